What follows belongs to an exercise in optimizing a design on an open flow for small area and a short achievable clock period; a production flow would make more cautious choices.
At most, simulation tests tie the RTL to the original design; equivalence was not proved.
Order is by start time. A run may have started before the one above it ended, and the first run may already hold edits.
Not every run is shown, and edits may drop behaviour that the tests do not exercise.
Only the layout flow was run in runs 2 and 4 to 8; the RTL was not checked for function there.
Power and IR drop assume default switching activity.

### design/flow/run.sh
#!/bin/bash
# synth_recipe.tcl (not shown) runs the flow's synth.tcl, then flattens the netlist and writes it again
# the make line also repeats each setting of config.mk as NAME=value (left out here)
make -C /OpenROAD-flow-scripts/flow DESIGN_CONFIG=/design/flow/config.mk WORK_HOME=/design/flow/orfs CLKGATE_MAP_FILE= SYNTH_SCRIPT=/design/flow/synth_recipe.tcl finish
### design/flow/config.mk
export PLATFORM = sky130hd
export DESIGN_NAME = ex2_1
export DESIGN_NICKNAME = ex2_1
export VERILOG_FILES = /design/flow/design.v
export SDC_FILE = /design/flow/constraint.sdc
export NUM_CORES = 4
export LEC_CHECK = 0
export CAP_MARGIN = 20
export CORE_MARGIN = 2
export CORE_UTILIZATION = 40
export SLEW_MARGIN = 20
### design/flow/constraint.sdc
create_clock -name core_clock -period 10.0 [get_ports {clk}]
set_input_delay 2.0000 -clock core_clock [delete_from_list [all_inputs] [get_ports {clk}]]
set_output_delay 2.0000 -clock core_clock [all_outputs]
set_load 0.01 [all_outputs]
### design/flow/design.v
module ex2_1 (
	      input 		 clk, rst, validi,
	      input [31:0] 	 data_in,
	      output logic 	 valido, 
	      output logic [31:0] data_out
	      );
   enum 			 {S0, S1, S2} state, next;
   logic [31:0]  		 a1, a2, a3;
   logic [31:0]			 counter;
   always_ff @(posedge clk or posedge rst) begin
      if (rst) begin
	 data_out <= 32'b0;
	 valido <= 1'b0;
	 state = S0;
	 counter = 0;
	 a1 = 0;
	 a2 = 0;
	 a3 = 0;
      end
      else begin
	 case (state)
	   S0: begin
	      if (validi) 
		  	begin
		  		a1 = data_in;
		  		a2 += data_in;
		  		a3 *= data_in;
		  		data_out <= a2;
		 		if(counter > 2 && (counter % 3 == 0)) 
					begin
	 	 				valido <= 1'b1;
		 			end
		 		next = S1;
		 		counter += 1;
		  	end
		  else 
		  	begin
		 		next = S0;
		 		counter = 0;
				valido <= 1'b0;
	      	end
	   end
	   S1: begin
	      if (validi) 
		  	begin
		 		a1 *= data_in;
		 		a2 = data_in;
		 		a3 += data_in;
		 		data_out <= a3;
		 		if(counter > 2 && (counter % 3 == 1)) 
					begin
	 	 				valido <= 1'b1;
		 			end
		 		next = S2;
		 		counter += 1;
			end	      
		  else 
		  	begin
				next = S0;
				counter = 0;
				valido <= 1'b0;
		  	end
	   end
	   S2: begin
	      if (validi) 
		  	begin
		 		a1 += data_in;
		 		a2 *= data_in;
		 		a3 = data_in;
		 		data_out <= a1;
		 		if(counter % 3 == 2) 
					begin
		 				valido <= 1'b1;
		  			end
	      		next = S0;
		  		counter += 1;
			end
		  else 
		  	begin
				next = S0;
		 		counter = 0;
				valido <= 1'b0;
			end
	   end
	 endcase
	 state = next;
      end
   end
endmodule
==> key figures, run 1 <==
Floorplan
  • Die ar.: 159000 um2
  • Die width: 399 um
  • I/O pin count: 68
  • Die Y-Extent: 399 um
  • Initial core utilization: 40.4%
  • Core Footprint: 154000 um2
  • Standard-cell rows: 144

Yosys
  • Sequential-to-total area share from yosys stat: 9.29%
  • Largest area contributor in the synthesized netlist: sky130_fd_sc_hd__fa_1
  • Number of different library cells in the post-synthesis netlist: 99
  • Commonest register cell after synthesis: sky130_fd_sc_hd__dfrtp_1
  • Area share of the leading cell type in the synthesized netlist: 39.4%
  • Cells after synthesis: 7328
  • Largest cells by area after synthesis: sky130_fd_sc_hd__fa_1, sky130_fd_sc_hd__inv_1, sky130_fd_sc_hd__ha_1
  • Post-synthesis cell area: 62300 um2
  • EDFF count, synth: 32
  • Synthesized area divided by synthesized cell count: 8.51 um2
  • Proportion of register bits with asynchronous set or reset after synthesis: 85.8%
  • Register bit total from synthesis: 225
  • Count of synthesis-stage warnings from yosys: 1

Final layout
  • Utilization of the core after routing: 44.3%
  • Area added between synthesis and finish: 9.65%
  • Final cell area excluding filler cells: 68400 um2
  • Top library cells by usage in the layout, fill and taps aside: sky130_fd_sc_hd__inv_1, sky130_fd_sc_hd__nand2_1, sky130_fd_sc_hd__fa_1
  • Leading cell type in the layout, fill and taps excluded: sky130_fd_sc_hd__inv_1
  • Final-layout fill cell count: 15200
  • Final nets: 9090
  • Fraction of final layout cells sized beyond drive strength 1: 7.46%

Timing
  • # setup viols final: 0
  • Worst-Margin Slew: 1070 ps
  • Final worst path period share: 96.9%
  • Max-Slew Margin vs Limit: 28.8%
  • RSZ-0062 raised after global routing: true
  • Worst clock skew: 19.9 ps
  • Number of max-slew violations in the final report: 0
  • Final-report hold violation count: 0
  • Fin Hold WS: 469 ps
  • Highest Clock Rate: 103 MHz
  • Post-layout minimum cycle time: 9690 ps

Min path
  • HP Class: reg -> reg
  • Cell depth of the worst min-delay path: 1
  • Hold worst-path end: state[10]$_DFF_PP0_
  • Startpoint of the lowest-slack hold path: next[10]$_DFFE_PN_

CTS
  • CTS tree: built
  • Root Buffer: sky130_fd_sc_hd__clkbuf_16
  • Clock latency reported for the late side of the worst-skew pair: 620 ps
  • H-tree depth reported by CTS: 1
  • Total clock buffers created by CTS: 30
  • Deepest clock path buffer count: 3
  • Clock-pin slew on the worst setup and hold paths: 70 ps
  • CTS Sinks: 225
  • CTS Hold Bufs: 0

Worst setup path
  • Library cell appearing most often on the critical path: sky130_fd_sc_hd__a21boi_2
  • Worst path arrival time: 10180 ps
  • Critical Path Slowest Stage Cell: sky130_fd_sc_hd__fa_2
  • Worst reg-to-reg setup slack: 720 ps
  • Worst reg2reg path depth: 32
  • Crit-path max cell delay: 560 ps
  • R2R Path Start: counter[29]$_DFFE_PP0P_
  • Peak fanout along the critical path: 5
  • Critical Path Sink Type: flip-flop
  • Reg2Reg Capture Point: valido$_DFFE_PP0P_
  • Worst EP required: 10490 ps
  • Startpoint type of the worst setup path: input port
  • Crit Path Class: in -> reg

Drt
  • Number of violations reported at the end of detailed-routing iteration 0: 4211
  • Router iterations before antenna repair: 6
  • Per-cell via count in the routed design: 5.34
  • Total Wirelength: 209000 um
  • Antenna Nets Post-Route: 0
  • Avg WL per Cell: 22.1 um
  • Total DRC errors in the routed layout: 0
  • Via count: 50400

GRT
  • Pin count of the biggest net entering global routing: 107
  • Aggregate global-route resource usage: 26.7%
  • Overflow left after global routing: 0
  • Number of antenna violations at the first check in global routing: 19
  • Via count of the first global-routing pass: 53100
  • Wire length of the first global-routing pass: 323000 um

Placed design
  • Final RePlAce weighted congestion: 0.973
  • Estimated wirelength of the detail-placed design: 165000 um
  • Placed Instance Area: 66700 um2
  • PortBufs: 67

Job
  • Max_cap viols: 0

Status
  • Result of the run: no timing/DRC/antenna violations
==> kinds of logic after synthesis <==
kind of cell | Yosys count | synth area share, %
compound gates | 781 | 8.19
xor+xnor | 341 | 4.79
fa+ha+maj | 1694 | 48.8
buf+inv | 1990 | 12.1
flops | 225 | 9.29
mux | 23 | 0.395
simple gates | 2274 | 16.5
==> final cells by class <==
class	instances	area (um2)	area share, %
clock inverter	18	284	0.415
multi-input combinational	5113	49300	72.1
sequential	225	5790	8.47
inverter	1557	5850	8.56
clock buffer	38	841	1.23
antenna	7	17.5	0.0256
tap	2044	2560	3.74
timing repair buffer	434	3710	5.43
==> timing repair <==
| item | CTS | global route |
|---|---|---|
| pin swaps | 7 | 60 |
| setup endpoints to repair | 9 | 20 |
| resized for setup | 22 | 96 |
| buffers inserted | 2 | 15 |
| hold endpoints to repair | 0 | 0 |
==> how the worst max path moves through the flow <==
stage | cells after the start | slack, ps | endpoint | start
finish | 39 | 310 | a2[31]$_DFFE_PP0P_ | data_in[4]
floorplan | 39 | 5 | a2[31]$_DFFE_PP0P_ | data_in[2]
CTS | 39 | 10 | a2[30]$_DFFE_PP0P_ | data_in[4]
global placement | 39 | -860 | a2[31]$_DFFE_PP0P_ | data_in[4]
detailed placement | 40 | -920 | a3[29]$_DFFE_PP0P_ | data_in[4]
global route | 38 | -70 | a2[31]$_DFFE_PP0P_ | data_in[4]
==> cell usage after synthesis, drive strengths merged, types with 12 or more instances <==
cell and number:
nor3 49, a221oi 21, inv 1557, and3 16, a21o 28, nand3 51, a21oi 207, edfxtp 32
clkbuf 390, nand4 18, o21bai 36, or3 12, dfrtp 193, o21ai 167, buf 43, and2 426
a31oi 87, nor2b 13, xor2 53, nor4 20, xnor2 288, fa 1227, mux2i 16, a22oi 45
nor2 261, o31a 22, a22o 14, a21boi 35, ha 467, o211ai 14, nand2b 18, nand2 1333
==> flip-flops by register name, summed over array words and instances (netlist names) <==
signal and flops:
a2 32, counter 32, valido 1, a1 32, state 32, a3 32, data_out 32, next 32
==> metal layers <==
layer / up-vias / track usage (%) / wire [um]
met5: - / 0 / 118
met4: 18 / 9.19 / 8240
met3: 446 / 6.27 / 20000
met2: 2147 / 42.9 / 95800
met1: 25600 / 35.4 / 84700
li1: 22200 / - / -
==> per-stage QoR <==
step	std cells	setup WS, ps	TNS (ps)
global placement	9356	-864	-9250
CTS	9414	12.6	0
finish	9436	312	0
global route	9431	-71.0	-166
floorplan	7328	4.88	0
detailed placement	9356	-919	-11220
==> critical path: cells and delay by family <==
kind / cells / cell delay [ps]
AOI/OAI and AO/OA: 22 / 3430
adders and majority gates: 10 / 3900
buffers and inverters: 6 / 490
and+or+nand+nor: 1 / 350
Power of run 1 is left out: the tool's default activity adds up to more than one toggle a clock period on the data nets, which glitch-free logic cannot reach.
==> run 2, diff against run 1 <==
==> design/flow/design.v (replaced) <==
module ex2_1 (
  input               clk, rst, validi,
  input        [31:0] data_in,
  output logic        valido,
  output logic [31:0] data_out
);
  logic        h1, h2;
  always_ff @(posedge clk or posedge rst) begin
    if (rst) begin
      h1     <= 1'b0;
      h2     <= 1'b0;
      valido <= 1'b0;
    end else begin
      h1     <= validi;
      h2     <= h1;
      valido <= validi & h1 & h2;
    end
  end
  logic [31:0] xa;
  logic [31:0] xa3;
  logic [10:0] one, two, thr, fou, neg;
  wire  [34:0] be = {2'b00, xa, 1'b0};
  logic [31:0] sum_r, car_r;
  always_ff @(posedge clk) begin
    xa <= data_in;
    xa3 <= data_in + {data_in[30:0], 1'b0};
    for (int i = 0; i < 11; i++) begin
      case (be[3*i+3 -: 4])
        4'b0000, 4'b1111: begin one[i] <= 0; two[i] <= 0; thr[i] <= 0; fou[i] <= 0; neg[i] <= 0; end
        4'b0001, 4'b0010: begin one[i] <= 1; two[i] <= 0; thr[i] <= 0; fou[i] <= 0; neg[i] <= 0; end
        4'b0011, 4'b0100: begin one[i] <= 0; two[i] <= 1; thr[i] <= 0; fou[i] <= 0; neg[i] <= 0; end
        4'b0101, 4'b0110: begin one[i] <= 0; two[i] <= 0; thr[i] <= 1; fou[i] <= 0; neg[i] <= 0; end
        4'b0111:          begin one[i] <= 0; two[i] <= 0; thr[i] <= 0; fou[i] <= 1; neg[i] <= 0; end
        4'b1000:          begin one[i] <= 0; two[i] <= 0; thr[i] <= 0; fou[i] <= 1; neg[i] <= 1; end
        4'b1001, 4'b1010: begin one[i] <= 0; two[i] <= 0; thr[i] <= 1; fou[i] <= 0; neg[i] <= 1; end
        4'b1011, 4'b1100: begin one[i] <= 0; two[i] <= 1; thr[i] <= 0; fou[i] <= 0; neg[i] <= 1; end
        default:          begin one[i] <= 1; two[i] <= 0; thr[i] <= 0; fou[i] <= 0; neg[i] <= 1; end
      endcase
    end
  end
  wire pp1;
  assign pp1 = ((one[0] & xa[0]) | (thr[0] & xa3[0])) ^ neg[0];
  wire pp2;
  assign pp2 = ((one[0] & xa[1]) | (thr[0] & xa3[1]) | (two[0] & xa[0])) ^ neg[0];
  wire pp3;
  assign pp3 = ((one[0] & xa[2]) | (thr[0] & xa3[2]) | (two[0] & xa[1]) | (fou[0] & xa[0])) ^ neg[0];
  wire pp4;
  assign pp4 = ((one[0] & xa[3]) | (thr[0] & xa3[3]) | (two[0] & xa[2]) | (fou[0] & xa[1])) ^ neg[0];
  wire pp5;
  assign pp5 = ((one[0] & xa[4]) | (thr[0] & xa3[4]) | (two[0] & xa[3]) | (fou[0] & xa[2])) ^ neg[0];
  wire pp6;
  assign pp6 = ((one[0] & xa[5]) | (thr[0] & xa3[5]) | (two[0] & xa[4]) | (fou[0] & xa[3])) ^ neg[0];
  wire pp7;
  assign pp7 = ((one[0] & xa[6]) | (thr[0] & xa3[6]) | (two[0] & xa[5]) | (fou[0] & xa[4])) ^ neg[0];
  wire pp8;
  assign pp8 = ((one[0] & xa[7]) | (thr[0] & xa3[7]) | (two[0] & xa[6]) | (fou[0] & xa[5])) ^ neg[0];
  wire pp9;
  assign pp9 = ((one[0] & xa[8]) | (thr[0] & xa3[8]) | (two[0] & xa[7]) | (fou[0] & xa[6])) ^ neg[0];
  wire pp10;
  assign pp10 = ((one[0] & xa[9]) | (thr[0] & xa3[9]) | (two[0] & xa[8]) | (fou[0] & xa[7])) ^ neg[0];
  wire pp11;
  assign pp11 = ((one[0] & xa[10]) | (thr[0] & xa3[10]) | (two[0] & xa[9]) | (fou[0] & xa[8])) ^ neg[0];
  wire pp12;
  assign pp12 = ((one[0] & xa[11]) | (thr[0] & xa3[11]) | (two[0] & xa[10]) | (fou[0] & xa[9])) ^ neg[0];
  wire pp13;
  assign pp13 = ((one[0] & xa[12]) | (thr[0] & xa3[12]) | (two[0] & xa[11]) | (fou[0] & xa[10])) ^ neg[0];
  wire pp14;
  assign pp14 = ((one[0] & xa[13]) | (thr[0] & xa3[13]) | (two[0] & xa[12]) | (fou[0] & xa[11])) ^ neg[0];
  wire pp15;
  assign pp15 = ((one[0] & xa[14]) | (thr[0] & xa3[14]) | (two[0] & xa[13]) | (fou[0] & xa[12])) ^ neg[0];
  wire pp16;
  assign pp16 = ((one[0] & xa[15]) | (thr[0] & xa3[15]) | (two[0] & xa[14]) | (fou[0] & xa[13])) ^ neg[0];
  wire pp17;
  assign pp17 = ((one[0] & xa[16]) | (thr[0] & xa3[16]) | (two[0] & xa[15]) | (fou[0] & xa[14])) ^ neg[0];
  wire pp18;
  assign pp18 = ((one[0] & xa[17]) | (thr[0] & xa3[17]) | (two[0] & xa[16]) | (fou[0] & xa[15])) ^ neg[0];
  wire pp19;
  assign pp19 = ((one[0] & xa[18]) | (thr[0] & xa3[18]) | (two[0] & xa[17]) | (fou[0] & xa[16])) ^ neg[0];
  wire pp20;
  assign pp20 = ((one[0] & xa[19]) | (thr[0] & xa3[19]) | (two[0] & xa[18]) | (fou[0] & xa[17])) ^ neg[0];
  wire pp21;
  assign pp21 = ((one[0] & xa[20]) | (thr[0] & xa3[20]) | (two[0] & xa[19]) | (fou[0] & xa[18])) ^ neg[0];
  wire pp22;
  assign pp22 = ((one[0] & xa[21]) | (thr[0] & xa3[21]) | (two[0] & xa[20]) | (fou[0] & xa[19])) ^ neg[0];
  wire pp23;
  assign pp23 = ((one[0] & xa[22]) | (thr[0] & xa3[22]) | (two[0] & xa[21]) | (fou[0] & xa[20])) ^ neg[0];
  wire pp24;
  assign pp24 = ((one[0] & xa[23]) | (thr[0] & xa3[23]) | (two[0] & xa[22]) | (fou[0] & xa[21])) ^ neg[0];
  wire pp25;
  assign pp25 = ((one[0] & xa[24]) | (thr[0] & xa3[24]) | (two[0] & xa[23]) | (fou[0] & xa[22])) ^ neg[0];
  wire pp26;
  assign pp26 = ((one[0] & xa[25]) | (thr[0] & xa3[25]) | (two[0] & xa[24]) | (fou[0] & xa[23])) ^ neg[0];
  wire pp27;
  assign pp27 = ((one[0] & xa[26]) | (thr[0] & xa3[26]) | (two[0] & xa[25]) | (fou[0] & xa[24])) ^ neg[0];
  wire pp28;
  assign pp28 = ((one[0] & xa[27]) | (thr[0] & xa3[27]) | (two[0] & xa[26]) | (fou[0] & xa[25])) ^ neg[0];
  wire pp29;
  assign pp29 = ((one[0] & xa[28]) | (thr[0] & xa3[28]) | (two[0] & xa[27]) | (fou[0] & xa[26])) ^ neg[0];
  wire pp30;
  assign pp30 = ((one[0] & xa[29]) | (thr[0] & xa3[29]) | (two[0] & xa[28]) | (fou[0] & xa[27])) ^ neg[0];
  wire pp31;
  assign pp31 = ((one[0] & xa[30]) | (thr[0] & xa3[30]) | (two[0] & xa[29]) | (fou[0] & xa[28])) ^ neg[0];
  wire pp32;
  assign pp32 = ((one[0] & xa[31]) | (thr[0] & xa3[31]) | (two[0] & xa[30]) | (fou[0] & xa[29])) ^ neg[0];
  wire pp33;
  assign pp33 = ((one[1] & xa[0]) | (thr[1] & xa3[0])) ^ neg[1];
  wire pp34;
  assign pp34 = ((one[1] & xa[1]) | (thr[1] & xa3[1]) | (two[1] & xa[0])) ^ neg[1];
  wire pp35;
  assign pp35 = ((one[1] & xa[2]) | (thr[1] & xa3[2]) | (two[1] & xa[1]) | (fou[1] & xa[0])) ^ neg[1];
  wire pp36;
  assign pp36 = ((one[1] & xa[3]) | (thr[1] & xa3[3]) | (two[1] & xa[2]) | (fou[1] & xa[1])) ^ neg[1];
  wire pp37;
  assign pp37 = ((one[1] & xa[4]) | (thr[1] & xa3[4]) | (two[1] & xa[3]) | (fou[1] & xa[2])) ^ neg[1];
  wire pp38;
  assign pp38 = ((one[1] & xa[5]) | (thr[1] & xa3[5]) | (two[1] & xa[4]) | (fou[1] & xa[3])) ^ neg[1];
  wire pp39;
  assign pp39 = ((one[1] & xa[6]) | (thr[1] & xa3[6]) | (two[1] & xa[5]) | (fou[1] & xa[4])) ^ neg[1];
  wire pp40;
  assign pp40 = ((one[1] & xa[7]) | (thr[1] & xa3[7]) | (two[1] & xa[6]) | (fou[1] & xa[5])) ^ neg[1];
  wire pp41;
  assign pp41 = ((one[1] & xa[8]) | (thr[1] & xa3[8]) | (two[1] & xa[7]) | (fou[1] & xa[6])) ^ neg[1];
  wire pp42;
  assign pp42 = ((one[1] & xa[9]) | (thr[1] & xa3[9]) | (two[1] & xa[8]) | (fou[1] & xa[7])) ^ neg[1];
  wire pp43;
  assign pp43 = ((one[1] & xa[10]) | (thr[1] & xa3[10]) | (two[1] & xa[9]) | (fou[1] & xa[8])) ^ neg[1];
  wire pp44;
  assign pp44 = ((one[1] & xa[11]) | (thr[1] & xa3[11]) | (two[1] & xa[10]) | (fou[1] & xa[9])) ^ neg[1];
  wire pp45;
  assign pp45 = ((one[1] & xa[12]) | (thr[1] & xa3[12]) | (two[1] & xa[11]) | (fou[1] & xa[10])) ^ neg[1];
  wire pp46;
  assign pp46 = ((one[1] & xa[13]) | (thr[1] & xa3[13]) | (two[1] & xa[12]) | (fou[1] & xa[11])) ^ neg[1];
  wire pp47;
  assign pp47 = ((one[1] & xa[14]) | (thr[1] & xa3[14]) | (two[1] & xa[13]) | (fou[1] & xa[12])) ^ neg[1];
  wire pp48;
  assign pp48 = ((one[1] & xa[15]) | (thr[1] & xa3[15]) | (two[1] & xa[14]) | (fou[1] & xa[13])) ^ neg[1];
  wire pp49;
  assign pp49 = ((one[1] & xa[16]) | (thr[1] & xa3[16]) | (two[1] & xa[15]) | (fou[1] & xa[14])) ^ neg[1];
  wire pp50;
  assign pp50 = ((one[1] & xa[17]) | (thr[1] & xa3[17]) | (two[1] & xa[16]) | (fou[1] & xa[15])) ^ neg[1];
  wire pp51;
  assign pp51 = ((one[1] & xa[18]) | (thr[1] & xa3[18]) | (two[1] & xa[17]) | (fou[1] & xa[16])) ^ neg[1];
  wire pp52;
  assign pp52 = ((one[1] & xa[19]) | (thr[1] & xa3[19]) | (two[1] & xa[18]) | (fou[1] & xa[17])) ^ neg[1];
  wire pp53;
  assign pp53 = ((one[1] & xa[20]) | (thr[1] & xa3[20]) | (two[1] & xa[19]) | (fou[1] & xa[18])) ^ neg[1];
  wire pp54;
  assign pp54 = ((one[1] & xa[21]) | (thr[1] & xa3[21]) | (two[1] & xa[20]) | (fou[1] & xa[19])) ^ neg[1];
  wire pp55;
  assign pp55 = ((one[1] & xa[22]) | (thr[1] & xa3[22]) | (two[1] & xa[21]) | (fou[1] & xa[20])) ^ neg[1];
  wire pp56;
  assign pp56 = ((one[1] & xa[23]) | (thr[1] & xa3[23]) | (two[1] & xa[22]) | (fou[1] & xa[21])) ^ neg[1];
  wire pp57;
  assign pp57 = ((one[1] & xa[24]) | (thr[1] & xa3[24]) | (two[1] & xa[23]) | (fou[1] & xa[22])) ^ neg[1];
  wire pp58;
  assign pp58 = ((one[1] & xa[25]) | (thr[1] & xa3[25]) | (two[1] & xa[24]) | (fou[1] & xa[23])) ^ neg[1];
  wire pp59;
  assign pp59 = ((one[1] & xa[26]) | (thr[1] & xa3[26]) | (two[1] & xa[25]) | (fou[1] & xa[24])) ^ neg[1];
  wire pp60;
  assign pp60 = ((one[1] & xa[27]) | (thr[1] & xa3[27]) | (two[1] & xa[26]) | (fou[1] & xa[25])) ^ neg[1];
  wire pp61;
  assign pp61 = ((one[1] & xa[28]) | (thr[1] & xa3[28]) | (two[1] & xa[27]) | (fou[1] & xa[26])) ^ neg[1];
  wire pp62;
  assign pp62 = ((one[2] & xa[0]) | (thr[2] & xa3[0])) ^ neg[2];
  wire pp63;
  assign pp63 = ((one[2] & xa[1]) | (thr[2] & xa3[1]) | (two[2] & xa[0])) ^ neg[2];
  wire pp64;
  assign pp64 = ((one[2] & xa[2]) | (thr[2] & xa3[2]) | (two[2] & xa[1]) | (fou[2] & xa[0])) ^ neg[2];
  wire pp65;
  assign pp65 = ((one[2] & xa[3]) | (thr[2] & xa3[3]) | (two[2] & xa[2]) | (fou[2] & xa[1])) ^ neg[2];
  wire pp66;
  assign pp66 = ((one[2] & xa[4]) | (thr[2] & xa3[4]) | (two[2] & xa[3]) | (fou[2] & xa[2])) ^ neg[2];
  wire pp67;
  assign pp67 = ((one[2] & xa[5]) | (thr[2] & xa3[5]) | (two[2] & xa[4]) | (fou[2] & xa[3])) ^ neg[2];
  wire pp68;
  assign pp68 = ((one[2] & xa[6]) | (thr[2] & xa3[6]) | (two[2] & xa[5]) | (fou[2] & xa[4])) ^ neg[2];
  wire pp69;
  assign pp69 = ((one[2] & xa[7]) | (thr[2] & xa3[7]) | (two[2] & xa[6]) | (fou[2] & xa[5])) ^ neg[2];
  wire pp70;
  assign pp70 = ((one[2] & xa[8]) | (thr[2] & xa3[8]) | (two[2] & xa[7]) | (fou[2] & xa[6])) ^ neg[2];
  wire pp71;
  assign pp71 = ((one[2] & xa[9]) | (thr[2] & xa3[9]) | (two[2] & xa[8]) | (fou[2] & xa[7])) ^ neg[2];
  wire pp72;
  assign pp72 = ((one[2] & xa[10]) | (thr[2] & xa3[10]) | (two[2] & xa[9]) | (fou[2] & xa[8])) ^ neg[2];
  wire pp73;
  assign pp73 = ((one[2] & xa[11]) | (thr[2] & xa3[11]) | (two[2] & xa[10]) | (fou[2] & xa[9])) ^ neg[2];
  wire pp74;
  assign pp74 = ((one[2] & xa[12]) | (thr[2] & xa3[12]) | (two[2] & xa[11]) | (fou[2] & xa[10])) ^ neg[2];
  wire pp75;
  assign pp75 = ((one[2] & xa[13]) | (thr[2] & xa3[13]) | (two[2] & xa[12]) | (fou[2] & xa[11])) ^ neg[2];
  wire pp76;
  assign pp76 = ((one[2] & xa[14]) | (thr[2] & xa3[14]) | (two[2] & xa[13]) | (fou[2] & xa[12])) ^ neg[2];
  wire pp77;
  assign pp77 = ((one[2] & xa[15]) | (thr[2] & xa3[15]) | (two[2] & xa[14]) | (fou[2] & xa[13])) ^ neg[2];
  wire pp78;
  assign pp78 = ((one[2] & xa[16]) | (thr[2] & xa3[16]) | (two[2] & xa[15]) | (fou[2] & xa[14])) ^ neg[2];
  wire pp79;
  assign pp79 = ((one[2] & xa[17]) | (thr[2] & xa3[17]) | (two[2] & xa[16]) | (fou[2] & xa[15])) ^ neg[2];
  wire pp80;
  assign pp80 = ((one[2] & xa[18]) | (thr[2] & xa3[18]) | (two[2] & xa[17]) | (fou[2] & xa[16])) ^ neg[2];
  wire pp81;
  assign pp81 = ((one[2] & xa[19]) | (thr[2] & xa3[19]) | (two[2] & xa[18]) | (fou[2] & xa[17])) ^ neg[2];
  wire pp82;
  assign pp82 = ((one[2] & xa[20]) | (thr[2] & xa3[20]) | (two[2] & xa[19]) | (fou[2] & xa[18])) ^ neg[2];
  wire pp83;
  assign pp83 = ((one[2] & xa[21]) | (thr[2] & xa3[21]) | (two[2] & xa[20]) | (fou[2] & xa[19])) ^ neg[2];
  wire pp84;
  assign pp84 = ((one[2] & xa[22]) | (thr[2] & xa3[22]) | (two[2] & xa[21]) | (fou[2] & xa[20])) ^ neg[2];
  wire pp85;
  assign pp85 = ((one[2] & xa[23]) | (thr[2] & xa3[23]) | (two[2] & xa[22]) | (fou[2] & xa[21])) ^ neg[2];
  wire pp86;
  assign pp86 = ((one[2] & xa[24]) | (thr[2] & xa3[24]) | (two[2] & xa[23]) | (fou[2] & xa[22])) ^ neg[2];
  wire pp87;
  assign pp87 = ((one[2] & xa[25]) | (thr[2] & xa3[25]) | (two[2] & xa[24]) | (fou[2] & xa[23])) ^ neg[2];
  wire pp88;
  assign pp88 = ((one[3] & xa[0]) | (thr[3] & xa3[0])) ^ neg[3];
  wire pp89;
  assign pp89 = ((one[3] & xa[1]) | (thr[3] & xa3[1]) | (two[3] & xa[0])) ^ neg[3];
  wire pp90;
  assign pp90 = ((one[3] & xa[2]) | (thr[3] & xa3[2]) | (two[3] & xa[1]) | (fou[3] & xa[0])) ^ neg[3];
  wire pp91;
  assign pp91 = ((one[3] & xa[3]) | (thr[3] & xa3[3]) | (two[3] & xa[2]) | (fou[3] & xa[1])) ^ neg[3];
  wire pp92;
  assign pp92 = ((one[3] & xa[4]) | (thr[3] & xa3[4]) | (two[3] & xa[3]) | (fou[3] & xa[2])) ^ neg[3];
  wire pp93;
  assign pp93 = ((one[3] & xa[5]) | (thr[3] & xa3[5]) | (two[3] & xa[4]) | (fou[3] & xa[3])) ^ neg[3];
  wire pp94;
  assign pp94 = ((one[3] & xa[6]) | (thr[3] & xa3[6]) | (two[3] & xa[5]) | (fou[3] & xa[4])) ^ neg[3];
  wire pp95;
  assign pp95 = ((one[3] & xa[7]) | (thr[3] & xa3[7]) | (two[3] & xa[6]) | (fou[3] & xa[5])) ^ neg[3];
  wire pp96;
  assign pp96 = ((one[3] & xa[8]) | (thr[3] & xa3[8]) | (two[3] & xa[7]) | (fou[3] & xa[6])) ^ neg[3];
  wire pp97;
  assign pp97 = ((one[3] & xa[9]) | (thr[3] & xa3[9]) | (two[3] & xa[8]) | (fou[3] & xa[7])) ^ neg[3];
  wire pp98;
  assign pp98 = ((one[3] & xa[10]) | (thr[3] & xa3[10]) | (two[3] & xa[9]) | (fou[3] & xa[8])) ^ neg[3];
  wire pp99;
  assign pp99 = ((one[3] & xa[11]) | (thr[3] & xa3[11]) | (two[3] & xa[10]) | (fou[3] & xa[9])) ^ neg[3];
  wire pp100;
  assign pp100 = ((one[3] & xa[12]) | (thr[3] & xa3[12]) | (two[3] & xa[11]) | (fou[3] & xa[10])) ^ neg[3];
  wire pp101;
  assign pp101 = ((one[3] & xa[13]) | (thr[3] & xa3[13]) | (two[3] & xa[12]) | (fou[3] & xa[11])) ^ neg[3];
  wire pp102;
  assign pp102 = ((one[3] & xa[14]) | (thr[3] & xa3[14]) | (two[3] & xa[13]) | (fou[3] & xa[12])) ^ neg[3];
  wire pp103;
  assign pp103 = ((one[3] & xa[15]) | (thr[3] & xa3[15]) | (two[3] & xa[14]) | (fou[3] & xa[13])) ^ neg[3];
  wire pp104;
  assign pp104 = ((one[3] & xa[16]) | (thr[3] & xa3[16]) | (two[3] & xa[15]) | (fou[3] & xa[14])) ^ neg[3];
  wire pp105;
  assign pp105 = ((one[3] & xa[17]) | (thr[3] & xa3[17]) | (two[3] & xa[16]) | (fou[3] & xa[15])) ^ neg[3];
  wire pp106;
  assign pp106 = ((one[3] & xa[18]) | (thr[3] & xa3[18]) | (two[3] & xa[17]) | (fou[3] & xa[16])) ^ neg[3];
  wire pp107;
  assign pp107 = ((one[3] & xa[19]) | (thr[3] & xa3[19]) | (two[3] & xa[18]) | (fou[3] & xa[17])) ^ neg[3];
  wire pp108;
  assign pp108 = ((one[3] & xa[20]) | (thr[3] & xa3[20]) | (two[3] & xa[19]) | (fou[3] & xa[18])) ^ neg[3];
  wire pp109;
  assign pp109 = ((one[3] & xa[21]) | (thr[3] & xa3[21]) | (two[3] & xa[20]) | (fou[3] & xa[19])) ^ neg[3];
  wire pp110;
  assign pp110 = ((one[3] & xa[22]) | (thr[3] & xa3[22]) | (two[3] & xa[21]) | (fou[3] & xa[20])) ^ neg[3];
  wire pp111;
  assign pp111 = ((one[4] & xa[0]) | (thr[4] & xa3[0])) ^ neg[4];
  wire pp112;
  assign pp112 = ((one[4] & xa[1]) | (thr[4] & xa3[1]) | (two[4] & xa[0])) ^ neg[4];
  wire pp113;
  assign pp113 = ((one[4] & xa[2]) | (thr[4] & xa3[2]) | (two[4] & xa[1]) | (fou[4] & xa[0])) ^ neg[4];
  wire pp114;
  assign pp114 = ((one[4] & xa[3]) | (thr[4] & xa3[3]) | (two[4] & xa[2]) | (fou[4] & xa[1])) ^ neg[4];
  wire pp115;
  assign pp115 = ((one[4] & xa[4]) | (thr[4] & xa3[4]) | (two[4] & xa[3]) | (fou[4] & xa[2])) ^ neg[4];
  wire pp116;
  assign pp116 = ((one[4] & xa[5]) | (thr[4] & xa3[5]) | (two[4] & xa[4]) | (fou[4] & xa[3])) ^ neg[4];
  wire pp117;
  assign pp117 = ((one[4] & xa[6]) | (thr[4] & xa3[6]) | (two[4] & xa[5]) | (fou[4] & xa[4])) ^ neg[4];
  wire pp118;
  assign pp118 = ((one[4] & xa[7]) | (thr[4] & xa3[7]) | (two[4] & xa[6]) | (fou[4] & xa[5])) ^ neg[4];
  wire pp119;
  assign pp119 = ((one[4] & xa[8]) | (thr[4] & xa3[8]) | (two[4] & xa[7]) | (fou[4] & xa[6])) ^ neg[4];
  wire pp120;
  assign pp120 = ((one[4] & xa[9]) | (thr[4] & xa3[9]) | (two[4] & xa[8]) | (fou[4] & xa[7])) ^ neg[4];
  wire pp121;
  assign pp121 = ((one[4] & xa[10]) | (thr[4] & xa3[10]) | (two[4] & xa[9]) | (fou[4] & xa[8])) ^ neg[4];
  wire pp122;
  assign pp122 = ((one[4] & xa[11]) | (thr[4] & xa3[11]) | (two[4] & xa[10]) | (fou[4] & xa[9])) ^ neg[4];
  wire pp123;
  assign pp123 = ((one[4] & xa[12]) | (thr[4] & xa3[12]) | (two[4] & xa[11]) | (fou[4] & xa[10])) ^ neg[4];
  wire pp124;
  assign pp124 = ((one[4] & xa[13]) | (thr[4] & xa3[13]) | (two[4] & xa[12]) | (fou[4] & xa[11])) ^ neg[4];
  wire pp125;
  assign pp125 = ((one[4] & xa[14]) | (thr[4] & xa3[14]) | (two[4] & xa[13]) | (fou[4] & xa[12])) ^ neg[4];
  wire pp126;
  assign pp126 = ((one[4] & xa[15]) | (thr[4] & xa3[15]) | (two[4] & xa[14]) | (fou[4] & xa[13])) ^ neg[4];
  wire pp127;
  assign pp127 = ((one[4] & xa[16]) | (thr[4] & xa3[16]) | (two[4] & xa[15]) | (fou[4] & xa[14])) ^ neg[4];
  wire pp128;
  assign pp128 = ((one[4] & xa[17]) | (thr[4] & xa3[17]) | (two[4] & xa[16]) | (fou[4] & xa[15])) ^ neg[4];
  wire pp129;
  assign pp129 = ((one[4] & xa[18]) | (thr[4] & xa3[18]) | (two[4] & xa[17]) | (fou[4] & xa[16])) ^ neg[4];
  wire pp130;
  assign pp130 = ((one[4] & xa[19]) | (thr[4] & xa3[19]) | (two[4] & xa[18]) | (fou[4] & xa[17])) ^ neg[4];
  wire pp131;
  assign pp131 = ((one[5] & xa[0]) | (thr[5] & xa3[0])) ^ neg[5];
  wire pp132;
  assign pp132 = ((one[5] & xa[1]) | (thr[5] & xa3[1]) | (two[5] & xa[0])) ^ neg[5];
  wire pp133;
  assign pp133 = ((one[5] & xa[2]) | (thr[5] & xa3[2]) | (two[5] & xa[1]) | (fou[5] & xa[0])) ^ neg[5];
  wire pp134;
  assign pp134 = ((one[5] & xa[3]) | (thr[5] & xa3[3]) | (two[5] & xa[2]) | (fou[5] & xa[1])) ^ neg[5];
  wire pp135;
  assign pp135 = ((one[5] & xa[4]) | (thr[5] & xa3[4]) | (two[5] & xa[3]) | (fou[5] & xa[2])) ^ neg[5];
  wire pp136;
  assign pp136 = ((one[5] & xa[5]) | (thr[5] & xa3[5]) | (two[5] & xa[4]) | (fou[5] & xa[3])) ^ neg[5];
  wire pp137;
  assign pp137 = ((one[5] & xa[6]) | (thr[5] & xa3[6]) | (two[5] & xa[5]) | (fou[5] & xa[4])) ^ neg[5];
  wire pp138;
  assign pp138 = ((one[5] & xa[7]) | (thr[5] & xa3[7]) | (two[5] & xa[6]) | (fou[5] & xa[5])) ^ neg[5];
  wire pp139;
  assign pp139 = ((one[5] & xa[8]) | (thr[5] & xa3[8]) | (two[5] & xa[7]) | (fou[5] & xa[6])) ^ neg[5];
  wire pp140;
  assign pp140 = ((one[5] & xa[9]) | (thr[5] & xa3[9]) | (two[5] & xa[8]) | (fou[5] & xa[7])) ^ neg[5];
  wire pp141;
  assign pp141 = ((one[5] & xa[10]) | (thr[5] & xa3[10]) | (two[5] & xa[9]) | (fou[5] & xa[8])) ^ neg[5];
  wire pp142;
  assign pp142 = ((one[5] & xa[11]) | (thr[5] & xa3[11]) | (two[5] & xa[10]) | (fou[5] & xa[9])) ^ neg[5];
  wire pp143;
  assign pp143 = ((one[5] & xa[12]) | (thr[5] & xa3[12]) | (two[5] & xa[11]) | (fou[5] & xa[10])) ^ neg[5];
  wire pp144;
  assign pp144 = ((one[5] & xa[13]) | (thr[5] & xa3[13]) | (two[5] & xa[12]) | (fou[5] & xa[11])) ^ neg[5];
  wire pp145;
  assign pp145 = ((one[5] & xa[14]) | (thr[5] & xa3[14]) | (two[5] & xa[13]) | (fou[5] & xa[12])) ^ neg[5];
  wire pp146;
  assign pp146 = ((one[5] & xa[15]) | (thr[5] & xa3[15]) | (two[5] & xa[14]) | (fou[5] & xa[13])) ^ neg[5];
  wire pp147;
  assign pp147 = ((one[5] & xa[16]) | (thr[5] & xa3[16]) | (two[5] & xa[15]) | (fou[5] & xa[14])) ^ neg[5];
  wire pp148;
  assign pp148 = ((one[6] & xa[0]) | (thr[6] & xa3[0])) ^ neg[6];
  wire pp149;
  assign pp149 = ((one[6] & xa[1]) | (thr[6] & xa3[1]) | (two[6] & xa[0])) ^ neg[6];
  wire pp150;
  assign pp150 = ((one[6] & xa[2]) | (thr[6] & xa3[2]) | (two[6] & xa[1]) | (fou[6] & xa[0])) ^ neg[6];
  wire pp151;
  assign pp151 = ((one[6] & xa[3]) | (thr[6] & xa3[3]) | (two[6] & xa[2]) | (fou[6] & xa[1])) ^ neg[6];
  wire pp152;
  assign pp152 = ((one[6] & xa[4]) | (thr[6] & xa3[4]) | (two[6] & xa[3]) | (fou[6] & xa[2])) ^ neg[6];
  wire pp153;
  assign pp153 = ((one[6] & xa[5]) | (thr[6] & xa3[5]) | (two[6] & xa[4]) | (fou[6] & xa[3])) ^ neg[6];
  wire pp154;
  assign pp154 = ((one[6] & xa[6]) | (thr[6] & xa3[6]) | (two[6] & xa[5]) | (fou[6] & xa[4])) ^ neg[6];
  wire pp155;
  assign pp155 = ((one[6] & xa[7]) | (thr[6] & xa3[7]) | (two[6] & xa[6]) | (fou[6] & xa[5])) ^ neg[6];
  wire pp156;
  assign pp156 = ((one[6] & xa[8]) | (thr[6] & xa3[8]) | (two[6] & xa[7]) | (fou[6] & xa[6])) ^ neg[6];
  wire pp157;
  assign pp157 = ((one[6] & xa[9]) | (thr[6] & xa3[9]) | (two[6] & xa[8]) | (fou[6] & xa[7])) ^ neg[6];
  wire pp158;
  assign pp158 = ((one[6] & xa[10]) | (thr[6] & xa3[10]) | (two[6] & xa[9]) | (fou[6] & xa[8])) ^ neg[6];
  wire pp159;
  assign pp159 = ((one[6] & xa[11]) | (thr[6] & xa3[11]) | (two[6] & xa[10]) | (fou[6] & xa[9])) ^ neg[6];
  wire pp160;
  assign pp160 = ((one[6] & xa[12]) | (thr[6] & xa3[12]) | (two[6] & xa[11]) | (fou[6] & xa[10])) ^ neg[6];
  wire pp161;
  assign pp161 = ((one[6] & xa[13]) | (thr[6] & xa3[13]) | (two[6] & xa[12]) | (fou[6] & xa[11])) ^ neg[6];
  wire pp162;
  assign pp162 = ((one[7] & xa[0]) | (thr[7] & xa3[0])) ^ neg[7];
  wire pp163;
  assign pp163 = ((one[7] & xa[1]) | (thr[7] & xa3[1]) | (two[7] & xa[0])) ^ neg[7];
  wire pp164;
  assign pp164 = ((one[7] & xa[2]) | (thr[7] & xa3[2]) | (two[7] & xa[1]) | (fou[7] & xa[0])) ^ neg[7];
  wire pp165;
  assign pp165 = ((one[7] & xa[3]) | (thr[7] & xa3[3]) | (two[7] & xa[2]) | (fou[7] & xa[1])) ^ neg[7];
  wire pp166;
  assign pp166 = ((one[7] & xa[4]) | (thr[7] & xa3[4]) | (two[7] & xa[3]) | (fou[7] & xa[2])) ^ neg[7];
  wire pp167;
  assign pp167 = ((one[7] & xa[5]) | (thr[7] & xa3[5]) | (two[7] & xa[4]) | (fou[7] & xa[3])) ^ neg[7];
  wire pp168;
  assign pp168 = ((one[7] & xa[6]) | (thr[7] & xa3[6]) | (two[7] & xa[5]) | (fou[7] & xa[4])) ^ neg[7];
  wire pp169;
  assign pp169 = ((one[7] & xa[7]) | (thr[7] & xa3[7]) | (two[7] & xa[6]) | (fou[7] & xa[5])) ^ neg[7];
  wire pp170;
  assign pp170 = ((one[7] & xa[8]) | (thr[7] & xa3[8]) | (two[7] & xa[7]) | (fou[7] & xa[6])) ^ neg[7];
  wire pp171;
  assign pp171 = ((one[7] & xa[9]) | (thr[7] & xa3[9]) | (two[7] & xa[8]) | (fou[7] & xa[7])) ^ neg[7];
  wire pp172;
  assign pp172 = ((one[7] & xa[10]) | (thr[7] & xa3[10]) | (two[7] & xa[9]) | (fou[7] & xa[8])) ^ neg[7];
  wire pp173;
  assign pp173 = ((one[8] & xa[0]) | (thr[8] & xa3[0])) ^ neg[8];
  wire pp174;
  assign pp174 = ((one[8] & xa[1]) | (thr[8] & xa3[1]) | (two[8] & xa[0])) ^ neg[8];
  wire pp175;
  assign pp175 = ((one[8] & xa[2]) | (thr[8] & xa3[2]) | (two[8] & xa[1]) | (fou[8] & xa[0])) ^ neg[8];
  wire pp176;
  assign pp176 = ((one[8] & xa[3]) | (thr[8] & xa3[3]) | (two[8] & xa[2]) | (fou[8] & xa[1])) ^ neg[8];
  wire pp177;
  assign pp177 = ((one[8] & xa[4]) | (thr[8] & xa3[4]) | (two[8] & xa[3]) | (fou[8] & xa[2])) ^ neg[8];
  wire pp178;
  assign pp178 = ((one[8] & xa[5]) | (thr[8] & xa3[5]) | (two[8] & xa[4]) | (fou[8] & xa[3])) ^ neg[8];
  wire pp179;
  assign pp179 = ((one[8] & xa[6]) | (thr[8] & xa3[6]) | (two[8] & xa[5]) | (fou[8] & xa[4])) ^ neg[8];
  wire pp180;
  assign pp180 = ((one[8] & xa[7]) | (thr[8] & xa3[7]) | (two[8] & xa[6]) | (fou[8] & xa[5])) ^ neg[8];
  wire pp181;
  assign pp181 = ((one[9] & xa[0]) | (thr[9] & xa3[0])) ^ neg[9];
  wire pp182;
  assign pp182 = ((one[9] & xa[1]) | (thr[9] & xa3[1]) | (two[9] & xa[0])) ^ neg[9];
  wire pp183;
  assign pp183 = ((one[9] & xa[2]) | (thr[9] & xa3[2]) | (two[9] & xa[1]) | (fou[9] & xa[0])) ^ neg[9];
  wire pp184;
  assign pp184 = ((one[9] & xa[3]) | (thr[9] & xa3[3]) | (two[9] & xa[2]) | (fou[9] & xa[1])) ^ neg[9];
  wire pp185;
  assign pp185 = ((one[9] & xa[4]) | (thr[9] & xa3[4]) | (two[9] & xa[3]) | (fou[9] & xa[2])) ^ neg[9];
  wire pp186;
  assign pp186 = ((one[10] & xa[0]) | (thr[10] & xa3[0])) ^ neg[10];
  wire pp187;
  assign pp187 = ((one[10] & xa[1]) | (thr[10] & xa3[1]) | (two[10] & xa[0])) ^ neg[10];
  wire s188;
  wire c189;
  assign s188 = neg[0] ^ pp1;
  assign c189 = neg[0] & pp1;
  wire s190;
  wire c191;
  assign s190 = pp2 ^ c189;
  assign c191 = pp2 & c189;
  wire s192;
  wire c193;
  assign s192 = pp3 ^ c191;
  assign c193 = pp3 & c191;
  wire s194;
  wire c195;
  assign s194 = neg[1] ^ pp4 ^ pp33;
  assign c195 = (neg[1] & pp4) | (neg[1] & pp33) | (pp4 & pp33);
  wire s196;
  wire c197;
  assign s196 = s194 ^ c193;
  assign c197 = s194 & c193;
  wire s198;
  wire c199;
  assign s198 = pp5 ^ pp34 ^ c195;
  assign c199 = (pp5 & pp34) | (pp5 & c195) | (pp34 & c195);
  wire s200;
  wire c201;
  assign s200 = s198 ^ c197;
  assign c201 = s198 & c197;
  wire s202;
  wire c203;
  assign s202 = pp6 ^ pp35 ^ c199;
  assign c203 = (pp6 & pp35) | (pp6 & c199) | (pp35 & c199);
  wire s204;
  wire c205;
  assign s204 = data_in[5] ^ c201;
  assign c205 = data_in[5] & c201;
  wire s206;
  wire c207;
  assign s206 = neg[2] ^ pp7 ^ pp36;
  assign c207 = (neg[2] & pp7) | (neg[2] & pp36) | (pp7 & pp36);
  wire s208;
  wire c209;
  assign s208 = pp62 ^ s206 ^ data_in[6];
  assign c209 = (pp62 & s206) | (pp62 & data_in[6]) | (s206 & data_in[6]);
  wire s210;
  wire c211;
  assign s210 = c203 ^ c205;
  assign c211 = c203 & c205;
  wire s212;
  wire c213;
  assign s212 = pp8 ^ pp37 ^ pp63;
  assign c213 = (pp8 & pp37) | (pp8 & pp63) | (pp37 & pp63);
  wire s214;
  wire c215;
  assign s214 = c207 ^ s212 ^ data_in[7];
  assign c215 = (c207 & s212) | (c207 & data_in[7]) | (s212 & data_in[7]);
  wire s216;
  wire c217;
  assign s216 = c209 ^ s214;
  assign c217 = c209 & s214;
  wire s218;
  wire c219;
  assign s218 = pp9 ^ pp38 ^ pp64;
  assign c219 = (pp9 & pp38) | (pp9 & pp64) | (pp38 & pp64);
  wire s220;
  wire c221;
  assign s220 = c213 ^ s218 ^ data_in[8];
  assign c221 = (c213 & s218) | (c213 & data_in[8]) | (s218 & data_in[8]);
  wire s222;
  wire c223;
  assign s222 = c215 ^ s220;
  assign c223 = c215 & s220;
  wire s224;
  wire c225;
  assign s224 = neg[3] ^ pp10 ^ pp39;
  assign c225 = (neg[3] & pp10) | (neg[3] & pp39) | (pp10 & pp39);
  wire s226;
  wire c227;
  assign s226 = pp65 ^ pp88 ^ c219;
  assign c227 = (pp65 & pp88) | (pp65 & c219) | (pp88 & c219);
  wire s228;
  wire c229;
  assign s228 = s224 ^ s226 ^ data_in[9];
  assign c229 = (s224 & s226) | (s224 & data_in[9]) | (s226 & data_in[9]);
  wire s230;
  wire c231;
  assign s230 = c221 ^ s228;
  assign c231 = c221 & s228;
  wire s232;
  wire c233;
  assign s232 = pp11 ^ pp40 ^ pp66;
  assign c233 = (pp11 & pp40) | (pp11 & pp66) | (pp40 & pp66);
  wire s234;
  wire c235;
  assign s234 = pp89 ^ c225 ^ s232;
  assign c235 = (pp89 & c225) | (pp89 & s232) | (c225 & s232);
  wire s236;
  wire c237;
  assign s236 = c227 ^ s234 ^ data_in[10];
  assign c237 = (c227 & s234) | (c227 & data_in[10]) | (s234 & data_in[10]);
  wire s238;
  wire c239;
  assign s238 = c229 ^ s236;
  assign c239 = c229 & s236;
  wire s240;
  wire c241;
  assign s240 = pp12 ^ pp41 ^ pp67;
  assign c241 = (pp12 & pp41) | (pp12 & pp67) | (pp41 & pp67);
  wire s242;
  wire c243;
  assign s242 = pp90 ^ c233 ^ s240;
  assign c243 = (pp90 & c233) | (pp90 & s240) | (c233 & s240);
  wire s244;
  wire c245;
  assign s244 = c235 ^ s242 ^ data_in[11];
  assign c245 = (c235 & s242) | (c235 & data_in[11]) | (s242 & data_in[11]);
  wire s246;
  wire c247;
  assign s246 = c237 ^ s244;
  assign c247 = c237 & s244;
  wire s248;
  wire c249;
  assign s248 = neg[4] ^ pp13 ^ pp42;
  assign c249 = (neg[4] & pp13) | (neg[4] & pp42) | (pp13 & pp42);
  wire s250;
  wire c251;
  assign s250 = pp68 ^ pp91 ^ pp111;
  assign c251 = (pp68 & pp91) | (pp68 & pp111) | (pp91 & pp111);
  wire s252;
  wire c253;
  assign s252 = c241 ^ s248 ^ s250;
  assign c253 = (c241 & s248) | (c241 & s250) | (s248 & s250);
  wire s254;
  wire c255;
  assign s254 = c243 ^ s252 ^ data_in[12];
  assign c255 = (c243 & s252) | (c243 & data_in[12]) | (s252 & data_in[12]);
  wire s256;
  wire c257;
  assign s256 = c245 ^ s254;
  assign c257 = c245 & s254;
  wire s258;
  wire c259;
  assign s258 = pp14 ^ pp43 ^ pp69;
  assign c259 = (pp14 & pp43) | (pp14 & pp69) | (pp43 & pp69);
  wire s260;
  wire c261;
  assign s260 = pp92 ^ pp112 ^ c249;
  assign c261 = (pp92 & pp112) | (pp92 & c249) | (pp112 & c249);
  wire s262;
  wire c263;
  assign s262 = c251 ^ s258 ^ c253;
  assign c263 = (c251 & s258) | (c251 & c253) | (s258 & c253);
  wire s264;
  wire c265;
  assign s264 = s260 ^ data_in[13] ^ s262;
  assign c265 = (s260 & data_in[13]) | (s260 & s262) | (data_in[13] & s262);
  wire s266;
  wire c267;
  assign s266 = c255 ^ c257;
  assign c267 = c255 & c257;
  wire s268;
  wire c269;
  assign s268 = pp15 ^ pp44 ^ pp70;
  assign c269 = (pp15 & pp44) | (pp15 & pp70) | (pp44 & pp70);
  wire s270;
  wire c271;
  assign s270 = pp93 ^ pp113 ^ c259;
  assign c271 = (pp93 & pp113) | (pp93 & c259) | (pp113 & c259);
  wire s272;
  wire c273;
  assign s272 = s268 ^ c261 ^ s270;
  assign c273 = (s268 & c261) | (s268 & s270) | (c261 & s270);
  wire s274;
  wire c275;
  assign s274 = data_in[14] ^ c263 ^ s272;
  assign c275 = (data_in[14] & c263) | (data_in[14] & s272) | (c263 & s272);
  wire s276;
  wire c277;
  assign s276 = c265 ^ s274;
  assign c277 = c265 & s274;
  wire s278;
  wire c279;
  assign s278 = neg[5] ^ pp16 ^ pp45;
  assign c279 = (neg[5] & pp16) | (neg[5] & pp45) | (pp16 & pp45);
  wire s280;
  wire c281;
  assign s280 = pp71 ^ pp94 ^ pp114;
  assign c281 = (pp71 & pp94) | (pp71 & pp114) | (pp94 & pp114);
  wire s282;
  wire c283;
  assign s282 = pp131 ^ c269 ^ s278;
  assign c283 = (pp131 & c269) | (pp131 & s278) | (c269 & s278);
  wire s284;
  wire c285;
  assign s284 = s280 ^ c271 ^ s282;
  assign c285 = (s280 & c271) | (s280 & s282) | (c271 & s282);
  wire s286;
  wire c287;
  assign s286 = data_in[15] ^ c273 ^ s284;
  assign c287 = (data_in[15] & c273) | (data_in[15] & s284) | (c273 & s284);
  wire s288;
  wire c289;
  assign s288 = c275 ^ s286;
  assign c289 = c275 & s286;
  wire s290;
  wire c291;
  assign s290 = pp17 ^ pp46 ^ pp72;
  assign c291 = (pp17 & pp46) | (pp17 & pp72) | (pp46 & pp72);
  wire s292;
  wire c293;
  assign s292 = pp95 ^ pp115 ^ pp132;
  assign c293 = (pp95 & pp115) | (pp95 & pp132) | (pp115 & pp132);
  wire s294;
  wire c295;
  assign s294 = c279 ^ c281 ^ s290;
  assign c295 = (c279 & c281) | (c279 & s290) | (c281 & s290);
  wire s296;
  wire c297;
  assign s296 = s292 ^ c283 ^ s294;
  assign c297 = (s292 & c283) | (s292 & s294) | (c283 & s294);
  wire s298;
  wire c299;
  assign s298 = data_in[16] ^ c285 ^ s296;
  assign c299 = (data_in[16] & c285) | (data_in[16] & s296) | (c285 & s296);
  wire s300;
  wire c301;
  assign s300 = c287 ^ s298;
  assign c301 = c287 & s298;
  wire s302;
  wire c303;
  assign s302 = pp18 ^ pp47 ^ pp73;
  assign c303 = (pp18 & pp47) | (pp18 & pp73) | (pp47 & pp73);
  wire s304;
  wire c305;
  assign s304 = pp96 ^ pp116 ^ pp133;
  assign c305 = (pp96 & pp116) | (pp96 & pp133) | (pp116 & pp133);
  wire s306;
  wire c307;
  assign s306 = c291 ^ c293 ^ s302;
  assign c307 = (c291 & c293) | (c291 & s302) | (c293 & s302);
  wire s308;
  wire c309;
  assign s308 = s304 ^ c295 ^ s306;
  assign c309 = (s304 & c295) | (s304 & s306) | (c295 & s306);
  wire s310;
  wire c311;
  assign s310 = data_in[17] ^ c297 ^ s308;
  assign c311 = (data_in[17] & c297) | (data_in[17] & s308) | (c297 & s308);
  wire s312;
  wire c313;
  assign s312 = c299 ^ s310;
  assign c313 = c299 & s310;
  wire s314;
  wire c315;
  assign s314 = neg[6] ^ pp19 ^ pp48;
  assign c315 = (neg[6] & pp19) | (neg[6] & pp48) | (pp19 & pp48);
  wire s316;
  wire c317;
  assign s316 = pp74 ^ pp97 ^ pp117;
  assign c317 = (pp74 & pp97) | (pp74 & pp117) | (pp97 & pp117);
  wire s318;
  wire c319;
  assign s318 = pp134 ^ pp148 ^ c303;
  assign c319 = (pp134 & pp148) | (pp134 & c303) | (pp148 & c303);
  wire s320;
  wire c321;
  assign s320 = c305 ^ s314 ^ s316;
  assign c321 = (c305 & s314) | (c305 & s316) | (s314 & s316);
  wire s322;
  wire c323;
  assign s322 = c307 ^ s318 ^ s320;
  assign c323 = (c307 & s318) | (c307 & s320) | (s318 & s320);
  wire s324;
  wire c325;
  assign s324 = data_in[18] ^ c309 ^ s322;
  assign c325 = (data_in[18] & c309) | (data_in[18] & s322) | (c309 & s322);
  wire s326;
  wire c327;
  assign s326 = c311 ^ s324;
  assign c327 = c311 & s324;
  wire s328;
  wire c329;
  assign s328 = pp20 ^ pp49 ^ pp75;
  assign c329 = (pp20 & pp49) | (pp20 & pp75) | (pp49 & pp75);
  wire s330;
  wire c331;
  assign s330 = pp98 ^ pp118 ^ pp135;
  assign c331 = (pp98 & pp118) | (pp98 & pp135) | (pp118 & pp135);
  wire s332;
  wire c333;
  assign s332 = pp149 ^ c315 ^ c317;
  assign c333 = (pp149 & c315) | (pp149 & c317) | (c315 & c317);
  wire s334;
  wire c335;
  assign s334 = s328 ^ s330 ^ c319;
  assign c335 = (s328 & s330) | (s328 & c319) | (s330 & c319);
  wire s336;
  wire c337;
  assign s336 = c321 ^ s332 ^ data_in[19];
  assign c337 = (c321 & s332) | (c321 & data_in[19]) | (s332 & data_in[19]);
  wire s338;
  wire c339;
  assign s338 = s334 ^ c323 ^ s336;
  assign c339 = (s334 & c323) | (s334 & s336) | (c323 & s336);
  wire s340;
  wire c341;
  assign s340 = c325 ^ s338;
  assign c341 = c325 & s338;
  wire s342;
  wire c343;
  assign s342 = pp21 ^ pp50 ^ pp76;
  assign c343 = (pp21 & pp50) | (pp21 & pp76) | (pp50 & pp76);
  wire s344;
  wire c345;
  assign s344 = pp99 ^ pp119 ^ pp136;
  assign c345 = (pp99 & pp119) | (pp99 & pp136) | (pp119 & pp136);
  wire s346;
  wire c347;
  assign s346 = pp150 ^ c329 ^ c331;
  assign c347 = (pp150 & c329) | (pp150 & c331) | (c329 & c331);
  wire s348;
  wire c349;
  assign s348 = s342 ^ s344 ^ c333;
  assign c349 = (s342 & s344) | (s342 & c333) | (s344 & c333);
  wire s350;
  wire c351;
  assign s350 = s346 ^ data_in[20] ^ c335;
  assign c351 = (s346 & data_in[20]) | (s346 & c335) | (data_in[20] & c335);
  wire s352;
  wire c353;
  assign s352 = s348 ^ c337 ^ s350;
  assign c353 = (s348 & c337) | (s348 & s350) | (c337 & s350);
  wire s354;
  wire c355;
  assign s354 = c339 ^ s352;
  assign c355 = c339 & s352;
  wire s356;
  wire c357;
  assign s356 = neg[7] ^ pp22 ^ pp51;
  assign c357 = (neg[7] & pp22) | (neg[7] & pp51) | (pp22 & pp51);
  wire s358;
  wire c359;
  assign s358 = pp77 ^ pp100 ^ pp120;
  assign c359 = (pp77 & pp100) | (pp77 & pp120) | (pp100 & pp120);
  wire s360;
  wire c361;
  assign s360 = pp137 ^ pp151 ^ pp162;
  assign c361 = (pp137 & pp151) | (pp137 & pp162) | (pp151 & pp162);
  wire s362;
  wire c363;
  assign s362 = c343 ^ c345 ^ s356;
  assign c363 = (c343 & c345) | (c343 & s356) | (c345 & s356);
  wire s364;
  wire c365;
  assign s364 = s358 ^ s360 ^ c347;
  assign c365 = (s358 & s360) | (s358 & c347) | (s360 & c347);
  wire s366;
  wire c367;
  assign s366 = s362 ^ data_in[21] ^ c349;
  assign c367 = (s362 & data_in[21]) | (s362 & c349) | (data_in[21] & c349);
  wire s368;
  wire c369;
  assign s368 = s364 ^ c351 ^ s366;
  assign c369 = (s364 & c351) | (s364 & s366) | (c351 & s366);
  wire s370;
  wire c371;
  assign s370 = c353 ^ s368;
  assign c371 = c353 & s368;
  wire s372;
  wire c373;
  assign s372 = pp23 ^ pp52 ^ pp78;
  assign c373 = (pp23 & pp52) | (pp23 & pp78) | (pp52 & pp78);
  wire s374;
  wire c375;
  assign s374 = pp101 ^ pp121 ^ pp138;
  assign c375 = (pp101 & pp121) | (pp101 & pp138) | (pp121 & pp138);
  wire s376;
  wire c377;
  assign s376 = pp152 ^ pp163 ^ c357;
  assign c377 = (pp152 & pp163) | (pp152 & c357) | (pp163 & c357);
  wire s378;
  wire c379;
  assign s378 = c359 ^ c361 ^ s372;
  assign c379 = (c359 & c361) | (c359 & s372) | (c361 & s372);
  wire s380;
  wire c381;
  assign s380 = s374 ^ c363 ^ s376;
  assign c381 = (s374 & c363) | (s374 & s376) | (c363 & s376);
  wire s382;
  wire c383;
  assign s382 = s378 ^ data_in[22] ^ c365;
  assign c383 = (s378 & data_in[22]) | (s378 & c365) | (data_in[22] & c365);
  wire s384;
  wire c385;
  assign s384 = s380 ^ c367 ^ s382;
  assign c385 = (s380 & c367) | (s380 & s382) | (c367 & s382);
  wire s386;
  wire c387;
  assign s386 = c369 ^ s384;
  assign c387 = c369 & s384;
  wire s388;
  wire c389;
  assign s388 = pp24 ^ pp53 ^ pp79;
  assign c389 = (pp24 & pp53) | (pp24 & pp79) | (pp53 & pp79);
  wire s390;
  wire c391;
  assign s390 = pp102 ^ pp122 ^ pp139;
  assign c391 = (pp102 & pp122) | (pp102 & pp139) | (pp122 & pp139);
  wire s392;
  wire c393;
  assign s392 = pp153 ^ pp164 ^ c373;
  assign c393 = (pp153 & pp164) | (pp153 & c373) | (pp164 & c373);
  wire s394;
  wire c395;
  assign s394 = c375 ^ s388 ^ s390;
  assign c395 = (c375 & s388) | (c375 & s390) | (s388 & s390);
  wire s396;
  wire c397;
  assign s396 = c377 ^ c379 ^ s392;
  assign c397 = (c377 & c379) | (c377 & s392) | (c379 & s392);
  wire s398;
  wire c399;
  assign s398 = s394 ^ data_in[23] ^ c381;
  assign c399 = (s394 & data_in[23]) | (s394 & c381) | (data_in[23] & c381);
  wire s400;
  wire c401;
  assign s400 = s396 ^ c383 ^ s398;
  assign c401 = (s396 & c383) | (s396 & s398) | (c383 & s398);
  wire s402;
  wire c403;
  assign s402 = c385 ^ s400;
  assign c403 = c385 & s400;
  wire s404;
  wire c405;
  assign s404 = neg[8] ^ pp25 ^ pp54;
  assign c405 = (neg[8] & pp25) | (neg[8] & pp54) | (pp25 & pp54);
  wire s406;
  wire c407;
  assign s406 = pp80 ^ pp103 ^ pp123;
  assign c407 = (pp80 & pp103) | (pp80 & pp123) | (pp103 & pp123);
  wire s408;
  wire c409;
  assign s408 = pp140 ^ pp154 ^ pp165;
  assign c409 = (pp140 & pp154) | (pp140 & pp165) | (pp154 & pp165);
  wire s410;
  wire c411;
  assign s410 = pp173 ^ c389 ^ c391;
  assign c411 = (pp173 & c389) | (pp173 & c391) | (c389 & c391);
  wire s412;
  wire c413;
  assign s412 = s404 ^ s406 ^ s408;
  assign c413 = (s404 & s406) | (s404 & s408) | (s406 & s408);
  wire s414;
  wire c415;
  assign s414 = c393 ^ c395 ^ s410;
  assign c415 = (c393 & c395) | (c393 & s410) | (c395 & s410);
  wire s416;
  wire c417;
  assign s416 = s412 ^ data_in[24] ^ c397;
  assign c417 = (s412 & data_in[24]) | (s412 & c397) | (data_in[24] & c397);
  wire s418;
  wire c419;
  assign s418 = s414 ^ c399 ^ s416;
  assign c419 = (s414 & c399) | (s414 & s416) | (c399 & s416);
  wire s420;
  wire c421;
  assign s420 = c401 ^ s418;
  assign c421 = c401 & s418;
  wire s422;
  wire c423;
  assign s422 = pp26 ^ pp55 ^ pp81;
  assign c423 = (pp26 & pp55) | (pp26 & pp81) | (pp55 & pp81);
  wire s424;
  wire c425;
  assign s424 = pp104 ^ pp124 ^ pp141;
  assign c425 = (pp104 & pp124) | (pp104 & pp141) | (pp124 & pp141);
  wire s426;
  wire c427;
  assign s426 = pp155 ^ pp166 ^ pp174;
  assign c427 = (pp155 & pp166) | (pp155 & pp174) | (pp166 & pp174);
  wire s428;
  wire c429;
  assign s428 = c405 ^ c407 ^ c409;
  assign c429 = (c405 & c407) | (c405 & c409) | (c407 & c409);
  wire s430;
  wire c431;
  assign s430 = s422 ^ s424 ^ s426;
  assign c431 = (s422 & s424) | (s422 & s426) | (s424 & s426);
  wire s432;
  wire c433;
  assign s432 = c411 ^ c413 ^ s428;
  assign c433 = (c411 & c413) | (c411 & s428) | (c413 & s428);
  wire s434;
  wire c435;
  assign s434 = s430 ^ data_in[25] ^ c415;
  assign c435 = (s430 & data_in[25]) | (s430 & c415) | (data_in[25] & c415);
  wire s436;
  wire c437;
  assign s436 = s432 ^ c417 ^ s434;
  assign c437 = (s432 & c417) | (s432 & s434) | (c417 & s434);
  wire s438;
  wire c439;
  assign s438 = c419 ^ s436;
  assign c439 = c419 & s436;
  wire s440;
  wire c441;
  assign s440 = pp27 ^ pp56 ^ pp82;
  assign c441 = (pp27 & pp56) | (pp27 & pp82) | (pp56 & pp82);
  wire s442;
  wire c443;
  assign s442 = pp105 ^ pp125 ^ pp142;
  assign c443 = (pp105 & pp125) | (pp105 & pp142) | (pp125 & pp142);
  wire s444;
  wire c445;
  assign s444 = pp156 ^ pp167 ^ pp175;
  assign c445 = (pp156 & pp167) | (pp156 & pp175) | (pp167 & pp175);
  wire s446;
  wire c447;
  assign s446 = c423 ^ c425 ^ c427;
  assign c447 = (c423 & c425) | (c423 & c427) | (c425 & c427);
  wire s448;
  wire c449;
  assign s448 = s440 ^ s442 ^ s444;
  assign c449 = (s440 & s442) | (s440 & s444) | (s442 & s444);
  wire s450;
  wire c451;
  assign s450 = c429 ^ c431 ^ s446;
  assign c451 = (c429 & c431) | (c429 & s446) | (c431 & s446);
  wire s452;
  wire c453;
  assign s452 = s448 ^ data_in[26] ^ c433;
  assign c453 = (s448 & data_in[26]) | (s448 & c433) | (data_in[26] & c433);
  wire s454;
  wire c455;
  assign s454 = s450 ^ c435 ^ s452;
  assign c455 = (s450 & c435) | (s450 & s452) | (c435 & s452);
  wire s456;
  wire c457;
  assign s456 = c437 ^ s454;
  assign c457 = c437 & s454;
  wire s458;
  wire c459;
  assign s458 = neg[9] ^ pp28 ^ pp57;
  assign c459 = (neg[9] & pp28) | (neg[9] & pp57) | (pp28 & pp57);
  wire s460;
  wire c461;
  assign s460 = pp83 ^ pp106 ^ pp126;
  assign c461 = (pp83 & pp106) | (pp83 & pp126) | (pp106 & pp126);
  wire s462;
  wire c463;
  assign s462 = pp143 ^ pp157 ^ pp168;
  assign c463 = (pp143 & pp157) | (pp143 & pp168) | (pp157 & pp168);
  wire s464;
  wire c465;
  assign s464 = pp176 ^ pp181 ^ c441;
  assign c465 = (pp176 & pp181) | (pp176 & c441) | (pp181 & c441);
  wire s466;
  wire c467;
  assign s466 = c443 ^ c445 ^ s458;
  assign c467 = (c443 & c445) | (c443 & s458) | (c445 & s458);
  wire s468;
  wire c469;
  assign s468 = s460 ^ s462 ^ c447;
  assign c469 = (s460 & s462) | (s460 & c447) | (s462 & c447);
  wire s470;
  wire c471;
  assign s470 = c449 ^ s464 ^ s466;
  assign c471 = (c449 & s464) | (c449 & s466) | (s464 & s466);
  wire s472;
  wire c473;
  assign s472 = data_in[27] ^ s468 ^ c451;
  assign c473 = (data_in[27] & s468) | (data_in[27] & c451) | (s468 & c451);
  wire s474;
  wire c475;
  assign s474 = s470 ^ c453 ^ s472;
  assign c475 = (s470 & c453) | (s470 & s472) | (c453 & s472);
  wire s476;
  wire c477;
  assign s476 = c455 ^ s474;
  assign c477 = c455 & s474;
  wire s478;
  wire c479;
  assign s478 = pp29 ^ pp58 ^ pp84;
  assign c479 = (pp29 & pp58) | (pp29 & pp84) | (pp58 & pp84);
  wire s480;
  wire c481;
  assign s480 = pp107 ^ pp127 ^ pp144;
  assign c481 = (pp107 & pp127) | (pp107 & pp144) | (pp127 & pp144);
  wire s482;
  wire c483;
  assign s482 = pp158 ^ pp169 ^ pp177;
  assign c483 = (pp158 & pp169) | (pp158 & pp177) | (pp169 & pp177);
  wire s484;
  wire c485;
  assign s484 = pp182 ^ c459 ^ c461;
  assign c485 = (pp182 & c459) | (pp182 & c461) | (c459 & c461);
  wire s486;
  wire c487;
  assign s486 = c463 ^ s478 ^ s480;
  assign c487 = (c463 & s478) | (c463 & s480) | (s478 & s480);
  wire s488;
  wire c489;
  assign s488 = s482 ^ c465 ^ c467;
  assign c489 = (s482 & c465) | (s482 & c467) | (c465 & c467);
  wire s490;
  wire c491;
  assign s490 = s484 ^ s486 ^ data_in[28];
  assign c491 = (s484 & s486) | (s484 & data_in[28]) | (s486 & data_in[28]);
  wire s492;
  wire c493;
  assign s492 = c469 ^ c471 ^ s488;
  assign c493 = (c469 & c471) | (c469 & s488) | (c471 & s488);
  wire s494;
  wire c495;
  assign s494 = s490 ^ c473 ^ s492;
  assign c495 = (s490 & c473) | (s490 & s492) | (c473 & s492);
  wire s496;
  wire c497;
  assign s496 = c475 ^ s494;
  assign c497 = c475 & s494;
  wire s498;
  wire c499;
  assign s498 = pp30 ^ pp59 ^ pp85;
  assign c499 = (pp30 & pp59) | (pp30 & pp85) | (pp59 & pp85);
  wire s500;
  wire c501;
  assign s500 = pp108 ^ pp128 ^ pp145;
  assign c501 = (pp108 & pp128) | (pp108 & pp145) | (pp128 & pp145);
  wire s502;
  wire c503;
  assign s502 = pp159 ^ pp170 ^ pp178;
  assign c503 = (pp159 & pp170) | (pp159 & pp178) | (pp170 & pp178);
  wire s504;
  wire c505;
  assign s504 = pp183 ^ c479 ^ c481;
  assign c505 = (pp183 & c479) | (pp183 & c481) | (c479 & c481);
  wire s506;
  wire c507;
  assign s506 = c483 ^ s498 ^ s500;
  assign c507 = (c483 & s498) | (c483 & s500) | (s498 & s500);
  wire s508;
  wire c509;
  assign s508 = s502 ^ c485 ^ c487;
  assign c509 = (s502 & c485) | (s502 & c487) | (c485 & c487);
  wire s510;
  wire c511;
  assign s510 = s504 ^ s506 ^ data_in[29];
  assign c511 = (s504 & s506) | (s504 & data_in[29]) | (s506 & data_in[29]);
  wire s512;
  wire c513;
  assign s512 = c489 ^ s508 ^ c491;
  assign c513 = (c489 & s508) | (c489 & c491) | (s508 & c491);
  wire s514;
  wire c515;
  assign s514 = s510 ^ c493 ^ s512;
  assign c515 = (s510 & c493) | (s510 & s512) | (c493 & s512);
  wire s516;
  wire c517;
  assign s516 = c495 ^ s514;
  assign c517 = c495 & s514;
  wire s518;
  wire c519;
  assign s518 = neg[10] ^ pp31 ^ pp60;
  assign c519 = (neg[10] & pp31) | (neg[10] & pp60) | (pp31 & pp60);
  wire s520;
  wire c521;
  assign s520 = pp86 ^ pp109 ^ pp129;
  assign c521 = (pp86 & pp109) | (pp86 & pp129) | (pp109 & pp129);
  wire s522;
  wire c523;
  assign s522 = pp146 ^ pp160 ^ pp171;
  assign c523 = (pp146 & pp160) | (pp146 & pp171) | (pp160 & pp171);
  wire s524;
  wire c525;
  assign s524 = pp179 ^ pp184 ^ pp186;
  assign c525 = (pp179 & pp184) | (pp179 & pp186) | (pp184 & pp186);
  wire s526;
  wire c527;
  assign s526 = c499 ^ c501 ^ c503;
  assign c527 = (c499 & c501) | (c499 & c503) | (c501 & c503);
  wire s528;
  wire c529;
  assign s528 = s518 ^ s520 ^ s522;
  assign c529 = (s518 & s520) | (s518 & s522) | (s520 & s522);
  wire s530;
  wire c531;
  assign s530 = s524 ^ c505 ^ c507;
  assign c531 = (s524 & c505) | (s524 & c507) | (c505 & c507);
  wire s532;
  wire c533;
  assign s532 = s526 ^ s528 ^ data_in[30];
  assign c533 = (s526 & s528) | (s526 & data_in[30]) | (s528 & data_in[30]);
  wire s534;
  wire c535;
  assign s534 = c509 ^ s530 ^ c511;
  assign c535 = (c509 & s530) | (c509 & c511) | (s530 & c511);
  wire s536;
  wire c537;
  assign s536 = s532 ^ c513 ^ s534;
  assign c537 = (s532 & c513) | (s532 & s534) | (c513 & s534);
  wire s538;
  wire c539;
  assign s538 = c515 ^ s536;
  assign c539 = c515 & s536;
  wire x540;
  assign x540 = pp32 ^ pp61;
  wire x541;
  assign x541 = pp87 ^ pp110;
  wire x542;
  assign x542 = pp130 ^ pp147;
  wire x543;
  assign x543 = pp161 ^ pp172;
  wire x544;
  assign x544 = pp180 ^ pp185;
  wire x545;
  assign x545 = pp187 ^ x540;
  wire x546;
  assign x546 = x541 ^ x542;
  wire x547;
  assign x547 = x543 ^ x544;
  wire x548;
  assign x548 = x545 ^ x546;
  wire x549;
  assign x549 = x547 ^ c519;
  wire x550;
  assign x550 = c521 ^ c523;
  wire x551;
  assign x551 = c525 ^ x548;
  wire x552;
  assign x552 = x549 ^ x550;
  wire x553;
  assign x553 = x551 ^ c527;
  wire x554;
  assign x554 = x552 ^ c529;
  wire x555;
  assign x555 = x553 ^ data_in[31];
  wire x556;
  assign x556 = x554 ^ x555;
  wire x557;
  assign x557 = c531 ^ c533;
  wire x558;
  assign x558 = x556 ^ x557;
  wire x559;
  assign x559 = c535 ^ x558;
  wire x560;
  assign x560 = x559 ^ c537;
  always_ff @(posedge clk) begin
    sum_r <= {c539, c517, c497, c477, c457, c439, c421, c403, c387, c371, c355, c341, c327, c313, c301, c289, c277, c267, s264, c247, c239, c231, c223, c217, c211, s208, s202, data_in[4], data_in[3], data_in[2], data_in[1], data_in[0]};
    car_r <= {x560, s538, s516, s496, s476, s456, s438, s420, s402, s386, s370, s354, s340, s326, s312, s300, s288, s276, s266, s256, s246, s238, s230, s222, s216, s210, s204, s200, s196, s192, s190, s188};
  end
  assign data_out = sum_r + car_r;
endmodule
==> run 2 against run 1 <==
  * Still clean on timing, DRC and antenna
  * Via count down 73%
  * Cell area down 73%
  * Utilization down 0.11 points
  * Hold slack worse by 83 ps
  * Sequential share of layout area up 11 points
  * Maximum frequency up 42%
  * Worst setup slack better by 2900 ps
  * Register-to-register slack better by 4300 ps
  * Synthesized cell count down 76%
  * Critical path depth down 24
  * Largest cell class unchanged
  * Highest routed layer is now met4
==> key figures, run 2 <==
CTS
  • Total clock buffers created by CTS: 17 (-43%)
  • Count of instances resized after the clock tree is built: 0 (-100%)
  • Setup repair bufs after CTS: 0 (-2)
  • Root Buffer: sky130_fd_sc_hd__clkbuf_16
  • CTS Hold Bufs: 0 (unchanged)
  • CTS Sinks: 178 (-21%)
  • Clock latency reported for the late side of the worst-skew pair: 470 ps (-150 ps)
  • H-tree depth reported by CTS: 4 (+3)
  • CTS tree: built
  • Clock-pin slew on the worst setup and hold paths: 70 ps (about the same)
  • Deepest clock path buffer count: 2 (-1)

Yosys
  • Most frequent cell after synthesis: sky130_fd_sc_hd__inv_1
  • Proportion of register bits with asynchronous set or reset after synthesis: 1.69% (-84 points)
  • Post-synthesis cell area: 16800 um2 (-73%)
  • Leading post-synthesis cells by instance count: sky130_fd_sc_hd__inv_1, sky130_fd_sc_hd__dfxtp_1, sky130_fd_sc_hd__a221oi_1
  • Largest area contributor in the synthesized netlist: sky130_fd_sc_hd__dfxtp_1
  • Synthesized area divided by synthesized cell count: 9.51 um2 (+12%)
  • Register bit total from synthesis: 178 (-21%)
  • EDFF count, synth: 0 (-100%)
  • Count of synthesis-stage warnings from yosys: 1 (unchanged)
  • Number of different library cells in the post-synthesis netlist: 61 (-38%)
  • Area share of the leading cell type in the synthesized netlist: 20.9% (-19 points)
  • Commonest register cell after synthesis: sky130_fd_sc_hd__dfxtp_1
  • Largest cells by area after synthesis: sky130_fd_sc_hd__dfxtp_1, sky130_fd_sc_hd__fa_1, sky130_fd_sc_hd__a221oi_1
  • Sequential-to-total area share from yosys stat: 21.3% (+12 points)
  • Cells after synthesis: 1764 (-76%)

Job
  • Max_cap viols: 0 (unchanged)

Placed design
  • Estimated wirelength of the detail-placed design: 38500 um (-77%)
  • Final RePlAce weighted congestion: 0.908 (-6.7%)
  • PortBufs: 67 (unchanged)
  • Placed Instance Area: 17800 um2 (-73%)
  • Placed instance count: 2242 (-76%)

Timing
  • Worst-Margin Slew: 974 ps (-94.5 ps)
  • Final-report hold violation count: 0 (unchanged)
  • Setup TNS after final layout: 0 ps (unchanged)
  • Number of max-slew violations in the final report: 0 (unchanged)
  • Post-layout minimum cycle time: 6840 ps (-2850 ps)
  • Worst clock skew: 13.6 ps (-6.29 ps)
  • Fin Hold WS: 385 ps (-83.2 ps)
  • # setup viols final: 0 (unchanged)
  • Highest Clock Rate: 146 MHz (+42%)
  • Final worst path period share: 68.4% (-29 points)
  • Max-Slew Margin vs Limit: 35.0% (+6.2 points)
  • RSZ-0062 raised after global routing: false

Worst setup path
  • Worst reg-to-reg setup slack: 5040 ps (+4320 ps)
  • R2R Path Start: xa[17]$_DFF_P_
  • Startpoint type of the worst setup path: flip-flop
  • Reg2Reg Capture Point: car_r[31]$_DFF_P_
  • Critical Path Sink Type: output port
  • Worst reg2reg path depth: 12 (-63%)
  • Worst EP required: 8000 ps (-2490 ps)
  • Peak fanout along the critical path: 37 (+32)
  • Crit Path Class: reg -> out
  • Worst path arrival time: 4840 ps (-5340 ps)

Final layout
  • Leading cell type in the layout, fill and taps excluded: sky130_fd_sc_hd__inv_1
  • Number of antenna repair diodes: 0 (-7)
  • Biggest regs: car_r: 32 flops, xa3: 32 flops, xa: 31 flops
  • Fraction of final layout cells sized beyond drive strength 1: 5.24% (-2.2 points)
  • Final nets: 2015 (-78%)
  • Top library cells by usage in the layout, fill and taps aside: sky130_fd_sc_hd__inv_1, sky130_fd_sc_hd__dfxtp_1, sky130_fd_sc_hd__a221oi_1
  • Final cell area excluding filler cells: 18400 um2 (-73%)
  • Number of non-filler instances in the completed layout: 2274 (-76%)
  • Utilization of the core after routing: 44.2% (-0.11 points)
  • Area added between synthesis and finish: 9.71% (about the same)

GRT
  • Pin count of the biggest net entering global routing: 38 (-64%)
  • Met2 track demand over resource: 39.7% (-3.2 points)
  • Global-route met3 utilization: 4.45% (-1.8 points)
  • GR Util met1: 31.9% (-3.5 points)
  • Via count of the first global-routing pass: 13600 (-74%)
  • Most heavily used metal layer in global routing: met2
  • Wire length of the first global-routing pass: 81600 um (-75%)
  • Aggregate global-route resource usage: 24.4% (-2.3 points)
  • Number of antenna violations at the first check in global routing: 0 (-19)
  • Overflow left after global routing: 0 (unchanged)

Power
  • Max IR drop VDD: 284 uV
  • Standby leakage power: 7.83 nW
  • Cell area power density: 351 nW/um2

Floorplan
  • Die Y-Extent: 209 um (-48%)
  • Die width: 209 um (-48%)
  • I/O pin count: 68 (unchanged)
  • Die ar.: 43600 um2 (-73%)
  • Standard-cell rows: 75 (-48%)
  • Core Footprint: 41700 um2 (-73%)
  • Initial core utilization: 40.3% (-0.12 points)

Drt
  • Total Wirelength: 52700 um (-75%)
  • Router iterations before antenna repair: 8 (+2)
  • Avg WL per Cell: 23.2 um (+4.6%)
  • Antenna Nets Post-Route: 0 (unchanged)
  • Via count: 13700 (-73%)
  • Per-cell via count in the routed design: 6.04 (+13%)
  • Total DRC errors in the routed layout: 0 (unchanged)
  • Number of violations reported at the end of detailed-routing iteration 0: 1360 (-68%)

Min path
  • HP Class: reg -> reg
  • Startpoint of the lowest-slack hold path: h1$_DFF_PP0_
  • Hold worst-path end: h2$_DFF_PP0_
  • Cell depth of the worst min-delay path: 0 (-1)

Status
  • Result of the run: no timing/DRC/antenna violations
run 2: cell count changes after synthesis, moves of 147 or more:
cell,change
sky130_fd_sc_hd__inv_1,-1361
sky130_fd_sc_hd__a21oi_1,-149
sky130_fd_sc_hd__clkbuf_1,-255
sky130_fd_sc_hd__and2_1,-412
sky130_fd_sc_hd__a22o_1,+151
sky130_fd_sc_hd__dfrtp_1,-190
sky130_fd_sc_hd__nor2_1,-219
sky130_fd_sc_hd__ha_1,-354
sky130_fd_sc_hd__dfxtp_1,+175
sky130_fd_sc_hd__xnor2_1,-147
sky130_fd_sc_hd__nand2_1,-1300
sky130_fd_sc_hd__fa_1,-1082
run 2: worst max-delay path: stages (launching register included):
cell                              delay, ps
sky130_fd_sc_hd__dfxtp_1                310
sky130_fd_sc_hd__buf_4                  360
sky130_fd_sc_hd__ha_1                   260
sky130_fd_sc_hd__inv_1                   60
sky130_fd_sc_hd__fa_1                   400
sky130_fd_sc_hd__nor2b_1                180
sky130_fd_sc_hd__o31ai_1                170
sky130_fd_sc_hd__a2111oi_1              420
sky130_fd_sc_hd__buf_4                  220
sky130_fd_sc_hd__o21ai_1                 90
sky130_fd_sc_hd__a21oi_1                410
sky130_fd_sc_hd__o2111ai_1              330
sky130_fd_sc_hd__a211oi_1               350
sky130_fd_sc_hd__nor3_1                 100
sky130_fd_sc_hd__xnor2_1                140
sky130_fd_sc_hd__clkdlybuf4s50_1        550
run 2: metal layers:
| metal | vias up | routed length (um) | share of wire, % |
|---|---|---|---|
| met3 | 136 | 3500 | 6.6 |
| li1 | 6178 | - | - |
| met4 | 0 | 2300 | 4.4 |
| met1 | 6790 | 22200 | 42 |
| met5 | - | 0 | 0 |
| met2 | 621 | 24600 | 47 |
run 2: cell type report:
cell class | instances | area (um2)
multi-input combinational | 1222 | 11800
sequential | 178 | 3580
clock buffer | 22 | 464
clock inverter | 10 | 149
inverter | 196 | 736
timing repair buffer | 107 | 971
fill | 4000 | 23300
tap | 539 | 674
run 2: cell families after synthesis:
family / count (synthesis) / share of synthesized area, %
muxes: 11 / 0.731
DFF: 178 / 21.3
and+or+nand+nor: 168 / 5.08
xor gates and xnor gates: 269 / 14.0
buffers and inverters: 364 / 8.15
AOI/OAI and AO/OA: 516 / 24.9
adders and majority gates: 258 / 25.7
run 2: worst max-delay path by stage:
stage,from,end,slack [ps],cells past startpoint
3_5_place_dp,xa3[0]$_DFF_P_,data_out[30],3660,15
5_1_grt,xa3[0]$_DFF_P_,data_out[30],2900,15
4_1_cts,xa3[0]$_DFF_P_,data_out[30],3120,15
3_3_place_gp,xa3[0]$_DFF_P_,data_out[30],3740,15
2_1_floorplan,xa[1]$_DFF_P_,data_out[30],4890,13
6_report,xa3[0]$_DFF_P_,data_out[30],3160,15
run 2: per-stage QoR:
step                setup slack [ps]  power (W)
floorplan                       4890    0.00426
global placement                3740    0.00574
detailed placement              3660    0.00581
CTS                             3120    0.00657
global route                    2900    0.00721
finish                          3160    0.00647
run 2: power breakdown:
group          internal [W]  switching [W]
Clock              0.000409       0.000308
Sequential         0.000976       0.000186
Combinational       0.00212        0.00247
## Run 3: large edit since run 2, in outline
design/flow/design.v: 1166 -> 1666 lines; modules unchanged: 0
  ex2_1: edited, 1166 -> 1666 lines, shown in part
==> module ex2_1, changes in run 3, first 35 of 2602 lines <==
@@ -17,1150 +17,1650 @@
     end
   end
   logic [31:0] xa;
-  logic [31:0] xa3;
-  logic [10:0] one, two, thr, fou, neg;
-  wire  [34:0] be = {2'b00, xa, 1'b0};
+  logic [15:0] one, two, neg;
+  wire  [32:0] be = {xa, 1'b0};
   logic [31:0] sum_r, car_r;
   always_ff @(posedge clk) begin
     xa <= data_in;
-    xa3 <= data_in + {data_in[30:0], 1'b0};
-    for (int i = 0; i < 11; i++) begin
-      case (be[3*i+3 -: 4])
-        4'b0000, 4'b1111: begin one[i] <= 0; two[i] <= 0; thr[i] <= 0; fou[i] <= 0; neg[i] <= 0; end
-        4'b0001, 4'b0010: begin one[i] <= 1; two[i] <= 0; thr[i] <= 0; fou[i] <= 0; neg[i] <= 0; end
-        4'b0011, 4'b0100: begin one[i] <= 0; two[i] <= 1; thr[i] <= 0; fou[i] <= 0; neg[i] <= 0; end
-        4'b0101, 4'b0110: begin one[i] <= 0; two[i] <= 0; thr[i] <= 1; fou[i] <= 0; neg[i] <= 0; end
-        4'b0111:          begin one[i] <= 0; two[i] <= 0; thr[i] <= 0; fou[i] <= 1; neg[i] <= 0; end
-        4'b1000:          begin one[i] <= 0; two[i] <= 0; thr[i] <= 0; fou[i] <= 1; neg[i] <= 1; end
-        4'b1001, 4'b1010: begin one[i] <= 0; two[i] <= 0; thr[i] <= 1; fou[i] <= 0; neg[i] <= 1; end
-        4'b1011, 4'b1100: begin one[i] <= 0; two[i] <= 1; thr[i] <= 0; fou[i] <= 0; neg[i] <= 1; end
-        default:          begin one[i] <= 1; two[i] <= 0; thr[i] <= 0; fou[i] <= 0; neg[i] <= 1; end
-      endcase
+    for (int i = 0; i < 16; i++) begin
+      one[i] <= be[2*i+1] ^ be[2*i];
+      two[i] <= (be[2*i+2] & ~be[2*i+1] & ~be[2*i]) | (~be[2*i+2] & be[2*i+1] & be[2*i]);
+      neg[i] <= be[2*i+2] & ~(be[2*i+1] & be[2*i]);
     end
   end
   wire pp1;
-  assign pp1 = ((one[0] & xa[0]) | (thr[0] & xa3[0])) ^ neg[0];
+  assign pp1 = (one[0] & xa[0]) ^ neg[0];
   wire pp2;
==> run 3 against run 2 <==
  * First-iteration DRC count is 3.2% higher
  * Non-clock buffer count is 3 higher
  * Still clean
  * Maximum frequency is 5.8% higher
  * Area after synthesis fell by 4.4%
  * Die area fell by 4.3%
  * Critical path depth fell by 2
  * Sequential cell count shrank 35
  * Synthesized cell count is 4.4% lower
  * Utilization up 0.52 points
  * Highest routed layer unchanged
==> key figures, run 3 <==
Worst setup path
  • Critical path cell sequence: buf_4, ha_1, inv_1, fa_1, nor2b_1, o31a_1, o21ba_2, o21ai_2, a21boi_0, o22ai_1, or4_1, nand4_1, clkdlybuf4s50_1
  • Worst reg2reg path depth: 14 (+2)
  • Worst path arrival time: 4460 ps (-380 ps)
  • Number of buffer and inverter stages on the critical path: 3 (-1)
  • Startpoint type of the worst setup path: flip-flop
  • Top cell family by delay on the critical path: compound AO/OA/AOI/OAI gates
  • Number of gates on the worst path with buffers counted: 13 (-2)
  • Reg2Reg Capture Point: car_r[31]$_DFF_P_
  • Peak fanout along the critical path: 35 (-5.4%)
  • Worst EP required: 8000 ps (about the same)
  • Crit-path max cell delay: 560 ps (about the same)
  • Worst setup endpoint: data_out[26]
  • Worst reg-to-reg setup slack: 4680 ps (-360 ps)
  • Critical Path Slowest Stage Cell: sky130_fd_sc_hd__or4_1
  • Setup crit start: xa[0]$_DFF_P_
  • Critical Path Sink Type: output port
  • R2R Path Start: neg[9]$_DFF_P_
  • Crit Path Class: reg -> out

Floorplan
  • Die width: 204 um (-2.2%)
  • Die ar.: 41700 um2 (-4.3%)
  • Standard-cell rows: 73 (-2.7%)
  • I/O pin count: 68 (unchanged)
  • Initial core utilization: 40.5% (+0.20 points)
  • Die Y-Extent: 204 um (-2.2%)
  • Core Footprint: 39600 um2 (-4.9%)

CTS
  • Root Buffer: sky130_fd_sc_hd__clkbuf_16
  • Setup repair bufs after CTS: 0 (unchanged)
  • CTS Hold Bufs: 0 (unchanged)
  • Total clock buffers created by CTS: 17 (unchanged)
  • CTS tree: built
  • Clock-pin slew on the worst setup and hold paths: 70 ps (about the same)
  • Clock latency reported for the late side of the worst-skew pair: 450 ps (-20 ps)
  • Deepest clock path buffer count: 2 (unchanged)
  • H-tree depth reported by CTS: 4 (unchanged)
  • CTS Sinks: 143 (-20%)
  • Count of instances resized after the clock tree is built: 0 (unchanged)

Drt
  • Router iterations before antenna repair: 8 (unchanged)
  • Total DRC errors in the routed layout: 0 (unchanged)
  • Antenna Nets Post-Route: 0 (unchanged)
  • Per-cell via count in the routed design: 5.51 (-8.8%)
  • Total Wirelength: 44800 um (-15%)
  • Uppermost layer routed: met4
  • Via count: 12100 (-12%)
  • Avg WL per Cell: 20.4 um (-12%)
  • Amount of wire on met3 after detailed routing: 3210 um (-8.3%)
  • Number of violations reported at the end of detailed-routing iteration 0: 1403 (+3.2%)
  • Detailed-routing wirelength on met1: 18800 um (-15%)
  • Met2 routed wirelength: 21300 um (-14%)

Min path
  • HP Class: reg -> reg

Yosys
  • Register bit total from synthesis: 143 (-20%)
  • Post-synthesis cell area: 16000 um2 (-4.4%)
  • Sequential-to-total area share from yosys stat: 17.9% (-3.4 points)
  • Count of synthesis-stage warnings from yosys: 1 (unchanged)
  • EDFF count, synth: 0 (unchanged)
  • Most frequent cell after synthesis: sky130_fd_sc_hd__a22oi_1
  • Proportion of register bits with asynchronous set or reset after synthesis: 2.10% (+0.41 points)
  • Number of different library cells in the post-synthesis netlist: 59 (-3.3%)
  • Synthesized area divided by synthesized cell count: 9.51 um2 (about the same)
  • Largest area contributor in the synthesized netlist: sky130_fd_sc_hd__fa_1
  • Commonest register cell after synthesis: sky130_fd_sc_hd__dfxtp_1
  • Area share of the leading cell type in the synthesized netlist: 28.1% (+7.2 points)
  • Leading post-synthesis cells by instance count: sky130_fd_sc_hd__a22oi_1, sky130_fd_sc_hd__inv_1, sky130_fd_sc_hd__fa_1
  • Largest cells by area after synthesis: sky130_fd_sc_hd__fa_1, sky130_fd_sc_hd__dfxtp_1, sky130_fd_sc_hd__a22oi_1
  • Cells after synthesis: 1686 (-4.4%)

Timing
  • Final-report hold violation count: 0 (unchanged)
  • Number of max-slew violations in the final report: 0 (unchanged)
  • RSZ-0062 raised after global routing: false
  • Highest Clock Rate: 155 MHz (+5.8%)
  • Fin Hold WS: 374 ps (-11.0 ps)
  • # setup viols final: 0 (unchanged)
  • Setup TNS after final layout: 0 ps (unchanged)
  • Worst clock skew: 10.9 ps (-2.70 ps)
  • Max-Slew Margin vs Limit: 27.3% (-7.7 points)
  • Worst-Margin Slew: 1090 ps (+115 ps)
  • Final worst path period share: 64.6% (-3.7 points)
  • Post-layout minimum cycle time: 6460 ps (-373 ps)

GRT
  • Overflow left after global routing: 0 (unchanged)
  • Aggregate global-route resource usage: 22.4% (-2.0 points)
  • Wire length of the first global-routing pass: 71900 um (-12%)
  • Via count of the first global-routing pass: 12700 (-6.9%)
  • Number of antenna violations at the first check in global routing: 0 (unchanged)
  • Pin count of the biggest net entering global routing: 38 (unchanged)

Placed design
  • PortBufs: 67 (unchanged)
  • Final RePlAce weighted congestion: 0.891 (-1.8%)
  • Estimated wirelength of the detail-placed design: 32500 um (-15%)

Final layout
  • Leading cell type in the layout, fill and taps excluded: sky130_fd_sc_hd__a22oi_1
  • Area added between synthesis and finish: 10.4%
  • Number of antenna repair diodes: 0 (unchanged)
  • Biggest regs: car_r: 32 flops, xa: 32 flops, sum_r: 28 flops
  • Fraction of final layout cells sized beyond drive strength 1: 5.42% (+0.18 points)
  • Top library cells by usage in the layout, fill and taps aside: sky130_fd_sc_hd__a22oi_1, sky130_fd_sc_hd__inv_1, sky130_fd_sc_hd__fa_1
  • Final nets: 2002 (-0.65%)

Status
  • Result of the run: no timing/DRC/antenna violations

Job
  • Max_cap viols: 0 (unchanged)
[run 3: worst min-delay path by stage]
| stage | from | end | slack (ps) | cells past startpoint |
|---|---|---|---|---|
| 2_1_floorplan | h1$_DFF_PP0_ | h2$_DFF_PP0_ | 350 | 0 |
| 5_1_grt | h1$_DFF_PP0_ | h2$_DFF_PP0_ | 400 | 0 |
| 6_report | h1$_DFF_PP0_ | h2$_DFF_PP0_ | 370 | 0 |
| 3_3_place_gp | h1$_DFF_PP0_ | h2$_DFF_PP0_ | 360 | 0 |
| 4_1_cts | h1$_DFF_PP0_ | h2$_DFF_PP0_ | 380 | 0 |
| 3_5_place_dp | h1$_DFF_PP0_ | h2$_DFF_PP0_ | 360 | 0 |
[run 3: worst register-to-register path: cells and delay by family (launching register included)]
family	cells	cell delay (ps)
buf+inv	1	80
xor+xnor	7	1270
flops	1	1040
fa+ha+maj	6	2800
[run 3: per-stage QoR]
stage | setup WS [ps] | cell area, um2 | util [%] | cells
2_1_floorplan | 4670 | 16000 | - | 1686
3_3_place_gp | 4080 | 17100 | 43.2 | 2172
3_5_place_dp | 4000 | 17100 | 43.2 | 2172
4_1_cts | 3500 | 17700 | 44.7 | 2203
5_1_grt | 3300 | 17700 | 44.7 | 2203
6_report | 3540 | 17700 | 44.7 | 2203
[run 3: kinds of logic after synthesis]
group                    count (synthesis)  share of synthesized area [%]
flip-flops                             143                           17.9
multiplexers                             2                          0.133
adder cells (fa/ha/maj)                301                           34.0
AO/OA/AOI/OAI                          360                           16.2
buffers and inverters                  384                           9.05
XOR/XNOR                               323                           17.6
AND/OR/NAND/NOR                        173                           5.01
[run 3: area by class of cell]
| class | instances | area (um2) |
|---|---|---|
| clock buffer | 18 | 439 |
| clock inverter | 13 | 151 |
| fill | 3816 | 21900 |
| inverter | 235 | 882 |
| multi-input combinational | 1159 | 11700 |
| sequential | 143 | 2880 |
| tap | 525 | 657 |
| timing repair buffer | 110 | 993 |
[run 3: routing by layer]
metal | global-route usage (%) | vias to the layer above
li1 | - | 5426
met1 | 29.6 | 6059
met2 | 37.0 | 548
met3 | 3.73 | 98
met4 | 8.00 | 0
met5 | 0 | -
Power of run 3 is not shown: the default activity estimate is doubtful for this run.
==> run 4, diff against run 3 <==
==> design/flow/design.v: back to that of run 2 <==
--- a/design/flow/config.mk
+++ b/design/flow/config.mk
@@ -8,4 +8,5 @@
 export CAP_MARGIN = 20
 export CORE_MARGIN = 2
 export CORE_UTILIZATION = 40
+export SETUP_SLACK_MARGIN = 5
 export SLEW_MARGIN = 20
==> run 4 against run 3 <==
  * Still clean on timing, DRC and antenna
  * Routed wire length is 21% higher
  * Critical path depth is 3 higher
  * Area after synthesis is 4.6% higher
==> key figures, run 4 <==
Placed design
  • Worst slack, placed: 3630 ps (-369 ps)
  • Estimated wirelength of the detail-placed design: 38400 um (+18%)
  • Final RePlAce weighted congestion: 0.926 (+3.9%)
  • PortBufs: 67 (unchanged)

Final layout
  • Sequential standard cell area: 3610 um2 (+25%)
  • Leading cell type in the layout, fill and taps excluded: sky130_fd_sc_hd__inv_1
  • Multi-input gate area: 12200 um2 (+4.4%)
  • Top library cells by usage in the layout, fill and taps aside: sky130_fd_sc_hd__inv_1, sky130_fd_sc_hd__a22o_1, sky130_fd_sc_hd__a221oi_1
  • Area added between synthesis and finish: 14.8%
  • Fraction of final layout cells sized beyond drive strength 1: 11.7% (+6.3 points)
  • Biggest regs: car_r: 32 flops, xa3: 32 flops, xa: 31 flops
  • Final-layout fill cell count: 3911 (+2.5%)
  • Final nets: 2054 (+2.6%)
  • Number of antenna repair diodes: 0 (unchanged)

Drt
  • Total DRC errors in the routed layout: 0 (unchanged)
  • Avg WL per Cell: 23.4 um (+15%)
  • Router iterations before antenna repair: 6 (-2)
  • Number of violations reported at the end of detailed-routing iteration 0: 1219 (-13%)
  • Via count: 14000 (+15%)
  • Antenna Nets Post-Route: 0 (unchanged)
  • Total Wirelength: 54200 um (+21%)
  • Per-cell via count in the routed design: 6.03 (+9.6%)

Yosys
  • Count of synthesis-stage warnings from yosys: 1 (unchanged)
  • Register bit total from synthesis: 178 (+24%)
  • Synthesized area divided by synthesized cell count: 9.51 um2 (about the same)
  • Post-synthesis cell area: 16800 um2 (+4.6%)
  • Number of different library cells in the post-synthesis netlist: 61 (+3.4%)
  • Proportion of register bits with asynchronous set or reset after synthesis: 1.69% (-0.41 points)
  • Sequential-to-total area share from yosys stat: 21.3% (+3.4 points)
  • Area share of the leading cell type in the synthesized netlist: 20.9% (-7.2 points)
  • Cells after synthesis: 1764 (+4.6%)
  • Most frequent cell after synthesis: sky130_fd_sc_hd__inv_1
  • Leading post-synthesis cells by instance count: sky130_fd_sc_hd__inv_1, sky130_fd_sc_hd__dfxtp_1, sky130_fd_sc_hd__a221oi_1
  • Commonest register cell after synthesis: sky130_fd_sc_hd__dfxtp_1
  • EDFF count, synth: 0 (unchanged)
  • Largest area contributor in the synthesized netlist: sky130_fd_sc_hd__dfxtp_1
  • Largest cells by area after synthesis: sky130_fd_sc_hd__dfxtp_1, sky130_fd_sc_hd__fa_1, sky130_fd_sc_hd__a221oi_1

Floorplan
  • Die width: 209 um (+2.2%)
  • Core Footprint: 41700 um2 (+5.1%)
  • Standard-cell rows: 75 (+2.7%)
  • Die ar.: 43600 um2 (+4.5%)
  • Initial core utilization: 40.3% (-0.20 points)
  • Die Y-Extent: 209 um (+2.2%)
  • I/O pin count: 68 (unchanged)

Worst setup path
  • Critical Path Slowest Stage Cell: sky130_fd_sc_hd__fa_2
  • Worst EP required: 8000 ps (about the same)
  • Top cell family by delay on the critical path: compound AO/OA/AOI/OAI gates
  • R2R Path Start: two[3]$_DFF_P_
  • Number of buffer and inverter stages on the critical path: 5 (+2)
  • Peak fanout along the critical path: 3 (-91%)
  • Critical Path Sink Type: output port
  • Critical path cell sequence: buf_12, ha_4, inv_2, fa_2, nor2b_4, o31ai_4, a2111oi_2, buf_4, o21ai_4, a21oi_2, buf_6, o2111ai_4, a211oi_2, nor3_2, xnor2_1, buf_2
  • Startpoint type of the worst setup path: flip-flop
  • Crit-path max cell delay: 370 ps (-190 ps)
  • Setup crit start: xa3[0]$_DFF_P_
  • Worst path arrival time: 3410 ps (-1050 ps)
  • Crit Path Class: reg -> out

GRT
  • Via count of the first global-routing pass: 13800 (+9.4%)
  • Number of antenna violations at the first check in global routing: 0 (unchanged)
  • Aggregate global-route resource usage: 25.0% (+2.6 points)
  • Wire length of the first global-routing pass: 83600 um (+16%)
  • Overflow left after global routing: 0 (unchanged)
  • Pin count of the biggest net entering global routing: 33 (-13%)

CTS
  • Total clock buffers created by CTS: 17 (unchanged)
  • Deepest clock path buffer count: 2 (unchanged)
  • H-tree depth reported by CTS: 4 (unchanged)
  • Root Buffer: sky130_fd_sc_hd__clkbuf_16
  • Clock latency reported for the late side of the worst-skew pair: 460 ps (about the same)
  • Clock-pin slew on the worst setup and hold paths: 80 ps (about the same)
  • CTS Sinks: 178 (+24%)
  • CTS tree: built
  • CTS Hold Bufs: 0 (unchanged)

Timing
  • RSZ-0062 raised after global routing: true
  • Highest Clock Rate: 185 MHz (+19%)
  • Setup TNS after final layout: 0 ps (unchanged)
  • Number of max-slew violations in the final report: 0 (unchanged)
  • Max-Slew Margin vs Limit: 34.5% (+7.2 points)
  • Final-report hold violation count: 0 (unchanged)
  • Worst-Margin Slew: 981 ps (-107 ps)
  • Worst clock skew: 10.9 ps (+0.0167 ps)
  • # setup viols final: 0 (unchanged)
  • Final worst setup slack: 4590 ps (+1050 ps)
  • Post-layout minimum cycle time: 5410 ps (-1050 ps)
  • Final worst path period share: 54.1% (-10 points)

Power
  • Cell area power density: 346 nW/um2
  • Max IR drop VDD: 265 uV
  • Standby leakage power: 8.22 nW

Min path
  • HP Class: reg -> reg
  • Startpoint of the lowest-slack hold path: h1$_DFF_PP0_

Status
  • Result of the run: no timing/DRC/antenna violations

Job
  • Max_cap viols: 0 (unchanged)
run 4: per-layer routing:
metal	vias to the layer above	GRT usage, %	part of all wire [%]
li1	6254	-	-
met1	6923	32.8	41
met2	644	41.1	47
met3	136	3.80	7.2
met4	0	10.9	4.3
met5	-	0	0
run 4: stage by stage:
step                      utilization [%]  hold slack [ps]  instance area [um2]  cells  total power, W
after global routing                 46.2              401                19300   2313         0.00742
after detailed placement             42.7              366                17800   2242         0.00581
after floorplan                         -              346                16800   1764         0.00426
after CTS                            45.7              383                19100   2306         0.00663
after global placement               42.7              357                17800   2242         0.00576
final                                46.2              380                19300   2313         0.00667
run 4: cells by family (layout without fill, tap and decap cells):
family	after synthesis	in the layout	share of synthesized area [%]
AOI/OAI and AO/OA	516	516	24.9
DFF	178	178	21.3
and+or+nand+nor	168	168	5.08
xor gates and xnor gates	269	269	14.0
muxes	11	11	0.731
buffers and inverters	364	374	8.15
adders and majority gates	258	258	25.7
run 4: cell type report:
type	count	area share, %
timing repair buffer	146	7.23
sequential	178	18.7
clock inverter	14	0.981
inverter	196	3.82
multi-input combinational	1222	63.5
clock buffer	18	2.23
tap	539	3.50
run 4: final timing paths:
| check | end | slack [ps] | depth (start not counted) |
|---|---|---|---|
| max in group asynchronous | h2$_DFF_PP0_ | 8180 | 2 |
| min | h2$_DFF_PP0_ | 380 | 0 |
| min reg2reg | h2$_DFF_PP0_ | 380 | 0 |
| min in group asynchronous | h1$_DFF_PP0_ | 1700 | 2 |
| max | data_out[30] | 4590 | 16 |
| max reg2reg | car_r[31]$_DFF_P_ | 5110 | 14 |
run 4: timing repair:
item | CTS | global route
gates cloned | 5 | 0
endpoints found under the setup margin | 30 | 23
resized for setup | 132 | 38
pin swaps | 31 | 27
buffers inserted | 27 | 7
run 4: report_power, final:
part | internal [W] | switching [W]
registers | 0.000976 | 0.000194
clock network | 0.000382 | 0.000335
logic | 0.00217 | 0.00261
total | 0.00352 | 0.00314
==> run 5, diff against run 4 <==
==> design/flow/flow/run.sh (new file) <==
#!/bin/bash
# Standard layout, with repair_timing asked for a larger setup margin.
cp standard.sh standard_copy.sh.txt
export SETUP_SLACK_MARGIN=6.5
bash standard.sh > standard.log 2>&1
==> design/flow/standard.sh (new file) <==
#!/bin/bash
# synth_recipe.tcl (not shown) runs the flow's synth.tcl, then flattens the netlist and writes it again
# the make line also repeats each setting of config.mk as NAME=value (left out here)
make -C /OpenROAD-flow-scripts/flow DESIGN_CONFIG=/design/flow/config.mk WORK_HOME=/design/flow/orfs CLKGATE_MAP_FILE= SYNTH_SCRIPT=/design/flow/synth_recipe.tcl "${@:-finish}"
--- a/design/flow/config.mk
+++ b/design/flow/config.mk
@@ -8,5 +8,4 @@
 export CAP_MARGIN = 20
 export CORE_MARGIN = 2
 export CORE_UTILIZATION = 40
-export SETUP_SLACK_MARGIN = 5
 export SLEW_MARGIN = 20
removed: design/flow/run.sh
==> run 5 against run 4 <==
  * Global-route usage increased by 1.3 points
  * Clock power fell by 2%
  * Still clean on timing, DRC and antenna
  * Final cell count increased by 2.6%
==> key figures, run 5 <==
Status
  • Result of the run: no timing/DRC/antenna violations

Placed design
  • Estimated wirelength of the detail-placed design: 38900 um (+1.4%)
  • Placed instance count: 2239 (-0.13%)
  • Final RePlAce weighted congestion: 0.895 (-3.3%)
  • PortBufs: 67 (unchanged)
  • Worst slack, placed: 3550 ps (-83.7 ps)

Timing
  • RSZ-0062 raised after global routing: true
  • # setup viols final: 0 (unchanged)
  • Final-report hold violation count: 0 (unchanged)
  • Max-Slew Margin vs Limit: 44.4% (+9.9 points)
  • Worst clock skew: 17.2 ps (+6.29 ps)
  • Setup TNS after final layout: 0 ps (unchanged)
  • Worst-Margin Slew: 833 ps (-148 ps)
  • Final worst setup slack: 4610 ps (+23.7 ps)
  • Number of max-slew violations in the final report: 0 (unchanged)
  • Highest Clock Rate: 186 MHz (+0.44%)
  • Final worst path period share: 53.9% (-0.24 points)
  • Post-layout minimum cycle time: 5390 ps (-23.7 ps)

Worst setup path
  • Worst path arrival time: 3390 ps (-20 ps)
  • Library cell appearing most often on the critical path: sky130_fd_sc_hd__buf_6
  • Critical Path Slowest Stage Cell: sky130_fd_sc_hd__dfxtp_4
  • Worst EP required: 8000 ps (about the same)
  • Peak fanout along the critical path: 3 (unchanged)
  • Startpoint type of the worst setup path: flip-flop
  • Crit-path max cell delay: 360 ps (about the same)
  • Crit Path Class: reg -> out
  • Critical path cell sequence: buf_12, ha_4, inv_2, fa_2, nor2b_4, o31ai_4, a2111oi_4, buf_6, o21ai_4, a21oi_2, buf_6, o2111ai_4, a211oi_2, nor3_2, xnor2_1, buf_2
  • Critical Path Sink Type: output port

CTS
  • Clock latency reported for the late side of the worst-skew pair: 480 ps (+20 ps)
  • Clock-pin slew on the worst setup and hold paths: 70 ps (about the same)
  • Deepest clock path buffer count: 2 (unchanged)
  • Root Buffer: sky130_fd_sc_hd__clkbuf_16
  • H-tree depth reported by CTS: 4 (unchanged)
  • Total clock buffers created by CTS: 17 (unchanged)
  • CTS tree: built
  • CTS Sinks: 178 (unchanged)

Power
  • Cell area power density: 353 nW/um2 (+1.8%)
  • Switching fraction of total power: 46.5% (-0.69 points)
  • Psw: 0.00352 W (+12%)
  • Max IR drop VDD: 344 uV (+30%)
  • Power Internal: 0.00405 W (+15%)
  • Total power consumption of the routed design: 0.00757 W (+14%)
  • Sequential group share of total power: 15.8% (-1.8 points)
  • Clock share of power: 9.3% (-1.5 points)
  • Portion of total power attributed to combinational logic: 74.8% (+3.1 points)
  • Standby leakage power: 8.82 nW (+7.4%)

Floorplan
  • Die Y-Extent: 209 um (unchanged)
  • Die ar.: 43600 um2 (unchanged)
  • Initial core utilization: 40.3% (unchanged)
  • I/O pin count: 68 (unchanged)
  • Die width: 209 um (unchanged)
  • Standard-cell rows: 75 (unchanged)
  • Core Footprint: 41700 um2 (unchanged)

Final layout
  • Biggest regs: car_r: 32 flops, xa3: 32 flops, xa: 31 flops
  • Number of non-filler instances in the completed layout: 2373 (+2.6%)
  • Top library cells by usage in the layout, fill and taps aside: sky130_fd_sc_hd__a22o_1, sky130_fd_sc_hd__inv_1, sky130_fd_sc_hd__dfxtp_1
  • Fraction of final layout cells sized beyond drive strength 1: 31.5% (+20 points)
  • Leading cell type in the layout, fill and taps excluded: sky130_fd_sc_hd__a22o_1
  • Number of antenna repair diodes: 0 (unchanged)
  • Final nets: 2114 (+2.9%)
  • Area added between synthesis and finish: 28.0%
  • Utilization of the core after routing: 51.5% (+5.3 points)

Yosys
  • EDFF count, synth: 0 (unchanged)
  • Cells after synthesis: 1764 (unchanged)
  • Count of synthesis-stage warnings from yosys: 1 (unchanged)
  • Post-synthesis cell area: 16800 um2 (unchanged)
  • Number of different library cells in the post-synthesis netlist: 61 (unchanged)
  • Synthesized area divided by synthesized cell count: 9.51 um2 (unchanged)
  • Largest area contributor in the synthesized netlist: sky130_fd_sc_hd__dfxtp_1
  • Leading post-synthesis cells by instance count: sky130_fd_sc_hd__inv_1, sky130_fd_sc_hd__dfxtp_1, sky130_fd_sc_hd__a221oi_1
  • Sequential-to-total area share from yosys stat: 21.3% (unchanged)
  • Proportion of register bits with asynchronous set or reset after synthesis: 1.69% (unchanged)
  • Area share of the leading cell type in the synthesized netlist: 20.9% (unchanged)
  • Commonest register cell after synthesis: sky130_fd_sc_hd__dfxtp_1
  • Most frequent cell after synthesis: sky130_fd_sc_hd__inv_1
  • Largest cells by area after synthesis: sky130_fd_sc_hd__dfxtp_1, sky130_fd_sc_hd__fa_1, sky130_fd_sc_hd__a221oi_1
  • Register bit total from synthesis: 178 (unchanged)

GRT
  • Wire length of the first global-routing pass: 87900 um (+5.1%)
  • Overflow left after global routing: 0 (unchanged)
  • Via count of the first global-routing pass: 14500 (+4.9%)
  • Number of antenna violations at the first check in global routing: 0 (unchanged)
  • Pin count of the biggest net entering global routing: 33 (unchanged)
  • Aggregate global-route resource usage: 26.4% (+1.3 points)

Drt
  • Via count: 14500 (+3.6%)
  • Per-cell via count in the routed design: 6.09 (+0.98%)
  • Antenna Nets Post-Route: 0 (unchanged)
  • Avg WL per Cell: 24.1 um (+2.8%)
  • Total Wirelength: 57100 um (+5.4%)
  • Router iterations before antenna repair: 5 (-1)
  • Number of violations reported at the end of detailed-routing iteration 0: 1157 (-5.1%)
  • Total DRC errors in the routed layout: 0 (unchanged)

Min path
  • HP Class: reg -> reg

Job
  • Max_cap viols: 0 (unchanged)
run 5: per-stage QoR:
| stage | hold slack [ps] | instance area (um2) |
|---|---|---|
| after floorplan | 346 | 17800 |
| after global placement | 358 | 18500 |
| after detailed placement | 366 | 18500 |
| after CTS | 383 | 20800 |
| after global routing | 408 | 21500 |
| final | 382 | 21500 |
run 5: path summary, 6_finish.rpt:
kind,startpoint,endpoint,slack (ps),cells past startpoint
worst min register to register,h1$_DFF_PP0_,h2$_DFF_PP0_,380,0
min in group asynchronous,rst,h2$_DFF_PP0_,1670,2
worst max register to register,xa[16]$_DFF_P_,car_r[31]$_DFF_P_,5520,16
worst min-delay path,h1$_DFF_PP0_,h2$_DFF_PP0_,380,0
max in group asynchronous,rst,h1$_DFF_PP0_,8200,2
worst max-delay path,xa3[0]$_DFF_P_,data_out[30],4610,16
run 5: worst max-delay path, delay by kind of cell (launching register included):
kind / cells / cell delay, ps
compound gates: 6 / 1070
buf+inv: 5 / 620
flops: 1 / 360
simple gates: 2 / 230
xor+xnor: 1 / 120
fa+ha+maj: 2 / 490
run 5: power groups by stage:
stage	registers (W)	clock network (W)	logic [W]
after global routing	0.00121	0.000744	0.00645
after CTS	0.00118	0.000716	0.00533
after floorplan	0.00107	0	0.00345
final	0.00120	0.000706	0.00566
after global placement	0.00119	0	0.00482
after detailed placement	0.00120	0	0.00490
run 5: layer usage:
metal	global-route usage (%)	vias up	share of wire, %
li1	-	6387	-
met1	33.1	7279	41
met2	43.0	641	47
met3	5.17	153	7.0
met4	13.7	0	5.5
met5	0	-	0
run 5: area by class of cell:
class	instances	area, um2
clock buffer	24	462
fill	3728	20200
clock inverter	8	130
inverter	196	738
timing repair buffer	206	2130
multi-input combinational	1222	13700
tap	539	674
sequential	178	3670
run 5: logic make-up after synthesis:
group | count (synthesis) | synth area share (%)
flops | 178 | 21.3
buf+inv | 364 | 8.15
fa+ha+maj | 258 | 25.7
mux | 11 | 0.731
simple gates | 168 | 5.08
compound gates | 516 | 24.9
xor+xnor | 269 | 14.0
run 5: timing repair:
item,4_1_cts,5_1_grt
setup endpoints to repair,100,87
hold buffers,0,0
gates resized for setup,422,125
buffers inserted,62,34
pin swaps,126,124
cloned,6,0
--- run 6: outline of the changes from run 5 ---
design/flow/design.v: 1166 -> 2165 lines; modules unchanged: 0
  ex2_1: edited, 1166 -> 40 lines
  ex2_1_add: new, 7 lines
  ex2_1_tree: new, 2118 lines, shown in part
==> module ex2_1 as of run 6 <==
module ex2_1 (
  input               clk, rst, validi,
  input        [31:0] data_in,
  output logic        valido,
  output logic [31:0] data_out
);
  logic        h1, h2;
  always_ff @(posedge clk or posedge rst) begin
    if (rst) begin
      h1     <= 1'b0;
      h2     <= 1'b0;
      valido <= 1'b0;
    end else begin
      h1     <= validi;
      h2     <= h1;
      valido <= validi & h1 & h2;
    end
  end
  logic [31:0] xa;
  logic [15:0] one, two, neg;
  wire  [32:0] be = {xa, 1'b0};
  always_ff @(posedge clk) begin
    xa <= data_in;
    for (int i = 0; i < 16; i++) begin
      one[i] <= be[2*i+1] ^ be[2*i];
      two[i] <= (be[2*i+2] & ~be[2*i+1] & ~be[2*i]) | (~be[2*i+2] & be[2*i+1] & be[2*i]);
      neg[i] <= be[2*i+2] & ~(be[2*i+1] & be[2*i]);
    end
  end
  logic [31:0] hi0_r, hi1_r;
  wire  [31:0] hi0_d, hi1_d;
  ex2_1_tree u_tree (.xa(xa), .one(one), .two(two), .neg(neg), .data_in(data_in), .hi0(hi0_d), .hi1(hi1_d));
  always_ff @(posedge clk) begin
    hi0_r <= hi0_d;
    hi1_r <= hi1_d;
  end
  wire [32:0] hi_sum;
  ex2_1_add #(32) u_hi (.a(hi0_r), .b(hi1_r), .ci(1'b0), .s(hi_sum));
  assign data_out = hi_sum[31:0];
endmodule
==> module ex2_1_add as of run 6 <==
module ex2_1_add #(parameter N = 32) (
  input  [N-1:0] a, b,
  input          ci,
  output [N:0]   s
);
  assign s = {1'b0, a} + {1'b0, b} + {{N{1'b0}}, ci};
endmodule
==> module ex2_1_tree as of run 6, first 49 of 2118 lines <==
module ex2_1_tree (
  input [31:0] xa, input [15:0] one, two, neg,
  input [31:0] data_in,
  output [31:0] hi0, hi1
);
  wire pp1;
  assign pp1 = (one[0] & xa[0]) ^ neg[0];
  wire pp2;
  assign pp2 = ((one[0] & xa[1]) | (two[0] & xa[0])) ^ neg[0];
  wire pp3;
  assign pp3 = ((one[0] & xa[2]) | (two[0] & xa[1])) ^ neg[0];
  wire pp4;
  assign pp4 = ((one[0] & xa[3]) | (two[0] & xa[2])) ^ neg[0];
  wire pp5;
  assign pp5 = ((one[0] & xa[4]) | (two[0] & xa[3])) ^ neg[0];
  wire pp6;
  assign pp6 = ((one[0] & xa[5]) | (two[0] & xa[4])) ^ neg[0];
  wire pp7;
  assign pp7 = ((one[0] & xa[6]) | (two[0] & xa[5])) ^ neg[0];
  wire pp8;
  assign pp8 = ((one[0] & xa[7]) | (two[0] & xa[6])) ^ neg[0];
  wire pp9;
  assign pp9 = ((one[0] & xa[8]) | (two[0] & xa[7])) ^ neg[0];
  wire pp10;
  assign pp10 = ((one[0] & xa[9]) | (two[0] & xa[8])) ^ neg[0];
  wire pp11;
  assign pp11 = ((one[0] & xa[10]) | (two[0] & xa[9])) ^ neg[0];
  wire pp12;
  assign pp12 = ((one[0] & xa[11]) | (two[0] & xa[10])) ^ neg[0];
  wire pp13;
  assign pp13 = ((one[0] & xa[12]) | (two[0] & xa[11])) ^ neg[0];
  wire pp14;
  assign pp14 = ((one[0] & xa[13]) | (two[0] & xa[12])) ^ neg[0];
  wire pp15;
  assign pp15 = ((one[0] & xa[14]) | (two[0] & xa[13])) ^ neg[0];
  wire pp16;
  assign pp16 = ((one[0] & xa[15]) | (two[0] & xa[14])) ^ neg[0];
  wire pp17;
  assign pp17 = ((one[0] & xa[16]) | (two[0] & xa[15])) ^ neg[0];
  wire pp18;
  assign pp18 = ((one[0] & xa[17]) | (two[0] & xa[16])) ^ neg[0];
  wire pp19;
  assign pp19 = ((one[0] & xa[18]) | (two[0] & xa[17])) ^ neg[0];
  wire pp20;
  assign pp20 = ((one[0] & xa[19]) | (two[0] & xa[18])) ^ neg[0];
  wire pp21;
  assign pp21 = ((one[0] & xa[20]) | (two[0] & xa[19])) ^ neg[0];
  wire pp22;
  assign pp22 = ((one[0] & xa[21]) | (two[0] & xa[20])) ^ neg[0];
removed: design/flow/flow/run.sh
removed: design/flow/standard.sh
==> design/flow/run.sh (new file) <==
#!/bin/bash
# synth_recipe.tcl (not shown) runs the flow's synth.tcl, then flattens the netlist and writes it again
# the make line also repeats each setting of config.mk as NAME=value (left out here)
make -C /OpenROAD-flow-scripts/flow DESIGN_CONFIG=/design/flow/config.mk WORK_HOME=/design/flow/orfs CLKGATE_MAP_FILE= SYNTH_SCRIPT=/design/flow/synth_recipe.tcl finish
--- a/design/flow/config.mk
+++ b/design/flow/config.mk
@@ -8,4 +8,6 @@
 export CAP_MARGIN = 20
 export CORE_MARGIN = 2
 export CORE_UTILIZATION = 40
+export SETUP_SLACK_MARGIN = 5
 export SLEW_MARGIN = 20
+export SYNTH_HIERARCHICAL = 1
==> run 6 against run 5 <==
  * Still clean
  * Worst setup slack improved by 170 ps
  * Clock skew shrank 3.6 ps
  * Non-clock buffer count decreased by 86
  * Count of clock-buffer cells in the layout is 6 lower
  * Cell area is 3.7% lower
  * Critical path depth shrank 4
  * Final cell count increased by 19%
  * Die area is 14% higher
  * Register-to-register slack worse by 260 ps
  * Via count increased by 7.7%
  * Sequential cell count decreased by 31
  * Largest cell class unchanged
==> key figures, run 6 <==
Floorplan
  • Die width: 223 um (+6.6%)
  • Standard-cell rows: 80 (+6.7%)
  • I/O pin count: 68 (unchanged)
  • Die ar.: 49500 um2 (+14%)
  • Die Y-Extent: 223 um (+6.6%)
  • Core Footprint: 47400 um2 (+14%)
  • Initial core utilization: 40.3% (about the same)

Yosys
  • Count of synthesis-stage warnings from yosys: 7 (+6)
  • Synthesized area divided by synthesized cell count: 8.53 um2 (-10%)
  • Post-synthesis cell area: 19100 um2 (+14%)
  • Cells after synthesis: 2242 (+27%)

Drt
  • Per-cell via count in the routed design: 5.51 (-9.5%)
  • Via count: 15600 (+7.7%)
  • Total DRC errors in the routed layout: 0 (unchanged)
  • Avg WL per Cell: 19.3 um (-20%)
  • Router iterations before antenna repair: 6 (+1)
  • Number of violations reported at the end of detailed-routing iteration 0: 1131 (-2.2%)
  • Total Wirelength: 54600 um (-4.4%)
  • Antenna Nets Post-Route: 0 (unchanged)

Placed design
  • Worst slack, placed: 4370 ps (+820 ps)
  • Final RePlAce weighted congestion: 0.866 (-3.2%)
  • Estimated wirelength of the detail-placed design: 38600 um (-0.77%)
  • PortBufs: 67 (unchanged)

Final layout
  • Multi-input gate area: 15100 um2 (+10%)
  • Area added between synthesis and finish: 8.22%
  • Top library cells by usage in the layout, fill and taps aside: sky130_fd_sc_hd__xnor2_1, sky130_fd_sc_hd__a22oi_1, sky130_fd_sc_hd__xor2_1
  • Number of antenna repair diodes: 0 (unchanged)
  • Final-layout fill cell count: 4695 (+26%)
  • Sequential standard cell area: 3010 um2 (-18%)
  • Biggest regs: hi0_r: 32 flops, hi1_r: 32 flops, xa: 32 flops
  • Utilization of the core after routing: 43.6% (-7.9 points)
  • Leading cell type in the layout, fill and taps excluded: sky130_fd_sc_hd__xnor2_1
  • Fraction of final layout cells sized beyond drive strength 1: 10.0% (-21 points)
  • Final nets: 2311 (+9.3%)

Timing
  • RSZ-0062 raised after global routing: true
  • Final worst setup slack: 4780 ps (+170 ps)
  • # setup viols final: 0 (unchanged)
  • Highest Clock Rate: 192 MHz (+3.2%)
  • Post-layout minimum cycle time: 5220 ps (-170 ps)
  • Setup TNS after final layout: 0 ps (unchanged)
  • Max-Slew Margin vs Limit: 38.7% (-5.7 points)
  • Worst clock skew: 13.6 ps (-3.58 ps)
  • Fin Hold WS: 371 ps (-11.8 ps)
  • Final-report hold violation count: 0 (unchanged)
  • Worst-Margin Slew: 913 ps (+79.2 ps)
  • Number of max-slew violations in the final report: 0 (unchanged)
  • Final worst path period share: 52.2% (-1.7 points)

CTS
  • Total clock buffers created by CTS: 17 (unchanged)
  • H-tree depth reported by CTS: 4 (unchanged)
  • CTS tree: built
  • CTS Sinks: 147 (-17%)
  • Clock-pin slew on the worst setup and hold paths: 60 ps (about the same)
  • Deepest clock path buffer count: 2 (unchanged)
  • Root Buffer: sky130_fd_sc_hd__clkbuf_16
  • Clock latency reported for the late side of the worst-skew pair: 460 ps (-20 ps)
  • CTS Hold Bufs: 0 (unchanged)

Worst setup path
  • Crit Path Class: reg -> out
  • Peak fanout along the critical path: 3 (unchanged)
  • Worst EP required: 8000 ps (about the same)
  • Startpoint type of the worst setup path: flip-flop
  • Worst path arrival time: 3220 ps (-170 ps)
  • Worst reg2reg path depth: 17 (+1)
  • Critical Path Sink Type: output port

GRT
  • Overflow left after global routing: 0 (unchanged)
  • Pin count of the biggest net entering global routing: 37 (+12%)
  • Wire length of the first global-routing pass: 85200 um (-3.1%)
  • Via count of the first global-routing pass: 15500 (+6.9%)
  • Aggregate global-route resource usage: 21.9% (-4.5 points)
  • Number of antenna violations at the first check in global routing: 2 (+2)

Status
  • Result of the run: no timing/DRC/antenna violations

Job
  • Max_cap viols: 0 (unchanged)

Min path
  • HP Class: reg -> reg
  • Cell depth of the worst min-delay path: 0 (unchanged)
## run 6: worst paths after layout
path	to	start	slack [ps]
max reg2reg	hi1_r[20]$_DFF_P_	one[3]$_DFF_P_	5260
min	h2$_DFF_PP0_	h1$_DFF_PP0_	370
min in group asynchronous	h2$_DFF_PP0_	rst	1710
min reg2reg	h2$_DFF_PP0_	h1$_DFF_PP0_	370
max	data_out[18]	hi1_r[0]$_DFF_P_	4780
max in group asynchronous	h1$_DFF_PP0_	rst	8160
## run 6: cell type report
cell class                 instances  share of cell area [%]
inverter                          50                   0.907
sequential                       147                    14.6
multi-input combinational       1861                    72.8
timing repair buffer             120                    5.07
clock buffer                      18                    2.07
tap                              615                    3.72
clock inverter                    14                   0.859
## run 6: timing repair
action / 4_1_cts / 5_1_grt
setup buffers: 14 / 2
endpoints found under the setup margin: 28 / 28
resized for setup: 98 / 58
gates cloned: 0 / 0
pin swaps: 21 / 19
## run 6: per-layer routing
metal	track usage, %	share of wire (%)
met1	27.7	44
met2	37.4	48
met3	3.86	5.9
met4	7.56	2.3
met5	0	0
## run 6: per-stage QoR
step	cell area, um2	instances
after global routing	20700	2825
after floorplan	19200	2263
after detailed placement	19700	2777
after CTS	20500	2823
after global placement	19700	2777
final	20700	2825
## run 6: worst max-delay path, stage by stage, from the launching register on
cell                        delay [ps]
sky130_fd_sc_hd__dfxtp_2           340
sky130_fd_sc_hd__fa_2              240
sky130_fd_sc_hd__fa_2              240
sky130_fd_sc_hd__a21oi_4            70
sky130_fd_sc_hd__o32ai_4           450
sky130_fd_sc_hd__o211ai_4          130
sky130_fd_sc_hd__buf_6             150
sky130_fd_sc_hd__a2111oi_4         410
sky130_fd_sc_hd__o21bai_2          100
sky130_fd_sc_hd__buf_4             150
sky130_fd_sc_hd__o21bai_1          160
sky130_fd_sc_hd__xor2_1            160
sky130_fd_sc_hd__buf_2             150
Power of run 6 is left out: the tool's default activity adds up to more than one toggle a clock period on the data nets, which glitch-free logic cannot reach.
==> run 7, diff against run 6 <==
==> design/flow/design.v (replaced) <==
module ex2_1 (
  input               clk, rst, validi,
  input        [31:0] data_in,
  output logic        valido,
  output logic [31:0] data_out
);
  logic        h1, h2;
  always_ff @(posedge clk or posedge rst) begin
    if (rst) begin
      h1     <= 1'b0;
      h2     <= 1'b0;
      valido <= 1'b0;
    end else begin
      h1     <= validi;
      h2     <= h1;
      valido <= validi & h1 & h2;
    end
  end
  logic [31:0] xa;
  logic [31:0] xa3;
  wire  [32:0] x3_d;
  ex2_1_add #(32) u_x3 (.a(data_in), .b({data_in[30:0], 1'b0}), .ci(1'b0), .s(x3_d));
  logic [10:0] one, two, thr, fou, neg;
  wire  [34:0] be = {2'b00, xa, 1'b0};
  always_ff @(posedge clk) begin
    xa <= data_in;
    xa3 <= x3_d[31:0];
    for (int i = 0; i < 11; i++) begin
      case (be[3*i+3 -: 4])
        4'b0000, 4'b1111: begin one[i] <= 0; two[i] <= 0; thr[i] <= 0; fou[i] <= 0; neg[i] <= 0; end
        4'b0001, 4'b0010: begin one[i] <= 1; two[i] <= 0; thr[i] <= 0; fou[i] <= 0; neg[i] <= 0; end
        4'b0011, 4'b0100: begin one[i] <= 0; two[i] <= 1; thr[i] <= 0; fou[i] <= 0; neg[i] <= 0; end
        4'b0101, 4'b0110: begin one[i] <= 0; two[i] <= 0; thr[i] <= 1; fou[i] <= 0; neg[i] <= 0; end
        4'b0111:          begin one[i] <= 0; two[i] <= 0; thr[i] <= 0; fou[i] <= 1; neg[i] <= 0; end
        4'b1000:          begin one[i] <= 0; two[i] <= 0; thr[i] <= 0; fou[i] <= 1; neg[i] <= 1; end
        4'b1001, 4'b1010: begin one[i] <= 0; two[i] <= 0; thr[i] <= 1; fou[i] <= 0; neg[i] <= 1; end
        4'b1011, 4'b1100: begin one[i] <= 0; two[i] <= 1; thr[i] <= 0; fou[i] <= 0; neg[i] <= 1; end
        default:          begin one[i] <= 1; two[i] <= 0; thr[i] <= 0; fou[i] <= 0; neg[i] <= 1; end
      endcase
    end
  end
  logic [31:0] hi0_r, hi1_r;
  wire  [31:0] hi0_d, hi1_d;
  ex2_1_tree u_tree (.xa(xa), .xa3(xa3), .one(one), .two(two), .thr(thr), .fou(fou), .neg(neg), .data_in(data_in), .hi0(hi0_d), .hi1(hi1_d));
  always_ff @(posedge clk) begin
    hi0_r <= hi0_d;
    hi1_r <= hi1_d;
  end
  wire [32:0] hi_sum;
  ex2_1_add #(32) u_hi (.a(hi0_r), .b(hi1_r), .ci(1'b0), .s(hi_sum));
  assign data_out = hi_sum[31:0];
endmodule
module ex2_1_add #(parameter N = 32) (
  input  [N-1:0] a, b,
  input          ci,
  output [N:0]   s
);
  assign s = {1'b0, a} + {1'b0, b} + {{N{1'b0}}, ci};
endmodule
module ex2_1_tree (
  input [31:0] xa, xa3, input [10:0] one, two, thr, fou, neg,
  input [31:0] data_in,
  output [31:0] hi0, hi1
);
  wire pp1;
  assign pp1 = ((one[0] & xa[0]) | (thr[0] & xa3[0])) ^ neg[0];
  wire pp2;
  assign pp2 = ((one[0] & xa[1]) | (thr[0] & xa3[1]) | (two[0] & xa[0])) ^ neg[0];
  wire pp3;
  assign pp3 = ((one[0] & xa[2]) | (thr[0] & xa3[2]) | (two[0] & xa[1]) | (fou[0] & xa[0])) ^ neg[0];
  wire pp4;
  assign pp4 = ((one[0] & xa[3]) | (thr[0] & xa3[3]) | (two[0] & xa[2]) | (fou[0] & xa[1])) ^ neg[0];
  wire pp5;
  assign pp5 = ((one[0] & xa[4]) | (thr[0] & xa3[4]) | (two[0] & xa[3]) | (fou[0] & xa[2])) ^ neg[0];
  wire pp6;
  assign pp6 = ((one[0] & xa[5]) | (thr[0] & xa3[5]) | (two[0] & xa[4]) | (fou[0] & xa[3])) ^ neg[0];
  wire pp7;
  assign pp7 = ((one[0] & xa[6]) | (thr[0] & xa3[6]) | (two[0] & xa[5]) | (fou[0] & xa[4])) ^ neg[0];
  wire pp8;
  assign pp8 = ((one[0] & xa[7]) | (thr[0] & xa3[7]) | (two[0] & xa[6]) | (fou[0] & xa[5])) ^ neg[0];
  wire pp9;
  assign pp9 = ((one[0] & xa[8]) | (thr[0] & xa3[8]) | (two[0] & xa[7]) | (fou[0] & xa[6])) ^ neg[0];
  wire pp10;
  assign pp10 = ((one[0] & xa[9]) | (thr[0] & xa3[9]) | (two[0] & xa[8]) | (fou[0] & xa[7])) ^ neg[0];
  wire pp11;
  assign pp11 = ((one[0] & xa[10]) | (thr[0] & xa3[10]) | (two[0] & xa[9]) | (fou[0] & xa[8])) ^ neg[0];
  wire pp12;
  assign pp12 = ((one[0] & xa[11]) | (thr[0] & xa3[11]) | (two[0] & xa[10]) | (fou[0] & xa[9])) ^ neg[0];
  wire pp13;
  assign pp13 = ((one[0] & xa[12]) | (thr[0] & xa3[12]) | (two[0] & xa[11]) | (fou[0] & xa[10])) ^ neg[0];
  wire pp14;
  assign pp14 = ((one[0] & xa[13]) | (thr[0] & xa3[13]) | (two[0] & xa[12]) | (fou[0] & xa[11])) ^ neg[0];
  wire pp15;
  assign pp15 = ((one[0] & xa[14]) | (thr[0] & xa3[14]) | (two[0] & xa[13]) | (fou[0] & xa[12])) ^ neg[0];
  wire pp16;
  assign pp16 = ((one[0] & xa[15]) | (thr[0] & xa3[15]) | (two[0] & xa[14]) | (fou[0] & xa[13])) ^ neg[0];
  wire pp17;
  assign pp17 = ((one[0] & xa[16]) | (thr[0] & xa3[16]) | (two[0] & xa[15]) | (fou[0] & xa[14])) ^ neg[0];
  wire pp18;
  assign pp18 = ((one[0] & xa[17]) | (thr[0] & xa3[17]) | (two[0] & xa[16]) | (fou[0] & xa[15])) ^ neg[0];
  wire pp19;
  assign pp19 = ((one[0] & xa[18]) | (thr[0] & xa3[18]) | (two[0] & xa[17]) | (fou[0] & xa[16])) ^ neg[0];
  wire pp20;
  assign pp20 = ((one[0] & xa[19]) | (thr[0] & xa3[19]) | (two[0] & xa[18]) | (fou[0] & xa[17])) ^ neg[0];
  wire pp21;
  assign pp21 = ((one[0] & xa[20]) | (thr[0] & xa3[20]) | (two[0] & xa[19]) | (fou[0] & xa[18])) ^ neg[0];
  wire pp22;
  assign pp22 = ((one[0] & xa[21]) | (thr[0] & xa3[21]) | (two[0] & xa[20]) | (fou[0] & xa[19])) ^ neg[0];
  wire pp23;
  assign pp23 = ((one[0] & xa[22]) | (thr[0] & xa3[22]) | (two[0] & xa[21]) | (fou[0] & xa[20])) ^ neg[0];
  wire pp24;
  assign pp24 = ((one[0] & xa[23]) | (thr[0] & xa3[23]) | (two[0] & xa[22]) | (fou[0] & xa[21])) ^ neg[0];
  wire pp25;
  assign pp25 = ((one[0] & xa[24]) | (thr[0] & xa3[24]) | (two[0] & xa[23]) | (fou[0] & xa[22])) ^ neg[0];
  wire pp26;
  assign pp26 = ((one[0] & xa[25]) | (thr[0] & xa3[25]) | (two[0] & xa[24]) | (fou[0] & xa[23])) ^ neg[0];
  wire pp27;
  assign pp27 = ((one[0] & xa[26]) | (thr[0] & xa3[26]) | (two[0] & xa[25]) | (fou[0] & xa[24])) ^ neg[0];
  wire pp28;
  assign pp28 = ((one[0] & xa[27]) | (thr[0] & xa3[27]) | (two[0] & xa[26]) | (fou[0] & xa[25])) ^ neg[0];
  wire pp29;
  assign pp29 = ((one[0] & xa[28]) | (thr[0] & xa3[28]) | (two[0] & xa[27]) | (fou[0] & xa[26])) ^ neg[0];
  wire pp30;
  assign pp30 = ((one[0] & xa[29]) | (thr[0] & xa3[29]) | (two[0] & xa[28]) | (fou[0] & xa[27])) ^ neg[0];
  wire pp31;
  assign pp31 = ((one[0] & xa[30]) | (thr[0] & xa3[30]) | (two[0] & xa[29]) | (fou[0] & xa[28])) ^ neg[0];
  wire pp32;
  assign pp32 = ((one[0] & xa[31]) | (thr[0] & xa3[31]) | (two[0] & xa[30]) | (fou[0] & xa[29])) ^ neg[0];
  wire pp33;
  assign pp33 = ((one[1] & xa[0]) | (thr[1] & xa3[0])) ^ neg[1];
  wire pp34;
  assign pp34 = ((one[1] & xa[1]) | (thr[1] & xa3[1]) | (two[1] & xa[0])) ^ neg[1];
  wire pp35;
  assign pp35 = ((one[1] & xa[2]) | (thr[1] & xa3[2]) | (two[1] & xa[1]) | (fou[1] & xa[0])) ^ neg[1];
  wire pp36;
  assign pp36 = ((one[1] & xa[3]) | (thr[1] & xa3[3]) | (two[1] & xa[2]) | (fou[1] & xa[1])) ^ neg[1];
  wire pp37;
  assign pp37 = ((one[1] & xa[4]) | (thr[1] & xa3[4]) | (two[1] & xa[3]) | (fou[1] & xa[2])) ^ neg[1];
  wire pp38;
  assign pp38 = ((one[1] & xa[5]) | (thr[1] & xa3[5]) | (two[1] & xa[4]) | (fou[1] & xa[3])) ^ neg[1];
  wire pp39;
  assign pp39 = ((one[1] & xa[6]) | (thr[1] & xa3[6]) | (two[1] & xa[5]) | (fou[1] & xa[4])) ^ neg[1];
  wire pp40;
  assign pp40 = ((one[1] & xa[7]) | (thr[1] & xa3[7]) | (two[1] & xa[6]) | (fou[1] & xa[5])) ^ neg[1];
  wire pp41;
  assign pp41 = ((one[1] & xa[8]) | (thr[1] & xa3[8]) | (two[1] & xa[7]) | (fou[1] & xa[6])) ^ neg[1];
  wire pp42;
  assign pp42 = ((one[1] & xa[9]) | (thr[1] & xa3[9]) | (two[1] & xa[8]) | (fou[1] & xa[7])) ^ neg[1];
  wire pp43;
  assign pp43 = ((one[1] & xa[10]) | (thr[1] & xa3[10]) | (two[1] & xa[9]) | (fou[1] & xa[8])) ^ neg[1];
  wire pp44;
  assign pp44 = ((one[1] & xa[11]) | (thr[1] & xa3[11]) | (two[1] & xa[10]) | (fou[1] & xa[9])) ^ neg[1];
  wire pp45;
  assign pp45 = ((one[1] & xa[12]) | (thr[1] & xa3[12]) | (two[1] & xa[11]) | (fou[1] & xa[10])) ^ neg[1];
  wire pp46;
  assign pp46 = ((one[1] & xa[13]) | (thr[1] & xa3[13]) | (two[1] & xa[12]) | (fou[1] & xa[11])) ^ neg[1];
  wire pp47;
  assign pp47 = ((one[1] & xa[14]) | (thr[1] & xa3[14]) | (two[1] & xa[13]) | (fou[1] & xa[12])) ^ neg[1];
  wire pp48;
  assign pp48 = ((one[1] & xa[15]) | (thr[1] & xa3[15]) | (two[1] & xa[14]) | (fou[1] & xa[13])) ^ neg[1];
  wire pp49;
  assign pp49 = ((one[1] & xa[16]) | (thr[1] & xa3[16]) | (two[1] & xa[15]) | (fou[1] & xa[14])) ^ neg[1];
  wire pp50;
  assign pp50 = ((one[1] & xa[17]) | (thr[1] & xa3[17]) | (two[1] & xa[16]) | (fou[1] & xa[15])) ^ neg[1];
  wire pp51;
  assign pp51 = ((one[1] & xa[18]) | (thr[1] & xa3[18]) | (two[1] & xa[17]) | (fou[1] & xa[16])) ^ neg[1];
  wire pp52;
  assign pp52 = ((one[1] & xa[19]) | (thr[1] & xa3[19]) | (two[1] & xa[18]) | (fou[1] & xa[17])) ^ neg[1];
  wire pp53;
  assign pp53 = ((one[1] & xa[20]) | (thr[1] & xa3[20]) | (two[1] & xa[19]) | (fou[1] & xa[18])) ^ neg[1];
  wire pp54;
  assign pp54 = ((one[1] & xa[21]) | (thr[1] & xa3[21]) | (two[1] & xa[20]) | (fou[1] & xa[19])) ^ neg[1];
  wire pp55;
  assign pp55 = ((one[1] & xa[22]) | (thr[1] & xa3[22]) | (two[1] & xa[21]) | (fou[1] & xa[20])) ^ neg[1];
  wire pp56;
  assign pp56 = ((one[1] & xa[23]) | (thr[1] & xa3[23]) | (two[1] & xa[22]) | (fou[1] & xa[21])) ^ neg[1];
  wire pp57;
  assign pp57 = ((one[1] & xa[24]) | (thr[1] & xa3[24]) | (two[1] & xa[23]) | (fou[1] & xa[22])) ^ neg[1];
  wire pp58;
  assign pp58 = ((one[1] & xa[25]) | (thr[1] & xa3[25]) | (two[1] & xa[24]) | (fou[1] & xa[23])) ^ neg[1];
  wire pp59;
  assign pp59 = ((one[1] & xa[26]) | (thr[1] & xa3[26]) | (two[1] & xa[25]) | (fou[1] & xa[24])) ^ neg[1];
  wire pp60;
  assign pp60 = ((one[1] & xa[27]) | (thr[1] & xa3[27]) | (two[1] & xa[26]) | (fou[1] & xa[25])) ^ neg[1];
  wire pp61;
  assign pp61 = ((one[1] & xa[28]) | (thr[1] & xa3[28]) | (two[1] & xa[27]) | (fou[1] & xa[26])) ^ neg[1];
  wire pp62;
  assign pp62 = ((one[2] & xa[0]) | (thr[2] & xa3[0])) ^ neg[2];
  wire pp63;
  assign pp63 = ((one[2] & xa[1]) | (thr[2] & xa3[1]) | (two[2] & xa[0])) ^ neg[2];
  wire pp64;
  assign pp64 = ((one[2] & xa[2]) | (thr[2] & xa3[2]) | (two[2] & xa[1]) | (fou[2] & xa[0])) ^ neg[2];
  wire pp65;
  assign pp65 = ((one[2] & xa[3]) | (thr[2] & xa3[3]) | (two[2] & xa[2]) | (fou[2] & xa[1])) ^ neg[2];
  wire pp66;
  assign pp66 = ((one[2] & xa[4]) | (thr[2] & xa3[4]) | (two[2] & xa[3]) | (fou[2] & xa[2])) ^ neg[2];
  wire pp67;
  assign pp67 = ((one[2] & xa[5]) | (thr[2] & xa3[5]) | (two[2] & xa[4]) | (fou[2] & xa[3])) ^ neg[2];
  wire pp68;
  assign pp68 = ((one[2] & xa[6]) | (thr[2] & xa3[6]) | (two[2] & xa[5]) | (fou[2] & xa[4])) ^ neg[2];
  wire pp69;
  assign pp69 = ((one[2] & xa[7]) | (thr[2] & xa3[7]) | (two[2] & xa[6]) | (fou[2] & xa[5])) ^ neg[2];
  wire pp70;
  assign pp70 = ((one[2] & xa[8]) | (thr[2] & xa3[8]) | (two[2] & xa[7]) | (fou[2] & xa[6])) ^ neg[2];
  wire pp71;
  assign pp71 = ((one[2] & xa[9]) | (thr[2] & xa3[9]) | (two[2] & xa[8]) | (fou[2] & xa[7])) ^ neg[2];
  wire pp72;
  assign pp72 = ((one[2] & xa[10]) | (thr[2] & xa3[10]) | (two[2] & xa[9]) | (fou[2] & xa[8])) ^ neg[2];
  wire pp73;
  assign pp73 = ((one[2] & xa[11]) | (thr[2] & xa3[11]) | (two[2] & xa[10]) | (fou[2] & xa[9])) ^ neg[2];
  wire pp74;
  assign pp74 = ((one[2] & xa[12]) | (thr[2] & xa3[12]) | (two[2] & xa[11]) | (fou[2] & xa[10])) ^ neg[2];
  wire pp75;
  assign pp75 = ((one[2] & xa[13]) | (thr[2] & xa3[13]) | (two[2] & xa[12]) | (fou[2] & xa[11])) ^ neg[2];
  wire pp76;
  assign pp76 = ((one[2] & xa[14]) | (thr[2] & xa3[14]) | (two[2] & xa[13]) | (fou[2] & xa[12])) ^ neg[2];
  wire pp77;
  assign pp77 = ((one[2] & xa[15]) | (thr[2] & xa3[15]) | (two[2] & xa[14]) | (fou[2] & xa[13])) ^ neg[2];
  wire pp78;
  assign pp78 = ((one[2] & xa[16]) | (thr[2] & xa3[16]) | (two[2] & xa[15]) | (fou[2] & xa[14])) ^ neg[2];
  wire pp79;
  assign pp79 = ((one[2] & xa[17]) | (thr[2] & xa3[17]) | (two[2] & xa[16]) | (fou[2] & xa[15])) ^ neg[2];
  wire pp80;
  assign pp80 = ((one[2] & xa[18]) | (thr[2] & xa3[18]) | (two[2] & xa[17]) | (fou[2] & xa[16])) ^ neg[2];
  wire pp81;
  assign pp81 = ((one[2] & xa[19]) | (thr[2] & xa3[19]) | (two[2] & xa[18]) | (fou[2] & xa[17])) ^ neg[2];
  wire pp82;
  assign pp82 = ((one[2] & xa[20]) | (thr[2] & xa3[20]) | (two[2] & xa[19]) | (fou[2] & xa[18])) ^ neg[2];
  wire pp83;
  assign pp83 = ((one[2] & xa[21]) | (thr[2] & xa3[21]) | (two[2] & xa[20]) | (fou[2] & xa[19])) ^ neg[2];
  wire pp84;
  assign pp84 = ((one[2] & xa[22]) | (thr[2] & xa3[22]) | (two[2] & xa[21]) | (fou[2] & xa[20])) ^ neg[2];
  wire pp85;
  assign pp85 = ((one[2] & xa[23]) | (thr[2] & xa3[23]) | (two[2] & xa[22]) | (fou[2] & xa[21])) ^ neg[2];
  wire pp86;
  assign pp86 = ((one[2] & xa[24]) | (thr[2] & xa3[24]) | (two[2] & xa[23]) | (fou[2] & xa[22])) ^ neg[2];
  wire pp87;
  assign pp87 = ((one[2] & xa[25]) | (thr[2] & xa3[25]) | (two[2] & xa[24]) | (fou[2] & xa[23])) ^ neg[2];
  wire pp88;
  assign pp88 = ((one[3] & xa[0]) | (thr[3] & xa3[0])) ^ neg[3];
  wire pp89;
  assign pp89 = ((one[3] & xa[1]) | (thr[3] & xa3[1]) | (two[3] & xa[0])) ^ neg[3];
  wire pp90;
  assign pp90 = ((one[3] & xa[2]) | (thr[3] & xa3[2]) | (two[3] & xa[1]) | (fou[3] & xa[0])) ^ neg[3];
  wire pp91;
  assign pp91 = ((one[3] & xa[3]) | (thr[3] & xa3[3]) | (two[3] & xa[2]) | (fou[3] & xa[1])) ^ neg[3];
  wire pp92;
  assign pp92 = ((one[3] & xa[4]) | (thr[3] & xa3[4]) | (two[3] & xa[3]) | (fou[3] & xa[2])) ^ neg[3];
  wire pp93;
  assign pp93 = ((one[3] & xa[5]) | (thr[3] & xa3[5]) | (two[3] & xa[4]) | (fou[3] & xa[3])) ^ neg[3];
  wire pp94;
  assign pp94 = ((one[3] & xa[6]) | (thr[3] & xa3[6]) | (two[3] & xa[5]) | (fou[3] & xa[4])) ^ neg[3];
  wire pp95;
  assign pp95 = ((one[3] & xa[7]) | (thr[3] & xa3[7]) | (two[3] & xa[6]) | (fou[3] & xa[5])) ^ neg[3];
  wire pp96;
  assign pp96 = ((one[3] & xa[8]) | (thr[3] & xa3[8]) | (two[3] & xa[7]) | (fou[3] & xa[6])) ^ neg[3];
  wire pp97;
  assign pp97 = ((one[3] & xa[9]) | (thr[3] & xa3[9]) | (two[3] & xa[8]) | (fou[3] & xa[7])) ^ neg[3];
  wire pp98;
  assign pp98 = ((one[3] & xa[10]) | (thr[3] & xa3[10]) | (two[3] & xa[9]) | (fou[3] & xa[8])) ^ neg[3];
  wire pp99;
  assign pp99 = ((one[3] & xa[11]) | (thr[3] & xa3[11]) | (two[3] & xa[10]) | (fou[3] & xa[9])) ^ neg[3];
  wire pp100;
  assign pp100 = ((one[3] & xa[12]) | (thr[3] & xa3[12]) | (two[3] & xa[11]) | (fou[3] & xa[10])) ^ neg[3];
  wire pp101;
  assign pp101 = ((one[3] & xa[13]) | (thr[3] & xa3[13]) | (two[3] & xa[12]) | (fou[3] & xa[11])) ^ neg[3];
  wire pp102;
  assign pp102 = ((one[3] & xa[14]) | (thr[3] & xa3[14]) | (two[3] & xa[13]) | (fou[3] & xa[12])) ^ neg[3];
  wire pp103;
  assign pp103 = ((one[3] & xa[15]) | (thr[3] & xa3[15]) | (two[3] & xa[14]) | (fou[3] & xa[13])) ^ neg[3];
  wire pp104;
  assign pp104 = ((one[3] & xa[16]) | (thr[3] & xa3[16]) | (two[3] & xa[15]) | (fou[3] & xa[14])) ^ neg[3];
  wire pp105;
  assign pp105 = ((one[3] & xa[17]) | (thr[3] & xa3[17]) | (two[3] & xa[16]) | (fou[3] & xa[15])) ^ neg[3];
  wire pp106;
  assign pp106 = ((one[3] & xa[18]) | (thr[3] & xa3[18]) | (two[3] & xa[17]) | (fou[3] & xa[16])) ^ neg[3];
  wire pp107;
  assign pp107 = ((one[3] & xa[19]) | (thr[3] & xa3[19]) | (two[3] & xa[18]) | (fou[3] & xa[17])) ^ neg[3];
  wire pp108;
  assign pp108 = ((one[3] & xa[20]) | (thr[3] & xa3[20]) | (two[3] & xa[19]) | (fou[3] & xa[18])) ^ neg[3];
  wire pp109;
  assign pp109 = ((one[3] & xa[21]) | (thr[3] & xa3[21]) | (two[3] & xa[20]) | (fou[3] & xa[19])) ^ neg[3];
  wire pp110;
  assign pp110 = ((one[3] & xa[22]) | (thr[3] & xa3[22]) | (two[3] & xa[21]) | (fou[3] & xa[20])) ^ neg[3];
  wire pp111;
  assign pp111 = ((one[4] & xa[0]) | (thr[4] & xa3[0])) ^ neg[4];
  wire pp112;
  assign pp112 = ((one[4] & xa[1]) | (thr[4] & xa3[1]) | (two[4] & xa[0])) ^ neg[4];
  wire pp113;
  assign pp113 = ((one[4] & xa[2]) | (thr[4] & xa3[2]) | (two[4] & xa[1]) | (fou[4] & xa[0])) ^ neg[4];
  wire pp114;
  assign pp114 = ((one[4] & xa[3]) | (thr[4] & xa3[3]) | (two[4] & xa[2]) | (fou[4] & xa[1])) ^ neg[4];
  wire pp115;
  assign pp115 = ((one[4] & xa[4]) | (thr[4] & xa3[4]) | (two[4] & xa[3]) | (fou[4] & xa[2])) ^ neg[4];
  wire pp116;
  assign pp116 = ((one[4] & xa[5]) | (thr[4] & xa3[5]) | (two[4] & xa[4]) | (fou[4] & xa[3])) ^ neg[4];
  wire pp117;
  assign pp117 = ((one[4] & xa[6]) | (thr[4] & xa3[6]) | (two[4] & xa[5]) | (fou[4] & xa[4])) ^ neg[4];
  wire pp118;
  assign pp118 = ((one[4] & xa[7]) | (thr[4] & xa3[7]) | (two[4] & xa[6]) | (fou[4] & xa[5])) ^ neg[4];
  wire pp119;
  assign pp119 = ((one[4] & xa[8]) | (thr[4] & xa3[8]) | (two[4] & xa[7]) | (fou[4] & xa[6])) ^ neg[4];
  wire pp120;
  assign pp120 = ((one[4] & xa[9]) | (thr[4] & xa3[9]) | (two[4] & xa[8]) | (fou[4] & xa[7])) ^ neg[4];
  wire pp121;
  assign pp121 = ((one[4] & xa[10]) | (thr[4] & xa3[10]) | (two[4] & xa[9]) | (fou[4] & xa[8])) ^ neg[4];
  wire pp122;
  assign pp122 = ((one[4] & xa[11]) | (thr[4] & xa3[11]) | (two[4] & xa[10]) | (fou[4] & xa[9])) ^ neg[4];
  wire pp123;
  assign pp123 = ((one[4] & xa[12]) | (thr[4] & xa3[12]) | (two[4] & xa[11]) | (fou[4] & xa[10])) ^ neg[4];
  wire pp124;
  assign pp124 = ((one[4] & xa[13]) | (thr[4] & xa3[13]) | (two[4] & xa[12]) | (fou[4] & xa[11])) ^ neg[4];
  wire pp125;
  assign pp125 = ((one[4] & xa[14]) | (thr[4] & xa3[14]) | (two[4] & xa[13]) | (fou[4] & xa[12])) ^ neg[4];
  wire pp126;
  assign pp126 = ((one[4] & xa[15]) | (thr[4] & xa3[15]) | (two[4] & xa[14]) | (fou[4] & xa[13])) ^ neg[4];
  wire pp127;
  assign pp127 = ((one[4] & xa[16]) | (thr[4] & xa3[16]) | (two[4] & xa[15]) | (fou[4] & xa[14])) ^ neg[4];
  wire pp128;
  assign pp128 = ((one[4] & xa[17]) | (thr[4] & xa3[17]) | (two[4] & xa[16]) | (fou[4] & xa[15])) ^ neg[4];
  wire pp129;
  assign pp129 = ((one[4] & xa[18]) | (thr[4] & xa3[18]) | (two[4] & xa[17]) | (fou[4] & xa[16])) ^ neg[4];
  wire pp130;
  assign pp130 = ((one[4] & xa[19]) | (thr[4] & xa3[19]) | (two[4] & xa[18]) | (fou[4] & xa[17])) ^ neg[4];
  wire pp131;
  assign pp131 = ((one[5] & xa[0]) | (thr[5] & xa3[0])) ^ neg[5];
  wire pp132;
  assign pp132 = ((one[5] & xa[1]) | (thr[5] & xa3[1]) | (two[5] & xa[0])) ^ neg[5];
  wire pp133;
  assign pp133 = ((one[5] & xa[2]) | (thr[5] & xa3[2]) | (two[5] & xa[1]) | (fou[5] & xa[0])) ^ neg[5];
  wire pp134;
  assign pp134 = ((one[5] & xa[3]) | (thr[5] & xa3[3]) | (two[5] & xa[2]) | (fou[5] & xa[1])) ^ neg[5];
  wire pp135;
  assign pp135 = ((one[5] & xa[4]) | (thr[5] & xa3[4]) | (two[5] & xa[3]) | (fou[5] & xa[2])) ^ neg[5];
  wire pp136;
  assign pp136 = ((one[5] & xa[5]) | (thr[5] & xa3[5]) | (two[5] & xa[4]) | (fou[5] & xa[3])) ^ neg[5];
  wire pp137;
  assign pp137 = ((one[5] & xa[6]) | (thr[5] & xa3[6]) | (two[5] & xa[5]) | (fou[5] & xa[4])) ^ neg[5];
  wire pp138;
  assign pp138 = ((one[5] & xa[7]) | (thr[5] & xa3[7]) | (two[5] & xa[6]) | (fou[5] & xa[5])) ^ neg[5];
  wire pp139;
  assign pp139 = ((one[5] & xa[8]) | (thr[5] & xa3[8]) | (two[5] & xa[7]) | (fou[5] & xa[6])) ^ neg[5];
  wire pp140;
  assign pp140 = ((one[5] & xa[9]) | (thr[5] & xa3[9]) | (two[5] & xa[8]) | (fou[5] & xa[7])) ^ neg[5];
  wire pp141;
  assign pp141 = ((one[5] & xa[10]) | (thr[5] & xa3[10]) | (two[5] & xa[9]) | (fou[5] & xa[8])) ^ neg[5];
  wire pp142;
  assign pp142 = ((one[5] & xa[11]) | (thr[5] & xa3[11]) | (two[5] & xa[10]) | (fou[5] & xa[9])) ^ neg[5];
  wire pp143;
  assign pp143 = ((one[5] & xa[12]) | (thr[5] & xa3[12]) | (two[5] & xa[11]) | (fou[5] & xa[10])) ^ neg[5];
  wire pp144;
  assign pp144 = ((one[5] & xa[13]) | (thr[5] & xa3[13]) | (two[5] & xa[12]) | (fou[5] & xa[11])) ^ neg[5];
  wire pp145;
  assign pp145 = ((one[5] & xa[14]) | (thr[5] & xa3[14]) | (two[5] & xa[13]) | (fou[5] & xa[12])) ^ neg[5];
  wire pp146;
  assign pp146 = ((one[5] & xa[15]) | (thr[5] & xa3[15]) | (two[5] & xa[14]) | (fou[5] & xa[13])) ^ neg[5];
  wire pp147;
  assign pp147 = ((one[5] & xa[16]) | (thr[5] & xa3[16]) | (two[5] & xa[15]) | (fou[5] & xa[14])) ^ neg[5];
  wire pp148;
  assign pp148 = ((one[6] & xa[0]) | (thr[6] & xa3[0])) ^ neg[6];
  wire pp149;
  assign pp149 = ((one[6] & xa[1]) | (thr[6] & xa3[1]) | (two[6] & xa[0])) ^ neg[6];
  wire pp150;
  assign pp150 = ((one[6] & xa[2]) | (thr[6] & xa3[2]) | (two[6] & xa[1]) | (fou[6] & xa[0])) ^ neg[6];
  wire pp151;
  assign pp151 = ((one[6] & xa[3]) | (thr[6] & xa3[3]) | (two[6] & xa[2]) | (fou[6] & xa[1])) ^ neg[6];
  wire pp152;
  assign pp152 = ((one[6] & xa[4]) | (thr[6] & xa3[4]) | (two[6] & xa[3]) | (fou[6] & xa[2])) ^ neg[6];
  wire pp153;
  assign pp153 = ((one[6] & xa[5]) | (thr[6] & xa3[5]) | (two[6] & xa[4]) | (fou[6] & xa[3])) ^ neg[6];
  wire pp154;
  assign pp154 = ((one[6] & xa[6]) | (thr[6] & xa3[6]) | (two[6] & xa[5]) | (fou[6] & xa[4])) ^ neg[6];
  wire pp155;
  assign pp155 = ((one[6] & xa[7]) | (thr[6] & xa3[7]) | (two[6] & xa[6]) | (fou[6] & xa[5])) ^ neg[6];
  wire pp156;
  assign pp156 = ((one[6] & xa[8]) | (thr[6] & xa3[8]) | (two[6] & xa[7]) | (fou[6] & xa[6])) ^ neg[6];
  wire pp157;
  assign pp157 = ((one[6] & xa[9]) | (thr[6] & xa3[9]) | (two[6] & xa[8]) | (fou[6] & xa[7])) ^ neg[6];
  wire pp158;
  assign pp158 = ((one[6] & xa[10]) | (thr[6] & xa3[10]) | (two[6] & xa[9]) | (fou[6] & xa[8])) ^ neg[6];
  wire pp159;
  assign pp159 = ((one[6] & xa[11]) | (thr[6] & xa3[11]) | (two[6] & xa[10]) | (fou[6] & xa[9])) ^ neg[6];
  wire pp160;
  assign pp160 = ((one[6] & xa[12]) | (thr[6] & xa3[12]) | (two[6] & xa[11]) | (fou[6] & xa[10])) ^ neg[6];
  wire pp161;
  assign pp161 = ((one[6] & xa[13]) | (thr[6] & xa3[13]) | (two[6] & xa[12]) | (fou[6] & xa[11])) ^ neg[6];
  wire pp162;
  assign pp162 = ((one[7] & xa[0]) | (thr[7] & xa3[0])) ^ neg[7];
  wire pp163;
  assign pp163 = ((one[7] & xa[1]) | (thr[7] & xa3[1]) | (two[7] & xa[0])) ^ neg[7];
  wire pp164;
  assign pp164 = ((one[7] & xa[2]) | (thr[7] & xa3[2]) | (two[7] & xa[1]) | (fou[7] & xa[0])) ^ neg[7];
  wire pp165;
  assign pp165 = ((one[7] & xa[3]) | (thr[7] & xa3[3]) | (two[7] & xa[2]) | (fou[7] & xa[1])) ^ neg[7];
  wire pp166;
  assign pp166 = ((one[7] & xa[4]) | (thr[7] & xa3[4]) | (two[7] & xa[3]) | (fou[7] & xa[2])) ^ neg[7];
  wire pp167;
  assign pp167 = ((one[7] & xa[5]) | (thr[7] & xa3[5]) | (two[7] & xa[4]) | (fou[7] & xa[3])) ^ neg[7];
  wire pp168;
  assign pp168 = ((one[7] & xa[6]) | (thr[7] & xa3[6]) | (two[7] & xa[5]) | (fou[7] & xa[4])) ^ neg[7];
  wire pp169;
  assign pp169 = ((one[7] & xa[7]) | (thr[7] & xa3[7]) | (two[7] & xa[6]) | (fou[7] & xa[5])) ^ neg[7];
  wire pp170;
  assign pp170 = ((one[7] & xa[8]) | (thr[7] & xa3[8]) | (two[7] & xa[7]) | (fou[7] & xa[6])) ^ neg[7];
  wire pp171;
  assign pp171 = ((one[7] & xa[9]) | (thr[7] & xa3[9]) | (two[7] & xa[8]) | (fou[7] & xa[7])) ^ neg[7];
  wire pp172;
  assign pp172 = ((one[7] & xa[10]) | (thr[7] & xa3[10]) | (two[7] & xa[9]) | (fou[7] & xa[8])) ^ neg[7];
  wire pp173;
  assign pp173 = ((one[8] & xa[0]) | (thr[8] & xa3[0])) ^ neg[8];
  wire pp174;
  assign pp174 = ((one[8] & xa[1]) | (thr[8] & xa3[1]) | (two[8] & xa[0])) ^ neg[8];
  wire pp175;
  assign pp175 = ((one[8] & xa[2]) | (thr[8] & xa3[2]) | (two[8] & xa[1]) | (fou[8] & xa[0])) ^ neg[8];
  wire pp176;
  assign pp176 = ((one[8] & xa[3]) | (thr[8] & xa3[3]) | (two[8] & xa[2]) | (fou[8] & xa[1])) ^ neg[8];
  wire pp177;
  assign pp177 = ((one[8] & xa[4]) | (thr[8] & xa3[4]) | (two[8] & xa[3]) | (fou[8] & xa[2])) ^ neg[8];
  wire pp178;
  assign pp178 = ((one[8] & xa[5]) | (thr[8] & xa3[5]) | (two[8] & xa[4]) | (fou[8] & xa[3])) ^ neg[8];
  wire pp179;
  assign pp179 = ((one[8] & xa[6]) | (thr[8] & xa3[6]) | (two[8] & xa[5]) | (fou[8] & xa[4])) ^ neg[8];
  wire pp180;
  assign pp180 = ((one[8] & xa[7]) | (thr[8] & xa3[7]) | (two[8] & xa[6]) | (fou[8] & xa[5])) ^ neg[8];
  wire pp181;
  assign pp181 = ((one[9] & xa[0]) | (thr[9] & xa3[0])) ^ neg[9];
  wire pp182;
  assign pp182 = ((one[9] & xa[1]) | (thr[9] & xa3[1]) | (two[9] & xa[0])) ^ neg[9];
  wire pp183;
  assign pp183 = ((one[9] & xa[2]) | (thr[9] & xa3[2]) | (two[9] & xa[1]) | (fou[9] & xa[0])) ^ neg[9];
  wire pp184;
  assign pp184 = ((one[9] & xa[3]) | (thr[9] & xa3[3]) | (two[9] & xa[2]) | (fou[9] & xa[1])) ^ neg[9];
  wire pp185;
  assign pp185 = ((one[9] & xa[4]) | (thr[9] & xa3[4]) | (two[9] & xa[3]) | (fou[9] & xa[2])) ^ neg[9];
  wire pp186;
  assign pp186 = ((one[10] & xa[0]) | (thr[10] & xa3[0])) ^ neg[10];
  wire pp187;
  assign pp187 = ((one[10] & xa[1]) | (thr[10] & xa3[1]) | (two[10] & xa[0])) ^ neg[10];
  wire s188;
  wire c189;
  assign s188 = neg[0] ^ pp1;
  assign c189 = neg[0] & pp1;
  wire s190;
  wire c191;
  assign s190 = pp2 ^ c189;
  assign c191 = pp2 & c189;
  wire s192;
  wire c193;
  assign s192 = pp3 ^ c191 ^ data_in[2];
  assign c193 = (pp3 & c191) | (pp3 & data_in[2]) | (c191 & data_in[2]);
  wire u194;
  wire v195;
  wire t196;
  wire s197;
  wire cy198;
  wire co199;
  assign u194 = neg[1] ^ pp4;
  assign v195 = pp33 ^ data_in[3];
  assign t196 = u194 ^ v195;
  assign co199 = u194 ? pp33 : neg[1];
  assign s197 = t196 ^ c193;
  assign cy198 = t196 ? c193 : data_in[3];
  wire u200;
  wire v201;
  wire t202;
  wire s203;
  wire cy204;
  wire co205;
  assign u200 = pp5 ^ pp34;
  assign v201 = co199 ^ data_in[4];
  assign t202 = u200 ^ v201;
  assign co205 = u200 ? co199 : pp5;
  assign s203 = t202 ^ cy198;
  assign cy204 = t202 ? cy198 : data_in[4];
  wire u206;
  wire v207;
  wire t208;
  wire s209;
  wire cy210;
  wire co211;
  assign u206 = pp6 ^ pp35;
  assign v207 = data_in[5] ^ co205;
  assign t208 = u206 ^ v207;
  assign co211 = u206 ? data_in[5] : pp6;
  assign s209 = t208 ^ cy204;
  assign cy210 = t208 ? cy204 : co205;
  wire u212;
  wire v213;
  wire t214;
  wire s215;
  wire cy216;
  wire co217;
  assign u212 = neg[2] ^ pp7;
  assign v213 = pp36 ^ pp62;
  assign t214 = u212 ^ v213;
  assign co217 = u212 ? pp36 : neg[2];
  assign s215 = t214 ^ data_in[6];
  assign cy216 = t214 ? data_in[6] : pp62;
  wire s218;
  wire c219;
  assign s218 = s215 ^ co211;
  assign c219 = s215 & co211;
  wire u220;
  wire v221;
  wire t222;
  wire s223;
  wire cy224;
  wire co225;
  assign u220 = pp8 ^ pp37;
  assign v221 = pp63 ^ co217;
  assign t222 = u220 ^ v221;
  assign co225 = u220 ? pp63 : pp8;
  assign s223 = t222 ^ data_in[7];
  assign cy224 = t222 ? data_in[7] : co217;
  wire s226;
  wire c227;
  assign s226 = cy216 ^ c219 ^ s223;
  assign c227 = (cy216 & c219) | (cy216 & s223) | (c219 & s223);
  wire u228;
  wire v229;
  wire t230;
  wire s231;
  wire cy232;
  wire co233;
  assign u228 = pp9 ^ pp38;
  assign v229 = pp64 ^ co225;
  assign t230 = u228 ^ v229;
  assign co233 = u228 ? pp64 : pp9;
  assign s231 = t230 ^ data_in[8];
  assign cy232 = t230 ? data_in[8] : co225;
  wire s234;
  wire c235;
  assign s234 = s231 ^ cy224;
  assign c235 = s231 & cy224;
  wire u236;
  wire v237;
  wire t238;
  wire s239;
  wire cy240;
  wire co241;
  assign u236 = neg[3] ^ pp10;
  assign v237 = pp39 ^ pp65;
  assign t238 = u236 ^ v237;
  assign co241 = u236 ? pp39 : neg[3];
  assign s239 = t238 ^ pp88;
  assign cy240 = t238 ? pp88 : pp65;
  wire u242;
  wire v243;
  wire t244;
  wire s245;
  wire cy246;
  wire co247;
  assign u242 = co233 ^ data_in[9];
  assign v243 = s239 ^ cy232;
  assign t244 = u242 ^ v243;
  assign co247 = u242 ? s239 : co233;
  assign s245 = t244 ^ c235;
  assign cy246 = t244 ? c235 : cy232;
  wire u248;
  wire v249;
  wire t250;
  wire s251;
  wire cy252;
  wire co253;
  assign u248 = pp11 ^ pp40;
  assign v249 = pp66 ^ pp89;
  assign t250 = u248 ^ v249;
  assign co253 = u248 ? pp66 : pp11;
  assign s251 = t250 ^ co241;
  assign cy252 = t250 ? co241 : pp89;
  wire u254;
  wire v255;
  wire t256;
  wire s257;
  wire cy258;
  wire co259;
  assign u254 = data_in[10] ^ cy240;
  assign v255 = s251 ^ co247;
  assign t256 = u254 ^ v255;
  assign co259 = u254 ? s251 : data_in[10];
  assign s257 = t256 ^ cy246;
  assign cy258 = t256 ? cy246 : co247;
  wire u260;
  wire v261;
  wire t262;
  wire s263;
  wire cy264;
  wire co265;
  assign u260 = pp12 ^ pp41;
  assign v261 = pp67 ^ pp90;
  assign t262 = u260 ^ v261;
  assign co265 = u260 ? pp67 : pp12;
  assign s263 = t262 ^ co253;
  assign cy264 = t262 ? co253 : pp90;
  wire u266;
  wire v267;
  wire t268;
  wire s269;
  wire cy270;
  wire co271;
  assign u266 = data_in[11] ^ s263;
  assign v267 = cy252 ^ co259;
  assign t268 = u266 ^ v267;
  assign co271 = u266 ? cy252 : data_in[11];
  assign s269 = t268 ^ cy258;
  assign cy270 = t268 ? cy258 : co259;
  wire u272;
  wire v273;
  wire t274;
  wire s275;
  wire cy276;
  wire co277;
  assign u272 = neg[4] ^ pp13;
  assign v273 = pp42 ^ pp68;
  assign t274 = u272 ^ v273;
  assign co277 = u272 ? pp42 : neg[4];
  assign s275 = t274 ^ pp91;
  assign cy276 = t274 ? pp91 : pp68;
  wire u278;
  wire v279;
  wire t280;
  wire s281;
  wire cy282;
  wire co283;
  assign u278 = pp111 ^ co265;
  assign v279 = data_in[12] ^ s275;
  assign t280 = u278 ^ v279;
  assign co283 = u278 ? data_in[12] : pp111;
  assign s281 = t280 ^ cy264;
  assign cy282 = t280 ? cy264 : s275;
  wire s284;
  wire c285;
  assign s284 = co271 ^ s281;
  assign c285 = co271 & s281;
  wire u286;
  wire v287;
  wire t288;
  wire s289;
  wire cy290;
  wire co291;
  assign u286 = pp14 ^ pp43;
  assign v287 = pp69 ^ pp92;
  assign t288 = u286 ^ v287;
  assign co291 = u286 ? pp69 : pp14;
  assign s289 = t288 ^ pp112;
  assign cy290 = t288 ? pp112 : pp92;
  wire u292;
  wire v293;
  wire t294;
  wire s295;
  wire cy296;
  wire co297;
  assign u292 = co277 ^ data_in[13];
  assign v293 = s289 ^ cy276;
  assign t294 = u292 ^ v293;
  assign co297 = u292 ? s289 : co277;
  assign s295 = t294 ^ co283;
  assign cy296 = t294 ? co283 : cy276;
  wire s298;
  wire c299;
  assign s298 = cy282 ^ s295 ^ c285;
  assign c299 = (cy282 & s295) | (cy282 & c285) | (s295 & c285);
  wire u300;
  wire v301;
  wire t302;
  wire s303;
  wire cy304;
  wire co305;
  assign u300 = pp15 ^ pp44;
  assign v301 = pp70 ^ pp93;
  assign t302 = u300 ^ v301;
  assign co305 = u300 ? pp70 : pp15;
  assign s303 = t302 ^ pp113;
  assign cy304 = t302 ? pp113 : pp93;
  wire u306;
  wire v307;
  wire t308;
  wire s309;
  wire cy310;
  wire co311;
  assign u306 = co291 ^ data_in[14];
  assign v307 = s303 ^ cy290;
  assign t308 = u306 ^ v307;
  assign co311 = u306 ? s303 : co291;
  assign s309 = t308 ^ co297;
  assign cy310 = t308 ? co297 : cy290;
  wire s312;
  wire c313;
  assign s312 = s309 ^ cy296;
  assign c313 = s309 & cy296;
  wire u314;
  wire v315;
  wire t316;
  wire s317;
  wire cy318;
  wire co319;
  assign u314 = neg[5] ^ pp16;
  assign v315 = pp45 ^ pp71;
  assign t316 = u314 ^ v315;
  assign co319 = u314 ? pp45 : neg[5];
  assign s317 = t316 ^ pp94;
  assign cy318 = t316 ? pp94 : pp71;
  wire u320;
  wire v321;
  wire t322;
  wire s323;
  wire cy324;
  wire co325;
  assign u320 = pp114 ^ pp131;
  assign v321 = co305 ^ data_in[15];
  assign t322 = u320 ^ v321;
  assign co325 = u320 ? co305 : pp114;
  assign s323 = t322 ^ s317;
  assign cy324 = t322 ? s317 : data_in[15];
  wire u326;
  wire v327;
  wire t328;
  wire s329;
  wire cy330;
  wire co331;
  assign u326 = cy304 ^ co311;
  assign v327 = s323 ^ cy310;
  assign t328 = u326 ^ v327;
  assign co331 = u326 ? s323 : cy304;
  assign s329 = t328 ^ c313;
  assign cy330 = t328 ? c313 : cy310;
  wire u332;
  wire v333;
  wire t334;
  wire s335;
  wire cy336;
  wire co337;
  assign u332 = pp17 ^ pp46;
  assign v333 = pp72 ^ pp95;
  assign t334 = u332 ^ v333;
  assign co337 = u332 ? pp72 : pp17;
  assign s335 = t334 ^ pp115;
  assign cy336 = t334 ? pp115 : pp95;
  wire u338;
  wire v339;
  wire t340;
  wire s341;
  wire cy342;
  wire co343;
  assign u338 = pp132 ^ co319;
  assign v339 = data_in[16] ^ s335;
  assign t340 = u338 ^ v339;
  assign co343 = u338 ? data_in[16] : pp132;
  assign s341 = t340 ^ cy318;
  assign cy342 = t340 ? cy318 : s335;
  wire u344;
  wire v345;
  wire t346;
  wire s347;
  wire cy348;
  wire co349;
  assign u344 = co325 ^ s341;
  assign v345 = cy324 ^ co331;
  assign t346 = u344 ^ v345;
  assign co349 = u344 ? cy324 : co325;
  assign s347 = t346 ^ cy330;
  assign cy348 = t346 ? cy330 : co331;
  wire u350;
  wire v351;
  wire t352;
  wire s353;
  wire cy354;
  wire co355;
  assign u350 = pp18 ^ pp47;
  assign v351 = pp73 ^ pp96;
  assign t352 = u350 ^ v351;
  assign co355 = u350 ? pp73 : pp18;
  assign s353 = t352 ^ pp116;
  assign cy354 = t352 ? pp116 : pp96;
  wire u356;
  wire v357;
  wire t358;
  wire s359;
  wire cy360;
  wire co361;
  assign u356 = pp133 ^ co337;
  assign v357 = data_in[17] ^ s353;
  assign t358 = u356 ^ v357;
  assign co361 = u356 ? data_in[17] : pp133;
  assign s359 = t358 ^ cy336;
  assign cy360 = t358 ? cy336 : s353;
  wire u362;
  wire v363;
  wire t364;
  wire s365;
  wire cy366;
  wire co367;
  assign u362 = co343 ^ s359;
  assign v363 = cy342 ^ co349;
  assign t364 = u362 ^ v363;
  assign co367 = u362 ? cy342 : co343;
  assign s365 = t364 ^ cy348;
  assign cy366 = t364 ? cy348 : co349;
  wire u368;
  wire v369;
  wire t370;
  wire s371;
  wire cy372;
  wire co373;
  assign u368 = neg[6] ^ pp19;
  assign v369 = pp48 ^ pp74;
  assign t370 = u368 ^ v369;
  assign co373 = u368 ? pp48 : neg[6];
  assign s371 = t370 ^ pp97;
  assign cy372 = t370 ? pp97 : pp74;
  wire u374;
  wire v375;
  wire t376;
  wire s377;
  wire cy378;
  wire co379;
  assign u374 = pp117 ^ pp134;
  assign v375 = pp148 ^ co355;
  assign t376 = u374 ^ v375;
  assign co379 = u374 ? pp148 : pp117;
  assign s377 = t376 ^ data_in[18];
  assign cy378 = t376 ? data_in[18] : co355;
  wire u380;
  wire v381;
  wire t382;
  wire s383;
  wire cy384;
  wire co385;
  assign u380 = s371 ^ cy354;
  assign v381 = co361 ^ s377;
  assign t382 = u380 ^ v381;
  assign co385 = u380 ? co361 : s371;
  assign s383 = t382 ^ cy360;
  assign cy384 = t382 ? cy360 : s377;
  wire s386;
  wire c387;
  assign s386 = co367 ^ s383;
  assign c387 = co367 & s383;
  wire u388;
  wire v389;
  wire t390;
  wire s391;
  wire cy392;
  wire co393;
  assign u388 = pp20 ^ pp49;
  assign v389 = pp75 ^ pp98;
  assign t390 = u388 ^ v389;
  assign co393 = u388 ? pp75 : pp20;
  assign s391 = t390 ^ pp118;
  assign cy392 = t390 ? pp118 : pp98;
  wire u394;
  wire v395;
  wire t396;
  wire s397;
  wire cy398;
  wire co399;
  assign u394 = pp135 ^ pp149;
  assign v395 = co373 ^ co379;
  assign t396 = u394 ^ v395;
  assign co399 = u394 ? co373 : pp135;
  assign s397 = t396 ^ data_in[19];
  assign cy398 = t396 ? data_in[19] : co379;
  wire u400;
  wire v401;
  wire t402;
  wire s403;
  wire cy404;
  wire co405;
  assign u400 = s391 ^ cy372;
  assign v401 = s397 ^ cy378;
  assign t402 = u400 ^ v401;
  assign co405 = u400 ? s397 : s391;
  assign s403 = t402 ^ co385;
  assign cy404 = t402 ? co385 : cy378;
  wire s406;
  wire c407;
  assign s406 = cy384 ^ s403 ^ c387;
  assign c407 = (cy384 & s403) | (cy384 & c387) | (s403 & c387);
  wire u408;
  wire v409;
  wire t410;
  wire s411;
  wire cy412;
  wire co413;
  assign u408 = pp21 ^ pp50;
  assign v409 = pp76 ^ pp99;
  assign t410 = u408 ^ v409;
  assign co413 = u408 ? pp76 : pp21;
  assign s411 = t410 ^ pp119;
  assign cy412 = t410 ? pp119 : pp99;
  wire u414;
  wire v415;
  wire t416;
  wire s417;
  wire cy418;
  wire co419;
  assign u414 = pp136 ^ pp150;
  assign v415 = co393 ^ data_in[20];
  assign t416 = u414 ^ v415;
  assign co419 = u414 ? co393 : pp136;
  assign s417 = t416 ^ s411;
  assign cy418 = t416 ? s411 : data_in[20];
  wire u420;
  wire v421;
  wire t422;
  wire s423;
  wire cy424;
  wire co425;
  assign u420 = cy392 ^ co399;
  assign v421 = cy398 ^ s417;
  assign t422 = u420 ^ v421;
  assign co425 = u420 ? cy398 : cy392;
  assign s423 = t422 ^ co405;
  assign cy424 = t422 ? co405 : s417;
  wire s426;
  wire c427;
  assign s426 = cy404 ^ s423;
  assign c427 = cy404 & s423;
  wire u428;
  wire v429;
  wire t430;
  wire s431;
  wire cy432;
  wire co433;
  assign u428 = neg[7] ^ pp22;
  assign v429 = pp51 ^ pp77;
  assign t430 = u428 ^ v429;
  assign co433 = u428 ? pp51 : neg[7];
  assign s431 = t430 ^ pp100;
  assign cy432 = t430 ? pp100 : pp77;
  wire u434;
  wire v435;
  wire t436;
  wire s437;
  wire cy438;
  wire co439;
  assign u434 = pp120 ^ pp137;
  assign v435 = pp151 ^ pp162;
  assign t436 = u434 ^ v435;
  assign co439 = u434 ? pp151 : pp120;
  assign s437 = t436 ^ co413;
  assign cy438 = t436 ? co413 : pp162;
  wire u440;
  wire v441;
  wire t442;
  wire s443;
  wire cy444;
  wire co445;
  assign u440 = data_in[21] ^ s431;
  assign v441 = cy412 ^ s437;
  assign t442 = u440 ^ v441;
  assign co445 = u440 ? cy412 : data_in[21];
  assign s443 = t442 ^ co419;
  assign cy444 = t442 ? co419 : s437;
  wire u446;
  wire v447;
  wire t448;
  wire s449;
  wire cy450;
  wire co451;
  assign u446 = cy418 ^ s443;
  assign v447 = co425 ^ cy424;
  assign t448 = u446 ^ v447;
  assign co451 = u446 ? co425 : cy418;
  assign s449 = t448 ^ c427;
  assign cy450 = t448 ? c427 : cy424;
  wire u452;
  wire v453;
  wire t454;
  wire s455;
  wire cy456;
  wire co457;
  assign u452 = pp23 ^ pp52;
  assign v453 = pp78 ^ pp101;
  assign t454 = u452 ^ v453;
  assign co457 = u452 ? pp78 : pp23;
  assign s455 = t454 ^ pp121;
  assign cy456 = t454 ? pp121 : pp101;
  wire u458;
  wire v459;
  wire t460;
  wire s461;
  wire cy462;
  wire co463;
  assign u458 = pp138 ^ pp152;
  assign v459 = pp163 ^ co433;
  assign t460 = u458 ^ v459;
  assign co463 = u458 ? pp163 : pp138;
  assign s461 = t460 ^ co439;
  assign cy462 = t460 ? co439 : co433;
  wire u464;
  wire v465;
  wire t466;
  wire s467;
  wire cy468;
  wire co469;
  assign u464 = data_in[22] ^ s455;
  assign v465 = cy432 ^ cy438;
  assign t466 = u464 ^ v465;
  assign co469 = u464 ? cy432 : data_in[22];
  assign s467 = t466 ^ co445;
  assign cy468 = t466 ? co445 : cy438;
  wire u470;
  wire v471;
  wire t472;
  wire s473;
  wire cy474;
  wire co475;
  assign u470 = s461 ^ cy444;
  assign v471 = s467 ^ co451;
  assign t472 = u470 ^ v471;
  assign co475 = u470 ? s467 : s461;
  assign s473 = t472 ^ cy450;
  assign cy474 = t472 ? cy450 : co451;
  wire u476;
  wire v477;
  wire t478;
  wire s479;
  wire cy480;
  wire co481;
  assign u476 = pp24 ^ pp53;
  assign v477 = pp79 ^ pp102;
  assign t478 = u476 ^ v477;
  assign co481 = u476 ? pp79 : pp24;
  assign s479 = t478 ^ pp122;
  assign cy480 = t478 ? pp122 : pp102;
  wire u482;
  wire v483;
  wire t484;
  wire s485;
  wire cy486;
  wire co487;
  assign u482 = pp139 ^ pp153;
  assign v483 = pp164 ^ co457;
  assign t484 = u482 ^ v483;
  assign co487 = u482 ? pp164 : pp139;
  assign s485 = t484 ^ co463;
  assign cy486 = t484 ? co463 : co457;
  wire u488;
  wire v489;
  wire t490;
  wire s491;
  wire cy492;
  wire co493;
  assign u488 = data_in[23] ^ s479;
  assign v489 = cy456 ^ co469;
  assign t490 = u488 ^ v489;
  assign co493 = u488 ? cy456 : data_in[23];
  assign s491 = t490 ^ s485;
  assign cy492 = t490 ? s485 : co469;
  wire u494;
  wire v495;
  wire t496;
  wire s497;
  wire cy498;
  wire co499;
  assign u494 = cy462 ^ cy468;
  assign v495 = s491 ^ co475;
  assign t496 = u494 ^ v495;
  assign co499 = u494 ? s491 : cy462;
  assign s497 = t496 ^ cy474;
  assign cy498 = t496 ? cy474 : co475;
  wire u500;
  wire v501;
  wire t502;
  wire s503;
  wire cy504;
  wire co505;
  assign u500 = neg[8] ^ pp25;
  assign v501 = pp54 ^ pp80;
  assign t502 = u500 ^ v501;
  assign co505 = u500 ? pp54 : neg[8];
  assign s503 = t502 ^ pp103;
  assign cy504 = t502 ? pp103 : pp80;
  wire u506;
  wire v507;
  wire t508;
  wire s509;
  wire cy510;
  wire co511;
  assign u506 = pp123 ^ pp140;
  assign v507 = pp154 ^ pp165;
  assign t508 = u506 ^ v507;
  assign co511 = u506 ? pp154 : pp123;
  assign s509 = t508 ^ pp173;
  assign cy510 = t508 ? pp173 : pp165;
  wire u512;
  wire v513;
  wire t514;
  wire s515;
  wire cy516;
  wire co517;
  assign u512 = co481 ^ co487;
  assign v513 = data_in[24] ^ s503;
  assign t514 = u512 ^ v513;
  assign co517 = u512 ? data_in[24] : co481;
  assign s515 = t514 ^ s509;
  assign cy516 = t514 ? s509 : s503;
  wire u518;
  wire v519;
  wire t520;
  wire s521;
  wire cy522;
  wire co523;
  assign u518 = cy480 ^ co493;
  assign v519 = cy486 ^ s515;
  assign t520 = u518 ^ v519;
  assign co523 = u518 ? cy486 : cy480;
  assign s521 = t520 ^ cy492;
  assign cy522 = t520 ? cy492 : s515;
  wire s524;
  wire c525;
  assign s524 = co499 ^ s521;
  assign c525 = co499 & s521;
  wire u526;
  wire v527;
  wire t528;
  wire s529;
  wire cy530;
  wire co531;
  assign u526 = pp26 ^ pp55;
  assign v527 = pp81 ^ pp104;
  assign t528 = u526 ^ v527;
  assign co531 = u526 ? pp81 : pp26;
  assign s529 = t528 ^ pp124;
  assign cy530 = t528 ? pp124 : pp104;
  wire u532;
  wire v533;
  wire t534;
  wire s535;
  wire cy536;
  wire co537;
  assign u532 = pp141 ^ pp155;
  assign v533 = pp166 ^ pp174;
  assign t534 = u532 ^ v533;
  assign co537 = u532 ? pp166 : pp141;
  assign s535 = t534 ^ co505;
  assign cy536 = t534 ? co505 : pp174;
  wire u538;
  wire v539;
  wire t540;
  wire s541;
  wire cy542;
  wire co543;
  assign u538 = co511 ^ data_in[25];
  assign v539 = s529 ^ cy504;
  assign t540 = u538 ^ v539;
  assign co543 = u538 ? s529 : co511;
  assign s541 = t540 ^ cy510;
  assign cy542 = t540 ? cy510 : cy504;
  wire u544;
  wire v545;
  wire t546;
  wire s547;
  wire cy548;
  wire co549;
  assign u544 = s535 ^ co517;
  assign v545 = cy516 ^ s541;
  assign t546 = u544 ^ v545;
  assign co549 = u544 ? cy516 : s535;
  assign s547 = t546 ^ co523;
  assign cy548 = t546 ? co523 : s541;
  wire s550;
  wire c551;
  assign s550 = s547 ^ cy522 ^ c525;
  assign c551 = (s547 & cy522) | (s547 & c525) | (cy522 & c525);
  wire u552;
  wire v553;
  wire t554;
  wire s555;
  wire cy556;
  wire co557;
  assign u552 = pp27 ^ pp56;
  assign v553 = pp82 ^ pp105;
  assign t554 = u552 ^ v553;
  assign co557 = u552 ? pp82 : pp27;
  assign s555 = t554 ^ pp125;
  assign cy556 = t554 ? pp125 : pp105;
  wire u558;
  wire v559;
  wire t560;
  wire s561;
  wire cy562;
  wire co563;
  assign u558 = pp142 ^ pp156;
  assign v559 = pp167 ^ pp175;
  assign t560 = u558 ^ v559;
  assign co563 = u558 ? pp167 : pp142;
  assign s561 = t560 ^ co531;
  assign cy562 = t560 ? co531 : pp175;
  wire u564;
  wire v565;
  wire t566;
  wire s567;
  wire cy568;
  wire co569;
  assign u564 = co537 ^ data_in[26];
  assign v565 = s555 ^ cy530;
  assign t566 = u564 ^ v565;
  assign co569 = u564 ? s555 : co537;
  assign s567 = t566 ^ s561;
  assign cy568 = t566 ? s561 : cy530;
  wire u570;
  wire v571;
  wire t572;
  wire s573;
  wire cy574;
  wire co575;
  assign u570 = cy536 ^ co543;
  assign v571 = s567 ^ cy542;
  assign t572 = u570 ^ v571;
  assign co575 = u570 ? s567 : cy536;
  assign s573 = t572 ^ co549;
  assign cy574 = t572 ? co549 : cy542;
  wire s576;
  wire c577;
  assign s576 = cy548 ^ s573;
  assign c577 = cy548 & s573;
  wire u578;
  wire v579;
  wire t580;
  wire s581;
  wire cy582;
  wire co583;
  assign u578 = neg[9] ^ pp28;
  assign v579 = pp57 ^ pp83;
  assign t580 = u578 ^ v579;
  assign co583 = u578 ? pp57 : neg[9];
  assign s581 = t580 ^ pp106;
  assign cy582 = t580 ? pp106 : pp83;
  wire u584;
  wire v585;
  wire t586;
  wire s587;
  wire cy588;
  wire co589;
  assign u584 = pp126 ^ pp143;
  assign v585 = pp157 ^ pp168;
  assign t586 = u584 ^ v585;
  assign co589 = u584 ? pp157 : pp126;
  assign s587 = t586 ^ pp176;
  assign cy588 = t586 ? pp176 : pp168;
  wire u590;
  wire v591;
  wire t592;
  wire s593;
  wire cy594;
  wire co595;
  assign u590 = pp181 ^ co557;
  assign v591 = co563 ^ data_in[27];
  assign t592 = u590 ^ v591;
  assign co595 = u590 ? co563 : pp181;
  assign s593 = t592 ^ s581;
  assign cy594 = t592 ? s581 : data_in[27];
  wire u596;
  wire v597;
  wire t598;
  wire s599;
  wire cy600;
  wire co601;
  assign u596 = s587 ^ cy556;
  assign v597 = cy562 ^ co569;
  assign t598 = u596 ^ v597;
  assign co601 = u596 ? cy562 : s587;
  assign s599 = t598 ^ s593;
  assign cy600 = t598 ? s593 : co569;
  wire u602;
  wire v603;
  wire t604;
  wire s605;
  wire cy606;
  wire co607;
  assign u602 = cy568 ^ co575;
  assign v603 = s599 ^ cy574;
  assign t604 = u602 ^ v603;
  assign co607 = u602 ? s599 : cy568;
  assign s605 = t604 ^ c577;
  assign cy606 = t604 ? c577 : cy574;
  wire u608;
  wire v609;
  wire t610;
  wire s611;
  wire cy612;
  wire co613;
  assign u608 = pp29 ^ pp58;
  assign v609 = pp84 ^ pp107;
  assign t610 = u608 ^ v609;
  assign co613 = u608 ? pp84 : pp29;
  assign s611 = t610 ^ pp127;
  assign cy612 = t610 ? pp127 : pp107;
  wire u614;
  wire v615;
  wire t616;
  wire s617;
  wire cy618;
  wire co619;
  assign u614 = pp144 ^ pp158;
  assign v615 = pp169 ^ pp177;
  assign t616 = u614 ^ v615;
  assign co619 = u614 ? pp169 : pp144;
  assign s617 = t616 ^ pp182;
  assign cy618 = t616 ? pp182 : pp177;
  wire u620;
  wire v621;
  wire t622;
  wire s623;
  wire cy624;
  wire co625;
  assign u620 = co583 ^ co589;
  assign v621 = data_in[28] ^ s611;
  assign t622 = u620 ^ v621;
  assign co625 = u620 ? data_in[28] : co583;
  assign s623 = t622 ^ s617;
  assign cy624 = t622 ? s617 : s611;
  wire u626;
  wire v627;
  wire t628;
  wire s629;
  wire cy630;
  wire co631;
  assign u626 = cy582 ^ cy588;
  assign v627 = co595 ^ co601;
  assign t628 = u626 ^ v627;
  assign co631 = u626 ? co595 : cy582;
  assign s629 = t628 ^ s623;
  assign cy630 = t628 ? s623 : co601;
  wire u632;
  wire v633;
  wire t634;
  wire s635;
  wire cy636;
  wire co637;
  assign u632 = cy594 ^ cy600;
  assign v633 = s629 ^ co607;
  assign t634 = u632 ^ v633;
  assign co637 = u632 ? s629 : cy594;
  assign s635 = t634 ^ cy606;
  assign cy636 = t634 ? cy606 : co607;
  wire u638;
  wire v639;
  wire t640;
  wire s641;
  wire cy642;
  wire co643;
  assign u638 = pp30 ^ pp59;
  assign v639 = pp85 ^ pp108;
  assign t640 = u638 ^ v639;
  assign co643 = u638 ? pp85 : pp30;
  assign s641 = t640 ^ pp128;
  assign cy642 = t640 ? pp128 : pp108;
  wire u644;
  wire v645;
  wire t646;
  wire s647;
  wire cy648;
  wire co649;
  assign u644 = pp145 ^ pp159;
  assign v645 = pp170 ^ pp178;
  assign t646 = u644 ^ v645;
  assign co649 = u644 ? pp170 : pp145;
  assign s647 = t646 ^ pp183;
  assign cy648 = t646 ? pp183 : pp178;
  wire u650;
  wire v651;
  wire t652;
  wire s653;
  wire cy654;
  wire co655;
  assign u650 = co613 ^ co619;
  assign v651 = data_in[29] ^ s641;
  assign t652 = u650 ^ v651;
  assign co655 = u650 ? data_in[29] : co613;
  assign s653 = t652 ^ s647;
  assign cy654 = t652 ? s647 : s641;
  wire u656;
  wire v657;
  wire t658;
  wire s659;
  wire cy660;
  wire co661;
  assign u656 = cy612 ^ cy618;
  assign v657 = co625 ^ co631;
  assign t658 = u656 ^ v657;
  assign co661 = u656 ? co625 : cy612;
  assign s659 = t658 ^ s653;
  assign cy660 = t658 ? s653 : co631;
  wire u662;
  wire v663;
  wire t664;
  wire s665;
  wire cy666;
  wire co667;
  assign u662 = cy624 ^ cy630;
  assign v663 = s659 ^ co637;
  assign t664 = u662 ^ v663;
  assign co667 = u662 ? s659 : cy624;
  assign s665 = t664 ^ cy636;
  assign cy666 = t664 ? cy636 : co637;
  wire u668;
  wire v669;
  wire t670;
  wire s671;
  wire cy672;
  wire co673;
  assign u668 = neg[10] ^ pp31;
  assign v669 = pp60 ^ pp86;
  assign t670 = u668 ^ v669;
  assign co673 = u668 ? pp60 : neg[10];
  assign s671 = t670 ^ pp109;
  assign cy672 = t670 ? pp109 : pp86;
  wire u674;
  wire v675;
  wire t676;
  wire s677;
  wire cy678;
  wire co679;
  assign u674 = pp129 ^ pp146;
  assign v675 = pp160 ^ pp171;
  assign t676 = u674 ^ v675;
  assign co679 = u674 ? pp160 : pp129;
  assign s677 = t676 ^ pp179;
  assign cy678 = t676 ? pp179 : pp171;
  wire u680;
  wire v681;
  wire t682;
  wire s683;
  wire cy684;
  wire co685;
  assign u680 = pp184 ^ pp186;
  assign v681 = co643 ^ co649;
  assign t682 = u680 ^ v681;
  assign co685 = u680 ? co643 : pp184;
  assign s683 = t682 ^ data_in[30];
  assign cy684 = t682 ? data_in[30] : co649;
  wire u686;
  wire v687;
  wire t688;
  wire s689;
  wire cy690;
  wire co691;
  assign u686 = s671 ^ s677;
  assign v687 = cy642 ^ cy648;
  assign t688 = u686 ^ v687;
  assign co691 = u686 ? cy642 : s671;
  assign s689 = t688 ^ co655;
  assign cy690 = t688 ? co655 : cy648;
  wire u692;
  wire v693;
  wire t694;
  wire s695;
  wire cy696;
  wire co697;
  assign u692 = s683 ^ co661;
  assign v693 = cy654 ^ s689;
  assign t694 = u692 ^ v693;
  assign co697 = u692 ? cy654 : s683;
  assign s695 = t694 ^ cy660;
  assign cy696 = t694 ? cy660 : s689;
  wire s698;
  wire c699;
  assign s698 = s695 ^ co667;
  assign c699 = s695 & co667;
  wire x700;
  assign x700 = pp32 ^ pp61;
  wire x701;
  assign x701 = pp87 ^ pp110;
  wire x702;
  assign x702 = pp130 ^ pp147;
  wire x703;
  assign x703 = pp161 ^ pp172;
  wire x704;
  assign x704 = pp180 ^ pp185;
  wire x705;
  assign x705 = pp187 ^ x700;
  wire x706;
  assign x706 = x701 ^ x702;
  wire x707;
  assign x707 = x703 ^ x704;
  wire x708;
  assign x708 = x705 ^ x706;
  wire x709;
  assign x709 = x707 ^ co673;
  wire x710;
  assign x710 = co679 ^ data_in[31];
  wire x711;
  assign x711 = x708 ^ cy672;
  wire x712;
  assign x712 = cy678 ^ x709;
  wire x713;
  assign x713 = co685 ^ x710;
  wire x714;
  assign x714 = x711 ^ x712;
  wire x715;
  assign x715 = x713 ^ co691;
  wire x716;
  assign x716 = x714 ^ cy684;
  wire x717;
  assign x717 = x715 ^ cy690;
  wire x718;
  assign x718 = x716 ^ x717;
  wire x719;
  assign x719 = co697 ^ x718;
  wire x720;
  assign x720 = x719 ^ cy696;
  assign hi0 = {x720, s698, s665, s635, s605, s576, s550, s524, s497, s473, s449, s426, s406, s386, s365, s347, s329, s312, s298, s284, s269, s257, s245, s234, s226, s218, s209, s203, s197, s192, s190, s188};
  assign hi1 = {c699, cy666, 1'b0, 1'b0, 1'b0, c551, 1'b0, cy498, 1'b0, 1'b0, 1'b0, c407, 1'b0, cy366, 1'b0, 1'b0, 1'b0, c299, 1'b0, cy270, 1'b0, 1'b0, 1'b0, c227, 1'b0, cy210, 1'b0, 1'b0, 1'b0, 1'b0, data_in[1], data_in[0]};
endmodule
==> run 7 against run 6 <==
  * Hold slack improved by 11 ps
  * Sequential cell count is 37 higher
  * Area after synthesis up 2.2%
  * Still clean
  * Die area grew 2.2%
  * Count of clock-buffer cells in the layout up 1
  * Critical path depth grew 1
==> key figures, run 7 <==
Floorplan
  • Die width: 225 um (+1.1%)
  • Initial core utilization: 40.7% (+0.46 points)
  • Die ar.: 50600 um2 (+2.2%)
  • I/O pin count: 68 (unchanged)
  • Die Y-Extent: 225 um (+1.1%)
  • Core Footprint: 47900 um2 (+1.1%)
  • Standard-cell rows: 80 (unchanged)

Min path
  • Hold worst-path end: h2$_DFF_PP0_
  • HP Class: reg -> reg
  • Cell depth of the worst min-delay path: 0 (unchanged)
  • Startpoint of the lowest-slack hold path: h1$_DFF_PP0_

Timing
  • Final-report hold violation count: 0 (unchanged)
  • Highest Clock Rate: 186 MHz (-3.1%)
  • Final worst path period share: 53.9% (+1.7 points)
  • RSZ-0062 raised after global routing: true
  • # setup viols final: 0 (unchanged)
  • Worst clock skew: 19.3 ps (+5.73 ps)
  • Max-Slew Margin vs Limit: 32.6% (-6.1 points)
  • Setup TNS after final layout: 0 ps (unchanged)
  • Post-layout minimum cycle time: 5390 ps (+169 ps)
  • Worst-Margin Slew: 1010 ps (+97.1 ps)
  • Number of max-slew violations in the final report: 0 (unchanged)

Worst setup path
  • Worst reg-to-reg setup slack: 5330 ps (+70 ps)
  • Startpoint type of the worst setup path: flip-flop
  • Worst reg2reg path depth: 15 (-2)
  • Number of buffer and inverter stages on the critical path: 5 (+2)
  • Crit Path Class: reg -> out
  • Critical Path Slowest Stage Cell: sky130_fd_sc_hd__fa_2
  • Library cell appearing most often on the critical path: sky130_fd_sc_hd__buf_6
  • Reg2Reg Capture Point: hi1_r[24]$_DFF_P_
  • Crit-path max cell delay: 390 ps (-60 ps)
  • Top cell family by delay on the critical path: compound AO/OA/AOI/OAI gates
  • Peak fanout along the critical path: 3 (unchanged)
  • Worst path arrival time: 3390 ps (+170 ps)
  • Worst EP required: 8000 ps (about the same)
  • Critical path cell sequence: fa_2, fa_2, a211oi_4, o211ai_1, buf_4, buf_6, a211oi_4, or2_4, buf_6, buf_6, o221a_1, o211ai_1, buf_2
  • Critical Path Sink Type: output port
  • R2R Path Start: xa[17]$_DFF_P_

Drt
  • Total DRC errors in the routed layout: 0 (unchanged)
  • Router iterations before antenna repair: 6 (unchanged)
  • Per-cell via count in the routed design: 6.06 (+9.8%)
  • Avg WL per Cell: 21.1 um (+9.3%)
  • Number of violations reported at the end of detailed-routing iteration 0: 1758 (+55%)
  • Antenna Nets Post-Route: 0 (unchanged)
  • Total Wirelength: 59000 um (+8.1%)
  • Via count: 16900 (+8.7%)

Placed design
  • PortBufs: 67 (unchanged)
  • Final RePlAce weighted congestion: 0.931 (+7.6%)
  • Placed Instance Area: 20200 um2 (+2.5%)
  • Estimated wirelength of the detail-placed design: 43700 um (+13%)

CTS
  • CTS Hold Bufs: 0 (unchanged)
  • Clock-pin slew on the worst setup and hold paths: 80 ps (+20 ps)
  • Deepest clock path buffer count: 2 (unchanged)
  • Root Buffer: sky130_fd_sc_hd__clkbuf_16
  • CTS tree: built
  • Total clock buffers created by CTS: 17 (unchanged)
  • CTS Sinks: 184 (+25%)
  • Clock latency reported for the late side of the worst-skew pair: 470 ps (about the same)
  • H-tree depth reported by CTS: 4 (unchanged)

Final layout
  • Top library cells by usage in the layout, fill and taps aside: sky130_fd_sc_hd__xnor2_1, sky130_fd_sc_hd__dfxtp_1, sky130_fd_sc_hd__a22o_1
  • Final nets: 2310 (-0.043%)
  • Number of antenna repair diodes: 0 (unchanged)
  • Sequential standard cell area: 3700 um2 (+23%)
  • Final-layout fill cell count: 4635 (-1.3%)
  • Fraction of final layout cells sized beyond drive strength 1: 6.88% (-3.2 points)
  • Leading cell type in the layout, fill and taps excluded: sky130_fd_sc_hd__xnor2_1
  • Multi-input gate area: 14600 um2 (-3.2%)
  • Area added between synthesis and finish: 7.20%
  • Final cell area excluding filler cells: 20900 um2 (+1.2%)

GRT
  • Wire length of the first global-routing pass: 92400 um (+8.4%)
  • Number of antenna violations at the first check in global routing: 1 (-1)
  • Pin count of the biggest net entering global routing: 37 (unchanged)
  • Via count of the first global-routing pass: 16100 (+3.8%)
  • Overflow left after global routing: 0 (unchanged)
  • Aggregate global-route resource usage: 23.3% (+1.4 points)

Yosys
  • Synthesized area divided by synthesized cell count: 8.72 um2 (+2.3%)
  • Post-synthesis cell area: 19500 um2 (+2.2%)
  • Count of synthesis-stage warnings from yosys: 7 (unchanged)
  • Cells after synthesis: 2240 (-0.089%)

Job
  • Max_cap viols: 0 (unchanged)

Status
  • Result of the run: no timing/DRC/antenna violations
[run 7: worst max path at each step]
stage | start | end | slack (ps) | depth (start not counted)
2_1_floorplan | data_in[24] | hi1_r[30]$_DFF_P_ | 5330 | 13
3_3_place_gp | hi0_r[0]$_DFF_P_ | data_out[30] | 3800 | 9
3_5_place_dp | hi0_r[0]$_DFF_P_ | data_out[30] | 3790 | 9
4_1_cts | hi1_r[0]$_DFF_P_ | data_out[30] | 4520 | 10
5_1_grt | hi1_r[0]$_DFF_P_ | data_out[30] | 4480 | 10
6_report | hi1_r[0]$_DFF_P_ | data_out[24] | 4610 | 13
[run 7: worst register-to-register path: stages (launching register included)]
cell	delay, ps
sky130_fd_sc_hd__dfxtp_1	860
sky130_fd_sc_hd__a22o_1	280
sky130_fd_sc_hd__a221oi_2	70
sky130_fd_sc_hd__xnor2_1	440
sky130_fd_sc_hd__xnor2_1	170
sky130_fd_sc_hd__xnor2_1	180
sky130_fd_sc_hd__maj3_1	380
sky130_fd_sc_hd__ha_1	340
sky130_fd_sc_hd__a21oi_1	270
sky130_fd_sc_hd__xnor2_1	140
sky130_fd_sc_hd__xnor2_1	140
sky130_fd_sc_hd__ha_1	230
sky130_fd_sc_hd__maj3_1	390
sky130_fd_sc_hd__maj3_1	350
sky130_fd_sc_hd__ha_1	200
sky130_fd_sc_hd__o21bai_1	140
[run 7: area by class of cell]
type	count	share of cell area, %
multi-input combinational	1778	69.6
sequential	184	17.7
timing repair buffer	119	4.97
tap	615	3.67
clock buffer	19	2.07
inverter	67	1.20
clock inverter	13	0.771
[run 7: through the flow]
step	worst slack [ps]	utilization [%]	hold slack, ps	cells
after detailed placement	3790	42.1	368	2749
after CTS	4520	43.6	383	2792
final	4610	43.7	382	2795
after floorplan	5330	-	346	2262
after global routing	4480	43.7	401	2795
after global placement	3800	42.1	357	2749
[run 7: routing by layer]
metal	track usage [%]	part of all wire, %
met5	0	0
met4	9.74	3.9
met3	4.02	8.8
met2	36.2	43
met1	31.8	44
[run 7: what timing repair did]
item                                    CTS  global route
resized for setup                        61             6
endpoints found under the setup margin   24            22
pin swaps                                18            13
setup buffers                            11             3
Power of run 7 is not shown: the default activity estimate is doubtful for this run.
==> run 8, diff against run 7 <==
--- a/design/flow/design.v
+++ b/design/flow/design.v
@@ -55,7 +55,8 @@
   input          ci,
   output [N:0]   s
 );
-  assign s = {1'b0, a} + {1'b0, b} + {{N{1'b0}}, ci};
+  wire [N+1:0] t = {1'b0, a, ci} + {1'b0, b, ci};
+  assign s = t[N+1:1];
 endmodule
 module ex2_1_tree (
   input [31:0] xa, xa3, input [10:0] one, two, thr, fou, neg,
==> design/flow/flow/run.sh (new file) <==
#!/bin/bash
# The standard layout (standard.sh), with repair_timing asked for a larger setup margin.
export SETUP_SLACK_MARGIN=6
bash standard.sh > standard.log 2>&1
==> design/flow/standard.sh (new file) <==
#!/bin/bash
# synth_recipe.tcl (not shown) runs the flow's synth.tcl, then flattens the netlist and writes it again
# the make line also repeats each setting of config.mk as NAME=value (left out here)
make -C /OpenROAD-flow-scripts/flow DESIGN_CONFIG=/design/flow/config.mk WORK_HOME=/design/flow/orfs CLKGATE_MAP_FILE= SYNTH_SCRIPT=/design/flow/synth_recipe.tcl "${@:-finish}"
--- a/design/flow/config.mk
+++ b/design/flow/config.mk
@@ -8,6 +8,5 @@
 export CAP_MARGIN = 20
 export CORE_MARGIN = 2
 export CORE_UTILIZATION = 40
-export SETUP_SLACK_MARGIN = 5
 export SLEW_MARGIN = 20
 export SYNTH_HIERARCHICAL = 1
removed: design/flow/run.sh
==> run 8 against run 7 <==
  * Area after synthesis rose by 1.2%
  * Cell area rose by 15%
  * Critical endpoint is now data_out[29]
  * Clock skew fell by 5.3 ps
  * Hold slack barely moved
  * Still clean on timing, DRC and antenna
  * Register-to-register slack improved by 570 ps
  * Maximum frequency rose by 13%
  * Worst setup slack improved by 610 ps
  * Via count rose by 5.5%
==> key figures, run 8 <==
Status
  • Result of the run: no timing/DRC/antenna violations

Timing
  • Max-Slew Margin vs Limit: 45.5% (+13 points)
  • Final worst path period share: 47.8% (-6.1 points)
  • Worst-Margin Slew: 816 ps (-194 ps)
  • Worst clock skew: 14.1 ps (-5.29 ps)
  • Fin Hold WS: 381 ps (-0.0240 ps)
  • # setup viols final: 0 (unchanged)
  • Final worst setup slack: 5220 ps (+611 ps)
  • RSZ-0062 raised after global routing: true
  • Number of max-slew violations in the final report: 0 (unchanged)
  • Setup TNS after final layout: 0 ps (unchanged)
  • Highest Clock Rate: 209 MHz (+13%)
  • Post-layout minimum cycle time: 4780 ps (-611 ps)
  • Final-report hold violation count: 0 (unchanged)

CTS
  • Total clock buffers created by CTS: 17 (unchanged)
  • Clock-pin slew on the worst setup and hold paths: 70 ps (about the same)
  • CTS tree: built
  • Root Buffer: sky130_fd_sc_hd__clkbuf_16
  • H-tree depth reported by CTS: 4 (unchanged)
  • Clock latency reported for the late side of the worst-skew pair: 480 ps (about the same)
  • CTS Sinks: 184 (unchanged)
  • Deepest clock path buffer count: 2 (unchanged)

Yosys
  • Post-synthesis cell area: 19800 um2 (+1.2%)
  • Cells after synthesis: 2278 (+1.7%)
  • Count of synthesis-stage warnings from yosys: 7 (unchanged)
  • Synthesized area divided by synthesized cell count: 8.68 um2 (-0.51%)

GRT
  • Met2 track demand over resource: 40.2% (+4.0 points)
  • Aggregate global-route resource usage: 25.2% (+1.9 points)
  • GR Util met1: 32.2% (+0.40 points)
  • Via count of the first global-routing pass: 17300 (+7.3%)
  • Number of antenna violations at the first check in global routing: 1 (unchanged)
  • Global-route met3 utilization: 5.81% (+1.8 points)
  • Wire length of the first global-routing pass: 100000 um (+8.3%)
  • Pin count of the biggest net entering global routing: 37 (unchanged)
  • Most heavily used metal layer in global routing: met2
  • Overflow left after global routing: 0 (unchanged)

Worst setup path
  • Critical Path Sink Type: output port
  • Peak fanout along the critical path: 7 (+4)
  • Critical path cell sequence: ha_4, a21oi_1, nand2_1, a31oi_4, buf_6, buf_6, a2bb2oi_4, mux2i_1, nand2_1, buf_2
  • Worst reg2reg path depth: 17 (+2)
  • Top cell family by delay on the critical path: compound AO/OA/AOI/OAI gates
  • Worst setup endpoint: data_out[29]
  • Number of gates on the worst path with buffers counted: 10 (-3)
  • Number of buffer and inverter stages on the critical path: 3 (-2)
  • Setup crit start: hi1_r[6]$_DFF_P_
  • R2R Path Start: thr[0]$_DFF_P_
  • Worst reg-to-reg setup slack: 5900 ps (+570 ps)
  • Crit-path max cell delay: 380 ps (about the same)
  • Startpoint type of the worst setup path: flip-flop
  • Crit Path Class: reg -> out
  • Worst EP required: 8000 ps (about the same)
  • Worst path arrival time: 2780 ps (-610 ps)
  • Critical Path Slowest Stage Cell: sky130_fd_sc_hd__a21oi_1
  • Reg2Reg Capture Point: hi1_r[30]$_DFF_P_

Placed design
  • Estimated wirelength of the detail-placed design: 45600 um (+4.5%)
  • PortBufs: 67 (unchanged)
  • Final RePlAce weighted congestion: 0.943 (+1.2%)
  • Worst slack, placed: 4810 ps (+1030 ps)

Final layout
  • Top library cells by usage in the layout, fill and taps aside: sky130_fd_sc_hd__xnor2_1, sky130_fd_sc_hd__a22o_1, sky130_fd_sc_hd__a221oi_1
  • Number of antenna repair diodes: 0 (unchanged)
  • Leading cell type in the layout, fill and taps excluded: sky130_fd_sc_hd__xnor2_1
  • Fraction of final layout cells sized beyond drive strength 1: 26.9% (+20 points)
  • Final nets: 2442 (+5.7%)
  • Utilization of the core after routing: 49.3% (+5.7 points)
  • Area added between synthesis and finish: 22.0%

Job
  • Max_cap viols: 0 (unchanged)

Floorplan
  • Initial core utilization: 40.5% (-0.28 points)
  • Standard-cell rows: 81 (+1.3%)
  • I/O pin count: 68 (unchanged)
  • Die Y-Extent: 226 um (+0.58%)
  • Die width: 226 um (+0.58%)
  • Die ar.: 51200 um2 (+1.2%)
  • Core Footprint: 48800 um2 (+1.9%)

Drt
  • Total DRC errors in the routed layout: 0 (unchanged)
  • Router iterations before antenna repair: 9 (+3)
  • Per-cell via count in the routed design: 6.00 (-0.93%)
  • Total Wirelength: 67100 um (+14%)
  • Number of violations reported at the end of detailed-routing iteration 0: 1675 (-4.7%)
  • Via count: 17800 (+5.5%)
  • Avg WL per Cell: 22.6 um (+6.8%)
  • Antenna Nets Post-Route: 0 (unchanged)

Min path
  • HP Class: reg -> reg
  • Cell depth of the worst min-delay path: 0 (unchanged)
run 8: metal layers:
metal / part of all wire [%] / routed length, um / vias up
met5: 0.16 / 107 / -
met4: 4.8 / 3260 / 2
met3: 8.2 / 5480 / 207
met2: 46 / 30700 / 799
met1: 41 / 27600 / 8596
li1: - / - / 8243
run 8: repair_timing:
item,4_1_cts,5_1_grt
pin swaps,89,109
hold buffers,0,0
hold endpoints to repair,0,0
setup buffers,55,54
cloned,0,6
setup endpoints to repair,63,47
resized for setup,429,236
run 8: area by class of cell:
cell class                      count  area, um2
Sequential cell                   184       3820
Inverter                           63        239
Multi-Input combinational cell   1813      16700
Clock inverter                     13        131
Timing Repair Buffer              220       1980
Fill cell                        4565      24700
Tap cell                          664        831
Clock buffer                       18        450
run 8: worst register-to-register path, cell delays in order (launching register included):
cell	delay (ps)
sky130_fd_sc_hd__dfxtp_4	350
sky130_fd_sc_hd__buf_12	150
sky130_fd_sc_hd__a22o_1	240
sky130_fd_sc_hd__a221oi_2	260
sky130_fd_sc_hd__xnor2_2	150
sky130_fd_sc_hd__maj3_2	400
sky130_fd_sc_hd__xor3_1	430
sky130_fd_sc_hd__maj3_2	380
sky130_fd_sc_hd__a21oi_4	210
sky130_fd_sc_hd__nand2b_4	100
sky130_fd_sc_hd__inv_4	60
sky130_fd_sc_hd__nor2_4	40
sky130_fd_sc_hd__xor2_2	150
sky130_fd_sc_hd__ha_4	190
sky130_fd_sc_hd__maj3_2	330
sky130_fd_sc_hd__o21ai_2	160
sky130_fd_sc_hd__a22oi_2	80
sky130_fd_sc_hd__maj3_2	290
run 8: per-stage QoR:
step,instances,area (um2)
after floorplan,2305,20000
after global placement,2829,20600
after detailed placement,2829,20600
after CTS,2915,22600
after global routing,2975,24100
final,2975,24100
run 8: worst min-delay path by stage:
stage,endpoint,start
2_1_floorplan,h2$_DFF_PP0_,h1$_DFF_PP0_
3_3_place_gp,h2$_DFF_PP0_,h1$_DFF_PP0_
3_5_place_dp,h2$_DFF_PP0_,h1$_DFF_PP0_
4_1_cts,h2$_DFF_PP0_,h1$_DFF_PP0_
5_1_grt,h2$_DFF_PP0_,h1$_DFF_PP0_
6_report,h2$_DFF_PP0_,h1$_DFF_PP0_
Power of run 8 is not shown: the default activity estimate is doubtful for this run.
==> run 9, diff against run 8 <==
==> design/flow/design.v: back to that of run 3 <==
--- a/design/flow/config.mk
+++ b/design/flow/config.mk
@@ -9,4 +9,3 @@
 export CORE_MARGIN = 2
 export CORE_UTILIZATION = 40
 export SLEW_MARGIN = 20
-export SYNTH_HIERARCHICAL = 1
==> run 9 against run 8 <==
  * Worst setup slack got worse by 290 ps
  * Utilization increased by 2.5 points
  * Synthesized cell count decreased by 26%
  * Final cell count decreased by 23%
  * Routed wire length decreased by 22%
  * Clock skew increased by 1.5 ps
  * Count of clock-buffer cells in the layout unchanged
  * Still clean on timing, DRC and antenna
==> key figures, run 9 <==
Drt
  • Amount of wire on met3 after detailed routing: 3700 um (-32%)
  • Router iterations before antenna repair: 7 (-2)
  • Detailed-routing wirelength on met1: 21200 um (-23%)
  • Avg WL per Cell: 22.8 um (+0.85%)
  • Total Wirelength: 52300 um (-22%)
  • Met2 routed wirelength: 25200 um (-18%)
  • Total DRC errors in the routed layout: 0 (unchanged)
  • Antenna Nets Post-Route: 0 (unchanged)
  • Uppermost layer routed: met4
  • Number of violations reported at the end of detailed-routing iteration 0: 1199 (-28%)
  • Per-cell via count in the routed design: 5.61 (-6.5%)
  • Via count: 12900 (-28%)

Yosys
  • Leading post-synthesis cells by instance count: sky130_fd_sc_hd__a22oi_1, sky130_fd_sc_hd__inv_1, sky130_fd_sc_hd__fa_1
  • Commonest register cell after synthesis: sky130_fd_sc_hd__dfxtp_1
  • Synthesized area divided by synthesized cell count: 9.51 um2 (+9.6%)
  • Largest area contributor in the synthesized netlist: sky130_fd_sc_hd__fa_1
  • Proportion of register bits with asynchronous set or reset after synthesis: 2.10%
  • EDFF count, synth: 0
  • Count of synthesis-stage warnings from yosys: 1 (-6)
  • Area share of the leading cell type in the synthesized netlist: 28.1%
  • Post-synthesis cell area: 16000 um2 (-19%)
  • Sequential-to-total area share from yosys stat: 17.9%
  • Most frequent cell after synthesis: sky130_fd_sc_hd__a22oi_1
  • Largest cells by area after synthesis: sky130_fd_sc_hd__fa_1, sky130_fd_sc_hd__dfxtp_1, sky130_fd_sc_hd__a22oi_1
  • Cells after synthesis: 1686 (-26%)
  • Number of different library cells in the post-synthesis netlist: 59
  • Register bit total from synthesis: 143

Placed design
  • Final RePlAce weighted congestion: 0.883 (-6.4%)
  • Worst slack, placed: 4390 ps (-420 ps)
  • Estimated wirelength of the detail-placed design: 32600 um (-29%)
  • PortBufs: 67 (unchanged)

CTS
  • CTS tree: built
  • CTS Hold Bufs: 0 (unchanged)
  • Root Buffer: sky130_fd_sc_hd__clkbuf_16
  • H-tree depth reported by CTS: 4 (unchanged)
  • Clock latency reported for the late side of the worst-skew pair: 460 ps (-20 ps)
  • Total clock buffers created by CTS: 17 (unchanged)
  • Deepest clock path buffer count: 2 (unchanged)
  • CTS Sinks: 143 (-22%)
  • Clock-pin slew on the worst setup and hold paths: 70 ps (about the same)

Worst setup path
  • Critical Path Sink Type: output port
  • Peak fanout along the critical path: 4 (-3)
  • Startpoint type of the worst setup path: flip-flop
  • Worst path arrival time: 3070 ps (+290 ps)
  • Critical Path Slowest Stage Cell: sky130_fd_sc_hd__or4_1
  • Worst EP required: 8000 ps (about the same)
  • Crit Path Class: reg -> out
  • Crit-path max cell delay: 420 ps (+40 ps)
  • Critical path cell sequence: buf_12, ha_4, inv_2, fa_2, nor2b_2, o31a_1, o21ba_4, o21ai_4, a21boi_4, o22ai_4, or4_1, o2111ai_2, buf_2

Floorplan
  • Die Y-Extent: 204 um (-9.7%)
  • Core Footprint: 39600 um2 (-19%)
  • I/O pin count: 68 (unchanged)
  • Initial core utilization: 40.5% (about the same)
  • Standard-cell rows: 73 (-9.9%)
  • Die width: 204 um (-9.7%)
  • Die ar.: 41700 um2 (-19%)

Final layout
  • Leading cell type in the layout, fill and taps excluded: sky130_fd_sc_hd__inv_1
  • Fraction of final layout cells sized beyond drive strength 1: 29.0% (+2.1 points)
  • Number of antenna repair diodes: 0 (unchanged)
  • Biggest regs: car_r: 32 flops, xa: 32 flops, sum_r: 28 flops
  • Utilization of the core after routing: 51.9% (+2.5 points)
  • Sequential standard cell area: 3030 um2 (-21%)
  • Multi-input gate area: 12900 um2 (-23%)
  • Final nets: 2095 (-14%)
  • Top library cells by usage in the layout, fill and taps aside: sky130_fd_sc_hd__inv_1, sky130_fd_sc_hd__a22oi_1, sky130_fd_sc_hd__xor2_1
  • Final-layout fill cell count: 3484 (-24%)
  • Area added between synthesis and finish: 28.3%

Status
  • Result of the run: no timing/DRC/antenna violations

Timing
  • Final worst setup slack: 4930 ps (-294 ps)
  • Final-report hold violation count: 0 (unchanged)
  • Post-layout minimum cycle time: 5070 ps (+294 ps)
  • Worst-Margin Slew: 555 ps (-261 ps)
  • Final worst path period share: 50.7% (+2.9 points)
  • Highest Clock Rate: 197 MHz (-5.8%)
  • Number of max-slew violations in the final report: 0 (unchanged)
  • # setup viols final: 0 (unchanged)
  • Worst clock skew: 15.6 ps (+1.52 ps)
  • RSZ-0062 raised after global routing: true
  • Setup TNS after final layout: 0 ps (unchanged)
  • Max-Slew Margin vs Limit: 63.0% (+17 points)

GRT
  • Aggregate global-route resource usage: 25.9% (+0.62 points)
  • Via count of the first global-routing pass: 13500 (-22%)
  • Overflow left after global routing: 0 (unchanged)
  • Wire length of the first global-routing pass: 80900 um (-19%)
  • Pin count of the biggest net entering global routing: 33 (-11%)
  • Number of antenna violations at the first check in global routing: 0 (-1)

Min path
  • HP Class: reg -> reg

Job
  • Max_cap viols: 0 (unchanged)
run 9: through the flow:
step	cell area [um2]	std cells	hold slack, ps
after floorplan	16700	1686	346
after global placement	17300	2169	357
after detailed placement	17300	2169	357
after CTS	20100	2286	383
after global routing	20600	2297	393
final	20600	2297	381
run 9: repair_timing:
| action | 4_1_cts | 5_1_grt |
|---|---|---|
| resized for setup | 474 | 87 |
| gates cloned | 18 | 0 |
| pin swaps | 144 | 62 |
| setup endpoints to repair | 67 | 58 |
| setup buffers | 67 | 11 |
run 9: final timing paths:
| check | from | to | slack [ps] | cells after the start |
|---|---|---|---|---|
| min in group asynchronous | rst | valido$_DFF_PP0_ | 1710 | 2 |
| setup reg to reg | xa[2]$_DFF_P_ | car_r[31]$_DFF_P_ | 5440 | 18 |
| setup / recovery | xa[0]$_DFF_P_ | data_out[22] | 4930 | 13 |
| hold / removal | h1$_DFF_PP0_ | h2$_DFF_PP0_ | 380 | 0 |
| hold reg to reg | h1$_DFF_PP0_ | h2$_DFF_PP0_ | 380 | 0 |
| max in group asynchronous | rst | h2$_DFF_PP0_ | 8170 | 2 |
run 9: layer usage:
metal	up-vias	GRT usage, %
met5	-	0
met4	0	10.7
met3	133	4.86
met2	604	43.1
met1	6519	32.9
li1	5625	-
run 9: area by class of cell:
type | instances | area share (%)
inverters | 235 | 4.30
multi-input cells | 1159 | 62.6
flip-flops and latches | 143 | 14.7
clock buffers | 18 | 2.13
clock inverters | 14 | 0.590
repair buffers | 203 | 12.4
well taps | 525 | 3.19
run 9: critical path, delay by kind of cell (launching register included):
kind	cells	cell delay, ps
AOI/OAI and AO/OA	6	920
and+or+nand+nor	2	580
adders and majority gates	2	460
DFF	1	360
buffers and inverters	3	280
run 9: cells by family (layout without fill, tap and decap cells):
| kind of cell | Yosys count | after routing | share of synthesized area [%] |
|---|---|---|---|
| simple gates | 173 | 173 | 5.01 |
| compound gates | 360 | 360 | 16.2 |
| xor+xnor | 323 | 323 | 17.6 |
| fa+ha+maj | 301 | 301 | 34.0 |
| flops | 143 | 143 | 17.9 |
| mux | 2 | 2 | 0.133 |
| buf+inv | 384 | 470 | 9.05 |
Power of run 9 is not shown: the default activity estimate is doubtful for this run.
==> run 10, diff against run 9 <==
==> design/flow/run.sh (new file) <==
#!/bin/bash
# synth_recipe.tcl (not shown) runs the flow's synth.tcl, then flattens the netlist and writes it again
# the make line also repeats each setting of config.mk as NAME=value (left out here)
make -C /OpenROAD-flow-scripts/flow DESIGN_CONFIG=/design/flow/config.mk WORK_HOME=/design/flow/orfs CLKGATE_MAP_FILE= SYNTH_SCRIPT=/design/flow/synth_recipe.tcl finish
--- a/design/flow/config.mk
+++ b/design/flow/config.mk
@@ -8,4 +8,5 @@
 export CAP_MARGIN = 20
 export CORE_MARGIN = 2
 export CORE_UTILIZATION = 40
+export SETUP_SLACK_MARGIN = 5
 export SLEW_MARGIN = 20
removed: design/flow/flow/run.sh
removed: design/flow/standard.sh
==> run 10 against run 9 <==
  * Sequential cell count stayed put
  * Clock skew hardly changed
  * Global-route usage is 1.8 points lower
  * Sequential share of layout area is 0.80 points higher
  * Critical endpoint is now data_out[26]
  * Non-clock buffer count is 42 lower
  * Worst setup slack worse by 48 ps
  * Final cell count is 1.8% lower
  * Cell area is 6.4% lower
  * Largest cell class unchanged
  * First-iteration DRC count is 17% higher
  * Still clean
==> key figures, run 10 <==
Timing
  • Worst-Margin Slew: 596 ps (+41.2 ps)
  • Post-layout minimum cycle time: 5120 ps (+48.1 ps)
  • Final worst path period share: 51.2% (+0.48 points)
  • Final-report hold violation count: 0 (unchanged)
  • Highest Clock Rate: 195 MHz (-0.94%)
  • # setup viols final: 0 (unchanged)
  • Worst clock skew: 16.1 ps (+0.498 ps)
  • Max-Slew Margin vs Limit: 60.3% (-2.7 points)
  • Setup TNS after final layout: 0 ps (unchanged)
  • Number of max-slew violations in the final report: 0 (unchanged)
  • RSZ-0062 raised after global routing: true
  • Fin Hold WS: 370 ps (-11.5 ps)

CTS
  • Clock-pin slew on the worst setup and hold paths: 70 ps (about the same)
  • Clock latency reported for the late side of the worst-skew pair: 460 ps (about the same)
  • H-tree depth reported by CTS: 4 (unchanged)
  • Total clock buffers created by CTS: 17 (unchanged)
  • CTS Sinks: 143 (unchanged)
  • Root Buffer: sky130_fd_sc_hd__clkbuf_16
  • Deepest clock path buffer count: 2 (unchanged)
  • CTS Hold Bufs: 0 (unchanged)
  • CTS tree: built

Placed design
  • PortBufs: 67 (unchanged)
  • Final RePlAce weighted congestion: 0.919 (+4.1%)
  • Estimated wirelength of the detail-placed design: 32700 um (+0.17%)

Drt
  • Number of violations reported at the end of detailed-routing iteration 0: 1404 (+17%)
  • Amount of wire on met3 after detailed routing: 4030 um (+8.7%)
  • Total DRC errors in the routed layout: 0 (unchanged)
  • Per-cell via count in the routed design: 5.61 (about the same)
  • Detailed-routing wirelength on met1: 20200 um (-4.9%)
  • Via count: 12700 (-1.8%)
  • Total Wirelength: 49900 um (-4.5%)
  • Avg WL per Cell: 22.1 um (-2.7%)
  • Uppermost layer routed: met4
  • Router iterations before antenna repair: 7 (unchanged)
  • Met2 routed wirelength: 24300 um (-3.7%)
  • Antenna Nets Post-Route: 0 (unchanged)

Yosys
  • Most frequent cell after synthesis: sky130_fd_sc_hd__a22oi_1
  • EDFF count, synth: 0 (unchanged)
  • Commonest register cell after synthesis: sky130_fd_sc_hd__dfxtp_1
  • Post-synthesis cell area: 16000 um2 (unchanged)
  • Proportion of register bits with asynchronous set or reset after synthesis: 2.10% (unchanged)
  • Count of synthesis-stage warnings from yosys: 1 (unchanged)
  • Cells after synthesis: 1686 (unchanged)
  • Largest cells by area after synthesis: sky130_fd_sc_hd__fa_1, sky130_fd_sc_hd__dfxtp_1, sky130_fd_sc_hd__a22oi_1
  • Sequential-to-total area share from yosys stat: 17.9% (unchanged)
  • Synthesized area divided by synthesized cell count: 9.51 um2 (unchanged)
  • Leading post-synthesis cells by instance count: sky130_fd_sc_hd__a22oi_1, sky130_fd_sc_hd__inv_1, sky130_fd_sc_hd__fa_1
  • Number of different library cells in the post-synthesis netlist: 59 (unchanged)
  • Register bit total from synthesis: 143 (unchanged)
  • Area share of the leading cell type in the synthesized netlist: 28.1% (unchanged)
  • Largest area contributor in the synthesized netlist: sky130_fd_sc_hd__fa_1

Floorplan
  • Die width: 204 um (unchanged)
  • Standard-cell rows: 73 (unchanged)
  • Initial core utilization: 40.5% (unchanged)
  • Core Footprint: 39600 um2 (unchanged)
  • Die ar.: 41700 um2 (unchanged)
  • Die Y-Extent: 204 um (unchanged)
  • I/O pin count: 68 (unchanged)

Final layout
  • Utilization of the core after routing: 48.6% (-3.3 points)
  • Leading cell type in the layout, fill and taps excluded: sky130_fd_sc_hd__a22oi_1
  • Final nets: 2053 (-2.0%)
  • Area added between synthesis and finish: 20.0%
  • Fraction of final layout cells sized beyond drive strength 1: 15.5% (-14 points)
  • Biggest regs: car_r: 32 flops, xa: 32 flops, sum_r: 28 flops
  • Number of antenna repair diodes: 0 (unchanged)
  • Top library cells by usage in the layout, fill and taps aside: sky130_fd_sc_hd__a22oi_1, sky130_fd_sc_hd__inv_1, sky130_fd_sc_hd__fa_1
  • Multi-input gate area: 12200 um2 (-5.4%)
  • Sequential standard cell area: 2990 um2 (-1.4%)
  • Final-layout fill cell count: 3665 (+5.2%)

Worst setup path
  • Peak fanout along the critical path: 4 (unchanged)
  • Worst reg-to-reg setup slack: 5160 ps (-280 ps)
  • Crit-path max cell delay: 480 ps (+60 ps)
  • Critical Path Sink Type: output port
  • Worst setup endpoint: data_out[26]
  • Number of buffer and inverter stages on the critical path: 3 (unchanged)
  • Setup crit start: xa[0]$_DFF_P_
  • Worst path arrival time: 3120 ps (+50 ps)
  • Critical Path Slowest Stage Cell: sky130_fd_sc_hd__or4_4
  • Crit Path Class: reg -> out
  • Reg2Reg Capture Point: car_r[31]$_DFF_P_
  • R2R Path Start: two[2]$_DFF_P_
  • Critical path cell sequence: buf_12, ha_4, inv_2, fa_2, nor2b_4, o31a_1, o21ba_4, o21ai_4, a21boi_4, o22ai_4, or4_4, nand4_1, buf_2
  • Startpoint type of the worst setup path: flip-flop
  • Worst reg2reg path depth: 14 (-4)
  • Worst EP required: 8000 ps (about the same)
  • Number of gates on the worst path with buffers counted: 13 (unchanged)
  • Top cell family by delay on the critical path: compound AO/OA/AOI/OAI gates

GRT
  • Number of antenna violations at the first check in global routing: 0 (unchanged)
  • Aggregate global-route resource usage: 24.1% (-1.8 points)
  • Via count of the first global-routing pass: 13300 (-2.0%)
  • Overflow left after global routing: 0 (unchanged)
  • Pin count of the biggest net entering global routing: 34 (+3.0%)
  • Wire length of the first global-routing pass: 76400 um (-5.6%)

Status
  • Result of the run: no timing/DRC/antenna violations

Job
  • Max_cap viols: 0 (unchanged)

Min path
  • HP Class: reg -> reg
  • Startpoint of the lowest-slack hold path: h1$_DFF_PP0_
## run 10: cell counts after synthesis
No cell type changed its count.
## run 10: per-stage QoR
step           instances  area [um2]  setup WS [ps]
2_1_floorplan       1686       16000           5000
3_3_place_gp        2172       17100           4110
3_5_place_dp        2172       17100           4020
4_1_cts             2235       18600           4790
5_1_grt             2255       19200           4770
6_report            2255       19200           4880
## run 10: worst min path at each step
stage / cells after the start / end
after global placement: 0 / h2$_DFF_PP0_
after floorplan: 0 / h2$_DFF_PP0_
after detailed placement: 0 / h2$_DFF_PP0_
after global routing: 0 / h2$_DFF_PP0_
final: 0 / h2$_DFF_PP0_
after CTS: 0 / h2$_DFF_PP0_
## run 10: logic make-up after synthesis
kind of cell    share of synthesized area [%]
buf+inv                                  9.05
mux                                     0.133
simple gates                             5.01
compound gates                           16.2
xor+xnor                                 17.6
flops                                    17.9
fa+ha+maj                                34.0
## run 10: timing repair
item,CTS,global route
pin swaps,27,42
cloned,7,7
buffers inserted,24,13
endpoints found under the setup margin,27,20
resized for setup,179,125
## run 10: cell type report
cell class / instances / share of cell area, %
clock buffers: 18 / 2.28
clock inverters: 14 / 0.637
inverters: 235 / 4.58
multi-input cells: 1159 / 63.3
flip-flops and latches: 143 / 15.5
well taps: 525 / 3.41
repair buffers: 161 / 10.3
## run 10: per-layer routing
metal / global-route usage (%) / vias to the layer above
met1: 31.4 / 6337
met4: 9.50 / 0
met3: 3.99 / 119
li1: - / 5543
met2: 39.8 / 652
met5: 0 / -
Power of run 10 is not shown: the default activity estimate is doubtful for this run.
==> run 11, diff against run 10 <==
==> design/flow/design.v (replaced) <==
module ex2_1 (
  input               clk, rst, validi,
  input        [31:0] data_in,
  output logic        valido,
  output logic [31:0] data_out
);
  logic        h1, h2;
  always_ff @(posedge clk or posedge rst) begin
    if (rst) begin
      h1     <= 1'b0;
      h2     <= 1'b0;
      valido <= 1'b0;
    end else begin
      h1     <= validi;
      h2     <= h1;
      valido <= validi & h1 & h2;
    end
  end
  logic [31:0] xa;
  logic [15:0] one, two, neg;
  wire  [32:0] be = {xa, 1'b0};
  always_ff @(posedge clk) begin
    xa <= data_in;
    for (int i = 0; i < 16; i++) begin
      one[i] <= be[2*i+1] ^ be[2*i];
      two[i] <= (be[2*i+2] & ~be[2*i+1] & ~be[2*i]) | (~be[2*i+2] & be[2*i+1] & be[2*i]);
      neg[i] <= be[2*i+2] & ~(be[2*i+1] & be[2*i]);
    end
  end
  logic [46:0] q_r;
  wire  [46:0] q_d;
  ex2_1_tree u_tree (.xa(xa), .one(one), .two(two), .neg(neg), .data_in(data_in), .q(q_d));
  always_ff @(posedge clk) q_r <= q_d;
  wire [31:0] hi0 = {q_r[31], q_r[30], q_r[29], q_r[28], q_r[27], q_r[26], q_r[25], q_r[24], q_r[23], q_r[22], q_r[21], q_r[20], q_r[19], q_r[18], q_r[17], q_r[16], q_r[15], q_r[14], q_r[13], q_r[12], q_r[11], q_r[10], q_r[9], q_r[8], q_r[7], q_r[6], q_r[5], q_r[4], q_r[3], q_r[2], q_r[1], q_r[0]};
  wire [31:0] hi1 = {q_r[45], 1'b0, q_r[44], 1'b0, q_r[43], 1'b0, q_r[42], 1'b0, q_r[41], 1'b0, q_r[40], 1'b0, q_r[39], 1'b0, q_r[38], 1'b0, q_r[37], 1'b0, q_r[36], 1'b0, q_r[35], 1'b0, q_r[34], 1'b0, q_r[33], 1'b0, q_r[32], 1'b0, 1'b0, xa[2], xa[1], xa[0]};
  wire [32:0] hi_sum;
  ex2_1_add #(32) u_hi (.a(hi0), .b(hi1), .ci(1'b0), .s(hi_sum));
  assign data_out = {hi_sum[31] ^ q_r[46], hi_sum[30:0]};
endmodule
module ex2_1_add #(parameter N = 32) (
  input  [N-1:0] a, b,
  input          ci,
  output [N:0]   s
);
  wire [N+1:0] t = {1'b0, a, ci} + {1'b0, b, ci};
  assign s = t[N+1:1];
endmodule
module ex2_1_tree (
  input [31:0] xa, input [15:0] one, two, neg,
  input [31:0] data_in,
  output [46:0] q
);
  wire pp1;
  assign pp1 = (one[0] & xa[0]) ^ neg[0];
  wire pp2;
  assign pp2 = ((one[0] & xa[1]) | (two[0] & xa[0])) ^ neg[0];
  wire pp3;
  assign pp3 = ((one[0] & xa[2]) | (two[0] & xa[1])) ^ neg[0];
  wire pp4;
  assign pp4 = ((one[0] & xa[3]) | (two[0] & xa[2])) ^ neg[0];
  wire pp5;
  assign pp5 = ((one[0] & xa[4]) | (two[0] & xa[3])) ^ neg[0];
  wire pp6;
  assign pp6 = ((one[0] & xa[5]) | (two[0] & xa[4])) ^ neg[0];
  wire pp7;
  assign pp7 = ((one[0] & xa[6]) | (two[0] & xa[5])) ^ neg[0];
  wire pp8;
  assign pp8 = ((one[0] & xa[7]) | (two[0] & xa[6])) ^ neg[0];
  wire pp9;
  assign pp9 = ((one[0] & xa[8]) | (two[0] & xa[7])) ^ neg[0];
  wire pp10;
  assign pp10 = ((one[0] & xa[9]) | (two[0] & xa[8])) ^ neg[0];
  wire pp11;
  assign pp11 = ((one[0] & xa[10]) | (two[0] & xa[9])) ^ neg[0];
  wire pp12;
  assign pp12 = ((one[0] & xa[11]) | (two[0] & xa[10])) ^ neg[0];
  wire pp13;
  assign pp13 = ((one[0] & xa[12]) | (two[0] & xa[11])) ^ neg[0];
  wire pp14;
  assign pp14 = ((one[0] & xa[13]) | (two[0] & xa[12])) ^ neg[0];
  wire pp15;
  assign pp15 = ((one[0] & xa[14]) | (two[0] & xa[13])) ^ neg[0];
  wire pp16;
  assign pp16 = ((one[0] & xa[15]) | (two[0] & xa[14])) ^ neg[0];
  wire pp17;
  assign pp17 = ((one[0] & xa[16]) | (two[0] & xa[15])) ^ neg[0];
  wire pp18;
  assign pp18 = ((one[0] & xa[17]) | (two[0] & xa[16])) ^ neg[0];
  wire pp19;
  assign pp19 = ((one[0] & xa[18]) | (two[0] & xa[17])) ^ neg[0];
  wire pp20;
  assign pp20 = ((one[0] & xa[19]) | (two[0] & xa[18])) ^ neg[0];
  wire pp21;
  assign pp21 = ((one[0] & xa[20]) | (two[0] & xa[19])) ^ neg[0];
  wire pp22;
  assign pp22 = ((one[0] & xa[21]) | (two[0] & xa[20])) ^ neg[0];
  wire pp23;
  assign pp23 = ((one[0] & xa[22]) | (two[0] & xa[21])) ^ neg[0];
  wire pp24;
  assign pp24 = ((one[0] & xa[23]) | (two[0] & xa[22])) ^ neg[0];
  wire pp25;
  assign pp25 = ((one[0] & xa[24]) | (two[0] & xa[23])) ^ neg[0];
  wire pp26;
  assign pp26 = ((one[0] & xa[25]) | (two[0] & xa[24])) ^ neg[0];
  wire pp27;
  assign pp27 = ((one[0] & xa[26]) | (two[0] & xa[25])) ^ neg[0];
  wire pp28;
  assign pp28 = ((one[0] & xa[27]) | (two[0] & xa[26])) ^ neg[0];
  wire pp29;
  assign pp29 = ((one[0] & xa[28]) | (two[0] & xa[27])) ^ neg[0];
  wire pp30;
  assign pp30 = ((one[0] & xa[29]) | (two[0] & xa[28])) ^ neg[0];
  wire pp31;
  assign pp31 = ((one[0] & xa[30]) | (two[0] & xa[29])) ^ neg[0];
  wire pp32;
  assign pp32 = ((one[0] & xa[31]) | (two[0] & xa[30])) ^ neg[0];
  wire pp33;
  assign pp33 = (one[1] & xa[0]) ^ neg[1];
  wire pp34;
  assign pp34 = ((one[1] & xa[1]) | (two[1] & xa[0])) ^ neg[1];
  wire pp35;
  assign pp35 = ((one[1] & xa[2]) | (two[1] & xa[1])) ^ neg[1];
  wire pp36;
  assign pp36 = ((one[1] & xa[3]) | (two[1] & xa[2])) ^ neg[1];
  wire pp37;
  assign pp37 = ((one[1] & xa[4]) | (two[1] & xa[3])) ^ neg[1];
  wire pp38;
  assign pp38 = ((one[1] & xa[5]) | (two[1] & xa[4])) ^ neg[1];
  wire pp39;
  assign pp39 = ((one[1] & xa[6]) | (two[1] & xa[5])) ^ neg[1];
  wire pp40;
  assign pp40 = ((one[1] & xa[7]) | (two[1] & xa[6])) ^ neg[1];
  wire pp41;
  assign pp41 = ((one[1] & xa[8]) | (two[1] & xa[7])) ^ neg[1];
  wire pp42;
  assign pp42 = ((one[1] & xa[9]) | (two[1] & xa[8])) ^ neg[1];
  wire pp43;
  assign pp43 = ((one[1] & xa[10]) | (two[1] & xa[9])) ^ neg[1];
  wire pp44;
  assign pp44 = ((one[1] & xa[11]) | (two[1] & xa[10])) ^ neg[1];
  wire pp45;
  assign pp45 = ((one[1] & xa[12]) | (two[1] & xa[11])) ^ neg[1];
  wire pp46;
  assign pp46 = ((one[1] & xa[13]) | (two[1] & xa[12])) ^ neg[1];
  wire pp47;
  assign pp47 = ((one[1] & xa[14]) | (two[1] & xa[13])) ^ neg[1];
  wire pp48;
  assign pp48 = ((one[1] & xa[15]) | (two[1] & xa[14])) ^ neg[1];
  wire pp49;
  assign pp49 = ((one[1] & xa[16]) | (two[1] & xa[15])) ^ neg[1];
  wire pp50;
  assign pp50 = ((one[1] & xa[17]) | (two[1] & xa[16])) ^ neg[1];
  wire pp51;
  assign pp51 = ((one[1] & xa[18]) | (two[1] & xa[17])) ^ neg[1];
  wire pp52;
  assign pp52 = ((one[1] & xa[19]) | (two[1] & xa[18])) ^ neg[1];
  wire pp53;
  assign pp53 = ((one[1] & xa[20]) | (two[1] & xa[19])) ^ neg[1];
  wire pp54;
  assign pp54 = ((one[1] & xa[21]) | (two[1] & xa[20])) ^ neg[1];
  wire pp55;
  assign pp55 = ((one[1] & xa[22]) | (two[1] & xa[21])) ^ neg[1];
  wire pp56;
  assign pp56 = ((one[1] & xa[23]) | (two[1] & xa[22])) ^ neg[1];
  wire pp57;
  assign pp57 = ((one[1] & xa[24]) | (two[1] & xa[23])) ^ neg[1];
  wire pp58;
  assign pp58 = ((one[1] & xa[25]) | (two[1] & xa[24])) ^ neg[1];
  wire pp59;
  assign pp59 = ((one[1] & xa[26]) | (two[1] & xa[25])) ^ neg[1];
  wire pp60;
  assign pp60 = ((one[1] & xa[27]) | (two[1] & xa[26])) ^ neg[1];
  wire pp61;
  assign pp61 = ((one[1] & xa[28]) | (two[1] & xa[27])) ^ neg[1];
  wire pp62;
  assign pp62 = ((one[1] & xa[29]) | (two[1] & xa[28])) ^ neg[1];
  wire pp63;
  assign pp63 = (one[2] & xa[0]) ^ neg[2];
  wire pp64;
  assign pp64 = ((one[2] & xa[1]) | (two[2] & xa[0])) ^ neg[2];
  wire pp65;
  assign pp65 = ((one[2] & xa[2]) | (two[2] & xa[1])) ^ neg[2];
  wire pp66;
  assign pp66 = ((one[2] & xa[3]) | (two[2] & xa[2])) ^ neg[2];
  wire pp67;
  assign pp67 = ((one[2] & xa[4]) | (two[2] & xa[3])) ^ neg[2];
  wire pp68;
  assign pp68 = ((one[2] & xa[5]) | (two[2] & xa[4])) ^ neg[2];
  wire pp69;
  assign pp69 = ((one[2] & xa[6]) | (two[2] & xa[5])) ^ neg[2];
  wire pp70;
  assign pp70 = ((one[2] & xa[7]) | (two[2] & xa[6])) ^ neg[2];
  wire pp71;
  assign pp71 = ((one[2] & xa[8]) | (two[2] & xa[7])) ^ neg[2];
  wire pp72;
  assign pp72 = ((one[2] & xa[9]) | (two[2] & xa[8])) ^ neg[2];
  wire pp73;
  assign pp73 = ((one[2] & xa[10]) | (two[2] & xa[9])) ^ neg[2];
  wire pp74;
  assign pp74 = ((one[2] & xa[11]) | (two[2] & xa[10])) ^ neg[2];
  wire pp75;
  assign pp75 = ((one[2] & xa[12]) | (two[2] & xa[11])) ^ neg[2];
  wire pp76;
  assign pp76 = ((one[2] & xa[13]) | (two[2] & xa[12])) ^ neg[2];
  wire pp77;
  assign pp77 = ((one[2] & xa[14]) | (two[2] & xa[13])) ^ neg[2];
  wire pp78;
  assign pp78 = ((one[2] & xa[15]) | (two[2] & xa[14])) ^ neg[2];
  wire pp79;
  assign pp79 = ((one[2] & xa[16]) | (two[2] & xa[15])) ^ neg[2];
  wire pp80;
  assign pp80 = ((one[2] & xa[17]) | (two[2] & xa[16])) ^ neg[2];
  wire pp81;
  assign pp81 = ((one[2] & xa[18]) | (two[2] & xa[17])) ^ neg[2];
  wire pp82;
  assign pp82 = ((one[2] & xa[19]) | (two[2] & xa[18])) ^ neg[2];
  wire pp83;
  assign pp83 = ((one[2] & xa[20]) | (two[2] & xa[19])) ^ neg[2];
  wire pp84;
  assign pp84 = ((one[2] & xa[21]) | (two[2] & xa[20])) ^ neg[2];
  wire pp85;
  assign pp85 = ((one[2] & xa[22]) | (two[2] & xa[21])) ^ neg[2];
  wire pp86;
  assign pp86 = ((one[2] & xa[23]) | (two[2] & xa[22])) ^ neg[2];
  wire pp87;
  assign pp87 = ((one[2] & xa[24]) | (two[2] & xa[23])) ^ neg[2];
  wire pp88;
  assign pp88 = ((one[2] & xa[25]) | (two[2] & xa[24])) ^ neg[2];
  wire pp89;
  assign pp89 = ((one[2] & xa[26]) | (two[2] & xa[25])) ^ neg[2];
  wire pp90;
  assign pp90 = ((one[2] & xa[27]) | (two[2] & xa[26])) ^ neg[2];
  wire pp91;
  assign pp91 = (one[3] & xa[0]) ^ neg[3];
  wire pp92;
  assign pp92 = ((one[3] & xa[1]) | (two[3] & xa[0])) ^ neg[3];
  wire pp93;
  assign pp93 = ((one[3] & xa[2]) | (two[3] & xa[1])) ^ neg[3];
  wire pp94;
  assign pp94 = ((one[3] & xa[3]) | (two[3] & xa[2])) ^ neg[3];
  wire pp95;
  assign pp95 = ((one[3] & xa[4]) | (two[3] & xa[3])) ^ neg[3];
  wire pp96;
  assign pp96 = ((one[3] & xa[5]) | (two[3] & xa[4])) ^ neg[3];
  wire pp97;
  assign pp97 = ((one[3] & xa[6]) | (two[3] & xa[5])) ^ neg[3];
  wire pp98;
  assign pp98 = ((one[3] & xa[7]) | (two[3] & xa[6])) ^ neg[3];
  wire pp99;
  assign pp99 = ((one[3] & xa[8]) | (two[3] & xa[7])) ^ neg[3];
  wire pp100;
  assign pp100 = ((one[3] & xa[9]) | (two[3] & xa[8])) ^ neg[3];
  wire pp101;
  assign pp101 = ((one[3] & xa[10]) | (two[3] & xa[9])) ^ neg[3];
  wire pp102;
  assign pp102 = ((one[3] & xa[11]) | (two[3] & xa[10])) ^ neg[3];
  wire pp103;
  assign pp103 = ((one[3] & xa[12]) | (two[3] & xa[11])) ^ neg[3];
  wire pp104;
  assign pp104 = ((one[3] & xa[13]) | (two[3] & xa[12])) ^ neg[3];
  wire pp105;
  assign pp105 = ((one[3] & xa[14]) | (two[3] & xa[13])) ^ neg[3];
  wire pp106;
  assign pp106 = ((one[3] & xa[15]) | (two[3] & xa[14])) ^ neg[3];
  wire pp107;
  assign pp107 = ((one[3] & xa[16]) | (two[3] & xa[15])) ^ neg[3];
  wire pp108;
  assign pp108 = ((one[3] & xa[17]) | (two[3] & xa[16])) ^ neg[3];
  wire pp109;
  assign pp109 = ((one[3] & xa[18]) | (two[3] & xa[17])) ^ neg[3];
  wire pp110;
  assign pp110 = ((one[3] & xa[19]) | (two[3] & xa[18])) ^ neg[3];
  wire pp111;
  assign pp111 = ((one[3] & xa[20]) | (two[3] & xa[19])) ^ neg[3];
  wire pp112;
  assign pp112 = ((one[3] & xa[21]) | (two[3] & xa[20])) ^ neg[3];
  wire pp113;
  assign pp113 = ((one[3] & xa[22]) | (two[3] & xa[21])) ^ neg[3];
  wire pp114;
  assign pp114 = ((one[3] & xa[23]) | (two[3] & xa[22])) ^ neg[3];
  wire pp115;
  assign pp115 = ((one[3] & xa[24]) | (two[3] & xa[23])) ^ neg[3];
  wire pp116;
  assign pp116 = ((one[3] & xa[25]) | (two[3] & xa[24])) ^ neg[3];
  wire pp117;
  assign pp117 = (one[4] & xa[0]) ^ neg[4];
  wire pp118;
  assign pp118 = ((one[4] & xa[1]) | (two[4] & xa[0])) ^ neg[4];
  wire pp119;
  assign pp119 = ((one[4] & xa[2]) | (two[4] & xa[1])) ^ neg[4];
  wire pp120;
  assign pp120 = ((one[4] & xa[3]) | (two[4] & xa[2])) ^ neg[4];
  wire pp121;
  assign pp121 = ((one[4] & xa[4]) | (two[4] & xa[3])) ^ neg[4];
  wire pp122;
  assign pp122 = ((one[4] & xa[5]) | (two[4] & xa[4])) ^ neg[4];
  wire pp123;
  assign pp123 = ((one[4] & xa[6]) | (two[4] & xa[5])) ^ neg[4];
  wire pp124;
  assign pp124 = ((one[4] & xa[7]) | (two[4] & xa[6])) ^ neg[4];
  wire pp125;
  assign pp125 = ((one[4] & xa[8]) | (two[4] & xa[7])) ^ neg[4];
  wire pp126;
  assign pp126 = ((one[4] & xa[9]) | (two[4] & xa[8])) ^ neg[4];
  wire pp127;
  assign pp127 = ((one[4] & xa[10]) | (two[4] & xa[9])) ^ neg[4];
  wire pp128;
  assign pp128 = ((one[4] & xa[11]) | (two[4] & xa[10])) ^ neg[4];
  wire pp129;
  assign pp129 = ((one[4] & xa[12]) | (two[4] & xa[11])) ^ neg[4];
  wire pp130;
  assign pp130 = ((one[4] & xa[13]) | (two[4] & xa[12])) ^ neg[4];
  wire pp131;
  assign pp131 = ((one[4] & xa[14]) | (two[4] & xa[13])) ^ neg[4];
  wire pp132;
  assign pp132 = ((one[4] & xa[15]) | (two[4] & xa[14])) ^ neg[4];
  wire pp133;
  assign pp133 = ((one[4] & xa[16]) | (two[4] & xa[15])) ^ neg[4];
  wire pp134;
  assign pp134 = ((one[4] & xa[17]) | (two[4] & xa[16])) ^ neg[4];
  wire pp135;
  assign pp135 = ((one[4] & xa[18]) | (two[4] & xa[17])) ^ neg[4];
  wire pp136;
  assign pp136 = ((one[4] & xa[19]) | (two[4] & xa[18])) ^ neg[4];
  wire pp137;
  assign pp137 = ((one[4] & xa[20]) | (two[4] & xa[19])) ^ neg[4];
  wire pp138;
  assign pp138 = ((one[4] & xa[21]) | (two[4] & xa[20])) ^ neg[4];
  wire pp139;
  assign pp139 = ((one[4] & xa[22]) | (two[4] & xa[21])) ^ neg[4];
  wire pp140;
  assign pp140 = ((one[4] & xa[23]) | (two[4] & xa[22])) ^ neg[4];
  wire pp141;
  assign pp141 = (one[5] & xa[0]) ^ neg[5];
  wire pp142;
  assign pp142 = ((one[5] & xa[1]) | (two[5] & xa[0])) ^ neg[5];
  wire pp143;
  assign pp143 = ((one[5] & xa[2]) | (two[5] & xa[1])) ^ neg[5];
  wire pp144;
  assign pp144 = ((one[5] & xa[3]) | (two[5] & xa[2])) ^ neg[5];
  wire pp145;
  assign pp145 = ((one[5] & xa[4]) | (two[5] & xa[3])) ^ neg[5];
  wire pp146;
  assign pp146 = ((one[5] & xa[5]) | (two[5] & xa[4])) ^ neg[5];
  wire pp147;
  assign pp147 = ((one[5] & xa[6]) | (two[5] & xa[5])) ^ neg[5];
  wire pp148;
  assign pp148 = ((one[5] & xa[7]) | (two[5] & xa[6])) ^ neg[5];
  wire pp149;
  assign pp149 = ((one[5] & xa[8]) | (two[5] & xa[7])) ^ neg[5];
  wire pp150;
  assign pp150 = ((one[5] & xa[9]) | (two[5] & xa[8])) ^ neg[5];
  wire pp151;
  assign pp151 = ((one[5] & xa[10]) | (two[5] & xa[9])) ^ neg[5];
  wire pp152;
  assign pp152 = ((one[5] & xa[11]) | (two[5] & xa[10])) ^ neg[5];
  wire pp153;
  assign pp153 = ((one[5] & xa[12]) | (two[5] & xa[11])) ^ neg[5];
  wire pp154;
  assign pp154 = ((one[5] & xa[13]) | (two[5] & xa[12])) ^ neg[5];
  wire pp155;
  assign pp155 = ((one[5] & xa[14]) | (two[5] & xa[13])) ^ neg[5];
  wire pp156;
  assign pp156 = ((one[5] & xa[15]) | (two[5] & xa[14])) ^ neg[5];
  wire pp157;
  assign pp157 = ((one[5] & xa[16]) | (two[5] & xa[15])) ^ neg[5];
  wire pp158;
  assign pp158 = ((one[5] & xa[17]) | (two[5] & xa[16])) ^ neg[5];
  wire pp159;
  assign pp159 = ((one[5] & xa[18]) | (two[5] & xa[17])) ^ neg[5];
  wire pp160;
  assign pp160 = ((one[5] & xa[19]) | (two[5] & xa[18])) ^ neg[5];
  wire pp161;
  assign pp161 = ((one[5] & xa[20]) | (two[5] & xa[19])) ^ neg[5];
  wire pp162;
  assign pp162 = ((one[5] & xa[21]) | (two[5] & xa[20])) ^ neg[5];
  wire pp163;
  assign pp163 = (one[6] & xa[0]) ^ neg[6];
  wire pp164;
  assign pp164 = ((one[6] & xa[1]) | (two[6] & xa[0])) ^ neg[6];
  wire pp165;
  assign pp165 = ((one[6] & xa[2]) | (two[6] & xa[1])) ^ neg[6];
  wire pp166;
  assign pp166 = ((one[6] & xa[3]) | (two[6] & xa[2])) ^ neg[6];
  wire pp167;
  assign pp167 = ((one[6] & xa[4]) | (two[6] & xa[3])) ^ neg[6];
  wire pp168;
  assign pp168 = ((one[6] & xa[5]) | (two[6] & xa[4])) ^ neg[6];
  wire pp169;
  assign pp169 = ((one[6] & xa[6]) | (two[6] & xa[5])) ^ neg[6];
  wire pp170;
  assign pp170 = ((one[6] & xa[7]) | (two[6] & xa[6])) ^ neg[6];
  wire pp171;
  assign pp171 = ((one[6] & xa[8]) | (two[6] & xa[7])) ^ neg[6];
  wire pp172;
  assign pp172 = ((one[6] & xa[9]) | (two[6] & xa[8])) ^ neg[6];
  wire pp173;
  assign pp173 = ((one[6] & xa[10]) | (two[6] & xa[9])) ^ neg[6];
  wire pp174;
  assign pp174 = ((one[6] & xa[11]) | (two[6] & xa[10])) ^ neg[6];
  wire pp175;
  assign pp175 = ((one[6] & xa[12]) | (two[6] & xa[11])) ^ neg[6];
  wire pp176;
  assign pp176 = ((one[6] & xa[13]) | (two[6] & xa[12])) ^ neg[6];
  wire pp177;
  assign pp177 = ((one[6] & xa[14]) | (two[6] & xa[13])) ^ neg[6];
  wire pp178;
  assign pp178 = ((one[6] & xa[15]) | (two[6] & xa[14])) ^ neg[6];
  wire pp179;
  assign pp179 = ((one[6] & xa[16]) | (two[6] & xa[15])) ^ neg[6];
  wire pp180;
  assign pp180 = ((one[6] & xa[17]) | (two[6] & xa[16])) ^ neg[6];
  wire pp181;
  assign pp181 = ((one[6] & xa[18]) | (two[6] & xa[17])) ^ neg[6];
  wire pp182;
  assign pp182 = ((one[6] & xa[19]) | (two[6] & xa[18])) ^ neg[6];
  wire pp183;
  assign pp183 = (one[7] & xa[0]) ^ neg[7];
  wire pp184;
  assign pp184 = ((one[7] & xa[1]) | (two[7] & xa[0])) ^ neg[7];
  wire pp185;
  assign pp185 = ((one[7] & xa[2]) | (two[7] & xa[1])) ^ neg[7];
  wire pp186;
  assign pp186 = ((one[7] & xa[3]) | (two[7] & xa[2])) ^ neg[7];
  wire pp187;
  assign pp187 = ((one[7] & xa[4]) | (two[7] & xa[3])) ^ neg[7];
  wire pp188;
  assign pp188 = ((one[7] & xa[5]) | (two[7] & xa[4])) ^ neg[7];
  wire pp189;
  assign pp189 = ((one[7] & xa[6]) | (two[7] & xa[5])) ^ neg[7];
  wire pp190;
  assign pp190 = ((one[7] & xa[7]) | (two[7] & xa[6])) ^ neg[7];
  wire pp191;
  assign pp191 = ((one[7] & xa[8]) | (two[7] & xa[7])) ^ neg[7];
  wire pp192;
  assign pp192 = ((one[7] & xa[9]) | (two[7] & xa[8])) ^ neg[7];
  wire pp193;
  assign pp193 = ((one[7] & xa[10]) | (two[7] & xa[9])) ^ neg[7];
  wire pp194;
  assign pp194 = ((one[7] & xa[11]) | (two[7] & xa[10])) ^ neg[7];
  wire pp195;
  assign pp195 = ((one[7] & xa[12]) | (two[7] & xa[11])) ^ neg[7];
  wire pp196;
  assign pp196 = ((one[7] & xa[13]) | (two[7] & xa[12])) ^ neg[7];
  wire pp197;
  assign pp197 = ((one[7] & xa[14]) | (two[7] & xa[13])) ^ neg[7];
  wire pp198;
  assign pp198 = ((one[7] & xa[15]) | (two[7] & xa[14])) ^ neg[7];
  wire pp199;
  assign pp199 = ((one[7] & xa[16]) | (two[7] & xa[15])) ^ neg[7];
  wire pp200;
  assign pp200 = ((one[7] & xa[17]) | (two[7] & xa[16])) ^ neg[7];
  wire pp201;
  assign pp201 = (one[8] & xa[0]) ^ neg[8];
  wire pp202;
  assign pp202 = ((one[8] & xa[1]) | (two[8] & xa[0])) ^ neg[8];
  wire pp203;
  assign pp203 = ((one[8] & xa[2]) | (two[8] & xa[1])) ^ neg[8];
  wire pp204;
  assign pp204 = ((one[8] & xa[3]) | (two[8] & xa[2])) ^ neg[8];
  wire pp205;
  assign pp205 = ((one[8] & xa[4]) | (two[8] & xa[3])) ^ neg[8];
  wire pp206;
  assign pp206 = ((one[8] & xa[5]) | (two[8] & xa[4])) ^ neg[8];
  wire pp207;
  assign pp207 = ((one[8] & xa[6]) | (two[8] & xa[5])) ^ neg[8];
  wire pp208;
  assign pp208 = ((one[8] & xa[7]) | (two[8] & xa[6])) ^ neg[8];
  wire pp209;
  assign pp209 = ((one[8] & xa[8]) | (two[8] & xa[7])) ^ neg[8];
  wire pp210;
  assign pp210 = ((one[8] & xa[9]) | (two[8] & xa[8])) ^ neg[8];
  wire pp211;
  assign pp211 = ((one[8] & xa[10]) | (two[8] & xa[9])) ^ neg[8];
  wire pp212;
  assign pp212 = ((one[8] & xa[11]) | (two[8] & xa[10])) ^ neg[8];
  wire pp213;
  assign pp213 = ((one[8] & xa[12]) | (two[8] & xa[11])) ^ neg[8];
  wire pp214;
  assign pp214 = ((one[8] & xa[13]) | (two[8] & xa[12])) ^ neg[8];
  wire pp215;
  assign pp215 = ((one[8] & xa[14]) | (two[8] & xa[13])) ^ neg[8];
  wire pp216;
  assign pp216 = ((one[8] & xa[15]) | (two[8] & xa[14])) ^ neg[8];
  wire pp217;
  assign pp217 = (one[9] & xa[0]) ^ neg[9];
  wire pp218;
  assign pp218 = ((one[9] & xa[1]) | (two[9] & xa[0])) ^ neg[9];
  wire pp219;
  assign pp219 = ((one[9] & xa[2]) | (two[9] & xa[1])) ^ neg[9];
  wire pp220;
  assign pp220 = ((one[9] & xa[3]) | (two[9] & xa[2])) ^ neg[9];
  wire pp221;
  assign pp221 = ((one[9] & xa[4]) | (two[9] & xa[3])) ^ neg[9];
  wire pp222;
  assign pp222 = ((one[9] & xa[5]) | (two[9] & xa[4])) ^ neg[9];
  wire pp223;
  assign pp223 = ((one[9] & xa[6]) | (two[9] & xa[5])) ^ neg[9];
  wire pp224;
  assign pp224 = ((one[9] & xa[7]) | (two[9] & xa[6])) ^ neg[9];
  wire pp225;
  assign pp225 = ((one[9] & xa[8]) | (two[9] & xa[7])) ^ neg[9];
  wire pp226;
  assign pp226 = ((one[9] & xa[9]) | (two[9] & xa[8])) ^ neg[9];
  wire pp227;
  assign pp227 = ((one[9] & xa[10]) | (two[9] & xa[9])) ^ neg[9];
  wire pp228;
  assign pp228 = ((one[9] & xa[11]) | (two[9] & xa[10])) ^ neg[9];
  wire pp229;
  assign pp229 = ((one[9] & xa[12]) | (two[9] & xa[11])) ^ neg[9];
  wire pp230;
  assign pp230 = ((one[9] & xa[13]) | (two[9] & xa[12])) ^ neg[9];
  wire pp231;
  assign pp231 = (one[10] & xa[0]) ^ neg[10];
  wire pp232;
  assign pp232 = ((one[10] & xa[1]) | (two[10] & xa[0])) ^ neg[10];
  wire pp233;
  assign pp233 = ((one[10] & xa[2]) | (two[10] & xa[1])) ^ neg[10];
  wire pp234;
  assign pp234 = ((one[10] & xa[3]) | (two[10] & xa[2])) ^ neg[10];
  wire pp235;
  assign pp235 = ((one[10] & xa[4]) | (two[10] & xa[3])) ^ neg[10];
  wire pp236;
  assign pp236 = ((one[10] & xa[5]) | (two[10] & xa[4])) ^ neg[10];
  wire pp237;
  assign pp237 = ((one[10] & xa[6]) | (two[10] & xa[5])) ^ neg[10];
  wire pp238;
  assign pp238 = ((one[10] & xa[7]) | (two[10] & xa[6])) ^ neg[10];
  wire pp239;
  assign pp239 = ((one[10] & xa[8]) | (two[10] & xa[7])) ^ neg[10];
  wire pp240;
  assign pp240 = ((one[10] & xa[9]) | (two[10] & xa[8])) ^ neg[10];
  wire pp241;
  assign pp241 = ((one[10] & xa[10]) | (two[10] & xa[9])) ^ neg[10];
  wire pp242;
  assign pp242 = ((one[10] & xa[11]) | (two[10] & xa[10])) ^ neg[10];
  wire pp243;
  assign pp243 = (one[11] & xa[0]) ^ neg[11];
  wire pp244;
  assign pp244 = ((one[11] & xa[1]) | (two[11] & xa[0])) ^ neg[11];
  wire pp245;
  assign pp245 = ((one[11] & xa[2]) | (two[11] & xa[1])) ^ neg[11];
  wire pp246;
  assign pp246 = ((one[11] & xa[3]) | (two[11] & xa[2])) ^ neg[11];
  wire pp247;
  assign pp247 = ((one[11] & xa[4]) | (two[11] & xa[3])) ^ neg[11];
  wire pp248;
  assign pp248 = ((one[11] & xa[5]) | (two[11] & xa[4])) ^ neg[11];
  wire pp249;
  assign pp249 = ((one[11] & xa[6]) | (two[11] & xa[5])) ^ neg[11];
  wire pp250;
  assign pp250 = ((one[11] & xa[7]) | (two[11] & xa[6])) ^ neg[11];
  wire pp251;
  assign pp251 = ((one[11] & xa[8]) | (two[11] & xa[7])) ^ neg[11];
  wire pp252;
  assign pp252 = ((one[11] & xa[9]) | (two[11] & xa[8])) ^ neg[11];
  wire pp253;
  assign pp253 = (one[12] & xa[0]) ^ neg[12];
  wire pp254;
  assign pp254 = ((one[12] & xa[1]) | (two[12] & xa[0])) ^ neg[12];
  wire pp255;
  assign pp255 = ((one[12] & xa[2]) | (two[12] & xa[1])) ^ neg[12];
  wire pp256;
  assign pp256 = ((one[12] & xa[3]) | (two[12] & xa[2])) ^ neg[12];
  wire pp257;
  assign pp257 = ((one[12] & xa[4]) | (two[12] & xa[3])) ^ neg[12];
  wire pp258;
  assign pp258 = ((one[12] & xa[5]) | (two[12] & xa[4])) ^ neg[12];
  wire pp259;
  assign pp259 = ((one[12] & xa[6]) | (two[12] & xa[5])) ^ neg[12];
  wire pp260;
  assign pp260 = ((one[12] & xa[7]) | (two[12] & xa[6])) ^ neg[12];
  wire pp261;
  assign pp261 = (one[13] & xa[0]) ^ neg[13];
  wire pp262;
  assign pp262 = ((one[13] & xa[1]) | (two[13] & xa[0])) ^ neg[13];
  wire pp263;
  assign pp263 = ((one[13] & xa[2]) | (two[13] & xa[1])) ^ neg[13];
  wire pp264;
  assign pp264 = ((one[13] & xa[3]) | (two[13] & xa[2])) ^ neg[13];
  wire pp265;
  assign pp265 = ((one[13] & xa[4]) | (two[13] & xa[3])) ^ neg[13];
  wire pp266;
  assign pp266 = ((one[13] & xa[5]) | (two[13] & xa[4])) ^ neg[13];
  wire pp267;
  assign pp267 = (one[14] & xa[0]) ^ neg[14];
  wire pp268;
  assign pp268 = ((one[14] & xa[1]) | (two[14] & xa[0])) ^ neg[14];
  wire pp269;
  assign pp269 = ((one[14] & xa[2]) | (two[14] & xa[1])) ^ neg[14];
  wire pp270;
  assign pp270 = ((one[14] & xa[3]) | (two[14] & xa[2])) ^ neg[14];
  wire pp271;
  assign pp271 = (one[15] & xa[0]) ^ neg[15];
  wire pp272;
  assign pp272 = ((one[15] & xa[1]) | (two[15] & xa[0])) ^ neg[15];
  wire s273;
  wire c274;
  assign s273 = neg[0] ^ pp1;
  assign c274 = neg[0] & pp1;
  wire s275;
  wire c276;
  assign s275 = pp2 ^ c274;
  assign c276 = pp2 & c274;
  wire s277;
  wire c278;
  assign {c278, s277} = {1'b0, neg[1]} + {1'b0, pp3} + {1'b0, pp33};
  wire s279;
  wire c280;
  assign s279 = c276 ^ s277;
  assign c280 = c276 & s277;
  wire s281;
  wire c282;
  assign {c282, s281} = {1'b0, pp4} + {1'b0, pp34} + {1'b0, c278};
  wire s283;
  wire c284;
  assign {c284, s283} = {1'b0, c280} + {1'b0, data_in[3]} + {1'b0, s281};
  wire s285;
  wire c286;
  assign {c286, s285} = {1'b0, neg[2]} + {1'b0, pp5} + {1'b0, pp35};
  wire s287;
  wire c288;
  assign {c288, s287} = {1'b0, pp63} + {1'b0, s285} + {1'b0, data_in[4]};
  wire s289;
  wire c290;
  assign {c290, s289} = {1'b0, c282} + {1'b0, s287} + {1'b0, c284};
  wire s291;
  wire c292;
  assign {c292, s291} = {1'b0, pp6} + {1'b0, pp36} + {1'b0, pp64};
  wire s293;
  wire c294;
  assign {c294, s293} = {1'b0, c286} + {1'b0, s291} + {1'b0, data_in[5]};
  wire s295;
  wire c296;
  assign s295 = c288 ^ s293;
  assign c296 = c288 & s293;
  wire s297;
  wire c298;
  assign {c298, s297} = {1'b0, neg[3]} + {1'b0, pp7} + {1'b0, pp37};
  wire s299;
  wire c300;
  assign {c300, s299} = {1'b0, pp65} + {1'b0, pp91} + {1'b0, c292};
  wire s301;
  wire c302;
  assign {c302, s301} = {1'b0, s297} + {1'b0, data_in[6]} + {1'b0, s299};
  wire s303;
  wire c304;
  assign {c304, s303} = {1'b0, c294} + {1'b0, s301} + {1'b0, c296};
  wire s305;
  wire c306;
  assign {c306, s305} = {1'b0, pp8} + {1'b0, pp38} + {1'b0, pp66};
  wire s307;
  wire c308;
  assign {c308, s307} = {1'b0, pp92} + {1'b0, c298} + {1'b0, s305};
  wire s309;
  wire c310;
  assign {c310, s309} = {1'b0, data_in[7]} + {1'b0, c300} + {1'b0, s307};
  wire s311;
  wire c312;
  assign s311 = c302 ^ s309;
  assign c312 = c302 & s309;
  wire s313;
  wire c314;
  assign {c314, s313} = {1'b0, neg[4]} + {1'b0, pp9} + {1'b0, pp39};
  wire s315;
  wire c316;
  assign {c316, s315} = {1'b0, pp67} + {1'b0, pp93} + {1'b0, pp117};
  wire s317;
  wire c318;
  assign {c318, s317} = {1'b0, c306} + {1'b0, s313} + {1'b0, s315};
  wire s319;
  wire c320;
  assign {c320, s319} = {1'b0, data_in[8]} + {1'b0, c308} + {1'b0, s317};
  wire s321;
  wire c322;
  assign {c322, s321} = {1'b0, c310} + {1'b0, s319} + {1'b0, c312};
  wire s323;
  wire c324;
  assign {c324, s323} = {1'b0, pp10} + {1'b0, pp40} + {1'b0, pp68};
  wire s325;
  wire c326;
  assign {c326, s325} = {1'b0, pp94} + {1'b0, pp118} + {1'b0, c314};
  wire s327;
  wire c328;
  assign {c328, s327} = {1'b0, c316} + {1'b0, s323} + {1'b0, data_in[9]};
  wire s329;
  wire c330;
  assign {c330, s329} = {1'b0, c318} + {1'b0, s325} + {1'b0, s327};
  wire s331;
  wire c332;
  assign s331 = c320 ^ s329;
  assign c332 = c320 & s329;
  wire s333;
  wire c334;
  assign {c334, s333} = {1'b0, neg[5]} + {1'b0, pp11} + {1'b0, pp41};
  wire s335;
  wire c336;
  assign {c336, s335} = {1'b0, pp69} + {1'b0, pp95} + {1'b0, pp119};
  wire s337;
  wire c338;
  assign {c338, s337} = {1'b0, pp141} + {1'b0, c324} + {1'b0, s333};
  wire s339;
  wire c340;
  assign {c340, s339} = {1'b0, s335} + {1'b0, data_in[10]} + {1'b0, c326};
  wire s341;
  wire c342;
  assign {c342, s341} = {1'b0, s337} + {1'b0, c328} + {1'b0, s339};
  wire s343;
  wire c344;
  assign {c344, s343} = {1'b0, c330} + {1'b0, s341} + {1'b0, c332};
  wire s345;
  wire c346;
  assign {c346, s345} = {1'b0, pp12} + {1'b0, pp42} + {1'b0, pp70};
  wire s347;
  wire c348;
  assign {c348, s347} = {1'b0, pp96} + {1'b0, pp120} + {1'b0, pp142};
  wire s349;
  wire c350;
  assign {c350, s349} = {1'b0, c334} + {1'b0, c336} + {1'b0, s345};
  wire s351;
  wire c352;
  assign {c352, s351} = {1'b0, s347} + {1'b0, data_in[11]} + {1'b0, c338};
  wire s353;
  wire c354;
  assign {c354, s353} = {1'b0, s349} + {1'b0, c340} + {1'b0, s351};
  wire s355;
  wire c356;
  assign s355 = c342 ^ s353;
  assign c356 = c342 & s353;
  wire s357;
  wire c358;
  assign {c358, s357} = {1'b0, neg[6]} + {1'b0, pp13} + {1'b0, pp43};
  wire s359;
  wire c360;
  assign {c360, s359} = {1'b0, pp71} + {1'b0, pp97} + {1'b0, pp121};
  wire s361;
  wire c362;
  assign {c362, s361} = {1'b0, pp143} + {1'b0, pp163} + {1'b0, c346};
  wire s363;
  wire c364;
  assign {c364, s363} = {1'b0, c348} + {1'b0, s357} + {1'b0, s359};
  wire s365;
  wire c366;
  assign {c366, s365} = {1'b0, data_in[12]} + {1'b0, c350} + {1'b0, s361};
  wire s367;
  wire c368;
  assign {c368, s367} = {1'b0, s363} + {1'b0, c352} + {1'b0, s365};
  wire s369;
  wire c370;
  assign {c370, s369} = {1'b0, c354} + {1'b0, s367} + {1'b0, c356};
  wire s371;
  wire c372;
  assign {c372, s371} = {1'b0, pp14} + {1'b0, pp44} + {1'b0, pp72};
  wire s373;
  wire c374;
  assign {c374, s373} = {1'b0, pp98} + {1'b0, pp122} + {1'b0, pp144};
  wire s375;
  wire c376;
  assign {c376, s375} = {1'b0, pp164} + {1'b0, c358} + {1'b0, c360};
  wire s377;
  wire c378;
  assign {c378, s377} = {1'b0, s371} + {1'b0, s373} + {1'b0, data_in[13]};
  wire s379;
  wire c380;
  assign {c380, s379} = {1'b0, c362} + {1'b0, c364} + {1'b0, s375};
  wire s381;
  wire c382;
  assign {c382, s381} = {1'b0, s377} + {1'b0, c366} + {1'b0, s379};
  wire s383;
  wire c384;
  assign s383 = c368 ^ s381;
  assign c384 = c368 & s381;
  wire s385;
  wire c386;
  assign {c386, s385} = {1'b0, neg[7]} + {1'b0, pp15} + {1'b0, pp45};
  wire s387;
  wire c388;
  assign {c388, s387} = {1'b0, pp73} + {1'b0, pp99} + {1'b0, pp123};
  wire s389;
  wire c390;
  assign {c390, s389} = {1'b0, pp145} + {1'b0, pp165} + {1'b0, pp183};
  wire s391;
  wire c392;
  assign {c392, s391} = {1'b0, c372} + {1'b0, c374} + {1'b0, s385};
  wire s393;
  wire c394;
  assign {c394, s393} = {1'b0, s387} + {1'b0, s389} + {1'b0, data_in[14]};
  wire s395;
  wire c396;
  assign {c396, s395} = {1'b0, c376} + {1'b0, s391} + {1'b0, c378};
  wire s397;
  wire c398;
  assign {c398, s397} = {1'b0, s393} + {1'b0, c380} + {1'b0, s395};
  wire s399;
  wire c400;
  assign {c400, s399} = {1'b0, c382} + {1'b0, c384} + {1'b0, s397};
  wire s401;
  wire c402;
  assign {c402, s401} = {1'b0, pp16} + {1'b0, pp46} + {1'b0, pp74};
  wire s403;
  wire c404;
  assign {c404, s403} = {1'b0, pp100} + {1'b0, pp124} + {1'b0, pp146};
  wire s405;
  wire c406;
  assign {c406, s405} = {1'b0, pp166} + {1'b0, pp184} + {1'b0, c386};
  wire s407;
  wire c408;
  assign {c408, s407} = {1'b0, c388} + {1'b0, c390} + {1'b0, s401};
  wire s409;
  wire c410;
  assign {c410, s409} = {1'b0, s403} + {1'b0, data_in[15]} + {1'b0, c392};
  wire s411;
  wire c412;
  assign {c412, s411} = {1'b0, s405} + {1'b0, s407} + {1'b0, c394};
  wire s413;
  wire c414;
  assign {c414, s413} = {1'b0, s409} + {1'b0, c396} + {1'b0, s411};
  wire s415;
  wire c416;
  assign s415 = c398 ^ s413;
  assign c416 = c398 & s413;
  wire s417;
  wire c418;
  assign {c418, s417} = {1'b0, neg[8]} + {1'b0, pp17} + {1'b0, pp47};
  wire s419;
  wire c420;
  assign {c420, s419} = {1'b0, pp75} + {1'b0, pp101} + {1'b0, pp125};
  wire s421;
  wire c422;
  assign {c422, s421} = {1'b0, pp147} + {1'b0, pp167} + {1'b0, pp185};
  wire s423;
  wire c424;
  assign {c424, s423} = {1'b0, pp201} + {1'b0, c402} + {1'b0, c404};
  wire s425;
  wire c426;
  assign {c426, s425} = {1'b0, s417} + {1'b0, s419} + {1'b0, s421};
  wire s427;
  wire c428;
  assign {c428, s427} = {1'b0, data_in[16]} + {1'b0, c406} + {1'b0, c408};
  wire s429;
  wire c430;
  assign {c430, s429} = {1'b0, s423} + {1'b0, s425} + {1'b0, c410};
  wire s431;
  wire c432;
  assign {c432, s431} = {1'b0, s427} + {1'b0, c412} + {1'b0, s429};
  wire s433;
  wire c434;
  assign {c434, s433} = {1'b0, c414} + {1'b0, s431} + {1'b0, c416};
  wire s435;
  wire c436;
  assign {c436, s435} = {1'b0, pp18} + {1'b0, pp48} + {1'b0, pp76};
  wire s437;
  wire c438;
  assign {c438, s437} = {1'b0, pp102} + {1'b0, pp126} + {1'b0, pp148};
  wire s439;
  wire c440;
  assign {c440, s439} = {1'b0, pp168} + {1'b0, pp186} + {1'b0, pp202};
  wire s441;
  wire c442;
  assign {c442, s441} = {1'b0, c418} + {1'b0, c420} + {1'b0, c422};
  wire s443;
  wire c444;
  assign {c444, s443} = {1'b0, s435} + {1'b0, s437} + {1'b0, s439};
  wire s445;
  wire c446;
  assign {c446, s445} = {1'b0, data_in[17]} + {1'b0, c424} + {1'b0, c426};
  wire s447;
  wire c448;
  assign {c448, s447} = {1'b0, s441} + {1'b0, s443} + {1'b0, c428};
  wire s449;
  wire c450;
  assign {c450, s449} = {1'b0, s445} + {1'b0, c430} + {1'b0, s447};
  wire s451;
  wire c452;
  assign s451 = c432 ^ s449;
  assign c452 = c432 & s449;
  wire s453;
  wire c454;
  assign {c454, s453} = {1'b0, neg[9]} + {1'b0, pp19} + {1'b0, pp49};
  wire s455;
  wire c456;
  assign {c456, s455} = {1'b0, pp77} + {1'b0, pp103} + {1'b0, pp127};
  wire s457;
  wire c458;
  assign {c458, s457} = {1'b0, pp149} + {1'b0, pp169} + {1'b0, pp187};
  wire s459;
  wire c460;
  assign {c460, s459} = {1'b0, pp203} + {1'b0, pp217} + {1'b0, c436};
  wire s461;
  wire c462;
  assign {c462, s461} = {1'b0, c438} + {1'b0, c440} + {1'b0, s453};
  wire s463;
  wire c464;
  assign {c464, s463} = {1'b0, s455} + {1'b0, s457} + {1'b0, data_in[18]};
  wire s465;
  wire c466;
  assign {c466, s465} = {1'b0, c442} + {1'b0, c444} + {1'b0, s459};
  wire s467;
  wire c468;
  assign {c468, s467} = {1'b0, s461} + {1'b0, s463} + {1'b0, c446};
  wire s469;
  wire c470;
  assign {c470, s469} = {1'b0, s465} + {1'b0, c448} + {1'b0, s467};
  wire s471;
  wire c472;
  assign {c472, s471} = {1'b0, c450} + {1'b0, s469} + {1'b0, c452};
  wire s473;
  wire c474;
  assign {c474, s473} = {1'b0, pp20} + {1'b0, pp50} + {1'b0, pp78};
  wire s475;
  wire c476;
  assign {c476, s475} = {1'b0, pp104} + {1'b0, pp128} + {1'b0, pp150};
  wire s477;
  wire c478;
  assign {c478, s477} = {1'b0, pp170} + {1'b0, pp188} + {1'b0, pp204};
  wire s479;
  wire c480;
  assign {c480, s479} = {1'b0, pp218} + {1'b0, c454} + {1'b0, c456};
  wire s481;
  wire c482;
  assign {c482, s481} = {1'b0, c458} + {1'b0, s473} + {1'b0, s475};
  wire s483;
  wire c484;
  assign {c484, s483} = {1'b0, s477} + {1'b0, data_in[19]} + {1'b0, c460};
  wire s485;
  wire c486;
  assign {c486, s485} = {1'b0, c462} + {1'b0, s479} + {1'b0, s481};
  wire s487;
  wire c488;
  assign {c488, s487} = {1'b0, c464} + {1'b0, c466} + {1'b0, s483};
  wire s489;
  wire c490;
  assign {c490, s489} = {1'b0, s485} + {1'b0, c468} + {1'b0, s487};
  wire s491;
  wire c492;
  assign s491 = c470 ^ s489;
  assign c492 = c470 & s489;
  wire s493;
  wire c494;
  assign {c494, s493} = {1'b0, neg[10]} + {1'b0, pp21} + {1'b0, pp51};
  wire s495;
  wire c496;
  assign {c496, s495} = {1'b0, pp79} + {1'b0, pp105} + {1'b0, pp129};
  wire s497;
  wire c498;
  assign {c498, s497} = {1'b0, pp151} + {1'b0, pp171} + {1'b0, pp189};
  wire s499;
  wire c500;
  assign {c500, s499} = {1'b0, pp205} + {1'b0, pp219} + {1'b0, pp231};
  wire s501;
  wire c502;
  assign {c502, s501} = {1'b0, c474} + {1'b0, c476} + {1'b0, c478};
  wire s503;
  wire c504;
  assign {c504, s503} = {1'b0, s493} + {1'b0, s495} + {1'b0, s497};
  wire s505;
  wire c506;
  assign {c506, s505} = {1'b0, s499} + {1'b0, data_in[20]} + {1'b0, c480};
  wire s507;
  wire c508;
  assign {c508, s507} = {1'b0, c482} + {1'b0, s501} + {1'b0, s503};
  wire s509;
  wire c510;
  assign {c510, s509} = {1'b0, c484} + {1'b0, s505} + {1'b0, c486};
  wire s511;
  wire c512;
  assign {c512, s511} = {1'b0, s507} + {1'b0, c488} + {1'b0, s509};
  wire s513;
  wire c514;
  assign {c514, s513} = {1'b0, c490} + {1'b0, s511} + {1'b0, c492};
  wire s515;
  wire c516;
  assign {c516, s515} = {1'b0, pp22} + {1'b0, pp52} + {1'b0, pp80};
  wire s517;
  wire c518;
  assign {c518, s517} = {1'b0, pp106} + {1'b0, pp130} + {1'b0, pp152};
  wire s519;
  wire c520;
  assign {c520, s519} = {1'b0, pp172} + {1'b0, pp190} + {1'b0, pp206};
  wire s521;
  wire c522;
  assign {c522, s521} = {1'b0, pp220} + {1'b0, pp232} + {1'b0, c494};
  wire s523;
  wire c524;
  assign {c524, s523} = {1'b0, c496} + {1'b0, c498} + {1'b0, c500};
  wire s525;
  wire c526;
  assign {c526, s525} = {1'b0, s515} + {1'b0, s517} + {1'b0, s519};
  wire s527;
  wire c528;
  assign {c528, s527} = {1'b0, data_in[21]} + {1'b0, c502} + {1'b0, c504};
  wire s529;
  wire c530;
  assign {c530, s529} = {1'b0, s521} + {1'b0, s523} + {1'b0, s525};
  wire s531;
  wire c532;
  assign {c532, s531} = {1'b0, c506} + {1'b0, c508} + {1'b0, s527};
  wire s533;
  wire c534;
  assign {c534, s533} = {1'b0, s529} + {1'b0, c510} + {1'b0, s531};
  wire s535;
  wire c536;
  assign s535 = c512 ^ s533;
  assign c536 = c512 & s533;
  wire s537;
  wire c538;
  assign {c538, s537} = {1'b0, neg[11]} + {1'b0, pp23} + {1'b0, pp53};
  wire s539;
  wire c540;
  assign {c540, s539} = {1'b0, pp81} + {1'b0, pp107} + {1'b0, pp131};
  wire s541;
  wire c542;
  assign {c542, s541} = {1'b0, pp153} + {1'b0, pp173} + {1'b0, pp191};
  wire s543;
  wire c544;
  assign {c544, s543} = {1'b0, pp207} + {1'b0, pp221} + {1'b0, pp233};
  wire s545;
  wire c546;
  assign {c546, s545} = {1'b0, pp243} + {1'b0, c516} + {1'b0, c518};
  wire s547;
  wire c548;
  assign {c548, s547} = {1'b0, c520} + {1'b0, s537} + {1'b0, s539};
  wire s549;
  wire c550;
  assign {c550, s549} = {1'b0, s541} + {1'b0, s543} + {1'b0, data_in[22]};
  wire s551;
  wire c552;
  assign {c552, s551} = {1'b0, c522} + {1'b0, c524} + {1'b0, c526};
  wire s553;
  wire c554;
  assign {c554, s553} = {1'b0, s545} + {1'b0, s547} + {1'b0, s549};
  wire s555;
  wire c556;
  assign {c556, s555} = {1'b0, c528} + {1'b0, c530} + {1'b0, s551};
  wire s557;
  wire c558;
  assign {c558, s557} = {1'b0, s553} + {1'b0, c532} + {1'b0, s555};
  wire s559;
  wire c560;
  assign {c560, s559} = {1'b0, c534} + {1'b0, s557} + {1'b0, c536};
  wire s561;
  wire c562;
  assign {c562, s561} = {1'b0, pp24} + {1'b0, pp54} + {1'b0, pp82};
  wire s563;
  wire c564;
  assign {c564, s563} = {1'b0, pp108} + {1'b0, pp132} + {1'b0, pp154};
  wire s565;
  wire c566;
  assign {c566, s565} = {1'b0, pp174} + {1'b0, pp192} + {1'b0, pp208};
  wire s567;
  wire c568;
  assign {c568, s567} = {1'b0, pp222} + {1'b0, pp234} + {1'b0, pp244};
  wire s569;
  wire c570;
  assign {c570, s569} = {1'b0, c538} + {1'b0, c540} + {1'b0, c542};
  wire s571;
  wire c572;
  assign {c572, s571} = {1'b0, c544} + {1'b0, s561} + {1'b0, s563};
  wire s573;
  wire c574;
  assign {c574, s573} = {1'b0, s565} + {1'b0, s567} + {1'b0, data_in[23]};
  wire s575;
  wire c576;
  assign {c576, s575} = {1'b0, c546} + {1'b0, c548} + {1'b0, s569};
  wire s577;
  wire c578;
  assign {c578, s577} = {1'b0, s571} + {1'b0, c550} + {1'b0, s573};
  wire s579;
  wire c580;
  assign {c580, s579} = {1'b0, c552} + {1'b0, s575} + {1'b0, c554};
  wire s581;
  wire c582;
  assign {c582, s581} = {1'b0, s577} + {1'b0, c556} + {1'b0, s579};
  wire s583;
  wire c584;
  assign s583 = c558 ^ s581;
  assign c584 = c558 & s581;
  wire s585;
  wire c586;
  assign {c586, s585} = {1'b0, neg[12]} + {1'b0, pp25} + {1'b0, pp55};
  wire s587;
  wire c588;
  assign {c588, s587} = {1'b0, pp83} + {1'b0, pp109} + {1'b0, pp133};
  wire s589;
  wire c590;
  assign {c590, s589} = {1'b0, pp155} + {1'b0, pp175} + {1'b0, pp193};
  wire s591;
  wire c592;
  assign {c592, s591} = {1'b0, pp209} + {1'b0, pp223} + {1'b0, pp235};
  wire s593;
  wire c594;
  assign {c594, s593} = {1'b0, pp245} + {1'b0, pp253} + {1'b0, c562};
  wire s595;
  wire c596;
  assign {c596, s595} = {1'b0, c564} + {1'b0, c566} + {1'b0, c568};
  wire s597;
  wire c598;
  assign {c598, s597} = {1'b0, s585} + {1'b0, s587} + {1'b0, s589};
  wire s599;
  wire c600;
  assign {c600, s599} = {1'b0, s591} + {1'b0, data_in[24]} + {1'b0, c570};
  wire s601;
  wire c602;
  assign {c602, s601} = {1'b0, c572} + {1'b0, s593} + {1'b0, s595};
  wire s603;
  wire c604;
  assign {c604, s603} = {1'b0, s597} + {1'b0, c574} + {1'b0, c576};
  wire s605;
  wire c606;
  assign {c606, s605} = {1'b0, s599} + {1'b0, s601} + {1'b0, c578};
  wire s607;
  wire c608;
  assign {c608, s607} = {1'b0, s603} + {1'b0, c580} + {1'b0, s605};
  wire s609;
  wire c610;
  assign {c610, s609} = {1'b0, c582} + {1'b0, s607} + {1'b0, c584};
  wire s611;
  wire c612;
  assign {c612, s611} = {1'b0, pp26} + {1'b0, pp56} + {1'b0, pp84};
  wire s613;
  wire c614;
  assign {c614, s613} = {1'b0, pp110} + {1'b0, pp134} + {1'b0, pp156};
  wire s615;
  wire c616;
  assign {c616, s615} = {1'b0, pp176} + {1'b0, pp194} + {1'b0, pp210};
  wire s617;
  wire c618;
  assign {c618, s617} = {1'b0, pp224} + {1'b0, pp236} + {1'b0, pp246};
  wire s619;
  wire c620;
  assign {c620, s619} = {1'b0, pp254} + {1'b0, c586} + {1'b0, c588};
  wire s621;
  wire c622;
  assign {c622, s621} = {1'b0, c590} + {1'b0, c592} + {1'b0, s611};
  wire s623;
  wire c624;
  assign {c624, s623} = {1'b0, s613} + {1'b0, s615} + {1'b0, s617};
  wire s625;
  wire c626;
  assign {c626, s625} = {1'b0, data_in[25]} + {1'b0, c594} + {1'b0, c596};
  wire s627;
  wire c628;
  assign {c628, s627} = {1'b0, c598} + {1'b0, s619} + {1'b0, s621};
  wire s629;
  wire c630;
  assign {c630, s629} = {1'b0, s623} + {1'b0, c600} + {1'b0, c602};
  wire s631;
  wire c632;
  assign {c632, s631} = {1'b0, s625} + {1'b0, s627} + {1'b0, c604};
  wire s633;
  wire c634;
  assign {c634, s633} = {1'b0, s629} + {1'b0, c606} + {1'b0, s631};
  wire s635;
  wire c636;
  assign s635 = c608 ^ s633;
  assign c636 = c608 & s633;
  wire s637;
  wire c638;
  assign {c638, s637} = {1'b0, neg[13]} + {1'b0, pp27} + {1'b0, pp57};
  wire s639;
  wire c640;
  assign {c640, s639} = {1'b0, pp85} + {1'b0, pp111} + {1'b0, pp135};
  wire s641;
  wire c642;
  assign {c642, s641} = {1'b0, pp157} + {1'b0, pp177} + {1'b0, pp195};
  wire s643;
  wire c644;
  assign {c644, s643} = {1'b0, pp211} + {1'b0, pp225} + {1'b0, pp237};
  wire s645;
  wire c646;
  assign {c646, s645} = {1'b0, pp247} + {1'b0, pp255} + {1'b0, pp261};
  wire s647;
  wire c648;
  assign {c648, s647} = {1'b0, c612} + {1'b0, c614} + {1'b0, c616};
  wire s649;
  wire c650;
  assign {c650, s649} = {1'b0, c618} + {1'b0, s637} + {1'b0, s639};
  wire s651;
  wire c652;
  assign {c652, s651} = {1'b0, s641} + {1'b0, s643} + {1'b0, s645};
  wire s653;
  wire c654;
  assign {c654, s653} = {1'b0, data_in[26]} + {1'b0, c620} + {1'b0, c622};
  wire s655;
  wire c656;
  assign {c656, s655} = {1'b0, c624} + {1'b0, s647} + {1'b0, s649};
  wire s657;
  wire c658;
  assign {c658, s657} = {1'b0, s651} + {1'b0, c626} + {1'b0, c628};
  wire s659;
  wire c660;
  assign {c660, s659} = {1'b0, s653} + {1'b0, s655} + {1'b0, c630};
  wire s661;
  wire c662;
  assign {c662, s661} = {1'b0, s657} + {1'b0, c632} + {1'b0, s659};
  wire s663;
  wire c664;
  assign {c664, s663} = {1'b0, c634} + {1'b0, s661} + {1'b0, c636};
  wire s665;
  wire c666;
  assign {c666, s665} = {1'b0, pp28} + {1'b0, pp58} + {1'b0, pp86};
  wire s667;
  wire c668;
  assign {c668, s667} = {1'b0, pp112} + {1'b0, pp136} + {1'b0, pp158};
  wire s669;
  wire c670;
  assign {c670, s669} = {1'b0, pp178} + {1'b0, pp196} + {1'b0, pp212};
  wire s671;
  wire c672;
  assign {c672, s671} = {1'b0, pp226} + {1'b0, pp238} + {1'b0, pp248};
  wire s673;
  wire c674;
  assign {c674, s673} = {1'b0, pp256} + {1'b0, pp262} + {1'b0, c638};
  wire s675;
  wire c676;
  assign {c676, s675} = {1'b0, c640} + {1'b0, c642} + {1'b0, c644};
  wire s677;
  wire c678;
  assign {c678, s677} = {1'b0, c646} + {1'b0, s665} + {1'b0, s667};
  wire s679;
  wire c680;
  assign {c680, s679} = {1'b0, s669} + {1'b0, s671} + {1'b0, data_in[27]};
  wire s681;
  wire c682;
  assign {c682, s681} = {1'b0, c648} + {1'b0, c650} + {1'b0, c652};
  wire s683;
  wire c684;
  assign {c684, s683} = {1'b0, s673} + {1'b0, s675} + {1'b0, s677};
  wire s685;
  wire c686;
  assign {c686, s685} = {1'b0, s679} + {1'b0, c654} + {1'b0, c656};
  wire s687;
  wire c688;
  assign {c688, s687} = {1'b0, s681} + {1'b0, s683} + {1'b0, c658};
  wire s689;
  wire c690;
  assign {c690, s689} = {1'b0, s685} + {1'b0, c660} + {1'b0, s687};
  wire s691;
  wire c692;
  assign s691 = c662 ^ s689;
  assign c692 = c662 & s689;
  wire s693;
  wire c694;
  assign {c694, s693} = {1'b0, neg[14]} + {1'b0, pp29} + {1'b0, pp59};
  wire s695;
  wire c696;
  assign {c696, s695} = {1'b0, pp87} + {1'b0, pp113} + {1'b0, pp137};
  wire s697;
  wire c698;
  assign {c698, s697} = {1'b0, pp159} + {1'b0, pp179} + {1'b0, pp197};
  wire s699;
  wire c700;
  assign {c700, s699} = {1'b0, pp213} + {1'b0, pp227} + {1'b0, pp239};
  wire s701;
  wire c702;
  assign {c702, s701} = {1'b0, pp249} + {1'b0, pp257} + {1'b0, pp263};
  wire s703;
  wire c704;
  assign {c704, s703} = {1'b0, pp267} + {1'b0, c666} + {1'b0, c668};
  wire s705;
  wire c706;
  assign {c706, s705} = {1'b0, c670} + {1'b0, c672} + {1'b0, s693};
  wire s707;
  wire c708;
  assign {c708, s707} = {1'b0, s695} + {1'b0, s697} + {1'b0, s699};
  wire s709;
  wire c710;
  assign {c710, s709} = {1'b0, s701} + {1'b0, data_in[28]} + {1'b0, c674};
  wire s711;
  wire c712;
  assign {c712, s711} = {1'b0, c676} + {1'b0, c678} + {1'b0, s703};
  wire s713;
  wire c714;
  assign {c714, s713} = {1'b0, s705} + {1'b0, s707} + {1'b0, c680};
  wire s715;
  wire c716;
  assign {c716, s715} = {1'b0, c682} + {1'b0, s709} + {1'b0, c684};
  wire s717;
  wire c718;
  assign {c718, s717} = {1'b0, s711} + {1'b0, s713} + {1'b0, c686};
  wire s719;
  wire c720;
  assign {c720, s719} = {1'b0, s715} + {1'b0, c688} + {1'b0, s717};
  wire s721;
  wire c722;
  assign {c722, s721} = {1'b0, c690} + {1'b0, s719} + {1'b0, c692};
  wire s723;
  wire c724;
  assign {c724, s723} = {1'b0, pp30} + {1'b0, pp60} + {1'b0, pp88};
  wire s725;
  wire c726;
  assign {c726, s725} = {1'b0, pp114} + {1'b0, pp138} + {1'b0, pp160};
  wire s727;
  wire c728;
  assign {c728, s727} = {1'b0, pp180} + {1'b0, pp198} + {1'b0, pp214};
  wire s729;
  wire c730;
  assign {c730, s729} = {1'b0, pp228} + {1'b0, pp240} + {1'b0, pp250};
  wire s731;
  wire c732;
  assign {c732, s731} = {1'b0, pp258} + {1'b0, pp264} + {1'b0, pp268};
  wire s733;
  wire c734;
  assign {c734, s733} = {1'b0, c694} + {1'b0, c696} + {1'b0, c698};
  wire s735;
  wire c736;
  assign {c736, s735} = {1'b0, c700} + {1'b0, c702} + {1'b0, s723};
  wire s737;
  wire c738;
  assign {c738, s737} = {1'b0, s725} + {1'b0, s727} + {1'b0, s729};
  wire s739;
  wire c740;
  assign {c740, s739} = {1'b0, s731} + {1'b0, data_in[29]} + {1'b0, c704};
  wire s741;
  wire c742;
  assign {c742, s741} = {1'b0, c706} + {1'b0, c708} + {1'b0, s733};
  wire s743;
  wire c744;
  assign {c744, s743} = {1'b0, s735} + {1'b0, s737} + {1'b0, c710};
  wire s745;
  wire c746;
  assign {c746, s745} = {1'b0, c712} + {1'b0, s739} + {1'b0, s741};
  wire s747;
  wire c748;
  assign {c748, s747} = {1'b0, c714} + {1'b0, s743} + {1'b0, c716};
  wire s749;
  wire c750;
  assign {c750, s749} = {1'b0, s745} + {1'b0, c718} + {1'b0, s747};
  wire s751;
  wire c752;
  assign s751 = c720 ^ s749;
  assign c752 = c720 & s749;
  wire s753;
  wire c754;
  assign {c754, s753} = {1'b0, neg[15]} + {1'b0, pp31} + {1'b0, pp61};
  wire s755;
  wire c756;
  assign {c756, s755} = {1'b0, pp89} + {1'b0, pp115} + {1'b0, pp139};
  wire s757;
  wire c758;
  assign {c758, s757} = {1'b0, pp161} + {1'b0, pp181} + {1'b0, pp199};
  wire s759;
  wire c760;
  assign {c760, s759} = {1'b0, pp215} + {1'b0, pp229} + {1'b0, pp241};
  wire s761;
  wire c762;
  assign {c762, s761} = {1'b0, pp251} + {1'b0, pp259} + {1'b0, pp265};
  wire s763;
  wire c764;
  assign {c764, s763} = {1'b0, pp269} + {1'b0, pp271} + {1'b0, c724};
  wire s765;
  wire c766;
  assign {c766, s765} = {1'b0, c726} + {1'b0, c728} + {1'b0, c730};
  wire s767;
  wire c768;
  assign {c768, s767} = {1'b0, c732} + {1'b0, s753} + {1'b0, s755};
  wire s769;
  wire c770;
  assign {c770, s769} = {1'b0, s757} + {1'b0, s759} + {1'b0, s761};
  wire s771;
  wire c772;
  assign {c772, s771} = {1'b0, data_in[30]} + {1'b0, c734} + {1'b0, c736};
  wire s773;
  wire c774;
  assign {c774, s773} = {1'b0, c738} + {1'b0, s763} + {1'b0, s765};
  wire s775;
  wire c776;
  assign {c776, s775} = {1'b0, s767} + {1'b0, s769} + {1'b0, c740};
  wire s777;
  wire c778;
  assign {c778, s777} = {1'b0, c742} + {1'b0, s771} + {1'b0, s773};
  wire s779;
  wire c780;
  assign {c780, s779} = {1'b0, c744} + {1'b0, s775} + {1'b0, c746};
  wire s781;
  wire c782;
  assign {c782, s781} = {1'b0, s777} + {1'b0, c748} + {1'b0, s779};
  wire s783;
  wire c784;
  assign {c784, s783} = {1'b0, c750} + {1'b0, s781} + {1'b0, c752};
  wire x785;
  assign x785 = pp32 ^ pp62;
  wire x786;
  assign x786 = pp90 ^ pp116;
  wire x787;
  assign x787 = pp140 ^ pp162;
  wire x788;
  assign x788 = pp182 ^ pp200;
  wire x789;
  assign x789 = pp216 ^ pp230;
  wire x790;
  assign x790 = pp242 ^ pp252;
  wire x791;
  assign x791 = pp260 ^ pp266;
  wire x792;
  assign x792 = pp270 ^ pp272;
  wire x793;
  assign x793 = x785 ^ x786;
  wire x794;
  assign x794 = x787 ^ x788;
  wire x795;
  assign x795 = x789 ^ x790;
  wire x796;
  assign x796 = x791 ^ x792;
  wire x797;
  assign x797 = x793 ^ x794;
  wire x798;
  assign x798 = x795 ^ x796;
  wire x799;
  assign x799 = c754 ^ c756;
  wire x800;
  assign x800 = c758 ^ c760;
  wire x801;
  assign x801 = c762 ^ x797;
  wire x802;
  assign x802 = x798 ^ x799;
  wire x803;
  assign x803 = x800 ^ x801;
  wire x804;
  assign x804 = x802 ^ data_in[31];
  wire x805;
  assign x805 = c764 ^ c766;
  wire x806;
  assign x806 = c768 ^ c770;
  wire x807;
  assign x807 = x803 ^ x804;
  wire x808;
  assign x808 = x805 ^ x806;
  wire x809;
  assign x809 = x807 ^ x808;
  wire x810;
  assign x810 = c772 ^ c774;
  wire x811;
  assign x811 = x809 ^ x810;
  wire x812;
  assign x812 = c776 ^ x811;
  wire x813;
  assign x813 = c778 ^ x812;
  wire x814;
  assign x814 = x813 ^ c780;
  assign q = {c784, c782, c722, c664, c610, c560, c514, c472, c434, c400, c370, c344, c322, c304, c290, x814, s783, s751, s721, s691, s663, s635, s609, s583, s559, s535, s513, s491, s471, s451, s433, s415, s399, s383, s369, s355, s343, s331, s321, s311, s303, s295, s289, s283, s279, s275, s273};
endmodule
==> run 11 against run 10 <==
  * Hold slack improved by 6.1 ps
  * Routed wire length decreased by 9.5%
  * First-iteration DRC count decreased by 19%
  * Global-route usage about the same
  * Sequential share of layout area decreased by 0.13 points
==> key figures, run 11 <==
Yosys
  • Register bit total from synthesis: 130 (-9.1%)
  • Cells after synthesis: 1530 (-9.3%)
  • Post-synthesis cell area: 15200 um2 (-5.2%)
  • Leading post-synthesis cells by instance count: sky130_fd_sc_hd__a22oi_1, sky130_fd_sc_hd__fa_1, sky130_fd_sc_hd__xor2_1
  • Count of synthesis-stage warnings from yosys: 1 (unchanged)
  • Largest area contributor in the synthesized netlist: sky130_fd_sc_hd__fa_1
  • Proportion of register bits with asynchronous set or reset after synthesis: 2.31% (+0.21 points)
  • Largest cells by area after synthesis: sky130_fd_sc_hd__fa_1, sky130_fd_sc_hd__dfxtp_1, sky130_fd_sc_hd__xor2_1
  • EDFF count, synth: 0 (unchanged)
  • Area share of the leading cell type in the synthesized netlist: 31.6% (+3.5 points)
  • Commonest register cell after synthesis: sky130_fd_sc_hd__dfxtp_1
  • Sequential-to-total area share from yosys stat: 17.2% (-0.72 points)
  • Synthesized area divided by synthesized cell count: 9.93 um2 (+4.4%)
  • Most frequent cell after synthesis: sky130_fd_sc_hd__a22oi_1
  • Number of different library cells in the post-synthesis netlist: 56 (-5.1%)

Drt
  • Router iterations before antenna repair: 6 (-1)
  • Total DRC errors in the routed layout: 0 (unchanged)
  • Avg WL per Cell: 22.0 um (-0.60%)
  • Via count: 11400 (-9.8%)
  • Number of violations reported at the end of detailed-routing iteration 0: 1139 (-19%)
  • Total Wirelength: 45200 um (-9.5%)
  • Per-cell via count in the routed design: 5.56 (-0.91%)
  • Antenna Nets Post-Route: 0 (unchanged)

Worst setup path
  • Critical path cell sequence: buf_12, ha_4, inv_2, fa_2, and2b_2, o2111ai_4, a2111o_2, a41oi_4, buf_6, buf_6, a21o_1, xor2_1, buf_2
  • Number of buffer and inverter stages on the critical path: 5 (+2)
  • Peak fanout along the critical path: 3 (-1)
  • Library cell appearing most often on the critical path: sky130_fd_sc_hd__buf_6
  • Crit Path Class: reg -> out
  • Top cell family by delay on the critical path: compound AO/OA/AOI/OAI gates
  • Critical Path Sink Type: output port
  • Worst EP required: 8000 ps (about the same)
  • Startpoint type of the worst setup path: flip-flop
  • Worst path arrival time: 3240 ps (+120 ps)
  • Crit-path max cell delay: 570 ps (+90 ps)
  • Critical Path Slowest Stage Cell: sky130_fd_sc_hd__a2111o_2

Timing
  • Post-layout minimum cycle time: 5240 ps (+117 ps)
  • Final worst setup slack: 4760 ps (-117 ps)
  • Final-report hold violation count: 0 (unchanged)
  • Worst clock skew: 10.2 ps (-5.89 ps)
  • Worst-Margin Slew: 828 ps (+232 ps)
  • Number of max-slew violations in the final report: 0 (unchanged)
  • Final worst path period share: 52.4% (+1.2 points)
  • Highest Clock Rate: 191 MHz (-2.2%)
  • # setup viols final: 0 (unchanged)
  • Setup TNS after final layout: 0 ps (unchanged)
  • Max-Slew Margin vs Limit: 44.7% (-16 points)
  • RSZ-0062 raised after global routing: true

CTS
  • Total clock buffers created by CTS: 17 (unchanged)
  • Deepest clock path buffer count: 2 (unchanged)
  • H-tree depth reported by CTS: 4 (unchanged)
  • Clock-pin slew on the worst setup and hold paths: 60 ps (about the same)
  • CTS Sinks: 130 (-9.1%)
  • Root Buffer: sky130_fd_sc_hd__clkbuf_16
  • Clock latency reported for the late side of the worst-skew pair: 460 ps (about the same)
  • CTS tree: built

Floorplan
  • Initial core utilization: 40.4% (about the same)
  • Die width: 199 um (-2.6%)
  • Standard-cell rows: 71 (-2.7%)
  • I/O pin count: 68 (unchanged)
  • Die ar.: 39600 um2 (-5.1%)
  • Die Y-Extent: 199 um (-2.6%)
  • Core Footprint: 37600 um2 (-5.2%)

Final layout
  • Fraction of final layout cells sized beyond drive strength 1: 11.5% (-4.0 points)
  • Number of non-filler instances in the completed layout: 2053 (-9.0%)
  • Number of antenna repair diodes: 0 (unchanged)
  • Final nets: 1851 (-9.8%)
  • Utilization of the core after routing: 46.2% (-2.4 points)
  • Top library cells by usage in the layout, fill and taps aside: sky130_fd_sc_hd__a22oi_1, sky130_fd_sc_hd__xor2_1, sky130_fd_sc_hd__fa_1
  • Top register by number of flip-flops: q_r
  • Largest register FFs: 47
  • Biggest regs: q_r: 47 flops, xa: 32 flops
  • Leading cell type in the layout, fill and taps excluded: sky130_fd_sc_hd__a22oi_1
  • Area added between synthesis and finish: 14.2%

GRT
  • Pin count of the biggest net entering global routing: 36 (+5.9%)
  • Wire length of the first global-routing pass: 70900 um (-7.2%)
  • Overflow left after global routing: 0 (unchanged)
  • Via count of the first global-routing pass: 12000 (-9.4%)
  • Aggregate global-route resource usage: 24.1% (about the same)
  • Number of antenna violations at the first check in global routing: 0 (unchanged)

Placed design
  • Estimated wirelength of the detail-placed design: 31700 um (-2.8%)
  • Placed instance count: 2002 (-7.8%)
  • Worst slack, placed: 4310 ps (+288 ps)
  • Final RePlAce weighted congestion: 0.862 (-6.2%)
  • PortBufs: 67 (unchanged)

Status
  • Result of the run: no timing/DRC/antenna violations

Job
  • Max_cap viols: 0 (unchanged)

Min path
  • HP Class: reg -> reg
run 11: cell types whose count changed after synthesis, moves of 8 or more:
cell and delta:
sky130_fd_sc_hd__nor2_1 -22, sky130_fd_sc_hd__clkbuf_1 -12, sky130_fd_sc_hd__xnor2_1 -56, sky130_fd_sc_hd__dfxtp_1 -13, sky130_fd_sc_hd__inv_1 -52, sky130_fd_sc_hd__xor2_1 +65
sky130_fd_sc_hd__ha_1 -30, sky130_fd_sc_hd__fa_1 +15, sky130_fd_sc_hd__nand2_1 -17, sky130_fd_sc_hd__nand2b_1 +8, sky130_fd_sc_hd__a21oi_1 -12
run 11: cells by family after synthesis:
group | synth area share (%)
flip-flops | 17.2
multiplexers | 0.0659
buffers and inverters | 8.23
adder cells (fa/ha/maj) | 35.4
AO/OA/AOI/OAI | 15.8
XOR/XNOR | 19.1
AND/OR/NAND/NOR | 4.17
run 11: per-layer routing:
layer	up-vias	routed length [um]	track usage (%)
li1	4985	-	-
met5	-	0	0
met2	508	21600	38.8
met3	92	3130	3.92
met4	0	1530	10.4
met1	5828	18900	32.0
run 11: final cells by class:
| cell class | instances | area, um2 |
|---|---|---|
| Clock buffer | 19 | 443 |
| Clock inverter | 12 | 180 |
| Fill cell | 3522 | 20200 |
| Inverter | 181 | 679 |
| Multi-Input combinational cell | 1073 | 11500 |
| Sequential cell | 130 | 2680 |
| Tap cell | 511 | 639 |
| Timing Repair Buffer | 127 | 1210 |
run 11: per-stage QoR:
step                      hold WS, ps  cell area [um2]
after floorplan                   346            15200
after global placement            358            16200
after detailed placement          363            16200
after CTS                         383            17200
after global routing              403            17400
final                             376            17400
run 11: what timing repair did:
| action | CTS | global route |
|---|---|---|
| hold buffers | 0 | 0 |
| pin swaps | 12 | 10 |
| resized for setup | 97 | 60 |
| gates cloned | 2 | 1 |
| setup endpoints to repair | 33 | 30 |
| buffers inserted | 12 | 5 |
run 11: path summary, 6_finish.rpt:
| path | to | slack (ps) | from | depth (start not counted) |
|---|---|---|---|---|
| setup / recovery | data_out[28] | 4760 | xa[0]$_DFF_P_ | 13 |
| hold / removal | h2$_DFF_PP0_ | 380 | h1$_DFF_PP0_ | 0 |
| setup reg to reg | q_r[28]$_DFF_P_ | 5180 | xa[3]$_DFF_P_ | 12 |
| hold reg to reg | h2$_DFF_PP0_ | 380 | h1$_DFF_PP0_ | 0 |
| max in group asynchronous | h1$_DFF_PP0_ | 8170 | rst | 2 |
| min in group asynchronous | h2$_DFF_PP0_ | 1710 | rst | 2 |
Power of run 11 is not shown: the default activity estimate is doubtful for this run.
==> run 12, diff against run 11 <==
--- a/design/flow/config.mk
+++ b/design/flow/config.mk
@@ -10,3 +10,4 @@
 export CORE_UTILIZATION = 40
 export SETUP_SLACK_MARGIN = 5
 export SLEW_MARGIN = 20
+export SYNTH_HIERARCHICAL = 1
==> run 12 against run 11 <==
  * Hold slack lost 5.8 ps
  * Utilization is 0.18 points lower
  * Non-clock buffer count rose by 12
  * Area after synthesis increased by 4.7%
  * Die area increased by 4.6%
  * Cell area rose by 4.6%
  * Final cell count increased by 5.3%
  * Critical path depth is 1 lower
  * Sequential share of layout area down 0.66 points
  * Global-route usage fell by 0.93 points
  * Still clean on timing, DRC and antenna
  * First-iteration DRC count down 23%
  * Sequential cell count did not move
==> key figures, run 12 <==
GRT
  • Aggregate global-route resource usage: 23.1% (-0.93 points)
  • Overflow left after global routing: 0 (unchanged)
  • Via count of the first global-routing pass: 12800 (+6.7%)
  • Number of antenna violations at the first check in global routing: 0 (unchanged)
  • Wire length of the first global-routing pass: 73100 um (+3.1%)
  • Pin count of the biggest net entering global routing: 36 (unchanged)

Timing
  • Max-Slew Margin vs Limit: 47.9% (+3.2 points)
  • # setup viols final: 0 (unchanged)
  • Post-layout minimum cycle time: 5090 ps (-143 ps)
  • Final worst path period share: 50.9% (-1.4 points)
  • Number of max-slew violations in the final report: 0 (unchanged)
  • Worst clock skew: 11.3 ps (+1.08 ps)
  • Fin Hold WS: 370 ps (-5.83 ps)
  • Final-report hold violation count: 0 (unchanged)
  • Setup TNS after final layout: 0 ps (unchanged)
  • Final worst setup slack: 4910 ps (+143 ps)
  • Worst-Margin Slew: 781 ps (-47.3 ps)
  • RSZ-0062 raised after global routing: true
  • Highest Clock Rate: 196 MHz (+2.8%)

Placed design
  • Estimated wirelength of the detail-placed design: 32600 um (+2.8%)
  • Worst slack, placed: 4240 ps (-67.4 ps)
  • PortBufs: 67 (unchanged)
  • Final RePlAce weighted congestion: 0.897 (+4.1%)

Yosys
  • Cells after synthesis: 1603 (+4.8%)
  • Post-synthesis cell area: 15900 um2 (+4.7%)
  • Synthesized area divided by synthesized cell count: 9.93 um2 (about the same)
  • Count of synthesis-stage warnings from yosys: 7 (+6)

CTS
  • Clock-pin slew on the worst setup and hold paths: 60 ps (about the same)
  • H-tree depth reported by CTS: 4 (unchanged)
  • CTS tree: built
  • CTS Hold Bufs: 0 (unchanged)
  • Deepest clock path buffer count: 2 (unchanged)
  • Root Buffer: sky130_fd_sc_hd__clkbuf_16
  • Clock latency reported for the late side of the worst-skew pair: 460 ps (about the same)
  • Total clock buffers created by CTS: 17 (unchanged)
  • CTS Sinks: 130 (unchanged)

Floorplan
  • Standard-cell rows: 73 (+2.8%)
  • I/O pin count: 68 (unchanged)
  • Die Y-Extent: 203 um (+2.3%)
  • Die ar.: 41400 um2 (+4.6%)
  • Core Footprint: 39500 um2 (+5.0%)
  • Die width: 203 um (+2.3%)
  • Initial core utilization: 40.3% (-0.11 points)

Drt
  • Per-cell via count in the routed design: 5.49 (-1.3%)
  • Met2 routed wirelength: 22500 um (+4.2%)
  • Router iterations before antenna repair: 7 (+1)
  • Via count: 11900 (+4.0%)
  • Total Wirelength: 46500 um (+2.8%)
  • Avg WL per Cell: 21.5 um (-2.4%)
  • Amount of wire on met3 after detailed routing: 2940 um (-6.1%)
  • Detailed-routing wirelength on met1: 19600 um (+3.4%)
  • Total DRC errors in the routed layout: 0 (unchanged)
  • Number of violations reported at the end of detailed-routing iteration 0: 875 (-23%)
  • Uppermost layer routed: met4
  • Antenna Nets Post-Route: 0 (unchanged)

Worst setup path
  • Worst path arrival time: 3090 ps (-150 ps)
  • Critical Path Sink Type: output port
  • Worst EP required: 8000 ps (about the same)
  • Peak fanout along the critical path: 4 (+1)
  • Startpoint type of the worst setup path: flip-flop
  • Crit Path Class: reg -> out

Job
  • Max_cap viols: 0 (unchanged)

Final layout
  • Area added between synthesis and finish: 14.1%
  • Utilization of the core after routing: 46.0% (-0.18 points)
  • Leading cell type in the layout, fill and taps excluded: sky130_fd_sc_hd__a22oi_1
  • Biggest regs: q_r: 47 flops, xa: 32 flops
  • Fraction of final layout cells sized beyond drive strength 1: 11.2% (-0.30 points)
  • Final nets: 1961 (+5.9%)
  • Top register by number of flip-flops: q_r
  • Top library cells by usage in the layout, fill and taps aside: sky130_fd_sc_hd__a22oi_1, sky130_fd_sc_hd__fa_1, sky130_fd_sc_hd__xor2_1
  • Largest register FFs: 47 (unchanged)
  • Number of antenna repair diodes: 0 (unchanged)

Status
  • Result of the run: no timing/DRC/antenna violations

Min path
  • HP Class: reg -> reg
==> run 12: changes by cell type in the layout (fill, tap and decap cells not counted), moves of 7 or more <==
cell / previous run / this run
sky130_fd_sc_hd__a21o_1: 1 / 14
sky130_fd_sc_hd__nand2_1: 50 / 41
sky130_fd_sc_hd__nand3b_1: 6 / 13
sky130_fd_sc_hd__buf_4: 40 / 54
sky130_fd_sc_hd__ha_1: 44 / 56
sky130_fd_sc_hd__conb_1: 0 / 18
sky130_fd_sc_hd__dfxtp_2: 31 / 22
sky130_fd_sc_hd__nand2b_1: 10 / 18
sky130_fd_sc_hd__inv_1: 180 / 192
sky130_fd_sc_hd__a21oi_1: 9 / 21
==> run 12: timing repair <==
action / in CTS / in global routing
pin swaps: 22 / 23
gates resized for setup: 89 / 56
buffers inserted: 16 / 12
gates cloned: 3 / 0
endpoints found under the setup margin: 30 / 23
endpoints found under the hold margin: 0 / 0
==> run 12: cell type report <==
class	instances	area [um2]
Clock buffer	19	454
Multi-Input combinational cell	1144	12200
Clock inverter	13	138
Tap cell	525	657
Fill cell	3744	21300
Sequential cell	130	2680
Inverter	192	721
Timing Repair Buffer	139	1330
==> run 12: per-layer routing <==
| layer | track usage [%] | vias to the layer above |
|---|---|---|
| met4 | 8.92 | 0 |
| met1 | 29.7 | 6025 |
| li1 | - | 5268 |
| met2 | 38.6 | 484 |
| met5 | 0 | - |
| met3 | 4.43 | 91 |
==> run 12: stage by stage <==
step / area (um2) / instances
final: 18200 / 2162
after global routing: 18200 / 2162
after CTS: 17900 / 2150
after detailed placement: 16900 / 2099
after global placement: 16900 / 2099
after floorplan: 16000 / 1620
==> run 12: worst max-delay path, cell delays in order (launching register included) <==
cell and delay [ps]:
sky130_fd_sc_hd__dfxtp_4 350, sky130_fd_sc_hd__buf_12 120, sky130_fd_sc_hd__fa_2 340, sky130_fd_sc_hd__a21o_1 200, sky130_fd_sc_hd__nand4_1 100, sky130_fd_sc_hd__nand2_1 90
sky130_fd_sc_hd__o21ai_1 140, sky130_fd_sc_hd__buf_4 200, sky130_fd_sc_hd__o21ai_4 100, sky130_fd_sc_hd__nor2_1 200, sky130_fd_sc_hd__a21oi_1 110, sky130_fd_sc_hd__xor2_1 140
sky130_fd_sc_hd__clkdlybuf4s50_1 550
==> run 12: worst paths after layout <==
| path | slack, ps | end | from | cells past startpoint |
|---|---|---|---|---|
| setup / recovery | 4910 | data_out[23] | xa[0]$_DFF_P_ | 12 |
| hold / removal | 370 | h2$_DFF_PP0_ | h1$_DFF_PP0_ | 0 |
| setup reg to reg | 5190 | q_r[26]$_DFF_P_ | neg[1]$_DFF_P_ | 13 |
| hold reg to reg | 370 | h2$_DFF_PP0_ | h1$_DFF_PP0_ | 0 |
| max in group asynchronous | 8160 | h1$_DFF_PP0_ | rst | 2 |
| min in group asynchronous | 1710 | valido$_DFF_PP0_ | rst | 2 |
Power of run 12 is not shown: the default activity estimate is doubtful for this run.
==> run 13, diff against run 12 <==
--- a/design/flow/config.mk
+++ b/design/flow/config.mk
@@ -7,7 +7,6 @@
 export LEC_CHECK = 0
 export CAP_MARGIN = 20
 export CORE_MARGIN = 2
-export CORE_UTILIZATION = 40
+export CORE_UTILIZATION = 60
 export SETUP_SLACK_MARGIN = 5
 export SLEW_MARGIN = 20
-export SYNTH_HIERARCHICAL = 1
==> run 13 against run 12 <==
  * First-iteration DRC count grew 61%
  * Utilization grew 22 points
  * Cell area shrank 5.6%
  * Sequential cell count is the same
  * Routed wire length shrank 6.1%
  * Count of clock-buffer cells in the layout shrank 2
  * Critical path depth grew 1
  * Synthesized cell count shrank 4.6%
  * Critical endpoint is now data_out[30]
  * Still clean on timing, DRC and antenna
  * Largest cell class unchanged
==> key figures, run 13 <==
Yosys
  • Number of different library cells in the post-synthesis netlist: 56
  • Fraction of synthesized area in multiplexers: 0.0659%
  • Area share of fa/ha/maj cells after synthesis: 35.4%
  • Largest area contributor in the synthesized netlist: sky130_fd_sc_hd__fa_1
  • Post-synthesis cell area: 15200 um2 (-4.5%)
  • Register bit total from synthesis: 130
  • Leading post-synthesis cells by instance count: sky130_fd_sc_hd__a22oi_1, sky130_fd_sc_hd__fa_1, sky130_fd_sc_hd__xor2_1
  • Commonest register cell after synthesis: sky130_fd_sc_hd__dfxtp_1
  • EDFF count, synth: 0
  • Count of synthesis-stage warnings from yosys: 1 (-6)
  • Sequential-to-total area share from yosys stat: 17.2%
  • Area fraction in compound gates after synthesis: 15.8%
  • Synthesized area divided by synthesized cell count: 9.93 um2 (about the same)
  • XOR/XNOR Fraction of Synth Area: 19.1%
  • Cells after synthesis: 1530 (-4.6%)
  • Most frequent cell after synthesis: sky130_fd_sc_hd__a22oi_1
  • Area share of the leading cell type in the synthesized netlist: 31.6%
  • Largest family of logic cells by synthesized area: adder cells
  • Proportion of register bits with asynchronous set or reset after synthesis: 2.31%
  • Largest cells by area after synthesis: sky130_fd_sc_hd__fa_1, sky130_fd_sc_hd__dfxtp_1, sky130_fd_sc_hd__xor2_1
  • Simple-gate share of the synthesized area: 4.17%

Timing
  • Final-report hold violation count: 0 (unchanged)
  • Post-layout minimum cycle time: 5260 ps (+163 ps)
  • Highest Clock Rate: 190 MHz (-3.1%)
  • Worst-Margin Slew: 812 ps (+31.4 ps)
  • Final worst setup slack: 4740 ps (-163 ps)
  • Final worst path period share: 52.6% (+1.6 points)
  • Worst clock skew: 17.3 ps (+6.04 ps)
  • Setup TNS after final layout: 0 ps (unchanged)
  • Max-Slew Margin vs Limit: 45.8% (-2.1 points)
  • RSZ-0062 raised after global routing: true
  • Number of max-slew violations in the final report: 0 (unchanged)
  • # setup viols final: 0 (unchanged)

CTS
  • Clock-pin slew on the worst setup and hold paths: 70 ps (about the same)
  • Total clock buffers created by CTS: 17 (unchanged)
  • Clock latency reported for the late side of the worst-skew pair: 440 ps (-20 ps)
  • CTS Sinks: 130 (unchanged)
  • Deepest clock path buffer count: 2 (unchanged)
  • Root Buffer: sky130_fd_sc_hd__clkbuf_16
  • CTS tree: built
  • H-tree depth reported by CTS: 4 (unchanged)

GRT
  • Via count of the first global-routing pass: 12000 (-6.9%)
  • Number of antenna violations at the first check in global routing: 1 (+1)
  • Pin count of the biggest net entering global routing: 36 (unchanged)
  • Overflow left after global routing: 0 (unchanged)
  • Wire length of the first global-routing pass: 69000 um (-5.5%)
  • Aggregate global-route resource usage: 34.6% (+11 points)

Placed design
  • Worst slack, placed: 4420 ps (+180 ps)
  • Estimated wirelength of the detail-placed design: 30100 um (-7.6%)
  • Final RePlAce weighted congestion: 0.890 (-0.84%)
  • PortBufs: 67 (unchanged)

Min path
  • HP Class: reg -> reg

Floorplan
  • Die Y-Extent: 163 um (-20%)
  • Die ar.: 26600 um2 (-36%)
  • Standard-cell rows: 58 (-21%)
  • I/O pin count: 68 (unchanged)
  • Core Footprint: 25000 um2 (-37%)
  • Initial core utilization: 60.7% (+20 points)
  • Die width: 163 um (-20%)

Drt
  • Router iterations before antenna repair: 6 (-1)
  • Number of violations reported at the end of detailed-routing iteration 0: 1411 (+61%)
  • Total Wirelength: 43600 um (-6.1%)
  • Avg WL per Cell: 23.2 um (+8.0%)
  • Per-cell via count in the routed design: 6.09 (+11%)
  • Antenna Nets Post-Route: 0 (unchanged)
  • Total DRC errors in the routed layout: 0 (unchanged)
  • Via count: 11400 (-3.5%)

Final layout
  • Area added between synthesis and finish: 12.8%
  • Top library cells by usage in the layout, fill and taps aside: sky130_fd_sc_hd__a22oi_1, sky130_fd_sc_hd__xor2_1, sky130_fd_sc_hd__fa_1
  • Final-layout fill cell count: 1960 (-48%)
  • Leading cell type in the layout, fill and taps excluded: sky130_fd_sc_hd__a22oi_1
  • Final nets: 1857 (-5.3%)
  • Top register by number of flip-flops: q_r
  • Biggest regs: q_r: 47 flops, xa: 32 flops
  • Fraction of final layout cells sized beyond drive strength 1: 10.9% (-0.27 points)
  • Number of antenna repair diodes: 0 (unchanged)
  • Largest register FFs: 47 (unchanged)

Worst setup path
  • Critical Path Sink Type: output port
  • Crit Path Class: reg -> out
  • Worst EP required: 8000 ps (about the same)
  • Critical path cell sequence: buf_12, ha_4, inv_2, fa_2, and2b_2, o2111ai_4, a2111o_1, a41oi_2, buf_4, buf_6, a31oi_1, xnor2_1, buf_2
  • Worst path arrival time: 3260 ps (+170 ps)
  • Startpoint type of the worst setup path: flip-flop
  • Critical Path Slowest Stage Cell: sky130_fd_sc_hd__a2111o_1
  • Worst reg-to-reg setup slack: 5190 ps (about the same)
  • Peak fanout along the critical path: 3 (-1)
  • Crit-path max cell delay: 530 ps (-20 ps)

Status
  • Result of the run: no timing/DRC/antenna violations

Job
  • Max_cap viols: 0 (unchanged)
## run 13: area by class of cell
type | count | area (um2) | share of cell area [%]
Clock buffer | 17 | 425 | 2.48
Tap cell | 330 | 413 | 2.41
Clock inverter | 15 | 185 | 1.08
Timing Repair Buffer | 133 | 1290 | 7.53
Multi-Input combinational cell | 1073 | 11500 | 67.0
Inverter | 181 | 679 | 3.96
Sequential cell | 130 | 2660 | 15.5
## run 13: what timing repair did
action                     CTS  global route
pin swaps                   14             6
setup endpoints to repair   27            25
gates cloned                 2             1
gates resized for setup     80            48
hold buffers                 0             0
buffers inserted            11             8
## run 13: logic make-up (layout without fill, tap and decap cells)
kind of cell | count (synthesis) | in the layout
buf+inv | 327 | 346
flops | 130 | 130
compound gates | 326 | 326
fa+ha+maj | 286 | 286
mux | 1 | 1
simple gates | 128 | 128
xor+xnor | 332 | 332
## run 13: path summary, 6_finish.rpt
kind	start	endpoint	cells after the start
min in group asynchronous	rst	h1$_DFF_PP0_	2
min reg2reg	h1$_DFF_PP0_	h2$_DFF_PP0_	0
max	xa[0]$_DFF_P_	data_out[30]	13
max reg2reg	xa[9]$_DFF_P_	q_r[30]$_DFF_P_	12
min	h1$_DFF_PP0_	h2$_DFF_PP0_	0
max in group asynchronous	rst	valido$_DFF_PP0_	2
## run 13: routing by layer
layer / GRT usage, % / routed length, um / vias up
met5: 0 / 0 / -
met4: 10.5 / 1300 / 0
met3: 6.02 / 3970 / 98
met2: 56.7 / 20800 / 634
met1: 47.2 / 17600 / 5717
li1: - / - / 5000
## run 13: per-stage QoR
step	utilization (%)	hold WS, ps	instances	cell area, um2
2_1_floorplan	-	346	1530	15200
3_3_place_gp	64.1	359	1825	16000
3_5_place_dp	64.1	362	1825	16000
4_1_cts	67.6	389	1870	16900
5_1_grt	68.5	395	1879	17100
6_report	68.5	388	1879	17100
## run 13: critical path: cells and delay by family (launching register included)
kind                       cells  cell delay, ps
buffers and inverters          5             540
xor gates and xnor gates       1             170
and+or+nand+nor                1             250
adders and majority gates      2             460
AOI/OAI and AO/OA              4            1030
DFF                            1             360
Power of run 13 is not shown: the default activity estimate is doubtful for this run.
==> run 14, diff against run 13 <==
--- a/design/flow/config.mk
+++ b/design/flow/config.mk
@@ -7,6 +7,7 @@
 export LEC_CHECK = 0
 export CAP_MARGIN = 20
 export CORE_MARGIN = 2
-export CORE_UTILIZATION = 60
+export CORE_UTILIZATION = 40
 export SETUP_SLACK_MARGIN = 5
 export SLEW_MARGIN = 20
+export TNS_END_PERCENT = 5
==> run 14 against run 13 <==
  * Still clean
  * Final cell count rose by 8.8%
  * Non-clock buffer count fell by 14
  * Utilization fell by 23 points
==> key figures, run 14 <==
Worst setup path
  • Worst EP required: 8000 ps (about the same)
  • Peak fanout along the critical path: 3 (unchanged)
  • Crit Path Class: reg -> out
  • Critical Path Sink Type: output port
  • Library cell appearing most often on the critical path: sky130_fd_sc_hd__buf_6
  • Startpoint type of the worst setup path: flip-flop
  • Critical Path Slowest Stage Cell: sky130_fd_sc_hd__a2111o_2
  • Crit-path max cell delay: 570 ps (+40 ps)
  • Worst path arrival time: 3250 ps (about the same)
  • Critical path cell sequence: buf_12, ha_4, inv_2, fa_2, and2b_2, o2111ai_4, a2111o_2, a41oi_4, buf_6, buf_6, a21o_1, xor2_1, buf_2

Final layout
  • Top library cells by usage in the layout, fill and taps aside: sky130_fd_sc_hd__a22oi_1, sky130_fd_sc_hd__fa_1, sky130_fd_sc_hd__xor2_1
  • Fraction of final layout cells sized beyond drive strength 1: 7.82% (-3.1 points)
  • Area added between synthesis and finish: 13.1%
  • Multi-input gate area: 11500 um2 (-0.25%)
  • Top register by number of flip-flops: q_r
  • Final cell area excluding filler cells: 17200 um2 (+0.22%)
  • Leading cell type in the layout, fill and taps excluded: sky130_fd_sc_hd__a22oi_1
  • Sequential standard cell area: 2630 um2 (-1.2%)
  • Largest register FFs: 47 (unchanged)
  • Final-layout fill cell count: 3543 (+81%)
  • Final nets: 1843 (-0.75%)
  • Number of antenna repair diodes: 0 (unchanged)
  • Biggest regs: q_r: 47 flops, xa: 32 flops

Yosys
  • Sequential-to-total area share from yosys stat: 17.2% (unchanged)
  • XOR/XNOR Fraction of Synth Area: 19.1% (unchanged)
  • Cells after synthesis: 1530 (unchanged)
  • Simple-gate share of the synthesized area: 4.17% (unchanged)
  • Area share of the leading cell type in the synthesized netlist: 31.6% (unchanged)
  • Most frequent cell after synthesis: sky130_fd_sc_hd__a22oi_1
  • Synthesized area divided by synthesized cell count: 9.93 um2 (unchanged)
  • Largest cells by area after synthesis: sky130_fd_sc_hd__fa_1, sky130_fd_sc_hd__dfxtp_1, sky130_fd_sc_hd__xor2_1
  • Commonest register cell after synthesis: sky130_fd_sc_hd__dfxtp_1
  • Post-synthesis cell area: 15200 um2 (unchanged)
  • Register bit total from synthesis: 130 (unchanged)
  • Leading post-synthesis cells by instance count: sky130_fd_sc_hd__a22oi_1, sky130_fd_sc_hd__fa_1, sky130_fd_sc_hd__xor2_1
  • Fraction of synthesized area in multiplexers: 0.0659% (unchanged)
  • Largest area contributor in the synthesized netlist: sky130_fd_sc_hd__fa_1
  • Area share of fa/ha/maj cells after synthesis: 35.4% (unchanged)
  • Proportion of register bits with asynchronous set or reset after synthesis: 2.31% (unchanged)
  • Largest family of logic cells by synthesized area: adder cells
  • Count of synthesis-stage warnings from yosys: 1 (unchanged)
  • Number of different library cells in the post-synthesis netlist: 56 (unchanged)
  • EDFF count, synth: 0 (unchanged)
  • Area fraction in compound gates after synthesis: 15.8% (unchanged)

Timing
  • Number of max-slew violations in the final report: 0 (unchanged)
  • # setup viols final: 0 (unchanged)
  • RSZ-0062 raised after global routing: true
  • Final worst path period share: 52.5% (about the same)
  • Post-layout minimum cycle time: 5250 ps (-5.03 ps)
  • Worst-Margin Slew: 1100 ps (+292 ps)
  • Max-Slew Margin vs Limit: 26.2% (-20 points)
  • Highest Clock Rate: 190 MHz (about the same)
  • Worst clock skew: 13.3 ps (-3.98 ps)
  • Setup TNS after final layout: 0 ps (unchanged)
  • Final-report hold violation count: 0 (unchanged)

Job
  • Max_cap viols: 0 (unchanged)

Drt
  • Per-cell via count in the routed design: 5.56 (-8.8%)
  • Router iterations before antenna repair: 6 (unchanged)
  • Via count: 11400 (-0.70%)
  • Number of violations reported at the end of detailed-routing iteration 0: 1160 (-18%)
  • Avg WL per Cell: 21.8 um (-5.9%)
  • Antenna Nets Post-Route: 0 (unchanged)
  • Total Wirelength: 44600 um (+2.4%)
  • Total DRC errors in the routed layout: 0 (unchanged)

GRT
  • Number of antenna violations at the first check in global routing: 0 (-1)
  • GR Util met1: 31.5% (-16 points)
  • Overflow left after global routing: 0 (unchanged)
  • Global-route met3 utilization: 4.24% (-1.8 points)
  • Wire length of the first global-routing pass: 70600 um (+2.2%)
  • Aggregate global-route resource usage: 23.9% (-11 points)
  • Via count of the first global-routing pass: 12000 (+0.49%)
  • Met2 track demand over resource: 38.9% (-18 points)
  • Most heavily used metal layer in global routing: met2
  • Pin count of the biggest net entering global routing: 36 (unchanged)

Placed design
  • PortBufs: 67 (unchanged)
  • Final RePlAce weighted congestion: 0.862 (-3.1%)
  • Estimated wirelength of the detail-placed design: 31700 um (+5.3%)
  • Placed Instance Area: 16200 um2 (+1.2%)

CTS
  • Total clock buffers created by CTS: 17 (unchanged)
  • Clock-pin slew on the worst setup and hold paths: 60 ps (about the same)
  • CTS tree: built
  • Root Buffer: sky130_fd_sc_hd__clkbuf_16
  • CTS Sinks: 130 (unchanged)
  • Deepest clock path buffer count: 2 (unchanged)
  • Clock latency reported for the late side of the worst-skew pair: 460 ps (+20 ps)
  • H-tree depth reported by CTS: 4 (unchanged)
  • CTS Hold Bufs: 0 (unchanged)

Floorplan
  • Standard-cell rows: 71 (+22%)
  • Die Y-Extent: 199 um (+22%)
  • Core Footprint: 37600 um2 (+50%)
  • Die ar.: 39600 um2 (+49%)
  • Initial core utilization: 40.4% (-20 points)
  • I/O pin count: 68 (unchanged)
  • Die width: 199 um (+22%)

Min path
  • HP Class: reg -> reg

Status
  • Result of the run: no timing/DRC/antenna violations
run 14: final timing paths:
kind	startpoint	to	slack (ps)	cells past startpoint
setup / recovery	xa[0]$_DFF_P_	data_out[28]	4750	13
hold / removal	h1$_DFF_PP0_	h2$_DFF_PP0_	380	0
setup reg to reg	two[0]$_DFF_P_	q_r[28]$_DFF_P_	4900	12
hold reg to reg	h1$_DFF_PP0_	h2$_DFF_PP0_	380	0
max in group asynchronous	rst	h1$_DFF_PP0_	8160	2
min in group asynchronous	rst	h2$_DFF_PP0_	1710	2
run 14: cell families after synthesis:
group | Yosys count
AOI/OAI and AO/OA | 326
xor gates and xnor gates | 332
adders and majority gates | 286
buffers and inverters | 327
DFF | 130
muxes | 1
and+or+nand+nor | 128
run 14: what timing repair did:
| action | CTS | global route |
|---|---|---|
| endpoints found under the setup margin | 33 | 34 |
| pin swaps | 9 | 1 |
| cloned | 2 | 0 |
| gates resized for setup | 50 | 6 |
| buffers inserted | 10 | 0 |
run 14: per-stage QoR:
step / cells / util (%) / hold slack (ps) / worst slack (ps)
2_1_floorplan: 1530 / - / 346 / 5020
3_3_place_gp: 2002 / 43.2 / 358 / 4360
3_5_place_dp: 2002 / 43.2 / 363 / 4310
4_1_cts: 2045 / 45.7 / 383 / 4730
5_1_grt: 2045 / 45.7 / 403 / 4610
6_report: 2045 / 45.7 / 376 / 4750
run 14: area by class of cell:
class / instances / area share, %
inverter: 181 / 3.95
tap: 511 / 3.72
clock buffer: 19 / 2.58
timing repair buffer: 119 / 6.69
clock inverter: 12 / 1.05
sequential: 130 / 15.3
multi-input combinational: 1073 / 66.7
run 14: metal layers:
| metal | wire, um | vias up |
|---|---|---|
| met2 | 21400 | 504 |
| met4 | 1400 | 0 |
| met5 | 0 | - |
| li1 | - | 4965 |
| met1 | 18700 | 5814 |
| met3 | 3070 | 86 |
run 14: critical path: cells and delay by family (launching register included):
kind / cells / cell delay [ps]
AOI/OAI and AO/OA: 4 / 1060
DFF: 1 / 350
xor gates and xnor gates: 1 / 130
and+or+nand+nor: 1 / 260
adders and majority gates: 2 / 470
buffers and inverters: 5 / 510
Power of run 14 is not shown: the default activity estimate is doubtful for this run.
==> run 15, diff against run 14 <==
==> design/flow/flow/run.sh (new file) <==
#!/bin/bash
# The standard layout (standard.sh), with repair_timing asked for a larger setup margin.
export SETUP_SLACK_MARGIN=5.5
bash standard.sh > standard.log 2>&1
==> design/flow/standard.sh (new file) <==
#!/bin/bash
# synth_recipe.tcl (not shown) runs the flow's synth.tcl, then flattens the netlist and writes it again
# the make line also repeats each setting of config.mk as NAME=value (left out here)
make -C /OpenROAD-flow-scripts/flow DESIGN_CONFIG=/design/flow/config.mk WORK_HOME=/design/flow/orfs CLKGATE_MAP_FILE= SYNTH_SCRIPT=/design/flow/synth_recipe.tcl "${@:-finish}"
--- a/design/flow/config.mk
+++ b/design/flow/config.mk
@@ -8,6 +8,5 @@
 export CAP_MARGIN = 20
 export CORE_MARGIN = 2
 export CORE_UTILIZATION = 40
-export SETUP_SLACK_MARGIN = 5
 export SLEW_MARGIN = 20
 export TNS_END_PERCENT = 5
removed: design/flow/run.sh
==> run 15 against run 14 <==
  * Area after synthesis did not move
  * Worst setup slack better by 91 ps
  * Sequential cell count did not move
  * Final cell count grew 0.39%
  * Die area is the same
  * Via count increased by 0.84%
  * Register-to-register slack better by 20 ps
  * Utilization increased by 0.21 points
  * First-iteration DRC count rose by 8.6%
  * Clock skew decreased by 3.3 ps
  * Critical endpoint unchanged
  * Largest cell class unchanged
==> key figures, run 15 <==
Final layout
  • Final nets: 1850 (+0.38%)
  • Largest register FFs: 47 (unchanged)
  • Biggest regs: q_r: 47 flops, xa: 32 flops
  • Final-layout fill cell count: 3570 (+0.76%)
  • Number of antenna repair diodes: 0 (unchanged)
  • Top library cells by usage in the layout, fill and taps aside: sky130_fd_sc_hd__a22oi_1, sky130_fd_sc_hd__xor2_1, sky130_fd_sc_hd__fa_1
  • Area added between synthesis and finish: 13.6%
  • Leading cell type in the layout, fill and taps excluded: sky130_fd_sc_hd__a22oi_1
  • Fraction of final layout cells sized beyond drive strength 1: 9.21% (+1.4 points)
  • Top register by number of flip-flops: q_r
  • Final cell area excluding filler cells: 17300 um2 (+0.47%)

CTS
  • Total clock buffers created by CTS: 17 (unchanged)
  • H-tree depth reported by CTS: 4 (unchanged)
  • Deepest clock path buffer count: 2 (unchanged)
  • CTS tree: built
  • CTS Hold Bufs: 0 (unchanged)
  • Root Buffer: sky130_fd_sc_hd__clkbuf_16
  • Clock-pin slew on the worst setup and hold paths: 60 ps (about the same)
  • Clock latency reported for the late side of the worst-skew pair: 450 ps (about the same)
  • CTS Sinks: 130 (unchanged)

Yosys
  • Sequential-to-total area share from yosys stat: 17.2% (unchanged)
  • Post-synthesis cell area: 15200 um2 (unchanged)
  • Synthesized area divided by synthesized cell count: 9.93 um2 (unchanged)
  • EDFF count, synth: 0 (unchanged)
  • Area share of the leading cell type in the synthesized netlist: 31.6% (unchanged)
  • Count of synthesis-stage warnings from yosys: 1 (unchanged)
  • Cells after synthesis: 1530 (unchanged)
  • Most frequent cell after synthesis: sky130_fd_sc_hd__a22oi_1
  • Register bit total from synthesis: 130 (unchanged)
  • Commonest register cell after synthesis: sky130_fd_sc_hd__dfxtp_1
  • Largest cells by area after synthesis: sky130_fd_sc_hd__fa_1, sky130_fd_sc_hd__dfxtp_1, sky130_fd_sc_hd__xor2_1
  • Proportion of register bits with asynchronous set or reset after synthesis: 2.31% (unchanged)
  • Leading post-synthesis cells by instance count: sky130_fd_sc_hd__a22oi_1, sky130_fd_sc_hd__fa_1, sky130_fd_sc_hd__xor2_1
  • Largest area contributor in the synthesized netlist: sky130_fd_sc_hd__fa_1
  • Number of different library cells in the post-synthesis netlist: 56 (unchanged)

Timing
  • Number of max-slew violations in the final report: 0 (unchanged)
  • Post-layout minimum cycle time: 5160 ps (-90.9 ps)
  • Worst clock skew: 10.0 ps (-3.31 ps)
  • Highest Clock Rate: 194 MHz (+1.8%)
  • Final worst setup slack: 4840 ps (+90.9 ps)
  • Max-Slew Margin vs Limit: 25.6% (-0.63 points)
  • RSZ-0062 raised after global routing: true
  • Final worst path period share: 51.6% (-0.91 points)
  • Setup TNS after final layout: 0 ps (unchanged)
  • Worst-Margin Slew: 1110 ps (+9.47 ps)
  • # setup viols final: 0 (unchanged)
  • Final-report hold violation count: 0 (unchanged)

Worst setup path
  • Peak fanout along the critical path: 3 (unchanged)
  • Critical path cell sequence: buf_12, ha_4, inv_2, fa_2, and2b_2, o2111ai_2, a2111o_2, a41oi_4, buf_6, a21o_1, xor2_2, buf_2
  • Critical Path Sink Type: output port
  • Startpoint type of the worst setup path: flip-flop
  • Crit Path Class: reg -> out
  • Worst path arrival time: 3160 ps (-90 ps)
  • Critical Path Slowest Stage Cell: sky130_fd_sc_hd__a2111o_2
  • Worst EP required: 8000 ps (about the same)
  • Crit-path max cell delay: 590 ps (+20 ps)

Placed design
  • Placed Instance Area: 16300 um2 (+0.39%)
  • Estimated wirelength of the detail-placed design: 31500 um (-0.81%)
  • Final RePlAce weighted congestion: 0.859 (-0.39%)
  • PortBufs: 67 (unchanged)
  • Worst slack, placed: 4410 ps (+99.0 ps)

Floorplan
  • I/O pin count: 68 (unchanged)
  • Die Y-Extent: 199 um (unchanged)
  • Core Footprint: 37600 um2 (unchanged)
  • Standard-cell rows: 71 (unchanged)
  • Die width: 199 um (unchanged)
  • Initial core utilization: 40.4% (unchanged)
  • Die ar.: 39600 um2 (unchanged)

Job
  • Max_cap viols: 0 (unchanged)

GRT
  • Number of antenna violations at the first check in global routing: 0 (unchanged)
  • Via count of the first global-routing pass: 12300 (+2.1%)
  • Pin count of the biggest net entering global routing: 36 (unchanged)
  • Wire length of the first global-routing pass: 71300 um (+1.1%)
  • Overflow left after global routing: 0 (unchanged)
  • Aggregate global-route resource usage: 24.2% (+0.24 points)

Status
  • Result of the run: no timing/DRC/antenna violations

Drt
  • Number of violations reported at the end of detailed-routing iteration 0: 1260 (+8.6%)
  • Total DRC errors in the routed layout: 0 (unchanged)
  • Avg WL per Cell: 22.4 um (+2.5%)
  • Router iterations before antenna repair: 6 (unchanged)
  • Total Wirelength: 45900 um (+2.9%)
  • Per-cell via count in the routed design: 5.58 (+0.45%)
  • Antenna Nets Post-Route: 0 (unchanged)
  • Via count: 11500 (+0.84%)

Min path
  • HP Class: reg -> reg
run 15: cell count changes in the layout (fill, tap and decap cells not counted), moves of 3 or more:
cell,change
sky130_fd_sc_hd__fa_1,-8
sky130_fd_sc_hd__fa_2,+8
sky130_fd_sc_hd__buf_4,+7
sky130_fd_sc_hd__clkdlybuf4s50_1,-5
sky130_fd_sc_hd__dlymetal6s2s_1,+5
sky130_fd_sc_hd__inv_6,+4
sky130_fd_sc_hd__buf_2,+3
sky130_fd_sc_hd__dfxtp_2,-3
run 15: cell type report:
class | count | area [um2] | share of cell area [%]
repair buffers | 126 | 1210 | 7.00
multi-input cells | 1073 | 11500 | 66.5
flip-flops and latches | 130 | 2630 | 15.3
clock buffers | 18 | 429 | 2.49
well taps | 511 | 639 | 3.70
inverters | 181 | 679 | 3.94
clock inverters | 14 | 199 | 1.15
run 15: cells by family after synthesis:
family,Yosys count,synth area share [%]
simple gates,128,4.17
flops,130,17.2
fa+ha+maj,286,35.4
mux,1,0.0659
compound gates,326,15.8
xor+xnor,332,19.1
buf+inv,327,8.23
run 15: worst max-delay path, delay by kind of cell (launching register included):
family	cells	cell delay (ps)
fa+ha+maj	2	460
buf+inv	4	420
flops	1	360
compound gates	4	1080
simple gates	1	240
xor+xnor	1	140
run 15: metrics by stage:
step / instances / utilization, % / hold slack [ps]
6_report: 2053 / 45.9 / 376
5_1_grt: 2053 / 45.9 / 394
3_5_place_dp: 2006 / 43.4 / 368
3_3_place_gp: 2006 / 43.4 / 358
2_1_floorplan: 1530 / - / 346
4_1_cts: 2051 / 45.7 / 381
run 15: worst paths after layout:
check                           slack, ps  cells past startpoint           start                to
worst max-delay path                 4840                     12   xa[0]$_DFF_P_      data_out[28]
worst min-delay path                  380                      0    h1$_DFF_PP0_      h2$_DFF_PP0_
worst max register to register       4920                     11  xa[18]$_DFF_P_   q_r[26]$_DFF_P_
worst min register to register        380                      0    h1$_DFF_PP0_      h2$_DFF_PP0_
max in group asynchronous            8160                      2             rst      h1$_DFF_PP0_
min in group asynchronous            1710                      2             rst  valido$_DFF_PP0_
run 15: per-layer routing:
metal / routed length (um) / global-route usage (%)
met5: 0 / 0
met4: 1440 / 9.76
met3: 3480 / 4.46
met2: 22300 / 39.9
met1: 18700 / 31.3
run 15: repair_timing:
| item | CTS | global route |
|---|---|---|
| gates resized for setup | 42 | 25 |
| endpoints found under the hold margin | 0 | 0 |
| endpoints found under the setup margin | 50 | 56 |
| buffers inserted | 11 | 1 |
| cloned | 2 | 1 |
| pin swaps | 10 | 10 |
Power of run 15 is not shown: the default activity estimate is doubtful for this run.
==> run 16, diff against run 15 <==
==> design/flow/run.sh (new file) <==
#!/bin/bash
# synth_recipe.tcl (not shown) runs the flow's synth.tcl, then flattens the netlist and writes it again
# the make line also repeats each setting of config.mk as NAME=value (left out here)
make -C /OpenROAD-flow-scripts/flow DESIGN_CONFIG=/design/flow/config.mk WORK_HOME=/design/flow/orfs CLKGATE_MAP_FILE= SYNTH_SCRIPT=/design/flow/synth_recipe.tcl finish
--- a/design/flow/config.mk
+++ b/design/flow/config.mk
@@ -8,5 +8,6 @@
 export CAP_MARGIN = 20
 export CORE_MARGIN = 2
 export CORE_UTILIZATION = 40
+export SETUP_SLACK_MARGIN = 4.5
 export SLEW_MARGIN = 20
 export TNS_END_PERCENT = 5
removed: design/flow/flow/run.sh
removed: design/flow/standard.sh
==> run 16 against run 15 <==
  * Via count decreased by 2.0%
  * Sequential share of layout area increased by 0.21 points
  * Hold slack better by 3.0 ps
  * Critical path depth did not move
  * Clock skew grew 3.6 ps
  * Area after synthesis did not move
  * Register-to-register slack got worse by 270 ps
  * Sequential cell count stayed put
  * Global-route usage fell by 0.16 points
  * Count of clock-buffer cells in the layout fell by 1
  * Critical endpoint is now data_out[30]
  * Highest routed layer unchanged
  * Routed wire length down 2.9%
==> key figures, run 16 <==
Worst setup path
  • Critical Path Sink Type: output port
  • Number of buffer and inverter stages on the critical path: 4 (unchanged)
  • Worst path arrival time: 3710 ps (+550 ps)
  • Critical Path Slowest Stage Cell: sky130_fd_sc_hd__a2111o_2
  • Top cell family by delay on the critical path: compound AO/OA/AOI/OAI gates
  • Worst EP required: 8000 ps (about the same)
  • Critical path cell sequence: buf_12, ha_1, inv_1, fa_1, and2b_1, o2111ai_2, a2111o_2, a41oi_4, buf_4, a31oi_1, xnor2_1, dlygate4sd2_1
  • Crit-path max cell delay: 640 ps (+50 ps)
  • Crit Path Class: reg -> out
  • Setup crit start: xa[0]$_DFF_P_
  • Peak fanout along the critical path: 18 (+15)
  • Startpoint type of the worst setup path: flip-flop
  • R2R Path Start: two[0]$_DFF_P_

Final layout
  • Largest register FFs: 47 (unchanged)
  • Biggest regs: q_r: 47 flops, xa: 32 flops
  • Multi-input gate area: 11400 um2 (-0.82%)
  • Fraction of final layout cells sized beyond drive strength 1: 6.16% (-3.0 points)
  • Top register by number of flip-flops: q_r
  • Number of antenna repair diodes: 0 (unchanged)
  • Utilization of the core after routing: 45.1% (-0.87 points)
  • Final-layout fill cell count: 3575 (+0.14%)
  • Top library cells by usage in the layout, fill and taps aside: sky130_fd_sc_hd__a22oi_1, sky130_fd_sc_hd__fa_1, sky130_fd_sc_hd__xor2_1
  • Leading cell type in the layout, fill and taps excluded: sky130_fd_sc_hd__a22oi_1
  • Sequential standard cell area: 2620 um2 (-0.52%)
  • Area added between synthesis and finish: 11.4%
  • Final nets: 1835 (-0.81%)

Floorplan
  • Standard-cell rows: 71 (unchanged)
  • I/O pin count: 68 (unchanged)
  • Die Y-Extent: 199 um (unchanged)
  • Core Footprint: 37600 um2 (unchanged)
  • Initial core utilization: 40.4% (unchanged)
  • Die ar.: 39600 um2 (unchanged)
  • Die width: 199 um (unchanged)

Yosys
  • EDFF count, synth: 0 (unchanged)
  • Largest cells by area after synthesis: sky130_fd_sc_hd__fa_1, sky130_fd_sc_hd__dfxtp_1, sky130_fd_sc_hd__xor2_1
  • Number of different library cells in the post-synthesis netlist: 56 (unchanged)
  • Cells after synthesis: 1530 (unchanged)
  • Proportion of register bits with asynchronous set or reset after synthesis: 2.31% (unchanged)
  • Sequential-to-total area share from yosys stat: 17.2% (unchanged)
  • Most frequent cell after synthesis: sky130_fd_sc_hd__a22oi_1
  • Area share of the leading cell type in the synthesized netlist: 31.6% (unchanged)
  • Post-synthesis cell area: 15200 um2 (unchanged)
  • Register bit total from synthesis: 130 (unchanged)
  • Count of synthesis-stage warnings from yosys: 1 (unchanged)
  • Synthesized area divided by synthesized cell count: 9.93 um2 (unchanged)
  • Leading post-synthesis cells by instance count: sky130_fd_sc_hd__a22oi_1, sky130_fd_sc_hd__fa_1, sky130_fd_sc_hd__xor2_1
  • Commonest register cell after synthesis: sky130_fd_sc_hd__dfxtp_1
  • Largest area contributor in the synthesized netlist: sky130_fd_sc_hd__fa_1

Drt
  • Amount of wire on met3 after detailed routing: 3000 um (-14%)
  • Antenna Nets Post-Route: 0 (unchanged)
  • Detailed-routing wirelength on met1: 18600 um (-0.67%)
  • Uppermost layer routed: met4
  • Total DRC errors in the routed layout: 0 (unchanged)
  • Total Wirelength: 44600 um (-2.9%)
  • Number of violations reported at the end of detailed-routing iteration 0: 1134 (-10%)
  • Met2 routed wirelength: 21800 um (-2.1%)
  • Router iterations before antenna repair: 9 (+3)
  • Via count: 11200 (-2.0%)
  • Avg WL per Cell: 21.9 um (-2.0%)
  • Per-cell via count in the routed design: 5.52 (-1.2%)

Timing
  • # setup viols final: 0 (unchanged)
  • Final worst path period share: 57.1% (+5.5 points)
  • Post-layout minimum cycle time: 5710 ps (+547 ps)
  • Final-report hold violation count: 0 (unchanged)
  • Worst clock skew: 13.6 ps (+3.56 ps)
  • Setup TNS after final layout: 0 ps (unchanged)
  • RSZ-0062 raised after global routing: true
  • Number of max-slew violations in the final report: 0 (unchanged)
  • Highest Clock Rate: 175 MHz (-9.6%)
  • Worst-Margin Slew: 1030 ps (-87.4 ps)
  • Max-Slew Margin vs Limit: 31.4% (+5.8 points)

CTS
  • H-tree depth reported by CTS: 4 (unchanged)
  • Clock latency reported for the late side of the worst-skew pair: 450 ps (about the same)
  • CTS tree: built
  • Root Buffer: sky130_fd_sc_hd__clkbuf_16
  • Total clock buffers created by CTS: 17 (unchanged)
  • CTS Sinks: 130 (unchanged)
  • Clock-pin slew on the worst setup and hold paths: 60 ps (about the same)
  • Deepest clock path buffer count: 2 (unchanged)

GRT
  • Number of antenna violations at the first check in global routing: 0 (unchanged)
  • Pin count of the biggest net entering global routing: 38 (+5.6%)
  • Wire length of the first global-routing pass: 70900 um (-0.65%)
  • Overflow left after global routing: 0 (unchanged)
  • Via count of the first global-routing pass: 11900 (-2.7%)
  • Aggregate global-route resource usage: 24.0% (-0.16 points)

Placed design
  • Final RePlAce weighted congestion: 0.857 (-0.17%)
  • Estimated wirelength of the detail-placed design: 31900 um (+1.2%)
  • PortBufs: 67 (unchanged)

Status
  • Result of the run: no timing/DRC/antenna violations

Min path
  • Startpoint of the lowest-slack hold path: h1$_DFF_PP0_
  • HP Class: reg -> reg

Job
  • Max_cap viols: 0 (unchanged)
[run 16: cell counts after synthesis]
No cell type changed its count.
[run 16: area by class of cell]
| class | count | share of cell area (%) |
|---|---|---|
| Timing Repair Buffer | 111 | 6.22 |
| Inverter | 181 | 4.01 |
| Tap cell | 511 | 3.78 |
| Multi-Input combinational cell | 1073 | 67.2 |
| Clock inverter | 13 | 0.813 |
| Clock buffer | 17 | 2.51 |
| Sequential cell | 130 | 15.5 |
[run 16: cell families after synthesis]
kind of cell,Yosys count,synth area share (%)
compound gates,326,15.8
mux,1,0.0659
flops,130,17.2
xor+xnor,332,19.1
buf+inv,327,8.23
fa+ha+maj,286,35.4
simple gates,128,4.17
[run 16: metrics by stage]
step,hold WS [ps],instances,worst slack (ps),instance area [um2]
2_1_floorplan,346,1530,5000,15200
4_1_cts,384,2036,4250,16900
6_report,379,2036,4290,16900
3_3_place_gp,358,2002,4360,16200
5_1_grt,394,2036,4170,16900
3_5_place_dp,367,2002,4250,16200
[run 16: routing by layer]
layer	GRT usage, %	vias to the layer above
li1	-	4945
met1	31.9	5744
met2	39.2	470
met3	4.43	74
met4	8.68	0
met5	0	-
[run 16: path summary, 6_finish.rpt]
kind	to	slack, ps	cells after the start
worst max-delay path	data_out[30]	4290	12
worst min-delay path	h2$_DFF_PP0_	380	0
worst max register to register	q_r[28]$_DFF_P_	4650	12
worst min register to register	h2$_DFF_PP0_	380	0
max in group asynchronous	h2$_DFF_PP0_	8160	2
min in group asynchronous	valido$_DFF_PP0_	1720	2
[run 16: what timing repair did]
action	in CTS	in global routing
hold buffers	0	0
setup endpoints to repair	21	17
gates resized for setup	16	8
pin swaps	3	2
buffers inserted	3	0
cloned	1	0
Power of run 16 is not shown: the default activity estimate is doubtful for this run.
==> run 17, diff against run 16 <==
==> design/flow/flow/run.sh (new file) <==
#!/bin/bash
# The standard layout (standard.sh), with two changes:
#  - after the standard synthesis, fapol.py removes inverters between full-adder
#    cells by choosing the polarity each full adder computes in (a full adder is
#    self-dual); registers and everything else are left as synthesis made them;
#  - repair_timing is asked for a larger setup margin.
set -e
NET=$PWD/orfs/results/sky130hd/ex2_1/base/1_2_yosys.v
bash standard.sh $NET > synth.log 2>&1
cp $NET 1_2_yosys.orig.v
python3 flow/fapol.py 1_2_yosys.orig.v $NET > fapol.log 2>&1
export SETUP_SLACK_MARGIN=5.5
bash standard.sh > standard.log 2>&1
==> design/flow/flow/fapol.py (new file) <==
#!/usr/bin/env python3
"""Remove inverters around full-adder cells in a mapped netlist.

A full adder is self-dual: FA(~a, ~b, ~c) = (~cout, ~sum). Synthesis leaves
inverters between full adders; this picks, for each full adder, whether it
computes on true or complemented signals so that as few inverters as
possible are needed, and rewrites the netlist accordingly.

usage: fapol.py in.v out.v
"""
import re
import sys
from collections import defaultdict

FA = 'sky130_fd_sc_hd__fa_1'
INV = ('sky130_fd_sc_hd__inv_1',)
OUTPINS = {'X', 'Y', 'Q', 'Q_N', 'SUM', 'COUT', 'HI', 'LO'}

src = open(sys.argv[1]).read()
cell_re = re.compile(r'^(\s*)(sky130_fd_sc_hd__\w+)\s+(\S+)\s*\((.*?)\);\n', re.M | re.S)
pin_re = re.compile(r'\.(\w+)\(((?:[^()]|\([^()]*\))*)\)')

cells = []   # [type, name, [(pin, net)], span]
for m in cell_re.finditer(src):
    pins = [(p, n.strip()) for p, n in pin_re.findall(m.group(4))]
    cells.append([m.group(2), m.group(3), pins, m.span()])

rest = cell_re.sub('', src)
rest = '\n'.join(l for l in rest.split('\n')
                 if not re.match(r'\s*(wire|input|output|inout|reg)\b', l))
outside = set()
for tok in re.findall(r'\\\S+ |[A-Za-z_][\w$]*(?:\[\d+\])?', rest):
    outside.add(tok.strip())

ports = set(re.findall(r'^\s*(?:input|output|inout)\s+(?:\[[^]]*\]\s*)?(\S+?)\s*;', src, re.M))


def is_port(n):
    return re.sub(r'\[\d+\]$', '', n) in ports


driver = {}
for ci, (typ, name, pins, _) in enumerate(cells):
    for p, n in pins:
        if p in OUTPINS:
            driver[n] = (ci, p)

# inverters that can be dissolved: output used only by cell pins
inv_of = {}   # out net -> in net
dissolve = set()
for ci, (typ, name, pins, _) in enumerate(cells):
    if typ in INV:
        d = dict(pins)
        if d['Y'] not in outside and not is_port(d['Y']) and d['Y']:
            inv_of[d['Y']] = d['A']
            dissolve.add(ci)


def resolve(n):
    par = 0
    seen = 0
    while n in inv_of and seen < 100:
        n = inv_of[n]
        par ^= 1
        seen += 1
    return n, par

fas = [ci for ci, c in enumerate(cells) if c[0] == FA]
fa_index = {ci: k for k, ci in enumerate(fas)}
flag = [0] * len(fas)
fixed = set()
for ci in fas:
    for p, n in cells[ci][2]:
        if p in OUTPINS and (n in outside or is_port(n)):
            fixed.add(fa_index[ci])

# consumers of each root: list of (fa k or None, parity)
cons = defaultdict(list)
for ci, (typ, name, pins, _) in enumerate(cells):
    if ci in dissolve:
        continue
    for p, n in pins:
        if p in OUTPINS:
            continue
        if not n or n.startswith("1'"):
            continue
        r, par = resolve(n)
        cons[r].append((fa_index.get(ci), par))
# nets used outside cells (ports, assigns) consume with parity 0 on their resolved root
for n in outside:
    r, par = resolve(n)
    cons[r].append((None, par))

root_drv = {}
for r in cons:
    d = driver.get(r)
    if d and d[0] in fa_index:
        root_drv[r] = fa_index[d[0]]

fa_roots = defaultdict(set)
for r, lst in cons.items():
    if r in root_drv:
        fa_roots[root_drv[r]].add(r)
    for k, _ in lst:
        if k is not None:
            fa_roots[k].add(r)


def root_cost(r):
    pd = flag[root_drv[r]] if r in root_drv else 0
    need = set()
    for k, par in cons[r]:
        pk = flag[k] if k is not None else 0
        need.add(par ^ pk ^ pd)
    return 1 if 1 in need else 0


def total():
    return sum(root_cost(r) for r in cons)

before = total()
import random
rng = random.Random(1)


def descend(order):
    improved = True
    it = 0
    while improved and it < 50:
        improved = False
        it += 1
        for k in order:
            rs = fa_roots[k]
            c0 = sum(root_cost(r) for r in rs)
            flag[k] ^= 1
            c1 = sum(root_cost(r) for r in rs)
            if c1 < c0 or (c1 == c0 and rng.random() < 0.3):
                improved = improved or c1 < c0
            else:
                flag[k] ^= 1

free = [k for k in range(len(fas)) if k not in fixed]
best = (before, list(flag))
for trial in range(60):
    if trial:
        flag[:] = best[1]
        for k in rng.sample(free, max(1, len(free) // 10)):
            flag[k] ^= 1
    order = list(free)
    rng.shuffle(order)
    descend(order)
    c = total()
    if c < best[0]:
        best = (c, list(flag))
flag[:] = best[1]
after = total()
sys.stderr.write(f'fapol: {len(fas)} full adders, {len(dissolve)} inverters dissolved, '
                 f'inverters needed {before} -> {after}, {sum(flag)} flipped\n')

# rewrite
newinv = {}
newwires = []
invcells = []


def inv_net(r):
    if r not in newinv:
        w = f'_fapol_{len(newinv)}_'
        newinv[r] = w
        newwires.append(w)
        invcells.append(f'  {INV[0]} _fapol_inv_{len(invcells)}_ (\n    .A({r if not r.startswith(chr(92)) else r + " "}),\n    .Y({w})\n  );\n')
    return newinv[r]


def fmt(n):
    return n + ' ' if n.startswith('\\') else n

out = []
pos = 0
for ci, (typ, name, pins, span) in enumerate(cells):
    out.append(src[pos:span[0]])
    pos = span[1]
    if ci in dissolve:
        continue
    k = fa_index.get(ci)
    pk = flag[k] if k is not None else 0
    newpins = []
    for p, n in pins:
        if p in OUTPINS or not n or n.startswith("1'"):
            newpins.append((p, n))
            continue
        r, par = resolve(n)
        pd = flag[root_drv[r]] if r in root_drv else 0
        if par ^ pk ^ pd:
            newpins.append((p, inv_net(r)))
        else:
            newpins.append((p, r))
    body = ',\n'.join(f'    .{p}({fmt(n)})' for p, n in newpins)
    out.append(f'  {typ} {name} (\n{body}\n  );\n')
out.append(src[pos:])
res = ''.join(out)
# nets used outside cells whose inverter was dissolved: drive them from the rewritten root
extra = []
for n in sorted(outside):
    if n in inv_of:
        r, par = resolve(n)
        pd = flag[root_drv[r]] if r in root_drv else 0
        extra.append(f'  assign {fmt(n)} = {fmt(inv_net(r)) if par ^ pd else fmt(r)};\n')
decl = ''.join(f'  wire {w};\n' for w in newwires)
i = res.rindex('endmodule')
res = res[:i] + ''.join(invcells) + ''.join(extra) + res[i:]
h = res.index(');', res.index('module ')) + 3
res = res[:h] + decl + res[h:]
open(sys.argv[2], 'w').write(res)
==> design/flow/standard.sh (new file) <==
#!/bin/bash
# synth_recipe.tcl (not shown) runs the flow's synth.tcl, then flattens the netlist and writes it again
# the make line also repeats each setting of config.mk as NAME=value (left out here)
make -C /OpenROAD-flow-scripts/flow DESIGN_CONFIG=/design/flow/config.mk WORK_HOME=/design/flow/orfs CLKGATE_MAP_FILE= SYNTH_SCRIPT=/design/flow/synth_recipe.tcl "${@:-finish}"
--- a/design/flow/config.mk
+++ b/design/flow/config.mk
@@ -8,6 +8,5 @@
 export CAP_MARGIN = 20
 export CORE_MARGIN = 2
 export CORE_UTILIZATION = 40
-export SETUP_SLACK_MARGIN = 4.5
 export SLEW_MARGIN = 20
 export TNS_END_PERCENT = 5
removed: design/flow/run.sh
==> run 17 against run 16 <==
  * Global-route usage hardly changed
  * Utilization is 1.2 points higher
  * Hold slack worse by 2.6 ps
  * Cell area is 0.29% higher
  * Final cell count is 4.9% lower
  * Maximum frequency is 9.7% higher
  * Area after synthesis is 1.8% lower
  * Synthesized cell count is 4.8% lower
  * Count of clock-buffer cells in the layout is 3 higher
  * Sequential share of layout area hardly changed
  * Clock skew is 1.9 ps lower
  * Register-to-register slack better by 290 ps
  * Critical endpoint unchanged
==> key figures, run 17 <==
Status
  • Result of the run: no timing/DRC/antenna violations

Worst setup path
  • Critical path cell sequence: buf_12, ha_4, inv_2, fa_2, and2b_2, o2111ai_4, a2111o_2, a41oi_4, buf_6, a31oi_4, xnor2_2, buf_2
  • Top cell family by delay on the critical path: compound AO/OA/AOI/OAI gates
  • Setup crit start: xa[0]$_DFF_P_
  • Worst EP required: 8000 ps (about the same)
  • Crit Path Class: reg -> out
  • Critical Path Sink Type: output port
  • Worst reg-to-reg setup slack: 4940 ps (+290 ps)
  • Number of buffer and inverter stages on the critical path: 4 (unchanged)
  • R2R Path Start: xa[21]$_DFF_P_
  • Peak fanout along the critical path: 4 (-14)
  • Crit-path max cell delay: 580 ps (-60 ps)
  • Startpoint type of the worst setup path: flip-flop
  • Worst path arrival time: 3200 ps (-510 ps)
  • Reg2Reg Capture Point: q_r[30]$_DFF_P_
  • Critical Path Slowest Stage Cell: sky130_fd_sc_hd__a2111o_2
  • Worst reg2reg path depth: 11 (-1)

CTS
  • Root Buffer: sky130_fd_sc_hd__clkbuf_16
  • CTS Sinks: 130 (unchanged)
  • CTS tree: built
  • Clock latency reported for the late side of the worst-skew pair: 450 ps (about the same)
  • CTS Hold Bufs: 0 (unchanged)
  • Deepest clock path buffer count: 2 (unchanged)
  • Clock-pin slew on the worst setup and hold paths: 60 ps (about the same)
  • Total clock buffers created by CTS: 17 (unchanged)
  • H-tree depth reported by CTS: 4 (unchanged)

Min path
  • Hold worst-path end: h2$_DFF_PP0_
  • Startpoint of the lowest-slack hold path: h1$_DFF_PP0_
  • HP Class: reg -> reg
  • Cell depth of the worst min-delay path: 0 (unchanged)

Timing
  • Number of max-slew violations in the final report: 0 (unchanged)
  • Final-report hold violation count: 0 (unchanged)
  • Max-Slew Margin vs Limit: 30.8% (-0.69 points)
  • Worst-Margin Slew: 1040 ps (+10.4 ps)
  • Worst clock skew: 11.6 ps (-1.92 ps)
  • Fin Hold WS: 376 ps (-2.62 ps)
  • RSZ-0062 raised after global routing: true
  • Setup TNS after final layout: 0 ps (unchanged)
  • Post-layout minimum cycle time: 5200 ps (-504 ps)
  • Final worst path period share: 52.0% (-5.0 points)
  • # setup viols final: 0 (unchanged)
  • Highest Clock Rate: 192 MHz (+9.7%)

Final layout
  • Leading cell type in the layout, fill and taps excluded: sky130_fd_sc_hd__a22oi_1
  • Number of non-filler instances in the completed layout: 1937 (-4.9%)
  • Number of antenna repair diodes: 0 (unchanged)
  • Area added between synthesis and finish: 13.8%
  • Top library cells by usage in the layout, fill and taps aside: sky130_fd_sc_hd__a22oi_1, sky130_fd_sc_hd__xor2_1, sky130_fd_sc_hd__fa_1
  • Fraction of final layout cells sized beyond drive strength 1: 10.4% (+4.3 points)
  • Biggest regs: q_r: 47 flops, xa: 32 flops
  • Top register by number of flip-flops: q_r
  • Final nets: 1777 (-3.2%)
  • Utilization of the core after routing: 46.3% (+1.2 points)
  • Largest register FFs: 47 (unchanged)

Floorplan
  • Initial core utilization: 40.7% (+0.21 points)
  • Die Y-Extent: 197 um (-0.90%)
  • Die width: 197 um (-0.90%)
  • Core Footprint: 36700 um2 (-2.3%)
  • Die ar.: 38900 um2 (-1.8%)
  • I/O pin count: 68 (unchanged)
  • Standard-cell rows: 70 (-1.4%)

Yosys
  • Cells after synthesis: 1456 (-4.8%)
  • Post-synthesis cell area: 14900 um2 (-1.8%)
  • Count of synthesis-stage warnings from yosys: 1 (unchanged)
  • Synthesized area divided by synthesized cell count: 10.2 um2 (+3.2%)

GRT
  • Wire length of the first global-routing pass: 70500 um (-0.52%)
  • Via count of the first global-routing pass: 11800 (-0.79%)
  • Overflow left after global routing: 0 (unchanged)
  • Aggregate global-route resource usage: 24.0% (about the same)
  • Pin count of the biggest net entering global routing: 36 (-5.3%)
  • Number of antenna violations at the first check in global routing: 0 (unchanged)

Drt
  • Avg WL per Cell: 23.2 um (+5.7%)
  • Total DRC errors in the routed layout: 0 (unchanged)
  • Antenna Nets Post-Route: 0 (unchanged)
  • Met2 routed wirelength: 21500 um (-1.4%)
  • Router iterations before antenna repair: 6 (-3)
  • Number of violations reported at the end of detailed-routing iteration 0: 1242 (+9.5%)
  • Per-cell via count in the routed design: 5.73 (+3.8%)
  • Via count: 11100 (-1.3%)
  • Detailed-routing wirelength on met1: 18800 um (+0.86%)
  • Amount of wire on met3 after detailed routing: 3110 um (+3.7%)
  • Total Wirelength: 44900 um (+0.56%)
  • Uppermost layer routed: met4

Placed design
  • Final RePlAce weighted congestion: 0.872 (+1.7%)
  • Placed instance count: 1887 (-5.7%)
  • Estimated wirelength of the detail-placed design: 31300 um (-1.7%)
  • PortBufs: 67 (unchanged)

Job
  • Max_cap viols: 0 (unchanged)
==> run 17: repair_timing <==
item / 4_1_cts / 5_1_grt
cloned: 2 / 1
pin swaps: 9 / 13
setup buffers: 10 / 5
setup endpoints to repair: 52 / 54
hold endpoints to repair: 0 / 0
resized for setup: 45 / 35
==> run 17: worst max path at each step <==
stage                            endpoint  cells after the start
after floorplan           q_r[30]$_DFF_P_                      8
after detailed placement     data_out[31]                      9
final                        data_out[30]                     12
after CTS                    data_out[30]                     12
after global placement       data_out[31]                      9
after global routing         data_out[30]                     12
==> run 17: layer usage <==
layer	global-route usage, %	vias to the layer above
li1	-	4836
met1	32.1	5629
met2	39.2	515
met3	3.79	112
met4	9.33	0
met5	0	-
==> run 17: per-stage QoR <==
stage / area, um2 / setup WS (ps)
after floorplan: 15100 / 5470
after global placement: 16000 / 4380
after detailed placement: 16000 / 4310
after CTS: 16800 / 4650
after global routing: 17000 / 4700
final: 17000 / 4800
==> run 17: area by class of cell <==
class                   instances  area [um2]
clock inverters                12         108
repair buffers                127        1220
clock buffers                  20         447
multi-input cells            1073       11600
well taps                     468         586
fillers                      3384       19700
flip-flops and latches        130        2630
inverters                     107         409
Power of run 17 is not shown: the default activity estimate is doubtful for this run.
==> run 18, diff against run 17 <==
==> design/flow/flow/run.sh (replaced) <==
#!/bin/bash
# The standard layout (standard.sh), with two changes:
#  - after the standard synthesis, fapol.py removes inverters between full-adder
#    cells by choosing the polarity each full adder computes in (a full adder is
#    self-dual); registers and everything else are left as synthesis made them;
#  - port buffers start as the smallest buffer (repair sizes them up as needed);
#  - repair_timing is asked for a larger setup margin.
set -e
NET=$PWD/orfs/results/sky130hd/ex2_1/base/1_2_yosys.v
bash standard.sh $NET > synth.log 2>&1
cp $NET 1_2_yosys.orig.v
python3 flow/fapol.py 1_2_yosys.orig.v $NET > fapol.log 2>&1
export SETUP_SLACK_MARGIN=5.5
export BUFFER_PORTS_ARGS="-buffer_cell sky130_fd_sc_hd__buf_2"
bash standard.sh > standard.log 2>&1
==> run 18 against run 17 <==
  * Routed wire length is 0.25% higher
  * Worst setup slack gained 120 ps
  * Critical path depth decreased by 1
  * Cell area is 2.5% lower
  * Synthesized cell count unchanged
  * Still clean on timing, DRC and antenna
  * Critical endpoint is now data_out[28]
  * Sequential cell count did not move
  * Die area unchanged
  * Sequential share of layout area rose by 0.42 points
  * Area after synthesis is the same
  * Maximum frequency up 2.3%
  * Largest cell class unchanged
  * Via count fell by 0.77%
  * Final cell count is 0.57% lower
==> key figures, run 18 <==
Floorplan
  • Die Y-Extent: 197 um (unchanged)
  • Die width: 197 um (unchanged)
  • Core Footprint: 36700 um2 (unchanged)
  • I/O pin count: 68 (unchanged)
  • Die ar.: 38900 um2 (unchanged)
  • Initial core utilization: 40.7% (unchanged)
  • Standard-cell rows: 70 (unchanged)

Timing
  • Setup TNS after final layout: 0 ps (unchanged)
  • Final-report hold violation count: 0 (unchanged)
  • # setup viols final: 0 (unchanged)
  • Worst clock skew: 9.15 ps (-2.50 ps)
  • Number of max-slew violations in the final report: 0 (unchanged)
  • Worst-Margin Slew: 972 ps (-64.8 ps)
  • Final worst path period share: 50.9% (-1.2 points)
  • Post-layout minimum cycle time: 5090 ps (-116 ps)
  • Highest Clock Rate: 197 MHz (+2.3%)
  • Max-Slew Margin vs Limit: 35.1% (+4.3 points)
  • RSZ-0062 raised after global routing: true

Drt
  • Antenna Nets Post-Route: 0 (unchanged)
  • Router iterations before antenna repair: 6 (unchanged)
  • Total DRC errors in the routed layout: 0 (unchanged)
  • Avg WL per Cell: 23.3 um (+0.82%)
  • Number of violations reported at the end of detailed-routing iteration 0: 1205 (-3.0%)
  • Total Wirelength: 45000 um (+0.25%)
  • Per-cell via count in the routed design: 5.71 (-0.20%)
  • Via count: 11000 (-0.77%)

GRT
  • Wire length of the first global-routing pass: 70500 um (about the same)
  • Via count of the first global-routing pass: 11800 (-0.69%)
  • Number of antenna violations at the first check in global routing: 0 (unchanged)
  • Aggregate global-route resource usage: 24.2% (+0.23 points)
  • Pin count of the biggest net entering global routing: 36 (unchanged)
  • Overflow left after global routing: 0 (unchanged)

CTS
  • Root Buffer: sky130_fd_sc_hd__clkbuf_16
  • CTS tree: built
  • CTS Sinks: 130 (unchanged)
  • Clock-pin slew on the worst setup and hold paths: 60 ps (about the same)
  • Clock latency reported for the late side of the worst-skew pair: 450 ps (about the same)
  • CTS Hold Bufs: 0 (unchanged)
  • Total clock buffers created by CTS: 17 (unchanged)
  • H-tree depth reported by CTS: 4 (unchanged)
  • Deepest clock path buffer count: 2 (unchanged)

Worst setup path
  • Critical Path Sink Type: output port
  • Worst path arrival time: 3090 ps (-110 ps)
  • Critical path cell sequence: buf_12, ha_4, inv_2, fa_2, and2b_2, o2111ai_4, a2111o_2, a41oi_4, a21o_1, xor2_2, buf_2
  • Critical Path Slowest Stage Cell: sky130_fd_sc_hd__a2111o_2
  • Crit-path max cell delay: 590 ps (about the same)
  • Crit Path Class: reg -> out
  • Worst EP required: 8000 ps (about the same)
  • Startpoint type of the worst setup path: flip-flop
  • Peak fanout along the critical path: 4 (unchanged)

Final layout
  • Fraction of final layout cells sized beyond drive strength 1: 13.9% (+3.4 points)
  • Top library cells by usage in the layout, fill and taps aside: sky130_fd_sc_hd__a22oi_1, sky130_fd_sc_hd__xor2_1, sky130_fd_sc_hd__fa_1
  • Largest register FFs: 47 (unchanged)
  • Leading cell type in the layout, fill and taps excluded: sky130_fd_sc_hd__a22oi_1
  • Final nets: 1766 (-0.62%)
  • Biggest regs: q_r: 47 flops, xa: 32 flops
  • Area added between synthesis and finish: 11.0%
  • Top register by number of flip-flops: q_r
  • Number of antenna repair diodes: 0 (unchanged)

Status
  • Result of the run: no timing/DRC/antenna violations

Yosys
  • Cells after synthesis: 1456 (unchanged)
  • Post-synthesis cell area: 14900 um2 (unchanged)
  • Synthesized area divided by synthesized cell count: 10.2 um2 (unchanged)
  • Count of synthesis-stage warnings from yosys: 1 (unchanged)

Placed design
  • PortBufs: 67 (unchanged)
  • Estimated wirelength of the detail-placed design: 31100 um (-0.63%)
  • Final RePlAce weighted congestion: 0.867 (-0.48%)

Job
  • Max_cap viols: 0 (unchanged)

Min path
  • HP Class: reg -> reg
[run 18: path summary, 6_finish.rpt]
check | cells after the start | slack (ps) | endpoint | startpoint
min reg2reg | 0 | 380 | h2$_DFF_PP0_ | h1$_DFF_PP0_
min in group asynchronous | 2 | 1400 | valido$_DFF_PP0_ | rst
max | 11 | 4910 | data_out[28] | xa[0]$_DFF_P_
min | 0 | 380 | h2$_DFF_PP0_ | h1$_DFF_PP0_
max in group asynchronous | 2 | 8470 | h2$_DFF_PP0_ | rst
max reg2reg | 10 | 4920 | q_r[30]$_DFF_P_ | one[7]$_DFF_P_
[run 18: repair_timing]
item | 4_1_cts | 5_1_grt
cloned | 2 | 1
setup endpoints to repair | 48 | 50
gates resized for setup | 19 | 25
buffers inserted | 8 | 1
pin swaps | 7 | 12
[run 18: area by class of cell]
| cell class | instances | area, um2 |
|---|---|---|
| Fill cell | 3449 | 20100 |
| Clock inverter | 12 | 158 |
| Inverter | 107 | 409 |
| Timing Repair Buffer | 116 | 812 |
| Sequential cell | 130 | 2640 |
| Clock buffer | 20 | 437 |
| Multi-Input combinational cell | 1073 | 11500 |
| Tap cell | 468 | 586 |
[run 18: worst max-delay path: cells and delay by family (launching register included)]
| family | cells | cell delay (ps) |
|---|---|---|
| XOR/XNOR | 1 | 120 |
| AO/OA/AOI/OAI | 4 | 1190 |
| AND/OR/NAND/NOR | 1 | 250 |
| flip-flops | 1 | 360 |
| adder cells (fa/ha/maj) | 2 | 450 |
| buffers and inverters | 3 | 260 |
[run 18: per-layer routing]
metal	global-route usage (%)	routed length, um	vias up
li1	-	-	4812
met1	32.2	19300	5665
met2	40.1	21700	458
met3	4.05	2890	72
met4	8.55	1140	0
met5	0	0	-
[run 18: stage by stage]
step | utilization (%) | instances | hold WS (ps) | cell area (um2) | setup slack [ps]
2_1_floorplan | - | 1456 | 346 | 15100 | 5470
3_3_place_gp | 42.5 | 1882 | 358 | 15600 | 4840
3_5_place_dp | 42.5 | 1882 | 362 | 15600 | 4770
4_1_cts | 44.7 | 1924 | 380 | 16400 | 4690
5_1_grt | 45.1 | 1926 | 393 | 16600 | 4770
6_report | 45.1 | 1926 | 378 | 16600 | 4910
Power of run 18 is not shown: the default activity estimate is doubtful for this run.
==> run 19, diff against run 18 <==
--- a/design/flow/flow/run.sh
+++ b/design/flow/flow/run.sh
@@ -11,5 +11,5 @@
 cp $NET 1_2_yosys.orig.v
 python3 flow/fapol.py 1_2_yosys.orig.v $NET > fapol.log 2>&1
 export SETUP_SLACK_MARGIN=5.5
-export BUFFER_PORTS_ARGS="-buffer_cell sky130_fd_sc_hd__buf_2"
+export BUFFER_PORTS_ARGS="-buffer_cell sky130_fd_sc_hd__buf_1"
 bash standard.sh > standard.log 2>&1
==> run 19 against run 18 <==
  * Worst setup slack got worse by 31 ps
  * Sequential share of layout area barely moved
  * Maximum frequency fell by 0.60%
  * Die area did not move
  * Via count rose by 0.13%
  * Synthesized cell count did not move
==> key figures, run 19 <==
Worst setup path
  • Critical Path Sink Type: output port
  • Peak fanout along the critical path: 7 (+3)
  • Worst EP required: 8000 ps (about the same)
  • Startpoint type of the worst setup path: flip-flop
  • Worst path arrival time: 3120 ps (+30 ps)
  • Worst reg2reg path depth: 11 (+1)
  • Crit Path Class: reg -> out

Timing
  • Final worst path period share: 51.2% (+0.31 points)
  • RSZ-0062 raised after global routing: true
  • # setup viols final: 0 (unchanged)
  • Number of max-slew violations in the final report: 0 (unchanged)
  • Final-report hold violation count: 0 (unchanged)
  • Highest Clock Rate: 195 MHz (-0.60%)
  • Post-layout minimum cycle time: 5120 ps (+30.8 ps)
  • Max-Slew Margin vs Limit: 42.8% (+7.7 points)
  • Worst-Margin Slew: 857 ps (-115 ps)
  • Worst clock skew: 8.24 ps (-0.917 ps)
  • Setup TNS after final layout: 0 ps (unchanged)

Final layout
  • Area added between synthesis and finish: 11.0% (about the same)
  • Top library cells by usage in the layout, fill and taps aside: sky130_fd_sc_hd__a22oi_1, sky130_fd_sc_hd__xor2_1, sky130_fd_sc_hd__fa_1
  • Fraction of final layout cells sized beyond drive strength 1: 9.94% (-3.9 points)
  • Largest register FFs: 47 (unchanged)
  • Biggest regs: q_r: 47 flops, xa: 32 flops
  • Top register by number of flip-flops: q_r
  • Final nets: 1777 (+0.62%)
  • Number of antenna repair diodes: 0 (unchanged)
  • Leading cell type in the layout, fill and taps excluded: sky130_fd_sc_hd__a22oi_1

Drt
  • Number of violations reported at the end of detailed-routing iteration 0: 1021 (-15%)
  • Router iterations before antenna repair: 6 (unchanged)
  • Per-cell via count in the routed design: 5.69 (-0.44%)
  • Total DRC errors in the routed layout: 0 (unchanged)
  • Antenna Nets Post-Route: 0 (unchanged)
  • Avg WL per Cell: 23.1 um (-1.2%)
  • Total Wirelength: 44700 um (-0.63%)
  • Via count: 11000 (+0.13%)

Placed design
  • Estimated wirelength of the detail-placed design: 30900 um (-0.66%)
  • Final RePlAce weighted congestion: 0.846 (-2.5%)
  • PortBufs: 67 (unchanged)

CTS
  • Clock-pin slew on the worst setup and hold paths: 60 ps (about the same)
  • Total clock buffers created by CTS: 17 (unchanged)
  • Root Buffer: sky130_fd_sc_hd__clkbuf_16
  • Clock latency reported for the late side of the worst-skew pair: 450 ps (about the same)
  • H-tree depth reported by CTS: 4 (unchanged)
  • CTS Sinks: 130 (unchanged)
  • CTS tree: built
  • Deepest clock path buffer count: 2 (unchanged)

Floorplan
  • I/O pin count: 68 (unchanged)
  • Core Footprint: 36700 um2 (unchanged)
  • Initial core utilization: 40.7% (unchanged)
  • Standard-cell rows: 70 (unchanged)
  • Die width: 197 um (unchanged)
  • Die Y-Extent: 197 um (unchanged)
  • Die ar.: 38900 um2 (unchanged)

GRT
  • Via count of the first global-routing pass: 11900 (+1.4%)
  • Pin count of the biggest net entering global routing: 36 (unchanged)
  • Aggregate global-route resource usage: 24.0% (-0.20 points)
  • Wire length of the first global-routing pass: 70500 um (-0.11%)
  • Number of antenna violations at the first check in global routing: 0 (unchanged)
  • Overflow left after global routing: 0 (unchanged)

Status
  • Result of the run: no timing/DRC/antenna violations

Yosys
  • Synthesized area divided by synthesized cell count: 10.2 um2 (unchanged)
  • Count of synthesis-stage warnings from yosys: 1 (unchanged)
  • Cells after synthesis: 1456 (unchanged)
  • Post-synthesis cell area: 14900 um2 (unchanged)

Min path
  • Cell depth of the worst min-delay path: 0 (unchanged)
  • HP Class: reg -> reg

Job
  • Max_cap viols: 0 (unchanged)
## run 19: cell count changes in the layout (fill, tap and decap cells not counted), sizes merged
| cell | before | now |
|---|---|---|
| clkbuf | 21 | 20 |
| clkinvlp | 3 | 4 |
| bufinv | 3 | 1 |
| buf | 113 | 123 |
| inv | 109 | 112 |
## run 19: worst paths after layout
check | from | end | slack [ps]
worst max-delay path | xa[1]$_DFF_P_ | data_out[31] | 4880
worst min-delay path | h1$_DFF_PP0_ | h2$_DFF_PP0_ | 370
worst max register to register | two[2]$_DFF_P_ | q_r[20]$_DFF_P_ | 5080
worst min register to register | h1$_DFF_PP0_ | h2$_DFF_PP0_ | 370
max in group asynchronous | rst | valido$_DFF_PP0_ | 8510
min in group asynchronous | rst | h1$_DFF_PP0_ | 1370
## run 19: area by class of cell
type	instances	area, um2
sequential	130	2630
inverter	107	409
fill	3456	20100
tap	468	586
multi-input combinational	1073	11500
clock inverter	14	130
timing repair buffer	127	836
clock buffer	18	439
## run 19: routing by layer
layer | share of wire, % | global-route usage, % | vias up
met5 | 0 | 0 | -
met4 | 3.2 | 9.89 | 0
met3 | 7.0 | 5.02 | 89
met2 | 48 | 39.1 | 479
met1 | 42 | 31.3 | 5617
li1 | - | - | 4836
## run 19: stage by stage
stage / std cells / utilization (%) / area [um2] / hold slack (ps) / setup slack (ps)
6_report: 1937 / 45.1 / 16600 / 375 / 4880
4_1_cts: 1928 / 44.6 / 16400 / 380 / 4700
3_3_place_gp: 1886 / 42.4 / 15500 / 358 / 4830
3_5_place_dp: 1886 / 42.4 / 15500 / 368 / 4770
2_1_floorplan: 1456 / - / 15100 / 346 / 5470
5_1_grt: 1937 / 45.1 / 16600 / 394 / 4750
## run 19: what timing repair did
action / CTS / global route
pin swaps: 7 / 14
setup endpoints to repair: 46 / 46
buffers inserted: 8 / 7
cloned: 2 / 1
hold buffers: 0 / 0
resized for setup: 25 / 21
## run 19: worst max-delay path: stages, from the launching register on
cell and delay, ps:
sky130_fd_sc_hd__dfxtp_4 350, sky130_fd_sc_hd__buf_12 120, sky130_fd_sc_hd__buf_8 130, sky130_fd_sc_hd__ha_4 270, sky130_fd_sc_hd__nand3_4 80, sky130_fd_sc_hd__a2111oi_4 460, sky130_fd_sc_hd__buf_6 210, sky130_fd_sc_hd__o21ai_4 90
sky130_fd_sc_hd__a2111oi_4 430, sky130_fd_sc_hd__o311ai_2 160, sky130_fd_sc_hd__xnor2_1 190, sky130_fd_sc_hd__buf_2 150
Power of run 19 is not shown: the default activity estimate is doubtful for this run.
==> run 20, diff against run 19 <==
--- a/design/flow/flow/run.sh
+++ b/design/flow/flow/run.sh
@@ -10,6 +10,6 @@
 bash standard.sh $NET > synth.log 2>&1
 cp $NET 1_2_yosys.orig.v
 python3 flow/fapol.py 1_2_yosys.orig.v $NET > fapol.log 2>&1
-export SETUP_SLACK_MARGIN=5.5
+export SETUP_SLACK_MARGIN=5.8
 export BUFFER_PORTS_ARGS="-buffer_cell sky130_fd_sc_hd__buf_1"
 bash standard.sh > standard.log 2>&1
==> run 20 against run 19 <==
  * Still clean
  * First-iteration DRC count did not move
  * Via count is the same
  * Die area unchanged
  * Area after synthesis stayed put
  * Register-to-register slack about the same
  * Utilization unchanged
  * Clock skew stayed put
  * Synthesized cell count unchanged
  * Critical path depth did not move
  * Cell area did not move
  * Sequential share of layout area stayed put
  * Sequential cell count is the same
==> key figures, run 20 <==
GRT
  • Overflow left after global routing: 0 (unchanged)
  • Wire length of the first global-routing pass: 70500 um (unchanged)
  • Pin count of the biggest net entering global routing: 36 (unchanged)
  • Aggregate global-route resource usage: 24.0% (unchanged)
  • Number of antenna violations at the first check in global routing: 0 (unchanged)
  • Via count of the first global-routing pass: 11900 (unchanged)

Drt
  • Total DRC errors in the routed layout: 0 (unchanged)
  • Number of violations reported at the end of detailed-routing iteration 0: 1021 (unchanged)
  • Antenna Nets Post-Route: 0 (unchanged)
  • Router iterations before antenna repair: 6 (unchanged)
  • Avg WL per Cell: 23.1 um (unchanged)
  • Via count: 11000 (unchanged)
  • Total Wirelength: 44700 um (unchanged)
  • Per-cell via count in the routed design: 5.69 (unchanged)

Final layout
  • Top register by number of flip-flops: q_r
  • Fraction of final layout cells sized beyond drive strength 1: 9.94% (unchanged)
  • Top library cells by usage in the layout, fill and taps aside: sky130_fd_sc_hd__a22oi_1, sky130_fd_sc_hd__xor2_1, sky130_fd_sc_hd__fa_1
  • Final-layout fill cell count: 3456 (unchanged)
  • Utilization of the core after routing: 45.1% (unchanged)
  • Biggest regs: q_r: 47 flops, xa: 32 flops
  • Leading cell type in the layout, fill and taps excluded: sky130_fd_sc_hd__a22oi_1
  • Largest register FFs: 47 (unchanged)
  • Number of antenna repair diodes: 0 (unchanged)
  • Area added between synthesis and finish: 11.0% (unchanged)
  • Final nets: 1777 (unchanged)

CTS
  • Deepest clock path buffer count: 2 (unchanged)
  • Clock-pin slew on the worst setup and hold paths: 60 ps (about the same)
  • Clock latency reported for the late side of the worst-skew pair: 450 ps (about the same)
  • CTS tree: built
  • Total clock buffers created by CTS: 17 (unchanged)
  • H-tree depth reported by CTS: 4 (unchanged)
  • CTS Sinks: 130 (unchanged)
  • Root Buffer: sky130_fd_sc_hd__clkbuf_16

Floorplan
  • Die Y-Extent: 197 um (unchanged)
  • Die width: 197 um (unchanged)
  • I/O pin count: 68 (unchanged)
  • Core Footprint: 36700 um2 (unchanged)
  • Standard-cell rows: 70 (unchanged)
  • Initial core utilization: 40.7% (unchanged)
  • Die ar.: 38900 um2 (unchanged)

Worst setup path
  • Crit Path Class: reg -> out
  • Worst EP required: 8000 ps (about the same)
  • Worst reg2reg path depth: 11 (unchanged)
  • R2R Path Start: two[2]$_DFF_P_
  • Setup crit start: xa[1]$_DFF_P_
  • Peak fanout along the critical path: 7 (unchanged)
  • Critical Path Sink Type: output port
  • Reg2Reg Capture Point: q_r[20]$_DFF_P_
  • Worst path arrival time: 3120 ps (about the same)
  • Worst setup endpoint: data_out[31]
  • Worst reg-to-reg setup slack: 5080 ps (about the same)
  • Startpoint type of the worst setup path: flip-flop

Min path
  • HP Class: reg -> reg

Timing
  • Max-Slew Margin vs Limit: 42.8% (unchanged)
  • Number of max-slew violations in the final report: 0 (unchanged)
  • Final worst path period share: 51.2% (unchanged)
  • RSZ-0062 raised after global routing: true
  • Final-report hold violation count: 0 (unchanged)
  • Setup TNS after final layout: 0 ps (unchanged)
  • Post-layout minimum cycle time: 5120 ps (unchanged)
  • Worst clock skew: 8.24 ps (unchanged)
  • Final worst setup slack: 4880 ps (unchanged)
  • Worst-Margin Slew: 857 ps (unchanged)
  • # setup viols final: 0 (unchanged)
  • Highest Clock Rate: 195 MHz (unchanged)

Placed design
  • Final RePlAce weighted congestion: 0.846 (unchanged)
  • Worst slack, placed: 4770 ps (unchanged)
  • Estimated wirelength of the detail-placed design: 30900 um (unchanged)
  • PortBufs: 67 (unchanged)

Job
  • Max_cap viols: 0 (unchanged)

Yosys
  • Synthesized area divided by synthesized cell count: 10.2 um2 (unchanged)
  • Count of synthesis-stage warnings from yosys: 1 (unchanged)
  • Post-synthesis cell area: 14900 um2 (unchanged)
  • Cells after synthesis: 1456 (unchanged)

Status
  • Result of the run: no timing/DRC/antenna violations
## run 20: routing by layer
| layer | GRT usage, % | wire, um | share of wire [%] |
|---|---|---|---|
| met1 | 31.3 | 18600 | 42 |
| met2 | 39.1 | 21600 | 48 |
| met3 | 5.02 | 3110 | 7.0 |
| met4 | 9.89 | 1450 | 3.2 |
| met5 | 0 | 0 | 0 |
## run 20: worst min-delay path by stage
stage	startpoint	endpoint	slack [ps]	cells past startpoint
after floorplan	h1$_DFF_PP0_	h2$_DFF_PP0_	350	0
final	h1$_DFF_PP0_	h2$_DFF_PP0_	370	0
after global routing	h1$_DFF_PP0_	h2$_DFF_PP0_	390	0
after detailed placement	h1$_DFF_PP0_	h2$_DFF_PP0_	370	0
after CTS	h1$_DFF_PP0_	h2$_DFF_PP0_	380	0
after global placement	h1$_DFF_PP0_	h2$_DFF_PP0_	360	0
## run 20: stage by stage
step,cells,instance area (um2),hold WS (ps)
after floorplan,1456,15100,346
after global placement,1886,15500,358
after detailed placement,1886,15500,368
after CTS,1928,16400,380
after global routing,1937,16600,394
final,1937,16600,375
## run 20: final cells by class
type	instances	area, um2	area share (%)
multi-input combinational	1073	11500	69.6
sequential	130	2630	15.9
timing repair buffer	127	836	5.05
tap	468	586	3.54
clock buffer	18	439	2.65
inverter	107	409	2.47
clock inverter	14	130	0.786
## run 20: repair_timing
| item | in CTS | in global routing |
|---|---|---|
| cloned | 2 | 1 |
| gates resized for setup | 25 | 21 |
| setup buffers | 8 | 7 |
| hold buffers | 0 | 0 |
| pin swaps | 7 | 14 |
| setup endpoints to repair | 59 | 57 |
## run 20: critical path, stage by stage, from the launching register on
cell and delay [ps]:
sky130_fd_sc_hd__dfxtp_4 350, sky130_fd_sc_hd__buf_12 120, sky130_fd_sc_hd__buf_8 130, sky130_fd_sc_hd__ha_4 270, sky130_fd_sc_hd__nand3_4 80, sky130_fd_sc_hd__a2111oi_4 460, sky130_fd_sc_hd__buf_6 210, sky130_fd_sc_hd__o21ai_4 90
sky130_fd_sc_hd__a2111oi_4 430, sky130_fd_sc_hd__o311ai_2 160, sky130_fd_sc_hd__xnor2_1 190, sky130_fd_sc_hd__buf_2 150
Power of run 20 is not shown: the default activity estimate is doubtful for this run.
==> run 21, diff against run 20 <==
--- a/design/flow/flow/run.sh
+++ b/design/flow/flow/run.sh
@@ -10,6 +10,6 @@
 bash standard.sh $NET > synth.log 2>&1
 cp $NET 1_2_yosys.orig.v
 python3 flow/fapol.py 1_2_yosys.orig.v $NET > fapol.log 2>&1
-export SETUP_SLACK_MARGIN=5.8
+export SETUP_SLACK_MARGIN=5.5
 export BUFFER_PORTS_ARGS="-buffer_cell sky130_fd_sc_hd__buf_1"
 bash standard.sh > standard.log 2>&1
--- a/design/flow/config.mk
+++ b/design/flow/config.mk
@@ -6,6 +6,8 @@
 export NUM_CORES = 4
 export LEC_CHECK = 0
 export CAP_MARGIN = 20
+export CELL_PAD_IN_SITES_DETAIL_PLACEMENT = 0
+export CELL_PAD_IN_SITES_GLOBAL_PLACEMENT = 0
 export CORE_MARGIN = 2
 export CORE_UTILIZATION = 40
 export SLEW_MARGIN = 20
==> run 21 against run 20 <==
  * Count of clock-buffer cells in the layout unchanged
  * Routed wire length unchanged
  * Synthesized cell count is the same
  * Still clean on timing, DRC and antenna
==> key figures, run 21 <==
Timing
  • Final worst path period share: 51.2% (unchanged)
  • Setup TNS after final layout: 0 ps (unchanged)
  • Final worst setup slack: 4880 ps (unchanged)
  • Fin Hold WS: 375 ps (unchanged)
  • # setup viols final: 0 (unchanged)
  • Max-Slew Margin vs Limit: 42.8% (unchanged)
  • Worst clock skew: 8.24 ps (unchanged)
  • Final-report hold violation count: 0 (unchanged)
  • RSZ-0062 raised after global routing: true
  • Post-layout minimum cycle time: 5120 ps (unchanged)
  • Number of max-slew violations in the final report: 0 (unchanged)
  • Worst-Margin Slew: 857 ps (unchanged)
  • Highest Clock Rate: 195 MHz (unchanged)

CTS
  • CTS Hold Bufs: 0 (unchanged)
  • Root Buffer: sky130_fd_sc_hd__clkbuf_16
  • H-tree depth reported by CTS: 4 (unchanged)
  • Total clock buffers created by CTS: 17 (unchanged)
  • Clock-pin slew on the worst setup and hold paths: 60 ps (about the same)
  • Clock latency reported for the late side of the worst-skew pair: 450 ps (about the same)
  • CTS tree: built
  • Deepest clock path buffer count: 2 (unchanged)
  • CTS Sinks: 130 (unchanged)

Final layout
  • Top library cells by usage in the layout, fill and taps aside: sky130_fd_sc_hd__a22oi_1, sky130_fd_sc_hd__xor2_1, sky130_fd_sc_hd__fa_1
  • Final-layout fill cell count: 3456 (unchanged)
  • Final nets: 1777 (unchanged)
  • Sequential standard cell area: 2630 um2 (unchanged)
  • Number of antenna repair diodes: 0 (unchanged)
  • Utilization of the core after routing: 45.1% (unchanged)
  • Biggest regs: q_r: 47 flops, xa: 32 flops
  • Fraction of final layout cells sized beyond drive strength 1: 9.94% (unchanged)
  • Leading cell type in the layout, fill and taps excluded: sky130_fd_sc_hd__a22oi_1
  • Area added between synthesis and finish: 11.0% (unchanged)
  • Largest register FFs: 47 (unchanged)
  • Top register by number of flip-flops: q_r
  • Multi-input gate area: 11500 um2 (unchanged)

GRT
  • Overflow left after global routing: 0 (unchanged)
  • Wire length of the first global-routing pass: 70500 um (unchanged)
  • Via count of the first global-routing pass: 11900 (unchanged)
  • Pin count of the biggest net entering global routing: 36 (unchanged)
  • Number of antenna violations at the first check in global routing: 0 (unchanged)
  • Aggregate global-route resource usage: 24.0% (unchanged)

Drt
  • Antenna Nets Post-Route: 0 (unchanged)
  • Router iterations before antenna repair: 6 (unchanged)
  • Total Wirelength: 44700 um (unchanged)
  • Avg WL per Cell: 23.1 um (unchanged)
  • Number of violations reported at the end of detailed-routing iteration 0: 1021 (unchanged)
  • Total DRC errors in the routed layout: 0 (unchanged)
  • Via count: 11000 (unchanged)
  • Per-cell via count in the routed design: 5.69 (unchanged)

Yosys
  • Post-synthesis cell area: 14900 um2 (unchanged)
  • Synthesized area divided by synthesized cell count: 10.2 um2 (unchanged)
  • Cells after synthesis: 1456 (unchanged)
  • Count of synthesis-stage warnings from yosys: 1 (unchanged)

Worst setup path
  • Peak fanout along the critical path: 7 (unchanged)
  • Critical path cell sequence: buf_12, buf_8, ha_4, nand3_4, a2111oi_4, buf_6, o21ai_4, a2111oi_4, o311ai_2, xnor2_1, buf_2
  • Startpoint type of the worst setup path: flip-flop
  • Number of buffer and inverter stages on the critical path: 4 (unchanged)
  • Critical Path Slowest Stage Cell: sky130_fd_sc_hd__a2111oi_4
  • Worst reg-to-reg setup slack: 5080 ps (about the same)
  • Crit Path Class: reg -> out
  • Crit-path max cell delay: 460 ps (about the same)
  • Top cell family by delay on the critical path: compound AO/OA/AOI/OAI gates
  • Critical Path Sink Type: output port
  • Library cell appearing most often on the critical path: sky130_fd_sc_hd__a2111oi_4
  • Worst EP required: 8000 ps (about the same)
  • Worst path arrival time: 3120 ps (about the same)

Floorplan
  • I/O pin count: 68 (unchanged)
  • Die width: 197 um (unchanged)
  • Initial core utilization: 40.7% (unchanged)
  • Die ar.: 38900 um2 (unchanged)
  • Core Footprint: 36700 um2 (unchanged)
  • Standard-cell rows: 70 (unchanged)
  • Die Y-Extent: 197 um (unchanged)

Job
  • Max_cap viols: 0 (unchanged)

Placed design
  • Estimated wirelength of the detail-placed design: 30900 um (unchanged)
  • Worst slack, placed: 4770 ps (unchanged)
  • Final RePlAce weighted congestion: 0.846 (unchanged)
  • PortBufs: 67 (unchanged)

Status
  • Result of the run: no timing/DRC/antenna violations

Min path
  • HP Class: reg -> reg
==> run 21: final timing paths <==
path,start,end,depth (start not counted)
worst max-delay path,xa[1]$_DFF_P_,data_out[31],11
worst min register to register,h1$_DFF_PP0_,h2$_DFF_PP0_,0
worst min-delay path,h1$_DFF_PP0_,h2$_DFF_PP0_,0
min in group asynchronous,rst,h1$_DFF_PP0_,2
max in group asynchronous,rst,valido$_DFF_PP0_,2
worst max register to register,two[2]$_DFF_P_,q_r[20]$_DFF_P_,11
==> run 21: timing repair <==
item,4_1_cts,5_1_grt
resized for setup,25,21
gates cloned,2,1
setup endpoints to repair,46,46
pin swaps,7,14
setup buffers,8,7
==> run 21: final cells by class <==
class                           instances  share of cell area (%)
Multi-Input combinational cell       1073                    69.6
Sequential cell                       130                    15.9
Timing Repair Buffer                  127                    5.05
Tap cell                              468                    3.54
Clock buffer                           18                    2.65
Inverter                              107                    2.47
Clock inverter                         14                   0.786
==> run 21: worst register-to-register path, stage by stage, from the launching register on <==
cell and delay [ps]:
sky130_fd_sc_hd__dfxtp_1 810, sky130_fd_sc_hd__buf_4 380, sky130_fd_sc_hd__a22oi_1 150, sky130_fd_sc_hd__xor2_1 190, sky130_fd_sc_hd__fa_1 490, sky130_fd_sc_hd__fa_1 520, sky130_fd_sc_hd__fa_1 490, sky130_fd_sc_hd__fa_1 520
sky130_fd_sc_hd__fa_1 550, sky130_fd_sc_hd__inv_1 40, sky130_fd_sc_hd__ha_1 190, sky130_fd_sc_hd__fa_1 480
==> run 21: through the flow <==
stage,cell area [um2],cells
floorplan,15100,1456
global placement,15500,1886
detailed placement,15500,1886
CTS,16400,1928
global route,16600,1937
finish,16600,1937
==> run 21: layer usage <==
metal | GRT usage (%) | wire (um) | vias up
met1 | 31.3 | 18600 | 5617
met3 | 5.02 | 3110 | 89
li1 | - | - | 4836
met4 | 9.89 | 1450 | 0
met2 | 39.1 | 21600 | 479
met5 | 0 | 0 | -
Power of run 21 is not shown: the default activity estimate is doubtful for this run.
==> run 22, diff against run 21 <==
==> design/flow/config.mk (replaced) <==
export PLATFORM = sky130hd
export DESIGN_NAME = ex2_1
export DESIGN_NICKNAME = ex2_1
export VERILOG_FILES = /design/flow/design.v
export SDC_FILE = /design/flow/constraint.sdc
export NUM_CORES = 4
export LEC_CHECK = 0
export CAP_MARGIN = 20
export CORE_MARGIN = 2
export CORE_UTILIZATION = 40
export SLEW_MARGIN = 20
export TNS_END_PERCENT = 20
==> run 22 against run 21 <==
  * Still clean
  * Final cell count grew 0.26%
  * Synthesized cell count is the same
  * Die area is the same
  * Non-clock buffer count grew 4
  * Clock skew is essentially flat
  * First-iteration DRC count shrank 2.6%
  * Largest cell class unchanged
==> key figures, run 22 <==
Placed design
  • Estimated wirelength of the detail-placed design: 30900 um (unchanged)
  • Placed Instance Area: 15500 um2 (unchanged)
  • PortBufs: 67 (unchanged)
  • Final RePlAce weighted congestion: 0.846 (unchanged)

Floorplan
  • I/O pin count: 68 (unchanged)
  • Initial core utilization: 40.7% (unchanged)
  • Die width: 197 um (unchanged)
  • Standard-cell rows: 70 (unchanged)
  • Die ar.: 38900 um2 (unchanged)
  • Core Footprint: 36700 um2 (unchanged)
  • Die Y-Extent: 197 um (unchanged)

CTS
  • CTS Hold Bufs: 0 (unchanged)
  • Total clock buffers created by CTS: 17 (unchanged)
  • Clock latency reported for the late side of the worst-skew pair: 450 ps (about the same)
  • CTS tree: built
  • CTS Sinks: 130 (unchanged)
  • H-tree depth reported by CTS: 4 (unchanged)
  • Clock-pin slew on the worst setup and hold paths: 60 ps (about the same)
  • Deepest clock path buffer count: 2 (unchanged)
  • Root Buffer: sky130_fd_sc_hd__clkbuf_16

Worst setup path
  • Peak fanout along the critical path: 4 (-3)
  • Crit-path max cell delay: 590 ps (+130 ps)
  • Crit Path Class: reg -> out
  • Number of buffer and inverter stages on the critical path: 3 (-1)
  • Critical Path Slowest Stage Cell: sky130_fd_sc_hd__a2111o_2
  • Startpoint type of the worst setup path: flip-flop
  • Critical Path Sink Type: output port
  • Top cell family by delay on the critical path: compound AO/OA/AOI/OAI gates
  • Worst path arrival time: 3090 ps (-30 ps)
  • Critical path cell sequence: buf_12, ha_4, inv_2, fa_2, and2b_2, o2111ai_4, a2111o_2, a41oi_4, a21o_1, xor2_2, buf_2
  • Worst EP required: 8000 ps (about the same)

Drt
  • Router iterations before antenna repair: 7 (+1)
  • Per-cell via count in the routed design: 5.75 (+1.0%)
  • Antenna Nets Post-Route: 0 (unchanged)
  • Total Wirelength: 45000 um (+0.68%)
  • Avg WL per Cell: 23.2 um (+0.43%)
  • Via count: 11200 (+1.3%)
  • Number of violations reported at the end of detailed-routing iteration 0: 994 (-2.6%)
  • Total DRC errors in the routed layout: 0 (unchanged)

Final layout
  • Biggest regs: q_r: 47 flops, xa: 32 flops
  • Top register by number of flip-flops: q_r
  • Multi-input gate area: 11600 um2 (+0.25%)
  • Largest register FFs: 47 (unchanged)
  • Final-layout fill cell count: 3442 (-0.41%)
  • Leading cell type in the layout, fill and taps excluded: sky130_fd_sc_hd__a22oi_1
  • Final cell area excluding filler cells: 16600 um2 (+0.48%)
  • Sequential standard cell area: 2630 um2 (unchanged)
  • Area added between synthesis and finish: 11.5%
  • Final nets: 1781 (+0.23%)
  • Top library cells by usage in the layout, fill and taps aside: sky130_fd_sc_hd__a22oi_1, sky130_fd_sc_hd__xor2_1, sky130_fd_sc_hd__fa_1
  • Fraction of final layout cells sized beyond drive strength 1: 10.7% (+0.79 points)

Timing
  • Post-layout minimum cycle time: 5090 ps (-33.1 ps)
  • Final worst path period share: 50.9% (-0.33 points)
  • # setup viols final: 0 (unchanged)
  • Final-report hold violation count: 0 (unchanged)
  • Setup TNS after final layout: 0 ps (unchanged)
  • RSZ-0062 raised after global routing: true
  • Fin Hold WS: 375 ps (+0.0780 ps)
  • Highest Clock Rate: 197 MHz (+0.65%)
  • Worst-Margin Slew: 874 ps (+16.9 ps)
  • Worst clock skew: 8.22 ps (-0.0131 ps)
  • Number of max-slew violations in the final report: 0 (unchanged)
  • Max-Slew Margin vs Limit: 41.6% (-1.1 points)

Job
  • Max_cap viols: 0 (unchanged)

Yosys
  • Synthesized area divided by synthesized cell count: 10.2 um2 (unchanged)
  • Post-synthesis cell area: 14900 um2 (unchanged)
  • Count of synthesis-stage warnings from yosys: 1 (unchanged)
  • Cells after synthesis: 1456 (unchanged)

GRT
  • Aggregate global-route resource usage: 24.4% (+0.35 points)
  • Overflow left after global routing: 0 (unchanged)
  • Number of antenna violations at the first check in global routing: 0 (unchanged)
  • Wire length of the first global-routing pass: 71300 um (+1.2%)
  • Pin count of the biggest net entering global routing: 36 (unchanged)
  • Via count of the first global-routing pass: 12000 (+0.29%)

Status
  • Result of the run: no timing/DRC/antenna violations

Min path
  • HP Class: reg -> reg
run 22: metrics by stage:
step | cells | util, % | setup slack, ps
floorplan | 1456 | - | 5470
global placement | 1886 | 42.4 | 4830
detailed placement | 1886 | 42.4 | 4770
CTS | 1936 | 45.0 | 4700
global route | 1941 | 45.3 | 4790
finish | 1942 | 45.3 | 4910
run 22: repair_timing:
item,in CTS,in global routing
setup buffers,15,4
setup endpoints to repair,46,45
endpoints found under the hold margin,0,0
gates cloned,3,0
gates resized for setup,41,19
pin swaps,15,17
run 22: layout make-up:
cell class,count,share of cell area (%)
inverters,107,2.46
repair buffers,131,5.32
flip-flops and latches,130,15.8
multi-input cells,1073,69.4
diodes,1,0.0150
clock buffers,18,2.64
well taps,468,3.52
clock inverters,14,0.782
run 22: worst paths after layout:
kind / start / to / slack, ps / depth (start not counted)
worst max register to register: xa[19]$_DFF_P_ / q_r[30]$_DFF_P_ / 5080 / 11
max in group asynchronous: rst / valido$_DFF_PP0_ / 8510 / 2
worst max-delay path: xa[0]$_DFF_P_ / data_out[28] / 4910 / 11
min in group asynchronous: rst / h1$_DFF_PP0_ / 1370 / 2
worst min-delay path: h1$_DFF_PP0_ / h2$_DFF_PP0_ / 370 / 0
worst min register to register: h1$_DFF_PP0_ / h2$_DFF_PP0_ / 370 / 0
run 22: layer usage:
layer	GRT usage, %	part of all wire, %	vias to the layer above
li1	-	-	4845
met1	32.0	42	5754
met2	39.5	48	481
met3	4.99	6.9	85
met4	9.91	3.1	0
met5	0	0	-
Power of run 22 is not shown: the default activity estimate is doubtful for this run.
==> run 23, diff against run 22 <==
--- a/design/flow/design.v
+++ b/design/flow/design.v
@@ -32,7 +32,7 @@
   ex2_1_tree u_tree (.xa(xa), .one(one), .two(two), .neg(neg), .data_in(data_in), .q(q_d));
   always_ff @(posedge clk) q_r <= q_d;
   wire [31:0] hi0 = {q_r[31], q_r[30], q_r[29], q_r[28], q_r[27], q_r[26], q_r[25], q_r[24], q_r[23], q_r[22], q_r[21], q_r[20], q_r[19], q_r[18], q_r[17], q_r[16], q_r[15], q_r[14], q_r[13], q_r[12], q_r[11], q_r[10], q_r[9], q_r[8], q_r[7], q_r[6], q_r[5], q_r[4], q_r[3], q_r[2], q_r[1], q_r[0]};
-  wire [31:0] hi1 = {q_r[45], 1'b0, q_r[44], 1'b0, q_r[43], 1'b0, q_r[42], 1'b0, q_r[41], 1'b0, q_r[40], 1'b0, q_r[39], 1'b0, q_r[38], 1'b0, q_r[37], 1'b0, q_r[36], 1'b0, q_r[35], 1'b0, q_r[34], 1'b0, q_r[33], 1'b0, q_r[32], 1'b0, 1'b0, xa[2], xa[1], xa[0]};
+  wire [31:0] hi1 = {q_r[45], q_r[44], 1'b0, q_r[43], 1'b0, q_r[42], 1'b0, q_r[41], 1'b0, q_r[40], 1'b0, q_r[39], 1'b0, q_r[38], 1'b0, q_r[37], 1'b0, q_r[36], 1'b0, q_r[35], 1'b0, q_r[34], 1'b0, 1'b0, q_r[33], 1'b0, q_r[32], 1'b0, 1'b0, xa[2], xa[1], xa[0]};
   wire [32:0] hi_sum;
   ex2_1_add #(32) u_hi (.a(hi0), .b(hi1), .ci(1'b0), .s(hi_sum));
   assign data_out = {hi_sum[31] ^ q_r[46], hi_sum[30:0]};
@@ -614,16 +614,16 @@
   assign {c282, s281} = {1'b0, pp4} + {1'b0, pp34} + {1'b0, c278};
   wire s283;
   wire c284;
-  assign {c284, s283} = {1'b0, c280} + {1'b0, data_in[3]} + {1'b0, s281};
+  assign {c284, s283} = {1'b0, c280} + {1'b0, s281} + {1'b0, data_in[3]};
   wire s285;
   wire c286;
   assign {c286, s285} = {1'b0, neg[2]} + {1'b0, pp5} + {1'b0, pp35};
   wire s287;
   wire c288;
-  assign {c288, s287} = {1'b0, pp63} + {1'b0, s285} + {1'b0, data_in[4]};
+  assign {c288, s287} = {1'b0, pp63} + {1'b0, s285} + {1'b0, c282};
   wire s289;
   wire c290;
-  assign {c290, s289} = {1'b0, c282} + {1'b0, s287} + {1'b0, c284};
+  assign {c290, s289} = {1'b0, data_in[4]} + {1'b0, s287} + {1'b0, c284};
   wire s291;
   wire c292;
   assign {c292, s291} = {1'b0, pp6} + {1'b0, pp36} + {1'b0, pp64};
@@ -642,7 +642,7 @@
   assign {c300, s299} = {1'b0, pp65} + {1'b0, pp91} + {1'b0, c292};
   wire s301;
   wire c302;
-  assign {c302, s301} = {1'b0, s297} + {1'b0, data_in[6]} + {1'b0, s299};
+  assign {c302, s301} = {1'b0, s297} + {1'b0, s299} + {1'b0, data_in[6]};
   wire s303;
   wire c304;
   assign {c304, s303} = {1'b0, c294} + {1'b0, s301} + {1'b0, c296};
@@ -654,7 +654,7 @@
   assign {c308, s307} = {1'b0, pp92} + {1'b0, c298} + {1'b0, s305};
   wire s309;
   wire c310;
-  assign {c310, s309} = {1'b0, data_in[7]} + {1'b0, c300} + {1'b0, s307};
+  assign {c310, s309} = {1'b0, c300} + {1'b0, s307} + {1'b0, data_in[7]};
   wire s311;
   wire c312;
   assign s311 = c302 ^ s309;
@@ -670,7 +670,7 @@
   assign {c318, s317} = {1'b0, c306} + {1'b0, s313} + {1'b0, s315};
   wire s319;
   wire c320;
-  assign {c320, s319} = {1'b0, data_in[8]} + {1'b0, c308} + {1'b0, s317};
+  assign {c320, s319} = {1'b0, c308} + {1'b0, s317} + {1'b0, data_in[8]};
   wire s321;
   wire c322;
   assign {c322, s321} = {1'b0, c310} + {1'b0, s319} + {1'b0, c312};
@@ -682,14 +682,13 @@
   assign {c326, s325} = {1'b0, pp94} + {1'b0, pp118} + {1'b0, c314};
   wire s327;
   wire c328;
-  assign {c328, s327} = {1'b0, c316} + {1'b0, s323} + {1'b0, data_in[9]};
+  assign {c328, s327} = {1'b0, c316} + {1'b0, s323} + {1'b0, c318};
   wire s329;
   wire c330;
-  assign {c330, s329} = {1'b0, c318} + {1'b0, s325} + {1'b0, s327};
+  assign {c330, s329} = {1'b0, s325} + {1'b0, data_in[9]} + {1'b0, s327};
   wire s331;
   wire c332;
-  assign s331 = c320 ^ s329;
-  assign c332 = c320 & s329;
+  assign {c332, s331} = {1'b0, c320} + {1'b0, s329} + {1'b0, c322};
   wire s333;
   wire c334;
   assign {c334, s333} = {1'b0, neg[5]} + {1'b0, pp11} + {1'b0, pp41};
@@ -701,13 +700,14 @@
   assign {c338, s337} = {1'b0, pp141} + {1'b0, c324} + {1'b0, s333};
   wire s339;
   wire c340;
-  assign {c340, s339} = {1'b0, s335} + {1'b0, data_in[10]} + {1'b0, c326};
+  assign {c340, s339} = {1'b0, s335} + {1'b0, c326} + {1'b0, s337};
   wire s341;
   wire c342;
-  assign {c342, s341} = {1'b0, s337} + {1'b0, c328} + {1'b0, s339};
+  assign {c342, s341} = {1'b0, data_in[10]} + {1'b0, c328} + {1'b0, s339};
   wire s343;
   wire c344;
-  assign {c344, s343} = {1'b0, c330} + {1'b0, s341} + {1'b0, c332};
+  assign s343 = c330 ^ s341;
+  assign c344 = c330 & s341;
   wire s345;
   wire c346;
   assign {c346, s345} = {1'b0, pp12} + {1'b0, pp42} + {1'b0, pp70};
@@ -719,14 +719,13 @@
   assign {c350, s349} = {1'b0, c334} + {1'b0, c336} + {1'b0, s345};
   wire s351;
   wire c352;
-  assign {c352, s351} = {1'b0, s347} + {1'b0, data_in[11]} + {1'b0, c338};
+  assign {c352, s351} = {1'b0, s347} + {1'b0, c338} + {1'b0, s349};
   wire s353;
   wire c354;
-  assign {c354, s353} = {1'b0, s349} + {1'b0, c340} + {1'b0, s351};
+  assign {c354, s353} = {1'b0, data_in[11]} + {1'b0, c340} + {1'b0, s351};
   wire s355;
   wire c356;
-  assign s355 = c342 ^ s353;
-  assign c356 = c342 & s353;
+  assign {c356, s355} = {1'b0, c342} + {1'b0, s353} + {1'b0, c344};
   wire s357;
   wire c358;
   assign {c358, s357} = {1'b0, neg[6]} + {1'b0, pp13} + {1'b0, pp43};
@@ -741,13 +740,14 @@
   assign {c364, s363} = {1'b0, c348} + {1'b0, s357} + {1'b0, s359};
   wire s365;
   wire c366;
-  assign {c366, s365} = {1'b0, data_in[12]} + {1'b0, c350} + {1'b0, s361};
+  assign {c366, s365} = {1'b0, c350} + {1'b0, s361} + {1'b0, s363};
   wire s367;
   wire c368;
-  assign {c368, s367} = {1'b0, s363} + {1'b0, c352} + {1'b0, s365};
+  assign {c368, s367} = {1'b0, data_in[12]} + {1'b0, c352} + {1'b0, s365};
   wire s369;
   wire c370;
-  assign {c370, s369} = {1'b0, c354} + {1'b0, s367} + {1'b0, c356};
+  assign s369 = c354 ^ s367;
+  assign c370 = c354 & s367;
   wire s371;
   wire c372;
   assign {c372, s371} = {1'b0, pp14} + {1'b0, pp44} + {1'b0, pp72};
@@ -759,17 +759,16 @@
   assign {c376, s375} = {1'b0, pp164} + {1'b0, c358} + {1'b0, c360};
   wire s377;
   wire c378;
-  assign {c378, s377} = {1'b0, s371} + {1'b0, s373} + {1'b0, data_in[13]};
+  assign {c378, s377} = {1'b0, s371} + {1'b0, s373} + {1'b0, c362};
   wire s379;
   wire c380;
-  assign {c380, s379} = {1'b0, c362} + {1'b0, c364} + {1'b0, s375};
+  assign {c380, s379} = {1'b0, c364} + {1'b0, s375} + {1'b0, data_in[13]};
   wire s381;
   wire c382;
   assign {c382, s381} = {1'b0, s377} + {1'b0, c366} + {1'b0, s379};
   wire s383;
   wire c384;
-  assign s383 = c368 ^ s381;
-  assign c384 = c368 & s381;
+  assign {c384, s383} = {1'b0, c368} + {1'b0, s381} + {1'b0, c370};
   wire s385;
   wire c386;
   assign {c386, s385} = {1'b0, neg[7]} + {1'b0, pp15} + {1'b0, pp45};
@@ -784,16 +783,17 @@
   assign {c392, s391} = {1'b0, c372} + {1'b0, c374} + {1'b0, s385};
   wire s393;
   wire c394;
-  assign {c394, s393} = {1'b0, s387} + {1'b0, s389} + {1'b0, data_in[14]};
+  assign {c394, s393} = {1'b0, s387} + {1'b0, s389} + {1'b0, c376};
   wire s395;
   wire c396;
-  assign {c396, s395} = {1'b0, c376} + {1'b0, s391} + {1'b0, c378};
+  assign {c396, s395} = {1'b0, s391} + {1'b0, data_in[14]} + {1'b0, c378};
   wire s397;
   wire c398;
   assign {c398, s397} = {1'b0, s393} + {1'b0, c380} + {1'b0, s395};
   wire s399;
   wire c400;
-  assign {c400, s399} = {1'b0, c382} + {1'b0, c384} + {1'b0, s397};
+  assign s399 = c382 ^ s397;
+  assign c400 = c382 & s397;
   wire s401;
   wire c402;
   assign {c402, s401} = {1'b0, pp16} + {1'b0, pp46} + {1'b0, pp74};
@@ -808,17 +808,16 @@
   assign {c408, s407} = {1'b0, c388} + {1'b0, c390} + {1'b0, s401};
   wire s409;
   wire c410;
-  assign {c410, s409} = {1'b0, s403} + {1'b0, data_in[15]} + {1'b0, c392};
+  assign {c410, s409} = {1'b0, s403} + {1'b0, c392} + {1'b0, s405};
   wire s411;
   wire c412;
-  assign {c412, s411} = {1'b0, s405} + {1'b0, s407} + {1'b0, c394};
+  assign {c412, s411} = {1'b0, s407} + {1'b0, data_in[15]} + {1'b0, c394};
   wire s413;
   wire c414;
   assign {c414, s413} = {1'b0, s409} + {1'b0, c396} + {1'b0, s411};
   wire s415;
   wire c416;
-  assign s415 = c398 ^ s413;
-  assign c416 = c398 & s413;
+  assign {c416, s415} = {1'b0, c398} + {1'b0, s413} + {1'b0, c400};
   wire s417;
   wire c418;
   assign {c418, s417} = {1'b0, neg[8]} + {1'b0, pp17} + {1'b0, pp47};
@@ -836,16 +835,17 @@
   assign {c426, s425} = {1'b0, s417} + {1'b0, s419} + {1'b0, s421};
   wire s427;
   wire c428;
-  assign {c428, s427} = {1'b0, data_in[16]} + {1'b0, c406} + {1'b0, c408};
+  assign {c428, s427} = {1'b0, c406} + {1'b0, c408} + {1'b0, s423};
   wire s429;
   wire c430;
-  assign {c430, s429} = {1'b0, s423} + {1'b0, s425} + {1'b0, c410};
+  assign {c430, s429} = {1'b0, s425} + {1'b0, data_in[16]} + {1'b0, c410};
   wire s431;
   wire c432;
   assign {c432, s431} = {1'b0, s427} + {1'b0, c412} + {1'b0, s429};
   wire s433;
   wire c434;
-  assign {c434, s433} = {1'b0, c414} + {1'b0, s431} + {1'b0, c416};
+  assign s433 = c414 ^ s431;
+  assign c434 = c414 & s431;
   wire s435;
   wire c436;
   assign {c436, s435} = {1'b0, pp18} + {1'b0, pp48} + {1'b0, pp76};
@@ -863,17 +863,16 @@
   assign {c444, s443} = {1'b0, s435} + {1'b0, s437} + {1'b0, s439};
   wire s445;
   wire c446;
-  assign {c446, s445} = {1'b0, data_in[17]} + {1'b0, c424} + {1'b0, c426};
+  assign {c446, s445} = {1'b0, c424} + {1'b0, c426} + {1'b0, s441};
   wire s447;
   wire c448;
-  assign {c448, s447} = {1'b0, s441} + {1'b0, s443} + {1'b0, c428};
+  assign {c448, s447} = {1'b0, s443} + {1'b0, data_in[17]} + {1'b0, c428};
   wire s449;
   wire c450;
   assign {c450, s449} = {1'b0, s445} + {1'b0, c430} + {1'b0, s447};
   wire s451;
   wire c452;
-  assign s451 = c432 ^ s449;
-  assign c452 = c432 & s449;
+  assign {c452, s451} = {1'b0, c432} + {1'b0, s449} + {1'b0, c434};
   wire s453;
   wire c454;
   assign {c454, s453} = {1'b0, neg[9]} + {1'b0, pp19} + {1'b0, pp49};
@@ -891,19 +890,20 @@
   assign {c462, s461} = {1'b0, c438} + {1'b0, c440} + {1'b0, s453};
   wire s463;
   wire c464;
-  assign {c464, s463} = {1'b0, s455} + {1'b0, s457} + {1'b0, data_in[18]};
+  assign {c464, s463} = {1'b0, s455} + {1'b0, s457} + {1'b0, c442};
   wire s465;
   wire c466;
-  assign {c466, s465} = {1'b0, c442} + {1'b0, c444} + {1'b0, s459};
+  assign {c466, s465} = {1'b0, c444} + {1'b0, s459} + {1'b0, s461};
   wire s467;
   wire c468;
-  assign {c468, s467} = {1'b0, s461} + {1'b0, s463} + {1'b0, c446};
+  assign {c468, s467} = {1'b0, data_in[18]} + {1'b0, c446} + {1'b0, s463};
   wire s469;
   wire c470;
   assign {c470, s469} = {1'b0, s465} + {1'b0, c448} + {1'b0, s467};
   wire s471;
   wire c472;
-  assign {c472, s471} = {1'b0, c450} + {1'b0, s469} + {1'b0, c452};
+  assign s471 = c450 ^ s469;
+  assign c472 = c450 & s469;
   wire s473;
   wire c474;
   assign {c474, s473} = {1'b0, pp20} + {1'b0, pp50} + {1'b0, pp78};
@@ -921,10 +921,10 @@
   assign {c482, s481} = {1'b0, c458} + {1'b0, s473} + {1'b0, s475};
   wire s483;
   wire c484;
-  assign {c484, s483} = {1'b0, s477} + {1'b0, data_in[19]} + {1'b0, c460};
+  assign {c484, s483} = {1'b0, s477} + {1'b0, c460} + {1'b0, c462};
   wire s485;
   wire c486;
-  assign {c486, s485} = {1'b0, c462} + {1'b0, s479} + {1'b0, s481};
+  assign {c486, s485} = {1'b0, s479} + {1'b0, s481} + {1'b0, data_in[19]};
   wire s487;
   wire c488;
   assign {c488, s487} = {1'b0, c464} + {1'b0, c466} + {1'b0, s483};
@@ -933,8 +933,7 @@
   assign {c490, s489} = {1'b0, s485} + {1'b0, c468} + {1'b0, s487};
   wire s491;
   wire c492;
-  assign s491 = c470 ^ s489;
-  assign c492 = c470 & s489;
+  assign {c492, s491} = {1'b0, c470} + {1'b0, s489} + {1'b0, c472};
   wire s493;
   wire c494;
   assign {c494, s493} = {1'b0, neg[10]} + {1'b0, pp21} + {1'b0, pp51};
@@ -955,10 +954,10 @@
   assign {c504, s503} = {1'b0, s493} + {1'b0, s495} + {1'b0, s497};
   wire s505;
   wire c506;
-  assign {c506, s505} = {1'b0, s499} + {1'b0, data_in[20]} + {1'b0, c480};
+  assign {c506, s505} = {1'b0, s499} + {1'b0, c480} + {1'b0, c482};
   wire s507;
   wire c508;
-  assign {c508, s507} = {1'b0, c482} + {1'b0, s501} + {1'b0, s503};
+  assign {c508, s507} = {1'b0, s501} + {1'b0, s503} + {1'b0, data_in[20]};
   wire s509;
   wire c510;
   assign {c510, s509} = {1'b0, c484} + {1'b0, s505} + {1'b0, c486};
@@ -967,7 +966,8 @@
   assign {c512, s511} = {1'b0, s507} + {1'b0, c488} + {1'b0, s509};
   wire s513;
   wire c514;
-  assign {c514, s513} = {1'b0, c490} + {1'b0, s511} + {1'b0, c492};
+  assign s513 = c490 ^ s511;
+  assign c514 = c490 & s511;
   wire s515;
   wire c516;
   assign {c516, s515} = {1'b0, pp22} + {1'b0, pp52} + {1'b0, pp80};
@@ -988,20 +988,19 @@
   assign {c526, s525} = {1'b0, s515} + {1'b0, s517} + {1'b0, s519};
   wire s527;
   wire c528;
-  assign {c528, s527} = {1'b0, data_in[21]} + {1'b0, c502} + {1'b0, c504};
+  assign {c528, s527} = {1'b0, c502} + {1'b0, c504} + {1'b0, s521};
   wire s529;
   wire c530;
-  assign {c530, s529} = {1'b0, s521} + {1'b0, s523} + {1'b0, s525};
+  assign {c530, s529} = {1'b0, s523} + {1'b0, s525} + {1'b0, data_in[21]};
   wire s531;
   wire c532;
-  assign {c532, s531} = {1'b0, c506} + {1'b0, c508} + {1'b0, s527};
+  assign {c532, s531} = {1'b0, c506} + {1'b0, s527} + {1'b0, c508};
   wire s533;
   wire c534;
   assign {c534, s533} = {1'b0, s529} + {1'b0, c510} + {1'b0, s531};
   wire s535;
   wire c536;
-  assign s535 = c512 ^ s533;
-  assign c536 = c512 & s533;
+  assign {c536, s535} = {1'b0, c512} + {1'b0, s533} + {1'b0, c514};
   wire s537;
   wire c538;
   assign {c538, s537} = {1'b0, neg[11]} + {1'b0, pp23} + {1'b0, pp53};
@@ -1022,22 +1021,23 @@
   assign {c548, s547} = {1'b0, c520} + {1'b0, s537} + {1'b0, s539};
   wire s549;
   wire c550;
-  assign {c550, s549} = {1'b0, s541} + {1'b0, s543} + {1'b0, data_in[22]};
+  assign {c550, s549} = {1'b0, s541} + {1'b0, s543} + {1'b0, c522};
   wire s551;
   wire c552;
-  assign {c552, s551} = {1'b0, c522} + {1'b0, c524} + {1'b0, c526};
+  assign {c552, s551} = {1'b0, c524} + {1'b0, c526} + {1'b0, s545};
   wire s553;
   wire c554;
-  assign {c554, s553} = {1'b0, s545} + {1'b0, s547} + {1'b0, s549};
+  assign {c554, s553} = {1'b0, s547} + {1'b0, data_in[22]} + {1'b0, c528};
   wire s555;
   wire c556;
-  assign {c556, s555} = {1'b0, c528} + {1'b0, c530} + {1'b0, s551};
+  assign {c556, s555} = {1'b0, s549} + {1'b0, s551} + {1'b0, c530};
   wire s557;
   wire c558;
   assign {c558, s557} = {1'b0, s553} + {1'b0, c532} + {1'b0, s555};
   wire s559;
   wire c560;
-  assign {c560, s559} = {1'b0, c534} + {1'b0, s557} + {1'b0, c536};
+  assign s559 = c534 ^ s557;
+  assign c560 = c534 & s557;
   wire s561;
   wire c562;
   assign {c562, s561} = {1'b0, pp24} + {1'b0, pp54} + {1'b0, pp82};
@@ -1058,23 +1058,22 @@
   assign {c572, s571} = {1'b0, c544} + {1'b0, s561} + {1'b0, s563};
   wire s573;
   wire c574;
-  assign {c574, s573} = {1'b0, s565} + {1'b0, s567} + {1'b0, data_in[23]};
+  assign {c574, s573} = {1'b0, s565} + {1'b0, s567} + {1'b0, c546};
   wire s575;
   wire c576;
-  assign {c576, s575} = {1'b0, c546} + {1'b0, c548} + {1'b0, s569};
+  assign {c576, s575} = {1'b0, c548} + {1'b0, s569} + {1'b0, s571};
   wire s577;
   wire c578;
-  assign {c578, s577} = {1'b0, s571} + {1'b0, c550} + {1'b0, s573};
+  assign {c578, s577} = {1'b0, data_in[23]} + {1'b0, c550} + {1'b0, c552};
   wire s579;
   wire c580;
-  assign {c580, s579} = {1'b0, c552} + {1'b0, s575} + {1'b0, c554};
+  assign {c580, s579} = {1'b0, s573} + {1'b0, s575} + {1'b0, c554};
   wire s581;
   wire c582;
   assign {c582, s581} = {1'b0, s577} + {1'b0, c556} + {1'b0, s579};
   wire s583;
   wire c584;
-  assign s583 = c558 ^ s581;
-  assign c584 = c558 & s581;
+  assign {c584, s583} = {1'b0, c558} + {1'b0, c560} + {1'b0, s581};
   wire s585;
   wire c586;
   assign {c586, s585} = {1'b0, neg[12]} + {1'b0, pp25} + {1'b0, pp55};
@@ -1098,13 +1097,13 @@
   assign {c598, s597} = {1'b0, s585} + {1'b0, s587} + {1'b0, s589};
   wire s599;
   wire c600;
-  assign {c600, s599} = {1'b0, s591} + {1'b0, data_in[24]} + {1'b0, c570};
+  assign {c600, s599} = {1'b0, s591} + {1'b0, c570} + {1'b0, c572};
   wire s601;
   wire c602;
-  assign {c602, s601} = {1'b0, c572} + {1'b0, s593} + {1'b0, s595};
+  assign {c602, s601} = {1'b0, s593} + {1'b0, s595} + {1'b0, s597};
   wire s603;
   wire c604;
-  assign {c604, s603} = {1'b0, s597} + {1'b0, c574} + {1'b0, c576};
+  assign {c604, s603} = {1'b0, data_in[24]} + {1'b0, c574} + {1'b0, c576};
   wire s605;
   wire c606;
   assign {c606, s605} = {1'b0, s599} + {1'b0, s601} + {1'b0, c578};
@@ -1113,7 +1112,8 @@
   assign {c608, s607} = {1'b0, s603} + {1'b0, c580} + {1'b0, s605};
   wire s609;
   wire c610;
-  assign {c610, s609} = {1'b0, c582} + {1'b0, s607} + {1'b0, c584};
+  assign s609 = c582 ^ s607;
+  assign c610 = c582 & s607;
   wire s611;
   wire c612;
   assign {c612, s611} = {1'b0, pp26} + {1'b0, pp56} + {1'b0, pp84};
@@ -1137,13 +1137,13 @@
   assign {c624, s623} = {1'b0, s613} + {1'b0, s615} + {1'b0, s617};
   wire s625;
   wire c626;
-  assign {c626, s625} = {1'b0, data_in[25]} + {1'b0, c594} + {1'b0, c596};
+  assign {c626, s625} = {1'b0, c594} + {1'b0, c596} + {1'b0, c598};
   wire s627;
   wire c628;
-  assign {c628, s627} = {1'b0, c598} + {1'b0, s619} + {1'b0, s621};
+  assign {c628, s627} = {1'b0, s619} + {1'b0, s621} + {1'b0, s623};
   wire s629;
   wire c630;
-  assign {c630, s629} = {1'b0, s623} + {1'b0, c600} + {1'b0, c602};
+  assign {c630, s629} = {1'b0, data_in[25]} + {1'b0, c600} + {1'b0, c602};
   wire s631;
   wire c632;
   assign {c632, s631} = {1'b0, s625} + {1'b0, s627} + {1'b0, c604};
@@ -1152,8 +1152,7 @@
   assign {c634, s633} = {1'b0, s629} + {1'b0, c606} + {1'b0, s631};
   wire s635;
   wire c636;
-  assign s635 = c608 ^ s633;
-  assign c636 = c608 & s633;
+  assign {c636, s635} = {1'b0, c608} + {1'b0, s633} + {1'b0, c610};
   wire s637;
   wire c638;
   assign {c638, s637} = {1'b0, neg[13]} + {1'b0, pp27} + {1'b0, pp57};
@@ -1180,13 +1179,13 @@
   assign {c652, s651} = {1'b0, s641} + {1'b0, s643} + {1'b0, s645};
   wire s653;
   wire c654;
-  assign {c654, s653} = {1'b0, data_in[26]} + {1'b0, c620} + {1'b0, c622};
+  assign {c654, s653} = {1'b0, c620} + {1'b0, c622} + {1'b0, c624};
   wire s655;
   wire c656;
-  assign {c656, s655} = {1'b0, c624} + {1'b0, s647} + {1'b0, s649};
+  assign {c656, s655} = {1'b0, s647} + {1'b0, s649} + {1'b0, s651};
   wire s657;
   wire c658;
-  assign {c658, s657} = {1'b0, s651} + {1'b0, c626} + {1'b0, c628};
+  assign {c658, s657} = {1'b0, data_in[26]} + {1'b0, c626} + {1'b0, c628};
   wire s659;
   wire c660;
   assign {c660, s659} = {1'b0, s653} + {1'b0, s655} + {1'b0, c630};
@@ -1195,7 +1194,8 @@
   assign {c662, s661} = {1'b0, s657} + {1'b0, c632} + {1'b0, s659};
   wire s663;
   wire c664;
-  assign {c664, s663} = {1'b0, c634} + {1'b0, s661} + {1'b0, c636};
+  assign s663 = c634 ^ s661;
+  assign c664 = c634 & s661;
   wire s665;
   wire c666;
   assign {c666, s665} = {1'b0, pp28} + {1'b0, pp58} + {1'b0, pp86};
@@ -1219,16 +1219,16 @@
   assign {c678, s677} = {1'b0, c646} + {1'b0, s665} + {1'b0, s667};
   wire s679;
   wire c680;
-  assign {c680, s679} = {1'b0, s669} + {1'b0, s671} + {1'b0, data_in[27]};
+  assign {c680, s679} = {1'b0, s669} + {1'b0, s671} + {1'b0, c648};
   wire s681;
   wire c682;
-  assign {c682, s681} = {1'b0, c648} + {1'b0, c650} + {1'b0, c652};
+  assign {c682, s681} = {1'b0, c650} + {1'b0, c652} + {1'b0, s673};
   wire s683;
   wire c684;
-  assign {c684, s683} = {1'b0, s673} + {1'b0, s675} + {1'b0, s677};
+  assign {c684, s683} = {1'b0, s675} + {1'b0, s677} + {1'b0, data_in[27]};
   wire s685;
   wire c686;
-  assign {c686, s685} = {1'b0, s679} + {1'b0, c654} + {1'b0, c656};
+  assign {c686, s685} = {1'b0, c654} + {1'b0, s679} + {1'b0, c656};
   wire s687;
   wire c688;
   assign {c688, s687} = {1'b0, s681} + {1'b0, s683} + {1'b0, c658};
@@ -1237,8 +1237,7 @@
   assign {c690, s689} = {1'b0, s685} + {1'b0, c660} + {1'b0, s687};
   wire s691;
   wire c692;
-  assign s691 = c662 ^ s689;
-  assign c692 = c662 & s689;
+  assign {c692, s691} = {1'b0, c662} + {1'b0, s689} + {1'b0, c664};
   wire s693;
   wire c694;
   assign {c694, s693} = {1'b0, neg[14]} + {1'b0, pp29} + {1'b0, pp59};
@@ -1265,13 +1264,13 @@
   assign {c708, s707} = {1'b0, s695} + {1'b0, s697} + {1'b0, s699};
   wire s709;
   wire c710;
-  assign {c710, s709} = {1'b0, s701} + {1'b0, data_in[28]} + {1'b0, c674};
+  assign {c710, s709} = {1'b0, s701} + {1'b0, c674} + {1'b0, c676};
   wire s711;
   wire c712;
-  assign {c712, s711} = {1'b0, c676} + {1'b0, c678} + {1'b0, s703};
+  assign {c712, s711} = {1'b0, c678} + {1'b0, s703} + {1'b0, s705};
   wire s713;
   wire c714;
-  assign {c714, s713} = {1'b0, s705} + {1'b0, s707} + {1'b0, c680};
+  assign {c714, s713} = {1'b0, s707} + {1'b0, data_in[28]} + {1'b0, c680};
   wire s715;
   wire c716;
   assign {c716, s715} = {1'b0, c682} + {1'b0, s709} + {1'b0, c684};
@@ -1283,7 +1282,8 @@
   assign {c720, s719} = {1'b0, s715} + {1'b0, c688} + {1'b0, s717};
   wire s721;
   wire c722;
-  assign {c722, s721} = {1'b0, c690} + {1'b0, s719} + {1'b0, c692};
+  assign s721 = c690 ^ s719;
+  assign c722 = c690 & s719;
   wire s723;
   wire c724;
   assign {c724, s723} = {1'b0, pp30} + {1'b0, pp60} + {1'b0, pp88};
@@ -1310,13 +1310,13 @@
   assign {c738, s737} = {1'b0, s725} + {1'b0, s727} + {1'b0, s729};
   wire s739;
   wire c740;
-  assign {c740, s739} = {1'b0, s731} + {1'b0, data_in[29]} + {1'b0, c704};
+  assign {c740, s739} = {1'b0, s731} + {1'b0, c704} + {1'b0, c706};
   wire s741;
   wire c742;
-  assign {c742, s741} = {1'b0, c706} + {1'b0, c708} + {1'b0, s733};
+  assign {c742, s741} = {1'b0, c708} + {1'b0, s733} + {1'b0, s735};
   wire s743;
   wire c744;
-  assign {c744, s743} = {1'b0, s735} + {1'b0, s737} + {1'b0, c710};
+  assign {c744, s743} = {1'b0, s737} + {1'b0, data_in[29]} + {1'b0, c710};
   wire s745;
   wire c746;
   assign {c746, s745} = {1'b0, c712} + {1'b0, s739} + {1'b0, s741};
@@ -1328,8 +1328,7 @@
   assign {c750, s749} = {1'b0, s745} + {1'b0, c718} + {1'b0, s747};
   wire s751;
   wire c752;
-  assign s751 = c720 ^ s749;
-  assign c752 = c720 & s749;
+  assign {c752, s751} = {1'b0, c720} + {1'b0, s749} + {1'b0, c722};
   wire s753;
   wire c754;
   assign {c754, s753} = {1'b0, neg[15]} + {1'b0, pp31} + {1'b0, pp61};
@@ -1359,13 +1358,13 @@
   assign {c770, s769} = {1'b0, s757} + {1'b0, s759} + {1'b0, s761};
   wire s771;
   wire c772;
-  assign {c772, s771} = {1'b0, data_in[30]} + {1'b0, c734} + {1'b0, c736};
+  assign {c772, s771} = {1'b0, c734} + {1'b0, c736} + {1'b0, c738};
   wire s773;
   wire c774;
-  assign {c774, s773} = {1'b0, c738} + {1'b0, s763} + {1'b0, s765};
+  assign {c774, s773} = {1'b0, s763} + {1'b0, s765} + {1'b0, s767};
   wire s775;
   wire c776;
-  assign {c776, s775} = {1'b0, s767} + {1'b0, s769} + {1'b0, c740};
+  assign {c776, s775} = {1'b0, s769} + {1'b0, data_in[30]} + {1'b0, c740};
   wire s777;
   wire c778;
   assign {c778, s777} = {1'b0, c742} + {1'b0, s771} + {1'b0, s773};
@@ -1377,7 +1376,8 @@
   assign {c782, s781} = {1'b0, s777} + {1'b0, c748} + {1'b0, s779};
   wire s783;
   wire c784;
-  assign {c784, s783} = {1'b0, c750} + {1'b0, s781} + {1'b0, c752};
+  assign s783 = c750 ^ s781;
+  assign c784 = c750 & s781;
   wire x785;
   assign x785 = pp32 ^ pp62;
   wire x786;
@@ -1417,13 +1417,13 @@
   wire x803;
   assign x803 = x800 ^ x801;
   wire x804;
-  assign x804 = x802 ^ data_in[31];
+  assign x804 = x802 ^ c764;
   wire x805;
-  assign x805 = c764 ^ c766;
+  assign x805 = c766 ^ c768;
   wire x806;
-  assign x806 = c768 ^ c770;
+  assign x806 = c770 ^ x803;
   wire x807;
-  assign x807 = x803 ^ x804;
+  assign x807 = data_in[31] ^ x804;
   wire x808;
   assign x808 = x805 ^ x806;
   wire x809;
@@ -1438,5 +1438,5 @@
   assign x813 = c778 ^ x812;
   wire x814;
   assign x814 = x813 ^ c780;
-  assign q = {c784, c782, c722, c664, c610, c560, c514, c472, c434, c400, c370, c344, c322, c304, c290, x814, s783, s751, s721, s691, s663, s635, s609, s583, s559, s535, s513, s491, s471, s451, s433, s415, s399, s383, s369, s355, s343, s331, s321, s311, s303, s295, s289, s283, s279, s275, s273};
+  assign q = {c784, c782, c752, c692, c636, c584, c536, c492, c452, c416, c384, c356, c332, c304, c290, x814, s783, s751, s721, s691, s663, s635, s609, s583, s559, s535, s513, s491, s471, s451, s433, s415, s399, s383, s369, s355, s343, s331, s321, s311, s303, s295, s289, s283, s279, s275, s273};
 endmodule
==> run 23 against run 22 <==
  * Worst setup slack better by 210 ps
  * Count of clock-buffer cells in the layout stayed put
  * Hold slack better by 5.0 ps
  * Critical endpoint is now data_out[25]
  * Routed wire length is 6.7% higher
  * Critical path depth stayed put
==> key figures, run 23 <==
Status
  • Result of the run: no timing/DRC/antenna violations

Worst setup path
  • Startpoint type of the worst setup path: flip-flop
  • Reg2Reg Capture Point: q_r[29]$_DFF_P_
  • Worst reg-to-reg setup slack: 5360 ps (+280 ps)
  • Worst reg2reg path depth: 14 (+3)
  • Worst setup endpoint: data_out[25]
  • Worst EP required: 8000 ps (about the same)
  • Peak fanout along the critical path: 4 (unchanged)
  • Critical Path Sink Type: output port
  • Setup crit start: xa[1]$_DFF_P_
  • R2R Path Start: xa[0]$_DFF_P_
  • Crit Path Class: reg -> out
  • Worst path arrival time: 2880 ps (-210 ps)

Floorplan
  • Die Y-Extent: 196 um (-0.47%)
  • I/O pin count: 68 (unchanged)
  • Die width: 196 um (-0.47%)
  • Standard-cell rows: 70 (unchanged)
  • Die ar.: 38500 um2 (-0.94%)
  • Initial core utilization: 40.5% (-0.20 points)
  • Core Footprint: 36500 um2 (-0.48%)

Placed design
  • Placed instance count: 1863 (-1.2%)
  • Placed Instance Area: 15400 um2 (-0.75%)
  • Final RePlAce weighted congestion: 0.889 (+5.1%)
  • Estimated wirelength of the detail-placed design: 30500 um (-1.3%)
  • PortBufs: 67 (unchanged)

Drt
  • Number of violations reported at the end of detailed-routing iteration 0: 1092 (+9.9%)
  • Total DRC errors in the routed layout: 0 (unchanged)
  • Avg WL per Cell: 24.4 um (+5.3%)
  • Router iterations before antenna repair: 7 (unchanged)
  • Via count: 11400 (+2.0%)
  • Per-cell via count in the routed design: 5.79 (+0.69%)
  • Total Wirelength: 48000 um (+6.7%)
  • Antenna Nets Post-Route: 0 (unchanged)

Final layout
  • Largest register FFs: 47 (unchanged)
  • Fraction of final layout cells sized beyond drive strength 1: 21.3% (+11 points)
  • Top library cells by usage in the layout, fill and taps aside: sky130_fd_sc_hd__xor2_1, sky130_fd_sc_hd__a22oi_1, sky130_fd_sc_hd__fa_1
  • Final cell area excluding filler cells: 17900 um2 (+7.8%)
  • Final-layout fill cell count: 3208 (-6.8%)
  • Leading cell type in the layout, fill and taps excluded: sky130_fd_sc_hd__xor2_1
  • Utilization of the core after routing: 49.1% (+3.8 points)
  • Number of antenna repair diodes: 0 (-1)
  • Top register by number of flip-flops: q_r
  • Area added between synthesis and finish: 21.4%
  • Number of non-filler instances in the completed layout: 1968 (+1.3%)
  • Biggest regs: q_r: 47 flops, xa: 32 flops
  • Final nets: 1808 (+1.5%)

CTS
  • H-tree depth reported by CTS: 4 (unchanged)
  • Clock-pin slew on the worst setup and hold paths: 60 ps (about the same)
  • CTS Hold Bufs: 0 (unchanged)
  • Deepest clock path buffer count: 2 (unchanged)
  • Total clock buffers created by CTS: 17 (unchanged)
  • CTS tree: built
  • CTS Sinks: 130 (unchanged)
  • Root Buffer: sky130_fd_sc_hd__clkbuf_16
  • Clock latency reported for the late side of the worst-skew pair: 460 ps (about the same)

Timing
  • Highest Clock Rate: 205 MHz (+4.2%)
  • Final-report hold violation count: 0 (unchanged)
  • Final worst path period share: 48.8% (-2.1 points)
  • RSZ-0062 raised after global routing: true
  • Post-layout minimum cycle time: 4880 ps (-207 ps)
  • Setup TNS after final layout: 0 ps (unchanged)
  • Worst-Margin Slew: 678 ps (-196 ps)
  • Worst clock skew: 13.4 ps (+5.20 ps)
  • # setup viols final: 0 (unchanged)
  • Number of max-slew violations in the final report: 0 (unchanged)
  • Max-Slew Margin vs Limit: 54.7% (+13 points)

GRT
  • Aggregate global-route resource usage: 24.7% (+0.36 points)
  • Wire length of the first global-routing pass: 71300 um (-0.11%)
  • Number of antenna violations at the first check in global routing: 0 (unchanged)
  • Overflow left after global routing: 0 (unchanged)
  • Via count of the first global-routing pass: 11700 (-2.1%)
  • Pin count of the biggest net entering global routing: 36 (unchanged)

Yosys
  • Count of synthesis-stage warnings from yosys: 1 (unchanged)
  • Post-synthesis cell area: 14800 um2 (-0.96%)
  • Synthesized area divided by synthesized cell count: 10.3 um2 (+0.63%)
  • Cells after synthesis: 1433 (-1.6%)

Min path
  • HP Class: reg -> reg

Job
  • Max_cap viols: 0 (unchanged)
## run 23: area by class of cell
cell class | instances | area (um2) | area share, %
multi-input combinational | 1052 | 11700 | 65.4
sequential | 130 | 2780 | 15.5
timing repair buffer | 180 | 1860 | 10.4
tap | 468 | 586 | 3.27
clock buffer | 18 | 439 | 2.45
inverter | 106 | 398 | 2.22
clock inverter | 14 | 155 | 0.865
## run 23: how the worst min path moves through the flow
| stage | startpoint | end | slack (ps) | cells past startpoint |
|---|---|---|---|---|
| floorplan | h1$_DFF_PP0_ | h2$_DFF_PP0_ | 350 | 0 |
| global placement | h1$_DFF_PP0_ | h2$_DFF_PP0_ | 360 | 0 |
| detailed placement | h1$_DFF_PP0_ | h2$_DFF_PP0_ | 360 | 0 |
| CTS | h1$_DFF_PP0_ | h2$_DFF_PP0_ | 380 | 0 |
| global route | h1$_DFF_PP0_ | h2$_DFF_PP0_ | 400 | 0 |
| finish | h1$_DFF_PP0_ | h2$_DFF_PP0_ | 380 | 0 |
## run 23: per-layer routing
layer,wire [um],global-route usage [%]
met1,19200,32.7
met2,23100,40.5
met3,3880,4.33
met4,1860,9.82
met5,0,0
## run 23: worst max-delay path, stage by stage, from the launching register on
cell,delay [ps]
sky130_fd_sc_hd__dfxtp_4,350
sky130_fd_sc_hd__buf_12,120
sky130_fd_sc_hd__ha_4,200
sky130_fd_sc_hd__a21o_4,220
sky130_fd_sc_hd__a21oi_4,200
sky130_fd_sc_hd__o221ai_4,190
sky130_fd_sc_hd__a31oi_4,240
sky130_fd_sc_hd__buf_12,140
sky130_fd_sc_hd__o21ba_4,140
sky130_fd_sc_hd__mux2_4,300
sky130_fd_sc_hd__a211oi_2,150
sky130_fd_sc_hd__buf_2,160
## run 23: timing repair
item / 4_1_cts / 5_1_grt
resized for setup: 66 / 243
setup buffers: 13 / 47
pin swaps: 14 / 70
cloned: 3 / 10
setup endpoints to repair: 49 / 50
hold endpoints to repair: 0 / 0
## run 23: stage by stage
step / setup slack (ps) / hold WS [ps]
after floorplan: 5490 / 346
after global placement: 4350 / 358
after detailed placement: 4360 / 361
after CTS: 5030 / 382
after global routing: 5040 / 400
final: 5120 / 380
Power of run 23 is not shown: the default activity estimate is doubtful for this run.
==> run 24, diff against run 23 <==
==> design/flow/design.v: back to that of run 11 <==
--- a/design/flow/flow/run.sh
+++ b/design/flow/flow/run.sh
@@ -10,6 +10,6 @@
 bash standard.sh $NET > synth.log 2>&1
 cp $NET 1_2_yosys.orig.v
 python3 flow/fapol.py 1_2_yosys.orig.v $NET > fapol.log 2>&1
-export SETUP_SLACK_MARGIN=5.5
+export SETUP_SLACK_MARGIN=5.2
 export BUFFER_PORTS_ARGS="-buffer_cell sky130_fd_sc_hd__buf_1"
 bash standard.sh > standard.log 2>&1
==> run 24 against run 23 <==
  * Still clean on timing, DRC and antenna
  * Critical path type unchanged
  * Synthesized cell count rose by 1.6%
  * Via count fell by 1.9%
  * First-iteration DRC count up 7.6%
  * Die area up 0.95%
  * Critical path depth increased by 1
  * Final cell count shrank 1.7%
  * Register-to-register slack got worse by 190 ps
  * Maximum frequency down 5.4%
  * Hold slack worse by 9.8 ps
  * Sequential share of layout area is 0.52 points higher
  * Cell area fell by 6.3%
==> key figures, run 24 <==
GRT
  • Pin count of the biggest net entering global routing: 36 (unchanged)
  • Wire length of the first global-routing pass: 70800 um (-0.60%)
  • Via count of the first global-routing pass: 11800 (+0.85%)
  • Number of antenna violations at the first check in global routing: 0 (unchanged)
  • Aggregate global-route resource usage: 24.3% (-0.41 points)
  • Overflow left after global routing: 0 (unchanged)

CTS
  • Root Buffer: sky130_fd_sc_hd__clkbuf_16
  • Clock-pin slew on the worst setup and hold paths: 60 ps (about the same)
  • Clock latency reported for the late side of the worst-skew pair: 460 ps (about the same)
  • CTS tree: built
  • CTS Hold Bufs: 0 (unchanged)
  • H-tree depth reported by CTS: 4 (unchanged)
  • Deepest clock path buffer count: 2 (unchanged)
  • Total clock buffers created by CTS: 17 (unchanged)
  • CTS Sinks: 130 (unchanged)

Final layout
  • Top register by number of flip-flops: q_r
  • Final-layout fill cell count: 3376 (+5.2%)
  • Top library cells by usage in the layout, fill and taps aside: sky130_fd_sc_hd__a22oi_1, sky130_fd_sc_hd__xor2_1, sky130_fd_sc_hd__fa_1
  • Area added between synthesis and finish: 12.7%
  • Fraction of final layout cells sized beyond drive strength 1: 12.3% (-9.1 points)
  • Number of non-filler instances in the completed layout: 1934 (-1.7%)
  • Final nets: 1776 (-1.8%)
  • Leading cell type in the layout, fill and taps excluded: sky130_fd_sc_hd__a22oi_1
  • Biggest regs: q_r: 47 flops, xa: 32 flops
  • Number of antenna repair diodes: 0 (unchanged)
  • Largest register FFs: 47 (unchanged)

Timing
  • Post-layout minimum cycle time: 5160 ps (+280 ps)
  • Final-report hold violation count: 0 (unchanged)
  • Final worst setup slack: 4840 ps (-280 ps)
  • Worst clock skew: 16.1 ps (+2.67 ps)
  • # setup viols final: 0 (unchanged)
  • Highest Clock Rate: 194 MHz (-5.4%)
  • Number of max-slew violations in the final report: 0 (unchanged)
  • Max-Slew Margin vs Limit: 45.9% (-8.8 points)
  • RSZ-0062 raised after global routing: true
  • Final worst path period share: 51.6% (+2.8 points)
  • Setup TNS after final layout: 0 ps (unchanged)
  • Worst-Margin Slew: 809 ps (+131 ps)

Drt
  • Per-cell via count in the routed design: 5.78 (-0.21%)
  • Uppermost layer routed: met4
  • Router iterations before antenna repair: 6 (-1)
  • Total Wirelength: 45400 um (-5.3%)
  • Amount of wire on met3 after detailed routing: 3480 um (-10%)
  • Total DRC errors in the routed layout: 0 (unchanged)
  • Via count: 11200 (-1.9%)
  • Avg WL per Cell: 23.5 um (-3.7%)
  • Number of violations reported at the end of detailed-routing iteration 0: 1175 (+7.6%)
  • Detailed-routing wirelength on met1: 18700 um (-2.3%)
  • Antenna Nets Post-Route: 0 (unchanged)
  • Met2 routed wirelength: 21200 um (-8.0%)

Floorplan
  • I/O pin count: 68 (unchanged)
  • Die width: 197 um (+0.47%)
  • Standard-cell rows: 70 (unchanged)
  • Core Footprint: 36700 um2 (+0.48%)
  • Die ar.: 38900 um2 (+0.95%)
  • Die Y-Extent: 197 um (+0.47%)
  • Initial core utilization: 40.7% (+0.20 points)

Worst setup path
  • Startpoint type of the worst setup path: flip-flop
  • Top cell family by delay on the critical path: compound AO/OA/AOI/OAI gates
  • Number of buffer and inverter stages on the critical path: 4 (+1)
  • Critical Path Slowest Stage Cell: sky130_fd_sc_hd__a2111o_2
  • Crit Path Class: reg -> out
  • Peak fanout along the critical path: 4 (unchanged)
  • Worst reg-to-reg setup slack: 5170 ps (-190 ps)
  • Critical path cell sequence: buf_12, ha_4, inv_2, fa_2, and2b_2, o2111ai_4, a2111o_2, a41oi_4, buf_4, a21oi_2, xnor2_1, buf_2
  • Critical Path Sink Type: output port
  • Worst path arrival time: 3160 ps (+280 ps)
  • Worst EP required: 8000 ps (about the same)
  • Crit-path max cell delay: 590 ps (+240 ps)

Placed design
  • Estimated wirelength of the detail-placed design: 30800 um (+0.99%)
  • Placed instance count: 1886 (+1.2%)
  • PortBufs: 67 (unchanged)
  • Worst slack, placed: 4630 ps (+261 ps)
  • Final RePlAce weighted congestion: 0.845 (-4.9%)

Yosys
  • Count of synthesis-stage warnings from yosys: 1 (unchanged)
  • Synthesized area divided by synthesized cell count: 10.2 um2 (-0.63%)
  • Post-synthesis cell area: 14900 um2 (+0.97%)
  • Cells after synthesis: 1456 (+1.6%)

Job
  • Max_cap viols: 0 (unchanged)

Status
  • Result of the run: no timing/DRC/antenna violations

Min path
  • HP Class: reg -> reg
==> run 24: final timing paths <==
check,start,end,cells past startpoint
worst max-delay path,xa[0]$_DFF_P_,data_out[26],12
worst min-delay path,h1$_DFF_PP0_,h2$_DFF_PP0_,0
worst max register to register,xa[7]$_DFF_P_,q_r[26]$_DFF_P_,12
worst min register to register,h1$_DFF_PP0_,h2$_DFF_PP0_,0
max in group asynchronous,rst,valido$_DFF_PP0_,2
min in group asynchronous,rst,h2$_DFF_PP0_,2
==> run 24: timing repair <==
action | CTS | global route
setup buffers | 6 | 9
gates resized for setup | 38 | 110
endpoints found under the setup margin | 39 | 39
cloned | 2 | 1
pin swaps | 10 | 18
==> run 24: per-stage QoR <==
stage          utilization, %  area, um2  hold WS (ps)
3_3_place_gp             42.2      15500           358
5_1_grt                  45.8      16800           392
4_1_cts                  44.5      16300           375
3_5_place_dp             42.2      15500           364
2_1_floorplan               -      14900           346
6_report                 45.8      16800           370
==> run 24: layout make-up <==
cell class / count / area [um2] / share of cell area (%)
timing repair buffer: 126 / 940 / 5.59
sequential: 130 / 2690 / 16.0
clock buffer: 18 / 439 / 2.61
multi-input combinational: 1073 / 11600 / 69.0
clock inverter: 12 / 159 / 0.945
tap: 468 / 586 / 3.48
inverter: 107 / 402 / 2.39
==> run 24: worst register-to-register path, delay by kind of cell, from the launching register on <==
family	cells	cell delay, ps
AOI/OAI and AO/OA	1	160
xor gates and xnor gates	1	190
adders and majority gates	8	3440
buffers and inverters	2	380
DFF	1	610
==> run 24: routing by layer <==
metal  up-vias  track usage [%]
li1       4834                -
met1      5681             32.4
met2       546             38.9
met3       112             4.87
met4         0             9.91
met5         -                0
Power of run 24 is not shown: the default activity estimate is doubtful for this run.
==> run 25, diff against run 24 <==
==> design/flow/design.v: back to that of run 23 <==
--- a/design/flow/flow/run.sh
+++ b/design/flow/flow/run.sh
@@ -10,6 +10,6 @@
 bash standard.sh $NET > synth.log 2>&1
 cp $NET 1_2_yosys.orig.v
 python3 flow/fapol.py 1_2_yosys.orig.v $NET > fapol.log 2>&1
-export SETUP_SLACK_MARGIN=5.2
+export SETUP_SLACK_MARGIN=5.5
 export BUFFER_PORTS_ARGS="-buffer_cell sky130_fd_sc_hd__buf_1"
 bash standard.sh > standard.log 2>&1
--- a/design/flow/config.mk
+++ b/design/flow/config.mk
@@ -9,4 +9,4 @@
 export CORE_MARGIN = 2
 export CORE_UTILIZATION = 40
 export SLEW_MARGIN = 20
-export TNS_END_PERCENT = 20
+export TNS_END_PERCENT = 5
==> run 25 against run 24 <==
  * Worst setup slack gained 220 ps
  * Highest routed layer unchanged
  * Via count decreased by 1.1%
  * Die area decreased by 0.94%
  * Register-to-register slack better by 30 ps
  * Count of clock-buffer cells in the layout did not move
  * Cell area is 0.65% lower
  * Utilization is 0.082 points lower
  * Critical path depth fell by 1
  * Hold slack better by 11 ps
==> key figures, run 25 <==
Status
  • Result of the run: no timing/DRC/antenna violations

GRT
  • Aggregate global-route resource usage: 24.6% (+0.31 points)
  • Pin count of the biggest net entering global routing: 36 (unchanged)
  • Wire length of the first global-routing pass: 70900 um (about the same)
  • Number of antenna violations at the first check in global routing: 0 (unchanged)
  • Overflow left after global routing: 0 (unchanged)
  • Via count of the first global-routing pass: 11600 (-1.4%)

Final layout
  • Top register by number of flip-flops: q_r
  • Final-layout fill cell count: 3322 (-1.6%)
  • Final nets: 1754 (-1.2%)
  • Top library cells by usage in the layout, fill and taps aside: sky130_fd_sc_hd__a22oi_1, sky130_fd_sc_hd__xor2_1, sky130_fd_sc_hd__fa_1
  • Final cell area excluding filler cells: 16700 um2 (-0.65%)
  • Fraction of final layout cells sized beyond drive strength 1: 13.2% (+0.93 points)
  • Biggest regs: q_r: 47 flops, xa: 32 flops
  • Number of antenna repair diodes: 0 (unchanged)
  • Leading cell type in the layout, fill and taps excluded: sky130_fd_sc_hd__a22oi_1
  • Largest register FFs: 47 (unchanged)
  • Number of non-filler instances in the completed layout: 1914 (-1.0%)
  • Area added between synthesis and finish: 13.0%

Worst setup path
  • Crit Path Class: reg -> out
  • Critical Path Slowest Stage Cell: sky130_fd_sc_hd__dfxtp_4
  • Crit-path max cell delay: 350 ps (-240 ps)
  • Library cell appearing most often on the critical path: sky130_fd_sc_hd__buf_12
  • Worst path arrival time: 2940 ps (-220 ps)
  • Critical Path Sink Type: output port
  • Peak fanout along the critical path: 4 (unchanged)
  • Startpoint type of the worst setup path: flip-flop
  • Top cell family by delay on the critical path: compound AO/OA/AOI/OAI gates
  • Number of buffer and inverter stages on the critical path: 3 (-1)
  • Critical path cell sequence: buf_12, ha_4, a21o_4, a21oi_4, o221ai_4, a31oi_4, buf_12, o21ba_4, mux2_4, a211oi_2, buf_2
  • Worst EP required: 8000 ps (about the same)

Yosys
  • Synthesized area divided by synthesized cell count: 10.3 um2 (+0.63%)
  • Cells after synthesis: 1433 (-1.6%)
  • Count of synthesis-stage warnings from yosys: 1 (unchanged)
  • Post-synthesis cell area: 14800 um2 (-0.96%)

Timing
  • Max-Slew Margin vs Limit: 54.8% (+8.9 points)
  • Worst clock skew: 13.5 ps (-2.56 ps)
  • Highest Clock Rate: 202 MHz (+4.4%)
  • Worst-Margin Slew: 678 ps (-131 ps)
  • Final worst path period share: 49.4% (-2.2 points)
  • Post-layout minimum cycle time: 4940 ps (-215 ps)
  • Number of max-slew violations in the final report: 0 (unchanged)
  • RSZ-0062 raised after global routing: true
  • # setup viols final: 0 (unchanged)
  • Setup TNS after final layout: 0 ps (unchanged)
  • Fin Hold WS: 381 ps (+11.4 ps)
  • Final-report hold violation count: 0 (unchanged)

Min path
  • HP Class: reg -> reg

Placed design
  • Placed instance count: 1863 (-1.2%)
  • Placed Instance Area: 15400 um2 (-0.40%)
  • Estimated wirelength of the detail-placed design: 30500 um (-0.98%)
  • Final RePlAce weighted congestion: 0.889 (+5.2%)
  • PortBufs: 67 (unchanged)

CTS
  • Deepest clock path buffer count: 2 (unchanged)
  • Root Buffer: sky130_fd_sc_hd__clkbuf_16
  • Clock latency reported for the late side of the worst-skew pair: 460 ps (about the same)
  • H-tree depth reported by CTS: 4 (unchanged)
  • CTS Sinks: 130 (unchanged)
  • CTS Hold Bufs: 0 (unchanged)
  • Clock-pin slew on the worst setup and hold paths: 60 ps (about the same)
  • Total clock buffers created by CTS: 17 (unchanged)
  • CTS tree: built

Floorplan
  • Standard-cell rows: 70 (unchanged)
  • Die width: 196 um (-0.47%)
  • Die Y-Extent: 196 um (-0.47%)
  • I/O pin count: 68 (unchanged)
  • Die ar.: 38500 um2 (-0.94%)
  • Core Footprint: 36500 um2 (-0.48%)
  • Initial core utilization: 40.5% (-0.20 points)

Drt
  • Per-cell via count in the routed design: 5.78 (about the same)
  • Number of violations reported at the end of detailed-routing iteration 0: 1021 (-13%)
  • Avg WL per Cell: 23.6 um (+0.30%)
  • Antenna Nets Post-Route: 0 (unchanged)
  • Router iterations before antenna repair: 7 (+1)
  • Total DRC errors in the routed layout: 0 (unchanged)
  • Via count: 11100 (-1.1%)
  • Total Wirelength: 45100 um (-0.74%)

Job
  • Max_cap viols: 0 (unchanged)
-- run 25: cell count changes in the layout (fill, tap and decap cells not counted), sizes merged, moves of 3 or more --
cell,previous run,this run
nand2b,10,5
xnor2,96,93
nand4,5,1
a21oi,12,7
-- run 25: final cells by class --
cell class	count	area, um2	share of cell area, %
Multi-Input combinational cell	1052	11400	68.4
Sequential cell	130	2730	16.3
Timing Repair Buffer	126	967	5.79
Tap cell	468	586	3.51
Clock buffer	18	439	2.63
Inverter	106	398	2.38
Clock inverter	14	155	0.929
-- run 25: layer usage --
metal  routed length, um  track usage (%)  up-vias
li1                    -                -     4742
met1               18500             32.5     5646
met2               21700             40.2      568
met3                3340             4.52       99
met4                1530             9.85        0
met5                   0                0        -
-- run 25: timing repair --
action | in CTS | in global routing
pin swaps | 10 | 12
setup endpoints to repair | 49 | 52
cloned | 3 | 0
gates resized for setup | 48 | 105
setup buffers | 10 | 6
-- run 25: per-stage QoR --
step                utilization (%)  worst slack, ps
finish                         45.7             5060
global route                   45.7             4960
CTS                            44.8             5020
detailed placement             42.3             4360
global placement               42.3             4350
floorplan                         -             5490
-- run 25: path summary, 6_finish.rpt --
check | from | to | slack, ps | cells past startpoint
worst max register to register | two[3]$_DFF_P_ | q_r[25]$_DFF_P_ | 5200 | 12
worst min register to register | h1$_DFF_PP0_ | h2$_DFF_PP0_ | 380 | 0
worst max-delay path | xa[1]$_DFF_P_ | data_out[25] | 5060 | 11
worst min-delay path | h1$_DFF_PP0_ | h2$_DFF_PP0_ | 380 | 0
max in group asynchronous | rst | h2$_DFF_PP0_ | 8500 | 2
min in group asynchronous | rst | valido$_DFF_PP0_ | 1380 | 2
Power of run 25 is not shown: the default activity estimate is doubtful for this run.

## separate check: timing with driven ports
The results above use ideal ports. As a check the final layouts listed here were re-extracted and re-timed, cells and wires unchanged.
Step 1: set_driving_cell puts a clkbuf_16 on clk and a buf_2 on each other input, an assumption about the parent block.
Step 2 times the ports against the registers' clock, not the clock port: input delays grow and output delays shrink by t, the midpoint of the rising clock arrivals with the driver on.
Slacks: ideal / step 1 / step 2; pairs: ideal / step 1.
| run | t (ns) | setup slack, ns | worst hold slack (ns) | slew at the worst register clock pin (ns) |
|---|---|---|---|---|
| run 1 | 0.679 | 0.312 / 0.184 / -0.495 | 0.469 / 0.469 / 0.469 | 0.07 / 0.07 |
| run 2 | 0.515 | 3.163 / 3.112 / 3.627 | 0.385 / 0.385 / 0.385 | 0.08 / 0.08 |
| run 3 | 0.496 | 3.537 / 3.483 / 3.979 | 0.374 / 0.374 / 0.374 | 0.07 / 0.07 |
| run 4 | 0.512 | 4.586 / 4.531 / 4.645 | 0.380 / 0.380 / 0.380 | 0.08 / 0.08 |
| run 5 | 0.530 | 4.609 / 4.554 / 5.084 | 0.382 / 0.382 / 0.382 | 0.07 / 0.07 |
| run 6 | 0.508 | 4.779 / 4.723 / 4.826 | 0.371 / 0.371 / 0.371 | 0.07 / 0.07 |
| run 7 | 0.516 | 4.610 / 4.558 / 4.636 | 0.382 / 0.382 / 0.382 | 0.09 / 0.09 |
| run 8 | 0.534 | 5.222 / 5.159 / 5.405 | 0.381 / 0.381 / 0.381 | 0.08 / 0.08 |
| run 9 | 0.511 | 4.928 / 4.870 / 5.073 | 0.381 / 0.381 / 0.381 | 0.07 / 0.07 |
| run 10 | 0.510 | 4.880 / 4.823 / 4.838 | 0.370 / 0.370 / 0.370 | 0.07 / 0.07 |
| run 11 | 0.504 | 4.763 / 4.711 / 4.648 | 0.376 / 0.376 / 0.376 | 0.06 / 0.06 |
| run 12 | 0.504 | 4.906 / 4.853 / 4.642 | 0.370 / 0.370 / 0.370 | 0.07 / 0.07 |
| run 13 | 0.481 | 4.743 / 4.694 / 4.685 | 0.388 / 0.388 / 0.388 | 0.08 / 0.08 |
| run 14 | 0.503 | 4.748 / 4.696 / 4.584 | 0.376 / 0.376 / 0.376 | 0.06 / 0.06 |
| run 15 | 0.503 | 4.839 / 4.785 / 4.782 | 0.376 / 0.376 / 0.376 | 0.07 / 0.07 |
| run 16 | 0.503 | 4.292 / 4.237 / 4.573 | 0.379 / 0.379 / 0.379 | 0.07 / 0.07 |
| run 17 | 0.496 | 4.796 / 4.743 / 4.759 | 0.376 / 0.376 / 0.376 | 0.06 / 0.06 |
| run 18 | 0.502 | 4.913 / 4.860 / 4.921 | 0.378 / 0.378 / 0.378 | 0.06 / 0.06 |
| run 19 | 0.502 | 4.882 / 4.828 / 5.075 | 0.375 / 0.375 / 0.375 | 0.07 / 0.07 |
| run 20 | 0.502 | 4.882 / 4.828 / 5.075 | 0.375 / 0.375 / 0.375 | 0.07 / 0.07 |
| run 21 | 0.502 | 4.882 / 4.828 / 5.075 | 0.375 / 0.375 / 0.375 | 0.07 / 0.07 |
| run 22 | 0.503 | 4.915 / 4.860 / 5.080 | 0.375 / 0.375 / 0.375 | 0.07 / 0.07 |
| run 23 | 0.505 | 5.122 / 5.065 / 5.242 | 0.380 / 0.380 / 0.380 | 0.07 / 0.07 |
| run 24 | 0.503 | 4.842 / 4.790 / 4.840 | 0.370 / 0.370 / 0.370 | 0.07 / 0.07 |
| run 25 | 0.504 | 5.057 / 5.002 / 5.198 | 0.381 / 0.381 / 0.381 | 0.07 / 0.07 |
With both steps, setup timing fails in run 1, where it was met with ideal ports. The setup slack of run 1, which loses most, moves by -0.128 ns with the drivers and by -0.807 ns with both steps.
